Context: an optimization exercise on an open-source flow, tuned for small area and a short achievable clock period. The choices shown serve that exercise and are no tape-out recipe. Where RTL was checked, it was by simulation tests only, not by an equivalence proof against the original. The runs stand in the order in which they began. Some may have run side by side, so a run need not build on the results above it, and the first need not be the original design. Not every run is shown, and edits may drop behaviour that the tests do not exercise. Only the layout flow was run in runs 3 and 4; the RTL was not checked for function there.

==> config.mk <==
export PLATFORM = sky130hd
export DESIGN_NAME = conv_kernel
export DESIGN_NICKNAME = conv_kernel
export VERILOG_FILES = /design/flow/design.v
export SDC_FILE = /design/flow/constraint.sdc
export NUM_CORES = 4
export LEC_CHECK = 0
export CAP_MARGIN = 20
export CORE_MARGIN = 2
export CORE_UTILIZATION = 40
export SLEW_MARGIN = 20
==> constraint.sdc <==
create_clock -name core_clock -period 12.0 [get_ports {clk}]
set_input_delay 2.4000 -clock core_clock [delete_from_list [all_inputs] [get_ports {clk}]]
set_output_delay 2.4000 -clock core_clock [all_outputs]
set_load 0.01 [all_outputs]
==> design.v <==
module floating_mult (
  input         s_axis_a_tvalid,
  input  [31:0] s_axis_a_tdata,
  input         s_axis_b_tvalid,
  input  [31:0] s_axis_b_tdata,
  output        m_axis_result_tvalid,
  output [31:0] m_axis_result_tdata
);
wire [31:0] a = s_axis_a_tdata;
wire [31:0] b = s_axis_b_tdata;
wire        sa = a[31];
wire        sb = b[31];
wire [7:0]  ea = a[30:23];
wire [7:0]  eb = b[30:23];
wire [22:0] fa = a[22:0];
wire [22:0] fb = b[22:0];
wire a_zero = (ea == 8'd0);
wire b_zero = (eb == 8'd0);
wire a_inf  = (ea == 8'hFF) && (fa == 23'd0);
wire b_inf  = (eb == 8'hFF) && (fb == 23'd0);
wire a_nan  = (ea == 8'hFF) && (fa != 23'd0);
wire b_nan  = (eb == 8'hFF) && (fb != 23'd0);
wire        s = sa ^ sb;
wire [47:0] p = {1'b1, fa} * {1'b1, fb};
wire signed [10:0] e0 = $signed({3'b000, ea}) + $signed({3'b000, eb}) - 11'sd127;
reg  [22:0] m;
reg         g;
reg         st;
reg  signed [10:0] e1;
always @(*) begin
  if (p[47]) begin
    m  = p[46:24];
    g  = p[23];
    st = |p[22:0];
    e1 = e0 + 11'sd1;
  end else begin
    m  = p[45:23];
    g  = p[22];
    st = |p[21:0];
    e1 = e0;
  end
end
wire        rnd = g & (st | m[0]);
wire [23:0] mr  = {1'b0, m} + {23'd0, rnd};
wire signed [10:0] e2 = mr[23] ? e1 + 11'sd1 : e1;
wire [22:0] mf  = mr[22:0];
reg [31:0] r;
always @(*) begin
  if (a_nan || b_nan || (a_inf && b_zero) || (b_inf && a_zero))
    r = 32'h7FC00000;
  else if (a_inf || b_inf)
    r = {s, 8'hFF, 23'd0};
  else if (a_zero || b_zero)
    r = {s, 31'd0};
  else if (e2 >= 11'sd255)
    r = {s, 8'hFF, 23'd0};
  else if (e2 <= 11'sd0)
    r = {s, 31'd0};
  else
    r = {s, e2[7:0], mf};
end
assign m_axis_result_tdata  = r;
assign m_axis_result_tvalid = 1'b1;
endmodule
module floating_adder (
  input         s_axis_a_tvalid,
  input  [31:0] s_axis_a_tdata,
  input         s_axis_a_tlast,
  input         s_axis_b_tvalid,
  input  [31:0] s_axis_b_tdata,
  output        m_axis_result_tvalid,
  output [31:0] m_axis_result_tdata,
  output        m_axis_result_tlast
);
wire [31:0] a = s_axis_a_tdata;
wire [31:0] b = s_axis_b_tdata;
wire a_zero = (a[30:23] == 8'd0);
wire b_zero = (b[30:23] == 8'd0);
wire a_inf  = (a[30:23] == 8'hFF) && (a[22:0] == 23'd0);
wire b_inf  = (b[30:23] == 8'hFF) && (b[22:0] == 23'd0);
wire a_nan  = (a[30:23] == 8'hFF) && (a[22:0] != 23'd0);
wire b_nan  = (b[30:23] == 8'hFF) && (b[22:0] != 23'd0);
wire        swap = (b[30:0] > a[30:0]);
wire [31:0] x = swap ? b : a;
wire [31:0] y = swap ? a : b;
wire        sx = x[31];
wire        sy = y[31];
wire [7:0]  ex = x[30:23];
wire [7:0]  ey = y[30:23];
wire [7:0]  d  = ex - ey;
wire        sub = sx ^ sy;
wire [26:0] mx = {1'b1, x[22:0], 3'b000};
wire [26:0] my = {1'b1, y[22:0], 3'b000};
wire        far    = (d >= 8'd27);
wire [26:0] my_sh  = far ? 27'd0 : (my >> d[4:0]);
wire [26:0] lost   = far ? my : (my & ~(27'h7FFFFFF << d[4:0]));
wire        sticky = |lost;
wire [26:0] my_al = {my_sh[26:1], my_sh[0] | sticky};
wire [27:0] s0 = sub ? ({1'b0, mx} - {1'b0, my_al}) : ({1'b0, mx} + {1'b0, my_al});
reg  [4:0]  lz;
always @(*) begin
  casez (s0[26:0])
    27'b1??????????????????????????: lz = 5'd0;
    27'b01?????????????????????????: lz = 5'd1;
    27'b001????????????????????????: lz = 5'd2;
    27'b0001???????????????????????: lz = 5'd3;
    27'b00001??????????????????????: lz = 5'd4;
    27'b000001?????????????????????: lz = 5'd5;
    27'b0000001????????????????????: lz = 5'd6;
    27'b00000001???????????????????: lz = 5'd7;
    27'b000000001??????????????????: lz = 5'd8;
    27'b0000000001?????????????????: lz = 5'd9;
    27'b00000000001????????????????: lz = 5'd10;
    27'b000000000001???????????????: lz = 5'd11;
    27'b0000000000001??????????????: lz = 5'd12;
    27'b00000000000001?????????????: lz = 5'd13;
    27'b000000000000001????????????: lz = 5'd14;
    27'b0000000000000001???????????: lz = 5'd15;
    27'b00000000000000001??????????: lz = 5'd16;
    27'b000000000000000001?????????: lz = 5'd17;
    27'b0000000000000000001????????: lz = 5'd18;
    27'b00000000000000000001???????: lz = 5'd19;
    27'b000000000000000000001??????: lz = 5'd20;
    27'b0000000000000000000001?????: lz = 5'd21;
    27'b00000000000000000000001????: lz = 5'd22;
    27'b000000000000000000000001???: lz = 5'd23;
    27'b0000000000000000000000001??: lz = 5'd24;
    27'b00000000000000000000000001?: lz = 5'd25;
    27'b000000000000000000000000001: lz = 5'd26;
    default:                          lz = 5'd27;
  endcase
end
wire [26:0] n  = s0[27] ? {s0[27:2], s0[1] | s0[0]} : (s0[26:0] << lz);
wire signed [9:0] en = s0[27] ? $signed({2'b00, ex}) + 10'sd1
                              : $signed({2'b00, ex}) - $signed({5'd0, lz});
wire        g   = n[2];
wire        st  = n[1] | n[0];
wire [22:0] m   = n[25:3];
wire        rnd = g & (st | m[0]);
wire [23:0] mr  = {1'b0, m} + {23'd0, rnd};
wire signed [9:0] e2 = mr[23] ? en + 10'sd1 : en;
reg [31:0] r;
always @(*) begin
  if (a_nan || b_nan || (a_inf && b_inf && (a[31] != b[31])))
    r = 32'h7FC00000;
  else if (a_inf)
    r = a;
  else if (b_inf)
    r = b;
  else if (a_zero && b_zero)
    r = {a[31] & b[31], 31'd0};
  else if (b_zero)
    r = a;
  else if (a_zero)
    r = b;
  else if (s0 == 28'd0)
    r = 32'd0;
  else if (e2 >= 10'sd255)
    r = {sx, 8'hFF, 23'd0};
  else if (e2 <= 10'sd0)
    r = {sx, 31'd0};
  else
    r = {sx, e2[7:0], mr[22:0]};
end
assign m_axis_result_tdata  = r;
assign m_axis_result_tvalid = 1'b1;
assign m_axis_result_tlast  = 1'b0;
endmodule
module conv_kernel(
	clk,
	rst_n,
	clear,
	i_pixel,
	i_weight,
	o_pixel
);
parameter	WIDTH	=	32;
input					clk;
input					rst_n;
input					clear;
input	[WIDTH-1:0]		i_pixel;
input	[WIDTH-1:0]		i_weight;
output	[WIDTH-1:0]		o_pixel;
reg		[WIDTH-1:0]		o_pixel;
reg		[WIDTH-1:0]		mult_a;
reg		[WIDTH-1:0]		mult_b;
wire	[WIDTH-1:0]		product;
reg		[WIDTH-1:0]		add_a;
reg		[WIDTH-1:0]		add_b;
wire	[WIDTH-1:0]		sum;
always @(posedge clk, negedge rst_n)	begin
	if(!rst_n) begin
		mult_a		<=	32'b0;
		mult_b		<=	32'b0;
	end
	else begin
		mult_a		<=	i_pixel;
		mult_b		<=	i_weight;
	end
end
always @(posedge clk, negedge rst_n)	begin
	if(!rst_n) begin
		add_a		<=	32'b0;
		add_b		<=	32'b0;
	end
	else if (clear) begin
		add_a		<=	32'b0;
		add_b		<=	32'b0;
	end			
	else begin
		add_a		<=	product;
		add_b		<=	sum;
	end
end
always @(posedge clk, negedge rst_n)	begin
	if(!rst_n) begin
		o_pixel		<=	32'b0;
	end
	else if (clear) begin
		o_pixel		<=	32'b0;
	end
	else begin
		o_pixel		<=	sum;
	end
end
floating_adder U_floating_adder (
  .s_axis_a_tvalid(),             
  .s_axis_a_tdata(add_a),               
  .s_axis_a_tlast(),               
  .s_axis_b_tvalid(),             
  .s_axis_b_tdata(add_b),               
  .m_axis_result_tvalid(),   
  .m_axis_result_tdata(sum),     
  .m_axis_result_tlast()     
);
floating_mult U_floating_mult (
  .s_axis_a_tvalid(),             
  .s_axis_a_tdata(mult_a),               
  .s_axis_b_tvalid(),             
  .s_axis_b_tdata(mult_b),               
  .m_axis_result_tvalid(),   
  .m_axis_result_tdata(product)     
);
endmodule
==> run.sh <==
#!/bin/bash
# synth_recipe.tcl (not shown) runs the flow's synth.tcl, then flattens the netlist and writes it again
# the make line also repeats each setting of config.mk as NAME=value (left out here)
make -C /OpenROAD-flow-scripts/flow DESIGN_CONFIG=/design/flow/config.mk WORK_HOME=/design/flow/orfs CLKGATE_MAP_FILE= SYNTH_SCRIPT=/design/flow/synth_recipe.tcl finish
==> results.txt, run 1 <==
final hold violations 0; Mapped Avg Cell Area 7.965 µm²; Rows 110; vias after detailed routing 34180; Max-cap violations 0; Synth area leader fa_1; final worst-path cycle share 95.73%; main area contributors after synthesis fa_1, ha_1, dfrtp_1; fill count between 9000 and 10000; area of the die 92880 µm²; Startpoint Class flop; Placed Instances 5862; arrival time worst endpoint 11860 ps; Worst Slack Setup Final 512.1 ps; Port Buf Inserts 98; WL/cell 22.63 µm; CP max stage delay 570 ps; Synth Warn # 3; post-DR vias/cell 5.781; final WL 133800 µm; GRT Overall Usage 28.71%; final std cells w/o fill around 5900; initial antenna violation count 1; min Tclk post-route 11490 ps; top-count cell post-synth inv_1; Num Clock Sinks 128; WP buf/inv 7; share of the synthesized area in the top cell type between 20% and 30%; critical path class reg -> reg; slew margin rel. 21.52%; Max Transition Viols Final 0; DP Worst Slack 144.0 ps; Num CTS Buffers 17; CP Data Required Time 12370 ps; Crit Path Max Fanout 30; Syn-to-layout area delta 13.44%; I/O pins 99; global placement routability congestion between 1 and 1.5; # setup viols final 0; HP Class reg -> reg; initial core utilization 40.26%; DRT iter0 DRCs 3238; share of cells above drive strength 1 11.02%; critical path's top delay family compound AO/OA/AOI/OAI gates; CTS HTree Levels 4; CTS root buffer clkbuf_16; Post-synth EDFFs 0; clock tree buffer depth 2; largest net degree at the start of global routing 74; Final #Nets 5548; Yosys cell types ~120; Post-Syn Instances 4543; Post-synth ARST share 100.0%; overall overflow remaining after global route 0; Die H 304.8 µm; TritonCTS clock tree yes; first-pass GRT wire length 206300 µm; Synth top cells by count inv_1, nand2_1, fa_1, a21oi_1, nor2_1; Worst Max-Slew Pin Slew 1177 ps; ANT nets after route 0; sequential-to-total area share from yosys stat 8.852%; Max stage delay cell, worst path or4_4; number of detailed-route iterations in the first pass 7; clock skew 15.66 ps; Post-DP HPWL 106400 µm; number of global-route vias before repair about 34000; status no timing/DRC/antenna violations; hold buffers post-CTS 0; Synth Register Bits 128; Die Wd 304.8 µm; mapped cell area 36180 µm²; core region area ~90000 µm²; clk latency of the worst-skew pair 500 ps; Clock transition at path regs 70 ps; CP Capture Type flop; # DRC 0; Peak Freq 0.08705 GHz; Most used DFF post-synth dfrtp_1
==> tightest hold or removal path, delay by kind of cell, from the launching register on <==
family	cells	cell delay, ps
AND/OR/NAND/NOR	1	40
XOR/XNOR	1	110
flip-flops	1	340
==> layout by cell type (no fill, tap or decap), types with 24 or more instances in the layout <==
cell type and instances:
o21bai_1 34, nor4_1 34, a31oi_1 44, nand2_1 602
and2_1 244, xnor2_1 97, o21ai_0 152, a21oi_1 272
nand2b_1 24, nor3_1 65, nand4_1 73, clkdlybuf4s50_1 97
o21ai_2 28, dfrtp_1 119, xor2_1 49, o31ai_1 25
or3_1 35, mux2i_1 74, nand3_1 95, a211oi_1 38
ha_1 268, inv_1 649, and3_1 30, buf_4 292
a21o_1 48, nor2_1 275, o211ai_1 27, fa_1 485
==> cell type report <==
cell class / instances / area, µm² / area share [%]
well taps: 1176 / 1471 / 3.585
diodes: 1 / 2.502 / 0.006096
repair buffers: 402 / 3402 / 8.288
flip-flops and latches: 128 / 3214 / 7.831
clock inverters: 14 / 203.9 / 0.4968
inverters: 657 / 2472 / 6.023
multi-input cells: 3517 / 29850 / 72.73
clock buffers: 18 / 429.2 / 1.046
==> state kept, by name (all words and copies together), names as in the netlist <==
signal and flops:
add_a 32, add_b 32, mult_a 32, mult_b 32
==> routing by layer <==
layer,global-route usage [%],up-vias,wire [µm]
met4,12.93,0,6217
met1,36.90,16960,55850
met2,47.64,1414,62740
li1,-,15500,-
met3,4.499,311,9021
met5,0,-,0
==> logic make-up (layout without fill, tap and decap cells) <==
| kind of cell | after synthesis | after routing | synth area share [%] |
|---|---|---|---|
| other cells | 0 | 1 | 0 |
| fa+ha+maj | 758 | 758 | 36.27 |
| xor+xnor | 151 | 151 | 3.728 |
| buf+inv | 898 | 1091 | 9.720 |
| simple gates | 1579 | 1579 | 21.09 |
| mux | 98 | 98 | 3.064 |
| compound gates | 931 | 931 | 17.28 |
| flops | 128 | 128 | 8.852 |
==> per-stage QoR <==
| step | util (%) | instance area, µm² | hold slack, ps | setup TNS, ps |
|---|---|---|---|---|
| 6_report | 45.67 | 41050 | 529.2 | 0 |
| 5_1_grt | 45.67 | 41050 | 573.8 | -3221 |
| 4_1_cts | 45.16 | 40590 | 535.1 | 0 |
| 3_5_place_dp | 44.46 | 39950 | 516.7 | 0 |
| 3_3_place_gp | 44.46 | 39950 | 511.7 | 0 |
| 2_1_floorplan | - | 36270 | 501.7 | 0 |
==> worst paths after layout <==
check	slack, ps	cells past startpoint	start	end
hold reg to reg	530	2	mult_a[31]$_DFF_PN0_	add_a[31]$_DFF_PN0_
setup reg to reg	510	51	add_a[23]$_DFF_PN0_	add_b[0]$_DFFE_PN0P_
max in group asynchronous	8730	2	rst_n	add_a[22]$_DFF_PN0_
hold / removal	530	2	mult_a[31]$_DFF_PN0_	add_a[31]$_DFF_PN0_
setup / recovery	510	51	add_a[23]$_DFF_PN0_	add_b[0]$_DFFE_PN0P_
min in group asynchronous	1880	1	rst_n	mult_b[25]$_DFF_PN0_
==> what timing repair did <==
action	in CTS	in global routing
setup buffers	0	17
endpoints found under the setup margin	0	52
gates resized for setup	0	74
Power of run 1 is not shown: default switching activity piles up to over one toggle a cycle in this logic, so the estimate is an artifact.
==> run 2, diff against run 1 <==
==> design.v (replaced) <==
module floating_mult (
  input  [31:0] a,
  input  [31:0] b,
  output [31:0] r
);
wire        sa = a[31];
wire        sb = b[31];
wire [7:0]  ea = a[30:23];
wire [7:0]  eb = b[30:23];
wire [22:0] fa = a[22:0];
wire [22:0] fb = b[22:0];
wire a_zero = (ea == 8'd0);
wire b_zero = (eb == 8'd0);
wire a_inf  = (ea == 8'hFF) && (fa == 23'd0);
wire b_inf  = (eb == 8'hFF) && (fb == 23'd0);
wire a_nan  = (ea == 8'hFF) && (fa != 23'd0);
wire b_nan  = (eb == 8'hFF) && (fb != 23'd0);
wire        s = sa ^ sb;
wire [47:0] p = {1'b1, fa} * {1'b1, fb};
wire signed [10:0] e0 = $signed({3'b000, ea}) + $signed({3'b000, eb}) - 11'sd127;
reg  [22:0] m;
reg         g;
reg         st;
reg  signed [10:0] e1;
always @(*) begin
  if (p[47]) begin
    m  = p[46:24];
    g  = p[23];
    st = |p[22:0];
    e1 = e0 + 11'sd1;
  end else begin
    m  = p[45:23];
    g  = p[22];
    st = |p[21:0];
    e1 = e0;
  end
end
wire        rnd = g & (st | m[0]);
wire [23:0] mr  = {1'b0, m} + {23'd0, rnd};
wire signed [10:0] e2 = mr[23] ? e1 + 11'sd1 : e1;
wire [22:0] mf  = mr[22:0];
reg [31:0] res;
always @(*) begin
  if (a_nan || b_nan || (a_inf && b_zero) || (b_inf && a_zero))
    res = 32'h7FC00000;
  else if (a_inf || b_inf)
    res = {s, 8'hFF, 23'd0};
  else if (a_zero || b_zero)
    res = {s, 31'd0};
  else if (e2 >= 11'sd255)
    res = {s, 8'hFF, 23'd0};
  else if (e2 <= 11'sd0)
    res = {s, 31'd0};
  else
    res = {s, e2[7:0], mf};
end
assign r = res;
endmodule
module floating_adder (
  input  [31:0] a,
  input  [31:0] b,
  output [31:0] r
);
wire        sa = a[31];
wire        sb = b[31];
wire [7:0]  ea = a[30:23];
wire [7:0]  eb = b[30:23];
wire [22:0] fa = a[22:0];
wire [22:0] fb = b[22:0];
wire a_zero = (ea == 8'd0);
wire b_zero = (eb == 8'd0);
wire a_max  = (ea == 8'hFF);
wire b_max  = (eb == 8'hFF);
wire a_inf  = a_max && (fa == 23'd0);
wire b_inf  = b_max && (fb == 23'd0);
wire a_nan  = a_max && (fa != 23'd0);
wire b_nan  = b_max && (fb != 23'd0);
wire sub = sa ^ sb;
wire [8:0] dab = {1'b0, ea} - {1'b0, eb};
wire [8:0] dba = {1'b0, eb} - {1'b0, ea};
wire       a_ge = ~dab[8];
wire [7:0] d  = a_ge ? dab[7:0] : dba[7:0];
wire [7:0]  ex = a_ge ? ea : eb;
wire        sx = a_ge ? sa : sb;
wire        sy = a_ge ? sb : sa;
wire [23:0] mx = a_ge ? {1'b1, fa} : {1'b1, fb};
wire [23:0] my = a_ge ? {1'b1, fb} : {1'b1, fa};
function [4:0] tz24;
  input [23:0] v;
  integer i;
  begin
    tz24 = 5'd23;
    for (i = 22; i >= 0; i = i - 1)
      if (v[i]) tz24 = i[4:0];
  end
endfunction
wire [4:0] tza = tz24({1'b1, fa});
wire [4:0] tzb = tz24({1'b1, fb});
wire [4:0] tzy = a_ge ? tzb : tza;
wire        big    = (d >= 8'd27);
wire [26:0] y27    = {my, 3'b000};
wire [26:0] y_sh   = big ? 27'd0 : (y27 >> d[4:0]);
wire        sticky = ({1'b0, d} > ({4'd0, tzy} + 9'd2));
wire [26:0] y_al   = {y_sh[26:1], y_sh[0] | sticky};
wire [26:0] x27    = {mx, 3'b000};
wire [27:0] s0 = sub ? ({1'b0, x27} - {1'b0, y_al}) : ({1'b0, x27} + {1'b0, y_al});
reg  [26:0] fn;
reg  [1:0]  fsel;    
always @(*) begin
  if (s0[27]) begin
    fn   = {s0[27:2], s0[1] | s0[0]};
    fsel = 2'd2;
  end else if (s0[26]) begin
    fn   = s0[26:0];
    fsel = 2'd1;
  end else begin
    fn   = {s0[25:0], 1'b0};
    fsel = 2'd0;
  end
end
wire        fg   = fn[2];
wire        fst  = fn[1] | fn[0];
wire [22:0] fm   = fn[25:3];
wire        frnd = fg & (fst | fm[0]);
wire [23:0] fmr  = {1'b0, fm} + {23'd0, frnd};
wire [9:0] fe = {2'b00, ex} - 10'd1 + {8'd0, fsel} + {9'd0, fmr[23]};
reg [31:0] rfar;
always @(*) begin
  if ($signed(fe) >= 10'sd255)
    rfar = {sx, 8'hFF, 23'd0};
  else if ($signed(fe) <= 10'sd0)
    rfar = {sx, 31'd0};
  else
    rfar = {sx, fe[7:0], fmr[22:0]};
end
wire [24:0] cx = {mx, 1'b0};
wire [24:0] cy = d[0] ? {1'b0, my} : {my, 1'b0};
wire [25:0] c1 = {1'b0, cx} - {1'b0, cy};
wire [25:0] c2 = {1'b0, cy} - {1'b0, cx};
wire        cneg = c1[25];
wire [24:0] c  = cneg ? c2[24:0] : c1[24:0];
wire        cs = cneg ? sy : sx;
function [4:0] lz25;
  input [24:0] v;
  integer i;
  begin
    lz25 = 5'd25;
    for (i = 0; i <= 24; i = i + 1)
      if (v[i]) lz25 = 5'd24 - i[4:0];
  end
endfunction
wire [4:0]  clz = lz25(c);
wire [24:0] cn  = c << clz;
wire [8:0]  ce  = {1'b0, ex} - {4'd0, clz};
reg [31:0] rclose;
always @(*) begin
  if (c == 25'd0)
    rclose = 32'd0;
  else if (ce[8] || ce[7:0] == 8'd0)
    rclose = {cs, 31'd0};
  else
    rclose = {cs, ce[7:0], cn[23:1]};
end
wire use_close = sub && (d[7:1] == 7'd0) && !c[24];
reg [31:0] res;
always @(*) begin
  if (a_nan || b_nan || (a_inf && b_inf && (sa != sb)))
    res = 32'h7FC00000;
  else if (a_inf)
    res = a;
  else if (b_inf)
    res = b;
  else if (a_zero && b_zero)
    res = {sa & sb, 31'd0};
  else if (b_zero)
    res = a;
  else if (a_zero)
    res = b;
  else if (use_close)
    res = rclose;
  else
    res = rfar;
end
assign r = res;
endmodule
module conv_kernel(
  input         clk,
  input         rst_n,
  input         clear,
  input  [31:0] i_pixel,
  input  [31:0] i_weight,
  output [31:0] o_pixel
);
reg  [31:0] mult_a;
reg  [31:0] mult_b;
reg  [31:0] add_a;
reg  [31:0] add_b;
wire [31:0] product;
wire [31:0] sum;
always @(posedge clk, negedge rst_n) begin
  if (!rst_n) begin
    mult_a <= 32'b0;
    mult_b <= 32'b0;
  end else begin
    mult_a <= i_pixel;
    mult_b <= i_weight;
  end
end
always @(posedge clk, negedge rst_n) begin
  if (!rst_n) begin
    add_a <= 32'b0;
    add_b <= 32'b0;
  end else if (clear) begin
    add_a <= 32'b0;
    add_b <= 32'b0;
  end else begin
    add_a <= product;
    add_b <= sum;
  end
end
assign o_pixel = add_b;
floating_mult U_floating_mult (.a(mult_a), .b(mult_b), .r(product));
floating_adder U_floating_adder (.a(add_a), .b(add_b), .r(sum));
endmodule
==> results.txt, run 2 <==
Crit Path Max Fanout 53 (+77%); critical path's top delay family compound AO/OA/AOI/OAI gates; final WL 140400 µm (+4.9%); HP Class reg -> reg; TNS Setup 0 ps (unchanged); Placed Instances 6267 (+6.9%); Final #Nets 5878 (+5.9%); WL/cell 22.26 µm (-1.7%); Finished Cell Area 42740 µm² (+4.1%); initial core utilization 40.37% (+0.11 points); final hold violations 0 (unchanged); Post-DP HPWL 111500 µm (+4.9%); Max-cap violations 0 (unchanged); Peak Freq 0.08943 GHz (+2.7%); R2R depth 45 (-12%); sequential-to-total area share from yosys stat 8.049% (-0.80 points); WHS Path Cells 2 (unchanged); largest net degree at the start of global routing 70 (-5.4%); # DRC 0 (unchanged); Post-Syn Instances 5064 (+11%); Clock transition at path regs 70 ps (about the same); Syn-to-layout area delta 7.401%; share of the synthesized area in the top cell type 24.70% (-2.1 points); mapped cell area 39790 µm² (+10%); CP Capture Type flop; status no timing/DRC/antenna violations; clock skew 16.64 ps (+0.9792 ps); Mapped Avg Cell Area 7.858 µm² (-1.3%); Yosys cell types 125 (+6.8%); TritonCTS clock tree yes; slew margin rel. 21.71% (+0.19 points); fill count 10070 (+12%); Synth Register Bits 128 (unchanged); initial antenna violation count 1 (unchanged); CTS root buffer clkbuf_16; RR Startpoint add_b[27]$_DFFE_PN0P_; most frequent cells in the layout inv_1, nand2_1, fa_1; WP buf/inv 5 (-2); overall overflow remaining after global route 0 (unchanged); # setup viols final 0 (unchanged); Num CTS Buffers 17 (unchanged); Num Clock Sinks 128 (unchanged); first-pass GRT wire length 219300 µm (+6.3%); main area contributors after synthesis fa_1, ha_1, dfrtp_1; I/O pins 99 (unchanged); ANT nets after route 0 (unchanged); Synth top cells by count inv_1, nand2_1, fa_1, ha_1, nor2_1; global placement routability congestion 1.005 (-2.3%); number of detailed-route iterations in the first pass 5 (-2); arrival time worst endpoint 11600 ps (-260 ps); vias after detailed routing 37150 (+8.7%); Worst path most repeated cell a21oi_1; Max Transition Viols Final 0 (unchanged); DRT iter0 DRCs 3719 (+15%); Worst Hold End add_a[31]$_DFF_PN0_; final worst-path cycle share 93.19% (-2.5 points); share of cells above drive strength 1 5.974% (-5.0 points); min Tclk post-route 11180 ps (-305.3 ps); Worst R2R Setup Slack 820 ps (+310 ps); Most used DFF post-synth dfrtp_1; core region area 98560 µm² (+9.7%); CP Data Required Time 12420 ps (+50 ps); GRT Overall Usage 27.56% (-1.2 points); post-DR vias/cell 5.887 (+1.8%); r2r endpoint add_b[11]$_DFFE_PN0P_; Post-synth EDFFs 0 (unchanged); clk latency of the worst-skew pair 510 ps (about the same); Die H 319.4 µm (+4.8%); Worst Max-Slew Pin Slew 1164 ps (-13.23 ps); RSZ-0062 raised after global routing no; top-count cell post-synth inv_1; clock tree buffer depth 2 (unchanged); Synth Warn # 3 (unchanged); Layout Utilization 43.36% (-2.3 points); placed inst area 41980 µm² (+5.1%); HP Start mult_a[31]$_DFF_PN0_; CP max stage delay 490 ps (-80 ps); Die Wd 319.4 µm (+4.8%); area of the die 102000 µm² (+9.8%); commonest non-fill, non-tap cell in the layout inv_1; final std cells w/o fill 6310 (+6.7%); number of global-route vias before repair 37190 (+8.1%); CTS HTree Levels 4 (unchanged); Synth area leader fa_1; Port Buf Inserts 98 (unchanged); Startpoint Class flop; critical path class reg -> reg; Rows 115 (+4.5%); Post-synth ARST share 100.0% (unchanged); Max stage delay cell, worst path dfrtp_1
==> run 2: cell count changes in the layout (fill, tap and decap cells not counted), sizes merged, moves of 34 or more <==
cell	before	now
inv	657	724
buf	304	119
nand2	607	662
a21o	48	94
nor3	74	108
mux2i	77	131
ha	273	311
==> run 2: area by class of cell <==
cell class / instances / area (µm²) / share of cell area [%]
Sequential cell: 128 / 3206 / 7.500
Multi-Input combinational cell: 3926 / 32710 / 76.52
Timing Repair Buffer: 216 / 1901 / 4.447
Inverter: 720 / 2705 / 6.329
Clock buffer: 18 / 429.2 / 1.004
Antenna cell: 1 / 2.502 / 0.005855
Clock inverter: 14 / 180.2 / 0.4216
Tap cell: 1287 / 1610 / 3.768
==> run 2: cells by family after synthesis <==
| group | count (synthesis) | share of synthesized area (%) |
|---|---|---|
| adder cells (fa/ha/maj) | 802 | 34.48 |
| flip-flops | 128 | 8.049 |
| AND/OR/NAND/NOR | 1755 | 21.59 |
| multiplexers | 168 | 4.861 |
| XOR/XNOR | 157 | 3.512 |
| other | 1 | 0.009423 |
| buffers and inverters | 1011 | 9.882 |
| AO/OA/AOI/OAI | 1042 | 17.62 |
==> run 2: worst reg2reg max path, delay by kind of cell (launching register included) <==
kind | cells | cell delay (ps)
simple gates | 13 | 2980
compound gates | 19 | 4140
fa+ha+maj | 5 | 1780
flops | 1 | 490
mux | 2 | 690
buf+inv | 5 | 910
xor+xnor | 1 | 130
==> run 2: stage by stage <==
stage / hold slack, ps / worst slack, ps
after CTS: 518.5 / 690.3
final: 514.9 / 817.4
after detailed placement: 510.1 / 739.2
after global placement: 512.0 / 975.4
after floorplan: 501.7 / 1991
after global routing: 550.1 / 2.211
==> run 2: worst max-delay path by stage <==
stage	end	slack, ps	cells past startpoint	start
final	add_b[11]$_DFFE_PN0P_	820	45	add_b[27]$_DFFE_PN0P_
after global routing	add_b[11]$_DFFE_PN0P_	2	48	add_a[23]$_DFF_PN0_
after floorplan	add_a[22]$_DFF_PN0_	1990	39	mult_b[3]$_DFF_PN0_
after CTS	add_b[11]$_DFFE_PN0P_	690	46	add_b[24]$_DFFE_PN0P_
after global placement	add_b[11]$_DFFE_PN0P_	980	48	add_a[23]$_DFF_PN0_
after detailed placement	add_b[7]$_DFFE_PN0P_	740	40	add_b[24]$_DFFE_PN0P_
==> run 2: layer usage <==
metal	vias up	wire length (µm)	GRT usage (%)
li1	16840	-	-
met1	18380	60850	38.08
met2	1681	62250	43.07
met3	249	11490	4.445
met4	0	5836	10.91
met5	-	0	0
==> run 2: repair_timing <==
| item | in CTS | in global routing |
|---|---|---|
| setup buffers | 0 | 8 |
| hold buffers | 0 | 0 |
| endpoints found under the setup margin | 0 | 29 |
| resized for setup | 0 | 8 |
Power of run 2 is left out for the same reason.
==> run 3, diff against run 2 <==
--- a/design.v
+++ b/design.v
@@ -96,12 +96,15 @@
 endfunction
 wire [4:0] tza = tz24({1'b1, fa});
 wire [4:0] tzb = tz24({1'b1, fb});
-wire [4:0] tzy = a_ge ? tzb : tza;
-wire        big    = (d >= 8'd27);
-wire [26:0] y27    = {my, 3'b000};
-wire [26:0] y_sh   = big ? 27'd0 : (y27 >> d[4:0]);
-wire        sticky = ({1'b0, d} > ({4'd0, tzy} + 9'd2));
-wire [26:0] y_al   = {y_sh[26:1], y_sh[0] | sticky};
+wire [26:0] a27 = {1'b1, fa, 3'b000};
+wire [26:0] b27 = {1'b1, fb, 3'b000};
+wire        bigab = (dab[7:0] >= 8'd27);
+wire        bigba = (dba[7:0] >= 8'd27);
+wire [26:0] b_sh  = bigab ? 27'd0 : (b27 >> dab[4:0]);
+wire [26:0] a_sh  = bigba ? 27'd0 : (a27 >> dba[4:0]);
+wire        stb   = (dab[7:0] > ({3'd0, tzb} + 8'd2));
+wire        sta   = (dba[7:0] > ({3'd0, tza} + 8'd2));
+wire [26:0] y_al  = a_ge ? {b_sh[26:1], b_sh[0] | stb} : {a_sh[26:1], a_sh[0] | sta};
 wire [26:0] x27    = {mx, 3'b000};
 wire [27:0] s0 = sub ? ({1'b0, x27} - {1'b0, y_al}) : ({1'b0, x27} + {1'b0, y_al});
 reg  [26:0] fn;
==> results.txt, run 3 <==
overall overflow remaining after global route 0 (unchanged); Max-cap violations 0 (unchanged); slew margin rel. 25.71% (+4.0 points); main combinational cell family by area after synthesis adder cells; CP Capture Type flop; final worst-path cycle share 94.97% (+1.8 points); number of global-route vias before repair 38050 (+2.3%); initial core utilization 40.27% (-0.10 points); main area contributors after synthesis fa_1, ha_1, dfrtp_1; Synth Warn # 3 (unchanged); first-pass GRT wire length 229300 µm (+4.6%); Max Transition Viols Final 0 (unchanged); Port Buf Inserts 98 (unchanged); TNS Setup 0 ps (unchanged); arrival time worst endpoint 11780 ps (+180 ps); XOR/XNOR share of the synthesized area 3.517% (+0.0048 points); initial antenna violation count 2 (+1); fill count 10370 (+3.0%); GRT Overall Usage 28.64% (+1.1 points); Synth area leader fa_1; diode count 0 (-1); CP max stage delay 980 ps (+490 ps); top-count cell post-synth inv_1; Final #Nets 6033 (+2.6%); Worst path most repeated cell fa_1; clock skew 19.15 ps (+2.514 ps); clock tree buffer depth 2 (unchanged); most frequent cells in the layout inv_1, nand2_1, fa_1; number of detailed-route iterations in the first pass 7 (+2); Worst Max-Slew Pin Slew 1114 ps (-49.57 ps); Worst Setup SP mult_b[6]$_DFF_PN0_; Max stage delay cell, worst path dfrtp_1; mux share of post-synthesis cell area 5.862% (+1.0 points); CTS root buffer clkbuf_16; post-synthesis adder-cell area fraction 33.72% (-0.76 points); TritonCTS clock tree yes; Worst R2R Setup Slack 600 ps (-210 ps); Post-CTS Setup Bufs 0 (unchanged); ANT nets after route 0 (unchanged); RSZ-0062 raised after global routing no; simple-gate area share of the yosys netlist 21.75% (+0.16 points); I/O pins 99 (unchanged); CP Data Required Time 12390 ps (-30 ps); WL/cell 22.91 µm (+2.9%); Rows 117 (+1.7%); Num Clock Sinks 128 (unchanged); largest net degree at the start of global routing 66 (-5.7%); CP endpoint add_a[8]$_DFF_PN0_; # setup viols final 0 (unchanged); Post-Syn Instances 5223 (+3.1%); Crit Path Max Fanout 22 (-58%); share of the synthesized area in the top cell type 24.02% (-0.68 points); Post-synth EDFFs 0 (unchanged); Clock transition at path regs 70 ps (about the same); final WL 149800 µm (+6.7%); Most used DFF post-synth dfrtp_1; hold buffers post-CTS 0 (unchanged); global placement routability congestion 1.010 (+0.56%); CTS HTree Levels 4 (unchanged); Peak Freq 0.08775 GHz (-1.9%); Synth top cells by count inv_1, nand2_1, fa_1, ha_1, nor2_1; share of cells above drive strength 1 6.190% (+0.22 points); clk latency of the worst-skew pair 520 ps (about the same); sequential-to-total area share from yosys stat 7.829% (-0.22 points); area of the die 104900 µm² (+2.8%); DRT iter0 DRCs 3697 (-0.59%); Synth Area in Compound Gates 17.67% (+0.050 points); min Tclk post-route 11400 ps (+214.0 ps); core region area 101600 µm² (+3.1%); Die Wd 323.8 µm (+1.4%); vias after detailed routing 38580 (+3.9%); HP Class reg -> reg; Yosys cell types 121 (-3.2%); R2R depth 30 (-33%); post-DR vias/cell 5.901 (+0.24%); Syn-to-layout area delta 7.287%; mapped cell area 40910 µm² (+2.8%); Num CTS Buffers 17 (unchanged); # DRC 0 (unchanged); Post-DP HPWL 120000 µm (+7.6%); r2r endpoint add_a[8]$_DFF_PN0_; final hold violations 0 (unchanged); Mapped Avg Cell Area 7.833 µm² (-0.32%); Startpoint Class flop; critical path class reg -> reg; status no timing/DRC/antenna violations; commonest non-fill, non-tap cell in the layout inv_1; Die H 323.8 µm (+1.4%); Post-synth ARST share 100.0% (unchanged); Synth Register Bits 128 (unchanged); RR Startpoint mult_b[6]$_DFF_PN0_
[run 3: kinds of logic (layout without fill, tap and decap cells)]
family | Yosys count | after routing
buffers and inverters | 1019 | 965
XOR/XNOR | 160 | 160
flip-flops | 128 | 128
multiplexers | 205 | 205
adder cells (fa/ha/maj) | 808 | 808
AND/OR/NAND/NOR | 1823 | 1823
AO/OA/AOI/OAI | 1079 | 1079
other | 1 | 2
[run 3: per-layer routing]
layer / part of all wire [%] / GRT usage (%) / wire length (µm) / up-vias
met5: 0.0087 / 0 / 13 / -
met4: 3.9 / 9.877 / 5776 / 2
met3: 9.4 / 6.824 / 14010 / 340
met2: 44 / 44.77 / 65800 / 1820
met1: 43 / 38.67 / 64190 / 18960
li1: - / - / - / 17460
[run 3: area by class of cell]
type	instances	area [µm²]	share of cell area, %
multi-input combinational	4077	33840	77.08
sequential	128	3216	7.325
inverter	722	2714	6.182
timing repair buffer	211	1831	4.170
tap	1368	1712	3.899
clock buffer	17	425.4	0.9691
clock inverter	14	156.4	0.3563
timing repair inverter	1	7.507	0.01710
[run 3: what timing repair did]
action,CTS,global route
cloned,0,1
gates resized for setup,1,20
setup endpoints to repair,1,52
[run 3: worst min-delay path by stage]
stage                     startpoint               endpoint  slack, ps  cells past startpoint
3_5_place_dp    mult_a[31]$_DFF_PN0_    add_a[31]$_DFF_PN0_        600                      2
2_1_floorplan   mult_a[31]$_DFF_PN0_    add_a[31]$_DFF_PN0_        500                      2
6_report        mult_a[31]$_DFF_PN0_    add_a[31]$_DFF_PN0_        580                      2
5_1_grt         mult_a[31]$_DFF_PN0_    add_a[31]$_DFF_PN0_        640                      2
3_3_place_gp   add_b[28]$_DFFE_PN0P_  add_b[28]$_DFFE_PN0P_        620                      1
4_1_cts         mult_a[31]$_DFF_PN0_    add_a[31]$_DFF_PN0_        620                      2
[run 3: critical path: cells and delay by family (launching register included)]
| family | cells | cell delay [ps] |
|---|---|---|
| compound gates | 5 | 2000 |
| fa+ha+maj | 9 | 4180 |
| mux | 2 | 560 |
| xor+xnor | 1 | 450 |
| buf+inv | 2 | 370 |
| simple gates | 11 | 2710 |
| flops | 1 | 980 |
[run 3: metrics by stage]
step	utilization [%]	cell area [µm²]	cells	setup WS, ps	hold WS [ps]
final	43.21	43900	6538	603.4	580.5
after global routing	43.21	43900	6538	0.5969	644.3
after CTS	43.14	43820	6537	130.3	618.5
after detailed placement	42.56	43240	6506	14.93	602.9
after global placement	42.56	43240	6506	126.8	617.4
after floorplan	-	40920	5224	2240	501.7
Power of run 3 is left out for the same reason.
==> run 4, diff against run 3 <==
--- a/config.mk
+++ b/config.mk
@@ -8,4 +8,5 @@
 export CAP_MARGIN = 20
 export CORE_MARGIN = 2
 export CORE_UTILIZATION = 40
+export SETUP_SLACK_MARGIN = 5
 export SLEW_MARGIN = 20
==> results.txt, run 4 <==
mapped cell area 40910 µm² (unchanged); I/O pins 99 (unchanged); CP Data Required Time 12390 ps (about the same); HP Class reg -> reg; Synth Warn # 3 (unchanged); number of global-route vias before repair 40120 (+5.4%); # DRC 0 (unchanged); clock tree buffer depth 2 (unchanged); WP buf/inv 6 (+4); core region area 101600 µm² (unchanged); Post-DP HPWL 119600 µm (-0.39%); critical path class reg -> reg; Post-synth EDFFs 0 (unchanged); RSZ-0062 raised after global routing yes; FF/Latch Area 3357 µm² (+4.4%); Die H 323.8 µm (unchanged); arrival time worst endpoint 9880 ps (-1900 ps); CP max stage delay 620 ps (-360 ps); final WL 160300 µm (+7.0%); clock skew 24.89 ps (+5.743 ps); largest net degree at the start of global routing 66 (unchanged); Yosys cell types 121 (unchanged); Synth top cells by count inv_1, nand2_1, fa_1, ha_1, nor2_1; WL/cell 23.30 µm (+1.7%); Num CTS Buffers 17 (unchanged); CP Capture Type flop; Rows 117 (unchanged); Synth Register Bits 128 (unchanged); Max stage delay cell, worst path or4_4; TritonCTS clock tree yes; hold buffers post-CTS 0 (unchanged); Synth area leader fa_1; commonest non-fill, non-tap cell in the layout inv_1; global placement routability congestion 1.038 (+2.8%); area of the die 104900 µm² (unchanged); Worst R2R Setup Slack 2510 ps (+1900 ps); share of cells above drive strength 1 21.29% (+15 points); Mapped Avg Cell Area 7.833 µm² (unchanged); initial antenna violation count 3 (+1); Post-Syn Instances 5223 (unchanged); Multi-input gate area 37080 µm² (+9.6%); final worst-path cycle share 79.10% (-16 points); final hold violations 0 (unchanged); Die Wd 323.8 µm (unchanged); initial core utilization 40.27% (unchanged); critical path's top delay family compound AO/OA/AOI/OAI gates; DRT iter0 DRCs 3728 (+0.84%); Port Buf Inserts 98 (unchanged); sequential-to-total area share from yosys stat 7.829% (unchanged); vias after detailed routing 40810 (+5.8%); Syn-to-layout area delta 24.20%; fill count 9734 (-6.1%); overall overflow remaining after global route 0 (unchanged); Final #Nets 6377 (+5.7%); DP Worst Slack 898.5 ps (+883.5 ps); top-count cell post-synth inv_1; post-DR vias/cell 5.929 (+0.48%); # setup viols final 0 (unchanged); CTS HTree Levels 4 (unchanged); Worst Slack Setup Final 2507 ps (+1904 ps); clk latency of the worst-skew pair 510 ps (about the same); number of detailed-route iterations in the first pass 8 (+1); Post-synth ARST share 100.0% (unchanged); Max Transition Viols Final 0 (unchanged); most frequent cells in the layout inv_1, nand2_1, fa_1; share of the synthesized area in the top cell type 24.02% (unchanged); Most used DFF post-synth dfrtp_1; Crit Path Max Fanout 6 (-73%); CTS root buffer clkbuf_16; Max-cap violations 0 (unchanged); Num Clock Sinks 128 (unchanged); GRT Overall Usage 30.07% (+1.4 points); slew margin rel. 25.52% (-0.19 points); status no timing/DRC/antenna violations; min Tclk post-route 9493 ps (-1904 ps); main area contributors after synthesis fa_1, ha_1, dfrtp_1; first-pass GRT wire length 241400 µm (+5.3%); TNS Setup 0 ps (unchanged); Startpoint Class flop; Peak Freq 0.1053 GHz (+20%); Worst Max-Slew Pin Slew 1117 ps (+2.849 ps); Clock transition at path regs 70 ps (about the same); diode count 0 (unchanged); ANT nets after route 0 (unchanged)
==> run 4: cell counts after synthesis <==
Identical to the previous run, type by type.
==> run 4: what timing repair did <==
item                       4_1_cts  5_1_grt
cloned                           7        8
gates resized for setup        456      325
pin swaps                      131      164
buffers inserted               207      121
setup endpoints to repair       63       63
==> run 4: routing by layer <==
layer  vias up  track usage, %  wire (µm)
met5         -               0         24
met4         4           11.50       6945
met3       405           6.474      15190
met2      1957           48.46      73390
met1     20280           39.41      64800
li1      18170               -          -
==> run 4: logic make-up after synthesis <==
logic type,after synthesis,synth area share [%]
buffers and inverters,1019,9.645
adders and majority gates,808,33.72
and+or+nand+nor,1823,21.75
other,1,0.009166
xor gates and xnor gates,160,3.517
AOI/OAI and AO/OA,1079,17.67
muxes,205,5.862
DFF,128,7.829
==> run 4: final timing paths <==
path	from	to	cells after the start
min	add_b[28]$_DFFE_PN0P_	add_b[28]$_DFFE_PN0P_	1
max in group asynchronous	rst_n	add_b[20]$_DFFE_PN0P_	2
max reg2reg	add_b[23]$_DFFE_PN0P_	add_b[21]$_DFFE_PN0P_	42
min in group asynchronous	rst_n	mult_a[10]$_DFF_PN0_	1
max	add_b[23]$_DFFE_PN0P_	add_b[21]$_DFFE_PN0P_	42
min reg2reg	add_b[28]$_DFFE_PN0P_	add_b[28]$_DFFE_PN0P_	1
==> run 4: cell type report <==
cell class / count / area share [%]
clock buffer: 17 / 0.8372
clock inverter: 15 / 0.3423
inverter: 722 / 5.422
multi-input combinational: 4081 / 72.97
sequential: 128 / 6.606
tap: 1368 / 3.368
timing repair buffer: 551 / 10.44
timing repair inverter: 1 / 0.01477
==> run 4: through the flow <==
step	hold WS [ps]	cells	utilization, %	cell area, µm²
2_1_floorplan	501.7	5224	-	41810
3_3_place_gp	581.4	6508	43.08	43760
3_5_place_dp	583.8	6508	43.08	43760
4_1_cts	600.3	6754	47.46	48210
5_1_grt	626.5	6883	50.02	50810
6_report	598.0	6883	50.02	50810
Power of run 4 is left out for the same reason.
==> run 5, diff against run 4 <==
==> design.v (replaced) <==
module floating_mult (
  input  [31:0] a,
  input  [31:0] b,
  output [31:0] r
);
wire        sa = a[31];
wire        sb = b[31];
wire [7:0]  ea = a[30:23];
wire [7:0]  eb = b[30:23];
wire [22:0] fa = a[22:0];
wire [22:0] fb = b[22:0];
wire [23:0] ma = {1'b1, fa};
wire [23:0] mb = {1'b1, fb};
wire a_zero = (ea == 8'd0);
wire b_zero = (eb == 8'd0);
wire a_inf  = (ea == 8'hFF) && (fa == 23'd0);
wire b_inf  = (eb == 8'hFF) && (fb == 23'd0);
wire a_nan  = (ea == 8'hFF) && (fa != 23'd0);
wire b_nan  = (eb == 8'hFF) && (fb != 23'd0);
wire s = sa ^ sb;
wire [26:0] bx = {2'b00, mb, 1'b0};
wire bn0 = bx[2] & ~(bx[1] & bx[0]);
wire b1_0 = bx[1] ^ bx[0];
wire b2_0 = (bx[2] & ~bx[1] & ~bx[0]) | (~bx[2] & bx[1] & bx[0]);
wire pp0_0 = (b1_0 & ma[0]) ^ bn0;
wire pp0_1 = ((b1_0 & ma[1]) | (b2_0 & ma[0])) ^ bn0;
wire pp0_2 = ((b1_0 & ma[2]) | (b2_0 & ma[1])) ^ bn0;
wire pp0_3 = ((b1_0 & ma[3]) | (b2_0 & ma[2])) ^ bn0;
wire pp0_4 = ((b1_0 & ma[4]) | (b2_0 & ma[3])) ^ bn0;
wire pp0_5 = ((b1_0 & ma[5]) | (b2_0 & ma[4])) ^ bn0;
wire pp0_6 = ((b1_0 & ma[6]) | (b2_0 & ma[5])) ^ bn0;
wire pp0_7 = ((b1_0 & ma[7]) | (b2_0 & ma[6])) ^ bn0;
wire pp0_8 = ((b1_0 & ma[8]) | (b2_0 & ma[7])) ^ bn0;
wire pp0_9 = ((b1_0 & ma[9]) | (b2_0 & ma[8])) ^ bn0;
wire pp0_10 = ((b1_0 & ma[10]) | (b2_0 & ma[9])) ^ bn0;
wire pp0_11 = ((b1_0 & ma[11]) | (b2_0 & ma[10])) ^ bn0;
wire pp0_12 = ((b1_0 & ma[12]) | (b2_0 & ma[11])) ^ bn0;
wire pp0_13 = ((b1_0 & ma[13]) | (b2_0 & ma[12])) ^ bn0;
wire pp0_14 = ((b1_0 & ma[14]) | (b2_0 & ma[13])) ^ bn0;
wire pp0_15 = ((b1_0 & ma[15]) | (b2_0 & ma[14])) ^ bn0;
wire pp0_16 = ((b1_0 & ma[16]) | (b2_0 & ma[15])) ^ bn0;
wire pp0_17 = ((b1_0 & ma[17]) | (b2_0 & ma[16])) ^ bn0;
wire pp0_18 = ((b1_0 & ma[18]) | (b2_0 & ma[17])) ^ bn0;
wire pp0_19 = ((b1_0 & ma[19]) | (b2_0 & ma[18])) ^ bn0;
wire pp0_20 = ((b1_0 & ma[20]) | (b2_0 & ma[19])) ^ bn0;
wire pp0_21 = ((b1_0 & ma[21]) | (b2_0 & ma[20])) ^ bn0;
wire pp0_22 = ((b1_0 & ma[22]) | (b2_0 & ma[21])) ^ bn0;
wire pp0_23 = ((b1_0 & ma[23]) | (b2_0 & ma[22])) ^ bn0;
wire pp0_24 = (b2_0 & ma[23]) ^ bn0;
wire ps0 = ~bn0;
wire bn1 = bx[4] & ~(bx[3] & bx[2]);
wire b1_1 = bx[3] ^ bx[2];
wire b2_1 = (bx[4] & ~bx[3] & ~bx[2]) | (~bx[4] & bx[3] & bx[2]);
wire pp1_0 = (b1_1 & ma[0]) ^ bn1;
wire pp1_1 = ((b1_1 & ma[1]) | (b2_1 & ma[0])) ^ bn1;
wire pp1_2 = ((b1_1 & ma[2]) | (b2_1 & ma[1])) ^ bn1;
wire pp1_3 = ((b1_1 & ma[3]) | (b2_1 & ma[2])) ^ bn1;
wire pp1_4 = ((b1_1 & ma[4]) | (b2_1 & ma[3])) ^ bn1;
wire pp1_5 = ((b1_1 & ma[5]) | (b2_1 & ma[4])) ^ bn1;
wire pp1_6 = ((b1_1 & ma[6]) | (b2_1 & ma[5])) ^ bn1;
wire pp1_7 = ((b1_1 & ma[7]) | (b2_1 & ma[6])) ^ bn1;
wire pp1_8 = ((b1_1 & ma[8]) | (b2_1 & ma[7])) ^ bn1;
wire pp1_9 = ((b1_1 & ma[9]) | (b2_1 & ma[8])) ^ bn1;
wire pp1_10 = ((b1_1 & ma[10]) | (b2_1 & ma[9])) ^ bn1;
wire pp1_11 = ((b1_1 & ma[11]) | (b2_1 & ma[10])) ^ bn1;
wire pp1_12 = ((b1_1 & ma[12]) | (b2_1 & ma[11])) ^ bn1;
wire pp1_13 = ((b1_1 & ma[13]) | (b2_1 & ma[12])) ^ bn1;
wire pp1_14 = ((b1_1 & ma[14]) | (b2_1 & ma[13])) ^ bn1;
wire pp1_15 = ((b1_1 & ma[15]) | (b2_1 & ma[14])) ^ bn1;
wire pp1_16 = ((b1_1 & ma[16]) | (b2_1 & ma[15])) ^ bn1;
wire pp1_17 = ((b1_1 & ma[17]) | (b2_1 & ma[16])) ^ bn1;
wire pp1_18 = ((b1_1 & ma[18]) | (b2_1 & ma[17])) ^ bn1;
wire pp1_19 = ((b1_1 & ma[19]) | (b2_1 & ma[18])) ^ bn1;
wire pp1_20 = ((b1_1 & ma[20]) | (b2_1 & ma[19])) ^ bn1;
wire pp1_21 = ((b1_1 & ma[21]) | (b2_1 & ma[20])) ^ bn1;
wire pp1_22 = ((b1_1 & ma[22]) | (b2_1 & ma[21])) ^ bn1;
wire pp1_23 = ((b1_1 & ma[23]) | (b2_1 & ma[22])) ^ bn1;
wire pp1_24 = (b2_1 & ma[23]) ^ bn1;
wire ps1 = ~bn1;
wire bn2 = bx[6] & ~(bx[5] & bx[4]);
wire b1_2 = bx[5] ^ bx[4];
wire b2_2 = (bx[6] & ~bx[5] & ~bx[4]) | (~bx[6] & bx[5] & bx[4]);
wire pp2_0 = (b1_2 & ma[0]) ^ bn2;
wire pp2_1 = ((b1_2 & ma[1]) | (b2_2 & ma[0])) ^ bn2;
wire pp2_2 = ((b1_2 & ma[2]) | (b2_2 & ma[1])) ^ bn2;
wire pp2_3 = ((b1_2 & ma[3]) | (b2_2 & ma[2])) ^ bn2;
wire pp2_4 = ((b1_2 & ma[4]) | (b2_2 & ma[3])) ^ bn2;
wire pp2_5 = ((b1_2 & ma[5]) | (b2_2 & ma[4])) ^ bn2;
wire pp2_6 = ((b1_2 & ma[6]) | (b2_2 & ma[5])) ^ bn2;
wire pp2_7 = ((b1_2 & ma[7]) | (b2_2 & ma[6])) ^ bn2;
wire pp2_8 = ((b1_2 & ma[8]) | (b2_2 & ma[7])) ^ bn2;
wire pp2_9 = ((b1_2 & ma[9]) | (b2_2 & ma[8])) ^ bn2;
wire pp2_10 = ((b1_2 & ma[10]) | (b2_2 & ma[9])) ^ bn2;
wire pp2_11 = ((b1_2 & ma[11]) | (b2_2 & ma[10])) ^ bn2;
wire pp2_12 = ((b1_2 & ma[12]) | (b2_2 & ma[11])) ^ bn2;
wire pp2_13 = ((b1_2 & ma[13]) | (b2_2 & ma[12])) ^ bn2;
wire pp2_14 = ((b1_2 & ma[14]) | (b2_2 & ma[13])) ^ bn2;
wire pp2_15 = ((b1_2 & ma[15]) | (b2_2 & ma[14])) ^ bn2;
wire pp2_16 = ((b1_2 & ma[16]) | (b2_2 & ma[15])) ^ bn2;
wire pp2_17 = ((b1_2 & ma[17]) | (b2_2 & ma[16])) ^ bn2;
wire pp2_18 = ((b1_2 & ma[18]) | (b2_2 & ma[17])) ^ bn2;
wire pp2_19 = ((b1_2 & ma[19]) | (b2_2 & ma[18])) ^ bn2;
wire pp2_20 = ((b1_2 & ma[20]) | (b2_2 & ma[19])) ^ bn2;
wire pp2_21 = ((b1_2 & ma[21]) | (b2_2 & ma[20])) ^ bn2;
wire pp2_22 = ((b1_2 & ma[22]) | (b2_2 & ma[21])) ^ bn2;
wire pp2_23 = ((b1_2 & ma[23]) | (b2_2 & ma[22])) ^ bn2;
wire pp2_24 = (b2_2 & ma[23]) ^ bn2;
wire ps2 = ~bn2;
wire bn3 = bx[8] & ~(bx[7] & bx[6]);
wire b1_3 = bx[7] ^ bx[6];
wire b2_3 = (bx[8] & ~bx[7] & ~bx[6]) | (~bx[8] & bx[7] & bx[6]);
wire pp3_0 = (b1_3 & ma[0]) ^ bn3;
wire pp3_1 = ((b1_3 & ma[1]) | (b2_3 & ma[0])) ^ bn3;
wire pp3_2 = ((b1_3 & ma[2]) | (b2_3 & ma[1])) ^ bn3;
wire pp3_3 = ((b1_3 & ma[3]) | (b2_3 & ma[2])) ^ bn3;
wire pp3_4 = ((b1_3 & ma[4]) | (b2_3 & ma[3])) ^ bn3;
wire pp3_5 = ((b1_3 & ma[5]) | (b2_3 & ma[4])) ^ bn3;
wire pp3_6 = ((b1_3 & ma[6]) | (b2_3 & ma[5])) ^ bn3;
wire pp3_7 = ((b1_3 & ma[7]) | (b2_3 & ma[6])) ^ bn3;
wire pp3_8 = ((b1_3 & ma[8]) | (b2_3 & ma[7])) ^ bn3;
wire pp3_9 = ((b1_3 & ma[9]) | (b2_3 & ma[8])) ^ bn3;
wire pp3_10 = ((b1_3 & ma[10]) | (b2_3 & ma[9])) ^ bn3;
wire pp3_11 = ((b1_3 & ma[11]) | (b2_3 & ma[10])) ^ bn3;
wire pp3_12 = ((b1_3 & ma[12]) | (b2_3 & ma[11])) ^ bn3;
wire pp3_13 = ((b1_3 & ma[13]) | (b2_3 & ma[12])) ^ bn3;
wire pp3_14 = ((b1_3 & ma[14]) | (b2_3 & ma[13])) ^ bn3;
wire pp3_15 = ((b1_3 & ma[15]) | (b2_3 & ma[14])) ^ bn3;
wire pp3_16 = ((b1_3 & ma[16]) | (b2_3 & ma[15])) ^ bn3;
wire pp3_17 = ((b1_3 & ma[17]) | (b2_3 & ma[16])) ^ bn3;
wire pp3_18 = ((b1_3 & ma[18]) | (b2_3 & ma[17])) ^ bn3;
wire pp3_19 = ((b1_3 & ma[19]) | (b2_3 & ma[18])) ^ bn3;
wire pp3_20 = ((b1_3 & ma[20]) | (b2_3 & ma[19])) ^ bn3;
wire pp3_21 = ((b1_3 & ma[21]) | (b2_3 & ma[20])) ^ bn3;
wire pp3_22 = ((b1_3 & ma[22]) | (b2_3 & ma[21])) ^ bn3;
wire pp3_23 = ((b1_3 & ma[23]) | (b2_3 & ma[22])) ^ bn3;
wire pp3_24 = (b2_3 & ma[23]) ^ bn3;
wire ps3 = ~bn3;
wire bn4 = bx[10] & ~(bx[9] & bx[8]);
wire b1_4 = bx[9] ^ bx[8];
wire b2_4 = (bx[10] & ~bx[9] & ~bx[8]) | (~bx[10] & bx[9] & bx[8]);
wire pp4_0 = (b1_4 & ma[0]) ^ bn4;
wire pp4_1 = ((b1_4 & ma[1]) | (b2_4 & ma[0])) ^ bn4;
wire pp4_2 = ((b1_4 & ma[2]) | (b2_4 & ma[1])) ^ bn4;
wire pp4_3 = ((b1_4 & ma[3]) | (b2_4 & ma[2])) ^ bn4;
wire pp4_4 = ((b1_4 & ma[4]) | (b2_4 & ma[3])) ^ bn4;
wire pp4_5 = ((b1_4 & ma[5]) | (b2_4 & ma[4])) ^ bn4;
wire pp4_6 = ((b1_4 & ma[6]) | (b2_4 & ma[5])) ^ bn4;
wire pp4_7 = ((b1_4 & ma[7]) | (b2_4 & ma[6])) ^ bn4;
wire pp4_8 = ((b1_4 & ma[8]) | (b2_4 & ma[7])) ^ bn4;
wire pp4_9 = ((b1_4 & ma[9]) | (b2_4 & ma[8])) ^ bn4;
wire pp4_10 = ((b1_4 & ma[10]) | (b2_4 & ma[9])) ^ bn4;
wire pp4_11 = ((b1_4 & ma[11]) | (b2_4 & ma[10])) ^ bn4;
wire pp4_12 = ((b1_4 & ma[12]) | (b2_4 & ma[11])) ^ bn4;
wire pp4_13 = ((b1_4 & ma[13]) | (b2_4 & ma[12])) ^ bn4;
wire pp4_14 = ((b1_4 & ma[14]) | (b2_4 & ma[13])) ^ bn4;
wire pp4_15 = ((b1_4 & ma[15]) | (b2_4 & ma[14])) ^ bn4;
wire pp4_16 = ((b1_4 & ma[16]) | (b2_4 & ma[15])) ^ bn4;
wire pp4_17 = ((b1_4 & ma[17]) | (b2_4 & ma[16])) ^ bn4;
wire pp4_18 = ((b1_4 & ma[18]) | (b2_4 & ma[17])) ^ bn4;
wire pp4_19 = ((b1_4 & ma[19]) | (b2_4 & ma[18])) ^ bn4;
wire pp4_20 = ((b1_4 & ma[20]) | (b2_4 & ma[19])) ^ bn4;
wire pp4_21 = ((b1_4 & ma[21]) | (b2_4 & ma[20])) ^ bn4;
wire pp4_22 = ((b1_4 & ma[22]) | (b2_4 & ma[21])) ^ bn4;
wire pp4_23 = ((b1_4 & ma[23]) | (b2_4 & ma[22])) ^ bn4;
wire pp4_24 = (b2_4 & ma[23]) ^ bn4;
wire ps4 = ~bn4;
wire bn5 = bx[12] & ~(bx[11] & bx[10]);
wire b1_5 = bx[11] ^ bx[10];
wire b2_5 = (bx[12] & ~bx[11] & ~bx[10]) | (~bx[12] & bx[11] & bx[10]);
wire pp5_0 = (b1_5 & ma[0]) ^ bn5;
wire pp5_1 = ((b1_5 & ma[1]) | (b2_5 & ma[0])) ^ bn5;
wire pp5_2 = ((b1_5 & ma[2]) | (b2_5 & ma[1])) ^ bn5;
wire pp5_3 = ((b1_5 & ma[3]) | (b2_5 & ma[2])) ^ bn5;
wire pp5_4 = ((b1_5 & ma[4]) | (b2_5 & ma[3])) ^ bn5;
wire pp5_5 = ((b1_5 & ma[5]) | (b2_5 & ma[4])) ^ bn5;
wire pp5_6 = ((b1_5 & ma[6]) | (b2_5 & ma[5])) ^ bn5;
wire pp5_7 = ((b1_5 & ma[7]) | (b2_5 & ma[6])) ^ bn5;
wire pp5_8 = ((b1_5 & ma[8]) | (b2_5 & ma[7])) ^ bn5;
wire pp5_9 = ((b1_5 & ma[9]) | (b2_5 & ma[8])) ^ bn5;
wire pp5_10 = ((b1_5 & ma[10]) | (b2_5 & ma[9])) ^ bn5;
wire pp5_11 = ((b1_5 & ma[11]) | (b2_5 & ma[10])) ^ bn5;
wire pp5_12 = ((b1_5 & ma[12]) | (b2_5 & ma[11])) ^ bn5;
wire pp5_13 = ((b1_5 & ma[13]) | (b2_5 & ma[12])) ^ bn5;
wire pp5_14 = ((b1_5 & ma[14]) | (b2_5 & ma[13])) ^ bn5;
wire pp5_15 = ((b1_5 & ma[15]) | (b2_5 & ma[14])) ^ bn5;
wire pp5_16 = ((b1_5 & ma[16]) | (b2_5 & ma[15])) ^ bn5;
wire pp5_17 = ((b1_5 & ma[17]) | (b2_5 & ma[16])) ^ bn5;
wire pp5_18 = ((b1_5 & ma[18]) | (b2_5 & ma[17])) ^ bn5;
wire pp5_19 = ((b1_5 & ma[19]) | (b2_5 & ma[18])) ^ bn5;
wire pp5_20 = ((b1_5 & ma[20]) | (b2_5 & ma[19])) ^ bn5;
wire pp5_21 = ((b1_5 & ma[21]) | (b2_5 & ma[20])) ^ bn5;
wire pp5_22 = ((b1_5 & ma[22]) | (b2_5 & ma[21])) ^ bn5;
wire pp5_23 = ((b1_5 & ma[23]) | (b2_5 & ma[22])) ^ bn5;
wire pp5_24 = (b2_5 & ma[23]) ^ bn5;
wire ps5 = ~bn5;
wire bn6 = bx[14] & ~(bx[13] & bx[12]);
wire b1_6 = bx[13] ^ bx[12];
wire b2_6 = (bx[14] & ~bx[13] & ~bx[12]) | (~bx[14] & bx[13] & bx[12]);
wire pp6_0 = (b1_6 & ma[0]) ^ bn6;
wire pp6_1 = ((b1_6 & ma[1]) | (b2_6 & ma[0])) ^ bn6;
wire pp6_2 = ((b1_6 & ma[2]) | (b2_6 & ma[1])) ^ bn6;
wire pp6_3 = ((b1_6 & ma[3]) | (b2_6 & ma[2])) ^ bn6;
wire pp6_4 = ((b1_6 & ma[4]) | (b2_6 & ma[3])) ^ bn6;
wire pp6_5 = ((b1_6 & ma[5]) | (b2_6 & ma[4])) ^ bn6;
wire pp6_6 = ((b1_6 & ma[6]) | (b2_6 & ma[5])) ^ bn6;
wire pp6_7 = ((b1_6 & ma[7]) | (b2_6 & ma[6])) ^ bn6;
wire pp6_8 = ((b1_6 & ma[8]) | (b2_6 & ma[7])) ^ bn6;
wire pp6_9 = ((b1_6 & ma[9]) | (b2_6 & ma[8])) ^ bn6;
wire pp6_10 = ((b1_6 & ma[10]) | (b2_6 & ma[9])) ^ bn6;
wire pp6_11 = ((b1_6 & ma[11]) | (b2_6 & ma[10])) ^ bn6;
wire pp6_12 = ((b1_6 & ma[12]) | (b2_6 & ma[11])) ^ bn6;
wire pp6_13 = ((b1_6 & ma[13]) | (b2_6 & ma[12])) ^ bn6;
wire pp6_14 = ((b1_6 & ma[14]) | (b2_6 & ma[13])) ^ bn6;
wire pp6_15 = ((b1_6 & ma[15]) | (b2_6 & ma[14])) ^ bn6;
wire pp6_16 = ((b1_6 & ma[16]) | (b2_6 & ma[15])) ^ bn6;
wire pp6_17 = ((b1_6 & ma[17]) | (b2_6 & ma[16])) ^ bn6;
wire pp6_18 = ((b1_6 & ma[18]) | (b2_6 & ma[17])) ^ bn6;
wire pp6_19 = ((b1_6 & ma[19]) | (b2_6 & ma[18])) ^ bn6;
wire pp6_20 = ((b1_6 & ma[20]) | (b2_6 & ma[19])) ^ bn6;
wire pp6_21 = ((b1_6 & ma[21]) | (b2_6 & ma[20])) ^ bn6;
wire pp6_22 = ((b1_6 & ma[22]) | (b2_6 & ma[21])) ^ bn6;
wire pp6_23 = ((b1_6 & ma[23]) | (b2_6 & ma[22])) ^ bn6;
wire pp6_24 = (b2_6 & ma[23]) ^ bn6;
wire ps6 = ~bn6;
wire bn7 = bx[16] & ~(bx[15] & bx[14]);
wire b1_7 = bx[15] ^ bx[14];
wire b2_7 = (bx[16] & ~bx[15] & ~bx[14]) | (~bx[16] & bx[15] & bx[14]);
wire pp7_0 = (b1_7 & ma[0]) ^ bn7;
wire pp7_1 = ((b1_7 & ma[1]) | (b2_7 & ma[0])) ^ bn7;
wire pp7_2 = ((b1_7 & ma[2]) | (b2_7 & ma[1])) ^ bn7;
wire pp7_3 = ((b1_7 & ma[3]) | (b2_7 & ma[2])) ^ bn7;
wire pp7_4 = ((b1_7 & ma[4]) | (b2_7 & ma[3])) ^ bn7;
wire pp7_5 = ((b1_7 & ma[5]) | (b2_7 & ma[4])) ^ bn7;
wire pp7_6 = ((b1_7 & ma[6]) | (b2_7 & ma[5])) ^ bn7;
wire pp7_7 = ((b1_7 & ma[7]) | (b2_7 & ma[6])) ^ bn7;
wire pp7_8 = ((b1_7 & ma[8]) | (b2_7 & ma[7])) ^ bn7;
wire pp7_9 = ((b1_7 & ma[9]) | (b2_7 & ma[8])) ^ bn7;
wire pp7_10 = ((b1_7 & ma[10]) | (b2_7 & ma[9])) ^ bn7;
wire pp7_11 = ((b1_7 & ma[11]) | (b2_7 & ma[10])) ^ bn7;
wire pp7_12 = ((b1_7 & ma[12]) | (b2_7 & ma[11])) ^ bn7;
wire pp7_13 = ((b1_7 & ma[13]) | (b2_7 & ma[12])) ^ bn7;
wire pp7_14 = ((b1_7 & ma[14]) | (b2_7 & ma[13])) ^ bn7;
wire pp7_15 = ((b1_7 & ma[15]) | (b2_7 & ma[14])) ^ bn7;
wire pp7_16 = ((b1_7 & ma[16]) | (b2_7 & ma[15])) ^ bn7;
wire pp7_17 = ((b1_7 & ma[17]) | (b2_7 & ma[16])) ^ bn7;
wire pp7_18 = ((b1_7 & ma[18]) | (b2_7 & ma[17])) ^ bn7;
wire pp7_19 = ((b1_7 & ma[19]) | (b2_7 & ma[18])) ^ bn7;
wire pp7_20 = ((b1_7 & ma[20]) | (b2_7 & ma[19])) ^ bn7;
wire pp7_21 = ((b1_7 & ma[21]) | (b2_7 & ma[20])) ^ bn7;
wire pp7_22 = ((b1_7 & ma[22]) | (b2_7 & ma[21])) ^ bn7;
wire pp7_23 = ((b1_7 & ma[23]) | (b2_7 & ma[22])) ^ bn7;
wire pp7_24 = (b2_7 & ma[23]) ^ bn7;
wire ps7 = ~bn7;
wire bn8 = bx[18] & ~(bx[17] & bx[16]);
wire b1_8 = bx[17] ^ bx[16];
wire b2_8 = (bx[18] & ~bx[17] & ~bx[16]) | (~bx[18] & bx[17] & bx[16]);
wire pp8_0 = (b1_8 & ma[0]) ^ bn8;
wire pp8_1 = ((b1_8 & ma[1]) | (b2_8 & ma[0])) ^ bn8;
wire pp8_2 = ((b1_8 & ma[2]) | (b2_8 & ma[1])) ^ bn8;
wire pp8_3 = ((b1_8 & ma[3]) | (b2_8 & ma[2])) ^ bn8;
wire pp8_4 = ((b1_8 & ma[4]) | (b2_8 & ma[3])) ^ bn8;
wire pp8_5 = ((b1_8 & ma[5]) | (b2_8 & ma[4])) ^ bn8;
wire pp8_6 = ((b1_8 & ma[6]) | (b2_8 & ma[5])) ^ bn8;
wire pp8_7 = ((b1_8 & ma[7]) | (b2_8 & ma[6])) ^ bn8;
wire pp8_8 = ((b1_8 & ma[8]) | (b2_8 & ma[7])) ^ bn8;
wire pp8_9 = ((b1_8 & ma[9]) | (b2_8 & ma[8])) ^ bn8;
wire pp8_10 = ((b1_8 & ma[10]) | (b2_8 & ma[9])) ^ bn8;
wire pp8_11 = ((b1_8 & ma[11]) | (b2_8 & ma[10])) ^ bn8;
wire pp8_12 = ((b1_8 & ma[12]) | (b2_8 & ma[11])) ^ bn8;
wire pp8_13 = ((b1_8 & ma[13]) | (b2_8 & ma[12])) ^ bn8;
wire pp8_14 = ((b1_8 & ma[14]) | (b2_8 & ma[13])) ^ bn8;
wire pp8_15 = ((b1_8 & ma[15]) | (b2_8 & ma[14])) ^ bn8;
wire pp8_16 = ((b1_8 & ma[16]) | (b2_8 & ma[15])) ^ bn8;
wire pp8_17 = ((b1_8 & ma[17]) | (b2_8 & ma[16])) ^ bn8;
wire pp8_18 = ((b1_8 & ma[18]) | (b2_8 & ma[17])) ^ bn8;
wire pp8_19 = ((b1_8 & ma[19]) | (b2_8 & ma[18])) ^ bn8;
wire pp8_20 = ((b1_8 & ma[20]) | (b2_8 & ma[19])) ^ bn8;
wire pp8_21 = ((b1_8 & ma[21]) | (b2_8 & ma[20])) ^ bn8;
wire pp8_22 = ((b1_8 & ma[22]) | (b2_8 & ma[21])) ^ bn8;
wire pp8_23 = ((b1_8 & ma[23]) | (b2_8 & ma[22])) ^ bn8;
wire pp8_24 = (b2_8 & ma[23]) ^ bn8;
wire ps8 = ~bn8;
wire bn9 = bx[20] & ~(bx[19] & bx[18]);
wire b1_9 = bx[19] ^ bx[18];
wire b2_9 = (bx[20] & ~bx[19] & ~bx[18]) | (~bx[20] & bx[19] & bx[18]);
wire pp9_0 = (b1_9 & ma[0]) ^ bn9;
wire pp9_1 = ((b1_9 & ma[1]) | (b2_9 & ma[0])) ^ bn9;
wire pp9_2 = ((b1_9 & ma[2]) | (b2_9 & ma[1])) ^ bn9;
wire pp9_3 = ((b1_9 & ma[3]) | (b2_9 & ma[2])) ^ bn9;
wire pp9_4 = ((b1_9 & ma[4]) | (b2_9 & ma[3])) ^ bn9;
wire pp9_5 = ((b1_9 & ma[5]) | (b2_9 & ma[4])) ^ bn9;
wire pp9_6 = ((b1_9 & ma[6]) | (b2_9 & ma[5])) ^ bn9;
wire pp9_7 = ((b1_9 & ma[7]) | (b2_9 & ma[6])) ^ bn9;
wire pp9_8 = ((b1_9 & ma[8]) | (b2_9 & ma[7])) ^ bn9;
wire pp9_9 = ((b1_9 & ma[9]) | (b2_9 & ma[8])) ^ bn9;
wire pp9_10 = ((b1_9 & ma[10]) | (b2_9 & ma[9])) ^ bn9;
wire pp9_11 = ((b1_9 & ma[11]) | (b2_9 & ma[10])) ^ bn9;
wire pp9_12 = ((b1_9 & ma[12]) | (b2_9 & ma[11])) ^ bn9;
wire pp9_13 = ((b1_9 & ma[13]) | (b2_9 & ma[12])) ^ bn9;
wire pp9_14 = ((b1_9 & ma[14]) | (b2_9 & ma[13])) ^ bn9;
wire pp9_15 = ((b1_9 & ma[15]) | (b2_9 & ma[14])) ^ bn9;
wire pp9_16 = ((b1_9 & ma[16]) | (b2_9 & ma[15])) ^ bn9;
wire pp9_17 = ((b1_9 & ma[17]) | (b2_9 & ma[16])) ^ bn9;
wire pp9_18 = ((b1_9 & ma[18]) | (b2_9 & ma[17])) ^ bn9;
wire pp9_19 = ((b1_9 & ma[19]) | (b2_9 & ma[18])) ^ bn9;
wire pp9_20 = ((b1_9 & ma[20]) | (b2_9 & ma[19])) ^ bn9;
wire pp9_21 = ((b1_9 & ma[21]) | (b2_9 & ma[20])) ^ bn9;
wire pp9_22 = ((b1_9 & ma[22]) | (b2_9 & ma[21])) ^ bn9;
wire pp9_23 = ((b1_9 & ma[23]) | (b2_9 & ma[22])) ^ bn9;
wire pp9_24 = (b2_9 & ma[23]) ^ bn9;
wire ps9 = ~bn9;
wire bn10 = bx[22] & ~(bx[21] & bx[20]);
wire b1_10 = bx[21] ^ bx[20];
wire b2_10 = (bx[22] & ~bx[21] & ~bx[20]) | (~bx[22] & bx[21] & bx[20]);
wire pp10_0 = (b1_10 & ma[0]) ^ bn10;
wire pp10_1 = ((b1_10 & ma[1]) | (b2_10 & ma[0])) ^ bn10;
wire pp10_2 = ((b1_10 & ma[2]) | (b2_10 & ma[1])) ^ bn10;
wire pp10_3 = ((b1_10 & ma[3]) | (b2_10 & ma[2])) ^ bn10;
wire pp10_4 = ((b1_10 & ma[4]) | (b2_10 & ma[3])) ^ bn10;
wire pp10_5 = ((b1_10 & ma[5]) | (b2_10 & ma[4])) ^ bn10;
wire pp10_6 = ((b1_10 & ma[6]) | (b2_10 & ma[5])) ^ bn10;
wire pp10_7 = ((b1_10 & ma[7]) | (b2_10 & ma[6])) ^ bn10;
wire pp10_8 = ((b1_10 & ma[8]) | (b2_10 & ma[7])) ^ bn10;
wire pp10_9 = ((b1_10 & ma[9]) | (b2_10 & ma[8])) ^ bn10;
wire pp10_10 = ((b1_10 & ma[10]) | (b2_10 & ma[9])) ^ bn10;
wire pp10_11 = ((b1_10 & ma[11]) | (b2_10 & ma[10])) ^ bn10;
wire pp10_12 = ((b1_10 & ma[12]) | (b2_10 & ma[11])) ^ bn10;
wire pp10_13 = ((b1_10 & ma[13]) | (b2_10 & ma[12])) ^ bn10;
wire pp10_14 = ((b1_10 & ma[14]) | (b2_10 & ma[13])) ^ bn10;
wire pp10_15 = ((b1_10 & ma[15]) | (b2_10 & ma[14])) ^ bn10;
wire pp10_16 = ((b1_10 & ma[16]) | (b2_10 & ma[15])) ^ bn10;
wire pp10_17 = ((b1_10 & ma[17]) | (b2_10 & ma[16])) ^ bn10;
wire pp10_18 = ((b1_10 & ma[18]) | (b2_10 & ma[17])) ^ bn10;
wire pp10_19 = ((b1_10 & ma[19]) | (b2_10 & ma[18])) ^ bn10;
wire pp10_20 = ((b1_10 & ma[20]) | (b2_10 & ma[19])) ^ bn10;
wire pp10_21 = ((b1_10 & ma[21]) | (b2_10 & ma[20])) ^ bn10;
wire pp10_22 = ((b1_10 & ma[22]) | (b2_10 & ma[21])) ^ bn10;
wire pp10_23 = ((b1_10 & ma[23]) | (b2_10 & ma[22])) ^ bn10;
wire pp10_24 = (b2_10 & ma[23]) ^ bn10;
wire ps10 = ~bn10;
wire bn11 = bx[24] & ~(bx[23] & bx[22]);
wire b1_11 = bx[23] ^ bx[22];
wire b2_11 = (bx[24] & ~bx[23] & ~bx[22]) | (~bx[24] & bx[23] & bx[22]);
wire pp11_0 = (b1_11 & ma[0]) ^ bn11;
wire pp11_1 = ((b1_11 & ma[1]) | (b2_11 & ma[0])) ^ bn11;
wire pp11_2 = ((b1_11 & ma[2]) | (b2_11 & ma[1])) ^ bn11;
wire pp11_3 = ((b1_11 & ma[3]) | (b2_11 & ma[2])) ^ bn11;
wire pp11_4 = ((b1_11 & ma[4]) | (b2_11 & ma[3])) ^ bn11;
wire pp11_5 = ((b1_11 & ma[5]) | (b2_11 & ma[4])) ^ bn11;
wire pp11_6 = ((b1_11 & ma[6]) | (b2_11 & ma[5])) ^ bn11;
wire pp11_7 = ((b1_11 & ma[7]) | (b2_11 & ma[6])) ^ bn11;
wire pp11_8 = ((b1_11 & ma[8]) | (b2_11 & ma[7])) ^ bn11;
wire pp11_9 = ((b1_11 & ma[9]) | (b2_11 & ma[8])) ^ bn11;
wire pp11_10 = ((b1_11 & ma[10]) | (b2_11 & ma[9])) ^ bn11;
wire pp11_11 = ((b1_11 & ma[11]) | (b2_11 & ma[10])) ^ bn11;
wire pp11_12 = ((b1_11 & ma[12]) | (b2_11 & ma[11])) ^ bn11;
wire pp11_13 = ((b1_11 & ma[13]) | (b2_11 & ma[12])) ^ bn11;
wire pp11_14 = ((b1_11 & ma[14]) | (b2_11 & ma[13])) ^ bn11;
wire pp11_15 = ((b1_11 & ma[15]) | (b2_11 & ma[14])) ^ bn11;
wire pp11_16 = ((b1_11 & ma[16]) | (b2_11 & ma[15])) ^ bn11;
wire pp11_17 = ((b1_11 & ma[17]) | (b2_11 & ma[16])) ^ bn11;
wire pp11_18 = ((b1_11 & ma[18]) | (b2_11 & ma[17])) ^ bn11;
wire pp11_19 = ((b1_11 & ma[19]) | (b2_11 & ma[18])) ^ bn11;
wire pp11_20 = ((b1_11 & ma[20]) | (b2_11 & ma[19])) ^ bn11;
wire pp11_21 = ((b1_11 & ma[21]) | (b2_11 & ma[20])) ^ bn11;
wire pp11_22 = ((b1_11 & ma[22]) | (b2_11 & ma[21])) ^ bn11;
wire pp11_23 = ((b1_11 & ma[23]) | (b2_11 & ma[22])) ^ bn11;
wire pp11_24 = (b2_11 & ma[23]) ^ bn11;
wire ps11 = ~bn11;
wire t_s1 = ps0 ^ pp1_23;
wire t_c2 = ps0 & pp1_23;
wire t_s3 = pp1_24 ^ pp2_22;
wire t_c4 = pp1_24 & pp2_22;
wire t_s5 = pp0_16 ^ pp1_14;
wire t_c6 = pp0_16 & pp1_14;
wire t_s7 = pp0_17 ^ pp1_15;
wire t_c8 = pp0_17 & pp1_15;
wire t_s9 = pp0_18 ^ pp1_16 ^ pp2_14;
wire t_c10 = (pp0_18 & pp1_16) | (pp0_18 & pp2_14) | (pp1_16 & pp2_14);
wire t_s11 = pp3_12 ^ pp4_10;
wire t_c12 = pp3_12 & pp4_10;
wire t_s13 = pp0_19 ^ pp1_17 ^ pp2_15;
wire t_c14 = (pp0_19 & pp1_17) | (pp0_19 & pp2_15) | (pp1_17 & pp2_15);
wire t_s15 = pp3_13 ^ pp4_11;
wire t_c16 = pp3_13 & pp4_11;
wire t_s17 = pp0_20 ^ pp1_18 ^ pp2_16;
wire t_c18 = (pp0_20 & pp1_18) | (pp0_20 & pp2_16) | (pp1_18 & pp2_16);
wire t_s19 = pp3_14 ^ pp4_12 ^ pp5_10;
wire t_c20 = (pp3_14 & pp4_12) | (pp3_14 & pp5_10) | (pp4_12 & pp5_10);
wire t_s21 = pp6_8 ^ pp7_6;
wire t_c22 = pp6_8 & pp7_6;
wire t_s23 = pp0_21 ^ pp1_19 ^ pp2_17;
wire t_c24 = (pp0_21 & pp1_19) | (pp0_21 & pp2_17) | (pp1_19 & pp2_17);
wire t_s25 = pp3_15 ^ pp4_13 ^ pp5_11;
wire t_c26 = (pp3_15 & pp4_13) | (pp3_15 & pp5_11) | (pp4_13 & pp5_11);
wire t_s27 = pp6_9 ^ pp7_7;
wire t_c28 = pp6_9 & pp7_7;
wire t_s29 = pp0_22 ^ pp1_20 ^ pp2_18;
wire t_c30 = (pp0_22 & pp1_20) | (pp0_22 & pp2_18) | (pp1_20 & pp2_18);
wire t_s31 = pp3_16 ^ pp4_14 ^ pp5_12;
wire t_c32 = (pp3_16 & pp4_14) | (pp3_16 & pp5_12) | (pp4_14 & pp5_12);
wire t_s33 = pp6_10 ^ pp7_8 ^ pp8_6;
wire t_c34 = (pp6_10 & pp7_8) | (pp6_10 & pp8_6) | (pp7_8 & pp8_6);
wire t_s35 = pp9_4 ^ pp10_2;
wire t_c36 = pp9_4 & pp10_2;
wire t_s37 = pp0_23 ^ pp1_21 ^ pp2_19;
wire t_c38 = (pp0_23 & pp1_21) | (pp0_23 & pp2_19) | (pp1_21 & pp2_19);
wire t_s39 = pp3_17 ^ pp4_15 ^ pp5_13;
wire t_c40 = (pp3_17 & pp4_15) | (pp3_17 & pp5_13) | (pp4_15 & pp5_13);
wire t_s41 = pp6_11 ^ pp7_9 ^ pp8_7;
wire t_c42 = (pp6_11 & pp7_9) | (pp6_11 & pp8_7) | (pp7_9 & pp8_7);
wire t_s43 = pp9_5 ^ pp10_3;
wire t_c44 = pp9_5 & pp10_3;
wire t_s45 = pp0_24 ^ pp1_22 ^ pp2_20;
wire t_c46 = (pp0_24 & pp1_22) | (pp0_24 & pp2_20) | (pp1_22 & pp2_20);
wire t_s47 = pp3_18 ^ pp4_16 ^ pp5_14;
wire t_c48 = (pp3_18 & pp4_16) | (pp3_18 & pp5_14) | (pp4_16 & pp5_14);
wire t_s49 = pp6_12 ^ pp7_10 ^ pp8_8;
wire t_c50 = (pp6_12 & pp7_10) | (pp6_12 & pp8_8) | (pp7_10 & pp8_8);
wire t_s51 = pp9_6 ^ pp10_4 ^ pp11_2;
wire t_c52 = (pp9_6 & pp10_4) | (pp9_6 & pp11_2) | (pp10_4 & pp11_2);
wire t_s53 = t_s1 ^ pp2_21 ^ pp3_19;
wire t_c54 = (t_s1 & pp2_21) | (t_s1 & pp3_19) | (pp2_21 & pp3_19);
wire t_s55 = pp4_17 ^ pp5_15 ^ pp6_13;
wire t_c56 = (pp4_17 & pp5_15) | (pp4_17 & pp6_13) | (pp5_15 & pp6_13);
wire t_s57 = pp7_11 ^ pp8_9 ^ pp9_7;
wire t_c58 = (pp7_11 & pp8_9) | (pp7_11 & pp9_7) | (pp8_9 & pp9_7);
wire t_s59 = pp10_5 ^ pp11_3 ^ ma[1];
wire t_c60 = (pp10_5 & pp11_3) | (pp10_5 & ma[1]) | (pp11_3 & ma[1]);
wire t_s61 = t_s3 ^ pp3_20 ^ pp4_18;
wire t_c62 = (t_s3 & pp3_20) | (t_s3 & pp4_18) | (pp3_20 & pp4_18);
wire t_s63 = pp5_16 ^ pp6_14 ^ pp7_12;
wire t_c64 = (pp5_16 & pp6_14) | (pp5_16 & pp7_12) | (pp6_14 & pp7_12);
wire t_s65 = pp8_10 ^ pp9_8 ^ pp10_6;
wire t_c66 = (pp8_10 & pp9_8) | (pp8_10 & pp10_6) | (pp9_8 & pp10_6);
wire t_s67 = pp11_4 ^ ma[2] ^ t_c2;
wire t_c68 = (pp11_4 & ma[2]) | (pp11_4 & t_c2) | (ma[2] & t_c2);
wire t_s69 = ps1 ^ pp2_23 ^ pp3_21;
wire t_c70 = (ps1 & pp2_23) | (ps1 & pp3_21) | (pp2_23 & pp3_21);
wire t_s71 = pp4_19 ^ pp5_17 ^ pp6_15;
wire t_c72 = (pp4_19 & pp5_17) | (pp4_19 & pp6_15) | (pp5_17 & pp6_15);
wire t_s73 = pp7_13 ^ pp8_11 ^ pp9_9;
wire t_c74 = (pp7_13 & pp8_11) | (pp7_13 & pp9_9) | (pp8_11 & pp9_9);
wire t_s75 = pp10_7 ^ pp11_5 ^ ma[3];
wire t_c76 = (pp10_7 & pp11_5) | (pp10_7 & ma[3]) | (pp11_5 & ma[3]);
wire t_s77 = pp2_24 ^ pp3_22 ^ pp4_20;
wire t_c78 = (pp2_24 & pp3_22) | (pp2_24 & pp4_20) | (pp3_22 & pp4_20);
wire t_s79 = pp5_18 ^ pp6_16 ^ pp7_14;
wire t_c80 = (pp5_18 & pp6_16) | (pp5_18 & pp7_14) | (pp6_16 & pp7_14);
wire t_s81 = pp8_12 ^ pp9_10 ^ pp10_8;
wire t_c82 = (pp8_12 & pp9_10) | (pp8_12 & pp10_8) | (pp9_10 & pp10_8);
wire t_s83 = pp11_6 ^ ma[4];
wire t_c84 = pp11_6 & ma[4];
wire t_s85 = ps2 ^ pp3_23 ^ pp4_21;
wire t_c86 = (ps2 & pp3_23) | (ps2 & pp4_21) | (pp3_23 & pp4_21);
wire t_s87 = pp5_19 ^ pp6_17 ^ pp7_15;
wire t_c88 = (pp5_19 & pp6_17) | (pp5_19 & pp7_15) | (pp6_17 & pp7_15);
wire t_s89 = pp8_13 ^ pp9_11 ^ pp10_9;
wire t_c90 = (pp8_13 & pp9_11) | (pp8_13 & pp10_9) | (pp9_11 & pp10_9);
wire t_s91 = pp3_24 ^ pp4_22 ^ pp5_20;
wire t_c92 = (pp3_24 & pp4_22) | (pp3_24 & pp5_20) | (pp4_22 & pp5_20);
wire t_s93 = pp6_18 ^ pp7_16 ^ pp8_14;
wire t_c94 = (pp6_18 & pp7_16) | (pp6_18 & pp8_14) | (pp7_16 & pp8_14);
wire t_s95 = pp9_12 ^ pp10_10;
wire t_c96 = pp9_12 & pp10_10;
wire t_s97 = ps3 ^ pp4_23 ^ pp5_21;
wire t_c98 = (ps3 & pp4_23) | (ps3 & pp5_21) | (pp4_23 & pp5_21);
wire t_s99 = pp6_19 ^ pp7_17 ^ pp8_15;
wire t_c100 = (pp6_19 & pp7_17) | (pp6_19 & pp8_15) | (pp7_17 & pp8_15);
wire t_s101 = pp4_24 ^ pp5_22 ^ pp6_20;
wire t_c102 = (pp4_24 & pp5_22) | (pp4_24 & pp6_20) | (pp5_22 & pp6_20);
wire t_s103 = pp7_18 ^ pp8_16;
wire t_c104 = pp7_18 & pp8_16;
wire t_s105 = ps4 ^ pp5_23 ^ pp6_21;
wire t_c106 = (ps4 & pp5_23) | (ps4 & pp6_21) | (pp5_23 & pp6_21);
wire t_s107 = pp5_24 ^ pp6_22;
wire t_c108 = pp5_24 & pp6_22;
wire t_s109 = pp0_10 ^ pp1_8;
wire t_c110 = pp0_10 & pp1_8;
wire t_s111 = pp0_11 ^ pp1_9;
wire t_c112 = pp0_11 & pp1_9;
wire t_s113 = pp0_12 ^ pp1_10 ^ pp2_8;
wire t_c114 = (pp0_12 & pp1_10) | (pp0_12 & pp2_8) | (pp1_10 & pp2_8);
wire t_s115 = pp3_6 ^ pp4_4;
wire t_c116 = pp3_6 & pp4_4;
wire t_s117 = pp0_13 ^ pp1_11 ^ pp2_9;
wire t_c118 = (pp0_13 & pp1_11) | (pp0_13 & pp2_9) | (pp1_11 & pp2_9);
wire t_s119 = pp3_7 ^ pp4_5;
wire t_c120 = pp3_7 & pp4_5;
wire t_s121 = pp0_14 ^ pp1_12 ^ pp2_10;
wire t_c122 = (pp0_14 & pp1_12) | (pp0_14 & pp2_10) | (pp1_12 & pp2_10);
wire t_s123 = pp3_8 ^ pp4_6 ^ pp5_4;
wire t_c124 = (pp3_8 & pp4_6) | (pp3_8 & pp5_4) | (pp4_6 & pp5_4);
wire t_s125 = pp6_2 ^ pp7_0;
wire t_c126 = pp6_2 & pp7_0;
wire t_s127 = pp0_15 ^ pp1_13 ^ pp2_11;
wire t_c128 = (pp0_15 & pp1_13) | (pp0_15 & pp2_11) | (pp1_13 & pp2_11);
wire t_s129 = pp3_9 ^ pp4_7 ^ pp5_5;
wire t_c130 = (pp3_9 & pp4_7) | (pp3_9 & pp5_5) | (pp4_7 & pp5_5);
wire t_s131 = pp6_3 ^ pp7_1;
wire t_c132 = pp6_3 & pp7_1;
wire t_s133 = t_s5 ^ pp2_12 ^ pp3_10;
wire t_c134 = (t_s5 & pp2_12) | (t_s5 & pp3_10) | (pp2_12 & pp3_10);
wire t_s135 = pp4_8 ^ pp5_6 ^ pp6_4;
wire t_c136 = (pp4_8 & pp5_6) | (pp4_8 & pp6_4) | (pp5_6 & pp6_4);
wire t_s137 = pp7_2 ^ pp8_0 ^ bn8;
wire t_c138 = (pp7_2 & pp8_0) | (pp7_2 & bn8) | (pp8_0 & bn8);
wire t_s139 = t_s7 ^ pp2_13 ^ pp3_11;
wire t_c140 = (t_s7 & pp2_13) | (t_s7 & pp3_11) | (pp2_13 & pp3_11);
wire t_s141 = pp4_9 ^ pp5_7 ^ pp6_5;
wire t_c142 = (pp4_9 & pp5_7) | (pp4_9 & pp6_5) | (pp5_7 & pp6_5);
wire t_s143 = pp7_3 ^ pp8_1 ^ t_c6;
wire t_c144 = (pp7_3 & pp8_1) | (pp7_3 & t_c6) | (pp8_1 & t_c6);
wire t_s145 = t_s9 ^ t_s11 ^ pp5_8;
wire t_c146 = (t_s9 & t_s11) | (t_s9 & pp5_8) | (t_s11 & pp5_8);
wire t_s147 = pp6_6 ^ pp7_4 ^ pp8_2;
wire t_c148 = (pp6_6 & pp7_4) | (pp6_6 & pp8_2) | (pp7_4 & pp8_2);
wire t_s149 = pp9_0 ^ bn9 ^ t_c8;
wire t_c150 = (pp9_0 & bn9) | (pp9_0 & t_c8) | (bn9 & t_c8);
wire t_s151 = t_s13 ^ t_s15 ^ pp5_9;
wire t_c152 = (t_s13 & t_s15) | (t_s13 & pp5_9) | (t_s15 & pp5_9);
wire t_s153 = pp6_7 ^ pp7_5 ^ pp8_3;
wire t_c154 = (pp6_7 & pp7_5) | (pp6_7 & pp8_3) | (pp7_5 & pp8_3);
wire t_s155 = pp9_1 ^ t_c10 ^ t_c12;
wire t_c156 = (pp9_1 & t_c10) | (pp9_1 & t_c12) | (t_c10 & t_c12);
wire t_s157 = t_s17 ^ t_s19 ^ t_s21;
wire t_c158 = (t_s17 & t_s19) | (t_s17 & t_s21) | (t_s19 & t_s21);
wire t_s159 = pp8_4 ^ pp9_2 ^ pp10_0;
wire t_c160 = (pp8_4 & pp9_2) | (pp8_4 & pp10_0) | (pp9_2 & pp10_0);
wire t_s161 = bn10 ^ t_c14 ^ t_c16;
wire t_c162 = (bn10 & t_c14) | (bn10 & t_c16) | (t_c14 & t_c16);
wire t_s163 = t_s23 ^ t_s25 ^ t_s27;
wire t_c164 = (t_s23 & t_s25) | (t_s23 & t_s27) | (t_s25 & t_s27);
wire t_s165 = pp8_5 ^ pp9_3 ^ pp10_1;
wire t_c166 = (pp8_5 & pp9_3) | (pp8_5 & pp10_1) | (pp9_3 & pp10_1);
wire t_s167 = t_c18 ^ t_c20 ^ t_c22;
wire t_c168 = (t_c18 & t_c20) | (t_c18 & t_c22) | (t_c20 & t_c22);
wire t_s169 = t_s29 ^ t_s31 ^ t_s33;
wire t_c170 = (t_s29 & t_s31) | (t_s29 & t_s33) | (t_s31 & t_s33);
wire t_s171 = t_s35 ^ pp11_0 ^ bn11;
wire t_c172 = (t_s35 & pp11_0) | (t_s35 & bn11) | (pp11_0 & bn11);
wire t_s173 = t_c24 ^ t_c26 ^ t_c28;
wire t_c174 = (t_c24 & t_c26) | (t_c24 & t_c28) | (t_c26 & t_c28);
wire t_s175 = t_s37 ^ t_s39 ^ t_s41;
wire t_c176 = (t_s37 & t_s39) | (t_s37 & t_s41) | (t_s39 & t_s41);
wire t_s177 = t_s43 ^ pp11_1 ^ t_c30;
wire t_c178 = (t_s43 & pp11_1) | (t_s43 & t_c30) | (pp11_1 & t_c30);
wire t_s179 = t_c32 ^ t_c34 ^ t_c36;
wire t_c180 = (t_c32 & t_c34) | (t_c32 & t_c36) | (t_c34 & t_c36);
wire t_s181 = t_s45 ^ t_s47 ^ t_s49;
wire t_c182 = (t_s45 & t_s47) | (t_s45 & t_s49) | (t_s47 & t_s49);
wire t_s183 = t_s51 ^ ma[0] ^ t_c38;
wire t_c184 = (t_s51 & ma[0]) | (t_s51 & t_c38) | (ma[0] & t_c38);
wire t_s185 = t_c40 ^ t_c42 ^ t_c44;
wire t_c186 = (t_c40 & t_c42) | (t_c40 & t_c44) | (t_c42 & t_c44);
wire t_s187 = t_s53 ^ t_s55 ^ t_s57;
wire t_c188 = (t_s53 & t_s55) | (t_s53 & t_s57) | (t_s55 & t_s57);
wire t_s189 = t_s59 ^ t_c46 ^ t_c48;
wire t_c190 = (t_s59 & t_c46) | (t_s59 & t_c48) | (t_c46 & t_c48);
wire t_s191 = t_c50 ^ t_c52 ^ t_c182;
wire t_c192 = (t_c50 & t_c52) | (t_c50 & t_c182) | (t_c52 & t_c182);
wire t_s193 = t_s61 ^ t_s63 ^ t_s65;
wire t_c194 = (t_s61 & t_s63) | (t_s61 & t_s65) | (t_s63 & t_s65);
wire t_s195 = t_s67 ^ t_c54 ^ t_c56;
wire t_c196 = (t_s67 & t_c54) | (t_s67 & t_c56) | (t_c54 & t_c56);
wire t_s197 = t_c58 ^ t_c60 ^ t_c188;
wire t_c198 = (t_c58 & t_c60) | (t_c58 & t_c188) | (t_c60 & t_c188);
wire t_s199 = t_s69 ^ t_s71 ^ t_s73;
wire t_c200 = (t_s69 & t_s71) | (t_s69 & t_s73) | (t_s71 & t_s73);
wire t_s201 = t_s75 ^ t_c4 ^ t_c62;
wire t_c202 = (t_s75 & t_c4) | (t_s75 & t_c62) | (t_c4 & t_c62);
wire t_s203 = t_c64 ^ t_c66 ^ t_c68;
wire t_c204 = (t_c64 & t_c66) | (t_c64 & t_c68) | (t_c66 & t_c68);
wire t_s205 = t_s77 ^ t_s79 ^ t_s81;
wire t_c206 = (t_s77 & t_s79) | (t_s77 & t_s81) | (t_s79 & t_s81);
wire t_s207 = t_s83 ^ t_c70 ^ t_c72;
wire t_c208 = (t_s83 & t_c70) | (t_s83 & t_c72) | (t_c70 & t_c72);
wire t_s209 = t_c74 ^ t_c76 ^ t_c200;
wire t_c210 = (t_c74 & t_c76) | (t_c74 & t_c200) | (t_c76 & t_c200);
wire t_s211 = t_s85 ^ t_s87 ^ t_s89;
wire t_c212 = (t_s85 & t_s87) | (t_s85 & t_s89) | (t_s87 & t_s89);
wire t_s213 = pp11_7 ^ ma[5] ^ t_c78;
wire t_c214 = (pp11_7 & ma[5]) | (pp11_7 & t_c78) | (ma[5] & t_c78);
wire t_s215 = t_c80 ^ t_c82 ^ t_c84;
wire t_c216 = (t_c80 & t_c82) | (t_c80 & t_c84) | (t_c82 & t_c84);
wire t_s217 = t_s91 ^ t_s93 ^ t_s95;
wire t_c218 = (t_s91 & t_s93) | (t_s91 & t_s95) | (t_s93 & t_s95);
wire t_s219 = pp11_8 ^ ma[6] ^ t_c86;
wire t_c220 = (pp11_8 & ma[6]) | (pp11_8 & t_c86) | (ma[6] & t_c86);
wire t_s221 = t_c88 ^ t_c90 ^ t_c212;
wire t_c222 = (t_c88 & t_c90) | (t_c88 & t_c212) | (t_c90 & t_c212);
wire t_s223 = t_s97 ^ t_s99 ^ pp9_13;
wire t_c224 = (t_s97 & t_s99) | (t_s97 & pp9_13) | (t_s99 & pp9_13);
wire t_s225 = pp10_11 ^ pp11_9 ^ ma[7];
wire t_c226 = (pp10_11 & pp11_9) | (pp10_11 & ma[7]) | (pp11_9 & ma[7]);
wire t_s227 = t_c92 ^ t_c94 ^ t_c96;
wire t_c228 = (t_c92 & t_c94) | (t_c92 & t_c96) | (t_c94 & t_c96);
wire t_s229 = t_s101 ^ t_s103 ^ pp9_14;
wire t_c230 = (t_s101 & t_s103) | (t_s101 & pp9_14) | (t_s103 & pp9_14);
wire t_s231 = pp10_12 ^ pp11_10 ^ ma[8];
wire t_c232 = (pp10_12 & pp11_10) | (pp10_12 & ma[8]) | (pp11_10 & ma[8]);
wire t_s233 = t_c98 ^ t_c100 ^ t_c224;
wire t_c234 = (t_c98 & t_c100) | (t_c98 & t_c224) | (t_c100 & t_c224);
wire t_s235 = t_s105 ^ pp7_19 ^ pp8_17;
wire t_c236 = (t_s105 & pp7_19) | (t_s105 & pp8_17) | (pp7_19 & pp8_17);
wire t_s237 = pp9_15 ^ pp10_13 ^ pp11_11;
wire t_c238 = (pp9_15 & pp10_13) | (pp9_15 & pp11_11) | (pp10_13 & pp11_11);
wire t_s239 = ma[9] ^ t_c102 ^ t_c104;
wire t_c240 = (ma[9] & t_c102) | (ma[9] & t_c104) | (t_c102 & t_c104);
wire t_s241 = t_s107 ^ pp7_20 ^ pp8_18;
wire t_c242 = (t_s107 & pp7_20) | (t_s107 & pp8_18) | (pp7_20 & pp8_18);
wire t_s243 = pp9_16 ^ pp10_14 ^ pp11_12;
wire t_c244 = (pp9_16 & pp10_14) | (pp9_16 & pp11_12) | (pp10_14 & pp11_12);
wire t_s245 = ma[10] ^ t_c106 ^ t_c236;
wire t_c246 = (ma[10] & t_c106) | (ma[10] & t_c236) | (t_c106 & t_c236);
wire t_s247 = ps5 ^ pp6_23 ^ pp7_21;
wire t_c248 = (ps5 & pp6_23) | (ps5 & pp7_21) | (pp6_23 & pp7_21);
wire t_s249 = pp8_19 ^ pp9_17 ^ pp10_15;
wire t_c250 = (pp8_19 & pp9_17) | (pp8_19 & pp10_15) | (pp9_17 & pp10_15);
wire t_s251 = pp11_13 ^ ma[11] ^ t_c108;
wire t_c252 = (pp11_13 & ma[11]) | (pp11_13 & t_c108) | (ma[11] & t_c108);
wire t_s253 = pp6_24 ^ pp7_22 ^ pp8_20;
wire t_c254 = (pp6_24 & pp7_22) | (pp6_24 & pp8_20) | (pp7_22 & pp8_20);
wire t_s255 = pp9_18 ^ pp10_16 ^ pp11_14;
wire t_c256 = (pp9_18 & pp10_16) | (pp9_18 & pp11_14) | (pp10_16 & pp11_14);
wire t_s257 = ma[12] ^ t_c248;
wire t_c258 = ma[12] & t_c248;
wire t_s259 = ps6 ^ pp7_23 ^ pp8_21;
wire t_c260 = (ps6 & pp7_23) | (ps6 & pp8_21) | (pp7_23 & pp8_21);
wire t_s261 = pp9_19 ^ pp10_17 ^ pp11_15;
wire t_c262 = (pp9_19 & pp10_17) | (pp9_19 & pp11_15) | (pp10_17 & pp11_15);
wire t_s263 = pp7_24 ^ pp8_22 ^ pp9_20;
wire t_c264 = (pp7_24 & pp8_22) | (pp7_24 & pp9_20) | (pp8_22 & pp9_20);
wire t_s265 = pp10_18 ^ pp11_16;
wire t_c266 = pp10_18 & pp11_16;
wire t_s267 = ps7 ^ pp8_23 ^ pp9_21;
wire t_c268 = (ps7 & pp8_23) | (ps7 & pp9_21) | (pp8_23 & pp9_21);
wire t_s269 = pp8_24 ^ pp9_22;
wire t_c270 = pp8_24 & pp9_22;
wire t_s271 = pp0_6 ^ pp1_4;
wire t_c272 = pp0_6 & pp1_4;
wire t_s273 = pp0_7 ^ pp1_5;
wire t_c274 = pp0_7 & pp1_5;
wire t_s275 = pp0_8 ^ pp1_6 ^ pp2_4;
wire t_c276 = (pp0_8 & pp1_6) | (pp0_8 & pp2_4) | (pp1_6 & pp2_4);
wire t_s277 = pp3_2 ^ pp4_0;
wire t_c278 = pp3_2 & pp4_0;
wire t_s279 = pp0_9 ^ pp1_7 ^ pp2_5;
wire t_c280 = (pp0_9 & pp1_7) | (pp0_9 & pp2_5) | (pp1_7 & pp2_5);
wire t_s281 = pp3_3 ^ pp4_1;
wire t_c282 = pp3_3 & pp4_1;
wire t_s283 = t_s109 ^ pp2_6 ^ pp3_4;
wire t_c284 = (t_s109 & pp2_6) | (t_s109 & pp3_4) | (pp2_6 & pp3_4);
wire t_s285 = pp4_2 ^ pp5_0 ^ bn5;
wire t_c286 = (pp4_2 & pp5_0) | (pp4_2 & bn5) | (pp5_0 & bn5);
wire t_s287 = t_s111 ^ pp2_7 ^ pp3_5;
wire t_c288 = (t_s111 & pp2_7) | (t_s111 & pp3_5) | (pp2_7 & pp3_5);
wire t_s289 = pp4_3 ^ pp5_1 ^ t_c110;
wire t_c290 = (pp4_3 & pp5_1) | (pp4_3 & t_c110) | (pp5_1 & t_c110);
wire t_s291 = t_s113 ^ t_s115 ^ pp5_2;
wire t_c292 = (t_s113 & t_s115) | (t_s113 & pp5_2) | (t_s115 & pp5_2);
wire t_s293 = pp6_0 ^ bn6 ^ t_c112;
wire t_c294 = (pp6_0 & bn6) | (pp6_0 & t_c112) | (bn6 & t_c112);
wire t_s295 = t_s117 ^ t_s119 ^ pp5_3;
wire t_c296 = (t_s117 & t_s119) | (t_s117 & pp5_3) | (t_s119 & pp5_3);
wire t_s297 = pp6_1 ^ t_c114 ^ t_c116;
wire t_c298 = (pp6_1 & t_c114) | (pp6_1 & t_c116) | (t_c114 & t_c116);
wire t_s299 = t_s121 ^ t_s123 ^ t_s125;
wire t_c300 = (t_s121 & t_s123) | (t_s121 & t_s125) | (t_s123 & t_s125);
wire t_s301 = bn7 ^ t_c118 ^ t_c120;
wire t_c302 = (bn7 & t_c118) | (bn7 & t_c120) | (t_c118 & t_c120);
wire t_s303 = t_s127 ^ t_s129 ^ t_s131;
wire t_c304 = (t_s127 & t_s129) | (t_s127 & t_s131) | (t_s129 & t_s131);
wire t_s305 = t_c122 ^ t_c124 ^ t_c126;
wire t_c306 = (t_c122 & t_c124) | (t_c122 & t_c126) | (t_c124 & t_c126);
wire t_s307 = t_s133 ^ t_s135 ^ t_s137;
wire t_c308 = (t_s133 & t_s135) | (t_s133 & t_s137) | (t_s135 & t_s137);
wire t_s309 = t_c128 ^ t_c130 ^ t_c132;
wire t_c310 = (t_c128 & t_c130) | (t_c128 & t_c132) | (t_c130 & t_c132);
wire t_s311 = t_s139 ^ t_s141 ^ t_s143;
wire t_c312 = (t_s139 & t_s141) | (t_s139 & t_s143) | (t_s141 & t_s143);
wire t_s313 = t_c134 ^ t_c136 ^ t_c138;
wire t_c314 = (t_c134 & t_c136) | (t_c134 & t_c138) | (t_c136 & t_c138);
wire t_s315 = t_s145 ^ t_s147 ^ t_s149;
wire t_c316 = (t_s145 & t_s147) | (t_s145 & t_s149) | (t_s147 & t_s149);
wire t_s317 = t_c140 ^ t_c142 ^ t_c144;
wire t_c318 = (t_c140 & t_c142) | (t_c140 & t_c144) | (t_c142 & t_c144);
wire t_s319 = t_s151 ^ t_s153 ^ t_s155;
wire t_c320 = (t_s151 & t_s153) | (t_s151 & t_s155) | (t_s153 & t_s155);
wire t_s321 = t_c146 ^ t_c148 ^ t_c150;
wire t_c322 = (t_c146 & t_c148) | (t_c146 & t_c150) | (t_c148 & t_c150);
wire t_s323 = t_s157 ^ t_s159 ^ t_s161;
wire t_c324 = (t_s157 & t_s159) | (t_s157 & t_s161) | (t_s159 & t_s161);
wire t_s325 = t_c152 ^ t_c154 ^ t_c156;
wire t_c326 = (t_c152 & t_c154) | (t_c152 & t_c156) | (t_c154 & t_c156);
wire t_s327 = t_s163 ^ t_s165 ^ t_s167;
wire t_c328 = (t_s163 & t_s165) | (t_s163 & t_s167) | (t_s165 & t_s167);
wire t_s329 = t_c158 ^ t_c160 ^ t_c162;
wire t_c330 = (t_c158 & t_c160) | (t_c158 & t_c162) | (t_c160 & t_c162);
wire t_s331 = t_s169 ^ t_s171 ^ t_s173;
wire t_c332 = (t_s169 & t_s171) | (t_s169 & t_s173) | (t_s171 & t_s173);
wire t_s333 = t_c164 ^ t_c166 ^ t_c168;
wire t_c334 = (t_c164 & t_c166) | (t_c164 & t_c168) | (t_c166 & t_c168);
wire t_s335 = t_s175 ^ t_s177 ^ t_s179;
wire t_c336 = (t_s175 & t_s177) | (t_s175 & t_s179) | (t_s177 & t_s179);
wire t_s337 = t_c170 ^ t_c172 ^ t_c174;
wire t_c338 = (t_c170 & t_c172) | (t_c170 & t_c174) | (t_c172 & t_c174);
wire t_s339 = t_s181 ^ t_s183 ^ t_s185;
wire t_c340 = (t_s181 & t_s183) | (t_s181 & t_s185) | (t_s183 & t_s185);
wire t_s341 = t_c176 ^ t_c178 ^ t_c180;
wire t_c342 = (t_c176 & t_c178) | (t_c176 & t_c180) | (t_c178 & t_c180);
wire t_s343 = t_s187 ^ t_s189 ^ t_s191;
wire t_c344 = (t_s187 & t_s189) | (t_s187 & t_s191) | (t_s189 & t_s191);
wire t_s345 = t_c184 ^ t_c186 ^ t_c340;
wire t_c346 = (t_c184 & t_c186) | (t_c184 & t_c340) | (t_c186 & t_c340);
wire t_s347 = t_s193 ^ t_s195 ^ t_s197;
wire t_c348 = (t_s193 & t_s195) | (t_s193 & t_s197) | (t_s195 & t_s197);
wire t_s349 = t_c190 ^ t_c192 ^ t_c344;
wire t_c350 = (t_c190 & t_c192) | (t_c190 & t_c344) | (t_c192 & t_c344);
wire t_s351 = t_s199 ^ t_s201 ^ t_s203;
wire t_c352 = (t_s199 & t_s201) | (t_s199 & t_s203) | (t_s201 & t_s203);
wire t_s353 = t_c194 ^ t_c196 ^ t_c198;
wire t_c354 = (t_c194 & t_c196) | (t_c194 & t_c198) | (t_c196 & t_c198);
wire t_s355 = t_s205 ^ t_s207 ^ t_s209;
wire t_c356 = (t_s205 & t_s207) | (t_s205 & t_s209) | (t_s207 & t_s209);
wire t_s357 = t_c202 ^ t_c204 ^ t_c352;
wire t_c358 = (t_c202 & t_c204) | (t_c202 & t_c352) | (t_c204 & t_c352);
wire t_s359 = t_s211 ^ t_s213 ^ t_s215;
wire t_c360 = (t_s211 & t_s213) | (t_s211 & t_s215) | (t_s213 & t_s215);
wire t_s361 = t_c206 ^ t_c208 ^ t_c210;
wire t_c362 = (t_c206 & t_c208) | (t_c206 & t_c210) | (t_c208 & t_c210);
wire t_s363 = t_s217 ^ t_s219 ^ t_s221;
wire t_c364 = (t_s217 & t_s219) | (t_s217 & t_s221) | (t_s219 & t_s221);
wire t_s365 = t_c214 ^ t_c216 ^ t_c360;
wire t_c366 = (t_c214 & t_c216) | (t_c214 & t_c360) | (t_c216 & t_c360);
wire t_s367 = t_s223 ^ t_s225 ^ t_s227;
wire t_c368 = (t_s223 & t_s225) | (t_s223 & t_s227) | (t_s225 & t_s227);
wire t_s369 = t_c218 ^ t_c220 ^ t_c222;
wire t_c370 = (t_c218 & t_c220) | (t_c218 & t_c222) | (t_c220 & t_c222);
wire t_s371 = t_s229 ^ t_s231 ^ t_s233;
wire t_c372 = (t_s229 & t_s231) | (t_s229 & t_s233) | (t_s231 & t_s233);
wire t_s373 = t_c226 ^ t_c228 ^ t_c368;
wire t_c374 = (t_c226 & t_c228) | (t_c226 & t_c368) | (t_c228 & t_c368);
wire t_s375 = t_s235 ^ t_s237 ^ t_s239;
wire t_c376 = (t_s235 & t_s237) | (t_s235 & t_s239) | (t_s237 & t_s239);
wire t_s377 = t_c230 ^ t_c232 ^ t_c234;
wire t_c378 = (t_c230 & t_c232) | (t_c230 & t_c234) | (t_c232 & t_c234);
wire t_s379 = t_s241 ^ t_s243 ^ t_s245;
wire t_c380 = (t_s241 & t_s243) | (t_s241 & t_s245) | (t_s243 & t_s245);
wire t_s381 = t_c238 ^ t_c240 ^ t_c376;
wire t_c382 = (t_c238 & t_c240) | (t_c238 & t_c376) | (t_c240 & t_c376);
wire t_s383 = t_s247 ^ t_s249 ^ t_s251;
wire t_c384 = (t_s247 & t_s249) | (t_s247 & t_s251) | (t_s249 & t_s251);
wire t_s385 = t_c242 ^ t_c244 ^ t_c246;
wire t_c386 = (t_c242 & t_c244) | (t_c242 & t_c246) | (t_c244 & t_c246);
wire t_s387 = t_s253 ^ t_s255 ^ t_s257;
wire t_c388 = (t_s253 & t_s255) | (t_s253 & t_s257) | (t_s255 & t_s257);
wire t_s389 = t_c250 ^ t_c252 ^ t_c384;
wire t_c390 = (t_c250 & t_c252) | (t_c250 & t_c384) | (t_c252 & t_c384);
wire t_s391 = t_s259 ^ t_s261 ^ ma[13];
wire t_c392 = (t_s259 & t_s261) | (t_s259 & ma[13]) | (t_s261 & ma[13]);
wire t_s393 = t_c254 ^ t_c256 ^ t_c258;
wire t_c394 = (t_c254 & t_c256) | (t_c254 & t_c258) | (t_c256 & t_c258);
wire t_s395 = t_s263 ^ t_s265 ^ ma[14];
wire t_c396 = (t_s263 & t_s265) | (t_s263 & ma[14]) | (t_s265 & ma[14]);
wire t_s397 = t_c260 ^ t_c262 ^ t_c392;
wire t_c398 = (t_c260 & t_c262) | (t_c260 & t_c392) | (t_c262 & t_c392);
wire t_s399 = t_s267 ^ pp10_19 ^ pp11_17;
wire t_c400 = (t_s267 & pp10_19) | (t_s267 & pp11_17) | (pp10_19 & pp11_17);
wire t_s401 = ma[15] ^ t_c264 ^ t_c266;
wire t_c402 = (ma[15] & t_c264) | (ma[15] & t_c266) | (t_c264 & t_c266);
wire t_s403 = t_s269 ^ pp10_20 ^ pp11_18;
wire t_c404 = (t_s269 & pp10_20) | (t_s269 & pp11_18) | (pp10_20 & pp11_18);
wire t_s405 = ma[16] ^ t_c268 ^ t_c400;
wire t_c406 = (ma[16] & t_c268) | (ma[16] & t_c400) | (t_c268 & t_c400);
wire t_s407 = ps8 ^ pp9_23 ^ pp10_21;
wire t_c408 = (ps8 & pp9_23) | (ps8 & pp10_21) | (pp9_23 & pp10_21);
wire t_s409 = pp11_19 ^ ma[17] ^ t_c270;
wire t_c410 = (pp11_19 & ma[17]) | (pp11_19 & t_c270) | (ma[17] & t_c270);
wire t_s411 = pp9_24 ^ pp10_22 ^ pp11_20;
wire t_c412 = (pp9_24 & pp10_22) | (pp9_24 & pp11_20) | (pp10_22 & pp11_20);
wire t_s413 = ma[18] ^ t_c408;
wire t_c414 = ma[18] & t_c408;
wire t_s415 = ps9 ^ pp10_23 ^ pp11_21;
wire t_c416 = (ps9 & pp10_23) | (ps9 & pp11_21) | (pp10_23 & pp11_21);
wire t_s417 = pp10_24 ^ pp11_22;
wire t_c418 = pp10_24 & pp11_22;
wire t_s419 = pp0_4 ^ pp1_2;
wire t_c420 = pp0_4 & pp1_2;
wire t_s421 = pp0_5 ^ pp1_3;
wire t_c422 = pp0_5 & pp1_3;
wire t_s423 = t_s271 ^ pp2_2 ^ pp3_0;
wire t_c424 = (t_s271 & pp2_2) | (t_s271 & pp3_0) | (pp2_2 & pp3_0);
wire t_s425 = t_s273 ^ pp2_3 ^ pp3_1;
wire t_c426 = (t_s273 & pp2_3) | (t_s273 & pp3_1) | (pp2_3 & pp3_1);
wire t_s427 = t_s275 ^ t_s277 ^ bn4;
wire t_c428 = (t_s275 & t_s277) | (t_s275 & bn4) | (t_s277 & bn4);
wire t_s429 = t_s279 ^ t_s281 ^ t_c276;
wire t_c430 = (t_s279 & t_s281) | (t_s279 & t_c276) | (t_s281 & t_c276);
wire t_s431 = t_s283 ^ t_s285 ^ t_c280;
wire t_c432 = (t_s283 & t_s285) | (t_s283 & t_c280) | (t_s285 & t_c280);
wire t_s433 = t_s287 ^ t_s289 ^ t_c284;
wire t_c434 = (t_s287 & t_s289) | (t_s287 & t_c284) | (t_s289 & t_c284);
wire t_s435 = t_s291 ^ t_s293 ^ t_c288;
wire t_c436 = (t_s291 & t_s293) | (t_s291 & t_c288) | (t_s293 & t_c288);
wire t_s437 = t_s295 ^ t_s297 ^ t_c292;
wire t_c438 = (t_s295 & t_s297) | (t_s295 & t_c292) | (t_s297 & t_c292);
wire t_s439 = t_s299 ^ t_s301 ^ t_c296;
wire t_c440 = (t_s299 & t_s301) | (t_s299 & t_c296) | (t_s301 & t_c296);
wire t_s441 = t_s303 ^ t_s305 ^ t_c300;
wire t_c442 = (t_s303 & t_s305) | (t_s303 & t_c300) | (t_s305 & t_c300);
wire t_s443 = t_s307 ^ t_s309 ^ t_c304;
wire t_c444 = (t_s307 & t_s309) | (t_s307 & t_c304) | (t_s309 & t_c304);
wire t_s445 = t_s311 ^ t_s313 ^ t_c308;
wire t_c446 = (t_s311 & t_s313) | (t_s311 & t_c308) | (t_s313 & t_c308);
wire t_s447 = t_s315 ^ t_s317 ^ t_c312;
wire t_c448 = (t_s315 & t_s317) | (t_s315 & t_c312) | (t_s317 & t_c312);
wire t_s449 = t_s319 ^ t_s321 ^ t_c316;
wire t_c450 = (t_s319 & t_s321) | (t_s319 & t_c316) | (t_s321 & t_c316);
wire t_s451 = t_s323 ^ t_s325 ^ t_c320;
wire t_c452 = (t_s323 & t_s325) | (t_s323 & t_c320) | (t_s325 & t_c320);
wire t_s453 = t_s327 ^ t_s329 ^ t_c324;
wire t_c454 = (t_s327 & t_s329) | (t_s327 & t_c324) | (t_s329 & t_c324);
wire t_s455 = t_s331 ^ t_s333 ^ t_c328;
wire t_c456 = (t_s331 & t_s333) | (t_s331 & t_c328) | (t_s333 & t_c328);
wire t_s457 = t_s335 ^ t_s337 ^ t_c332;
wire t_c458 = (t_s335 & t_s337) | (t_s335 & t_c332) | (t_s337 & t_c332);
wire t_s459 = t_s339 ^ t_s341 ^ t_c336;
wire t_c460 = (t_s339 & t_s341) | (t_s339 & t_c336) | (t_s341 & t_c336);
wire t_s461 = t_s343 ^ t_s345 ^ t_c342;
wire t_c462 = (t_s343 & t_s345) | (t_s343 & t_c342) | (t_s345 & t_c342);
wire t_s463 = t_s347 ^ t_s349 ^ t_c346;
wire t_c464 = (t_s347 & t_s349) | (t_s347 & t_c346) | (t_s349 & t_c346);
wire t_s465 = t_s351 ^ t_s353 ^ t_c348;
wire t_c466 = (t_s351 & t_s353) | (t_s351 & t_c348) | (t_s353 & t_c348);
wire t_s467 = t_s355 ^ t_s357 ^ t_c354;
wire t_c468 = (t_s355 & t_s357) | (t_s355 & t_c354) | (t_s357 & t_c354);
wire t_s469 = t_s359 ^ t_s361 ^ t_c356;
wire t_c470 = (t_s359 & t_s361) | (t_s359 & t_c356) | (t_s361 & t_c356);
wire t_s471 = t_s363 ^ t_s365 ^ t_c362;
wire t_c472 = (t_s363 & t_s365) | (t_s363 & t_c362) | (t_s365 & t_c362);
wire t_s473 = t_s367 ^ t_s369 ^ t_c364;
wire t_c474 = (t_s367 & t_s369) | (t_s367 & t_c364) | (t_s369 & t_c364);
wire t_s475 = t_s371 ^ t_s373 ^ t_c370;
wire t_c476 = (t_s371 & t_s373) | (t_s371 & t_c370) | (t_s373 & t_c370);
wire t_s477 = t_s375 ^ t_s377 ^ t_c372;
wire t_c478 = (t_s375 & t_s377) | (t_s375 & t_c372) | (t_s377 & t_c372);
wire t_s479 = t_s379 ^ t_s381 ^ t_c378;
wire t_c480 = (t_s379 & t_s381) | (t_s379 & t_c378) | (t_s381 & t_c378);
wire t_s481 = t_s383 ^ t_s385 ^ t_c380;
wire t_c482 = (t_s383 & t_s385) | (t_s383 & t_c380) | (t_s385 & t_c380);
wire t_s483 = t_s387 ^ t_s389 ^ t_c386;
wire t_c484 = (t_s387 & t_s389) | (t_s387 & t_c386) | (t_s389 & t_c386);
wire t_s485 = t_s391 ^ t_s393 ^ t_c388;
wire t_c486 = (t_s391 & t_s393) | (t_s391 & t_c388) | (t_s393 & t_c388);
wire t_s487 = t_s395 ^ t_s397 ^ t_c394;
wire t_c488 = (t_s395 & t_s397) | (t_s395 & t_c394) | (t_s397 & t_c394);
wire t_s489 = t_s399 ^ t_s401 ^ t_c396;
wire t_c490 = (t_s399 & t_s401) | (t_s399 & t_c396) | (t_s401 & t_c396);
wire t_s491 = t_s403 ^ t_s405 ^ t_c402;
wire t_c492 = (t_s403 & t_s405) | (t_s403 & t_c402) | (t_s405 & t_c402);
wire t_s493 = t_s407 ^ t_s409 ^ t_c404;
wire t_c494 = (t_s407 & t_s409) | (t_s407 & t_c404) | (t_s409 & t_c404);
wire t_s495 = t_s411 ^ t_s413 ^ t_c410;
wire t_c496 = (t_s411 & t_s413) | (t_s411 & t_c410) | (t_s413 & t_c410);
wire t_s497 = t_s415 ^ ma[19] ^ t_c412;
wire t_c498 = (t_s415 & ma[19]) | (t_s415 & t_c412) | (ma[19] & t_c412);
wire t_s499 = t_s417 ^ ma[20] ^ t_c416;
wire t_c500 = (t_s417 & ma[20]) | (t_s417 & t_c416) | (ma[20] & t_c416);
wire t_s501 = ps10 ^ pp11_23 ^ ma[21];
wire t_c502 = (ps10 & pp11_23) | (ps10 & ma[21]) | (pp11_23 & ma[21]);
wire t_s503 = pp11_24 ^ ma[22];
wire t_c504 = pp11_24 & ma[22];
wire t_s505 = pp0_2 ^ pp1_0;
wire t_c506 = pp0_2 & pp1_0;
wire t_s507 = pp0_3 ^ pp1_1;
wire t_c508 = pp0_3 & pp1_1;
wire t_s509 = t_s419 ^ pp2_0 ^ bn2;
wire t_c510 = (t_s419 & pp2_0) | (t_s419 & bn2) | (pp2_0 & bn2);
wire t_s511 = t_s421 ^ pp2_1 ^ t_c420;
wire t_c512 = (t_s421 & pp2_1) | (t_s421 & t_c420) | (pp2_1 & t_c420);
wire t_s513 = t_s423 ^ bn3 ^ t_c422;
wire t_c514 = (t_s423 & bn3) | (t_s423 & t_c422) | (bn3 & t_c422);
wire t_s515 = t_s425 ^ t_c272 ^ t_c424;
wire t_c516 = (t_s425 & t_c272) | (t_s425 & t_c424) | (t_c272 & t_c424);
wire t_s517 = t_s427 ^ t_c274 ^ t_c426;
wire t_c518 = (t_s427 & t_c274) | (t_s427 & t_c426) | (t_c274 & t_c426);
wire t_s519 = t_s429 ^ t_c278 ^ t_c428;
wire t_c520 = (t_s429 & t_c278) | (t_s429 & t_c428) | (t_c278 & t_c428);
wire t_s521 = t_s431 ^ t_c282 ^ t_c430;
wire t_c522 = (t_s431 & t_c282) | (t_s431 & t_c430) | (t_c282 & t_c430);
wire t_s523 = t_s433 ^ t_c286 ^ t_c432;
wire t_c524 = (t_s433 & t_c286) | (t_s433 & t_c432) | (t_c286 & t_c432);
wire t_s525 = t_s435 ^ t_c290 ^ t_c434;
wire t_c526 = (t_s435 & t_c290) | (t_s435 & t_c434) | (t_c290 & t_c434);
wire t_s527 = t_s437 ^ t_c294 ^ t_c436;
wire t_c528 = (t_s437 & t_c294) | (t_s437 & t_c436) | (t_c294 & t_c436);
wire t_s529 = t_s439 ^ t_c298 ^ t_c438;
wire t_c530 = (t_s439 & t_c298) | (t_s439 & t_c438) | (t_c298 & t_c438);
wire t_s531 = t_s441 ^ t_c302 ^ t_c440;
wire t_c532 = (t_s441 & t_c302) | (t_s441 & t_c440) | (t_c302 & t_c440);
wire t_s533 = t_s443 ^ t_c306 ^ t_c442;
wire t_c534 = (t_s443 & t_c306) | (t_s443 & t_c442) | (t_c306 & t_c442);
wire t_s535 = t_s445 ^ t_c310 ^ t_c444;
wire t_c536 = (t_s445 & t_c310) | (t_s445 & t_c444) | (t_c310 & t_c444);
wire t_s537 = t_s447 ^ t_c314 ^ t_c446;
wire t_c538 = (t_s447 & t_c314) | (t_s447 & t_c446) | (t_c314 & t_c446);
wire t_s539 = t_s449 ^ t_c318 ^ t_c448;
wire t_c540 = (t_s449 & t_c318) | (t_s449 & t_c448) | (t_c318 & t_c448);
wire t_s541 = t_s451 ^ t_c322 ^ t_c450;
wire t_c542 = (t_s451 & t_c322) | (t_s451 & t_c450) | (t_c322 & t_c450);
wire t_s543 = t_s453 ^ t_c326 ^ t_c452;
wire t_c544 = (t_s453 & t_c326) | (t_s453 & t_c452) | (t_c326 & t_c452);
wire t_s545 = t_s455 ^ t_c330 ^ t_c454;
wire t_c546 = (t_s455 & t_c330) | (t_s455 & t_c454) | (t_c330 & t_c454);
wire t_s547 = t_s457 ^ t_c334 ^ t_c456;
wire t_c548 = (t_s457 & t_c334) | (t_s457 & t_c456) | (t_c334 & t_c456);
wire t_s549 = t_s459 ^ t_c338 ^ t_c458;
wire t_c550 = (t_s459 & t_c338) | (t_s459 & t_c458) | (t_c338 & t_c458);
wire t_s551 = t_s461 ^ t_c460 ^ t_c550;
wire t_c552 = (t_s461 & t_c460) | (t_s461 & t_c550) | (t_c460 & t_c550);
wire t_s553 = t_s463 ^ t_c462 ^ t_c552;
wire t_c554 = (t_s463 & t_c462) | (t_s463 & t_c552) | (t_c462 & t_c552);
wire t_s555 = t_s465 ^ t_c350 ^ t_c464;
wire t_c556 = (t_s465 & t_c350) | (t_s465 & t_c464) | (t_c350 & t_c464);
wire t_s557 = t_s467 ^ t_c466 ^ t_c556;
wire t_c558 = (t_s467 & t_c466) | (t_s467 & t_c556) | (t_c466 & t_c556);
wire t_s559 = t_s469 ^ t_c358 ^ t_c468;
wire t_c560 = (t_s469 & t_c358) | (t_s469 & t_c468) | (t_c358 & t_c468);
wire t_s561 = t_s471 ^ t_c470 ^ t_c560;
wire t_c562 = (t_s471 & t_c470) | (t_s471 & t_c560) | (t_c470 & t_c560);
wire t_s563 = t_s473 ^ t_c366 ^ t_c472;
wire t_c564 = (t_s473 & t_c366) | (t_s473 & t_c472) | (t_c366 & t_c472);
wire t_s565 = t_s475 ^ t_c474 ^ t_c564;
wire t_c566 = (t_s475 & t_c474) | (t_s475 & t_c564) | (t_c474 & t_c564);
wire t_s567 = t_s477 ^ t_c374 ^ t_c476;
wire t_c568 = (t_s477 & t_c374) | (t_s477 & t_c476) | (t_c374 & t_c476);
wire t_s569 = t_s479 ^ t_c478 ^ t_c568;
wire t_c570 = (t_s479 & t_c478) | (t_s479 & t_c568) | (t_c478 & t_c568);
wire t_s571 = t_s481 ^ t_c382 ^ t_c480;
wire t_c572 = (t_s481 & t_c382) | (t_s481 & t_c480) | (t_c382 & t_c480);
wire t_s573 = t_s483 ^ t_c482 ^ t_c572;
wire t_c574 = (t_s483 & t_c482) | (t_s483 & t_c572) | (t_c482 & t_c572);
wire t_s575 = t_s485 ^ t_c390 ^ t_c484;
wire t_c576 = (t_s485 & t_c390) | (t_s485 & t_c484) | (t_c390 & t_c484);
wire t_s577 = t_s487 ^ t_c486 ^ t_c576;
wire t_c578 = (t_s487 & t_c486) | (t_s487 & t_c576) | (t_c486 & t_c576);
wire t_s579 = t_s489 ^ t_c398 ^ t_c488;
wire t_c580 = (t_s489 & t_c398) | (t_s489 & t_c488) | (t_c398 & t_c488);
wire t_s581 = t_s491 ^ t_c490 ^ t_c580;
wire t_c582 = (t_s491 & t_c490) | (t_s491 & t_c580) | (t_c490 & t_c580);
wire t_s583 = t_s493 ^ t_c406 ^ t_c492;
wire t_c584 = (t_s493 & t_c406) | (t_s493 & t_c492) | (t_c406 & t_c492);
wire t_s585 = t_s495 ^ t_c494 ^ t_c584;
wire t_c586 = (t_s495 & t_c494) | (t_s495 & t_c584) | (t_c494 & t_c584);
wire t_s587 = t_s497 ^ t_c414 ^ t_c496;
wire t_c588 = (t_s497 & t_c414) | (t_s497 & t_c496) | (t_c414 & t_c496);
wire t_s589 = t_s499 ^ t_c498 ^ t_c588;
wire t_c590 = (t_s499 & t_c498) | (t_s499 & t_c588) | (t_c498 & t_c588);
wire t_s591 = t_s501 ^ t_c418 ^ t_c500;
wire t_c592 = (t_s501 & t_c418) | (t_s501 & t_c500) | (t_c418 & t_c500);
wire t_s593 = t_s503 ^ t_c502 ^ t_c592;
wire t_c594 = (t_s503 & t_c502) | (t_s503 & t_c592) | (t_c502 & t_c592);
wire t_s595 = ps11 ^ ma[23] ^ t_c504;
wire t_c596 = (ps11 & ma[23]) | (ps11 & t_c504) | (ma[23] & t_c504);
wire [47:0] r1 = {t_s595, t_s593, t_s591, t_s589, t_s587, t_s585, t_s583, t_s581, t_s579, t_s577, t_s575, t_s573, t_s571, t_s569, t_s567, t_s565, t_s563, t_s561, t_s559, t_s557, t_s555, t_s553, t_s551, t_s549, t_s547, t_s545, t_s543, t_s541, t_s539, t_s537, t_s535, t_s533, t_s531, t_s529, t_s527, t_s525, t_s523, t_s521, t_s519, t_s517, t_s515, t_s513, t_s511, t_s509, t_s507, t_s505, pp0_1, pp0_0};
wire [47:0] r2 = {t_c594, 1'b1, t_c590, 1'b1, t_c586, 1'b1, t_c582, 1'b1, t_c578, 1'b1, t_c574, 1'b1, t_c570, 1'b1, t_c566, 1'b1, t_c562, 1'b1, t_c558, 1'b1, t_c554, 1'b1, 1'b1, t_c548, t_c546, t_c544, t_c542, t_c540, t_c538, t_c536, t_c534, t_c532, t_c530, t_c528, t_c526, t_c524, t_c522, t_c520, t_c518, t_c516, t_c514, t_c512, t_c510, t_c508, t_c506, bn1, 1'b0, bn0};
wire [22:0] lo = {1'b0, r1[21:0]} + {1'b0, r2[21:0]};
wire        c22 = lo[22];
wire [25:0] su = r1[47:22] + r2[47:22] + {25'd0, c22} + 26'd1;
wire [25:0] sn = r1[47:22] + r2[47:22] + {25'd0, c22} + 26'd2;
function [4:0] tz24;
  input [23:0] v;
  integer i;
  begin
    tz24 = 5'd23;
    for (i = 22; i >= 0; i = i - 1)
      if (v[i]) tz24 = i[4:0];
  end
endfunction
wire [5:0] tzp   = {1'b0, tz24(ma)} + {1'b0, tz24(mb)};
wire       tie_u = (tzp == 6'd22);
wire       tie_n = (tzp == 6'd23);
wire        nrm = su[25];
wire [22:0] mf  = nrm ? {sn[24:3], sn[2] & ~tie_n} : {su[23:2], su[1] & ~tie_u};
wire signed [10:0] e0 = $signed({3'b000, ea}) + $signed({3'b000, eb}) - 11'sd127;
wire signed [10:0] e2 = nrm ? e0 + 11'sd1 : e0;
reg [31:0] res;
always @(*) begin
  if (a_nan || b_nan || (a_inf && b_zero) || (b_inf && a_zero))
    res = 32'h7FC00000;
  else if (a_inf || b_inf)
    res = {s, 8'hFF, 23'd0};
  else if (a_zero || b_zero)
    res = {s, 31'd0};
  else if (e2 >= 11'sd255)
    res = {s, 8'hFF, 23'd0};
  else if (e2 <= 11'sd0)
    res = {s, 31'd0};
  else
    res = {s, e2[7:0], mf};
end
assign r = res;
endmodule
module floating_adder (
  input  [31:0] a,
  input  [31:0] b,
  output [31:0] r
);
wire        sa = a[31];
wire        sb = b[31];
wire [7:0]  ea = a[30:23];
wire [7:0]  eb = b[30:23];
wire [22:0] fa = a[22:0];
wire [22:0] fb = b[22:0];
wire [23:0] ma = {1'b1, fa};
wire [23:0] mb = {1'b1, fb};
wire a_zero = (ea == 8'd0);
wire b_zero = (eb == 8'd0);
wire a_max  = (ea == 8'hFF);
wire b_max  = (eb == 8'hFF);
wire a_inf  = a_max && (fa == 23'd0);
wire b_inf  = b_max && (fb == 23'd0);
wire a_nan  = a_max && (fa != 23'd0);
wire b_nan  = b_max && (fb != 23'd0);
wire sub = sa ^ sb;
wire [8:0] dab  = {1'b0, ea} - {1'b0, eb};
wire [8:0] dba  = {1'b0, eb} - {1'b0, ea};
wire       a_ge = ~dab[8];
wire [7:0]  ex = a_ge ? ea : eb;
wire        sx = a_ge ? sa : sb;
wire [23:0] mx = a_ge ? ma : mb;
function [4:0] tz24;
  input [23:0] v;
  integer i;
  begin
    tz24 = 5'd23;
    for (i = 22; i >= 0; i = i - 1)
      if (v[i]) tz24 = i[4:0];
  end
endfunction
wire [4:0] tza = tz24(ma);
wire [4:0] tzb = tz24(mb);
wire [26:0] a27   = {ma, 3'b000};
wire [26:0] b27   = {mb, 3'b000};
wire        bigab = (dab[7:0] >= 8'd27);
wire        bigba = (dba[7:0] >= 8'd27);
wire [26:0] b_sh  = bigab ? 27'd0 : (b27 >> dab[4:0]);
wire [26:0] a_sh  = bigba ? 27'd0 : (a27 >> dba[4:0]);
wire        stb   = (dab[7:0] > ({3'd0, tzb} + 8'd2));
wire        sta   = (dba[7:0] > ({3'd0, tza} + 8'd2));
wire [26:0] y_al  = a_ge ? {b_sh[26:1], b_sh[0] | stb} : {a_sh[26:1], a_sh[0] | sta};
wire [23:0] zh = sub ? ~y_al[26:3] : y_al[26:3];
wire [2:0]  yl = y_al[2:0];
wire [3:0]  lo = sub ? ({1'b0, ~yl} + 4'd1) : {1'b0, yl};
wire [2:0]  tl = lo[2:0];
wire        c3 = lo[3];
wire [24:0] h0 = {1'b0, mx} + {1'b0, zh};
wire [24:0] h1 = {1'b0, mx} + {1'b0, zh} + 25'd1;
wire [24:0] h  = c3 ? h1 : h0;
wire caseR = ~sub & h0[24];
wire caseL = sub & ~h[23];
wire        rR   = h0[0] & ((|tl) | h0[1]);
wire [22:0] fR   = rR ? h1[23:1] : h0[23:1];
wire        rN   = tl[2] & (tl[1] | tl[0] | h0[0]);
wire [23:0] mN   = (rN | c3) ? h1[23:0] : h0[23:0];
wire        oN   = ~mN[23];
wire        rL   = tl[1] & (tl[0] | tl[2]);
wire [23:0] mL   = (rL & tl[2]) ? {h1[22:0], 1'b0} : {h[22:0], tl[2] | rL};
wire        oL   = ~mL[23];
wire [22:0] ff = caseR ? fR : caseL ? mL[22:0] : mN[22:0];
wire [9:0] exm1 = {2'b00, ex} - 10'd1;
wire [9:0] ex0  = {2'b00, ex};
wire [9:0] exp1 = {2'b00, ex} + 10'd1;
wire [9:0] fe   = caseR ? exp1 :
                  caseL ? (oL ? ex0 : exm1) :
                          (oN ? exp1 : ex0);
reg [31:0] rfar;
always @(*) begin
  if (fe >= 10'd255)
    rfar = {sx, 8'hFF, 23'd0};
  else if (fe == 10'd0)
    rfar = {sx, 31'd0};
  else
    rfar = {sx, fe[7:0], ff};
end
wire        e_eq = (ea == eb);
wire        e_a1 = (dab == 9'd1);
wire        e_b1 = (dba == 9'd1);
wire [25:0] cab  = {1'b0, ma, 1'b0} - {2'b00, mb};
wire [25:0] cba  = {1'b0, mb, 1'b0} - {2'b00, ma};
wire [25:0] cea  = {1'b0, ma, 1'b0} - {1'b0, mb, 1'b0};
wire [25:0] ceb  = {1'b0, mb, 1'b0} - {1'b0, ma, 1'b0};
wire        eneg = cea[25];
reg [24:0] c;
reg        cs;
always @(*) begin
  if (e_a1) begin
    c  = cab[24:0];
    cs = sa;
  end else if (e_b1) begin
    c  = cba[24:0];
    cs = sb;
  end else if (eneg) begin
    c  = ceb[24:0];
    cs = sb;
  end else begin
    c  = cea[24:0];
    cs = sa;
  end
end
function [4:0] lz25;
  input [24:0] v;
  integer i;
  begin
    lz25 = 5'd25;
    for (i = 0; i <= 24; i = i + 1)
      if (v[i]) lz25 = 5'd24 - i[4:0];
  end
endfunction
wire [4:0]  clz = lz25(c);
wire [24:0] cn  = c << clz;
wire [8:0]  ce  = {1'b0, ex} - {4'd0, clz};
reg [31:0] rclose;
always @(*) begin
  if (c == 25'd0)
    rclose = 32'd0;
  else if (ce[8] || ce[7:0] == 8'd0)
    rclose = {cs, 31'd0};
  else
    rclose = {cs, ce[7:0], cn[23:1]};
end
wire use_close = sub && (e_eq || e_a1 || e_b1) && !c[24];
reg [31:0] res;
always @(*) begin
  if (a_nan || b_nan || (a_inf && b_inf && (sa != sb)))
    res = 32'h7FC00000;
  else if (a_inf)
    res = a;
  else if (b_inf)
    res = b;
  else if (a_zero && b_zero)
    res = {sa & sb, 31'd0};
  else if (b_zero)
    res = a;
  else if (a_zero)
    res = b;
  else if (use_close)
    res = rclose;
  else
    res = rfar;
end
assign r = res;
endmodule
module conv_kernel(
  input         clk,
  input         rst_n,
  input         clear,
  input  [31:0] i_pixel,
  input  [31:0] i_weight,
  output [31:0] o_pixel
);
reg  [31:0] mult_a;
reg  [31:0] mult_b;
reg  [31:0] add_a;
reg  [31:0] add_b;
wire [31:0] product;
wire [31:0] sum;
always @(posedge clk, negedge rst_n) begin
  if (!rst_n) begin
    mult_a <= 32'b0;
    mult_b <= 32'b0;
  end else begin
    mult_a <= i_pixel;
    mult_b <= i_weight;
  end
end
always @(posedge clk, negedge rst_n) begin
  if (!rst_n) begin
    add_a <= 32'b0;
    add_b <= 32'b0;
  end else if (clear) begin
    add_a <= 32'b0;
    add_b <= 32'b0;
  end else begin
    add_a <= product;
    add_b <= sum;
  end
end
assign o_pixel = add_b;
floating_mult U_floating_mult (.a(mult_a), .b(mult_b), .r(product));
floating_adder U_floating_adder (.a(add_a), .b(add_b), .r(sum));
endmodule
--- a/config.mk
+++ b/config.mk
@@ -8,5 +8,4 @@
 export CAP_MARGIN = 20
 export CORE_MARGIN = 2
 export CORE_UTILIZATION = 40
-export SETUP_SLACK_MARGIN = 5
 export SLEW_MARGIN = 20
==> results.txt, run 5 <==
Multi-input gate area 31260 µm² (-16%); simple-gate area share of the yosys netlist 17.73% (-4.0 points); Max stage delay cell, worst path or4_4; global placement routability congestion 1.014 (-2.4%); commonest non-fill, non-tap cell in the layout inv_1; # DRC 0 (unchanged); Synth Area in Compound Gates 26.35% (+8.7 points); core region area 92910 µm² (-8.5%); final WL 146700 µm (-8.5%); worst hold slack 602.6 ps (+4.647 ps); first-pass GRT wire length 222600 µm (-7.8%); status no timing/DRC/antenna violations; Peak Freq 0.09002 GHz (-15%); post-DR vias/cell 6.233 (+5.1%); Synth Register Bits 128 (unchanged); CP Data Required Time 12430 ps (+40 ps); critical path's top delay family adder cells; DRT iter0 DRCs 4640 (+24%); TritonCTS clock tree yes; post-synthesis adder-cell area fraction 22.80% (-11 points); clock skew 24.41 ps (-0.4861 ps); hold buffers post-CTS 0 (unchanged); sequential-to-total area share from yosys stat 8.580% (+0.75 points); clk latency of the worst-skew pair 520 ps (about the same); final worst-path cycle share 92.57% (+13 points); area of the die 95790 µm² (-8.6%); overall overflow remaining after global route 0 (unchanged); R2R depth 42 (unchanged); top-count cell post-synth inv_1; Synth area leader fa_1; Crit Path Max Fanout 22 (+16); HP Class reg -> reg; main area contributors after synthesis fa_1, dfrtp_1, ha_1; slew margin rel. 28.51% (+3.0 points); gr busiest metal met2; mapped cell area 37330 µm² (-8.8%); clock tree buffer depth 2 (unchanged); largest net degree at the start of global routing 75 (+14%); CP Capture Type flop; met2 Usage GRT 47.20% (-1.3 points); mux share of post-synthesis cell area 4.752% (-1.1 points); Num Clock Sinks 128 (unchanged); vias after detailed routing 37720 (-7.6%); Post-synth ARST share 100.0% (unchanged); Rows 112 (-4.3%); Synth top cells by count inv_1, nand2_1, xnor2_1, a21oi_1, nor2_1; Max-cap violations 0 (unchanged); Synth Warn # 3 (unchanged); main combinational cell family by area after synthesis compound AO/OA/AOI/OAI gates; Yosys cell types 111 (-8.3%); Syn-to-layout area delta 7.698%; most frequent cells in the layout inv_1, nand2_1, xnor2_1; Most used DFF post-synth dfrtp_1; ANT nets after route 0 (unchanged); RSZ-0062 raised after global routing no; diode count 0 (unchanged); final hold violations 0 (unchanged); number of detailed-route iterations in the first pass 8 (unchanged); Worst Max-Slew Pin Slew 1061 ps (-56.11 ps); Final #Nets 5371 (-16%); Num CTS Buffers 17 (unchanged); Mapped Avg Cell Area 7.649 µm² (-2.4%); I/O pins 99 (unchanged); WP buf/inv 6 (unchanged); Clock transition at path regs 80 ps (about the same); Die Wd 309.5 µm (-4.4%); CP max stage delay 710 ps (+90 ps); instance count on the critical path 42 (unchanged); Post-Syn Instances 4881 (-6.5%); number of global-route vias before repair 36050 (-10%); met1 usage 39.41% (about the same); Post-synth EDFFs 0 (unchanged); Startpoint Class flop; Max Transition Viols Final 0 (unchanged); GR Util met3 5.444% (-1.0 points); fill count 9573 (-1.7%); FF/Latch Area 3203 µm² (-4.6%); Worst path most repeated cell fa_1; # setup viols final 0 (unchanged); GRT Overall Usage 30.41% (+0.35 points); share of cells above drive strength 1 6.357% (-15 points); CTS HTree Levels 4 (unchanged); Post-DP HPWL 114100 µm (-4.6%); arrival time worst endpoint 11540 ps (+1660 ps); CTS root buffer clkbuf_16; TNS Setup 0 ps (unchanged); min Tclk post-route 11110 ps (+1616 ps); share of the synthesized area in the top cell type 14.42% (-9.6 points); WHS Path Cells 2 (+1); Port Buf Inserts 98 (unchanged); XOR/XNOR share of the synthesized area 11.72% (+8.2 points); initial antenna violation count 0 (-3); Die H 309.5 µm (-4.4%); critical path class reg -> reg; WL/cell 24.24 µm (+4.1%); initial core utilization 40.18% (-0.089 points)
==> run 5: logic make-up (layout without fill, tap and decap cells) <==
| logic type | count (synthesis) | after routing |
|---|---|---|
| AO/OA/AOI/OAI | 1450 | 1450 |
| buffers and inverters | 779 | 695 |
| XOR/XNOR | 497 | 497 |
| multiplexers | 158 | 158 |
| adder cells (fa/ha/maj) | 519 | 519 |
| other | 1 | 2 |
| flip-flops | 128 | 128 |
| AND/OR/NAND/NOR | 1349 | 1349 |
==> run 5: what timing repair did <==
| item | CTS | global route |
|---|---|---|
| gates resized for setup | 0 | 1 |
| hold endpoints to repair | 0 | 0 |
| setup buffers | 0 | 3 |
| setup endpoints to repair | 0 | 22 |
==> run 5: worst paths after layout <==
check / startpoint / to / slack, ps
setup / recovery: mult_b[1]$_DFF_PN0_ / add_a[13]$_DFF_PN0_ / 890
hold / removal: add_a[31]$_DFF_PN0_ / add_b[31]$_DFFE_PN0P_ / 600
setup reg to reg: mult_b[1]$_DFF_PN0_ / add_a[13]$_DFF_PN0_ / 890
hold reg to reg: add_a[31]$_DFF_PN0_ / add_b[31]$_DFFE_PN0P_ / 600
max in group asynchronous: rst_n / mult_a[1]$_DFF_PN0_ / 8850
min in group asynchronous: rst_n / mult_a[24]$_DFF_PN0_ / 1900
==> run 5: area by class of cell <==
type | instances | share of cell area [%]
well taps | 1254 | 3.902
clock buffers | 19 | 1.126
inverters | 442 | 4.126
flip-flops and latches | 128 | 7.966
repair buffers | 221 | 4.771
multi-input cells | 3975 | 77.74
clock inverters | 13 | 0.3641
==> run 5: per-stage QoR <==
step	std cells	util [%]	instance area [µm²]	setup slack [ps]
2_1_floorplan	4882	-	37340	1985
3_3_place_gp	6016	42.58	39560	637.2
3_5_place_dp	6016	42.58	39560	484.6
4_1_cts	6048	43.22	40160	422.0
5_1_grt	6052	43.28	40210	90.58
6_report	6052	43.28	40210	891.6
==> run 5: worst reg2reg max path: cells and delay by family, from the launching register on <==
| kind | cells | cell delay (ps) |
|---|---|---|
| and+or+nand+nor | 12 | 3180 |
| adders and majority gates | 9 | 3450 |
| buffers and inverters | 6 | 680 |
| DFF | 1 | 690 |
| muxes | 1 | 330 |
| AOI/OAI and AO/OA | 11 | 2070 |
| xor gates and xnor gates | 3 | 650 |
==> run 5: layer usage <==
metal	routed length (µm)	part of all wire [%]	up-vias
li1	-	-	17200
met1	59950	41	18190
met2	64250	44	1925
met3	12750	8.7	407
met4	9756	6.6	0
met5	0	0	-
Power of run 5 is left out for the same reason.
==> run 6, diff against run 5 <==
==> design.v (replaced) <==
module floating_mult (
  input  [31:0] a,
  input  [31:0] b,
  output [31:0] r
);
wire        sa = a[31];
wire        sb = b[31];
wire [7:0]  ea = a[30:23];
wire [7:0]  eb = b[30:23];
wire [22:0] fa = a[22:0];
wire [22:0] fb = b[22:0];
wire [23:0] ma = {1'b1, fa};
wire [23:0] mb = {1'b1, fb};
wire a_zero = (ea == 8'd0);
wire b_zero = (eb == 8'd0);
wire a_inf  = (ea == 8'hFF) && (fa == 23'd0);
wire b_inf  = (eb == 8'hFF) && (fb == 23'd0);
wire a_nan  = (ea == 8'hFF) && (fa != 23'd0);
wire b_nan  = (eb == 8'hFF) && (fb != 23'd0);
wire s = sa ^ sb;
wire [26:0] bx = {2'b00, mb, 1'b0};
wire bn0 = bx[2] & ~(bx[1] & bx[0]);
wire b1_0 = bx[1] ^ bx[0];
wire b2_0 = (bx[2] & ~bx[1] & ~bx[0]) | (~bx[2] & bx[1] & bx[0]);
wire pp0_0 = (b1_0 & ma[0]) ^ bn0;
wire pp0_1 = ((b1_0 & ma[1]) | (b2_0 & ma[0])) ^ bn0;
wire pp0_2 = ((b1_0 & ma[2]) | (b2_0 & ma[1])) ^ bn0;
wire pp0_3 = ((b1_0 & ma[3]) | (b2_0 & ma[2])) ^ bn0;
wire pp0_4 = ((b1_0 & ma[4]) | (b2_0 & ma[3])) ^ bn0;
wire pp0_5 = ((b1_0 & ma[5]) | (b2_0 & ma[4])) ^ bn0;
wire pp0_6 = ((b1_0 & ma[6]) | (b2_0 & ma[5])) ^ bn0;
wire pp0_7 = ((b1_0 & ma[7]) | (b2_0 & ma[6])) ^ bn0;
wire pp0_8 = ((b1_0 & ma[8]) | (b2_0 & ma[7])) ^ bn0;
wire pp0_9 = ((b1_0 & ma[9]) | (b2_0 & ma[8])) ^ bn0;
wire pp0_10 = ((b1_0 & ma[10]) | (b2_0 & ma[9])) ^ bn0;
wire pp0_11 = ((b1_0 & ma[11]) | (b2_0 & ma[10])) ^ bn0;
wire pp0_12 = ((b1_0 & ma[12]) | (b2_0 & ma[11])) ^ bn0;
wire pp0_13 = ((b1_0 & ma[13]) | (b2_0 & ma[12])) ^ bn0;
wire pp0_14 = ((b1_0 & ma[14]) | (b2_0 & ma[13])) ^ bn0;
wire pp0_15 = ((b1_0 & ma[15]) | (b2_0 & ma[14])) ^ bn0;
wire pp0_16 = ((b1_0 & ma[16]) | (b2_0 & ma[15])) ^ bn0;
wire pp0_17 = ((b1_0 & ma[17]) | (b2_0 & ma[16])) ^ bn0;
wire pp0_18 = ((b1_0 & ma[18]) | (b2_0 & ma[17])) ^ bn0;
wire pp0_19 = ((b1_0 & ma[19]) | (b2_0 & ma[18])) ^ bn0;
wire pp0_20 = ((b1_0 & ma[20]) | (b2_0 & ma[19])) ^ bn0;
wire pp0_21 = ((b1_0 & ma[21]) | (b2_0 & ma[20])) ^ bn0;
wire pp0_22 = ((b1_0 & ma[22]) | (b2_0 & ma[21])) ^ bn0;
wire pp0_23 = ((b1_0 & ma[23]) | (b2_0 & ma[22])) ^ bn0;
wire pp0_24 = (b2_0 & ma[23]) ^ bn0;
wire ps0 = ~bn0;
wire bn1 = bx[4] & ~(bx[3] & bx[2]);
wire b1_1 = bx[3] ^ bx[2];
wire b2_1 = (bx[4] & ~bx[3] & ~bx[2]) | (~bx[4] & bx[3] & bx[2]);
wire pp1_0 = (b1_1 & ma[0]) ^ bn1;
wire pp1_1 = ((b1_1 & ma[1]) | (b2_1 & ma[0])) ^ bn1;
wire pp1_2 = ((b1_1 & ma[2]) | (b2_1 & ma[1])) ^ bn1;
wire pp1_3 = ((b1_1 & ma[3]) | (b2_1 & ma[2])) ^ bn1;
wire pp1_4 = ((b1_1 & ma[4]) | (b2_1 & ma[3])) ^ bn1;
wire pp1_5 = ((b1_1 & ma[5]) | (b2_1 & ma[4])) ^ bn1;
wire pp1_6 = ((b1_1 & ma[6]) | (b2_1 & ma[5])) ^ bn1;
wire pp1_7 = ((b1_1 & ma[7]) | (b2_1 & ma[6])) ^ bn1;
wire pp1_8 = ((b1_1 & ma[8]) | (b2_1 & ma[7])) ^ bn1;
wire pp1_9 = ((b1_1 & ma[9]) | (b2_1 & ma[8])) ^ bn1;
wire pp1_10 = ((b1_1 & ma[10]) | (b2_1 & ma[9])) ^ bn1;
wire pp1_11 = ((b1_1 & ma[11]) | (b2_1 & ma[10])) ^ bn1;
wire pp1_12 = ((b1_1 & ma[12]) | (b2_1 & ma[11])) ^ bn1;
wire pp1_13 = ((b1_1 & ma[13]) | (b2_1 & ma[12])) ^ bn1;
wire pp1_14 = ((b1_1 & ma[14]) | (b2_1 & ma[13])) ^ bn1;
wire pp1_15 = ((b1_1 & ma[15]) | (b2_1 & ma[14])) ^ bn1;
wire pp1_16 = ((b1_1 & ma[16]) | (b2_1 & ma[15])) ^ bn1;
wire pp1_17 = ((b1_1 & ma[17]) | (b2_1 & ma[16])) ^ bn1;
wire pp1_18 = ((b1_1 & ma[18]) | (b2_1 & ma[17])) ^ bn1;
wire pp1_19 = ((b1_1 & ma[19]) | (b2_1 & ma[18])) ^ bn1;
wire pp1_20 = ((b1_1 & ma[20]) | (b2_1 & ma[19])) ^ bn1;
wire pp1_21 = ((b1_1 & ma[21]) | (b2_1 & ma[20])) ^ bn1;
wire pp1_22 = ((b1_1 & ma[22]) | (b2_1 & ma[21])) ^ bn1;
wire pp1_23 = ((b1_1 & ma[23]) | (b2_1 & ma[22])) ^ bn1;
wire pp1_24 = (b2_1 & ma[23]) ^ bn1;
wire ps1 = ~bn1;
wire bn2 = bx[6] & ~(bx[5] & bx[4]);
wire b1_2 = bx[5] ^ bx[4];
wire b2_2 = (bx[6] & ~bx[5] & ~bx[4]) | (~bx[6] & bx[5] & bx[4]);
wire pp2_0 = (b1_2 & ma[0]) ^ bn2;
wire pp2_1 = ((b1_2 & ma[1]) | (b2_2 & ma[0])) ^ bn2;
wire pp2_2 = ((b1_2 & ma[2]) | (b2_2 & ma[1])) ^ bn2;
wire pp2_3 = ((b1_2 & ma[3]) | (b2_2 & ma[2])) ^ bn2;
wire pp2_4 = ((b1_2 & ma[4]) | (b2_2 & ma[3])) ^ bn2;
wire pp2_5 = ((b1_2 & ma[5]) | (b2_2 & ma[4])) ^ bn2;
wire pp2_6 = ((b1_2 & ma[6]) | (b2_2 & ma[5])) ^ bn2;
wire pp2_7 = ((b1_2 & ma[7]) | (b2_2 & ma[6])) ^ bn2;
wire pp2_8 = ((b1_2 & ma[8]) | (b2_2 & ma[7])) ^ bn2;
wire pp2_9 = ((b1_2 & ma[9]) | (b2_2 & ma[8])) ^ bn2;
wire pp2_10 = ((b1_2 & ma[10]) | (b2_2 & ma[9])) ^ bn2;
wire pp2_11 = ((b1_2 & ma[11]) | (b2_2 & ma[10])) ^ bn2;
wire pp2_12 = ((b1_2 & ma[12]) | (b2_2 & ma[11])) ^ bn2;
wire pp2_13 = ((b1_2 & ma[13]) | (b2_2 & ma[12])) ^ bn2;
wire pp2_14 = ((b1_2 & ma[14]) | (b2_2 & ma[13])) ^ bn2;
wire pp2_15 = ((b1_2 & ma[15]) | (b2_2 & ma[14])) ^ bn2;
wire pp2_16 = ((b1_2 & ma[16]) | (b2_2 & ma[15])) ^ bn2;
wire pp2_17 = ((b1_2 & ma[17]) | (b2_2 & ma[16])) ^ bn2;
wire pp2_18 = ((b1_2 & ma[18]) | (b2_2 & ma[17])) ^ bn2;
wire pp2_19 = ((b1_2 & ma[19]) | (b2_2 & ma[18])) ^ bn2;
wire pp2_20 = ((b1_2 & ma[20]) | (b2_2 & ma[19])) ^ bn2;
wire pp2_21 = ((b1_2 & ma[21]) | (b2_2 & ma[20])) ^ bn2;
wire pp2_22 = ((b1_2 & ma[22]) | (b2_2 & ma[21])) ^ bn2;
wire pp2_23 = ((b1_2 & ma[23]) | (b2_2 & ma[22])) ^ bn2;
wire pp2_24 = (b2_2 & ma[23]) ^ bn2;
wire ps2 = ~bn2;
wire bn3 = bx[8] & ~(bx[7] & bx[6]);
wire b1_3 = bx[7] ^ bx[6];
wire b2_3 = (bx[8] & ~bx[7] & ~bx[6]) | (~bx[8] & bx[7] & bx[6]);
wire pp3_0 = (b1_3 & ma[0]) ^ bn3;
wire pp3_1 = ((b1_3 & ma[1]) | (b2_3 & ma[0])) ^ bn3;
wire pp3_2 = ((b1_3 & ma[2]) | (b2_3 & ma[1])) ^ bn3;
wire pp3_3 = ((b1_3 & ma[3]) | (b2_3 & ma[2])) ^ bn3;
wire pp3_4 = ((b1_3 & ma[4]) | (b2_3 & ma[3])) ^ bn3;
wire pp3_5 = ((b1_3 & ma[5]) | (b2_3 & ma[4])) ^ bn3;
wire pp3_6 = ((b1_3 & ma[6]) | (b2_3 & ma[5])) ^ bn3;
wire pp3_7 = ((b1_3 & ma[7]) | (b2_3 & ma[6])) ^ bn3;
wire pp3_8 = ((b1_3 & ma[8]) | (b2_3 & ma[7])) ^ bn3;
wire pp3_9 = ((b1_3 & ma[9]) | (b2_3 & ma[8])) ^ bn3;
wire pp3_10 = ((b1_3 & ma[10]) | (b2_3 & ma[9])) ^ bn3;
wire pp3_11 = ((b1_3 & ma[11]) | (b2_3 & ma[10])) ^ bn3;
wire pp3_12 = ((b1_3 & ma[12]) | (b2_3 & ma[11])) ^ bn3;
wire pp3_13 = ((b1_3 & ma[13]) | (b2_3 & ma[12])) ^ bn3;
wire pp3_14 = ((b1_3 & ma[14]) | (b2_3 & ma[13])) ^ bn3;
wire pp3_15 = ((b1_3 & ma[15]) | (b2_3 & ma[14])) ^ bn3;
wire pp3_16 = ((b1_3 & ma[16]) | (b2_3 & ma[15])) ^ bn3;
wire pp3_17 = ((b1_3 & ma[17]) | (b2_3 & ma[16])) ^ bn3;
wire pp3_18 = ((b1_3 & ma[18]) | (b2_3 & ma[17])) ^ bn3;
wire pp3_19 = ((b1_3 & ma[19]) | (b2_3 & ma[18])) ^ bn3;
wire pp3_20 = ((b1_3 & ma[20]) | (b2_3 & ma[19])) ^ bn3;
wire pp3_21 = ((b1_3 & ma[21]) | (b2_3 & ma[20])) ^ bn3;
wire pp3_22 = ((b1_3 & ma[22]) | (b2_3 & ma[21])) ^ bn3;
wire pp3_23 = ((b1_3 & ma[23]) | (b2_3 & ma[22])) ^ bn3;
wire pp3_24 = (b2_3 & ma[23]) ^ bn3;
wire ps3 = ~bn3;
wire bn4 = bx[10] & ~(bx[9] & bx[8]);
wire b1_4 = bx[9] ^ bx[8];
wire b2_4 = (bx[10] & ~bx[9] & ~bx[8]) | (~bx[10] & bx[9] & bx[8]);
wire pp4_0 = (b1_4 & ma[0]) ^ bn4;
wire pp4_1 = ((b1_4 & ma[1]) | (b2_4 & ma[0])) ^ bn4;
wire pp4_2 = ((b1_4 & ma[2]) | (b2_4 & ma[1])) ^ bn4;
wire pp4_3 = ((b1_4 & ma[3]) | (b2_4 & ma[2])) ^ bn4;
wire pp4_4 = ((b1_4 & ma[4]) | (b2_4 & ma[3])) ^ bn4;
wire pp4_5 = ((b1_4 & ma[5]) | (b2_4 & ma[4])) ^ bn4;
wire pp4_6 = ((b1_4 & ma[6]) | (b2_4 & ma[5])) ^ bn4;
wire pp4_7 = ((b1_4 & ma[7]) | (b2_4 & ma[6])) ^ bn4;
wire pp4_8 = ((b1_4 & ma[8]) | (b2_4 & ma[7])) ^ bn4;
wire pp4_9 = ((b1_4 & ma[9]) | (b2_4 & ma[8])) ^ bn4;
wire pp4_10 = ((b1_4 & ma[10]) | (b2_4 & ma[9])) ^ bn4;
wire pp4_11 = ((b1_4 & ma[11]) | (b2_4 & ma[10])) ^ bn4;
wire pp4_12 = ((b1_4 & ma[12]) | (b2_4 & ma[11])) ^ bn4;
wire pp4_13 = ((b1_4 & ma[13]) | (b2_4 & ma[12])) ^ bn4;
wire pp4_14 = ((b1_4 & ma[14]) | (b2_4 & ma[13])) ^ bn4;
wire pp4_15 = ((b1_4 & ma[15]) | (b2_4 & ma[14])) ^ bn4;
wire pp4_16 = ((b1_4 & ma[16]) | (b2_4 & ma[15])) ^ bn4;
wire pp4_17 = ((b1_4 & ma[17]) | (b2_4 & ma[16])) ^ bn4;
wire pp4_18 = ((b1_4 & ma[18]) | (b2_4 & ma[17])) ^ bn4;
wire pp4_19 = ((b1_4 & ma[19]) | (b2_4 & ma[18])) ^ bn4;
wire pp4_20 = ((b1_4 & ma[20]) | (b2_4 & ma[19])) ^ bn4;
wire pp4_21 = ((b1_4 & ma[21]) | (b2_4 & ma[20])) ^ bn4;
wire pp4_22 = ((b1_4 & ma[22]) | (b2_4 & ma[21])) ^ bn4;
wire pp4_23 = ((b1_4 & ma[23]) | (b2_4 & ma[22])) ^ bn4;
wire pp4_24 = (b2_4 & ma[23]) ^ bn4;
wire ps4 = ~bn4;
wire bn5 = bx[12] & ~(bx[11] & bx[10]);
wire b1_5 = bx[11] ^ bx[10];
wire b2_5 = (bx[12] & ~bx[11] & ~bx[10]) | (~bx[12] & bx[11] & bx[10]);
wire pp5_0 = (b1_5 & ma[0]) ^ bn5;
wire pp5_1 = ((b1_5 & ma[1]) | (b2_5 & ma[0])) ^ bn5;
wire pp5_2 = ((b1_5 & ma[2]) | (b2_5 & ma[1])) ^ bn5;
wire pp5_3 = ((b1_5 & ma[3]) | (b2_5 & ma[2])) ^ bn5;
wire pp5_4 = ((b1_5 & ma[4]) | (b2_5 & ma[3])) ^ bn5;
wire pp5_5 = ((b1_5 & ma[5]) | (b2_5 & ma[4])) ^ bn5;
wire pp5_6 = ((b1_5 & ma[6]) | (b2_5 & ma[5])) ^ bn5;
wire pp5_7 = ((b1_5 & ma[7]) | (b2_5 & ma[6])) ^ bn5;
wire pp5_8 = ((b1_5 & ma[8]) | (b2_5 & ma[7])) ^ bn5;
wire pp5_9 = ((b1_5 & ma[9]) | (b2_5 & ma[8])) ^ bn5;
wire pp5_10 = ((b1_5 & ma[10]) | (b2_5 & ma[9])) ^ bn5;
wire pp5_11 = ((b1_5 & ma[11]) | (b2_5 & ma[10])) ^ bn5;
wire pp5_12 = ((b1_5 & ma[12]) | (b2_5 & ma[11])) ^ bn5;
wire pp5_13 = ((b1_5 & ma[13]) | (b2_5 & ma[12])) ^ bn5;
wire pp5_14 = ((b1_5 & ma[14]) | (b2_5 & ma[13])) ^ bn5;
wire pp5_15 = ((b1_5 & ma[15]) | (b2_5 & ma[14])) ^ bn5;
wire pp5_16 = ((b1_5 & ma[16]) | (b2_5 & ma[15])) ^ bn5;
wire pp5_17 = ((b1_5 & ma[17]) | (b2_5 & ma[16])) ^ bn5;
wire pp5_18 = ((b1_5 & ma[18]) | (b2_5 & ma[17])) ^ bn5;
wire pp5_19 = ((b1_5 & ma[19]) | (b2_5 & ma[18])) ^ bn5;
wire pp5_20 = ((b1_5 & ma[20]) | (b2_5 & ma[19])) ^ bn5;
wire pp5_21 = ((b1_5 & ma[21]) | (b2_5 & ma[20])) ^ bn5;
wire pp5_22 = ((b1_5 & ma[22]) | (b2_5 & ma[21])) ^ bn5;
wire pp5_23 = ((b1_5 & ma[23]) | (b2_5 & ma[22])) ^ bn5;
wire pp5_24 = (b2_5 & ma[23]) ^ bn5;
wire ps5 = ~bn5;
wire bn6 = bx[14] & ~(bx[13] & bx[12]);
wire b1_6 = bx[13] ^ bx[12];
wire b2_6 = (bx[14] & ~bx[13] & ~bx[12]) | (~bx[14] & bx[13] & bx[12]);
wire pp6_0 = (b1_6 & ma[0]) ^ bn6;
wire pp6_1 = ((b1_6 & ma[1]) | (b2_6 & ma[0])) ^ bn6;
wire pp6_2 = ((b1_6 & ma[2]) | (b2_6 & ma[1])) ^ bn6;
wire pp6_3 = ((b1_6 & ma[3]) | (b2_6 & ma[2])) ^ bn6;
wire pp6_4 = ((b1_6 & ma[4]) | (b2_6 & ma[3])) ^ bn6;
wire pp6_5 = ((b1_6 & ma[5]) | (b2_6 & ma[4])) ^ bn6;
wire pp6_6 = ((b1_6 & ma[6]) | (b2_6 & ma[5])) ^ bn6;
wire pp6_7 = ((b1_6 & ma[7]) | (b2_6 & ma[6])) ^ bn6;
wire pp6_8 = ((b1_6 & ma[8]) | (b2_6 & ma[7])) ^ bn6;
wire pp6_9 = ((b1_6 & ma[9]) | (b2_6 & ma[8])) ^ bn6;
wire pp6_10 = ((b1_6 & ma[10]) | (b2_6 & ma[9])) ^ bn6;
wire pp6_11 = ((b1_6 & ma[11]) | (b2_6 & ma[10])) ^ bn6;
wire pp6_12 = ((b1_6 & ma[12]) | (b2_6 & ma[11])) ^ bn6;
wire pp6_13 = ((b1_6 & ma[13]) | (b2_6 & ma[12])) ^ bn6;
wire pp6_14 = ((b1_6 & ma[14]) | (b2_6 & ma[13])) ^ bn6;
wire pp6_15 = ((b1_6 & ma[15]) | (b2_6 & ma[14])) ^ bn6;
wire pp6_16 = ((b1_6 & ma[16]) | (b2_6 & ma[15])) ^ bn6;
wire pp6_17 = ((b1_6 & ma[17]) | (b2_6 & ma[16])) ^ bn6;
wire pp6_18 = ((b1_6 & ma[18]) | (b2_6 & ma[17])) ^ bn6;
wire pp6_19 = ((b1_6 & ma[19]) | (b2_6 & ma[18])) ^ bn6;
wire pp6_20 = ((b1_6 & ma[20]) | (b2_6 & ma[19])) ^ bn6;
wire pp6_21 = ((b1_6 & ma[21]) | (b2_6 & ma[20])) ^ bn6;
wire pp6_22 = ((b1_6 & ma[22]) | (b2_6 & ma[21])) ^ bn6;
wire pp6_23 = ((b1_6 & ma[23]) | (b2_6 & ma[22])) ^ bn6;
wire pp6_24 = (b2_6 & ma[23]) ^ bn6;
wire ps6 = ~bn6;
wire bn7 = bx[16] & ~(bx[15] & bx[14]);
wire b1_7 = bx[15] ^ bx[14];
wire b2_7 = (bx[16] & ~bx[15] & ~bx[14]) | (~bx[16] & bx[15] & bx[14]);
wire pp7_0 = (b1_7 & ma[0]) ^ bn7;
wire pp7_1 = ((b1_7 & ma[1]) | (b2_7 & ma[0])) ^ bn7;
wire pp7_2 = ((b1_7 & ma[2]) | (b2_7 & ma[1])) ^ bn7;
wire pp7_3 = ((b1_7 & ma[3]) | (b2_7 & ma[2])) ^ bn7;
wire pp7_4 = ((b1_7 & ma[4]) | (b2_7 & ma[3])) ^ bn7;
wire pp7_5 = ((b1_7 & ma[5]) | (b2_7 & ma[4])) ^ bn7;
wire pp7_6 = ((b1_7 & ma[6]) | (b2_7 & ma[5])) ^ bn7;
wire pp7_7 = ((b1_7 & ma[7]) | (b2_7 & ma[6])) ^ bn7;
wire pp7_8 = ((b1_7 & ma[8]) | (b2_7 & ma[7])) ^ bn7;
wire pp7_9 = ((b1_7 & ma[9]) | (b2_7 & ma[8])) ^ bn7;
wire pp7_10 = ((b1_7 & ma[10]) | (b2_7 & ma[9])) ^ bn7;
wire pp7_11 = ((b1_7 & ma[11]) | (b2_7 & ma[10])) ^ bn7;
wire pp7_12 = ((b1_7 & ma[12]) | (b2_7 & ma[11])) ^ bn7;
wire pp7_13 = ((b1_7 & ma[13]) | (b2_7 & ma[12])) ^ bn7;
wire pp7_14 = ((b1_7 & ma[14]) | (b2_7 & ma[13])) ^ bn7;
wire pp7_15 = ((b1_7 & ma[15]) | (b2_7 & ma[14])) ^ bn7;
wire pp7_16 = ((b1_7 & ma[16]) | (b2_7 & ma[15])) ^ bn7;
wire pp7_17 = ((b1_7 & ma[17]) | (b2_7 & ma[16])) ^ bn7;
wire pp7_18 = ((b1_7 & ma[18]) | (b2_7 & ma[17])) ^ bn7;
wire pp7_19 = ((b1_7 & ma[19]) | (b2_7 & ma[18])) ^ bn7;
wire pp7_20 = ((b1_7 & ma[20]) | (b2_7 & ma[19])) ^ bn7;
wire pp7_21 = ((b1_7 & ma[21]) | (b2_7 & ma[20])) ^ bn7;
wire pp7_22 = ((b1_7 & ma[22]) | (b2_7 & ma[21])) ^ bn7;
wire pp7_23 = ((b1_7 & ma[23]) | (b2_7 & ma[22])) ^ bn7;
wire pp7_24 = (b2_7 & ma[23]) ^ bn7;
wire ps7 = ~bn7;
wire bn8 = bx[18] & ~(bx[17] & bx[16]);
wire b1_8 = bx[17] ^ bx[16];
wire b2_8 = (bx[18] & ~bx[17] & ~bx[16]) | (~bx[18] & bx[17] & bx[16]);
wire pp8_0 = (b1_8 & ma[0]) ^ bn8;
wire pp8_1 = ((b1_8 & ma[1]) | (b2_8 & ma[0])) ^ bn8;
wire pp8_2 = ((b1_8 & ma[2]) | (b2_8 & ma[1])) ^ bn8;
wire pp8_3 = ((b1_8 & ma[3]) | (b2_8 & ma[2])) ^ bn8;
wire pp8_4 = ((b1_8 & ma[4]) | (b2_8 & ma[3])) ^ bn8;
wire pp8_5 = ((b1_8 & ma[5]) | (b2_8 & ma[4])) ^ bn8;
wire pp8_6 = ((b1_8 & ma[6]) | (b2_8 & ma[5])) ^ bn8;
wire pp8_7 = ((b1_8 & ma[7]) | (b2_8 & ma[6])) ^ bn8;
wire pp8_8 = ((b1_8 & ma[8]) | (b2_8 & ma[7])) ^ bn8;
wire pp8_9 = ((b1_8 & ma[9]) | (b2_8 & ma[8])) ^ bn8;
wire pp8_10 = ((b1_8 & ma[10]) | (b2_8 & ma[9])) ^ bn8;
wire pp8_11 = ((b1_8 & ma[11]) | (b2_8 & ma[10])) ^ bn8;
wire pp8_12 = ((b1_8 & ma[12]) | (b2_8 & ma[11])) ^ bn8;
wire pp8_13 = ((b1_8 & ma[13]) | (b2_8 & ma[12])) ^ bn8;
wire pp8_14 = ((b1_8 & ma[14]) | (b2_8 & ma[13])) ^ bn8;
wire pp8_15 = ((b1_8 & ma[15]) | (b2_8 & ma[14])) ^ bn8;
wire pp8_16 = ((b1_8 & ma[16]) | (b2_8 & ma[15])) ^ bn8;
wire pp8_17 = ((b1_8 & ma[17]) | (b2_8 & ma[16])) ^ bn8;
wire pp8_18 = ((b1_8 & ma[18]) | (b2_8 & ma[17])) ^ bn8;
wire pp8_19 = ((b1_8 & ma[19]) | (b2_8 & ma[18])) ^ bn8;
wire pp8_20 = ((b1_8 & ma[20]) | (b2_8 & ma[19])) ^ bn8;
wire pp8_21 = ((b1_8 & ma[21]) | (b2_8 & ma[20])) ^ bn8;
wire pp8_22 = ((b1_8 & ma[22]) | (b2_8 & ma[21])) ^ bn8;
wire pp8_23 = ((b1_8 & ma[23]) | (b2_8 & ma[22])) ^ bn8;
wire pp8_24 = (b2_8 & ma[23]) ^ bn8;
wire ps8 = ~bn8;
wire bn9 = bx[20] & ~(bx[19] & bx[18]);
wire b1_9 = bx[19] ^ bx[18];
wire b2_9 = (bx[20] & ~bx[19] & ~bx[18]) | (~bx[20] & bx[19] & bx[18]);
wire pp9_0 = (b1_9 & ma[0]) ^ bn9;
wire pp9_1 = ((b1_9 & ma[1]) | (b2_9 & ma[0])) ^ bn9;
wire pp9_2 = ((b1_9 & ma[2]) | (b2_9 & ma[1])) ^ bn9;
wire pp9_3 = ((b1_9 & ma[3]) | (b2_9 & ma[2])) ^ bn9;
wire pp9_4 = ((b1_9 & ma[4]) | (b2_9 & ma[3])) ^ bn9;
wire pp9_5 = ((b1_9 & ma[5]) | (b2_9 & ma[4])) ^ bn9;
wire pp9_6 = ((b1_9 & ma[6]) | (b2_9 & ma[5])) ^ bn9;
wire pp9_7 = ((b1_9 & ma[7]) | (b2_9 & ma[6])) ^ bn9;
wire pp9_8 = ((b1_9 & ma[8]) | (b2_9 & ma[7])) ^ bn9;
wire pp9_9 = ((b1_9 & ma[9]) | (b2_9 & ma[8])) ^ bn9;
wire pp9_10 = ((b1_9 & ma[10]) | (b2_9 & ma[9])) ^ bn9;
wire pp9_11 = ((b1_9 & ma[11]) | (b2_9 & ma[10])) ^ bn9;
wire pp9_12 = ((b1_9 & ma[12]) | (b2_9 & ma[11])) ^ bn9;
wire pp9_13 = ((b1_9 & ma[13]) | (b2_9 & ma[12])) ^ bn9;
wire pp9_14 = ((b1_9 & ma[14]) | (b2_9 & ma[13])) ^ bn9;
wire pp9_15 = ((b1_9 & ma[15]) | (b2_9 & ma[14])) ^ bn9;
wire pp9_16 = ((b1_9 & ma[16]) | (b2_9 & ma[15])) ^ bn9;
wire pp9_17 = ((b1_9 & ma[17]) | (b2_9 & ma[16])) ^ bn9;
wire pp9_18 = ((b1_9 & ma[18]) | (b2_9 & ma[17])) ^ bn9;
wire pp9_19 = ((b1_9 & ma[19]) | (b2_9 & ma[18])) ^ bn9;
wire pp9_20 = ((b1_9 & ma[20]) | (b2_9 & ma[19])) ^ bn9;
wire pp9_21 = ((b1_9 & ma[21]) | (b2_9 & ma[20])) ^ bn9;
wire pp9_22 = ((b1_9 & ma[22]) | (b2_9 & ma[21])) ^ bn9;
wire pp9_23 = ((b1_9 & ma[23]) | (b2_9 & ma[22])) ^ bn9;
wire pp9_24 = (b2_9 & ma[23]) ^ bn9;
wire ps9 = ~bn9;
wire bn10 = bx[22] & ~(bx[21] & bx[20]);
wire b1_10 = bx[21] ^ bx[20];
wire b2_10 = (bx[22] & ~bx[21] & ~bx[20]) | (~bx[22] & bx[21] & bx[20]);
wire pp10_0 = (b1_10 & ma[0]) ^ bn10;
wire pp10_1 = ((b1_10 & ma[1]) | (b2_10 & ma[0])) ^ bn10;
wire pp10_2 = ((b1_10 & ma[2]) | (b2_10 & ma[1])) ^ bn10;
wire pp10_3 = ((b1_10 & ma[3]) | (b2_10 & ma[2])) ^ bn10;
wire pp10_4 = ((b1_10 & ma[4]) | (b2_10 & ma[3])) ^ bn10;
wire pp10_5 = ((b1_10 & ma[5]) | (b2_10 & ma[4])) ^ bn10;
wire pp10_6 = ((b1_10 & ma[6]) | (b2_10 & ma[5])) ^ bn10;
wire pp10_7 = ((b1_10 & ma[7]) | (b2_10 & ma[6])) ^ bn10;
wire pp10_8 = ((b1_10 & ma[8]) | (b2_10 & ma[7])) ^ bn10;
wire pp10_9 = ((b1_10 & ma[9]) | (b2_10 & ma[8])) ^ bn10;
wire pp10_10 = ((b1_10 & ma[10]) | (b2_10 & ma[9])) ^ bn10;
wire pp10_11 = ((b1_10 & ma[11]) | (b2_10 & ma[10])) ^ bn10;
wire pp10_12 = ((b1_10 & ma[12]) | (b2_10 & ma[11])) ^ bn10;
wire pp10_13 = ((b1_10 & ma[13]) | (b2_10 & ma[12])) ^ bn10;
wire pp10_14 = ((b1_10 & ma[14]) | (b2_10 & ma[13])) ^ bn10;
wire pp10_15 = ((b1_10 & ma[15]) | (b2_10 & ma[14])) ^ bn10;
wire pp10_16 = ((b1_10 & ma[16]) | (b2_10 & ma[15])) ^ bn10;
wire pp10_17 = ((b1_10 & ma[17]) | (b2_10 & ma[16])) ^ bn10;
wire pp10_18 = ((b1_10 & ma[18]) | (b2_10 & ma[17])) ^ bn10;
wire pp10_19 = ((b1_10 & ma[19]) | (b2_10 & ma[18])) ^ bn10;
wire pp10_20 = ((b1_10 & ma[20]) | (b2_10 & ma[19])) ^ bn10;
wire pp10_21 = ((b1_10 & ma[21]) | (b2_10 & ma[20])) ^ bn10;
wire pp10_22 = ((b1_10 & ma[22]) | (b2_10 & ma[21])) ^ bn10;
wire pp10_23 = ((b1_10 & ma[23]) | (b2_10 & ma[22])) ^ bn10;
wire pp10_24 = (b2_10 & ma[23]) ^ bn10;
wire ps10 = ~bn10;
wire bn11 = bx[24] & ~(bx[23] & bx[22]);
wire b1_11 = bx[23] ^ bx[22];
wire b2_11 = (bx[24] & ~bx[23] & ~bx[22]) | (~bx[24] & bx[23] & bx[22]);
wire pp11_0 = (b1_11 & ma[0]) ^ bn11;
wire pp11_1 = ((b1_11 & ma[1]) | (b2_11 & ma[0])) ^ bn11;
wire pp11_2 = ((b1_11 & ma[2]) | (b2_11 & ma[1])) ^ bn11;
wire pp11_3 = ((b1_11 & ma[3]) | (b2_11 & ma[2])) ^ bn11;
wire pp11_4 = ((b1_11 & ma[4]) | (b2_11 & ma[3])) ^ bn11;
wire pp11_5 = ((b1_11 & ma[5]) | (b2_11 & ma[4])) ^ bn11;
wire pp11_6 = ((b1_11 & ma[6]) | (b2_11 & ma[5])) ^ bn11;
wire pp11_7 = ((b1_11 & ma[7]) | (b2_11 & ma[6])) ^ bn11;
wire pp11_8 = ((b1_11 & ma[8]) | (b2_11 & ma[7])) ^ bn11;
wire pp11_9 = ((b1_11 & ma[9]) | (b2_11 & ma[8])) ^ bn11;
wire pp11_10 = ((b1_11 & ma[10]) | (b2_11 & ma[9])) ^ bn11;
wire pp11_11 = ((b1_11 & ma[11]) | (b2_11 & ma[10])) ^ bn11;
wire pp11_12 = ((b1_11 & ma[12]) | (b2_11 & ma[11])) ^ bn11;
wire pp11_13 = ((b1_11 & ma[13]) | (b2_11 & ma[12])) ^ bn11;
wire pp11_14 = ((b1_11 & ma[14]) | (b2_11 & ma[13])) ^ bn11;
wire pp11_15 = ((b1_11 & ma[15]) | (b2_11 & ma[14])) ^ bn11;
wire pp11_16 = ((b1_11 & ma[16]) | (b2_11 & ma[15])) ^ bn11;
wire pp11_17 = ((b1_11 & ma[17]) | (b2_11 & ma[16])) ^ bn11;
wire pp11_18 = ((b1_11 & ma[18]) | (b2_11 & ma[17])) ^ bn11;
wire pp11_19 = ((b1_11 & ma[19]) | (b2_11 & ma[18])) ^ bn11;
wire pp11_20 = ((b1_11 & ma[20]) | (b2_11 & ma[19])) ^ bn11;
wire pp11_21 = ((b1_11 & ma[21]) | (b2_11 & ma[20])) ^ bn11;
wire pp11_22 = ((b1_11 & ma[22]) | (b2_11 & ma[21])) ^ bn11;
wire pp11_23 = ((b1_11 & ma[23]) | (b2_11 & ma[22])) ^ bn11;
wire pp11_24 = (b2_11 & ma[23]) ^ bn11;
wire ps11 = ~bn11;
wire t_s1 = pp0_16 ^ pp1_14;
wire t_c2 = pp0_16 & pp1_14;
wire t_s3 = pp0_17 ^ pp1_15;
wire t_c4 = pp0_17 & pp1_15;
wire t_s5 = pp0_18 ^ pp1_16 ^ pp2_14;
wire t_c6 = (pp0_18 & pp1_16) | (pp0_18 & pp2_14) | (pp1_16 & pp2_14);
wire t_s7 = pp3_12 ^ pp4_10;
wire t_c8 = pp3_12 & pp4_10;
wire t_s9 = pp0_19 ^ pp1_17 ^ pp2_15;
wire t_c10 = (pp0_19 & pp1_17) | (pp0_19 & pp2_15) | (pp1_17 & pp2_15);
wire t_s11 = pp3_13 ^ pp4_11;
wire t_c12 = pp3_13 & pp4_11;
wire t_s13 = pp0_20 ^ pp1_18 ^ pp2_16;
wire t_c14 = (pp0_20 & pp1_18) | (pp0_20 & pp2_16) | (pp1_18 & pp2_16);
wire t_s15 = pp3_14 ^ pp4_12 ^ pp5_10;
wire t_c16 = (pp3_14 & pp4_12) | (pp3_14 & pp5_10) | (pp4_12 & pp5_10);
wire t_s17 = pp6_8 ^ pp7_6;
wire t_c18 = pp6_8 & pp7_6;
wire t_s19 = pp0_21 ^ pp1_19 ^ pp2_17;
wire t_c20 = (pp0_21 & pp1_19) | (pp0_21 & pp2_17) | (pp1_19 & pp2_17);
wire t_s21 = pp3_15 ^ pp4_13 ^ pp5_11;
wire t_c22 = (pp3_15 & pp4_13) | (pp3_15 & pp5_11) | (pp4_13 & pp5_11);
wire t_s23 = pp6_9 ^ pp7_7;
wire t_c24 = pp6_9 & pp7_7;
wire t_s25 = pp0_22 ^ pp1_20 ^ pp2_18;
wire t_c26 = (pp0_22 & pp1_20) | (pp0_22 & pp2_18) | (pp1_20 & pp2_18);
wire t_s27 = pp3_16 ^ pp4_14 ^ pp5_12;
wire t_c28 = (pp3_16 & pp4_14) | (pp3_16 & pp5_12) | (pp4_14 & pp5_12);
wire t_s29 = pp6_10 ^ pp7_8 ^ pp8_6;
wire t_c30 = (pp6_10 & pp7_8) | (pp6_10 & pp8_6) | (pp7_8 & pp8_6);
wire t_s31 = pp9_4 ^ pp10_2;
wire t_c32 = pp9_4 & pp10_2;
wire t_s33 = pp0_23 ^ pp1_21 ^ pp2_19;
wire t_c34 = (pp0_23 & pp1_21) | (pp0_23 & pp2_19) | (pp1_21 & pp2_19);
wire t_s35 = pp3_17 ^ pp4_15 ^ pp5_13;
wire t_c36 = (pp3_17 & pp4_15) | (pp3_17 & pp5_13) | (pp4_15 & pp5_13);
wire t_s37 = pp6_11 ^ pp7_9 ^ pp8_7;
wire t_c38 = (pp6_11 & pp7_9) | (pp6_11 & pp8_7) | (pp7_9 & pp8_7);
wire t_s39 = pp9_5 ^ pp10_3;
wire t_c40 = pp9_5 & pp10_3;
wire t_s41 = pp0_24 ^ pp1_22 ^ pp2_20;
wire t_c42 = (pp0_24 & pp1_22) | (pp0_24 & pp2_20) | (pp1_22 & pp2_20);
wire t_s43 = pp3_18 ^ pp4_16 ^ pp5_14;
wire t_c44 = (pp3_18 & pp4_16) | (pp3_18 & pp5_14) | (pp4_16 & pp5_14);
wire t_s45 = pp6_12 ^ pp7_10 ^ pp8_8;
wire t_c46 = (pp6_12 & pp7_10) | (pp6_12 & pp8_8) | (pp7_10 & pp8_8);
wire t_s47 = pp9_6 ^ pp10_4 ^ pp11_2;
wire t_c48 = (pp9_6 & pp10_4) | (pp9_6 & pp11_2) | (pp10_4 & pp11_2);
wire t_s49 = bn0 ^ pp1_23 ^ pp2_21;
wire t_c50 = (bn0 & pp1_23) | (bn0 & pp2_21) | (pp1_23 & pp2_21);
wire t_s51 = pp3_19 ^ pp4_17 ^ pp5_15;
wire t_c52 = (pp3_19 & pp4_17) | (pp3_19 & pp5_15) | (pp4_17 & pp5_15);
wire t_s53 = pp6_13 ^ pp7_11 ^ pp8_9;
wire t_c54 = (pp6_13 & pp7_11) | (pp6_13 & pp8_9) | (pp7_11 & pp8_9);
wire t_s55 = pp9_7 ^ pp10_5 ^ pp11_3;
wire t_c56 = (pp9_7 & pp10_5) | (pp9_7 & pp11_3) | (pp10_5 & pp11_3);
wire t_s57 = bn0 ^ pp1_24 ^ pp2_22;
wire t_c58 = (bn0 & pp1_24) | (bn0 & pp2_22) | (pp1_24 & pp2_22);
wire t_s59 = pp3_20 ^ pp4_18 ^ pp5_16;
wire t_c60 = (pp3_20 & pp4_18) | (pp3_20 & pp5_16) | (pp4_18 & pp5_16);
wire t_s61 = pp6_14 ^ pp7_12 ^ pp8_10;
wire t_c62 = (pp6_14 & pp7_12) | (pp6_14 & pp8_10) | (pp7_12 & pp8_10);
wire t_s63 = pp9_8 ^ pp10_6 ^ pp11_4;
wire t_c64 = (pp9_8 & pp10_6) | (pp9_8 & pp11_4) | (pp10_6 & pp11_4);
wire t_s65 = ps0 ^ ps1 ^ pp2_23;
wire t_c66 = (ps0 & ps1) | (ps0 & pp2_23) | (ps1 & pp2_23);
wire t_s67 = pp3_21 ^ pp4_19 ^ pp5_17;
wire t_c68 = (pp3_21 & pp4_19) | (pp3_21 & pp5_17) | (pp4_19 & pp5_17);
wire t_s69 = pp6_15 ^ pp7_13 ^ pp8_11;
wire t_c70 = (pp6_15 & pp7_13) | (pp6_15 & pp8_11) | (pp7_13 & pp8_11);
wire t_s71 = pp9_9 ^ pp10_7 ^ pp11_5;
wire t_c72 = (pp9_9 & pp10_7) | (pp9_9 & pp11_5) | (pp10_7 & pp11_5);
wire t_s73 = pp2_24 ^ pp3_22 ^ pp4_20;
wire t_c74 = (pp2_24 & pp3_22) | (pp2_24 & pp4_20) | (pp3_22 & pp4_20);
wire t_s75 = pp5_18 ^ pp6_16 ^ pp7_14;
wire t_c76 = (pp5_18 & pp6_16) | (pp5_18 & pp7_14) | (pp6_16 & pp7_14);
wire t_s77 = pp8_12 ^ pp9_10 ^ pp10_8;
wire t_c78 = (pp8_12 & pp9_10) | (pp8_12 & pp10_8) | (pp9_10 & pp10_8);
wire t_s79 = pp11_6 ^ ma[4];
wire t_c80 = pp11_6 & ma[4];
wire t_s81 = ps2 ^ pp3_23 ^ pp4_21;
wire t_c82 = (ps2 & pp3_23) | (ps2 & pp4_21) | (pp3_23 & pp4_21);
wire t_s83 = pp5_19 ^ pp6_17 ^ pp7_15;
wire t_c84 = (pp5_19 & pp6_17) | (pp5_19 & pp7_15) | (pp6_17 & pp7_15);
wire t_s85 = pp8_13 ^ pp9_11 ^ pp10_9;
wire t_c86 = (pp8_13 & pp9_11) | (pp8_13 & pp10_9) | (pp9_11 & pp10_9);
wire t_s87 = pp3_24 ^ pp4_22 ^ pp5_20;
wire t_c88 = (pp3_24 & pp4_22) | (pp3_24 & pp5_20) | (pp4_22 & pp5_20);
wire t_s89 = pp6_18 ^ pp7_16 ^ pp8_14;
wire t_c90 = (pp6_18 & pp7_16) | (pp6_18 & pp8_14) | (pp7_16 & pp8_14);
wire t_s91 = pp9_12 ^ pp10_10;
wire t_c92 = pp9_12 & pp10_10;
wire t_s93 = ps3 ^ pp4_23 ^ pp5_21;
wire t_c94 = (ps3 & pp4_23) | (ps3 & pp5_21) | (pp4_23 & pp5_21);
wire t_s95 = pp6_19 ^ pp7_17 ^ pp8_15;
wire t_c96 = (pp6_19 & pp7_17) | (pp6_19 & pp8_15) | (pp7_17 & pp8_15);
wire t_s97 = pp4_24 ^ pp5_22 ^ pp6_20;
wire t_c98 = (pp4_24 & pp5_22) | (pp4_24 & pp6_20) | (pp5_22 & pp6_20);
wire t_s99 = pp7_18 ^ pp8_16;
wire t_c100 = pp7_18 & pp8_16;
wire t_s101 = ps4 ^ pp5_23 ^ pp6_21;
wire t_c102 = (ps4 & pp5_23) | (ps4 & pp6_21) | (pp5_23 & pp6_21);
wire t_s103 = pp5_24 ^ pp6_22;
wire t_c104 = pp5_24 & pp6_22;
wire t_s105 = pp0_10 ^ pp1_8;
wire t_c106 = pp0_10 & pp1_8;
wire t_s107 = pp0_11 ^ pp1_9;
wire t_c108 = pp0_11 & pp1_9;
wire t_s109 = pp0_12 ^ pp1_10 ^ pp2_8;
wire t_c110 = (pp0_12 & pp1_10) | (pp0_12 & pp2_8) | (pp1_10 & pp2_8);
wire t_s111 = pp3_6 ^ pp4_4;
wire t_c112 = pp3_6 & pp4_4;
wire t_s113 = pp0_13 ^ pp1_11 ^ pp2_9;
wire t_c114 = (pp0_13 & pp1_11) | (pp0_13 & pp2_9) | (pp1_11 & pp2_9);
wire t_s115 = pp3_7 ^ pp4_5;
wire t_c116 = pp3_7 & pp4_5;
wire t_s117 = pp0_14 ^ pp1_12 ^ pp2_10;
wire t_c118 = (pp0_14 & pp1_12) | (pp0_14 & pp2_10) | (pp1_12 & pp2_10);
wire t_s119 = pp3_8 ^ pp4_6 ^ pp5_4;
wire t_c120 = (pp3_8 & pp4_6) | (pp3_8 & pp5_4) | (pp4_6 & pp5_4);
wire t_s121 = pp6_2 ^ pp7_0;
wire t_c122 = pp6_2 & pp7_0;
wire t_s123 = pp0_15 ^ pp1_13 ^ pp2_11;
wire t_c124 = (pp0_15 & pp1_13) | (pp0_15 & pp2_11) | (pp1_13 & pp2_11);
wire t_s125 = pp3_9 ^ pp4_7 ^ pp5_5;
wire t_c126 = (pp3_9 & pp4_7) | (pp3_9 & pp5_5) | (pp4_7 & pp5_5);
wire t_s127 = pp6_3 ^ pp7_1;
wire t_c128 = pp6_3 & pp7_1;
wire t_s129 = t_s1 ^ pp2_12 ^ pp3_10;
wire t_c130 = (t_s1 & pp2_12) | (t_s1 & pp3_10) | (pp2_12 & pp3_10);
wire t_s131 = pp4_8 ^ pp5_6 ^ pp6_4;
wire t_c132 = (pp4_8 & pp5_6) | (pp4_8 & pp6_4) | (pp5_6 & pp6_4);
wire t_s133 = pp7_2 ^ pp8_0 ^ bn8;
wire t_c134 = (pp7_2 & pp8_0) | (pp7_2 & bn8) | (pp8_0 & bn8);
wire t_s135 = t_s3 ^ pp2_13 ^ pp3_11;
wire t_c136 = (t_s3 & pp2_13) | (t_s3 & pp3_11) | (pp2_13 & pp3_11);
wire t_s137 = pp4_9 ^ pp5_7 ^ pp6_5;
wire t_c138 = (pp4_9 & pp5_7) | (pp4_9 & pp6_5) | (pp5_7 & pp6_5);
wire t_s139 = pp7_3 ^ pp8_1 ^ t_c2;
wire t_c140 = (pp7_3 & pp8_1) | (pp7_3 & t_c2) | (pp8_1 & t_c2);
wire t_s141 = t_s5 ^ t_s7 ^ pp5_8;
wire t_c142 = (t_s5 & t_s7) | (t_s5 & pp5_8) | (t_s7 & pp5_8);
wire t_s143 = pp6_6 ^ pp7_4 ^ pp8_2;
wire t_c144 = (pp6_6 & pp7_4) | (pp6_6 & pp8_2) | (pp7_4 & pp8_2);
wire t_s145 = pp9_0 ^ bn9 ^ t_c4;
wire t_c146 = (pp9_0 & bn9) | (pp9_0 & t_c4) | (bn9 & t_c4);
wire t_s147 = t_s9 ^ t_s11 ^ pp5_9;
wire t_c148 = (t_s9 & t_s11) | (t_s9 & pp5_9) | (t_s11 & pp5_9);
wire t_s149 = pp6_7 ^ pp7_5 ^ pp8_3;
wire t_c150 = (pp6_7 & pp7_5) | (pp6_7 & pp8_3) | (pp7_5 & pp8_3);
wire t_s151 = pp9_1 ^ t_c6 ^ t_c8;
wire t_c152 = (pp9_1 & t_c6) | (pp9_1 & t_c8) | (t_c6 & t_c8);
wire t_s153 = t_s13 ^ t_s15 ^ t_s17;
wire t_c154 = (t_s13 & t_s15) | (t_s13 & t_s17) | (t_s15 & t_s17);
wire t_s155 = pp8_4 ^ pp9_2 ^ pp10_0;
wire t_c156 = (pp8_4 & pp9_2) | (pp8_4 & pp10_0) | (pp9_2 & pp10_0);
wire t_s157 = bn10 ^ t_c10 ^ t_c12;
wire t_c158 = (bn10 & t_c10) | (bn10 & t_c12) | (t_c10 & t_c12);
wire t_s159 = t_s19 ^ t_s21 ^ t_s23;
wire t_c160 = (t_s19 & t_s21) | (t_s19 & t_s23) | (t_s21 & t_s23);
wire t_s161 = pp8_5 ^ pp9_3 ^ pp10_1;
wire t_c162 = (pp8_5 & pp9_3) | (pp8_5 & pp10_1) | (pp9_3 & pp10_1);
wire t_s163 = t_c14 ^ t_c16 ^ t_c18;
wire t_c164 = (t_c14 & t_c16) | (t_c14 & t_c18) | (t_c16 & t_c18);
wire t_s165 = t_s25 ^ t_s27 ^ t_s29;
wire t_c166 = (t_s25 & t_s27) | (t_s25 & t_s29) | (t_s27 & t_s29);
wire t_s167 = t_s31 ^ pp11_0 ^ bn11;
wire t_c168 = (t_s31 & pp11_0) | (t_s31 & bn11) | (pp11_0 & bn11);
wire t_s169 = t_c20 ^ t_c22 ^ t_c24;
wire t_c170 = (t_c20 & t_c22) | (t_c20 & t_c24) | (t_c22 & t_c24);
wire t_s171 = t_s33 ^ t_s35 ^ t_s37;
wire t_c172 = (t_s33 & t_s35) | (t_s33 & t_s37) | (t_s35 & t_s37);
wire t_s173 = t_s39 ^ pp11_1 ^ t_c26;
wire t_c174 = (t_s39 & pp11_1) | (t_s39 & t_c26) | (pp11_1 & t_c26);
wire t_s175 = t_c28 ^ t_c30 ^ t_c32;
wire t_c176 = (t_c28 & t_c30) | (t_c28 & t_c32) | (t_c30 & t_c32);
wire t_s177 = t_s41 ^ t_s43 ^ t_s45;
wire t_c178 = (t_s41 & t_s43) | (t_s41 & t_s45) | (t_s43 & t_s45);
wire t_s179 = t_s47 ^ ma[0] ^ t_c34;
wire t_c180 = (t_s47 & ma[0]) | (t_s47 & t_c34) | (ma[0] & t_c34);
wire t_s181 = t_c36 ^ t_c38 ^ t_c40;
wire t_c182 = (t_c36 & t_c38) | (t_c36 & t_c40) | (t_c38 & t_c40);
wire t_s183 = t_s49 ^ t_s51 ^ t_s53;
wire t_c184 = (t_s49 & t_s51) | (t_s49 & t_s53) | (t_s51 & t_s53);
wire t_s185 = t_s55 ^ ma[1] ^ t_c42;
wire t_c186 = (t_s55 & ma[1]) | (t_s55 & t_c42) | (ma[1] & t_c42);
wire t_s187 = t_c44 ^ t_c46 ^ t_c48;
wire t_c188 = (t_c44 & t_c46) | (t_c44 & t_c48) | (t_c46 & t_c48);
wire t_s189 = t_s57 ^ t_s59 ^ t_s61;
wire t_c190 = (t_s57 & t_s59) | (t_s57 & t_s61) | (t_s59 & t_s61);
wire t_s191 = t_s63 ^ ma[2] ^ t_c50;
wire t_c192 = (t_s63 & ma[2]) | (t_s63 & t_c50) | (ma[2] & t_c50);
wire t_s193 = t_c52 ^ t_c54 ^ t_c56;
wire t_c194 = (t_c52 & t_c54) | (t_c52 & t_c56) | (t_c54 & t_c56);
wire t_s195 = t_s65 ^ t_s67 ^ t_s69;
wire t_c196 = (t_s65 & t_s67) | (t_s65 & t_s69) | (t_s67 & t_s69);
wire t_s197 = t_s71 ^ ma[3] ^ t_c58;
wire t_c198 = (t_s71 & ma[3]) | (t_s71 & t_c58) | (ma[3] & t_c58);
wire t_s199 = t_c60 ^ t_c62 ^ t_c64;
wire t_c200 = (t_c60 & t_c62) | (t_c60 & t_c64) | (t_c62 & t_c64);
wire t_s201 = t_s73 ^ t_s75 ^ t_s77;
wire t_c202 = (t_s73 & t_s75) | (t_s73 & t_s77) | (t_s75 & t_s77);
wire t_s203 = t_s79 ^ t_c66 ^ t_c68;
wire t_c204 = (t_s79 & t_c66) | (t_s79 & t_c68) | (t_c66 & t_c68);
wire t_s205 = t_c70 ^ t_c72 ^ t_c196;
wire t_c206 = (t_c70 & t_c72) | (t_c70 & t_c196) | (t_c72 & t_c196);
wire t_s207 = t_s81 ^ t_s83 ^ t_s85;
wire t_c208 = (t_s81 & t_s83) | (t_s81 & t_s85) | (t_s83 & t_s85);
wire t_s209 = pp11_7 ^ ma[5] ^ t_c74;
wire t_c210 = (pp11_7 & ma[5]) | (pp11_7 & t_c74) | (ma[5] & t_c74);
wire t_s211 = t_c76 ^ t_c78 ^ t_c80;
wire t_c212 = (t_c76 & t_c78) | (t_c76 & t_c80) | (t_c78 & t_c80);
wire t_s213 = t_s87 ^ t_s89 ^ t_s91;
wire t_c214 = (t_s87 & t_s89) | (t_s87 & t_s91) | (t_s89 & t_s91);
wire t_s215 = pp11_8 ^ ma[6] ^ t_c82;
wire t_c216 = (pp11_8 & ma[6]) | (pp11_8 & t_c82) | (ma[6] & t_c82);
wire t_s217 = t_c84 ^ t_c86 ^ t_c208;
wire t_c218 = (t_c84 & t_c86) | (t_c84 & t_c208) | (t_c86 & t_c208);
wire t_s219 = t_s93 ^ t_s95 ^ pp9_13;
wire t_c220 = (t_s93 & t_s95) | (t_s93 & pp9_13) | (t_s95 & pp9_13);
wire t_s221 = pp10_11 ^ pp11_9 ^ ma[7];
wire t_c222 = (pp10_11 & pp11_9) | (pp10_11 & ma[7]) | (pp11_9 & ma[7]);
wire t_s223 = t_c88 ^ t_c90 ^ t_c92;
wire t_c224 = (t_c88 & t_c90) | (t_c88 & t_c92) | (t_c90 & t_c92);
wire t_s225 = t_s97 ^ t_s99 ^ pp9_14;
wire t_c226 = (t_s97 & t_s99) | (t_s97 & pp9_14) | (t_s99 & pp9_14);
wire t_s227 = pp10_12 ^ pp11_10 ^ ma[8];
wire t_c228 = (pp10_12 & pp11_10) | (pp10_12 & ma[8]) | (pp11_10 & ma[8]);
wire t_s229 = t_c94 ^ t_c96 ^ t_c220;
wire t_c230 = (t_c94 & t_c96) | (t_c94 & t_c220) | (t_c96 & t_c220);
wire t_s231 = t_s101 ^ pp7_19 ^ pp8_17;
wire t_c232 = (t_s101 & pp7_19) | (t_s101 & pp8_17) | (pp7_19 & pp8_17);
wire t_s233 = pp9_15 ^ pp10_13 ^ pp11_11;
wire t_c234 = (pp9_15 & pp10_13) | (pp9_15 & pp11_11) | (pp10_13 & pp11_11);
wire t_s235 = ma[9] ^ t_c98 ^ t_c100;
wire t_c236 = (ma[9] & t_c98) | (ma[9] & t_c100) | (t_c98 & t_c100);
wire t_s237 = t_s103 ^ pp7_20 ^ pp8_18;
wire t_c238 = (t_s103 & pp7_20) | (t_s103 & pp8_18) | (pp7_20 & pp8_18);
wire t_s239 = pp9_16 ^ pp10_14 ^ pp11_12;
wire t_c240 = (pp9_16 & pp10_14) | (pp9_16 & pp11_12) | (pp10_14 & pp11_12);
wire t_s241 = ma[10] ^ t_c102 ^ t_c232;
wire t_c242 = (ma[10] & t_c102) | (ma[10] & t_c232) | (t_c102 & t_c232);
wire t_s243 = ps5 ^ pp6_23 ^ pp7_21;
wire t_c244 = (ps5 & pp6_23) | (ps5 & pp7_21) | (pp6_23 & pp7_21);
wire t_s245 = pp8_19 ^ pp9_17 ^ pp10_15;
wire t_c246 = (pp8_19 & pp9_17) | (pp8_19 & pp10_15) | (pp9_17 & pp10_15);
wire t_s247 = pp11_13 ^ ma[11] ^ t_c104;
wire t_c248 = (pp11_13 & ma[11]) | (pp11_13 & t_c104) | (ma[11] & t_c104);
wire t_s249 = pp6_24 ^ pp7_22 ^ pp8_20;
wire t_c250 = (pp6_24 & pp7_22) | (pp6_24 & pp8_20) | (pp7_22 & pp8_20);
wire t_s251 = pp9_18 ^ pp10_16 ^ pp11_14;
wire t_c252 = (pp9_18 & pp10_16) | (pp9_18 & pp11_14) | (pp10_16 & pp11_14);
wire t_s253 = ma[12] ^ t_c244;
wire t_c254 = ma[12] & t_c244;
wire t_s255 = ps6 ^ pp7_23 ^ pp8_21;
wire t_c256 = (ps6 & pp7_23) | (ps6 & pp8_21) | (pp7_23 & pp8_21);
wire t_s257 = pp9_19 ^ pp10_17 ^ pp11_15;
wire t_c258 = (pp9_19 & pp10_17) | (pp9_19 & pp11_15) | (pp10_17 & pp11_15);
wire t_s259 = pp7_24 ^ pp8_22 ^ pp9_20;
wire t_c260 = (pp7_24 & pp8_22) | (pp7_24 & pp9_20) | (pp8_22 & pp9_20);
wire t_s261 = pp10_18 ^ pp11_16;
wire t_c262 = pp10_18 & pp11_16;
wire t_s263 = ps7 ^ pp8_23 ^ pp9_21;
wire t_c264 = (ps7 & pp8_23) | (ps7 & pp9_21) | (pp8_23 & pp9_21);
wire t_s265 = pp8_24 ^ pp9_22;
wire t_c266 = pp8_24 & pp9_22;
wire t_s267 = pp0_6 ^ pp1_4;
wire t_c268 = pp0_6 & pp1_4;
wire t_s269 = pp0_7 ^ pp1_5;
wire t_c270 = pp0_7 & pp1_5;
wire t_s271 = pp0_8 ^ pp1_6 ^ pp2_4;
wire t_c272 = (pp0_8 & pp1_6) | (pp0_8 & pp2_4) | (pp1_6 & pp2_4);
wire t_s273 = pp3_2 ^ pp4_0;
wire t_c274 = pp3_2 & pp4_0;
wire t_s275 = pp0_9 ^ pp1_7 ^ pp2_5;
wire t_c276 = (pp0_9 & pp1_7) | (pp0_9 & pp2_5) | (pp1_7 & pp2_5);
wire t_s277 = pp3_3 ^ pp4_1;
wire t_c278 = pp3_3 & pp4_1;
wire t_s279 = t_s105 ^ pp2_6 ^ pp3_4;
wire t_c280 = (t_s105 & pp2_6) | (t_s105 & pp3_4) | (pp2_6 & pp3_4);
wire t_s281 = pp4_2 ^ pp5_0 ^ bn5;
wire t_c282 = (pp4_2 & pp5_0) | (pp4_2 & bn5) | (pp5_0 & bn5);
wire t_s283 = t_s107 ^ pp2_7 ^ pp3_5;
wire t_c284 = (t_s107 & pp2_7) | (t_s107 & pp3_5) | (pp2_7 & pp3_5);
wire t_s285 = pp4_3 ^ pp5_1 ^ t_c106;
wire t_c286 = (pp4_3 & pp5_1) | (pp4_3 & t_c106) | (pp5_1 & t_c106);
wire t_s287 = t_s109 ^ t_s111 ^ pp5_2;
wire t_c288 = (t_s109 & t_s111) | (t_s109 & pp5_2) | (t_s111 & pp5_2);
wire t_s289 = pp6_0 ^ bn6 ^ t_c108;
wire t_c290 = (pp6_0 & bn6) | (pp6_0 & t_c108) | (bn6 & t_c108);
wire t_s291 = t_s113 ^ t_s115 ^ pp5_3;
wire t_c292 = (t_s113 & t_s115) | (t_s113 & pp5_3) | (t_s115 & pp5_3);
wire t_s293 = pp6_1 ^ t_c110 ^ t_c112;
wire t_c294 = (pp6_1 & t_c110) | (pp6_1 & t_c112) | (t_c110 & t_c112);
wire t_s295 = t_s117 ^ t_s119 ^ t_s121;
wire t_c296 = (t_s117 & t_s119) | (t_s117 & t_s121) | (t_s119 & t_s121);
wire t_s297 = bn7 ^ t_c114 ^ t_c116;
wire t_c298 = (bn7 & t_c114) | (bn7 & t_c116) | (t_c114 & t_c116);
wire t_s299 = t_s123 ^ t_s125 ^ t_s127;
wire t_c300 = (t_s123 & t_s125) | (t_s123 & t_s127) | (t_s125 & t_s127);
wire t_s301 = t_c118 ^ t_c120 ^ t_c122;
wire t_c302 = (t_c118 & t_c120) | (t_c118 & t_c122) | (t_c120 & t_c122);
wire t_s303 = t_s129 ^ t_s131 ^ t_s133;
wire t_c304 = (t_s129 & t_s131) | (t_s129 & t_s133) | (t_s131 & t_s133);
wire t_s305 = t_c124 ^ t_c126 ^ t_c128;
wire t_c306 = (t_c124 & t_c126) | (t_c124 & t_c128) | (t_c126 & t_c128);
wire t_s307 = t_s135 ^ t_s137 ^ t_s139;
wire t_c308 = (t_s135 & t_s137) | (t_s135 & t_s139) | (t_s137 & t_s139);
wire t_s309 = t_c130 ^ t_c132 ^ t_c134;
wire t_c310 = (t_c130 & t_c132) | (t_c130 & t_c134) | (t_c132 & t_c134);
wire t_s311 = t_s141 ^ t_s143 ^ t_s145;
wire t_c312 = (t_s141 & t_s143) | (t_s141 & t_s145) | (t_s143 & t_s145);
wire t_s313 = t_c136 ^ t_c138 ^ t_c140;
wire t_c314 = (t_c136 & t_c138) | (t_c136 & t_c140) | (t_c138 & t_c140);
wire t_s315 = t_s147 ^ t_s149 ^ t_s151;
wire t_c316 = (t_s147 & t_s149) | (t_s147 & t_s151) | (t_s149 & t_s151);
wire t_s317 = t_c142 ^ t_c144 ^ t_c146;
wire t_c318 = (t_c142 & t_c144) | (t_c142 & t_c146) | (t_c144 & t_c146);
wire t_s319 = t_s153 ^ t_s155 ^ t_s157;
wire t_c320 = (t_s153 & t_s155) | (t_s153 & t_s157) | (t_s155 & t_s157);
wire t_s321 = t_c148 ^ t_c150 ^ t_c152;
wire t_c322 = (t_c148 & t_c150) | (t_c148 & t_c152) | (t_c150 & t_c152);
wire t_s323 = t_s159 ^ t_s161 ^ t_s163;
wire t_c324 = (t_s159 & t_s161) | (t_s159 & t_s163) | (t_s161 & t_s163);
wire t_s325 = t_c154 ^ t_c156 ^ t_c158;
wire t_c326 = (t_c154 & t_c156) | (t_c154 & t_c158) | (t_c156 & t_c158);
wire t_s327 = t_s165 ^ t_s167 ^ t_s169;
wire t_c328 = (t_s165 & t_s167) | (t_s165 & t_s169) | (t_s167 & t_s169);
wire t_s329 = t_c160 ^ t_c162 ^ t_c164;
wire t_c330 = (t_c160 & t_c162) | (t_c160 & t_c164) | (t_c162 & t_c164);
wire t_s331 = t_s171 ^ t_s173 ^ t_s175;
wire t_c332 = (t_s171 & t_s173) | (t_s171 & t_s175) | (t_s173 & t_s175);
wire t_s333 = t_c166 ^ t_c168 ^ t_c170;
wire t_c334 = (t_c166 & t_c168) | (t_c166 & t_c170) | (t_c168 & t_c170);
wire t_s335 = t_s177 ^ t_s179 ^ t_s181;
wire t_c336 = (t_s177 & t_s179) | (t_s177 & t_s181) | (t_s179 & t_s181);
wire t_s337 = t_c172 ^ t_c174 ^ t_c176;
wire t_c338 = (t_c172 & t_c174) | (t_c172 & t_c176) | (t_c174 & t_c176);
wire t_s339 = t_s183 ^ t_s185 ^ t_s187;
wire t_c340 = (t_s183 & t_s185) | (t_s183 & t_s187) | (t_s185 & t_s187);
wire t_s341 = t_c178 ^ t_c180 ^ t_c182;
wire t_c342 = (t_c178 & t_c180) | (t_c178 & t_c182) | (t_c180 & t_c182);
wire t_s343 = t_s189 ^ t_s191 ^ t_s193;
wire t_c344 = (t_s189 & t_s191) | (t_s189 & t_s193) | (t_s191 & t_s193);
wire t_s345 = t_c184 ^ t_c186 ^ t_c188;
wire t_c346 = (t_c184 & t_c186) | (t_c184 & t_c188) | (t_c186 & t_c188);
wire t_s347 = t_s195 ^ t_s197 ^ t_s199;
wire t_c348 = (t_s195 & t_s197) | (t_s195 & t_s199) | (t_s197 & t_s199);
wire t_s349 = t_c190 ^ t_c192 ^ t_c194;
wire t_c350 = (t_c190 & t_c192) | (t_c190 & t_c194) | (t_c192 & t_c194);
wire t_s351 = t_s201 ^ t_s203 ^ t_s205;
wire t_c352 = (t_s201 & t_s203) | (t_s201 & t_s205) | (t_s203 & t_s205);
wire t_s353 = t_c198 ^ t_c200 ^ t_c348;
wire t_c354 = (t_c198 & t_c200) | (t_c198 & t_c348) | (t_c200 & t_c348);
wire t_s355 = t_s207 ^ t_s209 ^ t_s211;
wire t_c356 = (t_s207 & t_s209) | (t_s207 & t_s211) | (t_s209 & t_s211);
wire t_s357 = t_c202 ^ t_c204 ^ t_c206;
wire t_c358 = (t_c202 & t_c204) | (t_c202 & t_c206) | (t_c204 & t_c206);
wire t_s359 = t_s213 ^ t_s215 ^ t_s217;
wire t_c360 = (t_s213 & t_s215) | (t_s213 & t_s217) | (t_s215 & t_s217);
wire t_s361 = t_c210 ^ t_c212 ^ t_c356;
wire t_c362 = (t_c210 & t_c212) | (t_c210 & t_c356) | (t_c212 & t_c356);
wire t_s363 = t_s219 ^ t_s221 ^ t_s223;
wire t_c364 = (t_s219 & t_s221) | (t_s219 & t_s223) | (t_s221 & t_s223);
wire t_s365 = t_c214 ^ t_c216 ^ t_c218;
wire t_c366 = (t_c214 & t_c216) | (t_c214 & t_c218) | (t_c216 & t_c218);
wire t_s367 = t_s225 ^ t_s227 ^ t_s229;
wire t_c368 = (t_s225 & t_s227) | (t_s225 & t_s229) | (t_s227 & t_s229);
wire t_s369 = t_c222 ^ t_c224 ^ t_c364;
wire t_c370 = (t_c222 & t_c224) | (t_c222 & t_c364) | (t_c224 & t_c364);
wire t_s371 = t_s231 ^ t_s233 ^ t_s235;
wire t_c372 = (t_s231 & t_s233) | (t_s231 & t_s235) | (t_s233 & t_s235);
wire t_s373 = t_c226 ^ t_c228 ^ t_c230;
wire t_c374 = (t_c226 & t_c228) | (t_c226 & t_c230) | (t_c228 & t_c230);
wire t_s375 = t_s237 ^ t_s239 ^ t_s241;
wire t_c376 = (t_s237 & t_s239) | (t_s237 & t_s241) | (t_s239 & t_s241);
wire t_s377 = t_c234 ^ t_c236 ^ t_c372;
wire t_c378 = (t_c234 & t_c236) | (t_c234 & t_c372) | (t_c236 & t_c372);
wire t_s379 = t_s243 ^ t_s245 ^ t_s247;
wire t_c380 = (t_s243 & t_s245) | (t_s243 & t_s247) | (t_s245 & t_s247);
wire t_s381 = t_c238 ^ t_c240 ^ t_c242;
wire t_c382 = (t_c238 & t_c240) | (t_c238 & t_c242) | (t_c240 & t_c242);
wire t_s383 = t_s249 ^ t_s251 ^ t_s253;
wire t_c384 = (t_s249 & t_s251) | (t_s249 & t_s253) | (t_s251 & t_s253);
wire t_s385 = t_c246 ^ t_c248 ^ t_c380;
wire t_c386 = (t_c246 & t_c248) | (t_c246 & t_c380) | (t_c248 & t_c380);
wire t_s387 = t_s255 ^ t_s257 ^ ma[13];
wire t_c388 = (t_s255 & t_s257) | (t_s255 & ma[13]) | (t_s257 & ma[13]);
wire t_s389 = t_c250 ^ t_c252 ^ t_c254;
wire t_c390 = (t_c250 & t_c252) | (t_c250 & t_c254) | (t_c252 & t_c254);
wire t_s391 = t_s259 ^ t_s261 ^ ma[14];
wire t_c392 = (t_s259 & t_s261) | (t_s259 & ma[14]) | (t_s261 & ma[14]);
wire t_s393 = t_c256 ^ t_c258 ^ t_c388;
wire t_c394 = (t_c256 & t_c258) | (t_c256 & t_c388) | (t_c258 & t_c388);
wire t_s395 = t_s263 ^ pp10_19 ^ pp11_17;
wire t_c396 = (t_s263 & pp10_19) | (t_s263 & pp11_17) | (pp10_19 & pp11_17);
wire t_s397 = ma[15] ^ t_c260 ^ t_c262;
wire t_c398 = (ma[15] & t_c260) | (ma[15] & t_c262) | (t_c260 & t_c262);
wire t_s399 = t_s265 ^ pp10_20 ^ pp11_18;
wire t_c400 = (t_s265 & pp10_20) | (t_s265 & pp11_18) | (pp10_20 & pp11_18);
wire t_s401 = ma[16] ^ t_c264 ^ t_c396;
wire t_c402 = (ma[16] & t_c264) | (ma[16] & t_c396) | (t_c264 & t_c396);
wire t_s403 = ps8 ^ pp9_23 ^ pp10_21;
wire t_c404 = (ps8 & pp9_23) | (ps8 & pp10_21) | (pp9_23 & pp10_21);
wire t_s405 = pp11_19 ^ ma[17] ^ t_c266;
wire t_c406 = (pp11_19 & ma[17]) | (pp11_19 & t_c266) | (ma[17] & t_c266);
wire t_s407 = pp9_24 ^ pp10_22 ^ pp11_20;
wire t_c408 = (pp9_24 & pp10_22) | (pp9_24 & pp11_20) | (pp10_22 & pp11_20);
wire t_s409 = ma[18] ^ t_c404;
wire t_c410 = ma[18] & t_c404;
wire t_s411 = ps9 ^ pp10_23 ^ pp11_21;
wire t_c412 = (ps9 & pp10_23) | (ps9 & pp11_21) | (pp10_23 & pp11_21);
wire t_s413 = pp10_24 ^ pp11_22;
wire t_c414 = pp10_24 & pp11_22;
wire t_s415 = pp0_4 ^ pp1_2;
wire t_c416 = pp0_4 & pp1_2;
wire t_s417 = pp0_5 ^ pp1_3;
wire t_c418 = pp0_5 & pp1_3;
wire t_s419 = t_s267 ^ pp2_2 ^ pp3_0;
wire t_c420 = (t_s267 & pp2_2) | (t_s267 & pp3_0) | (pp2_2 & pp3_0);
wire t_s421 = t_s269 ^ pp2_3 ^ pp3_1;
wire t_c422 = (t_s269 & pp2_3) | (t_s269 & pp3_1) | (pp2_3 & pp3_1);
wire t_s423 = t_s271 ^ t_s273 ^ bn4;
wire t_c424 = (t_s271 & t_s273) | (t_s271 & bn4) | (t_s273 & bn4);
wire t_s425 = t_s275 ^ t_s277 ^ t_c272;
wire t_c426 = (t_s275 & t_s277) | (t_s275 & t_c272) | (t_s277 & t_c272);
wire t_s427 = t_s279 ^ t_s281 ^ t_c276;
wire t_c428 = (t_s279 & t_s281) | (t_s279 & t_c276) | (t_s281 & t_c276);
wire t_s429 = t_s283 ^ t_s285 ^ t_c280;
wire t_c430 = (t_s283 & t_s285) | (t_s283 & t_c280) | (t_s285 & t_c280);
wire t_s431 = t_s287 ^ t_s289 ^ t_c284;
wire t_c432 = (t_s287 & t_s289) | (t_s287 & t_c284) | (t_s289 & t_c284);
wire t_s433 = t_s291 ^ t_s293 ^ t_c288;
wire t_c434 = (t_s291 & t_s293) | (t_s291 & t_c288) | (t_s293 & t_c288);
wire t_s435 = t_s295 ^ t_s297 ^ t_c292;
wire t_c436 = (t_s295 & t_s297) | (t_s295 & t_c292) | (t_s297 & t_c292);
wire t_s437 = t_s299 ^ t_s301 ^ t_c296;
wire t_c438 = (t_s299 & t_s301) | (t_s299 & t_c296) | (t_s301 & t_c296);
wire t_s439 = t_s303 ^ t_s305 ^ t_c300;
wire t_c440 = (t_s303 & t_s305) | (t_s303 & t_c300) | (t_s305 & t_c300);
wire t_s441 = t_s307 ^ t_s309 ^ t_c304;
wire t_c442 = (t_s307 & t_s309) | (t_s307 & t_c304) | (t_s309 & t_c304);
wire t_s443 = t_s311 ^ t_s313 ^ t_c308;
wire t_c444 = (t_s311 & t_s313) | (t_s311 & t_c308) | (t_s313 & t_c308);
wire t_s445 = t_s315 ^ t_s317 ^ t_c312;
wire t_c446 = (t_s315 & t_s317) | (t_s315 & t_c312) | (t_s317 & t_c312);
wire t_s447 = t_s319 ^ t_s321 ^ t_c316;
wire t_c448 = (t_s319 & t_s321) | (t_s319 & t_c316) | (t_s321 & t_c316);
wire t_s449 = t_s323 ^ t_s325 ^ t_c320;
wire t_c450 = (t_s323 & t_s325) | (t_s323 & t_c320) | (t_s325 & t_c320);
wire t_s451 = t_s327 ^ t_s329 ^ t_c324;
wire t_c452 = (t_s327 & t_s329) | (t_s327 & t_c324) | (t_s329 & t_c324);
wire t_s453 = t_s331 ^ t_s333 ^ t_c328;
wire t_c454 = (t_s331 & t_s333) | (t_s331 & t_c328) | (t_s333 & t_c328);
wire t_s455 = t_s335 ^ t_s337 ^ t_c332;
wire t_c456 = (t_s335 & t_s337) | (t_s335 & t_c332) | (t_s337 & t_c332);
wire t_s457 = t_s339 ^ t_s341 ^ t_c336;
wire t_c458 = (t_s339 & t_s341) | (t_s339 & t_c336) | (t_s341 & t_c336);
wire t_s459 = t_s343 ^ t_s345 ^ t_c340;
wire t_c460 = (t_s343 & t_s345) | (t_s343 & t_c340) | (t_s345 & t_c340);
wire t_s461 = t_s347 ^ t_s349 ^ t_c344;
wire t_c462 = (t_s347 & t_s349) | (t_s347 & t_c344) | (t_s349 & t_c344);
wire t_s463 = t_s351 ^ t_s353 ^ t_c350;
wire t_c464 = (t_s351 & t_s353) | (t_s351 & t_c350) | (t_s353 & t_c350);
wire t_s465 = t_s355 ^ t_s357 ^ t_c352;
wire t_c466 = (t_s355 & t_s357) | (t_s355 & t_c352) | (t_s357 & t_c352);
wire t_s467 = t_s359 ^ t_s361 ^ t_c358;
wire t_c468 = (t_s359 & t_s361) | (t_s359 & t_c358) | (t_s361 & t_c358);
wire t_s469 = t_s363 ^ t_s365 ^ t_c360;
wire t_c470 = (t_s363 & t_s365) | (t_s363 & t_c360) | (t_s365 & t_c360);
wire t_s471 = t_s367 ^ t_s369 ^ t_c366;
wire t_c472 = (t_s367 & t_s369) | (t_s367 & t_c366) | (t_s369 & t_c366);
wire t_s473 = t_s371 ^ t_s373 ^ t_c368;
wire t_c474 = (t_s371 & t_s373) | (t_s371 & t_c368) | (t_s373 & t_c368);
wire t_s475 = t_s375 ^ t_s377 ^ t_c374;
wire t_c476 = (t_s375 & t_s377) | (t_s375 & t_c374) | (t_s377 & t_c374);
wire t_s477 = t_s379 ^ t_s381 ^ t_c376;
wire t_c478 = (t_s379 & t_s381) | (t_s379 & t_c376) | (t_s381 & t_c376);
wire t_s479 = t_s383 ^ t_s385 ^ t_c382;
wire t_c480 = (t_s383 & t_s385) | (t_s383 & t_c382) | (t_s385 & t_c382);
wire t_s481 = t_s387 ^ t_s389 ^ t_c384;
wire t_c482 = (t_s387 & t_s389) | (t_s387 & t_c384) | (t_s389 & t_c384);
wire t_s483 = t_s391 ^ t_s393 ^ t_c390;
wire t_c484 = (t_s391 & t_s393) | (t_s391 & t_c390) | (t_s393 & t_c390);
wire t_s485 = t_s395 ^ t_s397 ^ t_c392;
wire t_c486 = (t_s395 & t_s397) | (t_s395 & t_c392) | (t_s397 & t_c392);
wire t_s487 = t_s399 ^ t_s401 ^ t_c398;
wire t_c488 = (t_s399 & t_s401) | (t_s399 & t_c398) | (t_s401 & t_c398);
wire t_s489 = t_s403 ^ t_s405 ^ t_c400;
wire t_c490 = (t_s403 & t_s405) | (t_s403 & t_c400) | (t_s405 & t_c400);
wire t_s491 = t_s407 ^ t_s409 ^ t_c406;
wire t_c492 = (t_s407 & t_s409) | (t_s407 & t_c406) | (t_s409 & t_c406);
wire t_s493 = t_s411 ^ ma[19] ^ t_c408;
wire t_c494 = (t_s411 & ma[19]) | (t_s411 & t_c408) | (ma[19] & t_c408);
wire t_s495 = t_s413 ^ ma[20] ^ t_c412;
wire t_c496 = (t_s413 & ma[20]) | (t_s413 & t_c412) | (ma[20] & t_c412);
wire t_s497 = ps10 ^ pp11_23 ^ ma[21];
wire t_c498 = (ps10 & pp11_23) | (ps10 & ma[21]) | (pp11_23 & ma[21]);
wire t_s499 = pp11_24 ^ ma[22];
wire t_c500 = pp11_24 & ma[22];
wire t_s501 = pp0_2 ^ pp1_0;
wire t_c502 = pp0_2 & pp1_0;
wire t_s503 = pp0_3 ^ pp1_1;
wire t_c504 = pp0_3 & pp1_1;
wire t_s505 = t_s415 ^ pp2_0 ^ bn2;
wire t_c506 = (t_s415 & pp2_0) | (t_s415 & bn2) | (pp2_0 & bn2);
wire t_s507 = t_s417 ^ pp2_1 ^ t_c416;
wire t_c508 = (t_s417 & pp2_1) | (t_s417 & t_c416) | (pp2_1 & t_c416);
wire t_s509 = t_s419 ^ bn3 ^ t_c418;
wire t_c510 = (t_s419 & bn3) | (t_s419 & t_c418) | (bn3 & t_c418);
wire t_s511 = t_s421 ^ t_c268 ^ t_c420;
wire t_c512 = (t_s421 & t_c268) | (t_s421 & t_c420) | (t_c268 & t_c420);
wire t_s513 = t_s423 ^ t_c270 ^ t_c422;
wire t_c514 = (t_s423 & t_c270) | (t_s423 & t_c422) | (t_c270 & t_c422);
wire t_s515 = t_s425 ^ t_c274 ^ t_c424;
wire t_c516 = (t_s425 & t_c274) | (t_s425 & t_c424) | (t_c274 & t_c424);
wire t_s517 = t_s427 ^ t_c278 ^ t_c426;
wire t_c518 = (t_s427 & t_c278) | (t_s427 & t_c426) | (t_c278 & t_c426);
wire t_s519 = t_s429 ^ t_c282 ^ t_c428;
wire t_c520 = (t_s429 & t_c282) | (t_s429 & t_c428) | (t_c282 & t_c428);
wire t_s521 = t_s431 ^ t_c286 ^ t_c430;
wire t_c522 = (t_s431 & t_c286) | (t_s431 & t_c430) | (t_c286 & t_c430);
wire t_s523 = t_s433 ^ t_c290 ^ t_c432;
wire t_c524 = (t_s433 & t_c290) | (t_s433 & t_c432) | (t_c290 & t_c432);
wire t_s525 = t_s435 ^ t_c294 ^ t_c434;
wire t_c526 = (t_s435 & t_c294) | (t_s435 & t_c434) | (t_c294 & t_c434);
wire t_s527 = t_s437 ^ t_c298 ^ t_c436;
wire t_c528 = (t_s437 & t_c298) | (t_s437 & t_c436) | (t_c298 & t_c436);
wire t_s529 = t_s439 ^ t_c302 ^ t_c438;
wire t_c530 = (t_s439 & t_c302) | (t_s439 & t_c438) | (t_c302 & t_c438);
wire t_s531 = t_s441 ^ t_c306 ^ t_c440;
wire t_c532 = (t_s441 & t_c306) | (t_s441 & t_c440) | (t_c306 & t_c440);
wire t_s533 = t_s443 ^ t_c310 ^ t_c442;
wire t_c534 = (t_s443 & t_c310) | (t_s443 & t_c442) | (t_c310 & t_c442);
wire t_s535 = t_s445 ^ t_c314 ^ t_c444;
wire t_c536 = (t_s445 & t_c314) | (t_s445 & t_c444) | (t_c314 & t_c444);
wire t_s537 = t_s447 ^ t_c318 ^ t_c446;
wire t_c538 = (t_s447 & t_c318) | (t_s447 & t_c446) | (t_c318 & t_c446);
wire t_s539 = t_s449 ^ t_c322 ^ t_c448;
wire t_c540 = (t_s449 & t_c322) | (t_s449 & t_c448) | (t_c322 & t_c448);
wire t_s541 = t_s451 ^ t_c326 ^ t_c450;
wire t_c542 = (t_s451 & t_c326) | (t_s451 & t_c450) | (t_c326 & t_c450);
wire t_s543 = t_s453 ^ t_c330 ^ t_c452;
wire t_c544 = (t_s453 & t_c330) | (t_s453 & t_c452) | (t_c330 & t_c452);
wire t_s545 = t_s455 ^ t_c334 ^ t_c454;
wire t_c546 = (t_s455 & t_c334) | (t_s455 & t_c454) | (t_c334 & t_c454);
wire t_s547 = t_s457 ^ t_c338 ^ t_c456;
wire t_c548 = (t_s457 & t_c338) | (t_s457 & t_c456) | (t_c338 & t_c456);
wire t_s549 = t_s459 ^ t_c342 ^ t_c458;
wire t_c550 = (t_s459 & t_c342) | (t_s459 & t_c458) | (t_c342 & t_c458);
wire t_s551 = t_s461 ^ t_c346 ^ t_c460;
wire t_c552 = (t_s461 & t_c346) | (t_s461 & t_c460) | (t_c346 & t_c460);
wire t_s553 = t_s463 ^ t_c462 ^ t_c552;
wire t_c554 = (t_s463 & t_c462) | (t_s463 & t_c552) | (t_c462 & t_c552);
wire t_s555 = t_s465 ^ t_c354 ^ t_c464;
wire t_c556 = (t_s465 & t_c354) | (t_s465 & t_c464) | (t_c354 & t_c464);
wire t_s557 = t_s467 ^ t_c466 ^ t_c556;
wire t_c558 = (t_s467 & t_c466) | (t_s467 & t_c556) | (t_c466 & t_c556);
wire t_s559 = t_s469 ^ t_c362 ^ t_c468;
wire t_c560 = (t_s469 & t_c362) | (t_s469 & t_c468) | (t_c362 & t_c468);
wire t_s561 = t_s471 ^ t_c470 ^ t_c560;
wire t_c562 = (t_s471 & t_c470) | (t_s471 & t_c560) | (t_c470 & t_c560);
wire t_s563 = t_s473 ^ t_c370 ^ t_c472;
wire t_c564 = (t_s473 & t_c370) | (t_s473 & t_c472) | (t_c370 & t_c472);
wire t_s565 = t_s475 ^ t_c474 ^ t_c564;
wire t_c566 = (t_s475 & t_c474) | (t_s475 & t_c564) | (t_c474 & t_c564);
wire t_s567 = t_s477 ^ t_c378 ^ t_c476;
wire t_c568 = (t_s477 & t_c378) | (t_s477 & t_c476) | (t_c378 & t_c476);
wire t_s569 = t_s479 ^ t_c478 ^ t_c568;
wire t_c570 = (t_s479 & t_c478) | (t_s479 & t_c568) | (t_c478 & t_c568);
wire t_s571 = t_s481 ^ t_c386 ^ t_c480;
wire t_c572 = (t_s481 & t_c386) | (t_s481 & t_c480) | (t_c386 & t_c480);
wire t_s573 = t_s483 ^ t_c482 ^ t_c572;
wire t_c574 = (t_s483 & t_c482) | (t_s483 & t_c572) | (t_c482 & t_c572);
wire t_s575 = t_s485 ^ t_c394 ^ t_c484;
wire t_c576 = (t_s485 & t_c394) | (t_s485 & t_c484) | (t_c394 & t_c484);
wire t_s577 = t_s487 ^ t_c486 ^ t_c576;
wire t_c578 = (t_s487 & t_c486) | (t_s487 & t_c576) | (t_c486 & t_c576);
wire t_s579 = t_s489 ^ t_c402 ^ t_c488;
wire t_c580 = (t_s489 & t_c402) | (t_s489 & t_c488) | (t_c402 & t_c488);
wire t_s581 = t_s491 ^ t_c490 ^ t_c580;
wire t_c582 = (t_s491 & t_c490) | (t_s491 & t_c580) | (t_c490 & t_c580);
wire t_s583 = t_s493 ^ t_c410 ^ t_c492;
wire t_c584 = (t_s493 & t_c410) | (t_s493 & t_c492) | (t_c410 & t_c492);
wire t_s585 = t_s495 ^ t_c494 ^ t_c584;
wire t_c586 = (t_s495 & t_c494) | (t_s495 & t_c584) | (t_c494 & t_c584);
wire t_s587 = t_s497 ^ t_c414 ^ t_c496;
wire t_c588 = (t_s497 & t_c414) | (t_s497 & t_c496) | (t_c414 & t_c496);
wire t_s589 = t_s499 ^ t_c498 ^ t_c588;
wire t_c590 = (t_s499 & t_c498) | (t_s499 & t_c588) | (t_c498 & t_c588);
wire t_s591 = ps11 ^ ma[23] ^ t_c500;
wire t_c592 = (ps11 & ma[23]) | (ps11 & t_c500) | (ma[23] & t_c500);
wire [47:0] r1 = {t_s591, t_s589, t_s587, t_s585, t_s583, t_s581, t_s579, t_s577, t_s575, t_s573, t_s571, t_s569, t_s567, t_s565, t_s563, t_s561, t_s559, t_s557, t_s555, t_s553, t_s551, t_s549, t_s547, t_s545, t_s543, t_s541, t_s539, t_s537, t_s535, t_s533, t_s531, t_s529, t_s527, t_s525, t_s523, t_s521, t_s519, t_s517, t_s515, t_s513, t_s511, t_s509, t_s507, t_s505, t_s503, t_s501, pp0_1, pp0_0};
wire [47:0] r2 = {t_c590, 1'b1, t_c586, 1'b1, t_c582, 1'b1, t_c578, 1'b1, t_c574, 1'b1, t_c570, 1'b1, t_c566, 1'b1, t_c562, 1'b1, t_c558, 1'b1, t_c554, 1'b1, t_c550, t_c548, t_c546, t_c544, t_c542, t_c540, t_c538, t_c536, t_c534, t_c532, t_c530, t_c528, t_c526, t_c524, t_c522, t_c520, t_c518, t_c516, t_c514, t_c512, t_c510, t_c508, t_c506, t_c504, t_c502, bn1, 1'b0, bn0};
wire [22:0] lo = {1'b0, r1[21:0]} + {1'b0, r2[21:0]};
wire        c22 = lo[22];
wire [25:0] w1_s = {(r1[47] ^ r2[47]), (r1[46] ^ r2[46]), (r1[45] ^ r2[45]), (r1[44] ^ r2[44]), (r1[43] ^ r2[43]), (r1[42] ^ r2[42]), (r1[41] ^ r2[41]), (r1[40] ^ r2[40]), (r1[39] ^ r2[39]), (r1[38] ^ r2[38]), (r1[37] ^ r2[37]), (r1[36] ^ r2[36]), (r1[35] ^ r2[35]), (r1[34] ^ r2[34]), (r1[33] ^ r2[33]), (r1[32] ^ r2[32]), (r1[31] ^ r2[31]), (r1[30] ^ r2[30]), (r1[29] ^ r2[29]), (r1[28] ^ r2[28]), (r1[27] ^ r2[27]), (r1[26] ^ r2[26]), (r1[25] ^ r2[25]), (r1[24] ^ r2[24]), (r1[23] ^ r2[23]), ~(r1[22] ^ r2[22])};
wire [25:0] w1_c = {(r1[46] & r2[46]), (r1[45] & r2[45]), (r1[44] & r2[44]), (r1[43] & r2[43]), (r1[42] & r2[42]), (r1[41] & r2[41]), (r1[40] & r2[40]), (r1[39] & r2[39]), (r1[38] & r2[38]), (r1[37] & r2[37]), (r1[36] & r2[36]), (r1[35] & r2[35]), (r1[34] & r2[34]), (r1[33] & r2[33]), (r1[32] & r2[32]), (r1[31] & r2[31]), (r1[30] & r2[30]), (r1[29] & r2[29]), (r1[28] & r2[28]), (r1[27] & r2[27]), (r1[26] & r2[26]), (r1[25] & r2[25]), (r1[24] & r2[24]), (r1[23] & r2[23]), (r1[22] | r2[22]), 1'b0};
wire [25:0] w1 = w1_s + w1_c;
wire [25:0] w2_s = {(r1[47] ^ r2[47]), (r1[46] ^ r2[46]), (r1[45] ^ r2[45]), (r1[44] ^ r2[44]), (r1[43] ^ r2[43]), (r1[42] ^ r2[42]), (r1[41] ^ r2[41]), (r1[40] ^ r2[40]), (r1[39] ^ r2[39]), (r1[38] ^ r2[38]), (r1[37] ^ r2[37]), (r1[36] ^ r2[36]), (r1[35] ^ r2[35]), (r1[34] ^ r2[34]), (r1[33] ^ r2[33]), (r1[32] ^ r2[32]), (r1[31] ^ r2[31]), (r1[30] ^ r2[30]), (r1[29] ^ r2[29]), (r1[28] ^ r2[28]), (r1[27] ^ r2[27]), (r1[26] ^ r2[26]), (r1[25] ^ r2[25]), (r1[24] ^ r2[24]), ~(r1[23] ^ r2[23]), (r1[22] ^ r2[22])};
wire [25:0] w2_c = {(r1[46] & r2[46]), (r1[45] & r2[45]), (r1[44] & r2[44]), (r1[43] & r2[43]), (r1[42] & r2[42]), (r1[41] & r2[41]), (r1[40] & r2[40]), (r1[39] & r2[39]), (r1[38] & r2[38]), (r1[37] & r2[37]), (r1[36] & r2[36]), (r1[35] & r2[35]), (r1[34] & r2[34]), (r1[33] & r2[33]), (r1[32] & r2[32]), (r1[31] & r2[31]), (r1[30] & r2[30]), (r1[29] & r2[29]), (r1[28] & r2[28]), (r1[27] & r2[27]), (r1[26] & r2[26]), (r1[25] & r2[25]), (r1[24] & r2[24]), (r1[23] | r2[23]), (r1[22] & r2[22]), 1'b0};
wire [25:0] w2 = w2_s + w2_c;
wire [25:0] w3_s = {(r1[47] ^ r2[47]), (r1[46] ^ r2[46]), (r1[45] ^ r2[45]), (r1[44] ^ r2[44]), (r1[43] ^ r2[43]), (r1[42] ^ r2[42]), (r1[41] ^ r2[41]), (r1[40] ^ r2[40]), (r1[39] ^ r2[39]), (r1[38] ^ r2[38]), (r1[37] ^ r2[37]), (r1[36] ^ r2[36]), (r1[35] ^ r2[35]), (r1[34] ^ r2[34]), (r1[33] ^ r2[33]), (r1[32] ^ r2[32]), (r1[31] ^ r2[31]), (r1[30] ^ r2[30]), (r1[29] ^ r2[29]), (r1[28] ^ r2[28]), (r1[27] ^ r2[27]), (r1[26] ^ r2[26]), (r1[25] ^ r2[25]), (r1[24] ^ r2[24]), ~(r1[23] ^ r2[23]), ~(r1[22] ^ r2[22])};
wire [25:0] w3_c = {(r1[46] & r2[46]), (r1[45] & r2[45]), (r1[44] & r2[44]), (r1[43] & r2[43]), (r1[42] & r2[42]), (r1[41] & r2[41]), (r1[40] & r2[40]), (r1[39] & r2[39]), (r1[38] & r2[38]), (r1[37] & r2[37]), (r1[36] & r2[36]), (r1[35] & r2[35]), (r1[34] & r2[34]), (r1[33] & r2[33]), (r1[32] & r2[32]), (r1[31] & r2[31]), (r1[30] & r2[30]), (r1[29] & r2[29]), (r1[28] & r2[28]), (r1[27] & r2[27]), (r1[26] & r2[26]), (r1[25] & r2[25]), (r1[24] & r2[24]), (r1[23] | r2[23]), (r1[22] | r2[22]), 1'b0};
wire [25:0] w3 = w3_s + w3_c;
wire [25:0] su = c22 ? w2 : w1;
wire [25:0] sn = c22 ? w3 : w2;
function [4:0] tz24;
  input [23:0] v;
  integer i;
  begin
    tz24 = 5'd23;
    for (i = 22; i >= 0; i = i - 1)
      if (v[i]) tz24 = i[4:0];
  end
endfunction
wire [5:0] tzp   = {1'b0, tz24(ma)} + {1'b0, tz24(mb)};
wire       tie_u = (tzp == 6'd22);
wire       tie_n = (tzp == 6'd23);
wire        nrm = su[25];
wire signed [10:0] e0  = $signed({3'b000, ea}) + $signed({3'b000, eb}) - 11'sd127;
wire [7:0]         e0l = ea + eb + 8'd129;
wire [7:0]         e1l = ea + eb + 8'd130;
wire ovf_u = (e0 >= 11'sd255);
wire ovf_n = (e0 >= 11'sd254);
wire unf_u = (e0 <= 11'sd0);
wire unf_n = (e0 <= -11'sd1);
wire        spec_nan  = a_nan || b_nan || (a_inf && b_zero) || (b_inf && a_zero);
wire        spec_inf  = a_inf || b_inf;
wire        spec_zero = a_zero || b_zero;
wire        spec      = spec_nan || spec_inf || spec_zero;
wire [31:0] rspec     = spec_nan ? 32'h7FC00000 : spec_inf ? {s, 8'hFF, 23'd0} : {s, 31'd0};
wire [22:0] mu = {su[23:2], su[1] & ~tie_u};
wire [22:0] mn = {sn[24:3], sn[2] & ~tie_n};
wire [31:0] ru = spec ? rspec : ovf_u ? {s, 8'hFF, 23'd0} : unf_u ? {s, 31'd0} : {s, e0l, mu};
wire [31:0] rn = spec ? rspec : ovf_n ? {s, 8'hFF, 23'd0} : unf_n ? {s, 31'd0} : {s, e1l, mn};
assign r = nrm ? rn : ru;
endmodule
module floating_adder (
  input  [31:0] a,
  input  [31:0] b,
  output [31:0] r
);
wire        sa = a[31];
wire        sb = b[31];
wire [7:0]  ea = a[30:23];
wire [7:0]  eb = b[30:23];
wire [22:0] fa = a[22:0];
wire [22:0] fb = b[22:0];
wire [23:0] ma = {1'b1, fa};
wire [23:0] mb = {1'b1, fb};
wire a_zero = (ea == 8'd0);
wire b_zero = (eb == 8'd0);
wire a_max  = (ea == 8'hFF);
wire b_max  = (eb == 8'hFF);
wire a_inf  = a_max && (fa == 23'd0);
wire b_inf  = b_max && (fb == 23'd0);
wire a_nan  = a_max && (fa != 23'd0);
wire b_nan  = b_max && (fb != 23'd0);
wire sub = sa ^ sb;
wire [8:0] dab  = {1'b0, ea} - {1'b0, eb};
wire [8:0] dba  = {1'b0, eb} - {1'b0, ea};
wire       a_ge = ~dab[8];
wire [7:0]  ex = a_ge ? ea : eb;
wire        sx = a_ge ? sa : sb;
wire [23:0] mx = a_ge ? ma : mb;
function [4:0] tz24;
  input [23:0] v;
  integer i;
  begin
    tz24 = 5'd23;
    for (i = 22; i >= 0; i = i - 1)
      if (v[i]) tz24 = i[4:0];
  end
endfunction
wire [4:0] tza = tz24(ma);
wire [4:0] tzb = tz24(mb);
wire [26:0] a27   = {ma, 3'b000};
wire [26:0] b27   = {mb, 3'b000};
wire        bigab = (dab[7:0] >= 8'd27);
wire        bigba = (dba[7:0] >= 8'd27);
wire [26:0] b_sh  = bigab ? 27'd0 : (b27 >> dab[4:0]);
wire [26:0] a_sh  = bigba ? 27'd0 : (a27 >> dba[4:0]);
wire        stb   = (dab[7:0] > ({3'd0, tzb} + 8'd2));
wire        sta   = (dba[7:0] > ({3'd0, tza} + 8'd2));
wire [26:0] y_al  = a_ge ? {b_sh[26:1], b_sh[0] | stb} : {a_sh[26:1], a_sh[0] | sta};
wire [23:0] zh = sub ? ~y_al[26:3] : y_al[26:3];
wire [2:0]  yl = y_al[2:0];
wire [3:0]  lo = sub ? ({1'b0, ~yl} + 4'd1) : {1'b0, yl};
wire [2:0]  tl = lo[2:0];
wire        c3 = lo[3];
wire [24:0] h0 = {1'b0, mx} + {1'b0, zh};
wire [24:0] h1 = {1'b0, mx} + {1'b0, zh} + 25'd1;
wire [24:0] h  = c3 ? h1 : h0;
wire caseR = ~sub & h0[24];
wire caseL = sub & ~h[23];
wire        rR   = h0[0] & ((|tl) | h0[1]);
wire [22:0] fR   = rR ? h1[23:1] : h0[23:1];
wire        rN   = tl[2] & (tl[1] | tl[0] | h0[0]);
wire [23:0] mN   = (rN | c3) ? h1[23:0] : h0[23:0];
wire        oN   = ~mN[23];
wire        rL   = tl[1] & (tl[0] | tl[2]);
wire [23:0] mL   = (rL & tl[2]) ? {h1[22:0], 1'b0} : {h[22:0], tl[2] | rL};
wire        oL   = ~mL[23];
wire [22:0] ff = caseR ? fR : caseL ? mL[22:0] : mN[22:0];
wire [7:0] exm1  = ex - 8'd1;
wire [7:0] exp1  = ex + 8'd1;
wire       ex254 = (ex == 8'd254);
wire       ex1   = (ex == 8'd1);
reg [31:0] rfar;
always @(*) begin
  if (caseR)
    rfar = ex254 ? {sx, 8'hFF, 23'd0} : {sx, exp1, fR};
  else if (caseL)
    rfar = (ex1 && !oL) ? {sx, 31'd0} : {sx, oL ? ex : exm1, mL[22:0]};
  else
    rfar = (ex254 && oN) ? {sx, 8'hFF, 23'd0} : {sx, oN ? exp1 : ex, mN[22:0]};
end
wire        e_eq = (ea == eb);
wire        e_a1 = (dab == 9'd1);
wire        e_b1 = (dba == 9'd1);
wire [25:0] cab  = {1'b0, ma, 1'b0} - {2'b00, mb};
wire [25:0] cba  = {1'b0, mb, 1'b0} - {2'b00, ma};
wire [25:0] cea  = {1'b0, ma, 1'b0} - {1'b0, mb, 1'b0};
wire [25:0] ceb  = {1'b0, mb, 1'b0} - {1'b0, ma, 1'b0};
wire        eneg = cea[25];
reg [24:0] c;
reg        cs;
always @(*) begin
  if (e_a1) begin
    c  = cab[24:0];
    cs = sa;
  end else if (e_b1) begin
    c  = cba[24:0];
    cs = sb;
  end else if (eneg) begin
    c  = ceb[24:0];
    cs = sb;
  end else begin
    c  = cea[24:0];
    cs = sa;
  end
end
function [4:0] lz25;
  input [24:0] v;
  integer i;
  begin
    lz25 = 5'd25;
    for (i = 0; i <= 24; i = i + 1)
      if (v[i]) lz25 = 5'd24 - i[4:0];
  end
endfunction
wire [4:0]  clz = lz25(c);
wire [24:0] cn  = c << clz;
wire [8:0]  ce  = {1'b0, ex} - {4'd0, clz};
reg [31:0] rclose;
always @(*) begin
  if (c == 25'd0)
    rclose = 32'd0;
  else if (ce[8] || ce[7:0] == 8'd0)
    rclose = {cs, 31'd0};
  else
    rclose = {cs, ce[7:0], cn[23:1]};
end
wire use_close = sub && (e_eq || e_a1 || e_b1) && !c[24];
reg [31:0] res;
always @(*) begin
  if (a_nan || b_nan || (a_inf && b_inf && (sa != sb)))
    res = 32'h7FC00000;
  else if (a_inf)
    res = a;
  else if (b_inf)
    res = b;
  else if (a_zero && b_zero)
    res = {sa & sb, 31'd0};
  else if (b_zero)
    res = a;
  else if (a_zero)
    res = b;
  else if (use_close)
    res = rclose;
  else
    res = rfar;
end
assign r = res;
endmodule
module conv_kernel(
  input         clk,
  input         rst_n,
  input         clear,
  input  [31:0] i_pixel,
  input  [31:0] i_weight,
  output [31:0] o_pixel
);
reg  [31:0] mult_a;
reg  [31:0] mult_b;
reg  [31:0] add_a;
reg  [31:0] add_b;
wire [31:0] product;
wire [31:0] sum;
always @(posedge clk, negedge rst_n) begin
  if (!rst_n) begin
    mult_a <= 32'b0;
    mult_b <= 32'b0;
  end else begin
    mult_a <= i_pixel;
    mult_b <= i_weight;
  end
end
always @(posedge clk, negedge rst_n) begin
  if (!rst_n) begin
    add_a <= 32'b0;
    add_b <= 32'b0;
  end else if (clear) begin
    add_a <= 32'b0;
    add_b <= 32'b0;
  end else begin
    add_a <= product;
    add_b <= sum;
  end
end
assign o_pixel = add_b;
floating_mult U_floating_mult (.a(mult_a), .b(mult_b), .r(product));
floating_adder U_floating_adder (.a(add_a), .b(add_b), .r(sum));
endmodule
==> results.txt, run 6 <==
Clock transition at path regs 70 ps (about the same); Most used DFF post-synth dfrtp_1; Mapped Avg Cell Area 7.752 µm² (+1.3%); Post-Syn Instances 4885 (+0.082%); Syn-to-layout area delta 7.091%; number of global-route vias before repair 37400 (+3.7%); min Tclk post-route 10030 ps (-1082 ps); Synth Warn # 3 (unchanged); Post-CTS Setup Bufs 0 (unchanged); mapped cell area 37870 µm² (+1.4%); CP endpoint add_b[21]$_DFFE_PN0P_; critical path class reg -> reg; top-count cell post-synth inv_1; hold buffers post-CTS 0 (unchanged); largest net degree at the start of global routing 67 (-11%); RR Startpoint add_a[0]$_DFF_PN0_; area of the die 97140 µm² (+1.4%); clock skew 12.19 ps (-12.22 ps); Worst Setup SP add_a[0]$_DFF_PN0_; arrival time worst endpoint 10420 ps (-1120 ps); Max stage delay cell, worst path o21a_1; most frequent cells in the layout inv_1, nand2_1, a21oi_1; sequential-to-total area share from yosys stat 8.459% (-0.12 points); Synth area leader fa_1; Startpoint Class flop; commonest non-fill, non-tap cell in the layout inv_1; initial antenna violation count 2 (+2); final hold violations 0 (unchanged); vias after detailed routing 38080 (+0.95%); slew margin rel. 16.78% (-12 points); CP Data Required Time 12390 ps (-40 ps); Max-cap violations 0 (unchanged); post-CTS sizing 0 (unchanged); GRT Overall Usage 31.29% (+0.87 points); post-DR vias/cell 6.303 (+1.1%); Num CTS Buffers 17 (unchanged); Port Buf Inserts 98 (unchanged); initial core utilization 40.45% (+0.27 points); highest routed metal layer met5; Crit Path Max Fanout 16 (-27%); Worst Max-Slew Pin Slew 1235 ps (+174.0 ps); DRT iter0 DRCs 4733 (+2.0%); WL/cell 25.76 µm (+6.3%); clk latency of the worst-skew pair 490 ps (-30 ps); ANT nets after route 0 (unchanged); I/O pins 99 (unchanged); share of cells above drive strength 1 6.433% (+0.076 points); Rows 112 (unchanged); Final #Nets 5394 (+0.43%); final worst-path cycle share 83.56% (-9.0 points); r2r endpoint add_b[21]$_DFFE_PN0P_; Yosys cell types 124 (+12%); met2 wire length 70770 µm (+10%); TNS Setup 0 ps (unchanged); final WL 155600 µm (+6.1%); Die H 311.7 µm (+0.70%); CP Capture Type flop; Post-synth EDFFs 0 (unchanged); status no timing/DRC/antenna violations; Worst R2R Setup Slack 1970 ps (+1080 ps); Post-synth ARST share 100.0% (unchanged); HP Class reg -> reg; R2R depth 32 (-24%); Layout Utilization 43.32% (+0.044 points); CTS HTree Levels 4 (unchanged); first-pass GRT wire length 234400 µm (+5.3%); core region area 93610 µm² (+0.75%); main area contributors after synthesis fa_1, ha_1, dfrtp_1; Die Wd 311.7 µm (+0.70%); clock tree buffer depth 2 (unchanged); TritonCTS clock tree yes; # setup viols final 0 (unchanged); DP Worst Slack 2256 ps (+1772 ps); CTS root buffer clkbuf_16; routed length on met1 60980 µm (+1.7%); number of detailed-route iterations in the first pass 6 (-2); Synth top cells by count inv_1, nand2_1, a21oi_1, xnor2_1, ha_1; met3 wire len 13360 µm (+4.7%); # DRC 0 (unchanged); share of the synthesized area in the top cell type 14.27% (-0.15 points); overall overflow remaining after global route 0 (unchanged); Post-DP HPWL 116800 µm (+2.4%); Peak Freq 0.09973 GHz (+11%); Synth Register Bits 128 (unchanged); CP max stage delay 850 ps (+140 ps); Num Clock Sinks 128 (unchanged); Max Transition Viols Final 0 (unchanged); diode count 0 (unchanged); Worst Slack Setup Final 1973 ps (+1082 ps); global placement routability congestion 0.9895 (-2.4%); RSZ-0062 raised after global routing no
-- run 6: changes by cell type after synthesis, moves of 15 or more --
| cell | change |
|---|---|
| nor2_1 | -21 |
| ha_1 | +32 |
| a22oi_1 | +17 |
| nand2_1 | -50 |
| xnor2_1 | -15 |
| buf_2 | +17 |
| mux2i_1 | -26 |
| clkbuf_1 | -22 |
| inv_1 | +53 |
| nor4_1 | -15 |
| xor2_1 | +24 |
| a21o_1 | +23 |
-- run 6: metal layers --
layer / up-vias / track usage, %
li1: 17140 / -
met1: 18350 / 39.44
met2: 2079 / 50.52
met3: 510 / 4.705
met4: 2 / 18.91
met5: - / 0
-- run 6: through the flow --
stage / hold WS (ps) / cell area [µm²] / std cells
floorplan: 501.7 / 37870 / 4886
global placement: 631.8 / 39930 / 6010
detailed placement: 650.9 / 39930 / 6010
CTS: 660.8 / 40540 / 6042
global route: 723.5 / 40550 / 6042
finish: 667.7 / 40550 / 6042
-- run 6: logic make-up after synthesis --
kind of cell,after synthesis,synth area share [%]
flops,128,8.459
buf+inv,833,8.736
xor+xnor,506,11.77
fa+ha+maj,552,23.59
compound gates,1501,27.35
simple gates,1233,15.96
other cells,1,0.009903
mux,131,4.124
-- run 6: how the worst min path moves through the flow --
stage,start,endpoint,slack [ps],depth (start not counted)
floorplan,mult_a[31]$_DFF_PN0_,add_a[31]$_DFF_PN0_,500,2
global placement,add_b[27]$_DFFE_PN0P_,add_b[27]$_DFFE_PN0P_,630,2
detailed placement,add_b[29]$_DFFE_PN0P_,add_b[29]$_DFFE_PN0P_,650,2
CTS,add_b[29]$_DFFE_PN0P_,add_b[29]$_DFFE_PN0P_,660,2
global route,add_b[29]$_DFFE_PN0P_,add_b[29]$_DFFE_PN0P_,720,2
finish,add_b[29]$_DFFE_PN0P_,add_b[29]$_DFFE_PN0P_,670,2
-- run 6: worst max-delay path: cells and delay by family, from the launching register on --
family                     cells  cell delay [ps]
xor gates and xnor gates       1              190
buffers and inverters          3              770
adders and majority gates      4             1450
DFF                            1              600
and+or+nand+nor                9             2150
AOI/OAI and AO/OA             15             4750
-- run 6: area by class of cell --
type	count	area (µm²)
clock buffer	18	439.2
clock inverter	14	167.7
fill	9682	53060
inverter	494	1854
multi-input combinational	3925	31500
sequential	128	3203
tap	1254	1569
timing repair buffer	209	1815
Power of run 6 is left out for the same reason.
==> run 7, diff against run 6 <==
--- a/config.mk
+++ b/config.mk
@@ -7,5 +7,5 @@
 export LEC_CHECK = 0
 export CAP_MARGIN = 20
 export CORE_MARGIN = 2
-export CORE_UTILIZATION = 40
+export CORE_UTILIZATION = 65
 export SLEW_MARGIN = 20
==> results.txt, run 7 <==
Synth Warn # 3 (unchanged); Worst Max-Slew Pin Slew 1066 ps (-169.1 ps); min Tclk post-route 10190 ps (+164.7 ps); core region area 57700 µm² (-38%); CP max stage delay 1220 ps (+370 ps); Max stage delay cell, worst path fa_2; simple-gate area share of the yosys netlist 15.96% (unchanged); Die H 245.4 µm (-21%); Max-cap violations 0 (unchanged); Startpoint Class flop; Clock transition at path regs 60 ps (about the same); CTS root buffer clkbuf_16; HP Start mult_b[31]$_DFF_PN0_; fill count 4843 (-50%); most frequent cells in the layout inv_1, nand2_1, a21oi_1; main combinational cell family by area after synthesis compound AO/OA/AOI/OAI gates; arrival time worst endpoint 10550 ps (+130 ps); # DRC 0 (unchanged); Synth top cells by count inv_1, nand2_1, a21oi_1, xnor2_1, ha_1; Num CTS Buffers 17 (unchanged); Post-DP HPWL 107100 µm (-8.4%); clock skew 15.48 ps (+3.293 ps); TNS Setup 0 ps (unchanged); Post-synth EDFFs 0 (unchanged); final hold violations 0 (unchanged); sequential-to-total area share from yosys stat 8.459% (unchanged); final WL 145900 µm (-6.3%); Max Transition Viols Final 0 (unchanged); CP Data Required Time 12360 ps (-30 ps); Synth area leader fa_1; first-pass GRT wire length 221500 µm (-5.5%); clk latency of the worst-skew pair 470 ps (-20 ps); TritonCTS clock tree yes; RSZ-0062 raised after global routing no; Syn-to-layout area delta 5.313%; Port Buf Inserts 98 (unchanged); Layout Utilization 69.12% (+26 points); Post-Syn Instances 4885 (unchanged); Worst Hold End add_a[31]$_DFF_PN0_; Mapped Avg Cell Area 7.752 µm² (unchanged); critical path class reg -> reg; Post-synth ARST share 100.0% (unchanged); WL/cell 26.28 µm (+2.0%); CTS HTree Levels 4 (unchanged); global placement routability congestion 1.134 (+15%); Peak Freq 0.09812 GHz (-1.6%); initial core utilization 65.63% (+25 points); Die Wd 245.4 µm (-21%); # setup viols final 0 (unchanged); Crit Path Max Fanout 37 (+21); share of cells above drive strength 1 6.250% (-0.18 points); ANT nets after route 0 (unchanged); RR Startpoint add_a[23]$_DFF_PN0_; r2r endpoint add_b[11]$_DFFE_PN0P_; area of the die 60200 µm² (-38%); mux share of post-synthesis cell area 4.124% (unchanged); post-CTS sizing 0 (unchanged); Rows 88 (-21%); WHS Path Cells 2 (unchanged); final worst-path cycle share 84.93% (+1.4 points); clock tree buffer depth 2 (unchanged); Num Clock Sinks 128 (unchanged); post-DR vias/cell 7.157 (+14%); Worst R2R Setup Slack 1810 ps (-160 ps); R2R depth 29 (-9.4%); status no timing/DRC/antenna violations; slew margin rel. 28.61% (+12 points); share of the synthesized area in the top cell type 14.27% (unchanged); number of detailed-route iterations in the first pass 7 (+1); post-synthesis adder-cell area fraction 23.59% (unchanged); commonest non-fill, non-tap cell in the layout inv_1; Synth Area in Compound Gates 27.35% (unchanged); number of global-route vias before repair 38150 (+2.0%); GRT Overall Usage 47.53% (+16 points); hold buffers post-CTS 0 (unchanged); Yosys cell types 124 (unchanged); Synth Register Bits 128 (unchanged); HP Class reg -> reg; vias after detailed routing 39720 (+4.3%); CP Capture Type flop; Final #Nets 5390 (-0.074%); XOR/XNOR share of the synthesized area 11.77% (unchanged); I/O pins 99 (unchanged); initial antenna violation count 3 (+1); mapped cell area 37870 µm² (unchanged); main area contributors after synthesis fa_1, ha_1, dfrtp_1; Most used DFF post-synth dfrtp_1; top-count cell post-synth inv_1; overall overflow remaining after global route 0 (unchanged); Post-CTS Setup Bufs 0 (unchanged); largest net degree at the start of global routing 67 (unchanged); DRT iter0 DRCs 6349 (+34%)
-- run 7: cell counts after synthesis --
Identical to the previous run, type by type.
-- run 7: worst max path at each step --
stage	start	to	slack, ps	cells after the start
2_1_floorplan	add_b[23]$_DFFE_PN0P_	add_b[27]$_DFFE_PN0P_	3910	32
3_3_place_gp	add_a[23]$_DFF_PN0_	add_b[11]$_DFFE_PN0P_	2230	30
3_5_place_dp	add_a[23]$_DFF_PN0_	add_b[11]$_DFFE_PN0P_	2270	30
4_1_cts	add_a[23]$_DFF_PN0_	add_b[11]$_DFFE_PN0P_	2220	30
5_1_grt	add_a[23]$_DFF_PN0_	add_b[11]$_DFFE_PN0P_	1260	30
6_report	add_a[23]$_DFF_PN0_	add_b[11]$_DFFE_PN0P_	1810	29
-- run 7: layout make-up --
| type | count | area [µm²] | share of cell area (%) |
|---|---|---|---|
| inverter | 494 | 1854 | 4.650 |
| sequential | 128 | 3203 | 8.032 |
| tap | 765 | 957.2 | 2.400 |
| clock inverter | 12 | 132.6 | 0.3326 |
| clock buffer | 20 | 466.7 | 1.170 |
| timing repair buffer | 205 | 1785 | 4.477 |
| antenna | 1 | 2.502 | 0.006275 |
| multi-input combinational | 3925 | 31480 | 78.93 |
-- run 7: per-stage QoR --
step                worst slack (ps)  instances  cell area, µm²  hold slack, ps
global route                    1265       5549           39880           556.3
global placement                2228       5517           39260           510.4
CTS                             2216       5549           39860           527.6
detailed placement              2271       5517           39260           519.6
finish                          1808       5550           39880           523.7
floorplan                       3909       4886           37870           501.7
-- run 7: metal layers --
layer | vias up | global-route usage (%) | routed length, µm
met4 | 4 | 37.56 | 14460
met2 | 3202 | 71.88 | 61640
met1 | 18380 | 57.33 | 50460
met3 | 994 | 12.61 | 19260
met5 | - | 0.4085 | 30
li1 | 17150 | - | -
-- run 7: cell families (layout without fill, tap and decap cells) --
family / Yosys count / in the layout
adders and majority gates: 552 / 552
AOI/OAI and AO/OA: 1501 / 1501
muxes: 131 / 131
other: 1 / 3
DFF: 128 / 128
xor gates and xnor gates: 506 / 506
and+or+nand+nor: 1233 / 1233
buffers and inverters: 833 / 731
-- run 7: worst max-delay path: cells and delay by family, from the launching register on --
| family | cells | cell delay (ps) |
|---|---|---|
| AO/OA/AOI/OAI | 14 | 4450 |
| buffers and inverters | 2 | 170 |
| XOR/XNOR | 1 | 210 |
| flip-flops | 1 | 480 |
| adder cells (fa/ha/maj) | 3 | 1870 |
| multiplexers | 2 | 650 |
| AND/OR/NAND/NOR | 7 | 2220 |
Power of run 7 is left out for the same reason.
==> run 8, diff against run 7 <==
--- a/config.mk
+++ b/config.mk
@@ -7,5 +7,7 @@
 export LEC_CHECK = 0
 export CAP_MARGIN = 20
 export CORE_MARGIN = 2
-export CORE_UTILIZATION = 65
+export CORE_UTILIZATION = 40
+export SETUP_SLACK_MARGIN = 2.5
 export SLEW_MARGIN = 20
+export TNS_END_PERCENT = 5
==> results.txt, run 8 <==
Mapped Avg Cell Area 7.752 µm² (unchanged); status no timing/DRC/antenna violations; Rows 112 (+27%); top-count cell post-synth inv_1; number of detailed-route iterations in the first pass 6 (-1); hold buffers post-CTS 0 (unchanged); Crit Path Max Fanout 16 (-57%); ANT nets after route 0 (unchanged); Peak Freq 0.1063 GHz (+8.3%); initial core utilization 40.45% (-25 points); CTS HTree Levels 4 (unchanged); Worst Max-Slew Pin Slew 1095 ps (+28.53 ps); share of the synthesized area in the top cell type 14.27% (unchanged); Post-synth EDFFs 0 (unchanged); number of global-route vias before repair 37460 (-1.8%); final worst-path cycle share 78.41% (-6.5 points); CTS root buffer clkbuf_16; Startpoint Class flop; mapped cell area 37870 µm² (unchanged); main area contributors after synthesis fa_1, ha_1, dfrtp_1; final hold violations 0 (unchanged); Max-cap violations 0 (unchanged); Synth Warn # 3 (unchanged); final WL 155900 µm (+6.9%); largest net degree at the start of global routing 67 (unchanged); Num CTS Buffers 17 (unchanged); Syn-to-layout area delta 7.478%; post-DR vias/cell 6.318 (-12%); CP Data Required Time 12370 ps (about the same); Num Clock Sinks 128 (unchanged); # DRC 0 (unchanged); sequential-to-total area share from yosys stat 8.459% (unchanged); Final #Nets 5398 (+0.15%); TritonCTS clock tree yes; final std cells w/o fill 6046 (+8.9%); Post-Syn Instances 4885 (unchanged); Max stage delay cell, worst path o21ai_1; vias after detailed routing 38200 (-3.8%); min Tclk post-route 9410 ps (-781.9 ps); Synth top cells by count inv_1, nand2_1, a21oi_1, xnor2_1, ha_1; global placement routability congestion 0.9895 (-13%); critical path's top delay family simple AND/OR/NAND/NOR gates; initial antenna violation count 1 (-2); slew margin rel. 26.46% (-2.2 points); Die Wd 311.7 µm (+27%); critical path class reg -> reg; Post-DP HPWL 116800 µm (+9.1%); most frequent cells in the layout inv_1, nand2_1, a21oi_1; Port Buf Inserts 98 (unchanged); RSZ-0062 raised after global routing yes; WL/cell 25.78 µm (-1.9%); I/O pins 99 (unchanged); CP Capture Type flop; Finished Cell Area 40700 µm² (+2.1%); Post-synth ARST share 100.0% (unchanged); diode count 0 (-1); core region area 93610 µm² (+62%); clock tree buffer depth 2 (unchanged); HP Class reg -> reg; commonest non-fill, non-tap cell in the layout inv_1; Placed Instances 6010 (+8.9%); GRT Overall Usage 31.28% (-16 points); placed inst area 39930 µm² (+1.7%); Most used DFF post-synth dfrtp_1; arrival time worst endpoint 9780 ps (-770 ps); DRT iter0 DRCs 4545 (-28%); area of the die 97140 µm² (+61%); TNS Setup 0 ps (unchanged); CP max stage delay 770 ps (-450 ps); Die H 311.7 µm (+27%); Max Transition Viols Final 0 (unchanged); Synth Register Bits 128 (unchanged); overall overflow remaining after global route 0 (unchanged); clock skew 12.39 ps (-3.093 ps); clk latency of the worst-skew pair 480 ps (about the same); share of cells above drive strength 1 6.803% (+0.55 points); Yosys cell types 124 (unchanged); # setup viols final 0 (unchanged); Clock transition at path regs 80 ps (+20 ps); first-pass GRT wire length 234400 µm (+5.8%); WP buf/inv 2 (unchanged); Synth area leader fa_1
==> run 8: cell types whose count changed in the layout (fill, tap and decap cells not counted), sizes merged, moves of 2 or more <==
cell | previous run | this run
inv | 494 | 501
clkbuf | 20 | 18
buf | 108 | 115
clkinv | 7 | 4
==> run 8: cell families after synthesis <==
group	count (synthesis)	synth area share, %
xor+xnor	506	11.77
buf+inv	833	8.736
other cells	1	0.009903
fa+ha+maj	552	23.59
mux	131	4.124
flops	128	8.459
simple gates	1233	15.96
compound gates	1501	27.35
==> run 8: cell type report <==
type                            instances  area, µm²
Sequential cell                       128       3203
Multi-Input combinational cell       3926      31620
Clock buffer                           18      439.2
Timing Repair Buffer                  212       1846
Inverter                              494       1858
Fill cell                            9668      52910
Clock inverter                         14      167.7
Tap cell                             1254       1569
==> run 8: worst paths after layout <==
kind                                             from                     to  slack, ps  depth (start not counted)
worst max register to register  add_b[23]$_DFFE_PN0P_  add_b[19]$_DFFE_PN0P_       2590                         28
max in group asynchronous                       rst_n   mult_a[22]$_DFF_PN0_       8630                          2
worst min-delay path            add_b[29]$_DFFE_PN0P_  add_b[29]$_DFFE_PN0P_        670                          2
worst max-delay path            add_b[23]$_DFFE_PN0P_  add_b[19]$_DFFE_PN0P_       2590                         28
worst min register to register  add_b[29]$_DFFE_PN0P_  add_b[29]$_DFFE_PN0P_        670                          2
min in group asynchronous                       rst_n  add_b[19]$_DFFE_PN0P_       1960                          1
==> run 8: routing by layer <==
layer,global-route usage (%),wire (µm),up-vias
li1,-,-,17150
met1,39.59,61250,18500
met2,50.40,70910,2040
met3,4.432,13200,507
met4,19.15,10530,0
met5,0,0,-
==> run 8: per-stage QoR <==
stage	hold WS (ps)	worst slack, ps	utilization, %
final	668.4	2590	43.48
after global routing	723.5	2322	43.48
after CTS	660.8	2336	43.32
after detailed placement	650.9	2256	42.66
after global placement	631.8	2252	42.66
after floorplan	501.7	3909	-
==> run 8: worst reg2reg max path, delay by kind of cell (launching register included) <==
family	cells	cell delay, ps
AND/OR/NAND/NOR	9	3530
AO/OA/AOI/OAI	13	3400
adder cells (fa/ha/maj)	3	1040
flip-flops	1	590
buffers and inverters	2	480
XOR/XNOR	1	220
==> run 8: what timing repair did <==
item	4_1_cts	5_1_grt
buffers inserted	0	3
pin swaps	0	4
resized for setup	5	23
endpoints found under the setup margin	19	31
cloned	0	1
Power of run 8 is left out for the same reason.
--- run 9: outline of the changes from run 8 ---
design.v: 1194 -> 1224 lines; modules unchanged: 0
  booth_enc: new, 34 lines
  floating_mult: edited, 1007 -> 970 lines, shown in part
  floating_adder: edited, 148 -> 160 lines
  conv_kernel: edited, 39 -> 60 lines
==> module booth_enc as of run 9 <==
module booth_enc (
  input  [31:0] b,
  output        sb,
  output [7:0]  eb,
  output        fbz,
  output [4:0]  tzb,
  output [35:0] bd
);
wire [26:0] bx = {2'b00, 1'b1, b[22:0], 1'b0};
assign sb  = b[31];
assign eb  = b[30:23];
assign fbz = (b[22:0] == 23'd0);
function [4:0] tz24e;
  input [23:0] v;
  integer i;
  begin
    tz24e = 5'd23;
    for (i = 22; i >= 0; i = i - 1)
      if (v[i]) tz24e = i[4:0];
  end
endfunction
assign tzb = tz24e({1'b1, b[22:0]});
genvar gi;
generate
  for (gi = 0; gi < 12; gi = gi + 1) begin : dig
    wire x2 = bx[2*gi+2];
    wire x1 = bx[2*gi+1];
    wire x0 = bx[2*gi];
    assign bd[3*gi]   = x2 & ~(x1 & x0);
    assign bd[3*gi+1] = x1 ^ x0;
    assign bd[3*gi+2] = (x2 & ~x1 & ~x0) | (~x2 & x1 & x0);
  end
endgenerate
endmodule
==> module floating_mult, changes in run 9, first 47 of 1084 lines <==
@@ -1,372 +1,335 @@
 module floating_mult (
   input  [31:0] a,
-  input  [31:0] b,
+  input         sb,
+  input  [7:0]  eb,
+  input         fbz,
+  input  [4:0]  tzb,
+  input  [35:0] bd,
   output [31:0] r
 );
 wire        sa = a[31];
-wire        sb = b[31];
 wire [7:0]  ea = a[30:23];
-wire [7:0]  eb = b[30:23];
 wire [22:0] fa = a[22:0];
-wire [22:0] fb = b[22:0];
 wire [23:0] ma = {1'b1, fa};
-wire [23:0] mb = {1'b1, fb};
 wire a_zero = (ea == 8'd0);
 wire b_zero = (eb == 8'd0);
 wire a_inf  = (ea == 8'hFF) && (fa == 23'd0);
-wire b_inf  = (eb == 8'hFF) && (fb == 23'd0);
+wire b_inf  = (eb == 8'hFF) && fbz;
 wire a_nan  = (ea == 8'hFF) && (fa != 23'd0);
-wire b_nan  = (eb == 8'hFF) && (fb != 23'd0);
+wire b_nan  = (eb == 8'hFF) && !fbz;
 wire s = sa ^ sb;
-wire [26:0] bx = {2'b00, mb, 1'b0};
-wire bn0 = bx[2] & ~(bx[1] & bx[0]);
-wire b1_0 = bx[1] ^ bx[0];
-wire b2_0 = (bx[2] & ~bx[1] & ~bx[0]) | (~bx[2] & bx[1] & bx[0]);
-wire pp0_0 = (b1_0 & ma[0]) ^ bn0;
-wire pp0_1 = ((b1_0 & ma[1]) | (b2_0 & ma[0])) ^ bn0;
-wire pp0_2 = ((b1_0 & ma[2]) | (b2_0 & ma[1])) ^ bn0;
-wire pp0_3 = ((b1_0 & ma[3]) | (b2_0 & ma[2])) ^ bn0;
-wire pp0_4 = ((b1_0 & ma[4]) | (b2_0 & ma[3])) ^ bn0;
-wire pp0_5 = ((b1_0 & ma[5]) | (b2_0 & ma[4])) ^ bn0;
-wire pp0_6 = ((b1_0 & ma[6]) | (b2_0 & ma[5])) ^ bn0;
-wire pp0_7 = ((b1_0 & ma[7]) | (b2_0 & ma[6])) ^ bn0;
-wire pp0_8 = ((b1_0 & ma[8]) | (b2_0 & ma[7])) ^ bn0;
-wire pp0_9 = ((b1_0 & ma[9]) | (b2_0 & ma[8])) ^ bn0;
-wire pp0_10 = ((b1_0 & ma[10]) | (b2_0 & ma[9])) ^ bn0;
-wire pp0_11 = ((b1_0 & ma[11]) | (b2_0 & ma[10])) ^ bn0;
-wire pp0_12 = ((b1_0 & ma[12]) | (b2_0 & ma[11])) ^ bn0;
-wire pp0_13 = ((b1_0 & ma[13]) | (b2_0 & ma[12])) ^ bn0;
-wire pp0_14 = ((b1_0 & ma[14]) | (b2_0 & ma[13])) ^ bn0;
==> module floating_adder as of run 9 <==
module floating_adder (
  input  [31:0] a,
  input  [31:0] b,
  output [31:0] r
);
wire        sa = a[31];
wire        sb = b[31];
wire [7:0]  ea = a[30:23];
wire [7:0]  eb = b[30:23];
wire [22:0] fa = a[22:0];
wire [22:0] fb = b[22:0];
wire [23:0] ma = {1'b1, fa};
wire [23:0] mb = {1'b1, fb};
wire a_zero = (ea == 8'd0);
wire b_zero = (eb == 8'd0);
wire a_max  = (ea == 8'hFF);
wire b_max  = (eb == 8'hFF);
wire a_inf  = a_max && (fa == 23'd0);
wire b_inf  = b_max && (fb == 23'd0);
wire a_nan  = a_max && (fa != 23'd0);
wire b_nan  = b_max && (fb != 23'd0);
wire sub = sa ^ sb;
wire [8:0] dab  = {1'b0, ea} - {1'b0, eb};
wire [8:0] dba  = {1'b0, eb} - {1'b0, ea};
wire       a_ge = ~dab[8];
wire [7:0]  ex = a_ge ? ea : eb;
wire        sx = a_ge ? sa : sb;
wire [23:0] mx = a_ge ? ma : mb;
function [4:0] tz24;
  input [23:0] v;
  integer i;
  begin
    tz24 = 5'd23;
    for (i = 22; i >= 0; i = i - 1)
      if (v[i]) tz24 = i[4:0];
  end
endfunction
wire [4:0] tza = tz24(ma);
wire [4:0] tzb = tz24(mb);
wire [26:0] a27   = {ma, 3'b000};
wire [26:0] b27   = {mb, 3'b000};
wire        bigab = (dab[7:0] >= 8'd27);
wire        bigba = (dba[7:0] >= 8'd27);
wire [26:0] b_sh  = bigab ? 27'd0 : (b27 >> dab[4:0]);
wire [26:0] a_sh  = bigba ? 27'd0 : (a27 >> dba[4:0]);
wire        stb   = (dab[7:0] > ({3'd0, tzb} + 8'd2));
wire        sta   = (dba[7:0] > ({3'd0, tza} + 8'd2));
wire [26:0] y_al  = a_ge ? {b_sh[26:1], b_sh[0] | stb} : {a_sh[26:1], a_sh[0] | sta};
wire [23:0] zh = sub ? ~y_al[26:3] : y_al[26:3];
wire [2:0]  yl = y_al[2:0];
wire [3:0]  lo = sub ? ({1'b0, ~yl} + 4'd1) : {1'b0, yl};
wire [2:0]  tl = lo[2:0];
wire        c3 = lo[3];
wire [24:0] h0 = {1'b0, mx} + {1'b0, zh};
wire [24:0] h1 = {1'b0, mx} + {1'b0, zh} + 25'd1;
wire [24:0] h  = c3 ? h1 : h0;
wire caseR = ~sub & h0[24];
wire caseL = sub & ~h[23];
wire caseN = ~caseR & ~caseL;
wire        rR   = h0[0] & ((|tl) | h0[1]);
wire [22:0] fR   = rR ? h1[23:1] : h0[23:1];
wire        rN   = tl[2] & (tl[1] | tl[0] | h0[0]);
wire [22:0] fN   = (rN | c3) ? h1[22:0] : h0[22:0];
wire        oN   = rN & ~c3 & ~h1[23];
wire        rL   = tl[1] & (tl[0] | tl[2]);
wire [22:0] fL   = (rL & tl[2]) ? {h1[21:0], 1'b0} : {h[21:0], tl[2] | rL};
wire        oL   = rL & tl[2] & ~h1[22];
wire [7:0] exm1  = ex - 8'd1;
wire [7:0] exp1  = ex + 8'd1;
wire       ex254 = (ex == 8'd254);
wire       ex1   = (ex == 8'd1);
wire [30:0] pR  = ex254 ? {8'hFF, 23'd0} : {exp1, fR};
wire [30:0] pN0 = {ex, fN};
wire [30:0] pN1 = ex254 ? {8'hFF, 23'd0} : {exp1, 23'd0};
wire [30:0] pL0 = ex1 ? 31'd0 : {exm1, fL};
wire [30:0] pL1 = {ex, 23'd0};
wire [30:0] pfar = ({31{caseR}}               & pR)
                 | ({31{caseN & ~oN}}         & pN0)
                 | ({31{caseN &  oN}}         & pN1)
                 | ({31{caseL & ~oL}}         & pL0)
                 | ({31{caseL &  oL}}         & pL1);
wire [31:0] rfar = {sx, pfar};
wire        e_eq = (ea == eb);
wire        e_a1 = (dab == 9'd1);
wire        e_b1 = (dba == 9'd1);
wire [25:0] cab  = {1'b0, ma, 1'b0} - {2'b00, mb};
wire [25:0] cba  = {1'b0, mb, 1'b0} - {2'b00, ma};
wire [25:0] cea  = {1'b0, ma, 1'b0} - {1'b0, mb, 1'b0};
wire [25:0] ceb  = {1'b0, mb, 1'b0} - {1'b0, ma, 1'b0};
wire        eneg = cea[25];
wire d0   = ~(ea[0] ^ eb[0]);
wire a_gt = (ea > eb);
wire [24:0] c1 = a_gt ? cab[24:0] : cba[24:0];
wire [24:0] c0 = eneg ? ceb[24:0] : cea[24:0];
wire [24:0] c  = d0 ? c0 : c1;
wire        cs = d0 ? (eneg ? sb : sa) : (a_gt ? sa : sb);
wire [31:0] cz = {c, 7'h7F};
reg  [15:0] v1;  reg [15:0] l1;
reg  [7:0]  v2;  reg [15:0] l2;
reg  [3:0]  v3;  reg [11:0] l3;
reg  [1:0]  v4;  reg [7:0]  l4;
reg  [4:0]  clz;
integer k;
always @(*) begin
  for (k = 0; k < 16; k = k + 1) begin
    v1[k] = cz[2*k+1] | cz[2*k];
    l1[k] = ~cz[2*k+1];
  end
  for (k = 0; k < 8; k = k + 1) begin
    v2[k] = v1[2*k+1] | v1[2*k];
    l2[2*k+1 -: 2] = v1[2*k+1] ? {1'b0, l1[2*k+1]} : {1'b1, l1[2*k]};
  end
  for (k = 0; k < 4; k = k + 1) begin
    v3[k] = v2[2*k+1] | v2[2*k];
    l3[3*k+2 -: 3] = v2[2*k+1] ? {1'b0, l2[4*k+3 -: 2]} : {1'b1, l2[4*k+1 -: 2]};
  end
  for (k = 0; k < 2; k = k + 1) begin
    v4[k] = v3[2*k+1] | v3[2*k];
    l4[4*k+3 -: 4] = v3[2*k+1] ? {1'b0, l3[6*k+5 -: 3]} : {1'b1, l3[6*k+2 -: 3]};
  end
  clz = v4[1] ? {1'b0, l4[7:4]} : {1'b1, l4[3:0]};
end
wire [24:0] n16 = clz[4] ? {c[8:0], 16'd0} : c;
wire [24:0] n8  = clz[3] ? {n16[16:0], 8'd0} : n16;
wire [24:0] n4  = clz[2] ? {n8[20:0], 4'd0} : n8;
wire [24:0] n2  = clz[1] ? {n4[22:0], 2'd0} : n4;
wire [24:0] cn  = clz[0] ? {n2[23:0], 1'b0} : n2;
wire [8:0]  ce  = {1'b0, ex} - {4'd0, clz};
wire        czero = e_eq && (fa == fb);
reg [31:0] rclose;
always @(*) begin
  if (czero)
    rclose = 32'd0;
  else if (ce[8] || ce[7:0] == 8'd0)
    rclose = {cs, 31'd0};
  else
    rclose = {cs, ce[7:0], cn[23:1]};
end
wire use_close = sub && (e_eq || e_a1 || e_b1) && !c[24];
reg [31:0] res;
always @(*) begin
  if (a_nan || b_nan || (a_inf && b_inf && (sa != sb)))
    res = 32'h7FC00000;
  else if (a_inf)
    res = a;
  else if (b_inf)
    res = b;
  else if (a_zero && b_zero)
    res = {sa & sb, 31'd0};
  else if (b_zero)
    res = a;
  else if (a_zero)
    res = b;
  else if (use_close)
    res = rclose;
  else
    res = rfar;
end
assign r = res;
endmodule
==> module conv_kernel as of run 9 <==
module conv_kernel(
  input         clk,
  input         rst_n,
  input         clear,
  input  [31:0] i_pixel,
  input  [31:0] i_weight,
  output [31:0] o_pixel
);
reg  [31:0] mult_a;
reg         mult_b_s;
reg  [7:0]  mult_b_e;
reg         mult_b_fz;
reg  [4:0]  mult_b_tz;
reg  [35:0] mult_b_bd;
reg  [31:0] add_a;
reg  [31:0] add_b;
wire [31:0] product;
wire [31:0] sum;
wire        w_s;
wire [7:0]  w_e;
wire        w_fz;
wire [4:0]  w_tz;
wire [35:0] w_bd;
booth_enc U_booth_enc (.b(i_weight), .sb(w_s), .eb(w_e), .fbz(w_fz), .tzb(w_tz), .bd(w_bd));
always @(posedge clk, negedge rst_n) begin
  if (!rst_n) begin
    mult_a    <= 32'b0;
    mult_b_s  <= 1'b0;
    mult_b_e  <= 8'b0;
    mult_b_fz <= 1'b0;
    mult_b_tz <= 5'b0;
    mult_b_bd <= 36'b0;
  end else begin
    mult_a    <= i_pixel;
    mult_b_s  <= w_s;
    mult_b_e  <= w_e;
    mult_b_fz <= w_fz;
    mult_b_tz <= w_tz;
    mult_b_bd <= w_bd;
  end
end
always @(posedge clk, negedge rst_n) begin
  if (!rst_n) begin
    add_a <= 32'b0;
    add_b <= 32'b0;
  end else if (clear) begin
    add_a <= 32'b0;
    add_b <= 32'b0;
  end else begin
    add_a <= product;
    add_b <= sum;
  end
end
assign o_pixel = add_b;
floating_mult U_floating_mult (
  .a(mult_a), .sb(mult_b_s), .eb(mult_b_e), .fbz(mult_b_fz), .tzb(mult_b_tz), .bd(mult_b_bd),
  .r(product)
);
floating_adder U_floating_adder (.a(add_a), .b(add_b), .r(sum));
endmodule
--- a/config.mk
+++ b/config.mk
@@ -8,6 +8,6 @@
 export CAP_MARGIN = 20
 export CORE_MARGIN = 2
 export CORE_UTILIZATION = 40
-export SETUP_SLACK_MARGIN = 2.5
+export SETUP_SLACK_MARGIN = 4
 export SLEW_MARGIN = 20
 export TNS_END_PERCENT = 5
==> results.txt, run 9 <==
DP Worst Slack 2615 ps (+358.4 ps); Post-synth EDFFs 0 (unchanged); final worst-path cycle share 66.02% (-12 points); RSZ-0062 raised after global routing yes; CP Data Required Time 12430 ps (+60 ps); clock skew 29.31 ps (+16.93 ps); number of detailed-route iterations in the first pass 9 (+3); main area contributors after synthesis fa_1, ha_1, dfrtp_1; final std cells w/o fill 6093 (+0.78%); diode count 0 (unchanged); Mapped Avg Cell Area 7.879 µm² (+1.6%); initial antenna violation count 2 (+1); Synth Warn # 4 (+1); clk latency of the worst-skew pair 500 ps (+20 ps); final WL 158000 µm (+1.3%); Final #Nets 5441 (+0.80%); Clock transition at path regs 90 ps (about the same); share of the synthesized area in the top cell type 13.67% (-0.61 points); Most used DFF post-synth dfrtp_1; number of global-route vias before repair 36930 (-1.4%); Max-cap violations 0 (unchanged); DRT iter0 DRCs 4881 (+7.4%); HP Class reg -> reg; commonest non-fill, non-tap cell in the layout inv_1; Worst Max-Slew Pin Slew 1038 ps (-56.70 ps); CP max stage delay 530 ps (-240 ps); area of the die 98450 µm² (+1.3%); # setup viols final 0 (unchanged); Finished Cell Area 42070 µm² (+3.4%); CTS root buffer clkbuf_16; share of cells above drive strength 1 10.05% (+3.2 points); Max stage delay cell, worst path or3_1; CP Capture Type flop; Post-Syn Instances 4871 (-0.29%); Num Clock Sinks 147 (+15%); critical path class reg -> reg; TNS Setup 0 ps (unchanged); GRT Overall Usage 30.90% (-0.38 points); I/O pins 99 (unchanged); arrival time worst endpoint 8350 ps (-1430 ps); Post-synth ARST share 100.0% (unchanged); overall overflow remaining after global route 0 (unchanged); met1 usage 40.10% (+0.51 points); Placed Instances 6009 (-0.017%); top-count cell post-synth inv_1; Post-DP HPWL 116500 µm (-0.30%); largest net degree at the start of global routing 85 (+27%); Synth Register Bits 147 (+15%); core region area 95010 µm² (+1.5%); Num CTS Buffers 17 (unchanged); most frequent cells in the layout inv_1, nand2_1, xnor2_1; placed inst area 40360 µm² (+1.1%); ANT nets after route 0 (unchanged); Max Transition Viols Final 0 (unchanged); WL/cell 25.93 µm (+0.57%); CTS HTree Levels 4 (unchanged); vias after detailed routing 38930 (+1.9%); min Tclk post-route 7923 ps (-1487 ps); hold buffers post-CTS 0 (unchanged); Syn-to-layout area delta 9.620%; met2 Usage GRT 46.88% (-3.5 points); Die Wd 313.8 µm (+0.67%); Die H 313.8 µm (+0.67%); gr busiest metal met2; GR Util met3 7.349% (+2.9 points); initial core utilization 40.40% (-0.055 points); global placement routability congestion 1.093 (+10%); mapped cell area 38380 µm² (+1.4%); Port Buf Inserts 98 (unchanged); clock tree buffer depth 2 (unchanged); Reg with most FFs mult_b_bd; Startpoint Class flop; TritonCTS clock tree yes; first-pass GRT wire length 233300 µm (-0.45%); post-DR vias/cell 6.389 (+1.1%); slew margin rel. 30.21% (+3.8 points); Worst Slack Setup Final 4077 ps (+1487 ps); status no timing/DRC/antenna violations; Yosys cell types 133 (+7.3%); final hold violations 0 (unchanged); Peak Freq 0.1262 GHz (+19%); Crit Path Max Fanout 10 (-6); Synth area leader fa_1; # DRC 0 (unchanged); Rows 113 (+0.89%); sequential-to-total area share from yosys stat 9.584% (+1.1 points); Synth top cells by count inv_1, nand2_1, xnor2_1, a21oi_1, ha_1; max reg flops 36
run 9: changes by cell type after synthesis, moves of 15 or more:
| cell | delta |
|---|---|
| xor2_1 | -27 |
| o22a_1 | +16 |
| nand2_1 | +29 |
| nand3_1 | -40 |
| o211ai_1 | -25 |
| dfrtp_1 | +19 |
| inv_1 | -47 |
| buf_4 | +15 |
| xnor2_1 | +42 |
| mux2i_1 | -15 |
| a21oi_1 | +33 |
run 9: layout make-up:
| type | instances | area, µm² |
|---|---|---|
| timing repair buffer | 258 | 2257 |
| fill | 9662 | 52940 |
| inverter | 451 | 1728 |
| multi-input combinational | 3941 | 32170 |
| clock buffer | 18 | 439.2 |
| tap | 1265 | 1583 |
| clock inverter | 12 | 181.4 |
| timing repair inverter | 1 | 5.005 |
| sequential | 147 | 3714 |
run 9: worst paths after layout:
check,start,to,slack (ps),depth (start not counted)
min in group asynchronous,rst_n,mult_b_bd[3]$_DFF_PN0_,1950,1
max,add_a[8]$_DFF_PN0_,add_b[29]$_DFFE_PN0P_,4080,30
max reg2reg,add_a[8]$_DFF_PN0_,add_b[29]$_DFFE_PN0P_,4080,30
max in group asynchronous,rst_n,add_a[16]$_DFF_PN0_,8560,2
min,add_b[29]$_DFFE_PN0P_,add_b[29]$_DFFE_PN0P_,680,2
min reg2reg,add_b[29]$_DFFE_PN0P_,add_b[29]$_DFFE_PN0P_,680,2
run 9: logic make-up (layout without fill, tap and decap cells):
logic type / after synthesis / count (layout) / synth area share [%]
fa+ha+maj: 557 / 557 / 23.28
xor+xnor: 523 / 523 / 12.01
other cells: 1 / 2 / 0.009771
mux: 131 / 131 / 4.287
compound gates: 1515 / 1515 / 27.10
buf+inv: 786 / 740 / 8.245
flops: 147 / 147 / 9.584
simple gates: 1211 / 1213 / 15.48
run 9: repair_timing:
item | in CTS | in global routing
gates cloned | 1 | 4
setup endpoints to repair | 62 | 61
hold endpoints to repair | 0 | 0
resized for setup | 50 | 117
pin swaps | 8 | 23
setup buffers | 10 | 39
run 9: through the flow:
stage                     util [%]  hold slack (ps)
after floorplan                  -            501.5
after global placement       42.47            636.1
after detailed placement     42.48            658.8
after CTS                    43.42            674.2
after global routing         44.28            705.3
final                        44.28            677.5
run 9: routing by layer:
layer | vias up | part of all wire, %
met4 | 0 | 6.6
met1 | 18740 | 39
met3 | 536 | 11
met2 | 2419 | 43
met5 | - | 0
li1 | 17230 | -
run 9: worst max-delay path, delay by kind of cell (launching register included):
family,cells,cell delay [ps]
compound gates,12,3010
mux,1,210
xor+xnor,2,540
flops,1,430
buf+inv,3,550
simple gates,10,2420
fa+ha+maj,2,660
Power of run 9 is left out for the same reason.
==> run 10, diff against run 9 <==
--- a/config.mk
+++ b/config.mk
@@ -8,6 +8,6 @@
 export CAP_MARGIN = 20
 export CORE_MARGIN = 2
 export CORE_UTILIZATION = 40
-export SETUP_SLACK_MARGIN = 4
+export SETUP_SLACK_MARGIN = 5
 export SLEW_MARGIN = 20
 export TNS_END_PERCENT = 5
==> results.txt, run 10 <==
Peak Freq 0.1352 GHz (+7.1%); Max Transition Viols Final 0 (unchanged); Num CTS Buffers 17 (unchanged); Post-DP HPWL 119500 µm (+2.6%); overall overflow remaining after global route 0 (unchanged); Max-cap violations 0 (unchanged); Placed Instances 6007 (-0.033%); critical path class reg -> reg; area of the die 98450 µm² (unchanged); # setup viols final 0 (unchanged); Synth top cells by count inv_1, nand2_1, xnor2_1, a21oi_1, ha_1; share of the synthesized area in the top cell type 13.67% (unchanged); Synth Register Bits 147 (unchanged); clock skew 33.14 ps (+3.832 ps); commonest non-fill, non-tap cell in the layout inv_1; mapped cell area 38380 µm² (unchanged); Synth Warn # 4 (unchanged); final worst-path cycle share 61.63% (-4.4 points); WL/cell 26.53 µm (+2.3%); Worst path most repeated cell buf_4; sequential-to-total area share from yosys stat 9.584% (unchanged); share of cells above drive strength 1 13.88% (+3.8 points); CTS root buffer clkbuf_16; max reg flops 36 (unchanged); final hold violations 0 (unchanged); CP Capture Type flop; Syn-to-layout area delta 13.85%; Clock transition at path regs 80 ps (about the same); global placement routability congestion 1.053 (-3.7%); Synth area leader fa_1; TNS Setup 0 ps (unchanged); Crit Path Max Fanout 5 (-5); final std cells w/o fill 6172 (+1.3%); vias after detailed routing 39350 (+1.1%); slew margin rel. 23.69% (-6.5 points); Die Wd 313.8 µm (unchanged); HP Class reg -> reg; ANT nets after route 0 (unchanged); top-count cell post-synth inv_1; number of detailed-route iterations in the first pass 9 (unchanged); R2R depth 31 (+3.3%); post-DR vias/cell 6.375 (-0.21%); core region area 95010 µm² (unchanged); Max stage delay cell, worst path fa_2; Post-synth EDFFs 0 (unchanged); min Tclk post-route 7395 ps (-527.4 ps); WHS Path Cells 2 (unchanged); # DRC 0 (unchanged); RSZ-0062 raised after global routing yes; Final #Nets 5517 (+1.4%); Worst Slack Setup Final 4605 ps (+527.4 ps); DP Worst Slack 2733 ps (+118.7 ps); clock tree buffer depth 2 (unchanged); GRT Overall Usage 32.12% (+1.2 points); arrival time worst endpoint 7770 ps (-580 ps); CP Data Required Time 12370 ps (-60 ps); CTS HTree Levels 4 (unchanged); Most used DFF post-synth dfrtp_1; I/O pins 99 (unchanged); clk latency of the worst-skew pair 510 ps (about the same); number of global-route vias before repair 37270 (+0.91%); Post-synth ARST share 100.0% (unchanged); Worst Max-Slew Pin Slew 1133 ps (+94.69 ps); first-pass GRT wire length 240600 µm (+3.1%); most frequent cells in the layout inv_1, nand2_1, xnor2_1; status no timing/DRC/antenna violations; Die H 313.8 µm (unchanged); Num Clock Sinks 147 (unchanged); CP max stage delay 680 ps (+150 ps); initial core utilization 40.40% (unchanged); DRT iter0 DRCs 4606 (-5.6%); final WL 163700 µm (+3.6%); largest net degree at the start of global routing 85 (unchanged); TritonCTS clock tree yes; Mapped Avg Cell Area 7.879 µm² (unchanged); Reg with most FFs mult_b_bd; Post-Syn Instances 4871 (unchanged); Yosys cell types 133 (unchanged); Port Buf Inserts 98 (unchanged); Rows 113 (unchanged); initial antenna violation count 1 (-1); main area contributors after synthesis fa_1, ha_1, dfrtp_1; Startpoint Class flop
-- run 10: final cells by class --
| class | instances | area, µm² |
|---|---|---|
| fill | 9513 | 51320 |
| multi-input combinational | 3943 | 32920 |
| sequential | 147 | 3769 |
| timing repair buffer | 331 | 3053 |
| inverter | 451 | 1753 |
| tap | 1265 | 1583 |
| clock buffer | 17 | 425.4 |
| clock inverter | 15 | 178.9 |
| timing repair inverter | 2 | 15.01 |
| antenna | 1 | 2.502 |
-- run 10: worst paths after layout --
check	startpoint	end	slack (ps)
hold / removal	add_b[24]$_DFFE_PN0P_	add_b[24]$_DFFE_PN0P_	670
setup reg to reg	add_a[23]$_DFF_PN0_	add_b[22]$_DFFE_PN0P_	4600
hold reg to reg	add_b[24]$_DFFE_PN0P_	add_b[24]$_DFFE_PN0P_	670
setup / recovery	add_a[23]$_DFF_PN0_	add_b[22]$_DFFE_PN0P_	4600
max in group asynchronous	rst_n	add_b[16]$_DFFE_PN0P_	8500
min in group asynchronous	rst_n	mult_b_bd[1]$_DFF_PN0_	1940
-- run 10: stage by stage --
stage,hold slack [ps],util [%],instance area [µm²]
2_1_floorplan,501.5,-,38510
3_3_place_gp,628.2,42.51,40390
3_5_place_dp,642.1,42.51,40390
4_1_cts,659.1,45.18,42920
5_1_grt,681.3,45.99,43690
6_report,668.2,45.99,43700
-- run 10: cell families after synthesis --
family / count (synthesis) / share of synthesized area (%)
AOI/OAI and AO/OA: 1515 / 27.10
buffers and inverters: 786 / 8.245
other: 1 / 0.009771
adders and majority gates: 557 / 23.28
xor gates and xnor gates: 523 / 12.01
DFF: 147 / 9.584
muxes: 131 / 4.287
and+or+nand+nor: 1211 / 15.48
-- run 10: what timing repair did --
item	4_1_cts	5_1_grt
gates resized for setup	284	92
setup buffers	83	37
cloned	9	3
endpoints found under the setup margin	62	62
hold endpoints to repair	0	0
pin swaps	59	63
hold buffers	0	0
-- run 10: per-layer routing --
metal  wire, µm  share of wire (%)  global-route usage [%]  vias to the layer above
met4       9769                6.0                   16.55                        0
li1           -                  -                       -                    17390
met3      18240                 11                   7.323                      501
met2      72170                 44                   50.03                     2418
met5          0                  0                       0                        -
met1      63560                 39                   41.56                    19040
-- run 10: worst max-delay path, delay by kind of cell (launching register included) --
kind            cells  cell delay, ps
compound gates     12            2620
xor+xnor            2             370
simple gates        4             820
buf+inv             8            1220
fa+ha+maj           3            1180
mux                 2             660
flops               1             440
Power of run 10 is left out for the same reason.
==> run 11, diff against run 10 <==
--- a/design.v
+++ b/design.v
@@ -1056,7 +1056,8 @@
 wire [2:0]  tl = lo[2:0];
 wire        c3 = lo[3];
 wire [24:0] h0 = {1'b0, mx} + {1'b0, zh};
-wire [24:0] h1 = {1'b0, mx} + {1'b0, zh} + 25'd1;
+wire [25:0] h1w = {1'b0, mx, 1'b1} + {1'b0, zh, 1'b1};
+wire [24:0] h1  = h1w[25:1];
 wire [24:0] h  = c3 ? h1 : h0;
 wire caseR = ~sub & h0[24];
 wire caseL = sub & ~h[23];
==> results.txt, run 11 <==
Most used DFF post-synth dfrtp_1; Reg with most FFs mult_b_bd; met1 usage 40.41% (-1.1 points); Syn-to-layout area delta 16.63%; Num CTS Buffers 17 (unchanged); Synth top cells by count inv_1, a21oi_1, xnor2_1, nand2_1, a22oi_1; critical path class reg -> reg; RR Startpoint add_b[23]$_DFFE_PN0P_; area of the die 96190 µm² (-2.3%); WP buf/inv 2 (-6); clock tree buffer depth 2 (unchanged); TNS Setup 0 ps (unchanged); largest net degree at the start of global routing 85 (unchanged); top-count cell post-synth inv_1; instance count on the critical path 27 (-13%); Post-Syn Instances 4768 (-2.1%); DRT iter0 DRCs 5055 (+9.7%); critical path's top delay family compound AO/OA/AOI/OAI gates; Worst Max-Slew Pin Slew 1177 ps (+44.66 ps); WL/cell 25.84 µm (-2.6%); core region area 93050 µm² (-2.1%); final std cells w/o fill 6079 (-1.5%); Worst Hold End add_b[31]$_DFFE_PN0P_; ANT nets after route 0 (unchanged); Synth Warn # 4 (unchanged); Die Wd 310.1 µm (-1.2%); HP Start add_b[31]$_DFFE_PN0P_; arrival time worst endpoint 7420 ps (-350 ps); I/O pins 99 (unchanged); Die H 310.1 µm (-1.2%); slew margin rel. 20.68% (-3.0 points); # DRC 0 (unchanged); CP max stage delay 630 ps (-50 ps); mapped cell area 37490 µm² (-2.3%); gr busiest metal met2; WHS Path Cells 2 (unchanged); Post-synth ARST share 100.0% (unchanged); Post-synth EDFFs 0 (unchanged); status no timing/DRC/antenna violations; final hold violations 0 (unchanged); min Tclk post-route 7008 ps (-387.4 ps); HP Class reg -> reg; number of global-route vias before repair 37130 (-0.38%); Layout Utilization 46.99% (+1.0 points); Yosys cell types 98 (-26%); initial antenna violation count 3 (+2); Placed Instances 5884 (-2.0%); most frequent cells in the layout inv_1, xnor2_1, nand2_1; clock skew 20.92 ps (-12.22 ps); r2r endpoint add_b[1]$_DFFE_PN0P_; vias after detailed routing 38810 (-1.4%); CTS root buffer clkbuf_16; Clock transition at path regs 70 ps (about the same); # setup viols final 0 (unchanged); Final #Nets 5438 (-1.4%); GRT Overall Usage 31.71% (-0.41 points); commonest non-fill, non-tap cell in the layout inv_1; Num Clock Sinks 147 (unchanged); share of cells above drive strength 1 15.51% (+1.6 points); Post-DP HPWL 112300 µm (-6.0%); CP Capture Type flop; CTS HTree Levels 4 (unchanged); R2R depth 27 (-13%); post-DR vias/cell 6.383 (+0.13%); TritonCTS clock tree yes; Mapped Avg Cell Area 7.863 µm² (-0.21%); first-pass GRT wire length 231700 µm (-3.7%); Port Buf Inserts 98 (unchanged); Crit Path Max Fanout 8 (+3); Peak Freq 0.1427 GHz (+5.5%); final worst-path cycle share 58.40% (-3.2 points); Synth area leader fa_1; Max stage delay cell, worst path nor3_1; Rows 112 (-0.88%); Worst R2R Setup Slack 4990 ps (+390 ps); sequential-to-total area share from yosys stat 9.812% (+0.23 points); Startpoint Class flop; Synth Register Bits 147 (unchanged); max reg flops 36 (unchanged); RSZ-0062 raised after global routing yes; overall overflow remaining after global route 0 (unchanged); main area contributors after synthesis fa_1, ha_1, dfrtp_1; final WL 157100 µm (-4.1%); number of detailed-route iterations in the first pass 6 (-3); GR Util met3 5.721% (-1.6 points); CP Data Required Time 12410 ps (+40 ps); clk latency of the worst-skew pair 510 ps (about the same); global placement routability congestion 1.045 (-0.73%); Max-cap violations 0 (unchanged); share of the synthesized area in the top cell type 14.04% (+0.38 points); Max Transition Viols Final 0 (unchanged); initial core utilization 40.29% (-0.11 points); met2 Usage GRT 50.11% (+0.084 points)
==> run 11: kinds of logic (layout without fill, tap and decap cells) <==
logic type / after synthesis / after routing / synth area share [%]
buf+inv: 814 / 866 / 8.461
fa+ha+maj: 559 / 559 / 23.92
simple gates: 1108 / 1108 / 14.27
mux: 182 / 182 / 5.921
compound gates: 1472 / 1475 / 26.25
xor+xnor: 485 / 485 / 11.35
flops: 147 / 147 / 9.812
other cells: 1 / 3 / 0.01000
==> run 11: metal layers <==
layer  share of wire [%]  vias up
met5               0.019        -
met2                  45     2410
met3                 9.7      567
li1                    -    17080
met4                 6.6        4
met1                  39    18750
==> run 11: worst register-to-register path: stages (launching register included) <==
cell and delay, ps:
dfrtp_2 470, inv_1 150, ha_4 150, inv_1 50, fa_2 370, a21o_1 210
a221oi_2 270, xor2_1 310, nand2_1 160, a2111o_2 530, o22ai_2 170, xnor2_2 130
ha_2 260, fa_1 420, a21o_1 210, a21oi_2 200, o21ai_0 160, a21boi_2 240
o21ai_2 130, a41o_1 290, o31a_1 280, nor3_4 250, nor2_1 80, nor3_1 630
o211ai_1 200, a22oi_1 320, a21oi_1 90, o31ai_1 200
==> run 11: final cells by class <==
type,instances,area [µm²]
sequential,147,3751
fill,9249,49320
inverter,465,1836
clock inverter,14,143.9
multi-input combinational,3811,32380
timing repair inverter,1,5.005
timing repair buffer,369,3610
clock buffer,17,425.4
antenna,1,2.502
tap,1254,1569
==> run 11: how the worst max path moves through the flow <==
stage	startpoint	end	slack (ps)
after floorplan	mult_a[22]$_DFF_PN0_	add_a[30]$_DFF_PN0_	4990
after global placement	mult_b_bd[6]$_DFF_PN0_	add_a[0]$_DFF_PN0_	2980
after detailed placement	mult_b_bd[6]$_DFF_PN0_	add_a[0]$_DFF_PN0_	2950
after CTS	add_b[19]$_DFFE_PN0P_	add_b[13]$_DFFE_PN0P_	4940
after global routing	mult_b_bd[22]$_DFF_PN0_	add_a[26]$_DFF_PN0_	4820
final	add_b[23]$_DFFE_PN0P_	add_b[1]$_DFFE_PN0P_	4990
==> run 11: what timing repair did <==
item / CTS / global route
pin swaps: 31 / 66
cloned: 7 / 6
setup endpoints to repair: 62 / 62
setup buffers: 46 / 104
hold buffers: 0 / 0
gates resized for setup: 256 / 274
==> run 11: per-stage QoR <==
stage / hold slack, ps / setup slack (ps) / area, µm²
after detailed placement: 552.1 / 2953 / 39550
after CTS: 572.7 / 4942 / 41600
after global routing: 624.4 / 4819 / 43720
after floorplan: 501.7 / 4987 / 37550
final: 577.6 / 4992 / 43720
after global placement: 559.8 / 2979 / 39550
Power of run 11 is left out for the same reason.
==> run 12, diff against run 11 <==
--- a/design.v
+++ b/design.v
@@ -958,17 +958,24 @@
 wire t_c592 = (ps11 & ma[23]) | (ps11 & t_c500) | (ma[23] & t_c500);
 wire [47:0] r1 = {t_s591, t_s589, t_s587, t_s585, t_s583, t_s581, t_s579, t_s577, t_s575, t_s573, t_s571, t_s569, t_s567, t_s565, t_s563, t_s561, t_s559, t_s557, t_s555, t_s553, t_s551, t_s549, t_s547, t_s545, t_s543, t_s541, t_s539, t_s537, t_s535, t_s533, t_s531, t_s529, t_s527, t_s525, t_s523, t_s521, t_s519, t_s517, t_s515, t_s513, t_s511, t_s509, t_s507, t_s505, t_s503, t_s501, pp0_1, pp0_0};
 wire [47:0] r2 = {t_c590, t_c588, t_c586, t_c584, t_c582, t_c580, t_c578, t_c576, t_c574, t_c572, t_c570, t_c568, t_c566, t_c564, t_c562, t_c560, t_c558, t_c556, t_c554, t_c552, t_c550, t_c548, t_c546, t_c544, t_c542, t_c540, t_c538, t_c536, t_c534, t_c532, t_c530, t_c528, t_c526, t_c524, t_c522, t_c520, t_c518, t_c516, t_c514, t_c512, t_c510, t_c508, t_c506, t_c504, t_c502, bd[3], 1'b0, bd[0]};
-wire [22:0] lo = {1'b0, r1[21:0]} + {1'b0, r2[21:0]};
+wire [22:0] lo;
+pfx_add #(.N(22)) u_lo (.a(r1[21:0]), .b(r2[21:0]), .ci(1'b0), .s(lo));
 wire        c22 = lo[22];
 wire [25:0] w1_s = {(r1[47] ^ r2[47]), (r1[46] ^ r2[46]), (r1[45] ^ r2[45]), (r1[44] ^ r2[44]), (r1[43] ^ r2[43]), (r1[42] ^ r2[42]), (r1[41] ^ r2[41]), (r1[40] ^ r2[40]), (r1[39] ^ r2[39]), (r1[38] ^ r2[38]), (r1[37] ^ r2[37]), (r1[36] ^ r2[36]), (r1[35] ^ r2[35]), (r1[34] ^ r2[34]), (r1[33] ^ r2[33]), (r1[32] ^ r2[32]), (r1[31] ^ r2[31]), (r1[30] ^ r2[30]), (r1[29] ^ r2[29]), (r1[28] ^ r2[28]), (r1[27] ^ r2[27]), (r1[26] ^ r2[26]), (r1[25] ^ r2[25]), (r1[24] ^ r2[24]), (r1[23] ^ r2[23]), ~(r1[22] ^ r2[22])};
 wire [25:0] w1_c = {(r1[46] & r2[46]), (r1[45] & r2[45]), (r1[44] & r2[44]), (r1[43] & r2[43]), (r1[42] & r2[42]), (r1[41] & r2[41]), (r1[40] & r2[40]), (r1[39] & r2[39]), (r1[38] & r2[38]), (r1[37] & r2[37]), (r1[36] & r2[36]), (r1[35] & r2[35]), (r1[34] & r2[34]), (r1[33] & r2[33]), (r1[32] & r2[32]), (r1[31] & r2[31]), (r1[30] & r2[30]), (r1[29] & r2[29]), (r1[28] & r2[28]), (r1[27] & r2[27]), (r1[26] & r2[26]), (r1[25] & r2[25]), (r1[24] & r2[24]), (r1[23] & r2[23]), (r1[22] | r2[22]), 1'b0};
-wire [25:0] w1 = w1_s + w1_c;
+wire [26:0] w1_x;
+pfx_add #(.N(26)) u_w1 (.a(w1_s), .b(w1_c), .ci(1'b0), .s(w1_x));
+wire [25:0] w1 = w1_x[25:0];
 wire [25:0] w2_s = {(r1[47] ^ r2[47]), (r1[46] ^ r2[46]), (r1[45] ^ r2[45]), (r1[44] ^ r2[44]), (r1[43] ^ r2[43]), (r1[42] ^ r2[42]), (r1[41] ^ r2[41]), (r1[40] ^ r2[40]), (r1[39] ^ r2[39]), (r1[38] ^ r2[38]), (r1[37] ^ r2[37]), (r1[36] ^ r2[36]), (r1[35] ^ r2[35]), (r1[34] ^ r2[34]), (r1[33] ^ r2[33]), (r1[32] ^ r2[32]), (r1[31] ^ r2[31]), (r1[30] ^ r2[30]), (r1[29] ^ r2[29]), (r1[28] ^ r2[28]), (r1[27] ^ r2[27]), (r1[26] ^ r2[26]), (r1[25] ^ r2[25]), (r1[24] ^ r2[24]), ~(r1[23] ^ r2[23]), (r1[22] ^ r2[22])};
 wire [25:0] w2_c = {(r1[46] & r2[46]), (r1[45] & r2[45]), (r1[44] & r2[44]), (r1[43] & r2[43]), (r1[42] & r2[42]), (r1[41] & r2[41]), (r1[40] & r2[40]), (r1[39] & r2[39]), (r1[38] & r2[38]), (r1[37] & r2[37]), (r1[36] & r2[36]), (r1[35] & r2[35]), (r1[34] & r2[34]), (r1[33] & r2[33]), (r1[32] & r2[32]), (r1[31] & r2[31]), (r1[30] & r2[30]), (r1[29] & r2[29]), (r1[28] & r2[28]), (r1[27] & r2[27]), (r1[26] & r2[26]), (r1[25] & r2[25]), (r1[24] & r2[24]), (r1[23] | r2[23]), (r1[22] & r2[22]), 1'b0};
-wire [25:0] w2 = w2_s + w2_c;
+wire [26:0] w2_x;
+pfx_add #(.N(26)) u_w2 (.a(w2_s), .b(w2_c), .ci(1'b0), .s(w2_x));
+wire [25:0] w2 = w2_x[25:0];
 wire [25:0] w3_s = {(r1[47] ^ r2[47]), (r1[46] ^ r2[46]), (r1[45] ^ r2[45]), (r1[44] ^ r2[44]), (r1[43] ^ r2[43]), (r1[42] ^ r2[42]), (r1[41] ^ r2[41]), (r1[40] ^ r2[40]), (r1[39] ^ r2[39]), (r1[38] ^ r2[38]), (r1[37] ^ r2[37]), (r1[36] ^ r2[36]), (r1[35] ^ r2[35]), (r1[34] ^ r2[34]), (r1[33] ^ r2[33]), (r1[32] ^ r2[32]), (r1[31] ^ r2[31]), (r1[30] ^ r2[30]), (r1[29] ^ r2[29]), (r1[28] ^ r2[28]), (r1[27] ^ r2[27]), (r1[26] ^ r2[26]), (r1[25] ^ r2[25]), (r1[24] ^ r2[24]), ~(r1[23] ^ r2[23]), ~(r1[22] ^ r2[22])};
 wire [25:0] w3_c = {(r1[46] & r2[46]), (r1[45] & r2[45]), (r1[44] & r2[44]), (r1[43] & r2[43]), (r1[42] & r2[42]), (r1[41] & r2[41]), (r1[40] & r2[40]), (r1[39] & r2[39]), (r1[38] & r2[38]), (r1[37] & r2[37]), (r1[36] & r2[36]), (r1[35] & r2[35]), (r1[34] & r2[34]), (r1[33] & r2[33]), (r1[32] & r2[32]), (r1[31] & r2[31]), (r1[30] & r2[30]), (r1[29] & r2[29]), (r1[28] & r2[28]), (r1[27] & r2[27]), (r1[26] & r2[26]), (r1[25] & r2[25]), (r1[24] & r2[24]), (r1[23] | r2[23]), (r1[22] | r2[22]), 1'b0};
-wire [25:0] w3 = w3_s + w3_c;
+wire [26:0] w3_x;
+pfx_add #(.N(26)) u_w3 (.a(w3_s), .b(w3_c), .ci(1'b0), .s(w3_x));
+wire [25:0] w3 = w3_x[25:0];
 wire [25:0] su = c22 ? w2 : w1;
 wire [25:0] sn = c22 ? w3 : w2;
 function [4:0] tz24;
@@ -1163,6 +1170,36 @@
 end
 assign r = res;
 endmodule
+module pfx_add #(parameter N = 26, parameter L = 5) (
+  input  [N-1:0] a,
+  input  [N-1:0] b,
+  input          ci,
+  output [N:0]   s
+);
+wire [N-1:0] p0 = a ^ b;
+wire [N-1:0] g0 = (a & b) | {{(N-1){1'b0}}, p0[0] & ci};
+wire [N-1:0] gl [0:L];
+wire [N-1:0] pl [0:L];
+assign gl[0] = g0;
+assign pl[0] = p0;
+genvar l, i;
+generate
+  for (l = 0; l < L; l = l + 1) begin : lev
+    for (i = 0; i < N; i = i + 1) begin : bit_
+      if ((i >> l) & 1) begin : comb
+        localparam integer J = ((i >> l) << l) - 1;
+        assign gl[l+1][i] = gl[l][i] | (pl[l][i] & gl[l][J]);
+        assign pl[l+1][i] = pl[l][i] & pl[l][J];
+      end else begin : pass
+        assign gl[l+1][i] = gl[l][i];
+        assign pl[l+1][i] = pl[l][i];
+      end
+    end
+  end
+endgenerate
+wire [N:0] cy = {gl[L], ci};
+assign s = {cy[N], p0 ^ cy[N-1:0]};
+endmodule
 module conv_kernel(
   input         clk,
   input         rst_n,
@@ -1187,34 +1224,34 @@
 wire [4:0]  w_tz;
 wire [35:0] w_bd;
 booth_enc U_booth_enc (.b(i_weight), .sb(w_s), .eb(w_e), .fbz(w_fz), .tzb(w_tz), .bd(w_bd));
+reg run;
 always @(posedge clk, negedge rst_n) begin
-  if (!rst_n) begin
-    mult_a    <= 32'b0;
-    mult_b_s  <= 1'b0;
-    mult_b_e  <= 8'b0;
-    mult_b_fz <= 1'b0;
-    mult_b_tz <= 5'b0;
-    mult_b_bd <= 36'b0;
-  end else begin
-    mult_a    <= i_pixel;
-    mult_b_s  <= w_s;
-    mult_b_e  <= w_e;
-    mult_b_fz <= w_fz;
-    mult_b_tz <= w_tz;
-    mult_b_bd <= w_bd;
-  end
+  if (!rst_n)
+    run <= 1'b0;
+  else
+    run <= 1'b1;
 end
-always @(posedge clk, negedge rst_n) begin
-  if (!rst_n) begin
+always @(posedge clk) begin
+  mult_a    <= i_pixel;
+  mult_b_s  <= w_s;
+  mult_b_e  <= w_e;
+  mult_b_fz <= w_fz;
+  mult_b_tz <= w_tz;
+  mult_b_bd <= w_bd;
+end
+always @(posedge clk) begin
+  if (clear || !run)
     add_a <= 32'b0;
+  else
+    add_a <= product;
+end
+always @(posedge clk, negedge rst_n) begin
+  if (!rst_n)
     add_b <= 32'b0;
-  end else if (clear) begin
-    add_a <= 32'b0;
+  else if (clear || !run)
     add_b <= 32'b0;
-  end else begin
-    add_a <= product;
+  else
     add_b <= sum;
-  end
 end
 assign o_pixel = add_b;
 floating_mult U_floating_mult (
==> results.txt, run 12 <==
Worst R2R Setup Slack 5000 ps (about the same); initial antenna violation count 2 (-1); Finished Cell Area 46190 µm² (+5.6%); Reg with most FFs mult_b_bd; Synth top cells by count inv_1, nand2_1, a21oi_1, xnor2_1, ha_1; Most used DFF post-synth dfxtp_1; TNS Setup 0 ps (unchanged); WL/cell 27.31 µm (+5.7%); Startpoint Class flop; Synth Warn # 6 (+2); status no timing/DRC/antenna violations; number of detailed-route iterations in the first pass 9 (+3); commonest non-fill, non-tap cell in the layout inv_1; critical path class reg -> reg; Synth Register Bits 148 (+0.68%); met3 wire len 18570 µm (+22%); CP Data Required Time 12330 ps (-80 ps); global placement routability congestion 1.046 (about the same); # DRC 0 (unchanged); clk latency of the worst-skew pair 520 ps (about the same); HP Class reg -> reg; worst hold slack 650.7 ps (+73.12 ps); max reg flops 36 (unchanged); CP Capture Type flop; final std cells w/o fill 6192 (+1.9%); CTS HTree Levels 4 (unchanged); post-DR vias/cell 6.506 (+1.9%); share of cells above drive strength 1 18.59% (+3.1 points); Die Wd 313.3 µm (+1.0%); Max-cap violations 0 (unchanged); final WL 169100 µm (+7.7%); min Tclk post-route 6998 ps (-9.350 ps); Syn-to-layout area delta 20.73%; Num CTS Buffers 17 (unchanged); ANT nets after route 0 (unchanged); I/O pins 99 (unchanged); Rows 113 (+0.89%); most frequent cells in the layout inv_1, nand2_1, xnor2_1; CP endpoint add_a[30]$_SDFF_PN0_; Post-DP HPWL 116400 µm (+3.7%); Placed Instances 5988 (+1.8%); Worst Setup SP mult_a[17]$_DFF_P_; share of the synthesized area in the top cell type 14.23% (+0.19 points); Mapped Avg Cell Area 7.904 µm² (+0.52%); Synth area leader fa_1; TritonCTS clock tree yes; Final #Nets 5549 (+2.0%); met2 wire length 73890 µm (+5.2%); mapped cell area 38250 µm² (+2.0%); Num Clock Sinks 148 (+0.68%); initial core utilization 40.32% (about the same); Crit Path Max Fanout 13 (+5); clock tree buffer depth 2 (unchanged); Post-Syn Instances 4840 (+1.5%); Yosys cell types 133 (+36%); number of global-route vias before repair 38370 (+3.4%); main area contributors after synthesis fa_1, ha_1, xnor2_1; CTS root buffer clkbuf_16; final hold violations 0 (unchanged); core region area 94870 µm² (+2.0%); first-pass GRT wire length 243100 µm (+4.9%); Worst Max-Slew Pin Slew 1178 ps (+0.6409 ps); placed inst area 40240 µm² (+1.7%); overall overflow remaining after global route 0 (unchanged); Peak Freq 0.1429 GHz (+0.13%); final worst-path cycle share 58.32% (-0.078 points); top-count cell post-synth inv_1; R2R depth 23 (-15%); Port Buf Inserts 98 (unchanged); WHS Path Cells 1 (-1); slew margin rel. 20.75% (+0.063 points); clock skew 33.20 ps (+12.27 ps); Clock transition at path regs 80 ps (about the same); sequential-to-total area share from yosys stat 8.177% (-1.6 points); area of the die 98130 µm² (+2.0%); routed length on met1 63000 µm (+3.0%); largest net degree at the start of global routing 56 (-34%); hold buffers post-CTS 0 (unchanged); GRT Overall Usage 32.39% (+0.68 points); vias after detailed routing 40290 (+3.8%); RSZ-0062 raised after global routing yes; Post-synth EDFFs 0 (unchanged); RR Startpoint mult_a[17]$_DFF_P_; diode count 0 (-1); Die H 313.3 µm (+1.0%); r2r endpoint add_a[30]$_SDFF_PN0_; DRT iter0 DRCs 5254 (+3.9%); Post-synth ARST share 22.30% (-78 points); # setup viols final 0 (unchanged); Max Transition Viols Final 0 (unchanged); arrival time worst endpoint 7330 ps (-90 ps); highest routed metal layer met5
[run 12: worst max-delay path, stage by stage, from the launching register on]
cell and delay (ps):
dfxtp_2 370, buf_12 160, a22oi_2 280, xnor2_2 110, fa_1 560, inv_1 60, fa_1 490, fa_1 580
fa_1 480, fa_1 570, inv_1 50, ha_1 290, nor2b_1 130, o21ai_1 160, nand2b_1 170, a21oi_2 170
nor2b_1 60, or4_4 620, o21ai_4 260, nor3b_4 250, nor3_4 90, buf_4 160, and3b_2 260, a221oi_1 470
[run 12: logic make-up after synthesis]
family / Yosys count / share of synthesized area (%)
AOI/OAI and AO/OA: 1480 / 26.71
and+or+nand+nor: 1143 / 15.00
buffers and inverters: 817 / 8.720
adders and majority gates: 568 / 23.92
xor gates and xnor gates: 462 / 10.75
muxes: 221 / 6.718
DFF: 148 / 8.177
other: 1 / 0.009803
[run 12: stage by stage]
stage | utilization [%] | worst slack (ps)
6_report | 48.68 | 5002
5_1_grt | 48.68 | 4850
4_1_cts | 46.06 | 4962
3_5_place_dp | 42.42 | 2717
3_3_place_gp | 42.41 | 2736
2_1_floorplan | - | 4996
[run 12: worst min path at each step]
| stage | start | slack (ps) | endpoint |
|---|---|---|---|
| CTS | add_a[0]$_SDFF_PN0_ | 690 | add_b[0]$_DFFE_PN0P_ |
| finish | add_b[24]$_DFFE_PN0P_ | 650 | add_b[24]$_DFFE_PN0P_ |
| floorplan | mult_a[31]$_DFF_P_ | 490 | add_a[31]$_SDFF_PN0_ |
| detailed placement | add_b[25]$_DFFE_PN0P_ | 670 | add_b[25]$_DFFE_PN0P_ |
| global placement | add_b[25]$_DFFE_PN0P_ | 640 | add_b[25]$_DFFE_PN0P_ |
| global route | add_b[24]$_DFFE_PN0P_ | 680 | add_b[24]$_DFFE_PN0P_ |
[run 12: timing repair]
action / 4_1_cts / 5_1_grt
setup buffers: 51 / 77
cloned: 23 / 21
gates resized for setup: 421 / 323
pin swaps: 59 / 144
setup endpoints to repair: 62 / 62
hold endpoints to repair: 0 / 0
[run 12: metal layers]
layer,vias up,GRT usage [%]
li1,17520,-
met1,19220,40.06
met2,2828,50.74
met3,715,6.960
met4,2,21.57
met5,-,0
[run 12: layout make-up]
type	count	area, µm²
tap	1265	1583
multi-input combinational	3879	33970
fill	9193	48680
timing repair inverter	2	15.01
inverter	480	1881
sequential	148	3291
clock inverter	15	202.7
clock buffer	17	425.4
timing repair buffer	386	4822
Power of run 12 is left out for the same reason.
==> run 13, diff against run 12 <==
--- a/design.v
+++ b/design.v
@@ -1,25 +1,24 @@
-module booth_enc (
-  input  [31:0] b,
-  output        sb,
-  output [7:0]  eb,
-  output        fbz,
-  output [4:0]  tzb,
-  output [35:0] bd
+module mult_front (
+  input  [31:0]     a,
+  input  [31:0]     b,
+  output [112:0]    t
 );
-wire [26:0] bx = {2'b00, 1'b1, b[22:0], 1'b0};
-assign sb  = b[31];
-assign eb  = b[30:23];
-assign fbz = (b[22:0] == 23'd0);
-function [4:0] tz24e;
-  input [23:0] v;
-  integer i;
-  begin
-    tz24e = 5'd23;
-    for (i = 22; i >= 0; i = i - 1)
-      if (v[i]) tz24e = i[4:0];
-  end
-endfunction
-assign tzb = tz24e({1'b1, b[22:0]});
+wire        sa = a[31];
+wire        sb = b[31];
+wire [7:0]  ea = a[30:23];
+wire [7:0]  eb = b[30:23];
+wire [22:0] fa = a[22:0];
+wire [22:0] fb = b[22:0];
+wire [23:0] ma = {1'b1, fa};
+wire [23:0] mb = {1'b1, fb};
+wire a_zero = (ea == 8'd0);
+wire b_zero = (eb == 8'd0);
+wire a_inf  = (ea == 8'hFF) && (fa == 23'd0);
+wire b_inf  = (eb == 8'hFF) && (fb == 23'd0);
+wire a_nan  = (ea == 8'hFF) && (fa != 23'd0);
+wire b_nan  = (eb == 8'hFF) && (fb != 23'd0);
+wire [26:0] bx = {2'b00, mb, 1'b0};
+wire [35:0] bd;
 genvar gi;
 generate
   for (gi = 0; gi < 12; gi = gi + 1) begin : dig
@@ -31,27 +30,6 @@
     assign bd[3*gi+2] = (x2 & ~x1 & ~x0) | (~x2 & x1 & x0);
   end
 endgenerate
-endmodule
-module floating_mult (
-  input  [31:0] a,
-  input         sb,
-  input  [7:0]  eb,
-  input         fbz,
-  input  [4:0]  tzb,
-  input  [35:0] bd,
-  output [31:0] r
-);
-wire        sa = a[31];
-wire [7:0]  ea = a[30:23];
-wire [22:0] fa = a[22:0];
-wire [23:0] ma = {1'b1, fa};
-wire a_zero = (ea == 8'd0);
-wire b_zero = (eb == 8'd0);
-wire a_inf  = (ea == 8'hFF) && (fa == 23'd0);
-wire b_inf  = (eb == 8'hFF) && fbz;
-wire a_nan  = (ea == 8'hFF) && (fa != 23'd0);
-wire b_nan  = (eb == 8'hFF) && !fbz;
-wire s = sa ^ sb;
 wire pp0_0 = (bd[1] & ma[0]) ^ bd[0];
 wire pp0_1 = ((bd[1] & ma[1]) | (bd[2] & ma[0])) ^ bd[0];
 wire pp0_2 = ((bd[1] & ma[2]) | (bd[2] & ma[1])) ^ bd[0];
@@ -956,58 +934,179 @@
 wire t_c590 = (t_s499 & t_c498) | (t_s499 & 1'b1) | (t_c498 & 1'b1);
 wire t_s591 = ps11 ^ ma[23] ^ t_c500;
 wire t_c592 = (ps11 & ma[23]) | (ps11 & t_c500) | (ma[23] & t_c500);
-wire [47:0] r1 = {t_s591, t_s589, t_s587, t_s585, t_s583, t_s581, t_s579, t_s577, t_s575, t_s573, t_s571, t_s569, t_s567, t_s565, t_s563, t_s561, t_s559, t_s557, t_s555, t_s553, t_s551, t_s549, t_s547, t_s545, t_s543, t_s541, t_s539, t_s537, t_s535, t_s533, t_s531, t_s529, t_s527, t_s525, t_s523, t_s521, t_s519, t_s517, t_s515, t_s513, t_s511, t_s509, t_s507, t_s505, t_s503, t_s501, pp0_1, pp0_0};
-wire [47:0] r2 = {t_c590, t_c588, t_c586, t_c584, t_c582, t_c580, t_c578, t_c576, t_c574, t_c572, t_c570, t_c568, t_c566, t_c564, t_c562, t_c560, t_c558, t_c556, t_c554, t_c552, t_c550, t_c548, t_c546, t_c544, t_c542, t_c540, t_c538, t_c536, t_c534, t_c532, t_c530, t_c528, t_c526, t_c524, t_c522, t_c520, t_c518, t_c516, t_c514, t_c512, t_c510, t_c508, t_c506, t_c504, t_c502, bd[3], 1'b0, bd[0]};
+assign t[0] = pp0_0;    
+assign t[1] = bd[0];    
+assign t[2] = pp0_1;    
+assign t[3] = t_s501;    
+assign t[4] = bd[3];    
+assign t[5] = t_s503;    
+assign t[6] = t_c502;    
+assign t[7] = t_s505;    
+assign t[8] = t_c504;    
+assign t[9] = t_s507;    
+assign t[10] = t_c506;    
+assign t[11] = t_s509;    
+assign t[12] = t_c508;    
+assign t[13] = t_s511;    
+assign t[14] = t_c510;    
+assign t[15] = t_s513;    
+assign t[16] = t_c512;    
+assign t[17] = t_s515;    
+assign t[18] = t_c514;    
+assign t[19] = t_s517;    
+assign t[20] = t_c516;    
+assign t[21] = t_s519;    
+assign t[22] = t_c518;    
+assign t[23] = t_s521;    
+assign t[24] = t_c520;    
+assign t[25] = t_s523;    
+assign t[26] = t_c522;    
+assign t[27] = t_s525;    
+assign t[28] = t_c524;    
+assign t[29] = t_s527;    
+assign t[30] = t_c526;    
+assign t[31] = t_s529;    
+assign t[32] = t_c528;    
+assign t[33] = t_s531;    
+assign t[34] = t_c530;    
+assign t[35] = t_s533;    
+assign t[36] = t_c532;    
+assign t[37] = t_s535;    
+assign t[38] = t_c534;    
+assign t[39] = t_s537;    
+assign t[40] = t_c536;    
+assign t[41] = t_s539;    
+assign t[42] = t_c538;    
+assign t[43] = t_s541;    
+assign t[44] = t_c540;    
+assign t[45] = t_s543;    
+assign t[46] = t_c542;    
+assign t[47] = t_s545;    
+assign t[48] = t_c544;    
+assign t[49] = t_s547;    
+assign t[50] = t_c546;    
+assign t[51] = t_s549;    
+assign t[52] = t_c548;    
+assign t[53] = t_s551;    
+assign t[54] = t_c550;    
+assign t[55] = t_s553;    
+assign t[56] = t_c552;    
+assign t[57] = t_s555;    
+assign t[58] = t_c554;    
+assign t[59] = t_s557;    
+assign t[60] = t_c556;    
+assign t[61] = t_s559;    
+assign t[62] = t_c558;    
+assign t[63] = t_s561;    
+assign t[64] = t_c560;    
+assign t[65] = t_s563;    
+assign t[66] = t_c562;    
+assign t[67] = t_s565;    
+assign t[68] = t_c564;    
+assign t[69] = t_s567;    
+assign t[70] = t_c566;    
+assign t[71] = t_s569;    
+assign t[72] = t_c568;    
+assign t[73] = t_s571;    
+assign t[74] = t_c570;    
+assign t[75] = t_s573;    
+assign t[76] = t_c572;    
+assign t[77] = t_s575;    
+assign t[78] = t_c574;    
+assign t[79] = t_s577;    
+assign t[80] = t_c576;    
+assign t[81] = t_s579;    
+assign t[82] = t_c578;    
+assign t[83] = t_s581;    
+assign t[84] = t_c580;    
+assign t[85] = t_s583;    
+assign t[86] = t_c582;    
+assign t[87] = t_s585;    
+assign t[88] = t_c584;    
+assign t[89] = t_s587;    
+assign t[90] = t_c586;    
+assign t[91] = t_s589;    
+assign t[92] = t_c588;    
+assign t[93] = t_s591;    
+assign t[94] = t_c590;    
+function [4:0] tz24;
+  input [23:0] v;
+  integer i;
+  begin
+    tz24 = 5'd23;
+    for (i = 22; i >= 0; i = i - 1)
+      if (v[i]) tz24 = i[4:0];
+  end
+endfunction
+wire [5:0] tzp   = {1'b0, tz24(ma)} + {1'b0, tz24(mb)};
+wire signed [10:0] e0 = $signed({3'b000, ea}) + $signed({3'b000, eb}) - 11'sd127;
+assign t[112:95] = {tzp == 6'd23, tzp == 6'd22, ea + eb + 8'd129,
+                   e0 <= -11'sd1, e0 <= 11'sd0, e0 >= 11'sd254, e0 >= 11'sd255,
+                   a_zero || b_zero, a_inf || b_inf,
+                   a_nan || b_nan || (a_inf && b_zero) || (b_inf && a_zero),
+                   sa ^ sb};
+endmodule
+module mult_back (
+  input  [112:0]    t,
+  output [31:0]     r
+);
+wire [47:0] r1 = {t[93], t[91], t[89], t[87], t[85], t[83], t[81], t[79], t[77], t[75], t[73], t[71], t[69], t[67], t[65], t[63], t[61], t[59], t[57], t[55], t[53], t[51], t[49], t[47], t[45], t[43], t[41], t[39], t[37], t[35], t[33], t[31], t[29], t[27], t[25], t[23], t[21], t[19], t[17], t[15], t[13], t[11], t[9], t[7], t[5], t[3], t[2], t[0]};
+wire [47:0] r2 = {t[94], t[92], t[90], t[88], t[86], t[84], t[82], t[80], t[78], t[76], t[74], t[72], t[70], t[68], t[66], t[64], t[62], t[60], t[58], t[56], t[54], t[52], t[50], t[48], t[46], t[44], t[42], t[40], t[38], t[36], t[34], t[32], t[30], t[28], t[26], t[24], t[22], t[20], t[18], t[16], t[14], t[12], t[10], t[8], t[6], t[4], 1'b0, t[1]};
+wire       s         = t[95];
+wire       spec_nan  = t[96];
+wire       spec_inf  = t[97];
+wire       spec_zero = t[98];
+wire       ovf_u     = t[99];
+wire       ovf_n     = t[100];
+wire       unf_u     = t[101];
+wire       unf_n     = t[102];
+wire [7:0] e0l       = t[110:103];
+wire       tie_u     = t[111];
+wire       tie_n     = t[112];
+wire [7:0] e1l       = e0l + 8'd1;
 wire [22:0] lo;
-pfx_add #(.N(22)) u_lo (.a(r1[21:0]), .b(r2[21:0]), .ci(1'b0), .s(lo));
+pfx_add #(.N(22), .L(5)) u_lo (.a(r1[21:0]), .b(r2[21:0]), .ci(1'b0), .s(lo));
 wire        c22 = lo[22];
 wire [25:0] w1_s = {(r1[47] ^ r2[47]), (r1[46] ^ r2[46]), (r1[45] ^ r2[45]), (r1[44] ^ r2[44]), (r1[43] ^ r2[43]), (r1[42] ^ r2[42]), (r1[41] ^ r2[41]), (r1[40] ^ r2[40]), (r1[39] ^ r2[39]), (r1[38] ^ r2[38]), (r1[37] ^ r2[37]), (r1[36] ^ r2[36]), (r1[35] ^ r2[35]), (r1[34] ^ r2[34]), (r1[33] ^ r2[33]), (r1[32] ^ r2[32]), (r1[31] ^ r2[31]), (r1[30] ^ r2[30]), (r1[29] ^ r2[29]), (r1[28] ^ r2[28]), (r1[27] ^ r2[27]), (r1[26] ^ r2[26]), (r1[25] ^ r2[25]), (r1[24] ^ r2[24]), (r1[23] ^ r2[23]), ~(r1[22] ^ r2[22])};
 wire [25:0] w1_c = {(r1[46] & r2[46]), (r1[45] & r2[45]), (r1[44] & r2[44]), (r1[43] & r2[43]), (r1[42] & r2[42]), (r1[41] & r2[41]), (r1[40] & r2[40]), (r1[39] & r2[39]), (r1[38] & r2[38]), (r1[37] & r2[37]), (r1[36] & r2[36]), (r1[35] & r2[35]), (r1[34] & r2[34]), (r1[33] & r2[33]), (r1[32] & r2[32]), (r1[31] & r2[31]), (r1[30] & r2[30]), (r1[29] & r2[29]), (r1[28] & r2[28]), (r1[27] & r2[27]), (r1[26] & r2[26]), (r1[25] & r2[25]), (r1[24] & r2[24]), (r1[23] & r2[23]), (r1[22] | r2[22]), 1'b0};
-wire [26:0] w1_x;
-pfx_add #(.N(26)) u_w1 (.a(w1_s), .b(w1_c), .ci(1'b0), .s(w1_x));
-wire [25:0] w1 = w1_x[25:0];
-wire [25:0] w2_s = {(r1[47] ^ r2[47]), (r1[46] ^ r2[46]), (r1[45] ^ r2[45]), (r1[44] ^ r2[44]), (r1[43] ^ r2[43]), (r1[42] ^ r2[42]), (r1[41] ^ r2[41]), (r1[40] ^ r2[40]), (r1[39] ^ r2[39]), (r1[38] ^ r2[38]), (r1[37] ^ r2[37]), (r1[36] ^ r2[36]), (r1[35] ^ r2[35]), (r1[34] ^ r2[34]), (r1[33] ^ r2[33]), (r1[32] ^ r2[32]), (r1[31] ^ r2[31]), (r1[30] ^ r2[30]), (r1[29] ^ r2[29]), (r1[28] ^ r2[28]), (r1[27] ^ r2[27]), (r1[26] ^ r2[26]), (r1[25] ^ r2[25]), (r1[24] ^ r2[24]), ~(r1[23] ^ r2[23]), (r1[22] ^ r2[22])};
-wire [25:0] w2_c = {(r1[46] & r2[46]), (r1[45] & r2[45]), (r1[44] & r2[44]), (r1[43] & r2[43]), (r1[42] & r2[42]), (r1[41] & r2[41]), (r1[40] & r2[40]), (r1[39] & r2[39]), (r1[38] & r2[38]), (r1[37] & r2[37]), (r1[36] & r2[36]), (r1[35] & r2[35]), (r1[34] & r2[34]), (r1[33] & r2[33]), (r1[32] & r2[32]), (r1[31] & r2[31]), (r1[30] & r2[30]), (r1[29] & r2[29]), (r1[28] & r2[28]), (r1[27] & r2[27]), (r1[26] & r2[26]), (r1[25] & r2[25]), (r1[24] & r2[24]), (r1[23] | r2[23]), (r1[22] & r2[22]), 1'b0};
-wire [26:0] w2_x;
-pfx_add #(.N(26)) u_w2 (.a(w2_s), .b(w2_c), .ci(1'b0), .s(w2_x));
-wire [25:0] w2 = w2_x[25:0];
 wire [25:0] w3_s = {(r1[47] ^ r2[47]), (r1[46] ^ r2[46]), (r1[45] ^ r2[45]), (r1[44] ^ r2[44]), (r1[43] ^ r2[43]), (r1[42] ^ r2[42]), (r1[41] ^ r2[41]), (r1[40] ^ r2[40]), (r1[39] ^ r2[39]), (r1[38] ^ r2[38]), (r1[37] ^ r2[37]), (r1[36] ^ r2[36]), (r1[35] ^ r2[35]), (r1[34] ^ r2[34]), (r1[33] ^ r2[33]), (r1[32] ^ r2[32]), (r1[31] ^ r2[31]), (r1[30] ^ r2[30]), (r1[29] ^ r2[29]), (r1[28] ^ r2[28]), (r1[27] ^ r2[27]), (r1[26] ^ r2[26]), (r1[25] ^ r2[25]), (r1[24] ^ r2[24]), ~(r1[23] ^ r2[23]), ~(r1[22] ^ r2[22])};
 wire [25:0] w3_c = {(r1[46] & r2[46]), (r1[45] & r2[45]), (r1[44] & r2[44]), (r1[43] & r2[43]), (r1[42] & r2[42]), (r1[41] & r2[41]), (r1[40] & r2[40]), (r1[39] & r2[39]), (r1[38] & r2[38]), (r1[37] & r2[37]), (r1[36] & r2[36]), (r1[35] & r2[35]), (r1[34] & r2[34]), (r1[33] & r2[33]), (r1[32] & r2[32]), (r1[31] & r2[31]), (r1[30] & r2[30]), (r1[29] & r2[29]), (r1[28] & r2[28]), (r1[27] & r2[27]), (r1[26] & r2[26]), (r1[25] & r2[25]), (r1[24] & r2[24]), (r1[23] | r2[23]), (r1[22] | r2[22]), 1'b0};
+wire [26:0] w1_x;
+wire [26:0] w2_x;
+cmp_add #(.N(26), .L(5)) u_w12 (.a(w1_s), .b(w1_c), .s0(w1_x), .s1(w2_x));
 wire [26:0] w3_x;
-pfx_add #(.N(26)) u_w3 (.a(w3_s), .b(w3_c), .ci(1'b0), .s(w3_x));
+pfx_add #(.N(26), .L(5)) u_w3 (.a(w3_s), .b(w3_c), .ci(1'b0), .s(w3_x));
+wire [25:0] w1 = w1_x[25:0];
+wire [25:0] w2 = w2_x[25:0];
 wire [25:0] w3 = w3_x[25:0];
-wire [25:0] su = c22 ? w2 : w1;
-wire [25:0] sn = c22 ? w3 : w2;
-function [4:0] tz24;
-  input [23:0] v;
-  integer i;
+wire        spec  = spec_nan || spec_inf || spec_zero;
+wire [31:0] rspec = spec_nan ? 32'h7FC00000 : spec_inf ? {s, 8'hFF, 23'd0} : {s, 31'd0};
+function [31:0] fin;
+  input        ov;
+  input        un;
+  input [7:0]  ef;
+  input [22:0] mf;
   begin
-    tz24 = 5'd23;
-    for (i = 22; i >= 0; i = i - 1)
-      if (v[i]) tz24 = i[4:0];
+    if (spec)
+      fin = rspec;
+    else if (ov)
+      fin = {s, 8'hFF, 23'd0};
+    else if (un)
+      fin = {s, 31'd0};
+    else
+      fin = {s, ef, mf};
   end
 endfunction
-wire [5:0] tzp   = {1'b0, tz24(ma)} + {1'b0, tzb};
-wire       tie_u = (tzp == 6'd22);
-wire       tie_n = (tzp == 6'd23);
-wire        nrm = su[25];
-wire signed [10:0] e0  = $signed({3'b000, ea}) + $signed({3'b000, eb}) - 11'sd127;
-wire [7:0]         e0l = ea + eb + 8'd129;
-wire [7:0]         e1l = ea + eb + 8'd130;
-wire ovf_u = (e0 >= 11'sd255);
-wire ovf_n = (e0 >= 11'sd254);
-wire unf_u = (e0 <= 11'sd0);
-wire unf_n = (e0 <= -11'sd1);
-wire        spec_nan  = a_nan || b_nan || (a_inf && b_zero) || (b_inf && a_zero);
-wire        spec_inf  = a_inf || b_inf;
-wire        spec_zero = a_zero || b_zero;
-wire        spec      = spec_nan || spec_inf || spec_zero;
-wire [31:0] rspec     = spec_nan ? 32'h7FC00000 : spec_inf ? {s, 8'hFF, 23'd0} : {s, 31'd0};
-wire [22:0] mu = {su[23:2], su[1] & ~tie_u};
-wire [22:0] mn = {sn[24:3], sn[2] & ~tie_n};
-wire [31:0] ru = spec ? rspec : ovf_u ? {s, 8'hFF, 23'd0} : unf_u ? {s, 31'd0} : {s, e0l, mu};
-wire [31:0] rn = spec ? rspec : ovf_n ? {s, 8'hFF, 23'd0} : unf_n ? {s, 31'd0} : {s, e1l, mn};
-assign r = nrm ? rn : ru;
+wire [31:0] r_u1 = fin(ovf_u, unf_u, e0l, {w1[23:2], w1[1] & ~tie_u});
+wire [31:0] r_n2 = fin(ovf_n, unf_n, e1l, {w2[24:3], w2[2] & ~tie_n});
+wire [31:0] r_u2 = fin(ovf_u, unf_u, e0l, {w2[23:2], w2[1] & ~tie_u});
+wire [31:0] r_n3 = fin(ovf_n, unf_n, e1l, {w3[24:3], w3[2] & ~tie_n});
+wire sel_u1 = ~c22 & ~w1[25];
+wire sel_n2 = ~c22 &  w1[25];
+wire sel_u2 =  c22 & ~w2[25];
+wire sel_n3 =  c22 &  w2[25];
+assign r = ({32{sel_u1}} & r_u1) | ({32{sel_n2}} & r_n2)
+         | ({32{sel_u2}} & r_u2) | ({32{sel_n3}} & r_n3);
 endmodule
 module floating_adder (
   input  [31:0] a,
@@ -1048,23 +1147,26 @@
 endfunction
 wire [4:0] tza = tz24(ma);
 wire [4:0] tzb = tz24(mb);
-wire [26:0] a27   = {ma, 3'b000};
-wire [26:0] b27   = {mb, 3'b000};
+wire [26:0] a27x  = {ma, 3'b000} ^ {27{sub}};
+wire [26:0] b27x  = {mb, 3'b000} ^ {27{sub}};
 wire        bigab = (dab[7:0] >= 8'd27);
 wire        bigba = (dba[7:0] >= 8'd27);
-wire [26:0] b_sh  = bigab ? 27'd0 : (b27 >> dab[4:0]);
-wire [26:0] a_sh  = bigba ? 27'd0 : (a27 >> dba[4:0]);
+wire [53:0] b_shw = {{27{sub}}, b27x} >> dab[4:0];
+wire [53:0] a_shw = {{27{sub}}, a27x} >> dba[4:0];
+wire [26:0] b_shx = bigab ? {27{sub}} : b_shw[26:0];
+wire [26:0] a_shx = bigba ? {27{sub}} : a_shw[26:0];
 wire        stb   = (dab[7:0] > ({3'd0, tzb} + 8'd2));
 wire        sta   = (dba[7:0] > ({3'd0, tza} + 8'd2));
-wire [26:0] y_al  = a_ge ? {b_sh[26:1], b_sh[0] | stb} : {a_sh[26:1], a_sh[0] | sta};
-wire [23:0] zh = sub ? ~y_al[26:3] : y_al[26:3];
-wire [2:0]  yl = y_al[2:0];
+wire [26:0] y_x   = a_ge ? b_shx : a_shx;
+wire        st_y  = a_ge ? stb : sta;
+wire [23:0] zh = y_x[26:3];
+wire [2:0]  yl = {y_x[2:1] ^ {2{sub}}, (y_x[0] ^ sub) | st_y};
 wire [3:0]  lo = sub ? ({1'b0, ~yl} + 4'd1) : {1'b0, yl};
 wire [2:0]  tl = lo[2:0];
 wire        c3 = lo[3];
-wire [24:0] h0 = {1'b0, mx} + {1'b0, zh};
-wire [25:0] h1w = {1'b0, mx, 1'b1} + {1'b0, zh, 1'b1};
-wire [24:0] h1  = h1w[25:1];
+wire [24:0] h0;
+wire [24:0] h1;
+cmp_add #(.N(24), .L(5)) u_h (.a(mx), .b(zh), .s0(h0), .s1(h1));
 wire [24:0] h  = c3 ? h1 : h0;
 wire caseR = ~sub & h0[24];
 wire caseL = sub & ~h[23];
@@ -1097,13 +1199,14 @@
 wire        e_b1 = (dba == 9'd1);
 wire [25:0] cab  = {1'b0, ma, 1'b0} - {2'b00, mb};
 wire [25:0] cba  = {1'b0, mb, 1'b0} - {2'b00, ma};
-wire [25:0] cea  = {1'b0, ma, 1'b0} - {1'b0, mb, 1'b0};
-wire [25:0] ceb  = {1'b0, mb, 1'b0} - {1'b0, ma, 1'b0};
-wire        eneg = cea[25];
+wire [24:0] dq0;
+wire [24:0] dq1;
+cmp_add #(.N(24), .L(5)) u_d (.a(ma), .b(~mb), .s0(dq0), .s1(dq1));
+wire        eneg = ~dq1[24];
 wire d0   = ~(ea[0] ^ eb[0]);
 wire a_gt = (ea > eb);
 wire [24:0] c1 = a_gt ? cab[24:0] : cba[24:0];
-wire [24:0] c0 = eneg ? ceb[24:0] : cea[24:0];
+wire [24:0] c0 = eneg ? {~dq0[23:0], 1'b0} : {dq1[23:0], 1'b0};
 wire [24:0] c  = d0 ? c0 : c1;
 wire        cs = d0 ? (eneg ? sb : sa) : (a_gt ? sa : sb);
 wire [31:0] cz = {c, 7'h7F};
@@ -1200,6 +1303,36 @@
 wire [N:0] cy = {gl[L], ci};
 assign s = {cy[N], p0 ^ cy[N-1:0]};
 endmodule
+module cmp_add #(parameter N = 25, parameter L = 5) (
+  input  [N-1:0] a,
+  input  [N-1:0] b,
+  output [N:0]   s0,
+  output [N:0]   s1
+);
+wire [N-1:0] gl [0:L];
+wire [N-1:0] pl [0:L];
+assign gl[0] = a & b;
+assign pl[0] = a ^ b;
+genvar l, i;
+generate
+  for (l = 0; l < L; l = l + 1) begin : lev
+    for (i = 0; i < N; i = i + 1) begin : bit_
+      if ((i >> l) & 1) begin : comb
+        localparam integer J = ((i >> l) << l) - 1;
+        assign gl[l+1][i] = gl[l][i] | (pl[l][i] & gl[l][J]);
+        assign pl[l+1][i] = pl[l][i] & pl[l][J];
+      end else begin : pass
+        assign gl[l+1][i] = gl[l][i];
+        assign pl[l+1][i] = pl[l][i];
+      end
+    end
+  end
+endgenerate
+wire [N:0] c0 = {gl[L], 1'b0};
+wire [N:0] c1 = {gl[L] | pl[L], 1'b1};
+assign s0 = {c0[N], pl[0] ^ c0[N-1:0]};
+assign s1 = {c1[N], pl[0] ^ c1[N-1:0]};
+endmodule
 module conv_kernel(
   input         clk,
   input         rst_n,
@@ -1208,22 +1341,13 @@
   input  [31:0] i_weight,
   output [31:0] o_pixel
 );
-reg  [31:0] mult_a;
-reg         mult_b_s;
-reg  [7:0]  mult_b_e;
-reg         mult_b_fz;
-reg  [4:0]  mult_b_tz;
-reg  [35:0] mult_b_bd;
-reg  [31:0] add_a;
-reg  [31:0] add_b;
-wire [31:0] product;
-wire [31:0] sum;
-wire        w_s;
-wire [7:0]  w_e;
-wire        w_fz;
-wire [4:0]  w_tz;
-wire [35:0] w_bd;
-booth_enc U_booth_enc (.b(i_weight), .sb(w_s), .eb(w_e), .fbz(w_fz), .tzb(w_tz), .bd(w_bd));
+reg  [112:0] mult_t;
+reg  [31:0]  add_a;
+reg  [31:0]  add_b;
+wire [112:0] front;
+wire [31:0]  product;
+wire [31:0]  sum;
+mult_front U_mult_front (.a(i_pixel), .b(i_weight), .t(front));
 reg run;
 always @(posedge clk, negedge rst_n) begin
   if (!rst_n)
@@ -1232,12 +1356,7 @@
     run <= 1'b1;
 end
 always @(posedge clk) begin
-  mult_a    <= i_pixel;
-  mult_b_s  <= w_s;
-  mult_b_e  <= w_e;
-  mult_b_fz <= w_fz;
-  mult_b_tz <= w_tz;
-  mult_b_bd <= w_bd;
+  mult_t <= front;
 end
 always @(posedge clk) begin
   if (clear || !run)
@@ -1254,9 +1373,6 @@
     add_b <= sum;
 end
 assign o_pixel = add_b;
-floating_mult U_floating_mult (
-  .a(mult_a), .sb(mult_b_s), .eb(mult_b_e), .fbz(mult_b_fz), .tzb(mult_b_tz), .bd(mult_b_bd),
-  .r(product)
-);
+mult_back U_mult_back (.t(mult_t), .r(product));
 floating_adder U_floating_adder (.a(add_a), .b(add_b), .r(sum));
 endmodule
==> results.txt, run 13 <==
ANT nets after route 0 (unchanged); final hold violations 0 (unchanged); main area contributors after synthesis fa_1, ha_1, dfxtp_1; TNS Setup 0 ps (unchanged); R2R depth 30 (+30%); GRT Overall Usage 31.85% (-0.53 points); Yosys cell types 108 (-19%); Synth top cells by count inv_1, nand2_1, a21oi_1, xnor2_1, ha_1; CP max stage delay 440 ps (-180 ps); Num Clock Sinks 178 (+20%); # DRC 0 (unchanged); DRT iter0 DRCs 4782 (-9.0%); Mapped Avg Cell Area 7.797 µm² (-1.4%); CP Capture Type flop; global placement routability congestion 1.035 (-1.0%); Synth area leader fa_1; status no timing/DRC/antenna violations; area of the die 98730 µm² (+0.61%); Largest regs mult_t x113, add_a x32, add_b x32; clk latency of the worst-skew pair 510 ps (about the same); vias after detailed routing 40340 (+0.14%); RSZ-0062 raised after global routing yes; Post-synth EDFFs 0 (unchanged); Max stage delay cell, worst path clkinvlp_4; mapped cell area 38490 µm² (+0.62%); Max-cap violations 0 (unchanged); r2r endpoint add_b[13]$_DFFE_PN0P_; Synth Warn # 8 (+2); WL/cell 26.19 µm (-4.1%); Die H 314.2 µm (+0.31%); final worst-path cycle share 58.44% (+0.12 points); initial antenna violation count 5 (+3); CTS root buffer clkbuf_16; Post-synth ARST share 18.54% (-3.8 points); # setup viols final 0 (unchanged); share of cells above drive strength 1 15.85% (-2.7 points); Rows 113 (unchanged); Startpoint Class flop; I/O pins 99 (unchanged); Post-DP HPWL 118800 µm (+2.1%); Num CTS Buffers 17 (unchanged); largest net degree at the start of global routing 54 (-3.6%); Reg with most FFs mult_t; RR Startpoint add_b[23]$_DFFE_PN0P_; clock tree buffer depth 2 (unchanged); share of the synthesized area in the top cell type 14.67% (+0.43 points); Final #Nets 5641 (+1.7%); arrival time worst endpoint 7400 ps (+70 ps); Die Wd 314.2 µm (+0.31%); TritonCTS clock tree yes; number of detailed-route iterations in the first pass 6 (-3); Clock transition at path regs 90 ps (about the same); most frequent cells in the layout inv_1, nand2_1, xnor2_1; Synth Register Bits 178 (+20%); Worst path most repeated cell buf_4; sequential-to-total area share from yosys stat 9.687% (+1.5 points); Worst R2R Setup Slack 4990 ps (about the same); top-count cell post-synth inv_1; Most used DFF post-synth dfxtp_1; slew margin rel. 15.41% (-5.3 points); CP Data Required Time 12390 ps (+60 ps); critical path class reg -> reg; min Tclk post-route 7013 ps (+14.10 ps); CP endpoint add_b[13]$_DFFE_PN0P_; Worst Setup SP add_b[23]$_DFFE_PN0P_; Post-Syn Instances 4937 (+2.0%); clock skew 17.19 ps (-16.01 ps); max reg flops 113 (+210%); post-DR vias/cell 6.417 (-1.4%); final WL 164700 µm (-2.6%); Syn-to-layout area delta 16.94%; CTS HTree Levels 4 (unchanged); Peak Freq 0.1426 GHz (-0.20%); diode count 0 (unchanged); Crit Path Max Fanout 24 (+11); number of global-route vias before repair 37730 (-1.7%); HP Class reg -> reg; core region area 95150 µm² (+0.30%); Port Buf Inserts 98 (unchanged); initial core utilization 40.45% (+0.13 points); overall overflow remaining after global route 0 (unchanged); Worst Max-Slew Pin Slew 1256 ps (+77.59 ps); Max Transition Viols Final 0 (unchanged); first-pass GRT wire length 241400 µm (-0.71%); commonest non-fill, non-tap cell in the layout inv_1
run 13: cell types whose count changed in the layout (fill, tap and decap cells not counted), moves of 22 or more:
cell / before / now
xor2_1: 139 / 186
o21ai_0: 208 / 238
inv_1: 444 / 416
a21oi_2: 46 / 19
dfxtp_1: 67 / 125
buf_4: 166 / 272
a21oi_1: 274 / 297
a22oi_2: 38 / 2
a22oi_1: 256 / 279
mux2_2: 51 / 15
nand3_1: 76 / 113
ha_4: 37 / 15
mux2i_1: 137 / 95
buf_12: 59 / 12
run 13: timing repair:
item | 4_1_cts | 5_1_grt
hold buffers | 0 | 0
endpoints found under the setup margin | 48 | 65
gates cloned | 10 | 8
buffers inserted | 62 | 131
pin swaps | 26 | 71
gates resized for setup | 228 | 287
run 13: cell type report:
| cell class | count | area (µm²) |
|---|---|---|
| well taps | 1265 | 1583 |
| repair buffers | 401 | 3585 |
| multi-input cells | 3959 | 33590 |
| inverters | 446 | 1765 |
| clock inverters | 15 | 210.2 |
| clock buffers | 17 | 425.4 |
| fillers | 9363 | 50140 |
| flip-flops and latches | 178 | 3809 |
| repair inverters | 6 | 41.29 |
run 13: worst min-delay path by stage:
stage                  startpoint                    to  slack (ps)  cells after the start
2_1_floorplan  mult_t[95]$_DFF_P_  add_a[31]$_SDFF_PN0_         440                      1
3_3_place_gp   mult_t[95]$_DFF_P_  add_a[31]$_SDFF_PN0_         460                      1
3_5_place_dp   mult_t[95]$_DFF_P_  add_a[31]$_SDFF_PN0_         470                      1
4_1_cts        mult_t[95]$_DFF_P_  add_a[31]$_SDFF_PN0_         480                      1
5_1_grt        mult_t[95]$_DFF_P_  add_a[31]$_SDFF_PN0_         500                      1
6_report       mult_t[95]$_DFF_P_  add_a[31]$_SDFF_PN0_         480                      1
run 13: kinds of logic (layout without fill, tap and decap cells):
family	after synthesis	in the layout	share of synthesized area, %
AOI/OAI and AO/OA	1536	1539	26.95
other	1	3	0.009742
and+or+nand+nor	1207	1209	15.53
adders and majority gates	565	565	23.87
xor gates and xnor gates	492	492	11.23
buffers and inverters	807	885	8.149
muxes	151	151	4.574
DFF	178	178	9.687
run 13: worst max-delay path, delay by kind of cell (launching register included):
family | cells | cell delay (ps)
flops | 1 | 420
simple gates | 8 | 1260
compound gates | 10 | 2150
buf+inv | 9 | 1980
fa+ha+maj | 3 | 1020
run 13: metal layers:
metal	vias up	global-route usage (%)	share of wire (%)
li1	17870	-	-
met1	19450	40.83	39
met2	2462	50.09	44
met3	553	5.916	10
met4	4	18.50	6.5
met5	-	0.09671	0.016
run 13: metrics by stage:
step	cell area (µm²)	cells	utilization (%)	setup slack, ps	hold WS [ps]
finish	45010	6287	47.31	4987	479.1
global placement	40550	6044	42.61	2759	464.9
CTS	42660	6148	44.83	4863	484.1
floorplan	38550	4939	-	4974	442.1
detailed placement	40560	6044	42.63	2760	472.0
global route	45010	6287	47.31	4763	497.4
Power of run 13 is left out for the same reason.
==> run 14, diff against run 13 <==
--- a/config.mk
+++ b/config.mk
@@ -8,6 +8,7 @@
 export CAP_MARGIN = 20
 export CORE_MARGIN = 2
 export CORE_UTILIZATION = 40
+export GPL_TIMING_DRIVEN = 1
 export SETUP_SLACK_MARGIN = 5
 export SLEW_MARGIN = 20
 export TNS_END_PERCENT = 5
==> results.txt, run 14 <==
Worst Hold End add_a[31]$_SDFF_PN0_; Mapped Avg Cell Area 7.797 µm² (unchanged); share of cells above drive strength 1 15.85% (unchanged); Startpoint Class flop; Synth Warn # 8 (unchanged); Max-cap violations 0 (unchanged); share of the synthesized area in the top cell type 14.67% (unchanged); Worst R2R Setup Slack 4990 ps (about the same); number of detailed-route iterations in the first pass 6 (unchanged); Clock transition at path regs 90 ps (about the same); Post-DP HPWL 118800 µm (unchanged); CTS HTree Levels 4 (unchanged); r2r endpoint add_b[13]$_DFFE_PN0P_; final hold violations 0 (unchanged); Syn-to-layout area delta 16.94% (unchanged); slew margin rel. 15.41% (unchanged); Die H 314.2 µm (unchanged); # setup viols final 0 (unchanged); Synth Register Bits 178 (unchanged); Most used DFF post-synth dfxtp_1; critical path's top delay family compound AO/OA/AOI/OAI gates; HP Start mult_t[95]$_DFF_P_; overall overflow remaining after global route 0 (unchanged); max reg flops 113 (unchanged); GR Util met3 5.916% (unchanged); initial core utilization 40.45% (unchanged); ANT nets after route 0 (unchanged); arrival time worst endpoint 7400 ps (about the same); global placement routability congestion 1.035 (unchanged); Post-synth ARST share 18.54% (unchanged); vias after detailed routing 40340 (unchanged); post-DR vias/cell 6.417 (unchanged); TNS Setup 0 ps (unchanged); CP Data Required Time 12390 ps (about the same); # DRC 0 (unchanged); R2R depth 30 (unchanged); Rows 113 (unchanged); Yosys cell types 108 (unchanged); final worst-path cycle share 58.44% (unchanged); critical path class reg -> reg; Die Wd 314.2 µm (unchanged); sequential-to-total area share from yosys stat 9.687% (unchanged); Largest regs mult_t x113, add_a x32, add_b x32; Synth area leader fa_1; RSZ-0062 raised after global routing yes; Num Clock Sinks 178 (unchanged); Crit Path Max Fanout 24 (unchanged); RR Startpoint add_b[23]$_DFFE_PN0P_; Post-synth EDFFs 0 (unchanged); GRT Overall Usage 31.85% (unchanged); core region area 95150 µm² (unchanged); CTS root buffer clkbuf_16; commonest non-fill, non-tap cell in the layout inv_1; CP max stage delay 440 ps (about the same); clock skew 17.19 ps (unchanged); diode count 0 (unchanged); HP Class reg -> reg; Worst Max-Slew Pin Slew 1256 ps (unchanged); Max stage delay cell, worst path clkinvlp_4; met2 Usage GRT 50.09% (unchanged); met1 usage 40.83% (unchanged); mapped cell area 38490 µm² (unchanged); Synth top cells by count inv_1, nand2_1, a21oi_1, xnor2_1, ha_1; WHS Path Cells 1 (unchanged); TritonCTS clock tree yes; largest net degree at the start of global routing 54 (unchanged); I/O pins 99 (unchanged); Num CTS Buffers 17 (unchanged); Worst path most repeated cell buf_4; Post-Syn Instances 4937 (unchanged); DRT iter0 DRCs 4782 (unchanged); top-count cell post-synth inv_1; number of global-route vias before repair 37730 (unchanged); area of the die 98730 µm² (unchanged); status no timing/DRC/antenna violations; WL/cell 26.19 µm (unchanged); hold buffers post-CTS 0 (unchanged); Port Buf Inserts 98 (unchanged); most frequent cells in the layout inv_1, nand2_1, xnor2_1; Final #Nets 5641 (unchanged); Peak Freq 0.1426 GHz (unchanged); clock tree buffer depth 2 (unchanged); WP buf/inv 9 (unchanged); Max Transition Viols Final 0 (unchanged); clk latency of the worst-skew pair 510 ps (about the same); CP Capture Type flop; initial antenna violation count 5 (unchanged); main area contributors after synthesis fa_1, ha_1, dfxtp_1; gr busiest metal met2; first-pass GRT wire length 241400 µm (unchanged); min Tclk post-route 7013 ps (unchanged); final WL 164700 µm (unchanged); Reg with most FFs mult_t
## run 14: cell counts after synthesis
No cell type changed its count.
## run 14: logic make-up after synthesis
group	count (synthesis)	share of synthesized area [%]
AO/OA/AOI/OAI	1536	26.95
adder cells (fa/ha/maj)	565	23.87
XOR/XNOR	492	11.23
other	1	0.009742
multiplexers	151	4.574
AND/OR/NAND/NOR	1207	15.53
flip-flops	178	9.687
buffers and inverters	807	8.149
## run 14: final cells by class
| type | count | area [µm²] |
|---|---|---|
| Timing Repair Buffer | 401 | 3585 |
| Timing Repair inverter | 6 | 41.29 |
| Clock inverter | 15 | 210.2 |
| Multi-Input combinational cell | 3959 | 33590 |
| Fill cell | 9363 | 50140 |
| Tap cell | 1265 | 1583 |
| Clock buffer | 17 | 425.4 |
| Sequential cell | 178 | 3809 |
| Inverter | 446 | 1765 |
## run 14: worst register-to-register path, delay by kind of cell (launching register included)
family,cells,cell delay (ps)
buf+inv,9,2020
flops,1,420
simple gates,8,1270
compound gates,10,2170
fa+ha+maj,3,1020
## run 14: per-layer routing
metal	part of all wire [%]	routed length (µm)
met2	44	73210
met5	0.016	27
met3	10	16390
met1	39	64310
met4	6.5	10720
## run 14: worst max path at each step
stage	startpoint	endpoint	slack (ps)	cells past startpoint
after floorplan	add_b[0]$_DFFE_PN0P_	add_b[29]$_DFFE_PN0P_	4970	36
after global placement	add_b[25]$_DFFE_PN0P_	add_b[27]$_DFFE_PN0P_	2760	26
after detailed placement	add_b[25]$_DFFE_PN0P_	add_b[27]$_DFFE_PN0P_	2760	26
after CTS	add_a[28]$_SDFF_PN0_	add_b[8]$_DFFE_PN0P_	4860	25
after global routing	add_b[23]$_DFFE_PN0P_	add_b[29]$_DFFE_PN0P_	4760	30
final	add_b[23]$_DFFE_PN0P_	add_b[13]$_DFFE_PN0P_	4990	30
## run 14: repair_timing
action / 4_1_cts / 5_1_grt
gates cloned: 10 / 8
pin swaps: 26 / 71
buffers inserted: 62 / 131
resized for setup: 228 / 287
setup endpoints to repair: 48 / 65
## run 14: metrics by stage
| stage | utilization [%] | cells | cell area [µm²] | setup WS [ps] | hold slack, ps |
|---|---|---|---|---|---|
| after global placement | 42.61 | 6044 | 40550 | 2759 | 464.9 |
| final | 47.31 | 6287 | 45010 | 4987 | 479.1 |
| after floorplan | - | 4939 | 38550 | 4974 | 442.1 |
| after detailed placement | 42.63 | 6044 | 40560 | 2760 | 472.0 |
| after global routing | 47.31 | 6287 | 45010 | 4763 | 497.4 |
| after CTS | 44.83 | 6148 | 42660 | 4863 | 484.1 |
Power of run 14 is left out for the same reason.
==> run 15, diff against run 14 <==
==> design.v: back to that of run 11 <==
--- a/config.mk
+++ b/config.mk
@@ -8,7 +8,6 @@
 export CAP_MARGIN = 20
 export CORE_MARGIN = 2
 export CORE_UTILIZATION = 40
-export GPL_TIMING_DRIVEN = 1
 export SETUP_SLACK_MARGIN = 5
 export SLEW_MARGIN = 20
-export TNS_END_PERCENT = 5
+export TNS_END_PERCENT = 0
==> results.txt, run 15 <==
status no timing/DRC/antenna violations; number of global-route vias before repair 36740 (-2.6%); max reg flops 36 (-68%); global placement routability congestion 1.033 (-0.20%); Post-Syn Instances 4768 (-3.4%); WHS Path Cells 2 (+1); Finished Cell Area 43660 µm² (-3.0%); final WL 156800 µm (-4.8%); GRT Overall Usage 31.70% (-0.15 points); final hold violations 0 (unchanged); share of cells above drive strength 1 15.33% (-0.52 points); Num CTS Buffers 17 (unchanged); top-count cell post-synth inv_1; post-DR vias/cell 6.353 (-0.99%); CTS HTree Levels 4 (unchanged); CP max stage delay 510 ps (+70 ps); Post-synth ARST share 100.0% (+81 points); fill count 9268 (-1.0%); Placed Instances 5884 (-2.6%); R2R depth 28 (-6.7%); Max-cap violations 0 (unchanged); vias after detailed routing 38550 (-4.4%); Most used DFF post-synth dfrtp_1; mapped cell area 37490 µm² (-2.6%); Die Wd 310.1 µm (-1.3%); r2r endpoint add_b[14]$_DFFE_PN0P_; Mapped Avg Cell Area 7.863 µm² (+0.85%); Final #Nets 5427 (-3.8%); Die H 310.1 µm (-1.3%); clock tree buffer depth 2 (unchanged); sequential-to-total area share from yosys stat 9.812% (+0.13 points); critical path class reg -> reg; Clock transition at path regs 80 ps (about the same); Post-synth EDFFs 0 (unchanged); RSZ-0062 raised after global routing yes; first-pass GRT wire length 231300 µm (-4.2%); placed inst area 39550 µm² (-2.5%); Worst Max-Slew Pin Slew 1126 ps (-129.4 ps); initial antenna violation count 2 (-3); WL/cell 25.83 µm (-1.4%); diode count 0 (unchanged); Num Clock Sinks 147 (-17%); main area contributors after synthesis fa_1, ha_1, dfrtp_1; HP Class reg -> reg; final std cells w/o fill 6068 (-3.5%); clock skew 19.12 ps (+1.924 ps); clk latency of the worst-skew pair 510 ps (about the same); arrival time worst endpoint 7440 ps (+40 ps); Peak Freq 0.1428 GHz (+0.11%); Layout Utilization 46.93% (-0.38 points); min Tclk post-route 7005 ps (-7.360 ps); Rows 112 (-0.88%); Synth top cells by count inv_1, a21oi_1, xnor2_1, nand2_1, a22oi_1; slew margin rel. 24.13% (+8.7 points); commonest non-fill, non-tap cell in the layout inv_1; RR Startpoint add_b[21]$_DFFE_PN0P_; Synth Warn # 4 (-4); most frequent cells in the layout inv_1, xnor2_1, nand2_1; core region area 93050 µm² (-2.2%); TNS Setup 0 ps (unchanged); Syn-to-layout area delta 16.47%; # setup viols final 0 (unchanged); Synth Register Bits 147 (-17%); Max stage delay cell, worst path a2111oi_0; Max Transition Viols Final 0 (unchanged); Worst Hold End add_b[31]$_DFFE_PN0P_; Worst R2R Setup Slack 4990 ps (about the same); CP Data Required Time 12440 ps (+50 ps); Synth area leader fa_1; I/O pins 99 (unchanged); DRT iter0 DRCs 4870 (+1.8%); HP Start add_b[31]$_DFFE_PN0P_; initial core utilization 40.29% (-0.16 points); final worst-path cycle share 58.38% (-0.061 points); Post-DP HPWL 111800 µm (-5.9%); largest net degree at the start of global routing 85 (+57%); Yosys cell types 98 (-9.3%); # DRC 0 (unchanged); CTS root buffer clkbuf_16; Reg with most FFs mult_b_bd; overall overflow remaining after global route 0 (unchanged); TritonCTS clock tree yes; Crit Path Max Fanout 26 (+8.3%); number of detailed-route iterations in the first pass 9 (+3); area of the die 96190 µm² (-2.6%); ANT nets after route 0 (unchanged); Port Buf Inserts 98 (unchanged); CP Capture Type flop; Startpoint Class flop; share of the synthesized area in the top cell type 14.04% (-0.62 points)
run 15: cell types whose count changed after synthesis, sizes merged, moves of 18 or more:
cell	before	now
and3	49	24
nand3	118	67
a31oi	54	35
xor2	189	153
dfxtp	145	0
clkbuf	268	239
o21ai	291	268
dfrtp	33	147
nor2	247	270
and2	40	22
o211ai	52	31
fa	282	263
a21oi	325	345
xnor2	303	332
run 15: metrics by stage:
stage,setup slack (ps),hold slack [ps]
detailed placement,2996,543.2
finish,4995,572.2
global placement,3076,553.7
floorplan,4968,501.7
global route,4792,614.4
CTS,4983,581.0
run 15: final cells by class:
type	instances	area, µm²	area share, %
repair inverters	1	5.005	0.01146
inverters	465	1828	4.186
flip-flops and latches	147	3757	8.605
clock buffers	18	429.2	0.9829
well taps	1254	1569	3.593
clock inverters	14	183.9	0.4212
repair buffers	356	3435	7.866
multi-input cells	3813	32460	74.33
run 15: cells by family after synthesis:
group	count (synthesis)	synth area share, %
AOI/OAI and AO/OA	1472	26.25
and+or+nand+nor	1108	14.27
buffers and inverters	814	8.461
adders and majority gates	559	23.92
xor gates and xnor gates	485	11.35
muxes	182	5.921
DFF	147	9.812
other	1	0.01000
run 15: how the worst max path moves through the flow:
stage | cells after the start | end | from | slack (ps)
floorplan | 36 | add_b[16]$_DFFE_PN0P_ | add_b[23]$_DFFE_PN0P_ | 4970
global placement | 28 | add_b[7]$_DFFE_PN0P_ | add_b[14]$_DFFE_PN0P_ | 3080
detailed placement | 29 | add_b[25]$_DFFE_PN0P_ | add_b[14]$_DFFE_PN0P_ | 3000
CTS | 30 | add_a[2]$_DFF_PN0_ | mult_b_bd[16]$_DFF_PN0_ | 4980
global route | 32 | add_b[13]$_DFFE_PN0P_ | add_a[0]$_DFF_PN0_ | 4790
finish | 28 | add_b[14]$_DFFE_PN0P_ | add_b[21]$_DFFE_PN0P_ | 4990
run 15: repair_timing:
action                                  in CTS  in global routing
endpoints found under the setup margin      62                 62
pin swaps                                   28                 65
cloned                                       9                  4
buffers inserted                            58                 81
hold buffers                                 0                  0
resized for setup                          253                301
run 15: layer usage:
metal / global-route usage (%) / part of all wire, % / up-vias
li1: - / - / 17050
met1: 40.04 / 39 / 18660
met2: 49.29 / 44 / 2321
met3: 6.927 / 9.9 / 519
met4: 19.65 / 6.9 / 2
met5: 0 / 0.0089 / -
run 15: critical path, delay by kind of cell (launching register included):
kind | cells | cell delay (ps)
and+or+nand+nor | 6 | 1170
adders and majority gates | 3 | 1070
buffers and inverters | 5 | 920
DFF | 1 | 440
AOI/OAI and AO/OA | 14 | 3320
Power of run 15 is left out for the same reason.
==> run 16, diff against run 15 <==
--- a/design.v
+++ b/design.v
@@ -958,19 +958,21 @@
 wire t_c592 = (ps11 & ma[23]) | (ps11 & t_c500) | (ma[23] & t_c500);
 wire [47:0] r1 = {t_s591, t_s589, t_s587, t_s585, t_s583, t_s581, t_s579, t_s577, t_s575, t_s573, t_s571, t_s569, t_s567, t_s565, t_s563, t_s561, t_s559, t_s557, t_s555, t_s553, t_s551, t_s549, t_s547, t_s545, t_s543, t_s541, t_s539, t_s537, t_s535, t_s533, t_s531, t_s529, t_s527, t_s525, t_s523, t_s521, t_s519, t_s517, t_s515, t_s513, t_s511, t_s509, t_s507, t_s505, t_s503, t_s501, pp0_1, pp0_0};
 wire [47:0] r2 = {t_c590, t_c588, t_c586, t_c584, t_c582, t_c580, t_c578, t_c576, t_c574, t_c572, t_c570, t_c568, t_c566, t_c564, t_c562, t_c560, t_c558, t_c556, t_c554, t_c552, t_c550, t_c548, t_c546, t_c544, t_c542, t_c540, t_c538, t_c536, t_c534, t_c532, t_c530, t_c528, t_c526, t_c524, t_c522, t_c520, t_c518, t_c516, t_c514, t_c512, t_c510, t_c508, t_c506, t_c504, t_c502, bd[3], 1'b0, bd[0]};
-wire [22:0] lo = {1'b0, r1[21:0]} + {1'b0, r2[21:0]};
+wire [22:0] lo;
+pfx_add #(.N(22), .L(5)) u_lo (.a(r1[21:0]), .b(r2[21:0]), .ci(1'b0), .s(lo));
 wire        c22 = lo[22];
 wire [25:0] w1_s = {(r1[47] ^ r2[47]), (r1[46] ^ r2[46]), (r1[45] ^ r2[45]), (r1[44] ^ r2[44]), (r1[43] ^ r2[43]), (r1[42] ^ r2[42]), (r1[41] ^ r2[41]), (r1[40] ^ r2[40]), (r1[39] ^ r2[39]), (r1[38] ^ r2[38]), (r1[37] ^ r2[37]), (r1[36] ^ r2[36]), (r1[35] ^ r2[35]), (r1[34] ^ r2[34]), (r1[33] ^ r2[33]), (r1[32] ^ r2[32]), (r1[31] ^ r2[31]), (r1[30] ^ r2[30]), (r1[29] ^ r2[29]), (r1[28] ^ r2[28]), (r1[27] ^ r2[27]), (r1[26] ^ r2[26]), (r1[25] ^ r2[25]), (r1[24] ^ r2[24]), (r1[23] ^ r2[23]), ~(r1[22] ^ r2[22])};
 wire [25:0] w1_c = {(r1[46] & r2[46]), (r1[45] & r2[45]), (r1[44] & r2[44]), (r1[43] & r2[43]), (r1[42] & r2[42]), (r1[41] & r2[41]), (r1[40] & r2[40]), (r1[39] & r2[39]), (r1[38] & r2[38]), (r1[37] & r2[37]), (r1[36] & r2[36]), (r1[35] & r2[35]), (r1[34] & r2[34]), (r1[33] & r2[33]), (r1[32] & r2[32]), (r1[31] & r2[31]), (r1[30] & r2[30]), (r1[29] & r2[29]), (r1[28] & r2[28]), (r1[27] & r2[27]), (r1[26] & r2[26]), (r1[25] & r2[25]), (r1[24] & r2[24]), (r1[23] & r2[23]), (r1[22] | r2[22]), 1'b0};
-wire [25:0] w1 = w1_s + w1_c;
-wire [25:0] w2_s = {(r1[47] ^ r2[47]), (r1[46] ^ r2[46]), (r1[45] ^ r2[45]), (r1[44] ^ r2[44]), (r1[43] ^ r2[43]), (r1[42] ^ r2[42]), (r1[41] ^ r2[41]), (r1[40] ^ r2[40]), (r1[39] ^ r2[39]), (r1[38] ^ r2[38]), (r1[37] ^ r2[37]), (r1[36] ^ r2[36]), (r1[35] ^ r2[35]), (r1[34] ^ r2[34]), (r1[33] ^ r2[33]), (r1[32] ^ r2[32]), (r1[31] ^ r2[31]), (r1[30] ^ r2[30]), (r1[29] ^ r2[29]), (r1[28] ^ r2[28]), (r1[27] ^ r2[27]), (r1[26] ^ r2[26]), (r1[25] ^ r2[25]), (r1[24] ^ r2[24]), ~(r1[23] ^ r2[23]), (r1[22] ^ r2[22])};
-wire [25:0] w2_c = {(r1[46] & r2[46]), (r1[45] & r2[45]), (r1[44] & r2[44]), (r1[43] & r2[43]), (r1[42] & r2[42]), (r1[41] & r2[41]), (r1[40] & r2[40]), (r1[39] & r2[39]), (r1[38] & r2[38]), (r1[37] & r2[37]), (r1[36] & r2[36]), (r1[35] & r2[35]), (r1[34] & r2[34]), (r1[33] & r2[33]), (r1[32] & r2[32]), (r1[31] & r2[31]), (r1[30] & r2[30]), (r1[29] & r2[29]), (r1[28] & r2[28]), (r1[27] & r2[27]), (r1[26] & r2[26]), (r1[25] & r2[25]), (r1[24] & r2[24]), (r1[23] | r2[23]), (r1[22] & r2[22]), 1'b0};
-wire [25:0] w2 = w2_s + w2_c;
 wire [25:0] w3_s = {(r1[47] ^ r2[47]), (r1[46] ^ r2[46]), (r1[45] ^ r2[45]), (r1[44] ^ r2[44]), (r1[43] ^ r2[43]), (r1[42] ^ r2[42]), (r1[41] ^ r2[41]), (r1[40] ^ r2[40]), (r1[39] ^ r2[39]), (r1[38] ^ r2[38]), (r1[37] ^ r2[37]), (r1[36] ^ r2[36]), (r1[35] ^ r2[35]), (r1[34] ^ r2[34]), (r1[33] ^ r2[33]), (r1[32] ^ r2[32]), (r1[31] ^ r2[31]), (r1[30] ^ r2[30]), (r1[29] ^ r2[29]), (r1[28] ^ r2[28]), (r1[27] ^ r2[27]), (r1[26] ^ r2[26]), (r1[25] ^ r2[25]), (r1[24] ^ r2[24]), ~(r1[23] ^ r2[23]), ~(r1[22] ^ r2[22])};
 wire [25:0] w3_c = {(r1[46] & r2[46]), (r1[45] & r2[45]), (r1[44] & r2[44]), (r1[43] & r2[43]), (r1[42] & r2[42]), (r1[41] & r2[41]), (r1[40] & r2[40]), (r1[39] & r2[39]), (r1[38] & r2[38]), (r1[37] & r2[37]), (r1[36] & r2[36]), (r1[35] & r2[35]), (r1[34] & r2[34]), (r1[33] & r2[33]), (r1[32] & r2[32]), (r1[31] & r2[31]), (r1[30] & r2[30]), (r1[29] & r2[29]), (r1[28] & r2[28]), (r1[27] & r2[27]), (r1[26] & r2[26]), (r1[25] & r2[25]), (r1[24] & r2[24]), (r1[23] | r2[23]), (r1[22] | r2[22]), 1'b0};
-wire [25:0] w3 = w3_s + w3_c;
-wire [25:0] su = c22 ? w2 : w1;
-wire [25:0] sn = c22 ? w3 : w2;
+wire [26:0] w1_x;
+wire [26:0] w2_x;
+cmp_add #(.N(26), .L(5)) u_w12 (.a(w1_s), .b(w1_c), .s0(w1_x), .s1(w2_x));
+wire [26:0] w3_x;
+pfx_add #(.N(26), .L(5)) u_w3 (.a(w3_s), .b(w3_c), .ci(1'b0), .s(w3_x));
+wire [25:0] w1 = w1_x[25:0];
+wire [25:0] w2 = w2_x[25:0];
+wire [25:0] w3 = w3_x[25:0];
 function [4:0] tz24;
   input [23:0] v;
   integer i;
@@ -983,7 +985,6 @@
 wire [5:0] tzp   = {1'b0, tz24(ma)} + {1'b0, tzb};
 wire       tie_u = (tzp == 6'd22);
 wire       tie_n = (tzp == 6'd23);
-wire        nrm = su[25];
 wire signed [10:0] e0  = $signed({3'b000, ea}) + $signed({3'b000, eb}) - 11'sd127;
 wire [7:0]         e0l = ea + eb + 8'd129;
 wire [7:0]         e1l = ea + eb + 8'd130;
@@ -996,11 +997,33 @@
 wire        spec_zero = a_zero || b_zero;
 wire        spec      = spec_nan || spec_inf || spec_zero;
 wire [31:0] rspec     = spec_nan ? 32'h7FC00000 : spec_inf ? {s, 8'hFF, 23'd0} : {s, 31'd0};
-wire [22:0] mu = {su[23:2], su[1] & ~tie_u};
-wire [22:0] mn = {sn[24:3], sn[2] & ~tie_n};
-wire [31:0] ru = spec ? rspec : ovf_u ? {s, 8'hFF, 23'd0} : unf_u ? {s, 31'd0} : {s, e0l, mu};
-wire [31:0] rn = spec ? rspec : ovf_n ? {s, 8'hFF, 23'd0} : unf_n ? {s, 31'd0} : {s, e1l, mn};
-assign r = nrm ? rn : ru;
+function [31:0] fin;
+  input        sp;
+  input        ov;
+  input        un;
+  input [7:0]  ef;
+  input [22:0] mf;
+  begin
+    if (sp)
+      fin = rspec;
+    else if (ov)
+      fin = {s, 8'hFF, 23'd0};
+    else if (un)
+      fin = {s, 31'd0};
+    else
+      fin = {s, ef, mf};
+  end
+endfunction
+wire [31:0] r_u1 = fin(spec, ovf_u, unf_u, e0l, {w1[23:2], w1[1] & ~tie_u});
+wire [31:0] r_n2 = fin(spec, ovf_n, unf_n, e1l, {w2[24:3], w2[2] & ~tie_n});
+wire [31:0] r_u2 = fin(spec, ovf_u, unf_u, e0l, {w2[23:2], w2[1] & ~tie_u});
+wire [31:0] r_n3 = fin(spec, ovf_n, unf_n, e1l, {w3[24:3], w3[2] & ~tie_n});
+wire sel_u1 = ~c22 & ~w1[25];
+wire sel_n2 = ~c22 &  w1[25];
+wire sel_u2 =  c22 & ~w2[25];
+wire sel_n3 =  c22 &  w2[25];
+assign r = ({32{sel_u1}} & r_u1) | ({32{sel_n2}} & r_n2)
+         | ({32{sel_u2}} & r_u2) | ({32{sel_n3}} & r_n3);
 endmodule
 module floating_adder (
   input  [31:0] a,
@@ -1041,23 +1064,26 @@
 endfunction
 wire [4:0] tza = tz24(ma);
 wire [4:0] tzb = tz24(mb);
-wire [26:0] a27   = {ma, 3'b000};
-wire [26:0] b27   = {mb, 3'b000};
+wire [26:0] a27x  = {ma, 3'b000} ^ {27{sub}};
+wire [26:0] b27x  = {mb, 3'b000} ^ {27{sub}};
 wire        bigab = (dab[7:0] >= 8'd27);
 wire        bigba = (dba[7:0] >= 8'd27);
-wire [26:0] b_sh  = bigab ? 27'd0 : (b27 >> dab[4:0]);
-wire [26:0] a_sh  = bigba ? 27'd0 : (a27 >> dba[4:0]);
+wire [53:0] b_shw = {{27{sub}}, b27x} >> dab[4:0];
+wire [53:0] a_shw = {{27{sub}}, a27x} >> dba[4:0];
+wire [26:0] b_shx = bigab ? {27{sub}} : b_shw[26:0];
+wire [26:0] a_shx = bigba ? {27{sub}} : a_shw[26:0];
 wire        stb   = (dab[7:0] > ({3'd0, tzb} + 8'd2));
 wire        sta   = (dba[7:0] > ({3'd0, tza} + 8'd2));
-wire [26:0] y_al  = a_ge ? {b_sh[26:1], b_sh[0] | stb} : {a_sh[26:1], a_sh[0] | sta};
-wire [23:0] zh = sub ? ~y_al[26:3] : y_al[26:3];
-wire [2:0]  yl = y_al[2:0];
+wire [26:0] y_x   = a_ge ? b_shx : a_shx;
+wire        st_y  = a_ge ? stb : sta;
+wire [23:0] zh = y_x[26:3];
+wire [2:0]  yl = {y_x[2:1] ^ {2{sub}}, (y_x[0] ^ sub) | st_y};
 wire [3:0]  lo = sub ? ({1'b0, ~yl} + 4'd1) : {1'b0, yl};
 wire [2:0]  tl = lo[2:0];
 wire        c3 = lo[3];
-wire [24:0] h0 = {1'b0, mx} + {1'b0, zh};
-wire [25:0] h1w = {1'b0, mx, 1'b1} + {1'b0, zh, 1'b1};
-wire [24:0] h1  = h1w[25:1];
+wire [24:0] h0;
+wire [24:0] h1;
+ks_cmp_add #(.N(24), .L(5)) u_h (.a(mx), .b(zh), .s0(h0), .s1(h1));
 wire [24:0] h  = c3 ? h1 : h0;
 wire caseR = ~sub & h0[24];
 wire caseL = sub & ~h[23];
@@ -1090,13 +1116,14 @@
 wire        e_b1 = (dba == 9'd1);
 wire [25:0] cab  = {1'b0, ma, 1'b0} - {2'b00, mb};
 wire [25:0] cba  = {1'b0, mb, 1'b0} - {2'b00, ma};
-wire [25:0] cea  = {1'b0, ma, 1'b0} - {1'b0, mb, 1'b0};
-wire [25:0] ceb  = {1'b0, mb, 1'b0} - {1'b0, ma, 1'b0};
-wire        eneg = cea[25];
+wire [24:0] dq0;
+wire [24:0] dq1;
+cmp_add #(.N(24), .L(5)) u_d (.a(ma), .b(~mb), .s0(dq0), .s1(dq1));
+wire        eneg = ~dq1[24];
 wire d0   = ~(ea[0] ^ eb[0]);
 wire a_gt = (ea > eb);
 wire [24:0] c1 = a_gt ? cab[24:0] : cba[24:0];
-wire [24:0] c0 = eneg ? ceb[24:0] : cea[24:0];
+wire [24:0] c0 = eneg ? {~dq0[23:0], 1'b0} : {dq1[23:0], 1'b0};
 wire [24:0] c  = d0 ? c0 : c1;
 wire        cs = d0 ? (eneg ? sb : sa) : (a_gt ? sa : sb);
 wire [31:0] cz = {c, 7'h7F};
@@ -1163,6 +1190,95 @@
 end
 assign r = res;
 endmodule
+module pfx_add #(parameter N = 26, parameter L = 5) (
+  input  [N-1:0] a,
+  input  [N-1:0] b,
+  input          ci,
+  output [N:0]   s
+);
+wire [N-1:0] p0 = a ^ b;
+wire [N-1:0] g0 = (a & b) | {{(N-1){1'b0}}, p0[0] & ci};
+wire [N-1:0] gl [0:L];
+wire [N-1:0] pl [0:L];
+assign gl[0] = g0;
+assign pl[0] = p0;
+genvar l, i;
+generate
+  for (l = 0; l < L; l = l + 1) begin : lev
+    for (i = 0; i < N; i = i + 1) begin : bit_
+      if ((i >> l) & 1) begin : comb
+        localparam integer J = ((i >> l) << l) - 1;
+        assign gl[l+1][i] = gl[l][i] | (pl[l][i] & gl[l][J]);
+        assign pl[l+1][i] = pl[l][i] & pl[l][J];
+      end else begin : pass
+        assign gl[l+1][i] = gl[l][i];
+        assign pl[l+1][i] = pl[l][i];
+      end
+    end
+  end
+endgenerate
+wire [N:0] cy = {gl[L], ci};
+assign s = {cy[N], p0 ^ cy[N-1:0]};
+endmodule
+module cmp_add #(parameter N = 25, parameter L = 5) (
+  input  [N-1:0] a,
+  input  [N-1:0] b,
+  output [N:0]   s0,
+  output [N:0]   s1
+);
+wire [N-1:0] gl [0:L];
+wire [N-1:0] pl [0:L];
+assign gl[0] = a & b;
+assign pl[0] = a ^ b;
+genvar l, i;
+generate
+  for (l = 0; l < L; l = l + 1) begin : lev
+    for (i = 0; i < N; i = i + 1) begin : bit_
+      if ((i >> l) & 1) begin : comb
+        localparam integer J = ((i >> l) << l) - 1;
+        assign gl[l+1][i] = gl[l][i] | (pl[l][i] & gl[l][J]);
+        assign pl[l+1][i] = pl[l][i] & pl[l][J];
+      end else begin : pass
+        assign gl[l+1][i] = gl[l][i];
+        assign pl[l+1][i] = pl[l][i];
+      end
+    end
+  end
+endgenerate
+wire [N:0] c0 = {gl[L], 1'b0};
+wire [N:0] c1 = {gl[L] | pl[L], 1'b1};
+assign s0 = {c0[N], pl[0] ^ c0[N-1:0]};
+assign s1 = {c1[N], pl[0] ^ c1[N-1:0]};
+endmodule
+module ks_cmp_add #(parameter N = 24, parameter L = 5) (
+  input  [N-1:0] a,
+  input  [N-1:0] b,
+  output [N:0]   s0,
+  output [N:0]   s1
+);
+wire [N-1:0] gl [0:L];
+wire [N-1:0] pl [0:L];
+assign gl[0] = a & b;
+assign pl[0] = a ^ b;
+genvar l, i;
+generate
+  for (l = 0; l < L; l = l + 1) begin : lev
+    for (i = 0; i < N; i = i + 1) begin : bit_
+      if (i >= (1 << l)) begin : comb
+        assign gl[l+1][i] = gl[l][i] | (pl[l][i] & gl[l][i - (1 << l)]);
+        assign pl[l+1][i] = pl[l][i] & pl[l][i - (1 << l)];
+      end else begin : pass
+        assign gl[l+1][i] = gl[l][i];
+        assign pl[l+1][i] = pl[l][i];
+      end
+    end
+  end
+endgenerate
+wire [N:0] c0 = {gl[L], 1'b0};
+wire [N:0] c1 = {gl[L] | pl[L], 1'b1};
+assign s0 = {c0[N], pl[0] ^ c0[N-1:0]};
+assign s1 = {c1[N], pl[0] ^ c1[N-1:0]};
+endmodule
 module conv_kernel(
   input         clk,
   input         rst_n,
@@ -1187,34 +1303,34 @@
 wire [4:0]  w_tz;
 wire [35:0] w_bd;
 booth_enc U_booth_enc (.b(i_weight), .sb(w_s), .eb(w_e), .fbz(w_fz), .tzb(w_tz), .bd(w_bd));
+reg run;
 always @(posedge clk, negedge rst_n) begin
-  if (!rst_n) begin
-    mult_a    <= 32'b0;
-    mult_b_s  <= 1'b0;
-    mult_b_e  <= 8'b0;
-    mult_b_fz <= 1'b0;
-    mult_b_tz <= 5'b0;
-    mult_b_bd <= 36'b0;
-  end else begin
-    mult_a    <= i_pixel;
-    mult_b_s  <= w_s;
-    mult_b_e  <= w_e;
-    mult_b_fz <= w_fz;
-    mult_b_tz <= w_tz;
-    mult_b_bd <= w_bd;
-  end
+  if (!rst_n)
+    run <= 1'b0;
+  else
+    run <= 1'b1;
 end
-always @(posedge clk, negedge rst_n) begin
-  if (!rst_n) begin
+always @(posedge clk) begin
+  mult_a    <= i_pixel;
+  mult_b_s  <= w_s;
+  mult_b_e  <= w_e;
+  mult_b_fz <= w_fz;
+  mult_b_tz <= w_tz;
+  mult_b_bd <= w_bd;
+end
+always @(posedge clk) begin
+  if (clear || !run)
     add_a <= 32'b0;
+  else
+    add_a <= product;
+end
+always @(posedge clk, negedge rst_n) begin
+  if (!rst_n)
     add_b <= 32'b0;
-  end else if (clear) begin
-    add_a <= 32'b0;
+  else if (clear || !run)
     add_b <= 32'b0;
-  end else begin
-    add_a <= product;
+  else
     add_b <= sum;
-  end
 end
 assign o_pixel = add_b;
 floating_mult U_floating_mult (
--- a/config.mk
+++ b/config.mk
@@ -10,4 +10,4 @@
 export CORE_UTILIZATION = 40
 export SETUP_SLACK_MARGIN = 5
 export SLEW_MARGIN = 20
-export TNS_END_PERCENT = 0
+export TNS_END_PERCENT = 5
==> results.txt, run 16 <==
Mapped Avg Cell Area 7.753 µm² (-1.4%); Crit Path Max Fanout 24 (-7.7%); Post-synth EDFFs 0 (unchanged); critical path class reg -> reg; Synth Register Bits 148 (+0.68%); Clock transition at path regs 80 ps (about the same); commonest non-fill, non-tap cell in the layout inv_1; overall overflow remaining after global route 0 (unchanged); # DRC 0 (unchanged); I/O pins 99 (unchanged); final hold violations 0 (unchanged); Synth top cells by count inv_1, nand2_1, xnor2_1, a21oi_1, nor2_1; core region area 94730 µm² (+1.8%); CTS HTree Levels 4 (unchanged); Yosys cell types 127 (+30%); TritonCTS clock tree yes; CP Capture Type flop; share of cells above drive strength 1 18.35% (+3.0 points); slew margin rel. 21.73% (-2.4 points); RR Startpoint mult_b_bd[16]$_DFF_P_; final worst-path cycle share 59.04% (+0.67 points); share of the synthesized area in the top cell type 14.21% (+0.17 points); number of global-route vias before repair 38970 (+6.1%); fill count 9184 (-0.91%); Max-cap violations 0 (unchanged); HP Start add_b[27]$_DFFE_PN0P_; initial antenna violation count 2 (unchanged); Post-DP HPWL 117600 µm (+5.2%); first-pass GRT wire length 247500 µm (+7.0%); status no timing/DRC/antenna violations; RSZ-0062 raised after global routing yes; clock skew 42.90 ps (+23.78 ps); Die Wd 312.9 µm (+0.89%); most frequent cells in the layout inv_1, nand2_1, xnor2_1; top-count cell post-synth inv_1; Placed Instances 6060 (+3.0%); max reg flops 36 (unchanged); clk latency of the worst-skew pair 530 ps (+20 ps); Max Transition Viols Final 0 (unchanged); min Tclk post-route 7085 ps (+79.80 ps); Post-Syn Instances 4923 (+3.3%); Worst Setup SP mult_b_bd[16]$_DFF_P_; initial core utilization 40.29% (about the same); Worst Max-Slew Pin Slew 1158 ps (+31.57 ps); number of detailed-route iterations in the first pass 7 (-2); Die H 312.9 µm (+0.89%); hold buffers post-CTS 0 (unchanged); area of the die 97910 µm² (+1.8%); vias after detailed routing 41040 (+6.4%); Synth Warn # 9 (+5); HP Class reg -> reg; final WL 170300 µm (+8.7%); mapped cell area 38170 µm² (+1.8%); Rows 113 (+0.89%); Num CTS Buffers 17 (unchanged); CTS root buffer clkbuf_16; final std cells w/o fill 6351 (+4.7%); Post-synth ARST share 22.30% (-78 points); Peak Freq 0.1411 GHz (-1.1%); Syn-to-layout area delta 21.36%; GRT Overall Usage 32.93% (+1.2 points); Port Buf Inserts 98 (unchanged); # setup viols final 0 (unchanged); ANT nets after route 0 (unchanged); clock tree buffer depth 2 (unchanged); global placement routability congestion 1.023 (-0.93%); WL/cell 26.82 µm (+3.8%); Most used DFF post-synth dfxtp_1; CP Data Required Time 12380 ps (-60 ps); TNS Setup 0 ps (unchanged); arrival time worst endpoint 7460 ps (+20 ps); post-DR vias/cell 6.461 (+1.7%); largest net degree at the start of global routing 68 (-20%); Startpoint Class flop; Synth area leader fa_1; main area contributors after synthesis fa_1, ha_1, xnor2_1; Reg with most FFs mult_b_bd; Num Clock Sinks 148 (+0.68%); Final #Nets 5686 (+4.8%); sequential-to-total area share from yosys stat 8.195% (-1.6 points); DRT iter0 DRCs 4736 (-2.8%)
## run 16: layout make-up
cell class	instances	area, µm²	area share, %
Antenna cell	1	2.502	0.005402
Clock inverter	13	167.7	0.3620
Tap cell	1265	1583	3.417
Timing Repair inverter	4	25.02	0.05402
Timing Repair Buffer	458	5012	10.82
Clock buffer	19	442.9	0.9562
Multi-Input combinational cell	3980	33980	73.35
Inverter	463	1839	3.971
Sequential cell	148	3271	7.061
## run 16: per-stage QoR
step / utilization (%) / area (µm²) / hold slack (ps) / worst slack, ps
2_1_floorplan: - / 38320 / 489.5 / 4900
3_3_place_gp: 42.46 / 40220 / 627.8 / 2266
3_5_place_dp: 42.46 / 40220 / 629.2 / 2275
4_1_cts: 46.28 / 43840 / 618.1 / 4938
5_1_grt: 48.89 / 46320 / 649.9 / 4646
6_report: 48.90 / 46320 / 627.3 / 4915
## run 16: timing repair
| item | CTS | global route |
|---|---|---|
| resized for setup | 428 | 291 |
| pin swaps | 54 | 117 |
| gates cloned | 21 | 13 |
| buffers inserted | 98 | 126 |
| endpoints found under the setup margin | 62 | 62 |
## run 16: critical path: stages, from the launching register on
cell       delay (ps)
dfxtp_1           360
buf_12            210
a22oi_2           110
xnor2_1           160
fa_1              570
inv_1              70
fa_1              510
fa_1              570
inv_1              60
fa_1              490
fa_2              600
ha_4              220
ha_4              280
a21o_1            190
a21o_1            180
a21oi_2           190
o21ai_2            90
a21o_1            250
a2111oi_4         320
o31ai_1           100
buf_4             170
xnor2_2           200
nor3_2             90
buf_2             290
a221o_1           380
a32o_1            260
## run 16: worst paths after layout
| path | depth (start not counted) | endpoint | slack, ps |
|---|---|---|---|
| worst max-delay path | 25 | add_a[1]$_SDFF_PN0_ | 4920 |
| worst min-delay path | 1 | add_b[27]$_DFFE_PN0P_ | 630 |
| worst max register to register | 25 | add_a[1]$_SDFF_PN0_ | 4920 |
| worst min register to register | 1 | add_b[27]$_DFFE_PN0P_ | 630 |
| max in group asynchronous | 1 | add_b[20]$_DFFE_PN0P_ | 9120 |
| min in group asynchronous | 1 | add_b[29]$_DFFE_PN0P_ | 2070 |
## run 16: kinds of logic (layout without fill, tap and decap cells)
kind of cell	count (synthesis)	after routing	share of synthesized area, %
flops	148	148	8.195
simple gates	1200	1203	15.26
compound gates	1565	1565	28.41
mux	175	175	5.307
fa+ha+maj	547	547	23.26
other cells	1	4	0.009825
buf+inv	800	957	8.304
xor+xnor	487	487	11.25
## run 16: routing by layer
layer	GRT usage, %	part of all wire (%)
met1	40.35	37
met5	0	0.0065
met2	52.30	44
met4	23.74	8.9
met3	5.683	9.7
Power of run 16 is left out for the same reason.
==> run 17, diff against run 16 <==
--- a/design.v
+++ b/design.v
@@ -958,21 +958,19 @@
 wire t_c592 = (ps11 & ma[23]) | (ps11 & t_c500) | (ma[23] & t_c500);
 wire [47:0] r1 = {t_s591, t_s589, t_s587, t_s585, t_s583, t_s581, t_s579, t_s577, t_s575, t_s573, t_s571, t_s569, t_s567, t_s565, t_s563, t_s561, t_s559, t_s557, t_s555, t_s553, t_s551, t_s549, t_s547, t_s545, t_s543, t_s541, t_s539, t_s537, t_s535, t_s533, t_s531, t_s529, t_s527, t_s525, t_s523, t_s521, t_s519, t_s517, t_s515, t_s513, t_s511, t_s509, t_s507, t_s505, t_s503, t_s501, pp0_1, pp0_0};
 wire [47:0] r2 = {t_c590, t_c588, t_c586, t_c584, t_c582, t_c580, t_c578, t_c576, t_c574, t_c572, t_c570, t_c568, t_c566, t_c564, t_c562, t_c560, t_c558, t_c556, t_c554, t_c552, t_c550, t_c548, t_c546, t_c544, t_c542, t_c540, t_c538, t_c536, t_c534, t_c532, t_c530, t_c528, t_c526, t_c524, t_c522, t_c520, t_c518, t_c516, t_c514, t_c512, t_c510, t_c508, t_c506, t_c504, t_c502, bd[3], 1'b0, bd[0]};
-wire [22:0] lo;
-pfx_add #(.N(22), .L(5)) u_lo (.a(r1[21:0]), .b(r2[21:0]), .ci(1'b0), .s(lo));
+wire [22:0] lo = {1'b0, r1[21:0]} + {1'b0, r2[21:0]};
 wire        c22 = lo[22];
 wire [25:0] w1_s = {(r1[47] ^ r2[47]), (r1[46] ^ r2[46]), (r1[45] ^ r2[45]), (r1[44] ^ r2[44]), (r1[43] ^ r2[43]), (r1[42] ^ r2[42]), (r1[41] ^ r2[41]), (r1[40] ^ r2[40]), (r1[39] ^ r2[39]), (r1[38] ^ r2[38]), (r1[37] ^ r2[37]), (r1[36] ^ r2[36]), (r1[35] ^ r2[35]), (r1[34] ^ r2[34]), (r1[33] ^ r2[33]), (r1[32] ^ r2[32]), (r1[31] ^ r2[31]), (r1[30] ^ r2[30]), (r1[29] ^ r2[29]), (r1[28] ^ r2[28]), (r1[27] ^ r2[27]), (r1[26] ^ r2[26]), (r1[25] ^ r2[25]), (r1[24] ^ r2[24]), (r1[23] ^ r2[23]), ~(r1[22] ^ r2[22])};
 wire [25:0] w1_c = {(r1[46] & r2[46]), (r1[45] & r2[45]), (r1[44] & r2[44]), (r1[43] & r2[43]), (r1[42] & r2[42]), (r1[41] & r2[41]), (r1[40] & r2[40]), (r1[39] & r2[39]), (r1[38] & r2[38]), (r1[37] & r2[37]), (r1[36] & r2[36]), (r1[35] & r2[35]), (r1[34] & r2[34]), (r1[33] & r2[33]), (r1[32] & r2[32]), (r1[31] & r2[31]), (r1[30] & r2[30]), (r1[29] & r2[29]), (r1[28] & r2[28]), (r1[27] & r2[27]), (r1[26] & r2[26]), (r1[25] & r2[25]), (r1[24] & r2[24]), (r1[23] & r2[23]), (r1[22] | r2[22]), 1'b0};
+wire [25:0] w1 = w1_s + w1_c;
+wire [25:0] w2_s = {(r1[47] ^ r2[47]), (r1[46] ^ r2[46]), (r1[45] ^ r2[45]), (r1[44] ^ r2[44]), (r1[43] ^ r2[43]), (r1[42] ^ r2[42]), (r1[41] ^ r2[41]), (r1[40] ^ r2[40]), (r1[39] ^ r2[39]), (r1[38] ^ r2[38]), (r1[37] ^ r2[37]), (r1[36] ^ r2[36]), (r1[35] ^ r2[35]), (r1[34] ^ r2[34]), (r1[33] ^ r2[33]), (r1[32] ^ r2[32]), (r1[31] ^ r2[31]), (r1[30] ^ r2[30]), (r1[29] ^ r2[29]), (r1[28] ^ r2[28]), (r1[27] ^ r2[27]), (r1[26] ^ r2[26]), (r1[25] ^ r2[25]), (r1[24] ^ r2[24]), ~(r1[23] ^ r2[23]), (r1[22] ^ r2[22])};
+wire [25:0] w2_c = {(r1[46] & r2[46]), (r1[45] & r2[45]), (r1[44] & r2[44]), (r1[43] & r2[43]), (r1[42] & r2[42]), (r1[41] & r2[41]), (r1[40] & r2[40]), (r1[39] & r2[39]), (r1[38] & r2[38]), (r1[37] & r2[37]), (r1[36] & r2[36]), (r1[35] & r2[35]), (r1[34] & r2[34]), (r1[33] & r2[33]), (r1[32] & r2[32]), (r1[31] & r2[31]), (r1[30] & r2[30]), (r1[29] & r2[29]), (r1[28] & r2[28]), (r1[27] & r2[27]), (r1[26] & r2[26]), (r1[25] & r2[25]), (r1[24] & r2[24]), (r1[23] | r2[23]), (r1[22] & r2[22]), 1'b0};
+wire [25:0] w2 = w2_s + w2_c;
 wire [25:0] w3_s = {(r1[47] ^ r2[47]), (r1[46] ^ r2[46]), (r1[45] ^ r2[45]), (r1[44] ^ r2[44]), (r1[43] ^ r2[43]), (r1[42] ^ r2[42]), (r1[41] ^ r2[41]), (r1[40] ^ r2[40]), (r1[39] ^ r2[39]), (r1[38] ^ r2[38]), (r1[37] ^ r2[37]), (r1[36] ^ r2[36]), (r1[35] ^ r2[35]), (r1[34] ^ r2[34]), (r1[33] ^ r2[33]), (r1[32] ^ r2[32]), (r1[31] ^ r2[31]), (r1[30] ^ r2[30]), (r1[29] ^ r2[29]), (r1[28] ^ r2[28]), (r1[27] ^ r2[27]), (r1[26] ^ r2[26]), (r1[25] ^ r2[25]), (r1[24] ^ r2[24]), ~(r1[23] ^ r2[23]), ~(r1[22] ^ r2[22])};
 wire [25:0] w3_c = {(r1[46] & r2[46]), (r1[45] & r2[45]), (r1[44] & r2[44]), (r1[43] & r2[43]), (r1[42] & r2[42]), (r1[41] & r2[41]), (r1[40] & r2[40]), (r1[39] & r2[39]), (r1[38] & r2[38]), (r1[37] & r2[37]), (r1[36] & r2[36]), (r1[35] & r2[35]), (r1[34] & r2[34]), (r1[33] & r2[33]), (r1[32] & r2[32]), (r1[31] & r2[31]), (r1[30] & r2[30]), (r1[29] & r2[29]), (r1[28] & r2[28]), (r1[27] & r2[27]), (r1[26] & r2[26]), (r1[25] & r2[25]), (r1[24] & r2[24]), (r1[23] | r2[23]), (r1[22] | r2[22]), 1'b0};
-wire [26:0] w1_x;
-wire [26:0] w2_x;
-cmp_add #(.N(26), .L(5)) u_w12 (.a(w1_s), .b(w1_c), .s0(w1_x), .s1(w2_x));
-wire [26:0] w3_x;
-pfx_add #(.N(26), .L(5)) u_w3 (.a(w3_s), .b(w3_c), .ci(1'b0), .s(w3_x));
-wire [25:0] w1 = w1_x[25:0];
-wire [25:0] w2 = w2_x[25:0];
-wire [25:0] w3 = w3_x[25:0];
+wire [25:0] w3 = w3_s + w3_c;
+wire [25:0] su = c22 ? w2 : w1;
+wire [25:0] sn = c22 ? w3 : w2;
 function [4:0] tz24;
   input [23:0] v;
   integer i;
@@ -985,6 +983,7 @@
 wire [5:0] tzp   = {1'b0, tz24(ma)} + {1'b0, tzb};
 wire       tie_u = (tzp == 6'd22);
 wire       tie_n = (tzp == 6'd23);
+wire        nrm = su[25];
 wire signed [10:0] e0  = $signed({3'b000, ea}) + $signed({3'b000, eb}) - 11'sd127;
 wire [7:0]         e0l = ea + eb + 8'd129;
 wire [7:0]         e1l = ea + eb + 8'd130;
@@ -997,33 +996,11 @@
 wire        spec_zero = a_zero || b_zero;
 wire        spec      = spec_nan || spec_inf || spec_zero;
 wire [31:0] rspec     = spec_nan ? 32'h7FC00000 : spec_inf ? {s, 8'hFF, 23'd0} : {s, 31'd0};
-function [31:0] fin;
-  input        sp;
-  input        ov;
-  input        un;
-  input [7:0]  ef;
-  input [22:0] mf;
-  begin
-    if (sp)
-      fin = rspec;
-    else if (ov)
-      fin = {s, 8'hFF, 23'd0};
-    else if (un)
-      fin = {s, 31'd0};
-    else
-      fin = {s, ef, mf};
-  end
-endfunction
-wire [31:0] r_u1 = fin(spec, ovf_u, unf_u, e0l, {w1[23:2], w1[1] & ~tie_u});
-wire [31:0] r_n2 = fin(spec, ovf_n, unf_n, e1l, {w2[24:3], w2[2] & ~tie_n});
-wire [31:0] r_u2 = fin(spec, ovf_u, unf_u, e0l, {w2[23:2], w2[1] & ~tie_u});
-wire [31:0] r_n3 = fin(spec, ovf_n, unf_n, e1l, {w3[24:3], w3[2] & ~tie_n});
-wire sel_u1 = ~c22 & ~w1[25];
-wire sel_n2 = ~c22 &  w1[25];
-wire sel_u2 =  c22 & ~w2[25];
-wire sel_n3 =  c22 &  w2[25];
-assign r = ({32{sel_u1}} & r_u1) | ({32{sel_n2}} & r_n2)
-         | ({32{sel_u2}} & r_u2) | ({32{sel_n3}} & r_n3);
+wire [22:0] mu = {su[23:2], su[1] & ~tie_u};
+wire [22:0] mn = {sn[24:3], sn[2] & ~tie_n};
+wire [31:0] ru = spec ? rspec : ovf_u ? {s, 8'hFF, 23'd0} : unf_u ? {s, 31'd0} : {s, e0l, mu};
+wire [31:0] rn = spec ? rspec : ovf_n ? {s, 8'hFF, 23'd0} : unf_n ? {s, 31'd0} : {s, e1l, mn};
+assign r = nrm ? rn : ru;
 endmodule
 module floating_adder (
   input  [31:0] a,
@@ -1064,26 +1041,23 @@
 endfunction
 wire [4:0] tza = tz24(ma);
 wire [4:0] tzb = tz24(mb);
-wire [26:0] a27x  = {ma, 3'b000} ^ {27{sub}};
-wire [26:0] b27x  = {mb, 3'b000} ^ {27{sub}};
+wire [26:0] a27   = {ma, 3'b000};
+wire [26:0] b27   = {mb, 3'b000};
 wire        bigab = (dab[7:0] >= 8'd27);
 wire        bigba = (dba[7:0] >= 8'd27);
-wire [53:0] b_shw = {{27{sub}}, b27x} >> dab[4:0];
-wire [53:0] a_shw = {{27{sub}}, a27x} >> dba[4:0];
-wire [26:0] b_shx = bigab ? {27{sub}} : b_shw[26:0];
-wire [26:0] a_shx = bigba ? {27{sub}} : a_shw[26:0];
+wire [26:0] b_sh  = bigab ? 27'd0 : (b27 >> dab[4:0]);
+wire [26:0] a_sh  = bigba ? 27'd0 : (a27 >> dba[4:0]);
 wire        stb   = (dab[7:0] > ({3'd0, tzb} + 8'd2));
 wire        sta   = (dba[7:0] > ({3'd0, tza} + 8'd2));
-wire [26:0] y_x   = a_ge ? b_shx : a_shx;
-wire        st_y  = a_ge ? stb : sta;
-wire [23:0] zh = y_x[26:3];
-wire [2:0]  yl = {y_x[2:1] ^ {2{sub}}, (y_x[0] ^ sub) | st_y};
+wire [26:0] y_al  = a_ge ? {b_sh[26:1], b_sh[0] | stb} : {a_sh[26:1], a_sh[0] | sta};
+wire [23:0] zh = sub ? ~y_al[26:3] : y_al[26:3];
+wire [2:0]  yl = y_al[2:0];
 wire [3:0]  lo = sub ? ({1'b0, ~yl} + 4'd1) : {1'b0, yl};
 wire [2:0]  tl = lo[2:0];
 wire        c3 = lo[3];
-wire [24:0] h0;
-wire [24:0] h1;
-ks_cmp_add #(.N(24), .L(5)) u_h (.a(mx), .b(zh), .s0(h0), .s1(h1));
+wire [24:0] h0 = {1'b0, mx} + {1'b0, zh};
+wire [25:0] h1w = {1'b0, mx, 1'b1} + {1'b0, zh, 1'b1};
+wire [24:0] h1  = h1w[25:1];
 wire [24:0] h  = c3 ? h1 : h0;
 wire caseR = ~sub & h0[24];
 wire caseL = sub & ~h[23];
@@ -1100,30 +1074,28 @@
 wire [7:0] exp1  = ex + 8'd1;
 wire       ex254 = (ex == 8'd254);
 wire       ex1   = (ex == 8'd1);
-wire [30:0] pR  = ex254 ? {8'hFF, 23'd0} : {exp1, fR};
-wire [30:0] pN0 = {ex, fN};
-wire [30:0] pN1 = ex254 ? {8'hFF, 23'd0} : {exp1, 23'd0};
-wire [30:0] pL0 = ex1 ? 31'd0 : {exm1, fL};
-wire [30:0] pL1 = {ex, 23'd0};
-wire [30:0] pfar = ({31{caseR}}               & pR)
-                 | ({31{caseN & ~oN}}         & pN0)
-                 | ({31{caseN &  oN}}         & pN1)
-                 | ({31{caseL & ~oL}}         & pL0)
-                 | ({31{caseL &  oL}}         & pL1);
+wire [22:0] mR = ex254 ? 23'd0 : fR;
+wire [22:0] mN = fN;
+wire [22:0] mL = ex1 ? 23'd0 : fL;
+wire [7:0]  eR = ex254 ? 8'hFF : exp1;
+wire [7:0]  eN = oN ? eR : ex;
+wire [7:0]  eL = oL ? ex : (ex1 ? 8'd0 : exm1);
+wire [30:0] pfar = ({31{caseR}} & {eR, mR})
+                 | ({31{caseN}} & {eN, mN})
+                 | ({31{caseL}} & {eL, mL});
 wire [31:0] rfar = {sx, pfar};
 wire        e_eq = (ea == eb);
 wire        e_a1 = (dab == 9'd1);
 wire        e_b1 = (dba == 9'd1);
 wire [25:0] cab  = {1'b0, ma, 1'b0} - {2'b00, mb};
 wire [25:0] cba  = {1'b0, mb, 1'b0} - {2'b00, ma};
-wire [24:0] dq0;
-wire [24:0] dq1;
-cmp_add #(.N(24), .L(5)) u_d (.a(ma), .b(~mb), .s0(dq0), .s1(dq1));
-wire        eneg = ~dq1[24];
+wire [25:0] cea  = {1'b0, ma, 1'b0} - {1'b0, mb, 1'b0};
+wire [25:0] ceb  = {1'b0, mb, 1'b0} - {1'b0, ma, 1'b0};
+wire        eneg = cea[25];
 wire d0   = ~(ea[0] ^ eb[0]);
 wire a_gt = (ea > eb);
 wire [24:0] c1 = a_gt ? cab[24:0] : cba[24:0];
-wire [24:0] c0 = eneg ? {~dq0[23:0], 1'b0} : {dq1[23:0], 1'b0};
+wire [24:0] c0 = eneg ? ceb[24:0] : cea[24:0];
 wire [24:0] c  = d0 ? c0 : c1;
 wire        cs = d0 ? (eneg ? sb : sa) : (a_gt ? sa : sb);
 wire [31:0] cz = {c, 7'h7F};
@@ -1190,95 +1162,6 @@
 end
 assign r = res;
 endmodule
-module pfx_add #(parameter N = 26, parameter L = 5) (
-  input  [N-1:0] a,
-  input  [N-1:0] b,
-  input          ci,
-  output [N:0]   s
-);
-wire [N-1:0] p0 = a ^ b;
-wire [N-1:0] g0 = (a & b) | {{(N-1){1'b0}}, p0[0] & ci};
-wire [N-1:0] gl [0:L];
-wire [N-1:0] pl [0:L];
-assign gl[0] = g0;
-assign pl[0] = p0;
-genvar l, i;
-generate
-  for (l = 0; l < L; l = l + 1) begin : lev
-    for (i = 0; i < N; i = i + 1) begin : bit_
-      if ((i >> l) & 1) begin : comb
-        localparam integer J = ((i >> l) << l) - 1;
-        assign gl[l+1][i] = gl[l][i] | (pl[l][i] & gl[l][J]);
-        assign pl[l+1][i] = pl[l][i] & pl[l][J];
-      end else begin : pass
-        assign gl[l+1][i] = gl[l][i];
-        assign pl[l+1][i] = pl[l][i];
-      end
-    end
-  end
-endgenerate
-wire [N:0] cy = {gl[L], ci};
-assign s = {cy[N], p0 ^ cy[N-1:0]};
-endmodule
-module cmp_add #(parameter N = 25, parameter L = 5) (
-  input  [N-1:0] a,
-  input  [N-1:0] b,
-  output [N:0]   s0,
-  output [N:0]   s1
-);
-wire [N-1:0] gl [0:L];
-wire [N-1:0] pl [0:L];
-assign gl[0] = a & b;
-assign pl[0] = a ^ b;
-genvar l, i;
-generate
-  for (l = 0; l < L; l = l + 1) begin : lev
-    for (i = 0; i < N; i = i + 1) begin : bit_
-      if ((i >> l) & 1) begin : comb
-        localparam integer J = ((i >> l) << l) - 1;
-        assign gl[l+1][i] = gl[l][i] | (pl[l][i] & gl[l][J]);
-        assign pl[l+1][i] = pl[l][i] & pl[l][J];
-      end else begin : pass
-        assign gl[l+1][i] = gl[l][i];
-        assign pl[l+1][i] = pl[l][i];
-      end
-    end
-  end
-endgenerate
-wire [N:0] c0 = {gl[L], 1'b0};
-wire [N:0] c1 = {gl[L] | pl[L], 1'b1};
-assign s0 = {c0[N], pl[0] ^ c0[N-1:0]};
-assign s1 = {c1[N], pl[0] ^ c1[N-1:0]};
-endmodule
-module ks_cmp_add #(parameter N = 24, parameter L = 5) (
-  input  [N-1:0] a,
-  input  [N-1:0] b,
-  output [N:0]   s0,
-  output [N:0]   s1
-);
-wire [N-1:0] gl [0:L];
-wire [N-1:0] pl [0:L];
-assign gl[0] = a & b;
-assign pl[0] = a ^ b;
-genvar l, i;
-generate
-  for (l = 0; l < L; l = l + 1) begin : lev
-    for (i = 0; i < N; i = i + 1) begin : bit_
-      if (i >= (1 << l)) begin : comb
-        assign gl[l+1][i] = gl[l][i] | (pl[l][i] & gl[l][i - (1 << l)]);
-        assign pl[l+1][i] = pl[l][i] & pl[l][i - (1 << l)];
-      end else begin : pass
-        assign gl[l+1][i] = gl[l][i];
-        assign pl[l+1][i] = pl[l][i];
-      end
-    end
-  end
-endgenerate
-wire [N:0] c0 = {gl[L], 1'b0};
-wire [N:0] c1 = {gl[L] | pl[L], 1'b1};
-assign s0 = {c0[N], pl[0] ^ c0[N-1:0]};
-assign s1 = {c1[N], pl[0] ^ c1[N-1:0]};
-endmodule
 module conv_kernel(
   input         clk,
   input         rst_n,
@@ -1303,34 +1186,34 @@
 wire [4:0]  w_tz;
 wire [35:0] w_bd;
 booth_enc U_booth_enc (.b(i_weight), .sb(w_s), .eb(w_e), .fbz(w_fz), .tzb(w_tz), .bd(w_bd));
-reg run;
 always @(posedge clk, negedge rst_n) begin
-  if (!rst_n)
-    run <= 1'b0;
-  else
-    run <= 1'b1;
-end
-always @(posedge clk) begin
-  mult_a    <= i_pixel;
-  mult_b_s  <= w_s;
-  mult_b_e  <= w_e;
-  mult_b_fz <= w_fz;
-  mult_b_tz <= w_tz;
-  mult_b_bd <= w_bd;
-end
-always @(posedge clk) begin
-  if (clear || !run)
-    add_a <= 32'b0;
-  else
-    add_a <= product;
+  if (!rst_n) begin
+    mult_a    <= 32'b0;
+    mult_b_s  <= 1'b0;
+    mult_b_e  <= 8'b0;
+    mult_b_fz <= 1'b0;
+    mult_b_tz <= 5'b0;
+    mult_b_bd <= 36'b0;
+  end else begin
+    mult_a    <= i_pixel;
+    mult_b_s  <= w_s;
+    mult_b_e  <= w_e;
+    mult_b_fz <= w_fz;
+    mult_b_tz <= w_tz;
+    mult_b_bd <= w_bd;
+  end
 end
 always @(posedge clk, negedge rst_n) begin
-  if (!rst_n)
+  if (!rst_n) begin
+    add_a <= 32'b0;
     add_b <= 32'b0;
-  else if (clear || !run)
+  end else if (clear) begin
+    add_a <= 32'b0;
     add_b <= 32'b0;
-  else
+  end else begin
+    add_a <= product;
     add_b <= sum;
+  end
 end
 assign o_pixel = add_b;
 floating_mult U_floating_mult (
==> results.txt, run 17 <==
CTS root buffer clkbuf_16; sequential-to-total area share from yosys stat 9.718% (+1.5 points); TritonCTS clock tree yes; Num CTS Buffers 17 (unchanged); Clock transition at path regs 70 ps (about the same); post-DR vias/cell 6.405 (-0.87%); R2R depth 34 (+36%); slew margin rel. 14.41% (-7.3 points); Post-DP HPWL 119100 µm (+1.3%); Worst path most repeated cell a21oi_1; Rows 112 (-0.88%); share of cells above drive strength 1 16.04% (-2.3 points); HP Start mult_a[31]$_DFF_PN0_; Peak Freq 0.1434 GHz (+1.6%); Most used DFF post-synth dfrtp_1; Post-synth ARST share 100.0% (+78 points); Startpoint Class flop; clock skew 35.03 ps (-7.862 ps); Layout Utilization 47.27% (-1.6 points); CP Data Required Time 12360 ps (-20 ps); overall overflow remaining after global route 0 (unchanged); min Tclk post-route 6975 ps (-109.9 ps); GRT Overall Usage 32.21% (-0.72 points); clk latency of the worst-skew pair 510 ps (-20 ps); number of detailed-route iterations in the first pass 9 (+2); # DRC 0 (unchanged); Worst R2R Setup Slack 5020 ps (+110 ps); RR Startpoint add_a[21]$_DFF_PN0_; Die H 311.6 µm (-0.41%); Num Clock Sinks 147 (-0.68%); Synth area leader fa_1; Yosys cell types 117 (-7.9%); DRT iter0 DRCs 5106 (+7.8%); Port Buf Inserts 98 (unchanged); I/O pins 99 (unchanged); area of the die 97100 µm² (-0.82%); # setup viols final 0 (unchanged); final WL 164600 µm (-3.3%); WHS Path Cells 2 (+1); commonest non-fill, non-tap cell in the layout inv_1; Synth top cells by count inv_1, nand2_1, a21oi_1, xnor2_1, a22oi_1; Worst Hold End add_a[31]$_DFF_PN0_; Post-Syn Instances 4823 (-2.0%); Post-synth EDFFs 0 (unchanged); HP Class reg -> reg; Max Transition Viols Final 0 (unchanged); top-count cell post-synth inv_1; CP Capture Type flop; TNS Setup 0 ps (unchanged); Crit Path Max Fanout 20 (-17%); WL/cell 26.66 µm (-0.59%); main area contributors after synthesis fa_1, ha_1, dfrtp_1; number of global-route vias before repair 37560 (-3.6%); CP max stage delay 550 ps (-50 ps); final hold violations 0 (unchanged); max reg flops 36 (unchanged); ANT nets after route 0 (unchanged); first-pass GRT wire length 240000 µm (-3.0%); arrival time worst endpoint 7330 ps (-130 ps); largest net degree at the start of global routing 52 (-24%); Die Wd 311.6 µm (-0.41%); mapped cell area 37850 µm² (-0.83%); hold buffers post-CTS 0 (unchanged); Syn-to-layout area delta 16.91%; Reg with most FFs mult_b_bd; Max-cap violations 0 (unchanged); most frequent cells in the layout inv_1, nand2_1, a21oi_1; Final #Nets 5531 (-2.7%); critical path class reg -> reg; initial core utilization 40.44% (+0.14 points); share of the synthesized area in the top cell type 13.91% (-0.30 points); r2r endpoint add_b[19]$_DFFE_PN0P_; CTS HTree Levels 4 (unchanged); clock tree buffer depth 2 (unchanged); Mapped Avg Cell Area 7.848 µm² (+1.2%); vias after detailed routing 39550 (-3.6%); core region area 93610 µm² (-1.2%); final worst-path cycle share 58.13% (-0.92 points); Max stage delay cell, worst path dfrtp_2; status no timing/DRC/antenna violations; RSZ-0062 raised after global routing yes; Worst Max-Slew Pin Slew 1272 ps (+114.5 ps); global placement routability congestion 1.026 (+0.23%); Synth Warn # 4 (-5); initial antenna violation count 4 (+2); Synth Register Bits 147 (-0.68%)
[run 17: logic make-up after synthesis]
group                      synth area share, %
AOI/OAI and AO/OA                        26.47
and+or+nand+nor                          14.63
buffers and inverters                    8.518
adders and majority gates                23.66
xor gates and xnor gates                 11.21
muxes                                    5.775
DFF                                      9.718
other                                 0.009907
[run 17: layout make-up]
cell class	count	area (µm²)
fillers	9446	49360
multi-input cells	3872	32840
flip-flops and latches	147	3762
repair buffers	403	3686
inverters	465	1814
well taps	1254	1569
clock buffers	20	446.7
clock inverters	11	128.9
diodes	3	7.507
[run 17: layer usage]
metal | vias up | part of all wire, % | track usage (%)
met3 | 531 | 10 | 6.030
met4 | 0 | 6.8 | 18.89
met5 | - | 0 | 0
met1 | 19160 | 39 | 41.83
li1 | 17310 | - | -
met2 | 2545 | 44 | 49.91
[run 17: critical path, delay by kind of cell (launching register included)]
family                     cells  cell delay (ps)
and+or+nand+nor                4              460
adders and majority gates      2              460
muxes                          2              450
xor gates and xnor gates       1              180
DFF                            1              550
AOI/OAI and AO/OA             22             4000
buffers and inverters          3              730
[run 17: what timing repair did]
item                                   CTS  global route
setup endpoints to repair               62            62
cloned                                   4             4
pin swaps                               30            75
endpoints found under the hold margin    0             0
gates resized for setup                241           304
setup buffers                           74           133
[run 17: worst max-delay path by stage]
stage                                from  slack (ps)               endpoint  cells after the start
detailed placement  add_b[21]$_DFFE_PN0P_        3090  add_b[28]$_DFFE_PN0P_                     30
CTS                   add_a[23]$_DFF_PN0_        4890  add_b[19]$_DFFE_PN0P_                     30
global placement    add_b[21]$_DFFE_PN0P_        3120  add_b[28]$_DFFE_PN0P_                     30
floorplan           add_b[23]$_DFFE_PN0P_        5010  add_b[27]$_DFFE_PN0P_                     37
global route          add_a[21]$_DFF_PN0_        4840  add_b[19]$_DFFE_PN0P_                     34
finish                add_a[21]$_DFF_PN0_        5020  add_b[19]$_DFFE_PN0P_                     34
[run 17: stage by stage]
stage               setup slack, ps  hold WS [ps]  instance area, µm²  cells
global route                   4844         586.2               44250   6173
finish                         5025         546.3               44250   6175
detailed placement             3090         540.4               39710   5926
global placement               3125         540.2               39700   5925
floorplan                      5013         501.7               37870   4824
CTS                            4888         556.4               41790   6035
Power of run 17 is left out for the same reason.
==> run 18, diff against run 17 <==
--- a/design.v
+++ b/design.v
@@ -1074,15 +1074,16 @@
 wire [7:0] exp1  = ex + 8'd1;
 wire       ex254 = (ex == 8'd254);
 wire       ex1   = (ex == 8'd1);
-wire [22:0] mR = ex254 ? 23'd0 : fR;
-wire [22:0] mN = fN;
-wire [22:0] mL = ex1 ? 23'd0 : fL;
-wire [7:0]  eR = ex254 ? 8'hFF : exp1;
-wire [7:0]  eN = oN ? eR : ex;
-wire [7:0]  eL = oL ? ex : (ex1 ? 8'd0 : exm1);
-wire [30:0] pfar = ({31{caseR}} & {eR, mR})
-                 | ({31{caseN}} & {eN, mN})
-                 | ({31{caseL}} & {eL, mL});
+wire [30:0] pR  = ex254 ? {8'hFF, 23'd0} : {exp1, fR};
+wire [30:0] pN0 = {ex, fN};
+wire [30:0] pN1 = ex254 ? {8'hFF, 23'd0} : {exp1, 23'd0};
+wire [30:0] pL0 = ex1 ? 31'd0 : {exm1, fL};
+wire [30:0] pL1 = {ex, 23'd0};
+wire [30:0] pfar = ({31{caseR}}               & pR)
+                 | ({31{caseN & ~oN}}         & pN0)
+                 | ({31{caseN &  oN}}         & pN1)
+                 | ({31{caseL & ~oL}}         & pL0)
+                 | ({31{caseL &  oL}}         & pL1);
 wire [31:0] rfar = {sx, pfar};
 wire        e_eq = (ea == eb);
 wire        e_a1 = (dab == 9'd1);
--- a/config.mk
+++ b/config.mk
@@ -5,9 +5,9 @@
 export SDC_FILE = /design/flow/constraint.sdc
 export NUM_CORES = 4
 export LEC_CHECK = 0
-export CAP_MARGIN = 20
+export CAP_MARGIN = 5
 export CORE_MARGIN = 2
 export CORE_UTILIZATION = 40
 export SETUP_SLACK_MARGIN = 5
-export SLEW_MARGIN = 20
+export SLEW_MARGIN = 5
 export TNS_END_PERCENT = 5
==> results.txt, run 18 <==
final worst-path cycle share 58.40% (+0.27 points); overall overflow remaining after global route 0 (unchanged); TNS Setup 0 ps (unchanged); core region area 93050 µm² (-0.60%); ANT nets after route 0 (unchanged); Die Wd 310.1 µm (-0.47%); CP Data Required Time 12410 ps (+50 ps); main area contributors after synthesis fa_1, ha_1, dfrtp_1; # DRC 0 (unchanged); WHS Path Cells 2 (unchanged); # setup viols final 0 (unchanged); area of the die 96190 µm² (-0.94%); global placement routability congestion 1.045 (+1.9%); sequential-to-total area share from yosys stat 9.812% (+0.094 points); first-pass GRT wire length 231700 µm (-3.5%); top-count cell post-synth inv_1; CP Capture Type flop; vias after detailed routing 38810 (-1.9%); Post-synth ARST share 100.0% (unchanged); commonest non-fill, non-tap cell in the layout inv_1; Clock transition at path regs 70 ps (about the same); number of detailed-route iterations in the first pass 6 (-3); Most used DFF post-synth dfrtp_1; max reg flops 36 (unchanged); r2r endpoint add_b[1]$_DFFE_PN0P_; Post-DP HPWL 112300 µm (-5.8%); Worst Hold End add_b[31]$_DFFE_PN0P_; Synth area leader fa_1; Rows 112 (unchanged); Reg with most FFs mult_b_bd; Synth top cells by count inv_1, a21oi_1, xnor2_1, nand2_1, a22oi_1; CTS HTree Levels 4 (unchanged); TritonCTS clock tree yes; Port Buf Inserts 98 (unchanged); Worst R2R Setup Slack 4990 ps (-30 ps); Synth Warn # 4 (unchanged); Yosys cell types 98 (-16%); HP Class reg -> reg; Num Clock Sinks 147 (unchanged); Final #Nets 5438 (-1.7%); CP max stage delay 630 ps (+80 ps); share of cells above drive strength 1 15.51% (-0.54 points); Max-cap violations 0 (unchanged); post-DR vias/cell 6.383 (-0.33%); critical path class reg -> reg; number of global-route vias before repair 37130 (-1.1%); Post-synth EDFFs 0 (unchanged); Syn-to-layout area delta 16.63%; initial core utilization 40.29% (-0.15 points); arrival time worst endpoint 7420 ps (+90 ps); Crit Path Max Fanout 8 (-60%); hold buffers post-CTS 0 (unchanged); Worst Max-Slew Pin Slew 1177 ps (-94.87 ps); clock tree buffer depth 2 (unchanged); Startpoint Class flop; Mapped Avg Cell Area 7.863 µm² (+0.18%); clk latency of the worst-skew pair 510 ps (about the same); WL/cell 25.84 µm (-3.1%); slew margin rel. 20.68% (+6.3 points); clock skew 20.92 ps (-14.11 ps); initial antenna violation count 3 (-1); Num CTS Buffers 17 (unchanged); Finished Cell Area 43720 µm² (-1.2%); HP Start add_b[31]$_DFFE_PN0P_; Synth Register Bits 147 (unchanged); Max stage delay cell, worst path nor3_1; placed inst area 39550 µm² (-0.39%); RSZ-0062 raised after global routing yes; DRT iter0 DRCs 5055 (-1.0%); final WL 157100 µm (-4.6%); largest net degree at the start of global routing 85 (+63%); status no timing/DRC/antenna violations; Layout Utilization 46.99% (-0.28 points); final hold violations 0 (unchanged); I/O pins 99 (unchanged); CTS root buffer clkbuf_16; RR Startpoint add_b[23]$_DFFE_PN0P_; mapped cell area 37490 µm² (-0.96%); most frequent cells in the layout inv_1, xnor2_1, nand2_1; share of the synthesized area in the top cell type 14.04% (+0.13 points); Peak Freq 0.1427 GHz (-0.47%); R2R depth 27 (-21%); Post-Syn Instances 4768 (-1.1%); GRT Overall Usage 31.71% (-0.50 points); Max Transition Viols Final 0 (unchanged); Die H 310.1 µm (-0.47%); min Tclk post-route 7008 ps (+32.74 ps)
==> run 18: timing repair <==
action / 4_1_cts / 5_1_grt
setup endpoints to repair: 62 / 62
gates resized for setup: 256 / 274
gates cloned: 7 / 6
setup buffers: 46 / 104
pin swaps: 31 / 66
==> run 18: logic make-up after synthesis <==
| logic type | count (synthesis) | share of synthesized area (%) |
|---|---|---|
| compound gates | 1472 | 26.25 |
| xor+xnor | 485 | 11.35 |
| fa+ha+maj | 559 | 23.92 |
| mux | 182 | 5.921 |
| flops | 147 | 9.812 |
| buf+inv | 814 | 8.461 |
| other cells | 1 | 0.01000 |
| simple gates | 1108 | 14.27 |
==> run 18: worst max-delay path, delay by kind of cell (launching register included) <==
kind	cells	cell delay [ps]
and+or+nand+nor	4	1120
DFF	1	470
buffers and inverters	2	200
adders and majority gates	4	1190
xor gates and xnor gates	2	440
AOI/OAI and AO/OA	15	3500
==> run 18: worst max-delay path by stage <==
| stage | slack (ps) | to | from |
|---|---|---|---|
| final | 4990 | add_b[1]$_DFFE_PN0P_ | add_b[23]$_DFFE_PN0P_ |
| after global routing | 4820 | add_a[26]$_DFF_PN0_ | mult_b_bd[22]$_DFF_PN0_ |
| after CTS | 4940 | add_b[13]$_DFFE_PN0P_ | add_b[19]$_DFFE_PN0P_ |
| after detailed placement | 2950 | add_a[0]$_DFF_PN0_ | mult_b_bd[6]$_DFF_PN0_ |
| after global placement | 2980 | add_a[0]$_DFF_PN0_ | mult_b_bd[6]$_DFF_PN0_ |
| after floorplan | 4990 | add_a[30]$_DFF_PN0_ | mult_a[22]$_DFF_PN0_ |
==> run 18: per-layer routing <==
metal / wire length (µm) / vias to the layer above / global-route usage (%)
met4: 10440 / 4 / 18.95
li1: - / 17080 / -
met3: 15210 / 567 / 5.721
met2: 70230 / 2410 / 50.11
met1: 61140 / 18750 / 40.41
met5: 30 / - / 0
==> run 18: final cells by class <==
cell class | instances | area (µm²)
Clock inverter | 14 | 143.9
Timing Repair inverter | 1 | 5.005
Antenna cell | 1 | 2.502
Sequential cell | 147 | 3751
Tap cell | 1254 | 1569
Multi-Input combinational cell | 3811 | 32380
Timing Repair Buffer | 369 | 3610
Inverter | 465 | 1836
Fill cell | 9249 | 49320
Clock buffer | 17 | 425.4
==> run 18: per-stage QoR <==
stage | hold WS [ps] | setup WS, ps | std cells
2_1_floorplan | 501.7 | 4987 | 4769
3_3_place_gp | 559.8 | 2979 | 5884
3_5_place_dp | 552.1 | 2953 | 5884
4_1_cts | 572.7 | 4942 | 5968
5_1_grt | 624.4 | 4819 | 6078
6_report | 577.6 | 4992 | 6079
Power of run 18 is left out for the same reason.
==> run 19, diff against run 18 <==
--- a/design.v
+++ b/design.v
@@ -1187,34 +1187,34 @@
 wire [4:0]  w_tz;
 wire [35:0] w_bd;
 booth_enc U_booth_enc (.b(i_weight), .sb(w_s), .eb(w_e), .fbz(w_fz), .tzb(w_tz), .bd(w_bd));
+reg run;
 always @(posedge clk, negedge rst_n) begin
-  if (!rst_n) begin
-    mult_a    <= 32'b0;
-    mult_b_s  <= 1'b0;
-    mult_b_e  <= 8'b0;
-    mult_b_fz <= 1'b0;
-    mult_b_tz <= 5'b0;
-    mult_b_bd <= 36'b0;
-  end else begin
-    mult_a    <= i_pixel;
-    mult_b_s  <= w_s;
-    mult_b_e  <= w_e;
-    mult_b_fz <= w_fz;
-    mult_b_tz <= w_tz;
-    mult_b_bd <= w_bd;
-  end
+  if (!rst_n)
+    run <= 1'b0;
+  else
+    run <= 1'b1;
 end
-always @(posedge clk, negedge rst_n) begin
-  if (!rst_n) begin
+always @(posedge clk) begin
+  mult_a    <= i_pixel;
+  mult_b_s  <= w_s;
+  mult_b_e  <= w_e;
+  mult_b_fz <= w_fz;
+  mult_b_tz <= w_tz;
+  mult_b_bd <= w_bd;
+end
+always @(posedge clk) begin
+  if (clear || !run)
     add_a <= 32'b0;
+  else
+    add_a <= product;
+end
+always @(posedge clk, negedge rst_n) begin
+  if (!rst_n)
     add_b <= 32'b0;
-  end else if (clear) begin
-    add_a <= 32'b0;
+  else if (clear || !run)
     add_b <= 32'b0;
-  end else begin
-    add_a <= product;
+  else
     add_b <= sum;
-  end
 end
 assign o_pixel = add_b;
 floating_mult U_floating_mult (
--- a/config.mk
+++ b/config.mk
@@ -5,9 +5,9 @@
 export SDC_FILE = /design/flow/constraint.sdc
 export NUM_CORES = 4
 export LEC_CHECK = 0
-export CAP_MARGIN = 5
+export CAP_MARGIN = 20
 export CORE_MARGIN = 2
 export CORE_UTILIZATION = 40
 export SETUP_SLACK_MARGIN = 5
-export SLEW_MARGIN = 5
+export SLEW_MARGIN = 20
 export TNS_END_PERCENT = 5
==> results.txt, run 19 <==
Reg with most FFs mult_b_bd; initial core utilization 40.24% (-0.053 points); Syn-to-layout area delta 15.20%; Worst R2R Setup Slack 5100 ps (+110 ps); critical path's top delay family compound AO/OA/AOI/OAI gates; Crit Path Max Fanout 20 (+12); post-DR vias/cell 6.507 (+1.9%); hold buffers post-CTS 0 (unchanged); commonest non-fill, non-tap cell in the layout inv_1; status no timing/DRC/antenna violations; first-pass GRT wire length 252100 µm (+8.8%); slew margin rel. 33.64% (+13 points); GRT Overall Usage 33.84% (+2.1 points); max reg flops 36 (unchanged); met2 Usage GRT 54.64% (+4.5 points); initial antenna violation count 4 (+1); ANT nets after route 0 (unchanged); vias after detailed routing 40360 (+4.0%); Mapped Avg Cell Area 7.748 µm² (-1.5%); clk latency of the worst-skew pair 490 ps (-20 ps); gr busiest metal met2; RSZ-0062 raised after global routing yes; Die Wd 312.5 µm (+0.75%); DRT iter0 DRCs 5055 (unchanged); largest net degree at the start of global routing 67 (-21%); share of the synthesized area in the top cell type 13.83% (-0.21 points); Port Buf Inserts 98 (unchanged); Worst Max-Slew Pin Slew 992.3 ps (-184.9 ps); mapped cell area 38060 µm² (+1.5%); Post-synth EDFFs 0 (unchanged); HP Class reg -> reg; Rows 113 (+0.89%); Yosys cell types 129 (+32%); GR Util met3 5.614% (-0.11 points); Max Transition Viols Final 0 (unchanged); WHS Path Cells 2 (unchanged); Max-cap violations 0 (unchanged); Num Clock Sinks 148 (+0.68%); Worst Hold End add_b[31]$_DFFE_PN0P_; core region area 94590 µm² (+1.7%); CP Capture Type flop; Post-synth ARST share 22.30% (-78 points); Most used DFF post-synth dfxtp_1; final WL 171900 µm (+9.4%); WL/cell 27.71 µm (+7.3%); final hold violations 0 (unchanged); Clock transition at path regs 80 ps (about the same); # setup viols final 0 (unchanged); number of global-route vias before repair 38630 (+4.0%); r2r endpoint add_b[8]$_DFFE_PN0P_; Synth area leader fa_1; Peak Freq 0.1450 GHz (+1.6%); area of the die 97630 µm² (+1.5%); final worst-path cycle share 57.48% (-0.92 points); top-count cell post-synth inv_1; Post-DP HPWL 127100 µm (+13%); HP Start add_a[31]$_SDFF_PN0_; RR Startpoint add_a[23]$_SDFF_PN0_; main area contributors after synthesis fa_1, ha_1, xnor2_1; Die H 312.5 µm (+0.75%); sequential-to-total area share from yosys stat 8.219% (-1.6 points); WP buf/inv 5 (+3); CP Data Required Time 12360 ps (-50 ps); CTS root buffer clkbuf_16; TritonCTS clock tree yes; CTS HTree Levels 4 (unchanged); overall overflow remaining after global route 0 (unchanged); TNS Setup 0 ps (unchanged); CP max stage delay 650 ps (+20 ps); Max stage delay cell, worst path fa_2; Startpoint Class flop; R2R depth 28 (+3.7%); share of cells above drive strength 1 14.93% (-0.57 points); met1 usage 43.36% (+3.0 points); critical path class reg -> reg; number of detailed-route iterations in the first pass 8 (+2); I/O pins 99 (unchanged); Num CTS Buffers 17 (unchanged); Synth Register Bits 148 (+0.68%); global placement routability congestion 1.048 (+0.22%); most frequent cells in the layout inv_1, a21oi_1, xnor2_1; clock tree buffer depth 2 (unchanged); Post-Syn Instances 4912 (+3.0%); Final #Nets 5549 (+2.0%); Synth Warn # 4 (unchanged); Synth top cells by count inv_1, a21oi_1, xnor2_1, ha_1, nand2_1; min Tclk post-route 6898 ps (-110.3 ps); arrival time worst endpoint 7260 ps (-160 ps); # DRC 0 (unchanged); clock skew 18.38 ps (-2.538 ps)
run 19: per-layer routing:
layer  vias to the layer above  wire length, µm
met3                       579            16150
li1                      17680                -
met4                        10            10890
met2                      2466            78000
met5                         -               71
met1                     19620            66760
run 19: how the worst max path moves through the flow:
stage / startpoint / end / slack [ps] / cells past startpoint
4_1_cts: add_a[0]$_SDFF_PN0_ / add_b[13]$_DFFE_PN0P_ / 4960 / 31
5_1_grt: add_b[22]$_DFFE_PN0P_ / add_b[5]$_DFFE_PN0P_ / 4920 / 38
3_5_place_dp: mult_b_bd[6]$_DFF_P_ / add_a[26]$_SDFF_PN0_ / 2960 / 23
3_3_place_gp: mult_b_bd[6]$_DFF_P_ / add_a[26]$_SDFF_PN0_ / 3040 / 23
2_1_floorplan: add_b[23]$_DFFE_PN0P_ / add_b[19]$_DFFE_PN0P_ / 5040 / 34
6_report: add_a[23]$_SDFF_PN0_ / add_b[8]$_DFFE_PN0P_ / 5100 / 28
run 19: repair_timing:
item                       in CTS  in global routing
pin swaps                      35                 65
gates resized for setup       256                266
cloned                          5                  4
setup buffers                  51                 85
setup endpoints to repair      62                 53
run 19: final cells by class:
cell class | instances | area, µm²
Antenna cell | 1 | 2.502
Clock buffer | 21 | 471.7
Clock inverter | 11 | 123.9
Fill cell | 9581 | 50750
Inverter | 459 | 1814
Multi-Input combinational cell | 3956 | 33280
Sequential cell | 148 | 3247
Tap cell | 1265 | 1583
Timing Repair Buffer | 341 | 3316
run 19: worst reg2reg max path: cells and delay by family (launching register included):
family / cells / cell delay (ps)
XOR/XNOR: 2 / 470
AO/OA/AOI/OAI: 11 / 2490
buffers and inverters: 5 / 770
adder cells (fa/ha/maj): 3 / 1290
AND/OR/NAND/NOR: 4 / 530
multiplexers: 3 / 860
flip-flops: 1 / 370
run 19: kinds of logic after synthesis:
logic type | share of synthesized area, %
XOR/XNOR | 11.22
multiplexers | 4.606
AND/OR/NAND/NOR | 16.00
other | 0.009853
AO/OA/AOI/OAI | 27.88
adder cells (fa/ha/maj) | 23.57
flip-flops | 8.219
buffers and inverters | 8.492
run 19: metrics by stage:
stage / hold WS [ps] / util, % / setup slack [ps] / cells / instance area (µm²)
floorplan: 470.2 / - / 5037 / 4914 / 38070
global placement: 569.9 / 42.22 / 3037 / 6024 / 39930
detailed placement: 565.3 / 42.22 / 2956 / 6024 / 39940
CTS: 573.7 / 44.39 / 4960 / 6112 / 41990
global route: 635.8 / 46.35 / 4924 / 6201 / 43840
finish: 575.9 / 46.35 / 5102 / 6202 / 43840
Power of run 19 is left out for the same reason.

## re-timing with driven ports
In the flow no input, the clock included, has a driving cell. The finished layouts below were timed again as built, in two steps.
Step 1 sets driving cells, clkbuf_16 on the clock port and buf_2 on the other inputs (assumed; they add their load-dependent delay and slew).
Step 2 also shifts input and output timing later by t, the mid clock arrival at the registers, as if the neighbouring blocks saw the same clock.
Slacks: ideal ports / drivers / drivers and shift; pairs: ideal ports / drivers.
run	shift t [ns]	setup WS [ns]	worst register clock-pin slew, ns
run 1	0.555	0.512 / 0.512 / 0.512	0.07 / 0.07
run 2	0.552	0.817 / 0.817 / 0.817	0.07 / 0.07
run 3	0.564	0.603 / 0.603 / 0.603	0.08 / 0.08
run 4	0.558	2.507 / 2.507 / 2.507	0.08 / 0.08
run 5	0.569	0.892 / 0.892 / 0.892	0.08 / 0.08
run 6	0.555	1.973 / 1.973 / 1.973	0.08 / 0.08
run 7	0.528	1.808 / 1.808 / 1.808	0.07 / 0.07
run 8	0.552	2.590 / 2.590 / 2.590	0.08 / 0.08
run 9	0.550	4.077 / 4.077 / 4.077	0.09 / 0.09
run 10	0.558	4.605 / 4.605 / 4.605	0.09 / 0.09
run 11	0.561	4.992 / 4.992 / 4.992	0.08 / 0.08
run 12	0.575	5.002 / 5.002 / 5.002	0.10 / 0.10
run 13	0.567	4.987 / 4.987 / 4.537	0.09 / 0.09
run 14	0.567	4.987 / 4.987 / 4.537	0.09 / 0.09
run 15	0.558	4.995 / 4.995 / 4.995	0.08 / 0.08
run 16	0.570	4.915 / 4.915 / 4.915	0.08 / 0.08
run 17	0.559	5.025 / 5.025 / 5.025	0.09 / 0.09
run 18	0.561	4.992 / 4.992 / 4.992	0.08 / 0.08
run 19	0.550	5.102 / 5.102 / 5.102	0.08 / 0.08
After both steps every run listed still meets setup and hold.
